Background: an optimization exercise with open tools, aiming at small area, a short achievable clock period and few clock cycles per item. Do not read the settings as production practice. RTL that was checked went through simulation tests only; none was proved equivalent to the original. The runs stand in the order in which they began. Some may have run side by side, so a run need not build on the results above it, and the first need not be the original design. Not every run is shown, and edits may drop behaviour that the tests do not exercise. For runs 1, 3 to 5, 7, 8, 10 to 14, 16, 17, 20 to 23, 30 and 32, only the layout was checked, not whether the RTL still works. Power is estimated from default activity; no workload was simulated.

--- flow/config.mk ---
export PLATFORM = sky130hd
export DESIGN_NAME = tanh
export DESIGN_NICKNAME = tanh
export VERILOG_FILES = /design/flow/design.v
export SDC_FILE = /design/flow/constraint.sdc
export NUM_CORES = 4
export LEC_CHECK = 0
export CAP_MARGIN = 20
export CORE_MARGIN = 2
export CORE_UTILIZATION = 40
export SLEW_MARGIN = 20
--- flow/constraint.sdc ---
create_clock -name core_clock -period 8.0 [get_ports {clk}]
set_input_delay 1.6000 -clock core_clock [delete_from_list [all_inputs] [get_ports {clk}]]
set_output_delay 1.6000 -clock core_clock [all_outputs]
set_load 0.01 [all_outputs]
--- flow/design.v ---
module tanh (
    input  clk,          
    input  rst,          
    input  [13:0] i_x,   
    input  i_valid,      
    output o_ready,      
    output [13:0] o_fx,  
    output o_valid,      
    input  i_ready       
);
localparam signed [13:0] A0 = 14'b11101010101011;  
localparam signed [13:0] A1 = 14'b00001000100010;  
localparam signed [13:0] A2 = 14'b11111100100011;  
localparam signed [13:0] A3 = 14'b00000001011001;  
localparam signed [13:0] A4 = 14'b11111111011100;  
logic signed [13:0] x_1, x_2, x_3, x_4, x_5, x_6, x_7, x_8, x_9, x_10, 
                    x_11, x_12, x_13, x_14, x_15, x_16, x_17, x_18, x_19, x_20, x_21, x_22;                     
logic signed [13:0] x2_1, x2_2, x2_3, x2_4, x2_5, x2_6, x2_7, x2_8, 
                    x2_9, x2_10, x2_11, x2_12, x2_13, x2_14, x2_15, x2_16, x2_17, x2_18;                        
logic signed [13:0] res_1, res_2, res_3, res_4, res_5, res_6, res_7, res_8, res_9, res_10, res_11;                          
logic signed [13:0] r_o, r_x;                                                                    
logic r_valid1, r_valid2, r_valid3, r_valid4, r_valid5, r_valid6, r_valid7, r_valid8, r_valid9, r_valid10, r_valid11, 
      r_valid12, r_valid13, r_valid14, r_valid15, r_valid16, r_valid17, r_valid18, r_valid19, r_valid20, r_valid21, r_valid22;                              
logic r_o_valid, r_i_valid;                                                                      
logic signed [27:0] temp1, temp2, temp3, temp4, temp5, temp6, temp7, temp8, temp9, temp10, temp11;                                                                        
always_ff @(posedge clk) begin                                                                   
    if (rst) begin                                                                               
        x_1 <= 0; x_2 <= 0; x_3 <= 0; x_4 <= 0; x_5 <= 0;                                        
        x_6 <= 0; x_7 <= 0; x_8 <= 0; x_9 <= 0; x_10 <= 0; x_11 <= 0;                            
        x2_1 <= 0; x2_2 <= 0; x2_3 <= 0; x2_4 <= 0; x2_5 <= 0;                                   
        x2_6 <= 0; x2_7 <= 0; x2_8 <= 0; x2_9 <= 0;                                              
        res_1 <= 0; res_2 <= 0; res_3 <= 0; res_4 <= 0; res_5 <= 0;                              
        res_6 <= 0; res_7 <= 0; res_8 <= 0; res_9 <= 0; res_10 <= 0; res_11 <= 0;                
        r_valid1 <= 0; r_valid2 <= 0; r_valid3 <= 0; r_valid4 <= 0; r_valid5 <= 0;               
        r_valid6 <= 0; r_valid7 <= 0; r_valid8 <= 0; r_valid9 <= 0; r_valid10 <= 0; r_valid11 <= 0;
        r_valid12 <= 0; r_valid13 <= 0; r_valid14 <= 0; r_valid15 <= 0; r_valid16 <= 0;
        r_valid17 <= 0; r_valid18 <= 0; r_valid19 <= 0; r_valid20 <= 0; r_valid21 <= 0;
        r_valid22 <= 0; r_i_valid <= 0;
        r_o <= 0;                                                                                
        r_o_valid <= 0;                                                                          
    end else if (i_ready) begin                                                                  
        r_i_valid <= i_valid;
        r_x <= i_x;
        r_valid1 <= r_i_valid;
        x_1 <= r_x;
        temp1 <= r_x * r_x;
        r_valid2 <= r_valid1;
        x_2 <= x_1;
        x2_2 <= temp1[25:12];
        res_1 <= temp1[25:12];
        r_valid3 <= r_valid2;
        x_3 <= x_2;
        temp2 <= A4 * res_1;
        x2_3 <= x2_2;
        r_valid4 <= r_valid3;
        x_4 <= x_3;
        res_2 <= temp2[25:12];
        x2_4 <= x2_3;
        r_valid5 <= r_valid4;
        x_5 <= x_4;
        temp3 <= res_2 + A3;
        x2_5 <= x2_4;
        r_valid6 <= r_valid5;
        x_6 <= x_5;
        res_3 <= temp3;
        x2_6 <= x2_5;
        r_valid7 <= r_valid6;
        x_7 <= x_6;
        temp4 <= res_3 * x2_6;
        x2_7 <= x2_6;
        r_valid8 <= r_valid7;
        x_8 <= x_7;
        res_4 <= temp4[25:12];
        x2_8 <= x2_7;
        r_valid9 <= r_valid8;
        x_9 <= x_8;
        temp5 <= A2 + res_4;
        x2_9 <= x2_8;
        r_valid10 <= r_valid9;
        x_10 <= x_9;
        res_5 <= temp5;
        x2_10 <= x2_9;
        r_valid11 <= r_valid10;
        x_11 <= x_10;
        temp6 <= res_5 * x2_10;
        x2_11 <= x2_10;
        r_valid12 <= r_valid11;
        x_12 <= x_11;
        res_6 <= temp6[25:12];
        x2_12 <= x2_11;
        r_valid13 <= r_valid12;
        x_13 <= x_12;
        temp7 <= A1 + res_6;
        x2_13 <= x2_12;
        r_valid14 <= r_valid13;
        x_14 <= x_13;
        res_7 <= temp7;
        x2_14 <= x2_13;
        r_valid15 <= r_valid14;
        x_15 <= x_14;
        temp8 <= res_7 * x2_14;
        x2_15 <= x2_14;
        r_valid16 <= r_valid15;
        x_16 <= x_15;
        res_8 <= temp8[25:12];
        x2_16 <= x2_15;
        r_valid17 <= r_valid16;
        x_17 <= x_16;
        temp9 <= A0 + res_8;
        x2_17 <= x2_16;
        r_valid18 <= r_valid17;
        x_18 <= x_17;
        res_9 <= temp9;
        x2_18 <= x2_17;
        r_valid19 <= r_valid18;
        x_19 <= x_18;
        temp10 <= res_9 * x2_18;
        r_valid20 <= r_valid19;
        x_20 <= x_19;
        res_10 <= temp10[25:12];
        r_valid21 <= r_valid20;
        x_21 <= x_20;
        temp11 <= res_10 * x_20;
        r_valid22 <= r_valid21;
        x_22 <= x_21;
        res_11 <= temp11[25:12];
        r_o_valid <= r_valid22;
        r_o <= res_11 + x_22;                                                         
    end                                                                                          
end                                                                                              
assign o_ready = i_ready;
assign o_valid = r_o_valid;
assign o_fx = r_o;
endmodule
--- flow/run.sh ---
#!/bin/bash
# synth_recipe.tcl (not shown) runs the flow's synth.tcl, then flattens the netlist and writes it again
# the make line also repeats each setting of config.mk as NAME=value (left out here)
make -C /OpenROAD-flow-scripts/flow DESIGN_CONFIG=/design/flow/config.mk WORK_HOME=/design/flow/orfs CLKGATE_MAP_FILE= SYNTH_SCRIPT=/design/flow/synth_recipe.tcl finish
==> metrics.cfg, run 1 <==
[outcome]
outcome=complete, no violations

[route]
drc_errors=0
routed_wl_mm=142.5
via_per_inst=4.743
postRouteAntennaNets=0
dr.pass1.iters=6
vias=41550
wl_per_cell_um=16.26
first_iter_violations=1908

[floorplanning]
core_um2=174000
die-area_um2=178600
die_h_um=422.6
row_count=153
io_pins=34
die_x_um=422.6
initial_utilization=0.4028

[worst_setup_path]
crit_fanout=19
ff2ff_path_depth=22
r2r_end=temp1[24]$_DFFE_PP_
worstPathRequired_ns=8.47
crit_type=register to register
rrSetupSlack_ns=1.32
crit_path_start=r_x[4]$_DFFE_PP_
cp-end-kind=register
cp-start-kind=register
cp_slowest_cell=edfxtp_1
rr_startpoint=r_x[4]$_DFFE_PP_
crit_chain=nand2_1, fa_1, inv_1, fa_1, fa_1, inv_1, fa_1, inv_1, fa_1, inv_1, fa_1, inv_1, ha_1, a21o_1, a21o_1, a211oi_1, a21o_1, a21oi_1, o2111ai_1, nand3b_1, a21oi_1, xnor2_1
cp.arrival_ns=7.15
cp_common_cell=fa_1
slowest_delay_ns=0.83
worstSetupEndpoint=temp1[24]$_DFFE_PP_

[layout]
nets=7864
layoutNonFillerInstCount=8760
utilization=0.4367
areaGrowthSynthToFinish_pct=8.422
drive_gt1_frac=0.03326

[clock_tree]
cts.clk_slew.worst_paths_ns=0.07
hold_buffers=0
clock_sinks=874
cts_resized=0
htreeDepth=3
worst_skew_pair.late_latency_ns=0.73
cts.path.max_buffers=3
numCtsBuffers=93
cts-root-buf=clkbuf_16
cts_tree=done
post_cts_buffers=0

[synthesis]
ys_async_sr_fraction=0
syn_area_per_cell_um2=10.87
ys_ff_latch=874
synth-main-ff-cell=edfxtp_1
syn-num-nets=7959
yosysTopAreaCell=fa_1
synthTopCellsByArea=fa_1 (31%), edfxtp_1 (19%), dfxtp_1 (12%)
syn_area_um2=70090
synth_edf_count=439
syn-instance-count=6448
synth_top_area_share=0.3053
ys_seq_area_frac=0.3123
yosys_warnings=1
ys_types=69

[global_routing]
gr-usage-met3=0.02131
grt_util_met1=0.2115
grt_max_degree=228
top_usage_layer=met2
grt_pass1_vias=44880
antenna_found_initial=2
grt_remaining_overflow=0
grt_use_total=0.1654
grt_pass1_wl_mm=236.9
grt_use_met2=0.2902

[min_path]
hp-class=register to register

[timing]
finalHoldViolCount=0
rsz0062_at_grt=no
worst_pin_slew_ns=1.132
finalSetupViolations=0
skew_ns=0.03366
max_slew_margin=0.2451
fin_tns_setup_ns=0
min_period_over_period=0.8351
hold_ws_ns=0.4100
slew_violations=0
fmax_ghz=0.1497
fin_crit_ns=6.681

[placement]
hpwl_mm=107.5
io_buffers=33
dp_cells=8583
place_congestion=0.8472

[pwr]
power.density_nw_per_um2=321.1
p_leak_nw=35.59
ir_drop_v=0.0005901

[run]
maxCapViolations=0

==> power by group <==
group / internal, mW / switching [mW]
Sequential: 5.84 / 0.456
Clock: 2.69 / 1.91
Combinational: 6.11 / 7.41
==> worst max-delay path, delay by kind of cell, from the launching register on <==
family / cells / cell delay [ns]
fa+ha+maj: 7 / 3.35
compound gates: 7 / 1.58
flops: 1 / 0.83
simple gates: 2 / 0.34
buf+inv: 5 / 0.27
xor+xnor: 1 / 0.07
==> Yosys cell counts (all sizes together), types with 2 or more instances <==
library cell / number
o31a: 2
o21a: 25
or2: 5
nand2: 466
o21ai: 39
a211oi: 10
or3: 4
and2: 511
o211a: 2
xnor2: 152
nor2b: 64
nand4: 9
ha: 424
o211ai: 7
edfxtp: 439
a221oi: 3
a21oi: 64
nand2b: 33
a31oi: 6
nand3b: 4
a21boi: 7
xor2: 52
buf: 38
a31o: 5
nand3: 25
nor3: 31
nor4: 2
fa: 1069
dfxtp: 435
and3: 12
nor2: 537
a311oi: 2
a41o: 3
and2b: 3
o311ai: 3
a2111oi: 3
o21bai: 5
nor3b: 2
a211o: 4
clkbuf: 215
inv: 1254
o2111ai: 5
a21o: 25
mux2i: 433
==> cell families (layout without fill, tap and decap cells) <==
| logic type | count (synthesis) | count (layout) | share of synthesized area |
|---|---|---|---|
| AND/OR/NAND/NOR | 1712 | 1712 | 0.1164 |
| buffers and inverters | 1507 | 1493 | 0.08077 |
| adder cells (fa/ha/maj) | 1493 | 1493 | 0.3810 |
| flip-flops | 874 | 874 | 0.3123 |
| multiplexers | 434 | 434 | 0.06199 |
| AO/OA/AOI/OAI | 224 | 224 | 0.02205 |
| XOR/XNOR | 204 | 204 | 0.02549 |
| other | 0 | 1 | 0 |
==> per-layer routing <==
metal | vias to the layer above | wire (µm)
met5 | - | 0
met1 | 21110 | 61170
met2 | 617 | 72010
met4 | 0 | 4243
met3 | 206 | 5049
li1 | 19620 | -
==> through the flow <==
| stage | worst slack (ns) | instance area (µm²) | total power, mW |
|---|---|---|---|
| final | 1.319 | 76000 | 24.40 |
| after global routing | 0.8849 | 76000 | 27.07 |
| after CTS | 1.274 | 76000 | 24.87 |
| after detailed placement | 1.302 | 72700 | 20.13 |
| after global placement | 1.421 | 72700 | 19.73 |
| after floorplan | -0.8544 | 70140 | 17.01 |
==> worst min path at each step <==
stage | cells after the start | startpoint | slack (ns) | end
after floorplan | 0 | x2_11[0]$_DFFE_PP_ | 0.40 | x2_12[0]$_DFFE_PP_
after global placement | 0 | x_19[8]$_DFFE_PP_ | 0.40 | x_20[8]$_DFFE_PP_
after detailed placement | 0 | x2_13[12]$_DFFE_PP_ | 0.40 | x2_14[12]$_DFFE_PP_
after CTS | 0 | x2_11[10]$_DFFE_PP_ | 0.41 | x2_12[10]$_DFFE_PP_
after global routing | 0 | x2_11[10]$_DFFE_PP_ | 0.42 | x2_12[10]$_DFFE_PP_
final | 0 | x2_11[10]$_DFFE_PP_ | 0.41 | x2_12[10]$_DFFE_PP_
==> layout make-up <==
class	count	area, µm²
repair buffers	63	640.6
clock buffers	134	2715
flip-flops and latches	874	21890
inverters	1254	4707
clock inverters	42	583.1
multi-input cells	4067	42550
diodes	1	2.502
fillers	16340	98020
well taps	2325	2909
==> cells in the final DEF, fill, tap and decap left out, types with 11 or more instances in the layout <==
cell type and count:
inv_1 1253, fa_1 1069, nor2_1 536, and2_1 511, nand2_1 466, edfxtp_1 439, dfxtp_1 435, mux2i_1 433
ha_1 424, xnor2_1 152, clkbuf_16 96, nor2b_1 63, a21oi_1 58, xor2_1 52, o21ai_0 36, nand2b_1 33
nor3_1 31, clkdlybuf4s50_1 31, nand3_1 25, o21a_1 25, a21o_1 24, buf_4 24, clkbuf_1 21, clkbuf_8 17
clkinv_2 12, and3_1 11
--- run 2: outline of the changes from run 1 ---
flow/design.v: 134 -> 2492 lines; modules unchanged: 0
  tanh: edited, 134 -> 2492 lines, shown in part
==> module tanh, changes in run 2, first 33 of 2624 lines <==
@@ -1,134 +1,2492 @@
 module tanh (
-    input  clk,          
-    input  rst,          
-    input  [13:0] i_x,   
-    input  i_valid,      
-    output o_ready,      
-    output [13:0] o_fx,  
-    output o_valid,      
-    input  i_ready       
+    input  clk,
+    input  rst,
+    input  [13:0] i_x,
+    input  i_valid,
+    output o_ready,
+    output [13:0] o_fx,
+    output o_valid,
+    input  i_ready
 );
-localparam signed [13:0] A0 = 14'b11101010101011;  
-localparam signed [13:0] A1 = 14'b00001000100010;  
-localparam signed [13:0] A2 = 14'b11111100100011;  
-localparam signed [13:0] A3 = 14'b00000001011001;  
-localparam signed [13:0] A4 = 14'b11111111011100;  
-logic signed [13:0] x_1, x_2, x_3, x_4, x_5, x_6, x_7, x_8, x_9, x_10, 
-                    x_11, x_12, x_13, x_14, x_15, x_16, x_17, x_18, x_19, x_20, x_21, x_22;                     
-logic signed [13:0] x2_1, x2_2, x2_3, x2_4, x2_5, x2_6, x2_7, x2_8, 
-                    x2_9, x2_10, x2_11, x2_12, x2_13, x2_14, x2_15, x2_16, x2_17, x2_18;                        
-logic signed [13:0] res_1, res_2, res_3, res_4, res_5, res_6, res_7, res_8, res_9, res_10, res_11;                          
-logic signed [13:0] r_o, r_x;                                                                    
-logic r_valid1, r_valid2, r_valid3, r_valid4, r_valid5, r_valid6, r_valid7, r_valid8, r_valid9, r_valid10, r_valid11, 
-      r_valid12, r_valid13, r_valid14, r_valid15, r_valid16, r_valid17, r_valid18, r_valid19, r_valid20, r_valid21, r_valid22;                              
-logic r_o_valid, r_i_valid;                                                                      
==> metrics.cfg, run 2 <==
[clock_tree]
cts.path.max_buffers=3  ; unchanged
cts.clk_slew.worst_paths_ns=0.07  ; about the same
numCtsBuffers=28  ; was 93
hold_buffers=0  ; unchanged
clock_sinks=225  ; was 874
cts-root-buf=clkbuf_16  ; unchanged
post_cts_buffers=0  ; unchanged
htreeDepth=1  ; was 3
cts_tree=done  ; unchanged
worst_skew_pair.late_latency_ns=0.61  ; was 0.73 ns
cts_resized=0  ; unchanged

[layout]
areaGrowthSynthToFinish_pct=6.665  ; was 8.422%
nets=4060  ; was 7864
multiInputGateArea_um2=23670  ; was 42550 µm²
layout_common_cells=fa_1 (624), inv_1 (614), and2_1 (542)  ; was inv_1 (1253), fa_1 (1069), nor2_1 (536)
n_antenna_cell=0  ; was 1
fill_cells=7901  ; was 16340
regArea_um2=6666  ; was 21890 µm²
utilization=0.4309  ; was 0.4367
layout_commonest_cell=fa_1  ; was inv_1
drive_gt1_frac=0.02791  ; was 0.03326

[route]
dr.pass1.iters=5  ; was 6
first_iter_violations=930  ; was 1908
vias=21000  ; was 41550
postRouteAntennaNets=0  ; unchanged
routed_wl_mm=70.19  ; was 142.5 mm
wl_per_cell_um=16.48  ; was 16.26 µm
via_per_inst=4.930  ; was 4.743
drc_errors=0  ; unchanged

[timing]
worst_pin_slew_ns=0.9643  ; was 1.132 ns
finalHoldViolCount=0  ; unchanged
fin_crit_ns=7.407  ; was 6.681 ns
hold_ws_ns=0.3781  ; was 0.4100 ns
fmax_ghz=0.1350  ; was 0.1497 GHz
min_period_over_period=0.9258  ; was 0.8351
skew_ns=0.05842  ; was 0.03366 ns
layout_setup_ws_ns=0.5933  ; was 1.319 ns
fin_tns_setup_ns=0  ; unchanged
slew_violations=0  ; unchanged
max_slew_margin=0.3571  ; was 0.2451
finalSetupViolations=0  ; unchanged
rsz0062_at_grt=no  ; unchanged

[floorplanning]
die_x_um=291.7  ; was 422.6 µm
die_h_um=291.7  ; was 422.6 µm
initial_utilization=0.4040  ; was 0.4028
row_count=105  ; was 153
core_um2=81980  ; was 174000 µm²
io_pins=34  ; unchanged
die-area_um2=85110  ; was 178600 µm²

[synthesis]
synthSimpleGateAreaFrac=0.1692  ; was 0.1164
yosysTopAreaCell=fa_1  ; unchanged
syn_area_per_cell_um2=10.28  ; was 10.87 µm²
syn_area_um2=33120  ; was 70090 µm²
synth_common_cells=fa_1 (624), inv_1 (614), and2_1 (542)  ; was inv_1 (1253), fa_1 (1069), nor2_1 (536)
synth_top_area_share=0.3772  ; was 0.3053
syn-instance-count=3222  ; was 6448
synth.area.mux_share=0.007481  ; was 0.06199
ys_ff_latch=225  ; was 874
synth_compound_area_frac=0.04564  ; was 0.02204
synthTopCellsByArea=fa_1 (38%), edfxtp_1 (20%), and2_1 (10%)  ; was fa_1 (31%), edfxtp_1 (19%), dfxtp_1 (12%)
yosys.area_share.xor_xnor=0.02116  ; was 0.02549
synth_edf_count=216  ; was 439
yosys_warnings=1  ; unchanged
ys_async_sr_fraction=0  ; unchanged
yosysMostFrequentCell=fa_1  ; was inv_1
synth-main-ff-cell=edfxtp_1  ; unchanged
synth_top_family_by_area=adder cells  ; unchanged
ys_seq_area_frac=0.2013  ; was 0.3123
yosys.area_share.adder=0.4709  ; was 0.3810
ys_types=65  ; was 69
syn-num-nets=4112  ; was 7959

[global_routing]
grt_pass1_wl_mm=119.7  ; was 236.9 mm
grt_use_total=0.1735  ; was 0.1654
grt_pass1_vias=22940  ; was 44880
grt_remaining_overflow=0  ; unchanged
antenna_found_initial=0  ; was 2
grt_max_degree=77  ; was 228

[worst_setup_path]
cp-end-kind=register  ; unchanged
cp.arrival_ns=7.78  ; was 7.15 ns
crit_type=register to register  ; unchanged
worstPathRequired_ns=8.37  ; was 8.47 ns
crit_fanout=11  ; was 19
slowest_delay_ns=0.54  ; was 0.83 ns
cp_slowest_cell=fa_1  ; was edfxtp_1
cp-start-kind=register  ; unchanged

[placement]
place_congestion=0.8232  ; was 0.8472
dp_slack_ns=0.3489  ; was 1.302 ns
hpwl_mm=53.00  ; was 107.5 mm
io_buffers=33  ; unchanged

[min_path]
hp-class=register to register  ; unchanged

[outcome]
outcome=complete, no violations  ; unchanged

[run]
maxCapViolations=0  ; unchanged

## run 2: cell types whose count changed after synthesis, sizes merged, moves of 49 or more
cell and delta:
dfxtp -426, fa -445, edfxtp -223, ha -176
mux2i -424, inv -640, xnor2 -101, nand2 -161
clkbuf -95, nor2b -49, nor2 -449
## run 2: cell type report
type	instances	share of cell area
Tap cell	1070	0.03790
Multi-Input combinational cell	2255	0.6700
Clock inverter	17	0.005632
Clock buffer	32	0.02026
Timing Repair Buffer	46	0.01226
Inverter	614	0.06525
Sequential cell	225	0.1887
## run 2: final timing paths
check / startpoint / to / slack, ns / depth (start not counted)
worst max register to register: q1[2]$_DFFE_PP_ / r2[9]$_DFFE_PP_ / 0.59 / 30
worst min register to register: x3[6]$_DFFE_PP_ / x4[6]$_DFFE_PP_ / 0.38 / 0
worst max-delay path: q1[2]$_DFFE_PP_ / r2[9]$_DFFE_PP_ / 0.59 / 30
worst min-delay path: x3[6]$_DFFE_PP_ / x4[6]$_DFFE_PP_ / 0.38 / 0
## run 2: per-layer routing
layer	part of all wire	wire, µm	track usage
met2	0.49	34290	0.2979
met3	0.034	2400	0.01796
met4	0.016	1095	0.02879
met5	0	0	0
met1	0.46	32410	0.2415
## run 2: cells by family (layout without fill, tap and decap cells)
| logic type | after synthesis | count (layout) |
|---|---|---|
| AO/OA/AOI/OAI | 224 | 224 |
| flip-flops | 225 | 225 |
| AND/OR/NAND/NOR | 1056 | 1056 |
| XOR/XNOR | 80 | 80 |
| buffers and inverters | 742 | 709 |
| adder cells (fa/ha/maj) | 872 | 872 |
| multiplexers | 23 | 23 |
## run 2: critical path, delay by kind of cell (launching register included)
kind / cells / cell delay, ns
AO/OA/AOI/OAI: 11 / 2.13
XOR/XNOR: 2 / 0.49
flip-flops: 1 / 0.49
buffers and inverters: 5 / 0.59
adder cells (fa/ha/maj): 7 / 2.91
AND/OR/NAND/NOR: 5 / 0.56
## run 2: metrics by stage
step | cell area, µm² | instances
6_report | 35320 | 4259
3_3_place_gp | 34400 | 4210
3_5_place_dp | 34400 | 4210
2_1_floorplan | 33120 | 3222
5_1_grt | 35320 | 4259
4_1_cts | 35320 | 4259
Testbench counts for the RTL of run 2, summed over its fixed seeds: cycles 16,056, items 16,000.
Power of run 2 is not shown: default switching activity piles up to over one toggle a cycle in this logic, so the estimate is an artifact.
--- run 3: outline of the changes from run 2 ---
flow/design.v: 2492 -> 1614 lines; modules unchanged: 0
  tanh: edited, 2492 -> 1614 lines, not shown
--- a/flow/config.mk
+++ b/flow/config.mk
@@ -9,3 +9,4 @@
 export CORE_MARGIN = 2
 export CORE_UTILIZATION = 40
+export SETUP_SLACK_MARGIN = 3
 export SLEW_MARGIN = 20
==> metrics.cfg, run 3 <==
[synthesis]
synth_top_area_share=0.2227  ; was 0.3772
syn-instance-count=3169  ; was 3222
synthTopCellsByArea=edfxtp_1 (22%), fa_1 (20%), ha_1 (12%)  ; was fa_1 (38%), edfxtp_1 (20%), and2_1 (10%)
synth_common_cells=inv_1 (433), xnor2_1 (331), fa_1 (305)  ; was fa_1 (624), inv_1 (614), and2_1 (542)
ys_seq_area_frac=0.2305  ; was 0.2013
syn-num-nets=3790  ; was 4112
yosysTopAreaCell=edfxtp_1  ; was fa_1
synth-main-ff-cell=edfxtp_1  ; unchanged
syn_area_per_cell_um2=9.786  ; was 10.28 µm²
ys_ff_latch=242  ; was 225
ys_types=76  ; was 65
ys_async_sr_fraction=0  ; unchanged
yosys_warnings=1  ; unchanged
syn_area_um2=31010  ; was 33120 µm²
yosysMostFrequentCell=inv_1  ; was fa_1
synth_edf_count=230  ; was 216

[global_routing]
grt_remaining_overflow=0  ; unchanged
grt_pass1_wl_mm=122.0  ; was 119.7 mm
grt_use_total=0.1877  ; was 0.1735
antenna_found_initial=2  ; was 0
grt_max_degree=87  ; was 77
grt_pass1_vias=23100  ; was 22940

[floorplanning]
io_pins=34  ; unchanged
die-area_um2=79770  ; was 85110 µm²
row_count=102  ; was 105
initial_utilization=0.4023  ; was 0.4040
die_x_um=282.4  ; was 291.7 µm
core_um2=77080  ; was 81980 µm²
die_h_um=282.4  ; was 291.7 µm

[worst_setup_path]
rr_startpoint=q_s1[2]$_DFFE_PP_  ; was q1[2]$_DFFE_PP_
cp_common_cell=fa_1
critPathTopFamily=adder cells  ; unchanged
critPathBufInv=5  ; unchanged
cp_slowest_cell=fa_1  ; unchanged
cp-end-kind=register  ; unchanged
rrSetupSlack_ns=1.40  ; was 0.59 ns
slowest_delay_ns=0.53  ; was 0.54 ns
ff2ff_path_depth=28  ; was 30
crit_type=register to register  ; unchanged
r2r_end=r_s2[9]$_DFFE_PP_  ; was r2[9]$_DFFE_PP_
worstPathRequired_ns=8.30  ; was 8.37 ns
cp-start-kind=register  ; unchanged
crit_fanout=16  ; was 11
cp.arrival_ns=6.91  ; was 7.78 ns

[clock_tree]
htreeDepth=1  ; unchanged
hold_buffers=0  ; unchanged
worst_skew_pair.late_latency_ns=0.57  ; was 0.61 ns
clock_sinks=242  ; was 225
cts.clk_slew.worst_paths_ns=0.07  ; about the same
cts.path.max_buffers=3  ; unchanged
cts_tree=done  ; unchanged
numCtsBuffers=27  ; was 28
cts-root-buf=clkbuf_16  ; unchanged

[layout]
fill_cells=7098  ; was 7901
areaGrowthSynthToFinish_pct=21.09  ; was 6.665%
layoutNonFillerInstCount=4359  ; was 4259
layout_commonest_cell=inv_1  ; was fa_1
nets=3919  ; was 4060
drive_gt1_frac=0.2242  ; was 0.02791
stdcell_area_um2=37550  ; was 35320 µm²
layout_common_cells=inv_1 (397), xnor2_1 (302), fa_1 (295)  ; was fa_1 (624), inv_1 (614), and2_1 (542)
n_antenna_cell=0  ; unchanged

[outcome]
outcome=complete, no violations  ; unchanged

[placement]
place_congestion=0.8718  ; was 0.8232
placed_area_um2=32740  ; was 34400 µm²
io_buffers=33  ; unchanged
dp_cells=4066  ; was 4210
dp_slack_ns=0.5031  ; was 0.3489 ns
hpwl_mm=51.94  ; was 53.00 mm

[timing]
layout_setup_ws_ns=1.396  ; was 0.5933 ns
worst_pin_slew_ns=0.8358  ; was 0.9643 ns
skew_ns=0.02463  ; was 0.05842 ns
fin_tns_setup_ns=0  ; unchanged
min_period_over_period=0.8256  ; was 0.9258
finalHoldViolCount=0  ; unchanged
max_slew_margin=0.4421  ; was 0.3571
finalSetupViolations=0  ; unchanged
slew_violations=0  ; unchanged
fmax_ghz=0.1514  ; was 0.1350 GHz
fin_crit_ns=6.604  ; was 7.407 ns
rsz0062_at_grt=yes  ; was no

[route]
vias=23240  ; was 21000
drc_errors=0  ; unchanged
routed_wl_mm=75.01  ; was 70.19 mm
via_per_inst=5.331  ; was 4.930
dr.pass1.iters=5  ; unchanged
wl_per_cell_um=17.21  ; was 16.48 µm
first_iter_violations=1704  ; was 930
postRouteAntennaNets=0  ; unchanged

[run]
maxCapViolations=0  ; unchanged

[min_path]
min_from=x_s1[11]$_DFFE_PP_  ; was x3[6]$_DFFE_PP_
min_to=x_s2[11]$_DFFE_PP_  ; was x4[6]$_DFFE_PP_
hp-class=register to register  ; unchanged
min_path_cells=0  ; unchanged

## run 3: cell types whose count changed after synthesis, sizes merged, moves of 50 or more
cell | previous run | this run
o21ai | 40 | 126
fa | 624 | 305
nand2 | 305 | 162
inv | 614 | 448
clkbuf | 120 | 182
a22oi | 1 | 286
ha | 248 | 298
and2 | 542 | 59
xnor2 | 51 | 331
## run 3: area by class of cell
| type | instances | area, µm² | area share |
|---|---|---|---|
| clock buffer | 28 | 679.4 | 0.01809 |
| clock inverter | 22 | 266.5 | 0.007097 |
| inverter | 453 | 1803 | 0.04801 |
| multi-input combinational | 2273 | 23690 | 0.6309 |
| sequential | 242 | 7151 | 0.1904 |
| tap | 1040 | 1301 | 0.03465 |
| timing repair buffer | 301 | 2659 | 0.07080 |
## run 3: cell families (layout without fill, tap and decap cells)
logic type / count (synthesis) / in the layout / synth area share
muxes: 69 / 73 / 0.02409
xor gates and xnor gates: 403 / 403 / 0.1141
adders and majority gates: 605 / 605 / 0.3178
and+or+nand+nor: 465 / 468 / 0.07170
DFF: 242 / 242 / 0.2305
AOI/OAI and AO/OA: 724 / 724 / 0.1614
buffers and inverters: 661 / 804 / 0.08053
## run 3: through the flow
step / util / hold WS, ns
after detailed placement: 0.4248 / 0.4045
final: 0.4872 / 0.4171
after global routing: 0.4872 / 0.4261
after global placement: 0.4248 / 0.4000
after CTS: 0.4677 / 0.4156
after floorplan: - / 0.4003
## run 3: worst max path at each step
| stage | start | end | slack (ns) | depth (start not counted) |
|---|---|---|---|---|
| 2_1_floorplan | q_s1[1]$_DFFE_PP_ | r_s2[9]$_DFFE_PP_ | 1.54 | 29 |
| 3_3_place_gp | q_s1[9]$_DFFE_PP_ | r_s2[9]$_DFFE_PP_ | 0.53 | 24 |
| 3_5_place_dp | q_s1[9]$_DFFE_PP_ | r_s2[9]$_DFFE_PP_ | 0.50 | 24 |
| 4_1_cts | q_s1[3]$_DFFE_PP_ | r_s2[9]$_DFFE_PP_ | 1.35 | 30 |
| 5_1_grt | q_s1[2]$_DFFE_PP_ | r_s2[9]$_DFFE_PP_ | 1.16 | 27 |
| 6_report | q_s1[2]$_DFFE_PP_ | r_s2[9]$_DFFE_PP_ | 1.40 | 28 |
## run 3: per-layer routing
metal  track usage  wire (µm)  vias to the layer above
met5             0          0                        -
met4       0.04463       1542                        0
met3       0.01825       3315                       93
met2        0.3150      36520                      558
met1        0.2609      33630                    11520
li1              -          -                    11070
## run 3: repair_timing
action / CTS / global route
pin swaps: 123 / 141
setup buffers: 162 / 74
setup endpoints to repair: 81 / 76
gates resized for setup: 240 / 201
cloned: 4 / 3
Power of run 3 is left out for the same reason.
--- run 4: outline of the changes from run 3 ---
flow/design.v: 1614 -> 1859 lines; modules unchanged: 0
  tanh: edited, 1614 -> 1859 lines, shown in part
==> module tanh, changes in run 4, first 57 of 2857 lines <==
@@ -15,22 +15,39 @@
 logic        ov_r;
 logic [13:0] e0, e1;
-logic [13:0] x_s1;
 logic [13:0] q_s1;
+logic [13:0] x_s1;
+logic [7:0] r_s2;
+logic [6:0] qe_one_s2;
+logic [6:0] qe_two_s2;
+logic [6:0] qe_neg_s2;
 logic [13:0] x_s2;
-logic [13:0] q_s2;
-logic [9:0] r_s2;
+logic [9:0] r_s3;
+logic [6:0] qe_one_s3;
+logic [6:0] qe_two_s3;
+logic [6:0] qe_neg_s3;
 logic [13:0] x_s3;
-logic [13:0] q_s3;
-logic [10:0] r_s3;
+logic [10:0] r_s4;
+logic [6:0] qe_one_s4;
+logic [6:0] qe_two_s4;
+logic [6:0] qe_neg_s4;
 logic [13:0] x_s4;
-logic [13:0] q_s4;
-logic [12:0] r_s4;
+logic [12:0] r_s5;
+logic [6:0] qe_one_s5;
+logic [6:0] qe_two_s5;
+logic [6:0] qe_neg_s5;
+logic [13:0] r_s6;
+logic [6:0] xe_one_s5;
+logic [6:0] xe_one_s6;
+logic [6:0] xe_two_s5;
+logic [6:0] xe_two_s6;
+logic [6:0] xe_neg_s5;
+logic [6:0] xe_neg_s6;
 logic [13:0] x_s5;
-logic [13:0] r_s5;
-logic v0, v1, v2, v3, v4, v5;
+logic [13:0] x_s6;
+logic v0, v1, v2, v3, v4, v5, v6;
 wire acc     = i_valid & rdy_r;
 wire in_v    = skid_v | acc;
 wire deliver = ov_r & i_ready;
-wire arrive  = adv & v5;
+wire arrive  = adv & v6;
 wire [1:0] cnt_n = cnt + {1'b0, arrive} - {1'b0, deliver};
 wire m1_pp_1 = x0[0] & x0[1];
@@ -259,5 +276,4 @@
 wire [25:0] m1_rb = {m1_c_222, m1_c_220, m1_c_218, m1_c_216, m1_c_214, m1_c_212, m1_c_210, m1_c_208, m1_c_206, m1_c_204, m1_c_202, m1_c_200, m1_c_198, m1_c_196, m1_c_194, m1_c_192, m1_c_190, m1_c_188, m1_c_186, m1_c_184, m1_c_182, x0[2], 1'b0, x0[1], 1'b0, 1'b0};
 wire [25:0] m1_sum = m1_ra + m1_rb;
-wire [13:0] m1_out = m1_sum[25:12];
 wire m2a_pp_223 = ~(q_s1[0]);
 wire m2a_pp_224 = ~(q_s1[1]);
@@ -299,1264 +315,1476 @@
--- a/flow/config.mk
+++ b/flow/config.mk
@@ -9,4 +9,4 @@
 export CORE_MARGIN = 2
 export CORE_UTILIZATION = 40
-export SETUP_SLACK_MARGIN = 3
+export SETUP_SLACK_MARGIN = 4
 export SLEW_MARGIN = 20
==> metrics.cfg, run 4 <==
[route]
dr.pass1.iters=6  ; was 5
postRouteAntennaNets=0  ; unchanged
vias=25430  ; was 23240
via_per_inst=5.204  ; was 5.331
routed_wl_mm=83.42  ; was 75.01 mm
drc_errors=0  ; unchanged
first_iter_violations=1851  ; was 1704
wl_per_cell_um=17.07  ; was 17.21 µm

[placement]
io_buffers=33  ; unchanged
hpwl_mm=53.46  ; was 51.94 mm
place_congestion=0.8354  ; was 0.8718

[worst_setup_path]
crit_type=register to register  ; unchanged
cp-start-kind=register  ; unchanged
worstPathRequired_ns=8.33  ; was 8.30 ns
cp-end-kind=register  ; unchanged
crit_fanout=3  ; was 16
cp.arrival_ns=5.80  ; was 6.91 ns

[floorplanning]
die-area_um2=89660  ; was 79770 µm²
die_x_um=299.4  ; was 282.4 µm
core_um2=86620  ; was 77080 µm²
die_h_um=299.4  ; was 282.4 µm
initial_utilization=0.4031  ; was 0.4023
io_pins=34  ; unchanged
row_count=108  ; was 102

[clock_tree]
cts-root-buf=clkbuf_16  ; unchanged
cts.clk_slew.worst_paths_ns=0.06  ; was 0.07 ns
clock_sinks=333  ; was 242
cts_tree=done  ; unchanged
cts.path.max_buffers=3  ; unchanged
htreeDepth=2  ; was 1
hold_buffers=0  ; unchanged
numCtsBuffers=38  ; was 27
worst_skew_pair.late_latency_ns=0.59  ; was 0.57 ns

[global_routing]
grt_pass1_wl_mm=136.7  ; was 122.0 mm
grt_pass1_vias=26390  ; was 23100
grt_remaining_overflow=0  ; unchanged
antenna_found_initial=1  ; was 2
grt_use_total=0.1859  ; was 0.1877
grt_max_degree=88  ; was 87

[synthesis]
synth_common_cells=inv_1 (501), xnor2_1 (393), fa_1 (352)  ; was inv_1 (433), xnor2_1 (331), fa_1 (305)
ys_ff_latch=333  ; was 242
syn-num-nets=3989  ; was 3790
yosysTopAreaCell=edfxtp_1  ; unchanged
synth_top_area_share=0.2752  ; was 0.2227
ys_seq_area_frac=0.2827  ; was 0.2305
syn-instance-count=3323  ; was 3169
yosys_warnings=1  ; unchanged
syn_area_per_cell_um2=10.51  ; was 9.786 µm²
ys_types=70  ; was 76
yosysMostFrequentCell=inv_1  ; unchanged
ys_async_sr_fraction=0  ; unchanged
synth-main-ff-cell=edfxtp_1  ; unchanged
synthTopCellsByArea=edfxtp_1 (28%), fa_1 (20%), ha_1 (11%)  ; was edfxtp_1 (22%), fa_1 (20%), ha_1 (12%)
syn_area_um2=34910  ; was 31010 µm²
synth_edf_count=320  ; was 230

[timing]
worst_pin_slew_ns=1.032  ; was 0.8358 ns
fin_tns_setup_ns=0  ; unchanged
fmax_ghz=0.1829  ; was 0.1514 GHz
finalHoldViolCount=0  ; unchanged
finalSetupViolations=0  ; unchanged
skew_ns=0.03603  ; was 0.02463 ns
min_period_over_period=0.6833  ; was 0.8256
slew_violations=0  ; unchanged
max_slew_margin=0.3121  ; was 0.4421
rsz0062_at_grt=yes  ; unchanged
fin_crit_ns=5.466  ; was 6.604 ns

[layout]
n_antenna_cell=0  ; unchanged
drive_gt1_frac=0.2594  ; was 0.2242
areaGrowthSynthToFinish_pct=25.09  ; was 21.09%
fill_cells=7621  ; was 7098
layout_common_cells=inv_1 (484), buf_4 (404), xnor2_1 (358)  ; was inv_1 (397), xnor2_1 (302), fa_1 (295)
nets=4367  ; was 3919
layout_commonest_cell=inv_1  ; unchanged

[run]
maxCapViolations=0  ; unchanged

[min_path]
hp-class=register to register  ; unchanged

[outcome]
outcome=complete, no violations  ; unchanged

[run 4: metal layers]
layer / GRT usage / wire (µm)
met3: 0.02421 / 3788
met4: 0.04500 / 1837
met5: 0 / 0
met2: 0.3143 / 40760
met1: 0.2534 / 37030
[run 4: worst paths after layout]
path	startpoint	to	slack (ns)	cells past startpoint
hold reg to reg	x_s5[6]$_DFFE_PP_	x_s6[6]$_DFFE_PP_	0.41	0
hold / removal	x_s5[6]$_DFFE_PP_	x_s6[6]$_DFFE_PP_	0.41	0
setup reg to reg	qe_two_s4[6]$_DFFE_PP_	r_s5[12]$_DFFE_PP_	2.53	16
setup / recovery	qe_two_s4[6]$_DFFE_PP_	r_s5[12]$_DFFE_PP_	2.53	16
[run 4: worst max-delay path: stages (launching register included)]
cell      delay (ns)
edfxtp_1        0.48
buf_4           0.20
a22oi_1         0.29
mux2_2          0.41
fa_1            0.50
fa_1            0.44
fa_1            0.54
inv_1           0.06
fa_2            0.41
ha_4            0.25
a21o_1          0.20
a22o_1          0.25
or2_4           0.23
a221o_1         0.39
a211o_1         0.36
a21oi_2         0.16
xnor2_1         0.08
[run 4: timing repair]
action | CTS | global route
pin swaps | 170 | 144
gates resized for setup | 180 | 166
setup endpoints to repair | 89 | 89
setup buffers | 412 | 83
[run 4: per-stage QoR]
step	hold WS, ns	cells	utilization	setup slack, ns	area, µm²
finish	0.4150	4886	0.5042	2.534	43670
global route	0.4157	4886	0.5042	2.379	43670
CTS	0.4165	4803	0.4877	2.608	42240
detailed placement	0.4045	4321	0.4232	2.064	36660
global placement	0.4007	4321	0.4232	2.107	36660
floorplan	0.4003	3323	-	2.839	36240
[run 4: cell type report]
| class | count | area [µm²] | area share |
|---|---|---|---|
| clock buffer | 43 | 969.7 | 0.02220 |
| clock inverter | 27 | 312.8 | 0.007162 |
| inverter | 509 | 1914 | 0.04383 |
| multi-input combinational | 2285 | 24480 | 0.5606 |
| sequential | 333 | 9873 | 0.2261 |
| tap | 1155 | 1445 | 0.03309 |
| timing repair buffer | 534 | 4676 | 0.1071 |
[run 4: kinds of logic (layout without fill, tap and decap cells)]
kind of cell    count (synthesis)  after routing  share of synthesized area
simple gates                  416            416                    0.05512
fa+ha+maj                     648            648                     0.3079
buf+inv                       705           1113                    0.07601
mux                            70             70                    0.02208
flops                         333            333                     0.2827
xor+xnor                      503            503                     0.1264
compound gates                648            648                     0.1298
Power of run 4 is left out for the same reason.
==> run 5: too many edits to list; what changed since run 4 <==
flow/design.v: 1859 -> 1867 lines; modules unchanged: 0
  tanh: edited, 1859 -> 1859 lines, not shown
  tanh_fa: new, 4 lines
  tanh_ha: new, 4 lines
==> module tanh_fa as of run 5 <==
module tanh_fa (input a, input b, input c, output s, output co);
assign s  = a ^ b ^ c;
assign co = (a & b) | (a & c) | (b & c);
endmodule
==> module tanh_ha as of run 5 <==
module tanh_ha (input a, input b, output s, output co);
assign s  = a ^ b;
assign co = a & b;
endmodule
--- a/flow/config.mk
+++ b/flow/config.mk
@@ -11,2 +11,4 @@
 export SETUP_SLACK_MARGIN = 4
 export SLEW_MARGIN = 20
+export SYNTH_HIERARCHICAL = 1
+export SYNTH_MINIMUM_KEEP_SIZE = 0
==> metrics.cfg, run 5 <==
[synthesis]
synth_top_area_share=0.2752  ; about the same
syn_area_um2=34920  ; was 34910 µm²
synth_common_cells=xnor2_1 (456), fa_1 (441), a22oi_1 (354)  ; was inv_1 (501), xnor2_1 (393), fa_1 (352)
synth-main-ff-cell=edfxtp_1  ; unchanged
syn-instance-count=2990  ; was 3323
ys_ff_latch=333  ; unchanged
synth_edf_count=320  ; unchanged
syn-num-nets=3746  ; was 3989
ys_seq_area_frac=0.2826  ; was 0.2827
yosysMostFrequentCell=xnor2_1  ; was inv_1
syn_area_per_cell_um2=11.68  ; was 10.51 µm²
yosys_warnings=7  ; was 1
yosysTopAreaCell=edfxtp_1  ; unchanged
synthTopCellsByArea=edfxtp_1 (28%), fa_1 (25%), xnor2_1 (11%)  ; was edfxtp_1 (28%), fa_1 (20%), ha_1 (11%)
ys_types=69  ; was 70
ys_async_sr_fraction=0  ; unchanged

[timing]
finalSetupViolations=0  ; unchanged
finalHoldViolCount=0  ; unchanged
min_period_over_period=0.6633  ; was 0.6833
fin_tns_setup_ns=0  ; unchanged
fmax_ghz=0.1884  ; was 0.1829 GHz
rsz0062_at_grt=yes  ; unchanged
max_slew_margin=0.2576  ; was 0.3121
hold_ws_ns=0.4145  ; was 0.4150 ns
fin_crit_ns=5.306  ; was 5.466 ns
slew_violations=0  ; unchanged
worst_pin_slew_ns=1.111  ; was 1.032 ns
skew_ns=0.02316  ; was 0.03603 ns

[route]
first_iter_violations=1529  ; was 1851
postRouteAntennaNets=0  ; unchanged
dr.pass1.iters=5  ; was 6
routed_wl_mm=85.60  ; was 83.42 mm
wl_per_cell_um=18.72  ; was 17.07 µm
vias=24670  ; was 25430
drc_errors=0  ; unchanged
via_per_inst=5.396  ; was 5.204

[run]
maxCapViolations=0  ; unchanged

[floorplanning]
row_count=108  ; unchanged
initial_utilization=0.4032  ; was 0.4031
io_pins=34  ; unchanged
die_x_um=299.5  ; was 299.4 µm
core_um2=86620  ; unchanged
die_h_um=299.5  ; was 299.4 µm
die-area_um2=89690  ; was 89660 µm²

[layout]
layout_common_cells=xnor2_1 (417), buf_4 (415), fa_1 (399)  ; was inv_1 (484), buf_4 (404), xnor2_1 (358)
n_antenna_cell=0  ; unchanged
fill_cells=7370  ; was 7621
layout_commonest_cell=xnor2_1  ; was inv_1
multiInputGateArea_um2=25540  ; was 24480 µm²
drive_gt1_frac=0.2817  ; was 0.2594
regArea_um2=9873  ; unchanged
nets=4146  ; was 4367
areaGrowthSynthToFinish_pct=25.80  ; was 25.09%

[worst_setup_path]
cp-end-kind=register  ; unchanged
cp.arrival_ns=5.62  ; was 5.80 ns
cp-start-kind=register  ; unchanged
critPathBufInv=3  ; was 2
crit_chain=buf_6, buf_4, a22oi_2, xnor2_2, fa_2, fa_2, fa_2, fa_1, fa_2, ha_2, nand3_1, nand2_1, a41oi_4, buf_4, nand2b_4, a31oi_1, xnor2_1  ; was buf_4, a22oi_1, mux2_2, fa_1, fa_1, fa_1, inv_1, fa_2, ha_4, a21o_1, a22o_1, or2_4, a221o_1, a211o_1, a21oi_2, xnor2_1
critPathTopFamily=adder cells  ; unchanged
cp_common_cell=fa_2  ; was fa_1
cp_slowest_cell=fa_2  ; was fa_1
crit_fanout=5  ; was 3
crit_type=register to register  ; unchanged
worstPathRequired_ns=8.31  ; was 8.33 ns
slowest_delay_ns=0.59  ; was 0.54 ns

[placement]
hpwl_mm=57.26  ; was 53.46 mm
place_congestion=0.8604  ; was 0.8354
io_buffers=33  ; unchanged

[clock_tree]
cts-root-buf=clkbuf_16  ; unchanged
worst_skew_pair.late_latency_ns=0.58  ; was 0.59 ns
cts_tree=done  ; unchanged
htreeDepth=2  ; unchanged
cts.clk_slew.worst_paths_ns=0.06  ; about the same
numCtsBuffers=37  ; was 38
clock_sinks=333  ; unchanged
cts.path.max_buffers=3  ; unchanged

[global_routing]
grt_use_total=0.1918  ; was 0.1859
grt_max_degree=163  ; was 88
grt_remaining_overflow=0  ; unchanged
grt_pass1_vias=26610  ; was 26390
grt_pass1_wl_mm=140.1  ; was 136.7 mm
antenna_found_initial=1  ; unchanged

[min_path]
hp-class=register to register  ; unchanged

[outcome]
outcome=complete, no violations  ; unchanged

run 5: cell count changes in the layout (fill, tap and decap cells not counted), moves of 16 or more:
| cell | previous run | this run |
|---|---|---|
| mux2_2 | 46 | 30 |
| xnor2_1 | 358 | 417 |
| nor2_1 | 89 | 60 |
| inv_1 | 484 | 202 |
| fa_1 | 336 | 399 |
| fa_2 | 16 | 42 |
| a22o_1 | 38 | 1 |
| inv_2 | 22 | 1 |
| a22oi_1 | 238 | 283 |
| o21ai_0 | 58 | 29 |
| xor2_1 | 101 | 42 |
| nand2_1 | 142 | 102 |
run 5: layout make-up:
class / count / share of cell area
Clock inverter: 26 / 0.006009
Multi-Input combinational cell: 2245 / 0.5813
Sequential cell: 333 / 0.2247
Tap cell: 1155 / 0.03289
Clock buffer: 41 / 0.02142
Inverter: 210 / 0.01854
Timing Repair Buffer: 563 / 0.1151
run 5: worst reg2reg max path: cells and delay by family, from the launching register on:
| family | cells | cell delay, ns |
|---|---|---|
| buffers and inverters | 3 | 0.51 |
| AND/OR/NAND/NOR | 3 | 0.24 |
| XOR/XNOR | 2 | 0.21 |
| flip-flops | 1 | 0.50 |
| adder cells (fa/ha/maj) | 6 | 2.93 |
| AO/OA/AOI/OAI | 3 | 0.66 |
run 5: logic make-up after synthesis:
family / share of synthesized area
AOI/OAI and AO/OA: 0.1240
adders and majority gates: 0.3592
xor gates and xnor gates: 0.1259
buffers and inverters: 0.04432
and+or+nand+nor: 0.05116
muxes: 0.01279
DFF: 0.2826
run 5: modules after synthesis, one instance, submodules excluded:
module   cell area [µm²]  flip-flops and latches  cells inside  copies in the design
tanh               24980                     333          2460                     1
tanh_fa            20.02                       0             1                   441
tanh_ha            12.51                       0             1                    89
run 5: per-layer routing:
layer,global-route usage,vias up,wire length (µm)
met3,0.02493,165,4227
met4,0.05738,2,2251
li1,-,11240,-
met5,0,-,18
met1,0.2592,12580,36850
met2,0.3224,690,42250
run 5: repair_timing:
action / CTS / global route
setup endpoints to repair: 87 / 88
pin swaps: 205 / 144
gates resized for setup: 213 / 117
buffers inserted: 459 / 62
hold buffers: 0 / 0
run 5: through the flow:
step	instances	setup slack, ns	util	instance area [µm²]
floorplan	2990	2.927	-	36370
global placement	3985	2.124	0.4243	36750
detailed placement	3985	2.031	0.4243	36750
CTS	4511	2.720	0.4947	42850
global route	4573	2.481	0.5072	43930
finish	4573	2.694	0.5072	43930
run 5: worst paths after layout:
| path | end | cells after the start | startpoint | slack [ns] |
|---|---|---|---|---|
| min | xe_one_s6[4]$_DFFE_PP_ | 0 | xe_one_s5[4]$_DFFE_PP_ | 0.41 |
| min reg2reg | xe_one_s6[4]$_DFFE_PP_ | 0 | xe_one_s5[4]$_DFFE_PP_ | 0.41 |
| max reg2reg | r_s5[12]$_DFFE_PP_ | 17 | r_s4[7]$_DFFE_PP_ | 2.69 |
| max | r_s5[12]$_DFFE_PP_ | 17 | r_s4[7]$_DFFE_PP_ | 2.69 |
Power of run 5 is left out for the same reason.
==> run 6: too many edits to list; what changed since run 5 <==
flow/design.v: 1867 -> 1679 lines; modules unchanged: 0
  tanh: edited, 1859 -> 1679 lines, not shown
  removed: tanh_fa, tanh_ha
--- a/flow/config.mk
+++ b/flow/config.mk
@@ -9,6 +9,3 @@
 export CORE_MARGIN = 2
 export CORE_UTILIZATION = 40
-export SETUP_SLACK_MARGIN = 4
 export SLEW_MARGIN = 20
-export SYNTH_HIERARCHICAL = 1
-export SYNTH_MINIMUM_KEEP_SIZE = 0
==> metrics.cfg, run 6 <==
[outcome]
outcome=complete, no violations  ; unchanged

[layout]
areaGrowthSynthToFinish_pct=8.030  ; was 25.80%
drive_gt1_frac=0.05359  ; was 0.2817
layout_common_cells=edfxtp_1 (492), inv_1 (436), xnor2_1 (360)  ; was xnor2_1 (417), buf_4 (415), fa_1 (399)
n_antenna_cell=0  ; unchanged
nets=3891  ; was 4146
layout_commonest_cell=edfxtp_1  ; was xnor2_1

[timing]
skew_ns=0.02593  ; was 0.02316 ns
min_period_over_period=0.6526  ; was 0.6633
finalSetupViolations=0  ; unchanged
worst_pin_slew_ns=1.026  ; was 1.111 ns
rsz0062_at_grt=no  ; was yes
fmax_ghz=0.1916  ; was 0.1884 GHz
layout_setup_ws_ns=2.780  ; was 2.694 ns
fin_crit_ns=5.220  ; was 5.306 ns
slew_violations=0  ; unchanged
hold_ws_ns=0.4137  ; was 0.4145 ns
fin_tns_setup_ns=0  ; unchanged
finalHoldViolCount=0  ; unchanged
max_slew_margin=0.3162  ; was 0.2576

[clock_tree]
post_cts_buffers=0  ; was 459
cts_resized=0  ; was 213
hold_buffers=0  ; unchanged
cts.clk_slew.worst_paths_ns=0.06  ; about the same
numCtsBuffers=54  ; was 37
htreeDepth=2  ; unchanged
cts-root-buf=clkbuf_16  ; unchanged
cts.path.max_buffers=3  ; unchanged
clock_sinks=510  ; was 333
cts_tree=done  ; unchanged
worst_skew_pair.late_latency_ns=0.62  ; was 0.58 ns

[synthesis]
syn_area_per_cell_um2=11.58  ; was 11.68 µm²
ys_seq_area_frac=0.3895  ; was 0.2826
synth_edf_count=492  ; was 320
ys_ff_latch=510  ; was 333
synth_common_cells=edfxtp_1 (492), inv_1 (436), xnor2_1 (360)  ; was xnor2_1 (456), fa_1 (441), a22oi_1 (354)
yosysMostFrequentCell=edfxtp_1  ; was xnor2_1
synthTopCellsByArea=edfxtp_1 (38%), fa_1 (16%), ha_1 (9.7%)  ; was edfxtp_1 (28%), fa_1 (25%), xnor2_1 (11%)
ys_async_sr_fraction=0  ; unchanged
syn_area_um2=38860  ; was 34920 µm²
syn-instance-count=3357  ; was 2990
synth-main-ff-cell=edfxtp_1  ; unchanged
yosysTopAreaCell=edfxtp_1  ; unchanged
syn-num-nets=3990  ; was 3746
yosys_warnings=1  ; was 7
ys_types=66  ; was 69
synth_top_area_share=0.3802  ; was 0.2752

[route]
routed_wl_mm=74.93  ; was 85.60 mm
vias=23750  ; was 24670
first_iter_violations=1309  ; was 1529
dr.pass1.iters=6  ; was 5
drc_errors=0  ; unchanged
postRouteAntennaNets=0  ; unchanged
via_per_inst=5.186  ; was 5.396
wl_per_cell_um=16.36  ; was 18.72 µm

[placement]
dp_slack_ns=2.829  ; was 2.031 ns
io_buffers=33  ; unchanged
place_congestion=0.8410  ; was 0.8604
hpwl_mm=53.85  ; was 57.26 mm

[floorplanning]
initial_utilization=0.4030  ; was 0.4032
core_um2=96420  ; was 86620 µm²
row_count=114  ; was 108
io_pins=34  ; unchanged
die_x_um=315.7  ; was 299.5 µm
die_h_um=315.7  ; was 299.5 µm
die-area_um2=99660  ; was 89690 µm²

[worst_setup_path]
crit_type=register to register  ; unchanged
crit_fanout=15  ; was 5
cp-start-kind=register  ; unchanged
cp-end-kind=register  ; unchanged
cp.arrival_ns=5.57  ; was 5.62 ns
worstPathRequired_ns=8.35  ; was 8.31 ns

[global_routing]
grt_pass1_vias=24010  ; was 26610
antenna_found_initial=0  ; was 1
grt_pass1_wl_mm=126.1  ; was 140.1 mm
grt_max_degree=193  ; was 163
grt_remaining_overflow=0  ; unchanged
grt_use_total=0.1538  ; was 0.1918

[run]
maxCapViolations=0  ; unchanged

[min_path]
hp-class=register to register  ; unchanged

run 6: cell count changes after synthesis, moves of 49 or more:
cell / change
a22oi_1: -54
edfxtp_1: +172
fa_1: -127
inv_1: +226
nand2_1: +51
xnor2_1: -96
xor2_1: +49
run 6: worst paths after layout:
kind,from,endpoint,slack [ns],depth (start not counted)
worst max-delay path,r_s8[1]$_DFFE_PP_,hc_s9$_DFFE_PP_,2.78,14
worst min register to register,x_s9[2]$_DFFE_PP_,x_s10[2]$_DFFE_PP_,0.41,0
worst max register to register,r_s8[1]$_DFFE_PP_,hc_s9$_DFFE_PP_,2.78,14
worst min-delay path,x_s9[2]$_DFFE_PP_,x_s10[2]$_DFFE_PP_,0.41,0
run 6: kinds of logic (layout without fill, tap and decap cells):
kind of cell | count (synthesis) | count (layout) | synth area share
buffers and inverters | 653 | 599 | 0.06353
AOI/OAI and AO/OA | 627 | 627 | 0.1133
adders and majority gates | 615 | 615 | 0.2587
DFF | 510 | 510 | 0.3895
xor gates and xnor gates | 455 | 455 | 0.1026
and+or+nand+nor | 432 | 432 | 0.05406
muxes | 65 | 65 | 0.01838
run 6: through the flow:
step,std cells,util,instance area [µm²]
after global placement,4478,0.4163,40140
after CTS,4579,0.4354,41980
after global routing,4579,0.4354,41980
final,4579,0.4354,41980
after detailed placement,4478,0.4163,40140
after floorplan,3357,-,38860
run 6: layout make-up:
cell class              count  area [µm²]
multi-input cells        2194       21260
flip-flops and latches    510       15140
fillers                  9125       54440
inverters                 454        1704
repair buffers             44       437.9
clock buffers              64        1420
well taps                1276        1597
clock inverters            37       421.7
run 6: metal layers:
layer,wire [µm],vias up,track usage,part of all wire
met3,3120,90,0.01745,0.042
met1,35440,11810,0.2223,0.47
met4,1263,0,0.03544,0.017
met2,35120,473,0.2486,0.47
met5,0,-,0,0
li1,-,11380,-,-
run 6: worst max-delay path: stages, from the launching register on:
cell       delay [ns]
edfxtp_1         0.77
inv_1            0.41
ha_1             0.69
a22oi_1          0.18
xnor2_1          0.18
fa_1             0.50
inv_1            0.05
fa_1             0.49
fa_1             0.41
ha_1             0.33
nand2_1          0.08
nor2_1           0.04
a2111oi_0        0.41
a21oi_1          0.12
a211o_1          0.28
Testbench counts for the RTL of run 6, summed over its fixed seeds: cycles 16,104, items 16,000.
Power of run 6 is left out for the same reason.
==> inputs of run 7 (changes only) <==
==> flow/design.v: back to that of run 4 <==
==> metrics.cfg, run 7 <==
[worst_setup_path]
crit_chain=clkinv_1, xnor2_1, fa_1, inv_1, fa_1, inv_1, fa_1, inv_1, fa_1, ha_1, o21a_1, o21ai_0, o311a_4, o211ai_2, a221o_1, a21oi_2, xnor2_2, mux2_2  ; was inv_1, ha_1, a22oi_1, xnor2_1, fa_1, inv_1, fa_1, fa_1, ha_1, nand2_1, nor2_1, a2111oi_0, a21oi_1, a211o_1
rr_startpoint=xe_neg_s6[1]$_DFFE_PP_  ; was r_s8[1]$_DFFE_PP_
worstPathRequired_ns=8.31  ; was 8.35 ns
crit_fanout=13  ; was 15
r2r_end=e0[10]$_DFFE_PP_  ; was hc_s9$_DFFE_PP_
cp_common_cell=fa_1  ; unchanged
cp.arrival_ns=6.38  ; was 5.57 ns
worstSetupEndpoint=e0[10]$_DFFE_PP_  ; was hc_s9$_DFFE_PP_
critPathTopFamily=adder cells  ; unchanged
rrSetupSlack_ns=1.93  ; was 2.78 ns
critPathBufInv=4  ; was 2
cp_num_cells=18  ; was 14
cp-end-kind=register  ; unchanged
cp_slowest_cell=edfxtp_1  ; unchanged
crit_path_start=xe_neg_s6[1]$_DFFE_PP_  ; was r_s8[1]$_DFFE_PP_
slowest_delay_ns=0.81  ; was 0.77 ns
cp-start-kind=register  ; unchanged
crit_type=register to register  ; unchanged
ff2ff_path_depth=18  ; was 14

[synthesis]
ys_async_sr_fraction=0  ; unchanged
synth_edf_count=320  ; was 492
ys_types=70  ; was 66
yosysMostFrequentCell=inv_1  ; was edfxtp_1
syn-instance-count=3323  ; was 3357
yosysTopAreaCell=edfxtp_1  ; unchanged
syn_area_per_cell_um2=10.51  ; was 11.58 µm²
yosys_warnings=1  ; unchanged
syn-num-nets=3989  ; was 3990
synth_top_area_share=0.2752  ; was 0.3802
syn_area_um2=34910  ; was 38860 µm²
synth-main-ff-cell=edfxtp_1  ; unchanged
ys_ff_latch=333  ; was 510
synth_common_cells=inv_1 (501), xnor2_1 (393), fa_1 (352)  ; was edfxtp_1 (492), inv_1 (436), xnor2_1 (360)
synthTopCellsByArea=edfxtp_1 (28%), fa_1 (20%), ha_1 (11%)  ; was edfxtp_1 (38%), fa_1 (16%), ha_1 (9.7%)
ys_seq_area_frac=0.2827  ; was 0.3895

[layout]
nets=3879  ; was 3891
multiInputGateArea_um2=22400  ; was 21260 µm²
drive_gt1_frac=0.04903  ; was 0.05359
layout_common_cells=inv_1 (501), xnor2_1 (393), fa_1 (352)  ; was edfxtp_1 (492), inv_1 (436), xnor2_1 (360)
layout_commonest_cell=inv_1  ; was edfxtp_1
layoutNonFillerInstCount=4399  ; was 4579
areaGrowthSynthToFinish_pct=6.938  ; was 8.030%
utilization=0.4310  ; was 0.4354
fill_cells=8183  ; was 9125
regArea_um2=9873  ; was 15140 µm²

[global_routing]
grt_pass1_wl_mm=130.3  ; was 126.1 mm
grt_pass1_vias=23690  ; was 24010
grt_remaining_overflow=0  ; unchanged
grt_use_total=0.1801  ; was 0.1538
grt_max_degree=84  ; was 193
antenna_found_initial=2  ; was 0

[timing]
hold_ws_ns=0.4147  ; was 0.4137 ns
max_slew_margin=0.2823  ; was 0.3162
skew_ns=0.01910  ; was 0.02593 ns
fin_tns_setup_ns=0  ; unchanged
fmax_ghz=0.1647  ; was 0.1916 GHz
finalSetupViolations=0  ; unchanged
worst_pin_slew_ns=1.077  ; was 1.026 ns
finalHoldViolCount=0  ; unchanged
min_period_over_period=0.7591  ; was 0.6526
fin_crit_ns=6.073  ; was 5.220 ns
rsz0062_at_grt=no  ; unchanged
slew_violations=0  ; unchanged

[clock_tree]
cts.clk_slew.worst_paths_ns=0.06  ; about the same
cts_tree=done  ; unchanged
cts.path.max_buffers=3  ; unchanged
cts-root-buf=clkbuf_16  ; unchanged
htreeDepth=2  ; unchanged
post_cts_buffers=0  ; unchanged
cts_resized=0  ; unchanged
worst_skew_pair.late_latency_ns=0.57  ; was 0.62 ns
hold_buffers=0  ; unchanged
numCtsBuffers=40  ; was 54
clock_sinks=333  ; was 510

[min_path]
min_from=x_s3[12]$_DFFE_PP_  ; was x_s9[2]$_DFFE_PP_
hp-class=register to register  ; unchanged

[floorplanning]
row_count=108  ; was 114
die-area_um2=89660  ; was 99660 µm²
die_h_um=299.4  ; was 315.7 µm
die_x_um=299.4  ; was 315.7 µm
io_pins=34  ; unchanged
initial_utilization=0.4031  ; was 0.4030
core_um2=86620  ; was 96420 µm²

[route]
postRouteAntennaNets=0  ; unchanged
routed_wl_mm=79.42  ; was 74.93 mm
first_iter_violations=1548  ; was 1309
drc_errors=0  ; unchanged
vias=23170  ; was 23750
via_per_inst=5.266  ; was 5.186
wl_per_cell_um=18.05  ; was 16.36 µm
dr.pass1.iters=6  ; unchanged

[placement]
io_buffers=33  ; unchanged
place_congestion=0.8540  ; was 0.8410
hpwl_mm=59.11  ; was 53.85 mm
dp_cells=4326  ; was 4478

[outcome]
outcome=complete, no violations  ; unchanged

[run]
maxCapViolations=0  ; unchanged

run 7: changes by cell type after synthesis, sizes merged, moves of 13 or more:
cell and delta:
xnor2 +34, o31ai -25, fa +38, edfxtp -172, xor2 +14, nor3 -18, a21oi +13, nor2 +38
a22o +26, nand2b -18, inv +53, o21ai +16, a22oi +18
run 7: how the worst min path moves through the flow:
stage,slack [ns],cells after the start,to
floorplan,0.40,0,x_s2[0]$_DFFE_PP_
global placement,0.40,0,x_s3[8]$_DFFE_PP_
detailed placement,0.40,0,x_s2[12]$_DFFE_PP_
CTS,0.41,0,x_s4[12]$_DFFE_PP_
global route,0.42,0,x_s3[9]$_DFFE_PP_
finish,0.41,0,x_s4[12]$_DFFE_PP_
run 7: area by class of cell:
type / instances / share of cell area
Antenna cell: 1 / 0.00006702
Clock buffer: 46 / 0.02795
Clock inverter: 26 / 0.006702
Inverter: 509 / 0.05117
Multi-Input combinational cell: 2285 / 0.5999
Sequential cell: 333 / 0.2644
Tap cell: 1155 / 0.03871
Timing Repair Buffer: 44 / 0.01106
run 7: layer usage:
metal / up-vias / routed length [µm] / global-route usage
met5: - / 11 / 0
met4: 2 / 2097 / 0.05155
met3: 123 / 3545 / 0.02102
met2: 558 / 38390 / 0.3033
met1: 11510 / 35380 / 0.2448
li1: 10980 / - / -
run 7: cells by family (layout without fill, tap and decap cells):
kind of cell / count (synthesis) / count (layout) / share of synthesized area
and+or+nand+nor: 416 / 416 / 0.05512
adders and majority gates: 648 / 648 / 0.3079
muxes: 70 / 70 / 0.02208
AOI/OAI and AO/OA: 648 / 648 / 0.1298
buffers and inverters: 705 / 625 / 0.07601
xor gates and xnor gates: 503 / 503 / 0.1264
other: 0 / 1 / 0
DFF: 333 / 333 / 0.2827
run 7: stage by stage:
| stage | setup WS [ns] | cell area [µm²] |
|---|---|---|
| finish | 1.927 | 37340 |
| global route | 1.543 | 37330 |
| CTS | 1.899 | 37330 |
| detailed placement | 1.922 | 36040 |
| global placement | 1.970 | 36040 |
| floorplan | 2.126 | 34910 |
Power of run 7 is left out for the same reason.
## Run 8: large edit since run 7, in outline
flow/design.v: 1859 -> 1667 lines; modules unchanged: 0
  tanh: edited, 1859 -> 1667 lines, not shown
--- a/flow/config.mk
+++ b/flow/config.mk
@@ -9,3 +9,4 @@
 export CORE_MARGIN = 2
 export CORE_UTILIZATION = 40
+export SETUP_SLACK_MARGIN = 5
 export SLEW_MARGIN = 20
==> metrics.cfg, run 8 <==
[route]
routed_wl_mm=86.40  ; was 79.42 mm
first_iter_violations=1897  ; was 1548
via_per_inst=5.125  ; was 5.266
wl_per_cell_um=16.69  ; was 18.05 µm
vias=26530  ; was 23170
dr.pass1.iters=5  ; was 6
drc_errors=0  ; unchanged
postRouteAntennaNets=0  ; unchanged

[timing]
max_slew_margin=0.3605  ; was 0.2823
worst_pin_slew_ns=0.9593  ; was 1.077 ns
slew_violations=0  ; unchanged
min_period_over_period=0.4827  ; was 0.7591
rsz0062_at_grt=yes  ; was no
fin_tns_setup_ns=0  ; unchanged
finalSetupViolations=0  ; unchanged
skew_ns=0.03059  ; was 0.01910 ns
fmax_ghz=0.2590  ; was 0.1647 GHz
fin_crit_ns=3.861  ; was 6.073 ns
finalHoldViolCount=0  ; unchanged

[floorplanning]
io_pins=34  ; unchanged
initial_utilization=0.4048  ; was 0.4031
row_count=117  ; was 108
die_h_um=325.6  ; was 299.4 µm
die-area_um2=106000  ; was 89660 µm²
core_um2=102200  ; was 86620 µm²
die_x_um=325.6  ; was 299.4 µm

[synthesis]
ys_seq_area_frac=0.4194  ; was 0.2827
yosys_warnings=1  ; unchanged
ys_async_sr_fraction=0  ; unchanged
synth_top_area_share=0.4102  ; was 0.2752
synthTopCellsByArea=edfxtp_1 (41%), fa_1 (15%), ha_1 (9.2%)  ; was edfxtp_1 (28%), fa_1 (20%), ha_1 (11%)
ys_ff_latch=584  ; was 333
syn_area_per_cell_um2=12.02  ; was 10.51 µm²
syn_area_um2=41360  ; was 34910 µm²
syn-instance-count=3440  ; was 3323
yosysTopAreaCell=edfxtp_1  ; unchanged
synth_edf_count=565  ; was 320
synth_common_cells=edfxtp_1 (565), inv_1 (469), a22oi_1 (357)  ; was inv_1 (501), xnor2_1 (393), fa_1 (352)
syn-num-nets=4080  ; was 3989
synth-main-ff-cell=edfxtp_1  ; unchanged
ys_types=68  ; was 70
yosysMostFrequentCell=edfxtp_1  ; was inv_1

[worst_setup_path]
worstPathRequired_ns=8.40  ; was 8.31 ns
critPathBufInv=5  ; was 4
crit_chain=buf_4, buf_4, a22oi_1, xor2_1, fa_1, inv_1, fa_1, inv_1, fa_1, inv_1, ha_1, a21o_1, a21o_1, a21oi_2, nand2_1, a211oi_2, nor2_1  ; was clkinv_1, xnor2_1, fa_1, inv_1, fa_1, inv_1, fa_1, inv_1, fa_1, ha_1, o21a_1, o21ai_0, o311a_4, o211ai_2, a221o_1, a21oi_2, xnor2_2, mux2_2
critPathTopFamily=adder cells  ; unchanged
cp-start-kind=register  ; unchanged
cp.arrival_ns=4.26  ; was 6.38 ns
slowest_delay_ns=0.53  ; was 0.81 ns
cp-end-kind=register  ; unchanged
cp_slowest_cell=fa_1  ; was edfxtp_1
crit_type=register to register  ; unchanged
crit_fanout=3  ; was 13

[clock_tree]
htreeDepth=2  ; unchanged
cts_tree=done  ; unchanged
cts.clk_slew.worst_paths_ns=0.07  ; was 0.06 ns
worst_skew_pair.late_latency_ns=0.66  ; was 0.57 ns
clock_sinks=584  ; was 333
cts-root-buf=clkbuf_16  ; unchanged
cts.path.max_buffers=3  ; unchanged
numCtsBuffers=61  ; was 40

[global_routing]
grt_pass1_wl_mm=140.8  ; was 130.3 mm
grt_use_total=0.1605  ; was 0.1801
grt_remaining_overflow=0  ; unchanged
grt_max_degree=200  ; was 84
antenna_found_initial=0  ; was 2
grt_pass1_vias=26930  ; was 23690

[layout]
nets=4395  ; was 3879
layout_common_cells=edfxtp_1 (565), inv_1 (435), buf_4 (349)  ; was inv_1 (501), xnor2_1 (393), fa_1 (352)
layout_commonest_cell=edfxtp_1  ; was inv_1
fill_cells=9057  ; was 8183
areaGrowthSynthToFinish_pct=20.34  ; was 6.938%
drive_gt1_frac=0.2324  ; was 0.04903
n_antenna_cell=0  ; was 1

[min_path]
hp-class=register to register  ; unchanged

[placement]
place_congestion=0.8460  ; was 0.8540
hpwl_mm=54.61  ; was 59.11 mm
io_buffers=33  ; unchanged

[run]
maxCapViolations=0  ; unchanged

[outcome]
outcome=complete, no violations  ; unchanged

[run 8: cells by family (layout without fill, tap and decap cells)]
kind of cell,Yosys count,after routing,share of synthesized area
AOI/OAI and AO/OA,629,629,0.1093
xor gates and xnor gates,477,477,0.1010
adders and majority gates,622,622,0.2457
buffers and inverters,679,1047,0.06165
DFF,584,584,0.4194
muxes,65,65,0.01718
and+or+nand+nor,384,384,0.04580
[run 8: final cells by class]
cell class                      count  area, µm²  area share
Timing Repair Buffer              462       3933     0.07900
Inverter                          469       1760     0.03536
Tap cell                         1368       1712     0.03438
Multi-Input combinational cell   2177      22830      0.4587
Sequential cell                   584      17350      0.3485
Clock buffer                       70       1560     0.03134
Clock inverter                     46      633.1     0.01272
[run 8: metal layers]
| layer | GRT usage | share of wire | vias up |
|---|---|---|---|
| met1 | 0.2170 | 0.44 | 13290 |
| met3 | 0.01809 | 0.044 | 126 |
| met2 | 0.2743 | 0.50 | 605 |
| li1 | - | - | 12510 |
| met5 | 0 | 0 | - |
| met4 | 0.04228 | 0.020 | 0 |
[run 8: worst reg2reg max path, delay by kind of cell, from the launching register on]
kind | cells | cell delay [ns]
fa+ha+maj | 4 | 1.52
compound gates | 5 | 0.80
flops | 1 | 0.45
buf+inv | 5 | 0.44
xor+xnor | 1 | 0.23
simple gates | 2 | 0.15
[run 8: through the flow]
step	hold slack, ns	cells	area, µm²	worst slack, ns	util
after floorplan	0.4003	3440	42340	2.489	-
after global placement	0.4003	4644	43050	3.935	0.4213
after detailed placement	0.4045	4644	43050	3.903	0.4213
after CTS	0.4068	5080	48420	4.176	0.4738
after global routing	0.4131	5176	49780	3.963	0.4872
final	0.3892	5176	49780	4.139	0.4872
[run 8: what timing repair did]
item / in CTS / in global routing
pin swaps: 142 / 151
setup buffers: 320 / 96
endpoints found under the setup margin: 322 / 359
gates cloned: 0 / 0
gates resized for setup: 195 / 169
hold buffers: 0 / 0
[run 8: path summary, 6_finish.rpt]
check | startpoint | to | slack [ns] | depth (start not counted)
worst min register to register | q_s6[2]$_DFFE_PP_ | q_s7[2]$_DFFE_PP_ | 0.39 | 0
worst max-delay path | q_s9[7]$_DFFE_PP_ | m5_hc$_DFFE_PP_ | 4.14 | 17
worst min-delay path | q_s6[2]$_DFFE_PP_ | q_s7[2]$_DFFE_PP_ | 0.39 | 0
worst max register to register | q_s9[7]$_DFFE_PP_ | m5_hc$_DFFE_PP_ | 4.14 | 17
Power of run 8 is left out for the same reason.
==> inputs of run 9 (changes only) <==
==> flow/design.v: back to that of run 6 <==
==> metrics.cfg, run 9 <==
[synthesis]
synth-main-ff-cell=edfxtp_1  ; unchanged
ys_async_sr_fraction=0  ; unchanged
ys_ff_latch=510  ; was 584
synth_edf_count=492  ; was 565
synth.area.mux_share=0.01838  ; was 0.01718
synth_top_family_by_area=adder cells  ; unchanged
syn-num-nets=3990  ; was 4080
yosys.area_share.xor_xnor=0.1026  ; was 0.1010
synthSimpleGateAreaFrac=0.05406  ; was 0.04580
yosysTopAreaCell=edfxtp_1  ; unchanged
synthTopCellsByArea=edfxtp_1 (38%), fa_1 (16%), ha_1 (9.7%)  ; was edfxtp_1 (41%), fa_1 (15%), ha_1 (9.2%)
syn_area_um2=38860  ; was 41360 µm²
yosys.area_share.adder=0.2587  ; was 0.2457
syn_area_per_cell_um2=11.58  ; was 12.02 µm²
ys_types=66  ; was 68
ys_seq_area_frac=0.3895  ; was 0.4194
synth_top_area_share=0.3802  ; was 0.4102
yosys_warnings=1  ; unchanged
synth_common_cells=edfxtp_1 (492), inv_1 (436), xnor2_1 (360)  ; was edfxtp_1 (565), inv_1 (469), a22oi_1 (357)
syn-instance-count=3357  ; was 3440
yosysMostFrequentCell=edfxtp_1  ; unchanged
synth_compound_area_frac=0.1133  ; was 0.1093

[timing]
max_slew_margin=0.3489  ; was 0.3605
worst_pin_slew_ns=0.9767  ; was 0.9593 ns
skew_ns=0.03540  ; was 0.03059 ns
finalSetupViolations=0  ; unchanged
fin_tns_setup_ns=0  ; unchanged
finalHoldViolCount=0  ; unchanged
fmax_ghz=0.2298  ; was 0.2590 GHz
slew_violations=0  ; unchanged
rsz0062_at_grt=yes  ; unchanged
min_period_over_period=0.5440  ; was 0.4827
fin_crit_ns=4.352  ; was 3.861 ns

[route]
via_per_inst=5.198  ; was 5.125
first_iter_violations=1810  ; was 1897
postRouteAntennaNets=0  ; unchanged
vias=25030  ; was 26530
drc_errors=0  ; unchanged
dr.pass1.iters=5  ; unchanged
routed_wl_mm=83.43  ; was 86.40 mm
wl_per_cell_um=17.32  ; was 16.69 µm

[placement]
io_buffers=33  ; unchanged
hpwl_mm=55.29  ; was 54.61 mm
place_congestion=0.8550  ; was 0.8460
placed_area_um2=40730  ; was 43050 µm²

[worst_setup_path]
cp-end-kind=register  ; unchanged
cp.arrival_ns=4.74  ; was 4.26 ns
worstPathRequired_ns=8.39  ; was 8.40 ns
cp-start-kind=register  ; unchanged
crit_fanout=6  ; was 3
crit_path_start=x0[0]$_DFFE_PP_  ; was q_s9[7]$_DFFE_PP_
crit_type=register to register  ; unchanged
rr_startpoint=x0[0]$_DFFE_PP_  ; was q_s9[7]$_DFFE_PP_
ff2ff_path_depth=13  ; was 17

[global_routing]
antenna_found_initial=0  ; unchanged
grt_max_degree=205  ; was 200
grt_use_total=0.1669  ; was 0.1605
grt_pass1_wl_mm=135.1  ; was 140.8 mm
grt_remaining_overflow=0  ; unchanged
grt_pass1_vias=24980  ; was 26930

[clock_tree]
cts.path.max_buffers=3  ; unchanged
clock_sinks=510  ; was 584
worst_skew_pair.late_latency_ns=0.63  ; was 0.66 ns
cts-root-buf=clkbuf_16  ; unchanged
cts_tree=done  ; unchanged
htreeDepth=2  ; unchanged
numCtsBuffers=54  ; was 61
cts.clk_slew.worst_paths_ns=0.07  ; about the same

[layout]
multiInputGateArea_um2=23490  ; was 22830 µm²
areaGrowthSynthToFinish_pct=19.76  ; was 20.34%
nets=4127  ; was 4395
stdcell_area_um2=46540  ; was 49780 µm²
layout_common_cells=edfxtp_1 (492), inv_1 (385), xnor2_1 (319)  ; was edfxtp_1 (565), inv_1 (435), buf_4 (349)
fill_cells=8580  ; was 9057
regArea_um2=15140  ; was 17350 µm²
drive_gt1_frac=0.2325  ; was 0.2324
layout_commonest_cell=edfxtp_1  ; unchanged
n_antenna_cell=0  ; unchanged

[min_path]
hp-class=register to register  ; unchanged
min_from=x_s9[6]$_DFFE_PP_  ; was q_s6[2]$_DFFE_PP_
min_path_cells=0  ; unchanged

[floorplanning]
io_pins=34  ; unchanged
core_um2=96420  ; was 102200 µm²
initial_utilization=0.4030  ; was 0.4048
die_x_um=315.7  ; was 325.6 µm
die_h_um=315.7  ; was 325.6 µm
die-area_um2=99660  ; was 106000 µm²
row_count=114  ; was 117

[run]
maxCapViolations=0  ; unchanged

[outcome]
outcome=complete, no violations  ; unchanged

## run 9: cells by family (layout without fill, tap and decap cells)
kind of cell | count (synthesis) | in the layout
compound gates | 627 | 627
flops | 510 | 510
mux | 65 | 70
simple gates | 432 | 432
buf+inv | 653 | 831
fa+ha+maj | 615 | 615
xor+xnor | 455 | 455
## run 9: timing repair
action                     4_1_cts  5_1_grt
pin swaps                      195      183
gates resized for setup        333      172
buffers inserted               178       55
gates cloned                     4        1
setup endpoints to repair      239      345
hold buffers                     0        0
## run 9: per-layer routing
layer / share of wire / track usage
met1: 0.46 / 0.2426
met2: 0.47 / 0.2656
met3: 0.043 / 0.02171
met4: 0.022 / 0.03953
met5: 0 / 0
## run 9: cell type report
cell class,count,area share
multi-input combinational,2199,0.5047
clock buffer,62,0.03014
tap,1276,0.03430
clock inverter,40,0.01086
timing repair buffer,275,0.05514
sequential,510,0.3253
inverter,454,0.03957
## run 9: critical path, cell delays in order, from the launching register on
cell and delay, ns:
edfxtp_1 0.38, buf_6 0.15, and2_4 0.15, fa_1 0.54
fa_1 0.44, fa_1 0.50, inv_1 0.05, fa_1 0.48
ha_4 0.33, nand2_4 0.06, or4b_4 0.52, and3_4 0.22
o21a_1 0.18, xnor2_1 0.11
## run 9: final timing paths
check / endpoint / slack [ns]
max: q_s1[5]$_DFFE_PP_ / 3.65
min reg2reg: x_s10[6]$_DFFE_PP_ / 0.39
max reg2reg: q_s1[5]$_DFFE_PP_ / 3.65
min: x_s10[6]$_DFFE_PP_ / 0.39
## run 9: through the flow
stage,utilization,instances,hold WS (ns),setup WS [ns]
detailed placement,0.4224,4476,0.4045,3.255
CTS,0.4701,4760,0.3846,3.604
floorplan,-,3357,0.4003,2.894
global route,0.4827,4816,0.3949,3.521
global placement,0.4224,4476,0.4009,3.286
finish,0.4827,4816,0.3928,3.648
Testbench counts for the RTL of run 9, summed over its fixed seeds: cycles 16,104, items 16,000.
Power of run 9 is left out for the same reason.
--- run 10: outline of the changes from run 9 ---
flow/design.v: 1679 -> 1673 lines; modules unchanged: 0
  tanh: edited, 1679 -> 1673 lines, shown in part
==> module tanh, changes in run 10, first 84 of 2728 lines <==
@@ -15,52 +15,61 @@
 logic        ov_r;
 logic [13:0] e0, e1;
+logic [0:0] m1_hc;
+logic [17:0] m1_ha;
+logic [17:0] m1_hb;
 logic [13:0] x_s1;
-logic [13:0] q_s1;
-logic [13:0] x_s2;
 logic [13:0] q_s2;
-logic [7:0] r_s2;
-logic [13:0] x_s3;
+logic [13:0] x_s2;
+logic [4:0] d1_one;
+logic [4:0] d1_two;
+logic [4:0] d1_neg;
 logic [13:0] q_s3;
-logic [7:0] r_s3;
-logic [13:0] ha_s3;
-logic [13:0] hb_s3;
-logic [0:0] hc_s3;
+logic [13:0] x_s3;
+logic [0:0] m2_hc;
+logic [17:0] m2_ha;
+logic [17:0] m2_hb;
 logic [13:0] x_s4;
 logic [13:0] q_s4;
-logic [9:0] r_s4;
+logic [5:0] d2_one;
+logic [5:0] d2_two;
+logic [5:0] d2_neg;
 logic [13:0] x_s5;
 logic [13:0] q_s5;
-logic [9:0] r_s5;
-logic [13:0] ha_s5;
-logic [13:0] hb_s5;
-logic [0:0] hc_s5;
+logic [0:0] m3_hc;
+logic [17:0] m3_ha;
+logic [17:0] m3_hb;
 logic [13:0] x_s6;
 logic [13:0] q_s6;
-logic [10:0] r_s6;
+logic [5:0] d3_one;
+logic [5:0] d3_two;
+logic [5:0] d3_neg;
 logic [13:0] x_s7;
 logic [13:0] q_s7;
-logic [10:0] r_s7;
-logic [13:0] ha_s7;
-logic [13:0] hb_s7;
-logic [0:0] hc_s7;
+logic [0:0] m4_hc;
+logic [17:0] m4_ha;
+logic [17:0] m4_hb;
 logic [13:0] x_s8;
 logic [13:0] q_s8;
-logic [12:0] r_s8;
+logic [6:0] d4_one;
+logic [6:0] d4_two;
+logic [6:0] d4_neg;
 logic [13:0] x_s9;
-logic [12:0] r_s9;
-logic [13:0] ha_s9;
-logic [13:0] hb_s9;
-logic [0:0] hc_s9;
+logic [13:0] q_s9;
+logic [0:0] m5_hc;
+logic [17:0] m5_ha;
+logic [17:0] m5_hb;
 logic [13:0] x_s10;
-logic [13:0] r_s10;
-logic [13:0] r_s11;
-logic [13:0] ha_s11;
-logic [13:0] hb_s11;
-logic [0:0] hc_s11;
-logic v0, v1, v2, v3, v4, v5, v6, v7, v8, v9, v10, v11;
+logic [6:0] d5_one;
+logic [6:0] d5_two;
+logic [6:0] d5_neg;
+logic [13:0] x_s11;
+logic [0:0] m6_hc;
+logic [17:0] m6_ha;
+logic [17:0] m6_hb;
==> metrics.cfg, run 10 <==
[synthesis]
synth_compound_area_frac=0.1102  ; was 0.1133
syn_area_per_cell_um2=12.41  ; was 11.58 µm²
synth-main-ff-cell=edfxtp_1  ; unchanged
synthSimpleGateAreaFrac=0.03710  ; was 0.05406
yosys.area_share.xor_xnor=0.1001  ; was 0.1026
ys_seq_area_frac=0.4410  ; was 0.3895
synth_top_area_share=0.4321  ; was 0.3802
ys_ff_latch=632  ; was 510
syn-instance-count=3433  ; was 3357
synth.area.mux_share=0.01892  ; was 0.01838
syn-num-nets=4067  ; was 3990
yosys_warnings=1  ; unchanged
yosysTopAreaCell=edfxtp_1  ; unchanged
synth_top_family_by_area=adder cells  ; unchanged
synthTopCellsByArea=edfxtp_1 (43%), fa_1 (14%), ha_1 (9.1%)  ; was edfxtp_1 (38%), fa_1 (16%), ha_1 (9.7%)
yosys.area_share.adder=0.2347  ; was 0.2587
yosysMostFrequentCell=edfxtp_1  ; unchanged
synth_common_cells=edfxtp_1 (613), inv_1 (448), xnor2_1 (370)  ; was edfxtp_1 (492), inv_1 (436), xnor2_1 (360)
syn_area_um2=42600  ; was 38860 µm²
ys_async_sr_fraction=0  ; unchanged
ys_types=74  ; was 66
synth_edf_count=613  ; was 492

[route]
postRouteAntennaNets=0  ; unchanged
vias=27150  ; was 25030
drc_errors=0  ; unchanged
wl_per_cell_um=17.34  ; was 17.32 µm
routed_wl_mm=91.32  ; was 83.43 mm
first_iter_violations=1524  ; was 1810
via_per_inst=5.154  ; was 5.198
dr.pass1.iters=6  ; was 5

[placement]
io_buffers=33  ; unchanged
hpwl_mm=55.19  ; was 55.29 mm
placed_area_um2=44360  ; was 40730 µm²
place_congestion=0.8212  ; was 0.8550

[layout]
fill_cells=9135  ; was 8580
drive_gt1_frac=0.2695  ; was 0.2325
stdcell_area_um2=52470  ; was 46540 µm²
layout_common_cells=edfxtp_1 (613), inv_1 (395), buf_4 (361)  ; was edfxtp_1 (492), inv_1 (385), xnor2_1 (319)
areaGrowthSynthToFinish_pct=23.17  ; was 19.76%
nets=4458  ; was 4127
utilization=0.4977  ; was 0.4827
layout_commonest_cell=edfxtp_1  ; unchanged
n_antenna_cell=0  ; unchanged

[worst_setup_path]
critPathBufInv=2  ; unchanged
crit_fanout=3  ; was 6
cp.arrival_ns=3.68  ; was 4.74 ns
crit_type=register to register  ; unchanged
worstPathRequired_ns=8.38  ; was 8.39 ns
crit_chain=buf_6, a22oi_2, xor2_1, fa_1, inv_1, fa_1, fa_2, fa_2  ; was buf_6, and2_4, fa_1, fa_1, fa_1, inv_1, fa_1, ha_4, nand2_4, or4b_4, and3_4, o21a_1, xnor2_1
cp_slowest_cell=fa_2  ; was fa_1
critPathTopFamily=adder cells  ; unchanged
slowest_delay_ns=0.55  ; was 0.54 ns
cp-end-kind=register  ; unchanged
cp-start-kind=register  ; unchanged

[clock_tree]
cts.path.max_buffers=3  ; unchanged
cts_tree=done  ; unchanged
cts.clk_slew.worst_paths_ns=0.06  ; was 0.07 ns
htreeDepth=3  ; was 2
clock_sinks=632  ; was 510
numCtsBuffers=74  ; was 54
cts-root-buf=clkbuf_16  ; unchanged
worst_skew_pair.late_latency_ns=0.66  ; was 0.63 ns

[min_path]
hp-class=register to register  ; unchanged

[global_routing]
grt_pass1_vias=27610  ; was 24980
grt_remaining_overflow=0  ; unchanged
grt_max_degree=198  ; was 205
grt_pass1_wl_mm=146.7  ; was 135.1 mm
grt_use_total=0.1667  ; was 0.1669
antenna_found_initial=0  ; unchanged

[floorplanning]
die_x_um=330.3  ; was 315.7 µm
initial_utilization=0.4041  ; was 0.4030
die-area_um2=109100  ; was 99660 µm²
die_h_um=330.3  ; was 315.7 µm
core_um2=105400  ; was 96420 µm²
io_pins=34  ; unchanged
row_count=119  ; was 114

[timing]
worst_pin_slew_ns=1.033  ; was 0.9767 ns
fmax_ghz=0.3032  ; was 0.2298 GHz
finalSetupViolations=0  ; unchanged
finalHoldViolCount=0  ; unchanged
max_slew_margin=0.3113  ; was 0.3489
rsz0062_at_grt=yes  ; unchanged
hold_ws_ns=0.4053  ; was 0.3928 ns
min_period_over_period=0.4123  ; was 0.5440
fin_crit_ns=3.298  ; was 4.352 ns
slew_violations=0  ; unchanged
skew_ns=0.02352  ; was 0.03540 ns
fin_tns_setup_ns=0  ; unchanged

[outcome]
outcome=complete, no violations  ; unchanged

[run]
maxCapViolations=0  ; unchanged

[run 10: path summary, 6_finish.rpt]
check,startpoint,endpoint,slack [ns],depth (start not counted)
setup / recovery,d4_one[0]$_DFFE_PP_,m5_ha[5]$_DFFE_PP_,4.70,8
hold / removal,x_s4[3]$_DFFE_PP_,x_s5[3]$_DFFE_PP_,0.41,0
setup reg to reg,d4_one[0]$_DFFE_PP_,m5_ha[5]$_DFFE_PP_,4.70,8
hold reg to reg,x_s4[3]$_DFFE_PP_,x_s5[3]$_DFFE_PP_,0.41,0
[run 10: area by class of cell]
type	count	area, µm²	share of cell area
clock buffer	81	1878	0.03579
sequential	632	18790	0.3581
multi-input combinational	2144	23050	0.4392
inverter	457	1722	0.03281
timing repair buffer	515	4671	0.08902
tap	1391	1740	0.03317
clock inverter	48	620.6	0.01183
[run 10: cells by family after synthesis]
family	count (synthesis)
simple gates	316
xor+xnor	487
mux	72
flops	632
fa+ha+maj	616
buf+inv	657
compound gates	653
[run 10: what timing repair did]
item                       4_1_cts  5_1_grt
pin swaps                      205      178
resized for setup              255      179
hold buffers                     0        0
setup endpoints to repair      251      219
cloned                           2        0
buffers inserted               408       68
[run 10: layer usage]
metal	global-route usage	vias to the layer above	part of all wire
li1	-	12710	-
met1	0.2176	13600	0.43
met2	0.2817	638	0.50
met3	0.02587	204	0.043
met4	0.05941	0	0.033
met5	0	-	0
[run 10: through the flow]
stage                     instances  worst slack [ns]
final                          5268             4.702
after global routing           5268             4.619
after CTS                      5200             4.699
after detailed placement       4661             4.117
after global placement         4661             4.153
after floorplan                3433             1.986
Power of run 10 is left out for the same reason.
--- run 11: outline of the changes from run 10 ---
flow/design.v: 1673 -> 1429 lines; modules unchanged: 0
  tanh: edited, 1673 -> 1429 lines, shown in part
==> module tanh, changes in run 11, first 70 of 2491 lines <==
@@ -15,7 +15,8 @@
 logic        ov_r;
 logic [13:0] e0, e1;
-logic [0:0] m1_hc;
+logic [1:0] m1_hc;
 logic [17:0] m1_ha;
 logic [17:0] m1_hb;
+logic [17:0] m1_hd;
 logic [13:0] x_s1;
 logic [13:0] q_s2;
@@ -26,7 +27,8 @@
 logic [13:0] q_s3;
 logic [13:0] x_s3;
-logic [0:0] m2_hc;
+logic [1:0] m2_hc;
 logic [17:0] m2_ha;
 logic [17:0] m2_hb;
+logic [17:0] m2_hd;
 logic [13:0] x_s4;
 logic [13:0] q_s4;
@@ -36,7 +38,8 @@
 logic [13:0] x_s5;
 logic [13:0] q_s5;
-logic [0:0] m3_hc;
+logic [1:0] m3_hc;
 logic [17:0] m3_ha;
 logic [17:0] m3_hb;
+logic [17:0] m3_hd;
 logic [13:0] x_s6;
 logic [13:0] q_s6;
@@ -46,7 +49,8 @@
 logic [13:0] x_s7;
 logic [13:0] q_s7;
-logic [0:0] m4_hc;
+logic [1:0] m4_hc;
 logic [17:0] m4_ha;
 logic [17:0] m4_hb;
+logic [17:0] m4_hd;
 logic [13:0] x_s8;
 logic [13:0] q_s8;
@@ -56,7 +60,8 @@
 logic [13:0] x_s9;
 logic [13:0] q_s9;
-logic [0:0] m5_hc;
+logic [1:0] m5_hc;
 logic [17:0] m5_ha;
 logic [17:0] m5_hb;
+logic [17:0] m5_hd;
 logic [13:0] x_s10;
 logic [6:0] d5_one;
@@ -64,7 +69,8 @@
 logic [6:0] d5_neg;
 logic [13:0] x_s11;
-logic [0:0] m6_hc;
+logic [1:0] m6_hc;
 logic [17:0] m6_ha;
 logic [17:0] m6_hb;
+logic [17:0] m6_hd;
 logic v0, v1, v2, v3, v4, v5, v6, v7, v8, v9, v10, v11, v12;
 wire acc     = i_valid & rdy_r;
@@ -253,89 +259,48 @@
 wire m1_s_179 = m1_pp_81 ^ m1_pp_84 ^ m1_pp_86;
 wire m1_c_180 = (m1_pp_81 & m1_pp_84) | (m1_pp_81 & m1_pp_86) | (m1_pp_84 & m1_pp_86);
-wire m1_s_181 = m1_pp_3 ^ m1_pp_14;
-wire m1_c_182 = m1_pp_3 & m1_pp_14;
-wire m1_s_183 = m1_pp_4 ^ m1_pp_15;
-wire m1_c_184 = m1_pp_4 & m1_pp_15;
-wire m1_s_185 = m1_s_147 ^ m1_pp_26 ^ x0[3];
-wire m1_c_186 = (m1_s_147 & m1_pp_26) | (m1_s_147 & x0[3]) | (m1_pp_26 & x0[3]);
-wire m1_s_187 = m1_s_149 ^ m1_pp_27 ^ m1_c_148;
==> metrics.cfg, run 11 <==
[worst_setup_path]
crit_type=register to register  ; unchanged
cp_slowest_cell=fa_1  ; was fa_2
cp.arrival_ns=4.35  ; was 3.68 ns
critPathTopFamily=compound AO/OA/AOI/OAI gates  ; was adder cells
cp-end-kind=register  ; unchanged
slowest_delay_ns=0.55  ; about the same
cp-start-kind=register  ; unchanged
crit_chain=inv_2, fa_1, inv_2, fa_2, ha_4, and4b_1, o21a_1, o21a_1, o21a_4, o41ai_4, nor2b_2, o31a_1, ha_2, mux2i_2, o32a_1, o311ai_1  ; was buf_6, a22oi_2, xor2_1, fa_1, inv_1, fa_1, fa_2, fa_2
crit_fanout=2  ; was 3
critPathBufInv=2  ; unchanged
worstPathRequired_ns=8.39  ; was 8.38 ns

[synthesis]
syn_area_per_cell_um2=12.57  ; was 12.41 µm²
yosysMostFrequentCell=edfxtp_1  ; unchanged
syn-instance-count=3713  ; was 3433
synth-main-ff-cell=edfxtp_1  ; unchanged
ys_seq_area_frac=0.4592  ; was 0.4410
ys_ff_latch=720  ; was 632
synth_edf_count=701  ; was 613
ys_types=77  ; was 74
yosysTopAreaCell=edfxtp_1  ; unchanged
synth_common_cells=edfxtp_1 (701), inv_1 (539), ha_1 (368)  ; was edfxtp_1 (613), inv_1 (448), xnor2_1 (370)
synth_top_area_share=0.4511  ; was 0.4321
synthTopCellsByArea=edfxtp_1 (45%), fa_1 (13%), ha_1 (9.9%)  ; was edfxtp_1 (43%), fa_1 (14%), ha_1 (9.1%)
syn_area_um2=46670  ; was 42600 µm²
syn-num-nets=4412  ; was 4067
yosys_warnings=1  ; unchanged
ys_async_sr_fraction=0  ; unchanged

[timing]
finalSetupViolations=0  ; unchanged
slew_violations=0  ; unchanged
finalHoldViolCount=0  ; unchanged
fin_tns_setup_ns=0  ; unchanged
fin_crit_ns=3.955  ; was 3.298 ns
max_slew_margin=0.3467  ; was 0.3113
rsz0062_at_grt=yes  ; unchanged
min_period_over_period=0.4944  ; was 0.4123
skew_ns=0.04724  ; was 0.02352 ns
worst_pin_slew_ns=0.9800  ; was 1.033 ns
fmax_ghz=0.2528  ; was 0.3032 GHz

[clock_tree]
cts_tree=done  ; unchanged
cts.path.max_buffers=3  ; unchanged
clock_sinks=720  ; was 632
worst_skew_pair.late_latency_ns=0.66  ; about the same
htreeDepth=3  ; unchanged
cts.clk_slew.worst_paths_ns=0.06  ; about the same
numCtsBuffers=82  ; was 74
cts-root-buf=clkbuf_16  ; unchanged

[layout]
regArea_um2=21430  ; was 18790 µm²
layout_commonest_cell=edfxtp_1  ; unchanged
layout_common_cells=edfxtp_1 (701), inv_1 (507), a22oi_1 (326)  ; was edfxtp_1 (613), inv_1 (395), buf_4 (361)
areaGrowthSynthToFinish_pct=20.68  ; was 23.17%
n_antenna_cell=0  ; unchanged
stdcell_area_um2=56320  ; was 52470 µm²
multiInputGateArea_um2=24810  ; was 23050 µm²
fill_cells=10070  ; was 9135
nets=4667  ; was 4458
drive_gt1_frac=0.2176  ; was 0.2695

[placement]
placed_area_um2=48670  ; was 44360 µm²
io_buffers=33  ; unchanged
hpwl_mm=59.73  ; was 55.19 mm
place_congestion=0.7963  ; was 0.8212

[global_routing]
antenna_found_initial=0  ; unchanged
grt_max_degree=86  ; was 198
grt_pass1_wl_mm=153.9  ; was 146.7 mm
grt_pass1_vias=29080  ; was 27610
grt_remaining_overflow=0  ; unchanged
grt_use_total=0.1572  ; was 0.1667

[run]
maxCapViolations=0  ; unchanged

[route]
vias=28490  ; was 27150
via_per_inst=5.126  ; was 5.154
first_iter_violations=1763  ; was 1524
postRouteAntennaNets=0  ; unchanged
routed_wl_mm=94.99  ; was 91.32 mm
dr.pass1.iters=6  ; unchanged
drc_errors=0  ; unchanged
wl_per_cell_um=17.09  ; was 17.34 µm

[floorplanning]
die-area_um2=119400  ; was 109100 µm²
io_pins=34  ; unchanged
core_um2=115900  ; was 105400 µm²
die_x_um=345.6  ; was 330.3 µm
initial_utilization=0.4027  ; was 0.4041
die_h_um=345.6  ; was 330.3 µm
row_count=125  ; was 119

[min_path]
hp-class=register to register  ; unchanged

[outcome]
outcome=complete, no violations  ; unchanged

[run 11: worst paths after layout]
kind	startpoint	end	slack [ns]	cells past startpoint
max	m3_hc[1]$_DFFE_PP_	d3_two[4]$_DFFE_PP_	4.04	16
min	x_s6[5]$_DFFE_PP_	x_s7[5]$_DFFE_PP_	0.40	0
max reg2reg	m3_hc[1]$_DFFE_PP_	d3_two[4]$_DFFE_PP_	4.04	16
min reg2reg	x_s6[5]$_DFFE_PP_	x_s7[5]$_DFFE_PP_	0.40	0
[run 11: worst register-to-register path, delay by kind of cell (launching register included)]
family / cells / cell delay, ns
compound gates: 7 / 1.49
fa+ha+maj: 4 / 1.33
simple gates: 2 / 0.27
buf+inv: 2 / 0.08
mux: 1 / 0.18
flops: 1 / 0.33
[run 11: area by class of cell]
| type | count | area share |
|---|---|---|
| multi-input cells | 2246 | 0.4406 |
| flip-flops and latches | 720 | 0.3806 |
| repair buffers | 378 | 0.05888 |
| clock buffers | 90 | 0.03697 |
| inverters | 540 | 0.03599 |
| well taps | 1524 | 0.03386 |
| clock inverters | 60 | 0.01306 |
[run 11: logic make-up (layout without fill, tap and decap cells)]
group	after synthesis	after routing	share of synthesized area
adder cells (fa/ha/maj)	681	681	0.2329
buffers and inverters	747	1068	0.06011
AO/OA/AOI/OAI	645	645	0.1005
XOR/XNOR	486	486	0.09137
flip-flops	720	720	0.4592
multiplexers	66	66	0.01547
AND/OR/NAND/NOR	368	368	0.04035
[run 11: repair_timing]
action / CTS / global route
pin swaps: 138 / 186
gates cloned: 0 / 1
hold buffers: 0 / 0
endpoints found under the setup margin: 394 / 205
setup buffers: 216 / 103
endpoints found under the hold margin: 0 / 0
resized for setup: 272 / 236
[run 11: stage by stage]
step | hold WS, ns | std cells | utilization | setup slack (ns)
CTS | 0.4020 | 5454 | 0.4688 | 4.043
floorplan | 0.4003 | 3713 | - | 1.478
finish | 0.4025 | 5558 | 0.4859 | 4.045
global route | 0.4096 | 5558 | 0.4859 | 3.858
global placement | 0.4008 | 5088 | 0.4200 | 4.098
detailed placement | 0.4045 | 5088 | 0.4200 | 3.999
[run 11: layer usage]
metal / vias to the layer above / GRT usage / wire (µm)
li1: 13390 / - / -
met1: 14350 / 0.2135 / 42450
met2: 571 / 0.2584 / 45700
met3: 175 / 0.02711 / 4483
met4: 0 / 0.04538 / 2364
met5: - / 0 / 0
Power of run 11 is left out for the same reason.
==> inputs of run 12 (changes only) <==
==> flow/design.v: back to that of run 10 <==
--- a/flow/config.mk
+++ b/flow/config.mk
@@ -8,5 +8,5 @@
 export CAP_MARGIN = 20
 export CORE_MARGIN = 2
-export CORE_UTILIZATION = 40
+export CORE_UTILIZATION = 65
 export SETUP_SLACK_MARGIN = 5
 export SLEW_MARGIN = 20
==> metrics.cfg, run 12 <==
[synthesis]
synth_top_area_share=0.4321  ; was 0.4511
ys_async_sr_fraction=0  ; unchanged
yosys_warnings=1  ; unchanged
syn_area_um2=42600  ; was 46670 µm²
ys_types=74  ; was 77
syn-num-nets=4067  ; was 4412
ys_seq_area_frac=0.4410  ; was 0.4592
syn_area_per_cell_um2=12.41  ; was 12.57 µm²
syn-instance-count=3433  ; was 3713
yosysMostFrequentCell=edfxtp_1  ; unchanged
synth_edf_count=613  ; was 701
synth-main-ff-cell=edfxtp_1  ; unchanged
synth_common_cells=edfxtp_1 (613), inv_1 (448), xnor2_1 (370)  ; was edfxtp_1 (701), inv_1 (539), ha_1 (368)
ys_ff_latch=632  ; was 720
yosysTopAreaCell=edfxtp_1  ; unchanged
synthTopCellsByArea=edfxtp_1 (43%), fa_1 (14%), ha_1 (9.1%)  ; was edfxtp_1 (45%), fa_1 (13%), ha_1 (9.9%)

[floorplanning]
row_count=93  ; was 125
initial_utilization=0.6596  ; was 0.4027
die_x_um=260.0  ; was 345.6 µm
core_um2=64580  ; was 115900 µm²
io_pins=34  ; unchanged
die_h_um=260.0  ; was 345.6 µm
die-area_um2=67600  ; was 119400 µm²

[layout]
nets=4482  ; was 4667
layoutNonFillerInstCount=4756  ; was 5558
areaGrowthSynthToFinish_pct=21.79  ; was 20.68%
layout_commonest_cell=edfxtp_1  ; unchanged
layout_common_cells=edfxtp_1 (613), inv_1 (391), buf_4 (384)  ; was edfxtp_1 (701), inv_1 (507), a22oi_1 (326)
n_antenna_cell=0  ; unchanged
fill_cells=3589  ; was 10070
drive_gt1_frac=0.2792  ; was 0.2176

[route]
first_iter_violations=2161  ; was 1763
drc_errors=0  ; unchanged
postRouteAntennaNets=0  ; unchanged
via_per_inst=5.902  ; was 5.126
vias=28070  ; was 28490
wl_per_cell_um=20.01  ; was 17.09 µm
routed_wl_mm=95.18  ; was 94.99 mm
dr.pass1.iters=5  ; was 6

[worst_setup_path]
rr_startpoint=q_s7[12]$_DFFE_PP_  ; was m3_hc[1]$_DFFE_PP_
crit_fanout=4  ; was 2
ff2ff_path_depth=8  ; was 16
worstSetupEndpoint=m4_ha[4]$_DFFE_PP_  ; was d3_two[4]$_DFFE_PP_
r2r_end=m4_ha[4]$_DFFE_PP_  ; was d3_two[4]$_DFFE_PP_
cp-start-kind=register  ; unchanged
crit_path_start=q_s7[12]$_DFFE_PP_  ; was m3_hc[1]$_DFFE_PP_
rrSetupSlack_ns=4.65  ; was 4.04 ns
crit_type=register to register  ; unchanged
cp.arrival_ns=3.69  ; was 4.35 ns
worstPathRequired_ns=8.34  ; was 8.39 ns
cp-end-kind=register  ; unchanged

[clock_tree]
cts.path.max_buffers=3  ; unchanged
htreeDepth=3  ; unchanged
numCtsBuffers=70  ; was 82
worst_skew_pair.late_latency_ns=0.61  ; was 0.66 ns
cts_tree=done  ; unchanged
cts.clk_slew.worst_paths_ns=0.06  ; about the same
cts-root-buf=clkbuf_16  ; unchanged
clock_sinks=632  ; was 720

[global_routing]
grt_util_met1=0.3637  ; was 0.2135
grt_use_total=0.2756  ; was 0.1572
gr-usage-met3=0.04591  ; was 0.02711
grt_use_met2=0.4574  ; was 0.2584
grt_pass1_wl_mm=148.0  ; was 153.9 mm
antenna_found_initial=0  ; unchanged
top_usage_layer=met2  ; unchanged
grt_max_degree=204  ; was 86
grt_remaining_overflow=0  ; unchanged
grt_pass1_vias=29020  ; was 29080

[timing]
fin_tns_setup_ns=0  ; unchanged
max_slew_margin=0.2982  ; was 0.3467
fin_crit_ns=3.348  ; was 3.955 ns
layout_setup_ws_ns=4.652  ; was 4.045 ns
fmax_ghz=0.2987  ; was 0.2528 GHz
finalHoldViolCount=0  ; unchanged
min_period_over_period=0.4185  ; was 0.4944
slew_violations=0  ; unchanged
hold_ws_ns=0.4136  ; was 0.4025 ns
skew_ns=0.01470  ; was 0.04724 ns
worst_pin_slew_ns=1.053  ; was 0.9800 ns
rsz0062_at_grt=yes  ; unchanged
finalSetupViolations=0  ; unchanged

[placement]
dp_cells=4126  ; was 5088
hpwl_mm=55.46  ; was 59.73 mm
dp_slack_ns=4.119  ; was 3.999 ns
io_buffers=33  ; unchanged
place_congestion=0.8734  ; was 0.7963

[run]
maxCapViolations=0  ; unchanged

[outcome]
outcome=complete, no violations  ; unchanged

[min_path]
hp-class=register to register  ; unchanged

==> run 12: cell count changes after synthesis, moves of 11 or more <==
cell / previous run / this run
a21o_1: 32 / 44
nand2_1: 107 / 96
inv_1: 539 / 448
xor2_1: 165 / 117
ha_1: 368 / 311
o21a_1: 24 / 8
nor3_1: 28 / 12
edfxtp_1: 701 / 613
a21oi_1: 53 / 71
xnor2_1: 320 / 370
nor2_1: 67 / 54
==> run 12: how the worst min path moves through the flow <==
stage | cells after the start | slack (ns) | to | from
finish | 0 | 0.41 | x_s9[4]$_DFFE_PP_ | x_s8[4]$_DFFE_PP_
global route | 0 | 0.42 | q_s7[0]$_DFFE_PP_ | q_s6[0]$_DFFE_PP_
CTS | 0 | 0.41 | q_s7[0]$_DFFE_PP_ | q_s6[0]$_DFFE_PP_
detailed placement | 0 | 0.40 | q_s5[11]$_DFFE_PP_ | q_s4[11]$_DFFE_PP_
global placement | 0 | 0.40 | x_s10[5]$_DFFE_PP_ | x_s9[5]$_DFFE_PP_
floorplan | 0 | 0.40 | q_s5[0]$_DFFE_PP_ | q_s4[0]$_DFFE_PP_
==> run 12: critical path, cell delays in order (launching register included) <==
cell      delay, ns
edfxtp_1       0.53
buf_6          0.19
a22oi_2        0.17
xor2_1         0.21
fa_1           0.50
fa_2           0.56
fa_1           0.42
inv_2          0.07
fa_2           0.41
==> run 12: cells by family after synthesis <==
group / synth area share
adders and majority gates: 0.2347
AOI/OAI and AO/OA: 0.1102
and+or+nand+nor: 0.03710
xor gates and xnor gates: 0.1001
buffers and inverters: 0.05795
DFF: 0.4410
muxes: 0.01891
==> run 12: layout make-up <==
type	count	area, µm²	area share
clock buffers	79	1817	0.03502
flip-flops and latches	632	18790	0.3622
well taps	855	1070	0.02062
repair buffers	543	4868	0.09384
clock inverters	46	399.1	0.007693
multi-input cells	2144	23210	0.4474
inverters	457	1722	0.03318
==> run 12: what timing repair did <==
item / in CTS / in global routing
gates cloned: 0 / 2
endpoints found under the setup margin: 200 / 346
hold buffers: 0 / 0
gates resized for setup: 245 / 232
buffers inserted: 406 / 97
pin swaps: 194 / 179
==> run 12: metrics by stage <==
| stage | utilization | instance area, µm² |
|---|---|---|
| 2_1_floorplan | - | 43500 |
| 3_3_place_gp | 0.6767 | 43700 |
| 3_5_place_dp | 0.6767 | 43700 |
| 4_1_cts | 0.7745 | 50020 |
| 5_1_grt | 0.8034 | 51880 |
| 6_report | 0.8034 | 51880 |
==> run 12: metal layers <==
| layer | vias up | routed length [µm] |
|---|---|---|
| met5 | - | 0 |
| met1 | 14040 | 38610 |
| li1 | 12730 | - |
| met3 | 271 | 6055 |
| met4 | 0 | 3697 |
| met2 | 1026 | 46810 |
Power of run 12 is left out for the same reason.
==> inputs of run 13 (changes only) <==
--- a/flow/config.mk
+++ b/flow/config.mk
@@ -8,5 +8,5 @@
 export CAP_MARGIN = 20
 export CORE_MARGIN = 2
-export CORE_UTILIZATION = 65
-export SETUP_SLACK_MARGIN = 5
+export CORE_UTILIZATION = 40
+export SETUP_SLACK_MARGIN = 4.5
 export SLEW_MARGIN = 20
==> metrics.cfg, run 13 <==
[timing]
min_period_over_period=0.4307  ; was 0.4185
fmax_ghz=0.2902  ; was 0.2987 GHz
skew_ns=0.03015  ; was 0.01470 ns
fin_tns_setup_ns=0  ; unchanged
worst_pin_slew_ns=1.078  ; was 1.053 ns
finalSetupViolations=0  ; unchanged
rsz0062_at_grt=yes  ; unchanged
max_slew_margin=0.2791  ; was 0.2982
slew_violations=0  ; unchanged
finalHoldViolCount=0  ; unchanged
fin_crit_ns=3.446  ; was 3.348 ns

[worst_setup_path]
crit_chain=a22oi_1, xor2_1, fa_1, fa_1, fa_1, inv_1, fa_1  ; was buf_6, a22oi_2, xor2_1, fa_1, fa_2, fa_1, inv_2, fa_2
critPathTopFamily=adder cells  ; unchanged
cp_common_cell=fa_1
cp-start-kind=register  ; unchanged
cp-end-kind=register  ; unchanged
critPathBufInv=1  ; was 2
crit_type=register to register  ; unchanged
slowest_delay_ns=0.57  ; was 0.56 ns
cp_slowest_cell=edfxtp_1  ; was fa_2
crit_fanout=12  ; was 4
worstPathRequired_ns=8.35  ; was 8.34 ns
cp.arrival_ns=3.79  ; was 3.69 ns

[clock_tree]
clock_sinks=632  ; unchanged
htreeDepth=3  ; unchanged
worst_skew_pair.late_latency_ns=0.63  ; was 0.61 ns
numCtsBuffers=75  ; was 70
cts.clk_slew.worst_paths_ns=0.06  ; about the same
cts.path.max_buffers=3  ; unchanged
cts_tree=done  ; unchanged
cts-root-buf=clkbuf_16  ; unchanged

[global_routing]
grt_remaining_overflow=0  ; unchanged
grt_max_degree=147  ; was 204
grt_pass1_vias=25580  ; was 29020
antenna_found_initial=0  ; unchanged
grt_use_total=0.1467  ; was 0.2756
grt_pass1_wl_mm=131.3  ; was 148.0 mm

[floorplanning]
row_count=119  ; was 93
die_x_um=330.3  ; was 260.0 µm
io_pins=34  ; unchanged
die-area_um2=109100  ; was 67600 µm²
initial_utilization=0.4041  ; was 0.6596
core_um2=105400  ; was 64580 µm²
die_h_um=330.3  ; was 260.0 µm

[synthesis]
synthTopCellsByArea=edfxtp_1 (43%), fa_1 (14%), ha_1 (9.1%)  ; unchanged
synth_common_cells=edfxtp_1 (613), inv_1 (448), xnor2_1 (370)  ; unchanged
synth_edf_count=613  ; unchanged
ys_async_sr_fraction=0  ; unchanged
yosysTopAreaCell=edfxtp_1  ; unchanged
syn-num-nets=4067  ; unchanged
ys_ff_latch=632  ; unchanged
synth-main-ff-cell=edfxtp_1  ; unchanged
yosysMostFrequentCell=edfxtp_1  ; unchanged
ys_types=74  ; unchanged
synth_top_area_share=0.4321  ; unchanged
syn_area_per_cell_um2=12.41  ; unchanged
yosys_warnings=1  ; unchanged
syn_area_um2=42600  ; unchanged
syn-instance-count=3433  ; unchanged
ys_seq_area_frac=0.4410  ; unchanged

[layout]
layout_commonest_cell=edfxtp_1  ; unchanged
layout_common_cells=edfxtp_1 (613), inv_1 (447), xnor2_1 (368)  ; was edfxtp_1 (613), inv_1 (391), buf_4 (384)
nets=4209  ; was 4482
drive_gt1_frac=0.1263  ; was 0.2792
n_antenna_cell=0  ; unchanged
areaGrowthSynthToFinish_pct=14.01  ; was 21.79%
fill_cells=9577  ; was 3589

[route]
postRouteAntennaNets=0  ; unchanged
vias=25370  ; was 28070
via_per_inst=5.050  ; was 5.902
drc_errors=0  ; unchanged
routed_wl_mm=79.42  ; was 95.18 mm
dr.pass1.iters=6  ; was 5
first_iter_violations=1596  ; was 2161
wl_per_cell_um=15.81  ; was 20.01 µm

[placement]
io_buffers=33  ; unchanged
hpwl_mm=53.98  ; was 55.46 mm
place_congestion=0.8209  ; was 0.8734

[outcome]
outcome=complete, no violations  ; unchanged

[min_path]
hp-class=register to register  ; unchanged

[run]
maxCapViolations=0  ; unchanged

[run 13: cell type report]
| class | instances | area [µm²] | area share |
|---|---|---|---|
| multi-input cells | 2144 | 21570 | 0.4441 |
| flip-flops and latches | 632 | 18790 | 0.3869 |
| inverters | 457 | 1720 | 0.03542 |
| repair buffers | 265 | 2247 | 0.04627 |
| well taps | 1391 | 1740 | 0.03583 |
| clock buffers | 89 | 1972 | 0.04060 |
| clock inverters | 46 | 526.8 | 0.01085 |
[run 13: path summary, 6_finish.rpt]
check / start / endpoint / slack, ns / cells after the start
worst max register to register: q_s5[12]$_DFFE_PP_ / m3_ha[6]$_DFFE_PP_ / 4.55 / 7
worst max-delay path: q_s5[12]$_DFFE_PP_ / m3_ha[6]$_DFFE_PP_ / 4.55 / 7
worst min register to register: q_s6[4]$_DFFE_PP_ / q_s7[4]$_DFFE_PP_ / 0.41 / 0
worst min-delay path: q_s6[4]$_DFFE_PP_ / q_s7[4]$_DFFE_PP_ / 0.41 / 0
[run 13: repair_timing]
action / 4_1_cts / 5_1_grt
hold buffers: 0 / 0
endpoints found under the setup margin: 18 / 33
gates resized for setup: 2 / 20
pin swaps: 1 / 6
setup buffers: 45 / 180
[run 13: routing by layer]
metal	vias up	routed length [µm]	GRT usage
met5	-	0	0
met4	0	1749	0.04102
met3	109	3073	0.02270
met2	453	38250	0.2414
met1	12610	36350	0.2017
li1	12200	-	-
[run 13: through the flow]
stage | hold WS [ns] | util | area, µm² | setup slack (ns) | instances
floorplan | 0.4003 | - | 42740 | 1.986 | 3433
global placement | 0.4005 | 0.4186 | 44120 | 4.170 | 4664
global route | 0.4193 | 0.4607 | 48570 | 4.437 | 5024
finish | 0.4137 | 0.4607 | 48570 | 4.554 | 5024
CTS | 0.4078 | 0.4458 | 46990 | 4.356 | 4844
detailed placement | 0.4045 | 0.4186 | 44120 | 4.119 | 4664
[run 13: logic make-up (layout without fill, tap and decap cells)]
| kind of cell | count (synthesis) | count (layout) | synth area share |
|---|---|---|---|
| buffers and inverters | 657 | 857 | 0.05795 |
| adder cells (fa/ha/maj) | 616 | 616 | 0.2347 |
| XOR/XNOR | 487 | 487 | 0.1001 |
| multiplexers | 72 | 72 | 0.01891 |
| AND/OR/NAND/NOR | 316 | 316 | 0.03710 |
| AO/OA/AOI/OAI | 653 | 653 | 0.1102 |
| flip-flops | 632 | 632 | 0.4410 |
[run 13: worst reg2reg max path, cell delays in order, from the launching register on]
cell and delay (ns):
edfxtp_1 0.57, a22oi_1 0.32, xor2_1 0.24, fa_1 0.47, fa_1 0.53, fa_1 0.55
inv_1 0.06, fa_1 0.46
Power of run 13 is left out for the same reason.
==> inputs of run 14 (changes only) <==
--- a/flow/config.mk
+++ b/flow/config.mk
@@ -9,4 +9,4 @@
 export CORE_MARGIN = 2
 export CORE_UTILIZATION = 40
-export SETUP_SLACK_MARGIN = 4.5
+export SETUP_SLACK_MARGIN = 4.0
 export SLEW_MARGIN = 20
==> metrics.cfg, run 14 <==
[global_routing]
grt_remaining_overflow=0  ; unchanged
grt_max_degree=190  ; was 147
antenna_found_initial=0  ; unchanged
grt_use_total=0.1454  ; was 0.1467
grt_pass1_wl_mm=130.6  ; was 131.3 mm
grt_pass1_vias=25240  ; was 25580

[synthesis]
syn-num-nets=4067  ; unchanged
yosysMostFrequentCell=edfxtp_1  ; unchanged
syn_area_per_cell_um2=12.41  ; unchanged
synth_top_area_share=0.4321  ; unchanged
syn_area_um2=42600  ; unchanged
yosysTopAreaCell=edfxtp_1  ; unchanged
synth-main-ff-cell=edfxtp_1  ; unchanged
ys_async_sr_fraction=0  ; unchanged
synthTopCellsByArea=edfxtp_1 (43%), fa_1 (14%), ha_1 (9.1%)  ; unchanged
synth_common_cells=edfxtp_1 (613), inv_1 (448), xnor2_1 (370)  ; unchanged
ys_ff_latch=632  ; unchanged
ys_seq_area_frac=0.4410  ; unchanged
syn-instance-count=3433  ; unchanged
synth_edf_count=613  ; unchanged
yosys_warnings=1  ; unchanged
ys_types=74  ; unchanged

[worst_setup_path]
worstSetupEndpoint=d5_two[5]$_DFFE_PP_  ; was m3_ha[6]$_DFFE_PP_
worstPathRequired_ns=8.37  ; was 8.35 ns
crit_fanout=5  ; was 12
crit_path_start=m5_ha[2]$_DFFE_PP_  ; was q_s5[12]$_DFFE_PP_
rrSetupSlack_ns=4.33  ; was 4.55 ns
cp.arrival_ns=4.04  ; was 3.79 ns
cp-start-kind=register  ; unchanged
rr_startpoint=m5_ha[2]$_DFFE_PP_  ; was q_s5[12]$_DFFE_PP_
r2r_end=d5_two[5]$_DFFE_PP_  ; was m3_ha[6]$_DFFE_PP_
ff2ff_path_depth=12  ; was 7
cp-end-kind=register  ; unchanged
crit_type=register to register  ; unchanged

[layout]
layout_commonest_cell=edfxtp_1  ; unchanged
drive_gt1_frac=0.06028  ; was 0.1263
areaGrowthSynthToFinish_pct=9.067  ; was 14.01%
multiInputGateArea_um2=21470  ; was 21570 µm²
fill_cells=9668  ; was 9577
n_antenna_cell=0  ; unchanged
regArea_um2=18790  ; unchanged
utilization=0.4407  ; was 0.4607
layout_common_cells=edfxtp_1 (613), inv_1 (447), xnor2_1 (369)  ; was edfxtp_1 (613), inv_1 (447), xnor2_1 (368)
nets=3978  ; was 4209

[floorplanning]
initial_utilization=0.4041  ; unchanged
die-area_um2=109100  ; unchanged
core_um2=105400  ; unchanged
die_h_um=330.3  ; unchanged
die_x_um=330.3  ; unchanged
io_pins=34  ; unchanged
row_count=119  ; unchanged

[clock_tree]
cts_tree=done  ; unchanged
worst_skew_pair.late_latency_ns=0.63  ; about the same
cts.path.max_buffers=3  ; unchanged
htreeDepth=3  ; unchanged
numCtsBuffers=71  ; was 75
cts-root-buf=clkbuf_16  ; unchanged
cts.clk_slew.worst_paths_ns=0.06  ; about the same
clock_sinks=632  ; unchanged

[route]
vias=24450  ; was 25370
dr.pass1.iters=5  ; was 6
wl_met2_mm=36.20  ; was 38.25 mm
wl_met1_mm=35.96  ; was 36.35 mm
postRouteAntennaNets=0  ; unchanged
first_iter_violations=1436  ; was 1596
drc_errors=0  ; unchanged
wl_met3_mm=2.888  ; was 3.073 mm
dr.max_layer_used=met4  ; unchanged
wl_per_cell_um=16.00  ; was 15.81 µm
via_per_inst=5.103  ; was 5.050
routed_wl_mm=76.68  ; was 79.42 mm

[timing]
fin_crit_ns=3.666  ; was 3.446 ns
slew_violations=0  ; unchanged
finalSetupViolations=0  ; unchanged
fin_tns_setup_ns=0  ; unchanged
skew_ns=0.03115  ; was 0.03015 ns
rsz0062_at_grt=no  ; was yes
min_period_over_period=0.4582  ; was 0.4307
worst_pin_slew_ns=1.102  ; was 1.078 ns
fmax_ghz=0.2728  ; was 0.2902 GHz
max_slew_margin=0.2656  ; was 0.2791
finalHoldViolCount=0  ; unchanged

[outcome]
outcome=complete, no violations  ; unchanged

[run]
maxCapViolations=0  ; unchanged

[placement]
place_congestion=0.8353  ; was 0.8209
io_buffers=33  ; unchanged
hpwl_mm=53.44  ; was 53.98 mm

[min_path]
hp-class=register to register  ; unchanged

run 14: cell count changes in the layout (fill, tap and decap cells not counted), moves of 3 or more:
cell / delta
clkbuf_1: +3
clkinvlp_4: -5
o21ai_0: +3
clkbuf_16: -5
buf_4: -216
buf_12: -11
clkinv_1: +9
ha_1: +3
clkinv_2: -6
run 14: how the worst min path moves through the flow:
stage / start / to / slack, ns / cells after the start
after global routing: q_s6[6]$_DFFE_PP_ / q_s7[6]$_DFFE_PP_ / 0.40 / 0
final: q_s6[6]$_DFFE_PP_ / q_s7[6]$_DFFE_PP_ / 0.40 / 0
after detailed placement: q_s6[3]$_DFFE_PP_ / q_s7[3]$_DFFE_PP_ / 0.40 / 0
after floorplan: q_s4[0]$_DFFE_PP_ / q_s5[0]$_DFFE_PP_ / 0.40 / 0
after CTS: q_s6[6]$_DFFE_PP_ / q_s7[6]$_DFFE_PP_ / 0.40 / 0
after global placement: q_s8[8]$_DFFE_PP_ / q_s9[8]$_DFFE_PP_ / 0.40 / 0
run 14: cell families after synthesis:
logic type                 after synthesis  share of synthesized area
buffers and inverters                  657                    0.05795
and+or+nand+nor                        316                    0.03710
xor gates and xnor gates               487                     0.1001
adders and majority gates              616                     0.2347
muxes                                   72                    0.01891
AOI/OAI and AO/OA                      653                     0.1102
DFF                                    632                     0.4410
run 14: critical path: stages, from the launching register on:
cell and delay [ns]:
edfxtp_1 0.36, ha_1 0.31, a21oi_1 0.07, o22ai_1 0.29, a41oi_2 0.29, a211oi_1 0.50, nor2_1 0.10, xnor2_1 0.38
inv_1 0.09, ha_1 0.25, nor2b_1 0.14, mux4_2 0.45, nand4b_1 0.18
run 14: what timing repair did:
action / CTS / global route
hold buffers: 0 / 0
setup endpoints to repair: 0 / 1
gates resized for setup: 0 / 1
setup buffers: 0 / 2
run 14: metal layers:
metal	global-route usage	vias to the layer above
met4	0.04072	0
met5	0	-
li1	-	11730
met3	0.02258	109
met1	0.2019	12200
met2	0.2369	418
run 14: layout make-up:
type	count	share of cell area
Clock inverter	41	0.009668
Clock buffer	89	0.04058
Inverter	457	0.03692
Sequential cell	632	0.4045
Multi-Input combinational cell	2144	0.4622
Timing Repair Buffer	38	0.008725
Tap cell	1391	0.03746
run 14: stage by stage:
step                hold slack (ns)  cell area [µm²]  cells  setup slack [ns]
finish                       0.4009            46460   4792             4.334
global route                 0.4040            46460   4792             4.041
CTS                          0.3965            46440   4790             4.192
detailed placement           0.4045            44110   4660             4.120
global placement             0.4001            44110   4660             4.171
floorplan                    0.4003            42740   3433             1.986
Power of run 14 is left out for the same reason.
==> run 15: too many edits to list; what changed since run 14 <==
flow/design.v: 1673 -> 1653 lines; modules unchanged: 0
  tanh: edited, 1673 -> 1653 lines, not shown
--- a/flow/config.mk
+++ b/flow/config.mk
@@ -9,4 +9,4 @@
 export CORE_MARGIN = 2
 export CORE_UTILIZATION = 40
-export SETUP_SLACK_MARGIN = 4.0
+export SETUP_SLACK_MARGIN = 4.5
 export SLEW_MARGIN = 20
==> metrics.cfg, run 15 <==
[outcome]
outcome=complete, no violations  ; unchanged

[synthesis]
syn_area_um2=42310  ; was 42600 µm²
synth_top_area_share=0.4357  ; was 0.4321
yosysTopAreaCell=edfxtp_1  ; unchanged
synth_edf_count=614  ; was 613
syn_area_per_cell_um2=12.38  ; was 12.41 µm²
ys_seq_area_frac=0.4447  ; was 0.4410
yosys_warnings=1  ; unchanged
syn-instance-count=3418  ; was 3433
syn-num-nets=4041  ; was 4067
synth-main-ff-cell=edfxtp_1  ; unchanged
yosysMostFrequentCell=edfxtp_1  ; unchanged
synthTopCellsByArea=edfxtp_1 (44%), fa_1 (14%), ha_1 (9.2%)  ; was edfxtp_1 (43%), fa_1 (14%), ha_1 (9.1%)
ys_types=67  ; was 74
synth_common_cells=edfxtp_1 (614), inv_1 (432), a22oi_1 (368)  ; was edfxtp_1 (613), inv_1 (448), xnor2_1 (370)
ys_async_sr_fraction=0  ; unchanged
ys_ff_latch=633  ; was 632

[global_routing]
grt_max_degree=179  ; was 190
grt_pass1_wl_mm=133.5  ; was 130.6 mm
antenna_found_initial=0  ; unchanged
grt_use_total=0.1499  ; was 0.1454
grt_pass1_vias=25440  ; was 25240
grt_remaining_overflow=0  ; unchanged

[timing]
slew_violations=0  ; unchanged
skew_ns=0.03721  ; was 0.03115 ns
fin_tns_setup_ns=0  ; unchanged
max_slew_margin=0.3307  ; was 0.2656
min_period_over_period=0.4309  ; was 0.4582
fmax_ghz=0.2901  ; was 0.2728 GHz
worst_pin_slew_ns=1.004  ; was 1.102 ns
finalHoldViolCount=0  ; unchanged
finalSetupViolations=0  ; unchanged
fin_crit_ns=3.447  ; was 3.666 ns
rsz0062_at_grt=yes  ; was no

[floorplanning]
die-area_um2=108400  ; was 109100 µm²
io_pins=34  ; unchanged
die_h_um=329.2  ; was 330.3 µm
row_count=119  ; unchanged
core_um2=105100  ; was 105400 µm²
die_x_um=329.2  ; was 330.3 µm
initial_utilization=0.4025  ; was 0.4041

[route]
via_per_inst=5.060  ; was 5.103
postRouteAntennaNets=0  ; unchanged
vias=25080  ; was 24450
drc_errors=0  ; unchanged
dr.pass1.iters=6  ; was 5
wl_per_cell_um=16.19  ; was 16.00 µm
first_iter_violations=1867  ; was 1436
routed_wl_mm=80.22  ; was 76.68 mm

[placement]
io_buffers=33  ; unchanged
place_congestion=0.8157  ; was 0.8353
hpwl_mm=54.70  ; was 53.44 mm

[clock_tree]
cts-root-buf=clkbuf_16  ; unchanged
numCtsBuffers=74  ; was 71
cts.path.max_buffers=3  ; unchanged
cts_tree=done  ; unchanged
clock_sinks=633  ; was 632
cts.clk_slew.worst_paths_ns=0.06  ; about the same
htreeDepth=3  ; unchanged
worst_skew_pair.late_latency_ns=0.66  ; was 0.63 ns

[layout]
nets=4130  ; was 3978
layout_commonest_cell=edfxtp_1  ; unchanged
layout_common_cells=edfxtp_1 (614), inv_1 (431), a22oi_1 (365)  ; was edfxtp_1 (613), inv_1 (447), xnor2_1 (369)
n_antenna_cell=0  ; unchanged
areaGrowthSynthToFinish_pct=12.72  ; was 9.067%
drive_gt1_frac=0.1105  ; was 0.06028
utilization=0.4537  ; was 0.4407

[worst_setup_path]
crit_type=register to register  ; unchanged
worstPathRequired_ns=8.37  ; about the same
cp-start-kind=register  ; unchanged
ff2ff_path_depth=9  ; was 12
cp-end-kind=register  ; unchanged
crit_fanout=6  ; was 5
cp.arrival_ns=3.82  ; was 4.04 ns

[run]
maxCapViolations=0  ; unchanged

[min_path]
min_path_cells=0  ; unchanged
hp-class=register to register  ; unchanged

-- run 15: repair_timing --
action / in CTS / in global routing
hold buffers: 0 / 0
resized for setup: 0 / 9
hold endpoints to repair: 0 / 0
pin swaps: 0 / 1
endpoints found under the setup margin: 19 / 26
buffers inserted: 37 / 139
-- run 15: cell families (layout without fill, tap and decap cells) --
logic type	Yosys count	count (layout)	share of synthesized area
AOI/OAI and AO/OA	655	655	0.1094
buffers and inverters	643	790	0.05710
DFF	633	633	0.4447
adders and majority gates	605	605	0.2312
xor gates and xnor gates	495	495	0.1025
and+or+nand+nor	318	318	0.03714
muxes	69	69	0.01795
-- run 15: layout make-up --
cell class / count / area [µm²]
clock inverter: 47 / 540.5
multi-input combinational: 2142 / 21240
clock buffer: 87 / 1921
inverter: 439 / 1648
fill: 9649 / 57420
tap: 1391 / 1740
sequential: 633 / 18820
timing repair buffer: 217 / 1782
-- run 15: path summary, 6_finish.rpt --
| check | from | to | slack, ns |
|---|---|---|---|
| worst max-delay path | r5p[12]$_DFFE_PP_ | m6_ha[4]$_DFFE_PP_ | 4.55 |
| worst min-delay path | x_s6[0]$_DFFE_PP_ | x_s7[0]$_DFFE_PP_ | 0.39 |
| worst max register to register | r5p[12]$_DFFE_PP_ | m6_ha[4]$_DFFE_PP_ | 4.55 |
| worst min register to register | x_s6[0]$_DFFE_PP_ | x_s7[0]$_DFFE_PP_ | 0.39 |
-- run 15: metal layers --
metal	global-route usage	share of wire
met1	0.2021	0.46
met2	0.2516	0.49
met3	0.02252	0.036
met4	0.04170	0.021
met5	0	0
-- run 15: critical path, stage by stage (launching register included) --
cell and delay [ns]:
edfxtp_1 0.53, a22oi_1 0.25, xor2_1 0.13, fa_1 0.57
inv_1 0.06, fa_1 0.53, inv_1 0.06, fa_1 0.53
inv_1 0.05, fa_1 0.47
-- run 15: through the flow --
stage | hold WS (ns) | setup slack (ns) | std cells | cell area (µm²)
after global placement | 0.4006 | 4.200 | 4646 | 43830
after CTS | 0.3836 | 4.509 | 4817 | 46570
after floorplan | 0.4003 | 1.982 | 3418 | 42460
final | 0.3888 | 4.553 | 4956 | 47700
after detailed placement | 0.4045 | 4.137 | 4646 | 43830
after global routing | 0.3981 | 4.459 | 4956 | 47700
Testbench counts for the RTL of run 15, summed over its fixed seeds: cycles 16,112, items 16,000.
Power of run 15 is left out for the same reason.
==> inputs of run 16 (changes only) <==
--- a/flow/design.v
+++ b/flow/design.v
@@ -9,6 +9,5 @@
     input  i_ready
 );
-logic        rdy_r, skid_v, adv;
-logic [13:0] skid_x;
+logic        adv;
 logic [13:0] x0;
 logic [1:0]  cnt;
@@ -68,6 +67,4 @@
 logic [17:0] m6_hb;
 logic v0, v1, v2, v3, v4, v5, v6, v7, v8, v9, v10, v11, v12;
-wire acc     = i_valid & rdy_r;
-wire in_v    = skid_v | acc;
 wire deliver = ov_r & i_ready;
 wire arrive  = adv & v12;
@@ -1561,6 +1558,4 @@
 always_ff @(posedge clk) begin
     if (rst) begin
-        rdy_r  <= 1'b1;
-        skid_v <= 1'b0;
         adv    <= 1'b1;
         cnt    <= 2'd0;
@@ -1572,18 +1567,12 @@
         adv  <= cnt_n[1] == 1'b0;
         if (adv) begin
-            skid_v <= 1'b0;
-            rdy_r  <= 1'b1;
-            v0 <= in_v;
+            v0 <= i_valid;
             v1 <= v0; v2 <= v1; v3 <= v2; v4 <= v3; v5 <= v4; v6 <= v5; v7 <= v6; v8 <= v7; v9 <= v8; v10 <= v9; v11 <= v10; v12 <= v11;
-        end else begin
-            skid_v <= in_v;
-            rdy_r  <= ~in_v;
         end
     end
 end
 always_ff @(posedge clk) begin
-    if (!adv && !skid_v) skid_x <= i_x;
     if (adv) begin
-        x0 <= skid_v ? skid_x : i_x;
+        x0 <= i_x;
         m1_hc <= m1_lo[8:8];
         m1_ha <= m1_ra[25:8];
@@ -1648,5 +1637,5 @@
         e1 <= fres;
 end
-assign o_ready = rdy_r;
+assign o_ready = adv;
 assign o_valid = ov_r;
 assign o_fx    = e0;
==> metrics.cfg, run 16 <==
[clock_tree]
cts_tree=done  ; unchanged
clock_sinks=617  ; was 633
numCtsBuffers=71  ; was 74
cts-root-buf=clkbuf_16  ; unchanged
cts.clk_slew.worst_paths_ns=0.06  ; about the same
hold_buffers=0  ; unchanged
htreeDepth=3  ; unchanged
cts.path.max_buffers=3  ; unchanged
worst_skew_pair.late_latency_ns=0.64  ; was 0.66 ns

[placement]
io_buffers=33  ; unchanged
hpwl_mm=53.42  ; was 54.70 mm
dp_slack_ns=4.187  ; was 4.137 ns
place_congestion=0.8208  ; was 0.8157
dp_cells=4616  ; was 4646

[floorplanning]
die_x_um=327.2  ; was 329.2 µm
die-area_um2=107000  ; was 108400 µm²
die_h_um=327.2  ; was 329.2 µm
initial_utilization=0.4036  ; was 0.4025
core_um2=103500  ; was 105100 µm²
io_pins=34  ; unchanged
row_count=118  ; was 119

[synthesis]
yosys_warnings=1  ; unchanged
synth_edf_count=600  ; was 614
syn-num-nets=4023  ; was 4041
ys_ff_latch=617  ; was 633
syn_area_per_cell_um2=12.29  ; was 12.38 µm²
ys_async_sr_fraction=0  ; unchanged
ys_seq_area_frac=0.4395  ; was 0.4447
syn-instance-count=3400  ; was 3418
yosysMostFrequentCell=edfxtp_1  ; unchanged
synth-main-ff-cell=edfxtp_1  ; unchanged
yosysTopAreaCell=edfxtp_1  ; unchanged
synth_top_area_share=0.4313  ; was 0.4357
synthTopCellsByArea=edfxtp_1 (43%), fa_1 (14%), ha_1 (9.3%)  ; was edfxtp_1 (44%), fa_1 (14%), ha_1 (9.2%)
synth_common_cells=edfxtp_1 (600), inv_1 (444), a22oi_1 (368)  ; was edfxtp_1 (614), inv_1 (432), a22oi_1 (368)
syn_area_um2=41770  ; was 42310 µm²
ys_types=70  ; was 67

[worst_setup_path]
crit_path_start=dx_two[2]$_DFFE_PP_  ; was r5p[12]$_DFFE_PP_
crit_fanout=8  ; was 6
cp.arrival_ns=3.82  ; about the same
rr_startpoint=dx_two[2]$_DFFE_PP_  ; was r5p[12]$_DFFE_PP_
cp-start-kind=register  ; unchanged
crit_type=register to register  ; unchanged
worstPathRequired_ns=8.38  ; was 8.37 ns
cp-end-kind=register  ; unchanged

[timing]
rsz0062_at_grt=yes  ; unchanged
skew_ns=0.05482  ; was 0.03721 ns
layout_setup_ws_ns=4.561  ; was 4.553 ns
fin_crit_ns=3.439  ; was 3.447 ns
finalHoldViolCount=0  ; unchanged
worst_pin_slew_ns=1.022  ; was 1.004 ns
fmax_ghz=0.2908  ; was 0.2901 GHz
finalSetupViolations=0  ; unchanged
slew_violations=0  ; unchanged
fin_tns_setup_ns=0  ; unchanged
min_period_over_period=0.4299  ; was 0.4309
max_slew_margin=0.3185  ; was 0.3307
hold_ws_ns=0.4099  ; was 0.3888 ns

[layout]
nets=4135  ; was 4130
n_antenna_cell=0  ; unchanged
layout_common_cells=edfxtp_1 (600), inv_1 (442), a22oi_1 (363)  ; was edfxtp_1 (614), inv_1 (431), a22oi_1 (365)
layoutNonFillerInstCount=4945  ; was 4956
layout_commonest_cell=edfxtp_1  ; unchanged
fill_cells=9316  ; was 9649
areaGrowthSynthToFinish_pct=12.97  ; was 12.72%
drive_gt1_frac=0.1133  ; was 0.1105

[route]
wl_per_cell_um=16.09  ; was 16.19 µm
postRouteAntennaNets=0  ; unchanged
vias=25000  ; was 25080
drc_errors=0  ; unchanged
via_per_inst=5.056  ; was 5.060
dr.pass1.iters=8  ; was 6
routed_wl_mm=79.56  ; was 80.22 mm
first_iter_violations=1691  ; was 1867

[min_path]
hp-class=register to register  ; unchanged
min_from=q_s8[11]$_DFFE_PP_  ; was x_s6[0]$_DFFE_PP_

[global_routing]
antenna_found_initial=0  ; unchanged
grt_remaining_overflow=0  ; unchanged
grt_max_degree=179  ; unchanged
grt_use_total=0.1486  ; was 0.1499
grt_pass1_wl_mm=131.0  ; was 133.5 mm
grt_pass1_vias=25180  ; was 25440

[run]
maxCapViolations=0  ; unchanged

[outcome]
outcome=complete, no violations  ; unchanged

-- run 16: final timing paths --
kind / end / slack [ns] / cells past startpoint
max: m6_ha[8]$_DFFE_PP_ / 4.56 / 8
min: q_s9[11]$_DFFE_PP_ / 0.41 / 0
max reg2reg: m6_ha[8]$_DFFE_PP_ / 4.56 / 8
min reg2reg: q_s9[11]$_DFFE_PP_ / 0.41 / 0
-- run 16: cell families (layout without fill, tap and decap cells) --
group / Yosys count / count (layout) / share of synthesized area
buffers and inverters: 653 / 818 / 0.05889
flip-flops: 617 / 617 / 0.4395
AO/OA/AOI/OAI: 664 / 664 / 0.1122
AND/OR/NAND/NOR: 315 / 315 / 0.03774
multiplexers: 57 / 57 / 0.01492
XOR/XNOR: 489 / 489 / 0.1025
adder cells (fa/ha/maj): 605 / 605 / 0.2342
-- run 16: metrics by stage --
step           instance area, µm²    util
6_report                    47190  0.4560
5_1_grt                     47190  0.4560
4_1_cts                     45950  0.4440
3_5_place_dp                43230  0.4177
3_3_place_gp                43230  0.4177
2_1_floorplan               41890       -
-- run 16: routing by layer --
layer	share of wire	wire length, µm	vias up	GRT usage
li1	-	-	12000	-
met1	0.46	36500	12430	0.2024
met2	0.48	38330	472	0.2471
met3	0.039	3126	100	0.02271
met4	0.020	1594	0	0.04118
met5	0	0	-	0
-- run 16: area by class of cell --
class,instances,area [µm²],area share
Multi-Input combinational cell,2130,21100,0.4472
Sequential cell,617,18360,0.3891
Timing Repair Buffer,241,1976,0.04187
Clock buffer,81,1814,0.03845
Tap cell,1380,1727,0.03659
Inverter,451,1693,0.03587
Clock inverter,45,516.7,0.01095
-- run 16: what timing repair did --
| action | CTS | global route |
|---|---|---|
| gates cloned | 0 | 0 |
| resized for setup | 1 | 16 |
| buffers inserted | 52 | 151 |
| setup endpoints to repair | 17 | 109 |
| endpoints found under the hold margin | 0 | 0 |
| pin swaps | 0 | 10 |
-- run 16: worst max-delay path, cell delays in order, from the launching register on --
cell	delay (ns)
edfxtp_1	0.54
buf_4	0.21
a22oi_2	0.17
xor2_1	0.20
fa_1	0.48
fa_1	0.51
fa_1	0.55
inv_1	0.06
fa_1	0.47
Power of run 16 is left out for the same reason.
==> inputs of run 17 (changes only) <==
--- a/flow/config.mk
+++ b/flow/config.mk
@@ -9,4 +9,5 @@
 export CORE_MARGIN = 2
 export CORE_UTILIZATION = 40
-export SETUP_SLACK_MARGIN = 4.5
+export SETUP_SLACK_MARGIN = 5
 export SLEW_MARGIN = 20
+export TNS_END_PERCENT = 10
==> metrics.cfg, run 17 <==
[outcome]
outcome=complete, no violations  ; unchanged

[synthesis]
syn-num-nets=4023  ; unchanged
synth-main-ff-cell=edfxtp_1  ; unchanged
syn_area_um2=41770  ; unchanged
ys_seq_area_frac=0.4395  ; unchanged
ys_types=70  ; unchanged
syn-instance-count=3400  ; unchanged
synth_common_cells=edfxtp_1 (600), inv_1 (444), a22oi_1 (368)  ; unchanged
synth_edf_count=600  ; unchanged
syn_area_per_cell_um2=12.29  ; unchanged
yosysTopAreaCell=edfxtp_1  ; unchanged
synth_top_area_share=0.4313  ; unchanged
yosysMostFrequentCell=edfxtp_1  ; unchanged
ys_async_sr_fraction=0  ; unchanged
synthTopCellsByArea=edfxtp_1 (43%), fa_1 (14%), ha_1 (9.3%)  ; unchanged
ys_ff_latch=617  ; unchanged
yosys_warnings=1  ; unchanged

[layout]
layout_commonest_cell=edfxtp_1  ; unchanged
drive_gt1_frac=0.1761  ; was 0.1133
layout_common_cells=edfxtp_1 (600), inv_1 (425), xnor2_1 (346)  ; was edfxtp_1 (600), inv_1 (442), a22oi_1 (363)
n_antenna_cell=0  ; unchanged
areaGrowthSynthToFinish_pct=17.07  ; was 12.97%
nets=4276  ; was 4135

[route]
vias=25900  ; was 25000
dr.pass1.iters=5  ; was 8
postRouteAntennaNets=0  ; unchanged
wl_per_cell_um=16.40  ; was 16.09 µm
first_iter_violations=1834  ; was 1691
drc_errors=0  ; unchanged
routed_wl_mm=83.48  ; was 79.56 mm
via_per_inst=5.090  ; was 5.056

[worst_setup_path]
crit_type=register to register  ; unchanged
cp-end-kind=register  ; unchanged
cp.arrival_ns=3.71  ; was 3.82 ns
crit_path_start=r5p[12]$_DFFE_PP_  ; was dx_two[2]$_DFFE_PP_
rr_startpoint=r5p[12]$_DFFE_PP_  ; was dx_two[2]$_DFFE_PP_
cp-start-kind=register  ; unchanged
ff2ff_path_depth=10  ; was 8
r2r_end=m6_ha[5]$_DFFE_PP_  ; was m6_ha[8]$_DFFE_PP_
worstPathRequired_ns=8.39  ; was 8.38 ns
rrSetupSlack_ns=4.68  ; was 4.56 ns
crit_fanout=5  ; was 8
worstSetupEndpoint=m6_ha[5]$_DFFE_PP_  ; was m6_ha[8]$_DFFE_PP_

[timing]
finalHoldViolCount=0  ; unchanged
worst_pin_slew_ns=1.055  ; was 1.022 ns
finalSetupViolations=0  ; unchanged
fin_crit_ns=3.322  ; was 3.439 ns
fmax_ghz=0.3010  ; was 0.2908 GHz
min_period_over_period=0.4153  ; was 0.4299
rsz0062_at_grt=yes  ; unchanged
fin_tns_setup_ns=0  ; unchanged
max_slew_margin=0.2969  ; was 0.3185
slew_violations=0  ; unchanged
skew_ns=0.04163  ; was 0.05482 ns

[global_routing]
grt_pass1_vias=26460  ; was 25180
grt_remaining_overflow=0  ; unchanged
grt_use_total=0.1575  ; was 0.1486
grt_max_degree=158  ; was 179
antenna_found_initial=0  ; unchanged
grt_pass1_wl_mm=137.3  ; was 131.0 mm

[clock_tree]
cts_tree=done  ; unchanged
clock_sinks=617  ; unchanged
htreeDepth=3  ; unchanged
worst_skew_pair.late_latency_ns=0.63  ; was 0.64 ns
cts-root-buf=clkbuf_16  ; unchanged
cts.path.max_buffers=3  ; unchanged
cts.clk_slew.worst_paths_ns=0.06  ; about the same
numCtsBuffers=71  ; unchanged

[floorplanning]
io_pins=34  ; unchanged
initial_utilization=0.4036  ; unchanged
core_um2=103500  ; unchanged
die_x_um=327.2  ; unchanged
die_h_um=327.2  ; unchanged
row_count=118  ; unchanged
die-area_um2=107000  ; unchanged

[placement]
place_congestion=0.8178  ; was 0.8208
io_buffers=33  ; unchanged
hpwl_mm=53.24  ; was 53.42 mm

[min_path]
min_path_cells=0  ; unchanged
min_from=q_s8[3]$_DFFE_PP_  ; was q_s8[11]$_DFFE_PP_
hp-class=register to register  ; unchanged

[run]
maxCapViolations=0  ; unchanged

[run 17: cell count changes in the layout (fill, tap and decap cells not counted), moves of 16 or more]
| cell | change |
|---|---|
| buf_4 | +105 |
| a22oi_1 | -46 |
| a22oi_2 | +46 |
| buf_6 | +30 |
| inv_1 | -17 |
| inv_2 | +16 |
[run 17: timing repair]
item	4_1_cts	5_1_grt
pin swaps	83	72
hold buffers	0	0
setup buffers	275	65
endpoints found under the hold margin	0	0
resized for setup	82	98
setup endpoints to repair	244	278
[run 17: cells by family (layout without fill, tap and decap cells)]
family | count (synthesis) | in the layout | synth area share
multiplexers | 57 | 57 | 0.01492
buffers and inverters | 653 | 962 | 0.05889
AO/OA/AOI/OAI | 664 | 664 | 0.1122
flip-flops | 617 | 617 | 0.4395
AND/OR/NAND/NOR | 315 | 315 | 0.03774
adder cells (fa/ha/maj) | 605 | 605 | 0.2342
XOR/XNOR | 489 | 489 | 0.1025
[run 17: critical path: stages, from the launching register on]
cell and delay, ns:
edfxtp_1 0.50, buf_4 0.19, a22oi_2 0.18, xor2_1 0.12
fa_1 0.52, inv_2 0.05, fa_2 0.53, inv_2 0.04
fa_1 0.38, fa_1 0.54, inv_1 0.04
[run 17: final cells by class]
cell class / count / area, µm²
fill: 9082 / 54590
multi-input combinational: 2130 / 21630
sequential: 617 / 18360
timing repair buffer: 382 / 3231
clock buffer: 80 / 1832
tap: 1380 / 1727
inverter: 451 / 1698
clock inverter: 49 / 429.2
[run 17: worst min path at each step]
stage                          to
6_report        q_s9[3]$_DFFE_PP_
5_1_grt         q_s9[3]$_DFFE_PP_
2_1_floorplan   q_s5[0]$_DFFE_PP_
3_5_place_dp   q_s7[13]$_DFFE_PP_
4_1_cts         q_s9[3]$_DFFE_PP_
3_3_place_gp    q_s7[9]$_DFFE_PP_
[run 17: metal layers]
layer | GRT usage | vias up | share of wire
met5 | 0 | - | 0
met4 | 0.05684 | 0 | 0.029
li1 | - | 12290 | -
met2 | 0.2593 | 596 | 0.48
met1 | 0.2101 | 12880 | 0.45
met3 | 0.02604 | 145 | 0.046
[run 17: through the flow]
stage	area, µm²	setup WS [ns]	utilization	cells	hold slack (ns)
floorplan	41890	2.252	-	3400	0.4003
global placement	43250	4.245	0.4179	4620	0.4006
detailed placement	43250	4.199	0.4179	4620	0.4045
CTS	47920	4.730	0.4630	5024	0.4033
global route	48900	4.577	0.4725	5089	0.4150
finish	48900	4.678	0.4725	5089	0.3983
Power of run 17 is left out for the same reason.
==> run 18: too many edits to list; what changed since run 17 <==
flow/design.v: 1642 -> 1650 lines; modules unchanged: 0
  tanh: edited, 1642 -> 1642 lines, shown in part
  tanh_fa: new, 4 lines
  tanh_ha: new, 4 lines
==> module tanh as of run 18, first 70 of 1642 lines <==
module tanh (
    input  clk,
    input  rst,
    input  [13:0] i_x,
    input  i_valid,
    output o_ready,
    output [13:0] o_fx,
    output o_valid,
    input  i_ready
);
logic        adv;
logic [13:0] x0;
logic [1:0]  cnt;
logic        ov_r;
logic [13:0] e0, e1;
logic [0:0] m1_hc;
logic [17:0] m1_ha;
logic [17:0] m1_hb;
logic [13:0] x_s1;
logic [13:0] q_s2;
logic [13:0] x_s2;
logic [4:0] d1_one;
logic [3:0] d1_two;
logic [3:0] d1_neg;
logic [13:0] q_s3;
logic [13:0] x_s3;
logic [0:0] m2_hc;
logic [17:0] m2_ha;
logic [17:0] m2_hb;
logic [13:0] x_s4;
logic [13:0] q_s4;
logic [5:0] d2_one;
logic [4:0] d2_two;
logic [4:0] d2_neg;
logic [13:0] x_s5;
logic [13:0] q_s5;
logic [0:0] m3_hc;
logic [17:0] m3_ha;
logic [17:0] m3_hb;
logic [13:0] x_s6;
logic [13:0] q_s6;
logic [5:0] d3_one;
logic [5:0] d3_two;
logic [4:0] d3_neg;
logic [13:0] x_s7;
logic [13:0] q_s7;
logic [0:0] m4_hc;
logic [17:0] m4_ha;
logic [17:0] m4_hb;
logic [13:0] x_s8;
logic [13:0] q_s8;
logic [6:0] d4_one;
logic [6:0] d4_two;
logic [5:0] d4_neg;
logic [13:0] x_s9;
logic [13:0] q_s9;
logic [0:0] m5_hc;
logic [17:0] m5_ha;
logic [17:0] m5_hb;
logic [13:0] x_s10;
logic [14:0] r5p;
logic [6:0] dx_one;
logic [6:0] dx_two;
logic [6:0] dx_neg;
logic [0:0] m6_hc;
logic [17:0] m6_ha;
logic [17:0] m6_hb;
logic v0, v1, v2, v3, v4, v5, v6, v7, v8, v9, v10, v11, v12;
wire deliver = ov_r & i_ready;
wire arrive  = adv & v12;
==> module tanh_fa as of run 18 <==
module tanh_fa (input a, input b, input c, output s, output co);
assign s  = a ^ b ^ c;
assign co = (a & b) | (a & c) | (b & c);
endmodule
==> module tanh_ha as of run 18 <==
module tanh_ha (input a, input b, output s, output co);
assign s  = a ^ b;
assign co = a & b;
endmodule
--- a/flow/config.mk
+++ b/flow/config.mk
@@ -9,5 +9,6 @@
 export CORE_MARGIN = 2
 export CORE_UTILIZATION = 40
-export SETUP_SLACK_MARGIN = 5
+export SETUP_SLACK_MARGIN = 4.5
 export SLEW_MARGIN = 20
-export TNS_END_PERCENT = 10
+export SYNTH_HIERARCHICAL = 1
+export SYNTH_MINIMUM_KEEP_SIZE = 0
==> metrics.cfg, run 18 <==
[outcome]
outcome=complete, no violations  ; unchanged

[synthesis]
synth-main-ff-cell=edfxtp_1  ; unchanged
synthSimpleGateAreaFrac=0.03854  ; was 0.03774
synth_edf_count=600  ; unchanged
syn-instance-count=3084  ; was 3400
synthTopCellsByArea=edfxtp_1 (44%), fa_1 (15%), ha_1 (9.4%)  ; was edfxtp_1 (43%), fa_1 (14%), ha_1 (9.3%)
yosys_warnings=7  ; was 1
yosysTopAreaCell=edfxtp_1  ; unchanged
syn_area_per_cell_um2=13.18  ; was 12.29 µm²
syn_area_um2=40640  ; was 41770 µm²
ys_ff_latch=617  ; unchanged
yosysMostFrequentCell=edfxtp_1  ; unchanged
synth_common_cells=edfxtp_1 (600), xnor2_1 (415), a22oi_1 (367)  ; was edfxtp_1 (600), inv_1 (444), a22oi_1 (368)
synth_top_family_by_area=adder cells  ; unchanged
synth.area.mux_share=0.01318  ; was 0.01492
synth_top_area_share=0.4433  ; was 0.4313
yosys.area_share.xor_xnor=0.1042  ; was 0.1025
synth_compound_area_frac=0.1106  ; was 0.1122
ys_types=64  ; was 70
ys_async_sr_fraction=0  ; unchanged
ys_seq_area_frac=0.4517  ; was 0.4395
syn-num-nets=3717  ; was 4023
yosys.area_share.adder=0.2466  ; was 0.2342

[route]
postRouteAntennaNets=0  ; unchanged
wl_per_cell_um=17.03  ; was 16.40 µm
routed_wl_mm=77.30  ; was 83.48 mm
dr.pass1.iters=5  ; unchanged
first_iter_violations=1482  ; was 1834
via_per_inst=5.179  ; was 5.090
vias=23500  ; was 25900
drc_errors=0  ; unchanged

[placement]
hpwl_mm=53.01  ; was 53.24 mm
place_congestion=0.7905  ; was 0.8178
io_buffers=33  ; unchanged
dp_cells=4282  ; was 4620

[clock_tree]
cts.path.max_buffers=3  ; unchanged
hold_buffers=0  ; unchanged
cts.clk_slew.worst_paths_ns=0.06  ; about the same
cts-root-buf=clkbuf_16  ; unchanged
numCtsBuffers=68  ; was 71
cts_tree=done  ; unchanged
htreeDepth=3  ; unchanged
clock_sinks=617  ; unchanged
worst_skew_pair.late_latency_ns=0.62  ; was 0.63 ns

[timing]
max_slew_margin=0.3189  ; was 0.2969
finalHoldViolCount=0  ; unchanged
worst_pin_slew_ns=1.022  ; was 1.055 ns
skew_ns=0.02015  ; was 0.04163 ns
finalSetupViolations=0  ; unchanged
rsz0062_at_grt=yes  ; unchanged
min_period_over_period=0.4263  ; was 0.4153
fin_crit_ns=3.410  ; was 3.322 ns
fin_tns_setup_ns=0  ; unchanged
fmax_ghz=0.2932  ; was 0.3010 GHz
slew_violations=0  ; unchanged

[global_routing]
grt_use_total=0.1506  ; was 0.1575
grt_pass1_vias=23930  ; was 26460
grt_pass1_wl_mm=127.2  ; was 137.3 mm
grt_remaining_overflow=0  ; unchanged
antenna_found_initial=0  ; unchanged
grt_max_degree=192  ; was 158

[layout]
layoutNonFillerInstCount=4538  ; was 5089
layout_common_cells=edfxtp_1 (600), xnor2_1 (414), a22oi_1 (367)  ; was edfxtp_1 (600), inv_1 (425), xnor2_1 (346)
drive_gt1_frac=0.1019  ; was 0.1761
layout_commonest_cell=edfxtp_1  ; unchanged
nets=3763  ; was 4276
utilization=0.4524  ; was 0.4725
areaGrowthSynthToFinish_pct=11.79  ; was 17.07%
n_antenna_cell=0  ; unchanged

[worst_setup_path]
crit_fanout=13  ; was 5
cp-start-kind=register  ; unchanged
cp.arrival_ns=3.76  ; was 3.71 ns
worstPathRequired_ns=8.35  ; was 8.39 ns
cp-end-kind=register  ; unchanged
rrSetupSlack_ns=4.59  ; was 4.68 ns
crit_type=register to register  ; unchanged

[run]
maxCapViolations=0  ; unchanged

[min_path]
hp-class=register to register  ; unchanged

[floorplanning]
die-area_um2=104200  ; was 107000 µm²
initial_utilization=0.4047  ; was 0.4036
io_pins=34  ; unchanged
die_h_um=322.8  ; was 327.2 µm
core_um2=100400  ; was 103500 µm²
die_x_um=322.8  ; was 327.2 µm
row_count=116  ; was 118

==> run 18: cell types whose count changed in the layout (fill, tap and decap cells not counted), sizes merged, moves of 7 or more <==
| cell | before | now |
|---|---|---|
| and2 | 82 | 94 |
| xnor2 | 353 | 417 |
| nor2 | 68 | 53 |
| xor2 | 136 | 65 |
| inv | 451 | 182 |
| o21ai | 82 | 69 |
| nand3 | 14 | 6 |
| fa | 295 | 310 |
| buf | 350 | 147 |
| clkinvlp | 9 | 2 |
| nor3 | 5 | 12 |
| a21o | 51 | 40 |
| nand2 | 94 | 82 |
==> run 18: worst max-delay path, stage by stage (launching register included) <==
cell      delay, ns
edfxtp_1       0.75
a22oi_1        0.17
xnor2_1        0.24
fa_1           0.48
fa_1           0.52
fa_1           0.52
fa_1           0.48
==> run 18: worst paths after layout <==
path / startpoint / to / cells after the start
worst max-delay path: q_s7[9]$_DFFE_PP_ / m4_ha[5]$_DFFE_PP_ / 6
worst min-delay path: x_s1[1]$_DFFE_PP_ / x_s2[1]$_DFFE_PP_ / 0
worst min register to register: x_s1[1]$_DFFE_PP_ / x_s2[1]$_DFFE_PP_ / 0
worst max register to register: q_s7[9]$_DFFE_PP_ / m4_ha[5]$_DFFE_PP_ / 6
==> run 18: final cells by class <==
type / instances / area [µm²]
clock buffers: 78 / 1759
clock inverters: 43 / 356.6
fillers: 9111 / 55000
inverters: 177 / 664.4
multi-input cells: 2086 / 21000
flip-flops and latches: 617 / 18360
well taps: 1357 / 1698
repair buffers: 180 / 1600
==> run 18: metrics by stage <==
stage / cell area [µm²] / hold slack, ns / setup slack [ns]
2_1_floorplan: 40780 / 0.4003 / 2.246
3_5_place_dp: 42130 / 0.4045 / 4.157
5_1_grt: 45430 / 0.4173 / 4.451
6_report: 45430 / 0.4128 / 4.590
4_1_cts: 44360 / 0.4129 / 4.389
3_3_place_gp: 42130 / 0.4005 / 4.209
==> run 18: repair_timing <==
action                                  CTS  global route
pin swaps                                 0             4
gates cloned                              0             0
setup buffers                            14           121
endpoints found under the setup margin   86           111
resized for setup                         5             5
==> run 18: per-layer routing <==
| layer | vias to the layer above | wire (µm) | track usage |
|---|---|---|---|
| met5 | - | 0 | 0 |
| met4 | 0 | 1685 | 0.04052 |
| met3 | 107 | 2800 | 0.02241 |
| met2 | 454 | 37660 | 0.2536 |
| met1 | 11800 | 35150 | 0.2030 |
| li1 | 11140 | - | - |
==> run 18: Yosys stat by module (local to each module, per instance) <==
| module | cells inside | area [µm²] | times used | flops+latches |
|---|---|---|---|---|
| tanh | 2690 | 33390 | 1 | 617 |
| tanh_fa | 1 | 20.02 | 310 | 0 |
| tanh_ha | 1 | 12.51 | 84 | 0 |
==> run 18: cell families (layout without fill, tap and decap cells) <==
kind of cell               count (synthesis)  count (layout)
AOI/OAI and AO/OA                        635             635
xor gates and xnor gates                 482             482
adders and majority gates                615             615
buffers and inverters                    381             478
DFF                                      617             617
muxes                                     49              49
and+or+nand+nor                          305             305
Testbench counts for the RTL of run 18, summed over its fixed seeds: cycles 16,112, items 16,000.
Power of run 18 is left out for the same reason.
==> inputs of run 19 (changes only) <==
--- a/flow/config.mk
+++ b/flow/config.mk
@@ -9,5 +9,5 @@
 export CORE_MARGIN = 2
 export CORE_UTILIZATION = 40
-export SETUP_SLACK_MARGIN = 4.5
+export SETUP_SLACK_MARGIN = 5
 export SLEW_MARGIN = 20
 export SYNTH_HIERARCHICAL = 1
==> metrics.cfg, run 19 <==
[synthesis]
synthTopCellsByArea=edfxtp_1 (44%), fa_1 (15%), ha_1 (9.4%)  ; unchanged
ys_types=64  ; unchanged
synth-main-ff-cell=edfxtp_1  ; unchanged
syn-instance-count=3084  ; unchanged
syn_area_per_cell_um2=13.18  ; unchanged
synth_top_area_share=0.4433  ; unchanged
syn_area_um2=40640  ; unchanged
ys_async_sr_fraction=0  ; unchanged
yosysTopAreaCell=edfxtp_1  ; unchanged
yosys_warnings=7  ; unchanged
ys_ff_latch=617  ; unchanged
syn-num-nets=3717  ; unchanged
ys_seq_area_frac=0.4517  ; unchanged
yosysMostFrequentCell=edfxtp_1  ; unchanged
synth_common_cells=edfxtp_1 (600), xnor2_1 (415), a22oi_1 (367)  ; unchanged
synth_edf_count=600  ; unchanged

[clock_tree]
cts.path.max_buffers=3  ; unchanged
worst_skew_pair.late_latency_ns=0.62  ; about the same
hold_buffers=0  ; unchanged
htreeDepth=3  ; unchanged
cts_tree=done  ; unchanged
cts-root-buf=clkbuf_16  ; unchanged
cts.clk_slew.worst_paths_ns=0.06  ; about the same
clock_sinks=617  ; unchanged
numCtsBuffers=68  ; unchanged

[timing]
hold_ws_ns=0.4144  ; was 0.4128 ns
min_period_over_period=0.4046  ; was 0.4263
fmax_ghz=0.3089  ; was 0.2932 GHz
max_slew_margin=0.3467  ; was 0.3189
finalHoldViolCount=0  ; unchanged
fin_crit_ns=3.237  ; was 3.410 ns
skew_ns=0.02374  ; was 0.02015 ns
rsz0062_at_grt=yes  ; unchanged
slew_violations=0  ; unchanged
finalSetupViolations=0  ; unchanged
fin_tns_setup_ns=0  ; unchanged
worst_pin_slew_ns=0.9800  ; was 1.022 ns

[worst_setup_path]
cp-end-kind=register  ; unchanged
crit_fanout=5  ; was 13
crit_type=register to register  ; unchanged
cp.arrival_ns=3.60  ; was 3.76 ns
cp-start-kind=register  ; unchanged
worstPathRequired_ns=8.36  ; was 8.35 ns

[route]
vias=24950  ; was 23500
first_iter_violations=1555  ; was 1482
via_per_inst=5.193  ; was 5.179
wl_per_cell_um=17.91  ; was 17.03 µm
drc_errors=0  ; unchanged
dr.pass1.iters=5  ; unchanged
routed_wl_mm=86.06  ; was 77.30 mm
postRouteAntennaNets=0  ; unchanged

[layout]
drive_gt1_frac=0.2404  ; was 0.1019
areaGrowthSynthToFinish_pct=21.41  ; was 11.79%
layout_commonest_cell=edfxtp_1  ; unchanged
stdcell_area_um2=49340  ; was 45430 µm²
nets=4035  ; was 3763
n_antenna_cell=0  ; unchanged
layout_common_cells=edfxtp_1 (600), xnor2_1 (380), buf_4 (327)  ; was edfxtp_1 (600), xnor2_1 (414), a22oi_1 (367)
layoutNonFillerInstCount=4805  ; was 4538

[floorplanning]
die_h_um=322.8  ; unchanged
die-area_um2=104200  ; unchanged
die_x_um=322.8  ; unchanged
row_count=116  ; unchanged
io_pins=34  ; unchanged
core_um2=100400  ; unchanged
initial_utilization=0.4047  ; unchanged

[global_routing]
grt_pass1_vias=25480  ; was 23930
grt_max_degree=161  ; was 192
grt_pass1_wl_mm=138.2  ; was 127.2 mm
antenna_found_initial=1  ; was 0
grt_remaining_overflow=0  ; unchanged
grt_use_total=0.1667  ; was 0.1506

[placement]
place_congestion=0.7914  ; was 0.7905
placed_area_um2=42430  ; was 42130 µm²
io_buffers=33  ; unchanged
hpwl_mm=55.25  ; was 53.01 mm
dp_cells=4285  ; was 4282

[run]
maxCapViolations=0  ; unchanged

[min_path]
hp-class=register to register  ; unchanged

[outcome]
outcome=complete, no violations  ; unchanged

[run 19: kinds of logic (layout without fill, tap and decap cells)]
logic type / count (synthesis) / after routing / synth area share
compound gates: 635 / 635 / 0.1106
xor+xnor: 482 / 482 / 0.1042
fa+ha+maj: 615 / 615 / 0.2466
buf+inv: 381 / 745 / 0.03522
flops: 617 / 617 / 0.4517
mux: 49 / 49 / 0.01318
simple gates: 305 / 305 / 0.03854
[run 19: worst paths after layout]
path                                      endpoint  slack, ns  depth (start not counted)          startpoint
worst max register to register  m5_ha[4]$_DFFE_PP_       4.76                          7  q_s9[12]$_DFFE_PP_
worst min register to register   q_s5[3]$_DFFE_PP_       0.41                          0   q_s4[3]$_DFFE_PP_
worst max-delay path            m5_ha[4]$_DFFE_PP_       4.76                          7  q_s9[12]$_DFFE_PP_
worst min-delay path             q_s5[3]$_DFFE_PP_       0.41                          0   q_s4[3]$_DFFE_PP_
[run 19: Yosys stat by module (local to each module, per instance)]
module   flip-flops and latches  times used  cells inside
tanh                        617           1          2690
tanh_ha                       0          84             1
tanh_fa                       0         310             1
[run 19: stage by stage]
step	setup WS (ns)	utilization
floorplan	2.246	-
global placement	4.270	0.4225
detailed placement	4.243	0.4225
CTS	4.780	0.4791
global route	4.671	0.4913
finish	4.763	0.4913
[run 19: area by class of cell]
cell class | count | area (µm²)
Inverter | 177 | 664.4
Timing Repair Buffer | 452 | 4203
Sequential cell | 617 | 18360
Tap cell | 1357 | 1698
Multi-Input combinational cell | 2086 | 22190
Clock buffer | 77 | 1767
Clock inverter | 39 | 462.9
Fill cell | 8735 | 51090
[run 19: layer usage]
| metal | share of wire | GRT usage | vias up |
|---|---|---|---|
| met5 | 0 | 0 | - |
| li1 | - | - | 11690 |
| met3 | 0.037 | 0.02154 | 167 |
| met2 | 0.50 | 0.2859 | 534 |
| met1 | 0.44 | 0.2178 | 12560 |
| met4 | 0.030 | 0.05643 | 0 |
[run 19: critical path: stages (launching register included)]
cell	delay [ns]
edfxtp_1	0.54
buf_4	0.21
a22oi_2	0.17
xnor2_2	0.10
fa_1	0.54
fa_2	0.46
fa_1	0.54
fa_2	0.43
[run 19: timing repair]
| action | CTS | global route |
|---|---|---|
| gates cloned | 3 | 0 |
| endpoints found under the setup margin | 138 | 284 |
| resized for setup | 130 | 155 |
| buffers inserted | 344 | 57 |
| pin swaps | 116 | 168 |
Power of run 19 is left out for the same reason.
==> inputs of run 20 (changes only) <==
--- a/flow/design.v
+++ b/flow/design.v
@@ -15,6 +15,6 @@
 logic [13:0] e0, e1;
 logic [0:0] m1_hc;
-logic [17:0] m1_ha;
-logic [17:0] m1_hb;
+logic [13:0] m1_ha;
+logic [13:0] m1_hb;
 logic [13:0] x_s1;
 logic [13:0] q_s2;
@@ -26,6 +26,6 @@
 logic [13:0] x_s3;
 logic [0:0] m2_hc;
-logic [17:0] m2_ha;
-logic [17:0] m2_hb;
+logic [13:0] m2_ha;
+logic [13:0] m2_hb;
 logic [13:0] x_s4;
 logic [13:0] q_s4;
@@ -36,6 +36,6 @@
 logic [13:0] q_s5;
 logic [0:0] m3_hc;
-logic [17:0] m3_ha;
-logic [17:0] m3_hb;
+logic [13:0] m3_ha;
+logic [13:0] m3_hb;
 logic [13:0] x_s6;
 logic [13:0] q_s6;
@@ -46,6 +46,6 @@
 logic [13:0] q_s7;
 logic [0:0] m4_hc;
-logic [17:0] m4_ha;
-logic [17:0] m4_hb;
+logic [13:0] m4_ha;
+logic [13:0] m4_hb;
 logic [13:0] x_s8;
 logic [13:0] q_s8;
@@ -56,6 +56,6 @@
 logic [13:0] q_s9;
 logic [0:0] m5_hc;
-logic [17:0] m5_ha;
-logic [17:0] m5_hb;
+logic [13:0] m5_ha;
+logic [13:0] m5_hb;
 logic [13:0] x_s10;
 logic [14:0] r5p;
@@ -64,6 +64,6 @@
 logic [6:0] dx_neg;
 logic [0:0] m6_hc;
-logic [17:0] m6_ha;
-logic [17:0] m6_hb;
+logic [13:0] m6_ha;
+logic [13:0] m6_hb;
 logic v0, v1, v2, v3, v4, v5, v6, v7, v8, v9, v10, v11, v12;
 wire deliver = ov_r & i_ready;
@@ -294,7 +294,7 @@
 wire [25:0] m1_ra = {m1_pp_90, m1_s_157, m1_s_156, m1_s_155, m1_s_154, m1_s_153, m1_s_152, m1_s_151, m1_s_150, m1_s_149, m1_s_148, m1_s_147, m1_s_146, m1_s_145, m1_s_144, m1_s_143, m1_s_142, m1_s_141, m1_s_140, m1_s_139, m1_s_138, m1_s_137, m1_pp_2, m1_pp_1, 1'b0, x0[0]};
 wire [25:0] m1_rb = {m1_c_157, m1_c_156, m1_c_155, m1_c_154, m1_c_153, m1_c_152, m1_c_151, m1_c_150, m1_c_149, m1_c_148, m1_c_147, m1_c_146, m1_c_145, m1_c_144, m1_c_143, m1_c_142, m1_c_141, m1_c_140, m1_c_139, m1_c_138, m1_c_137, x0[2], 1'b0, x0[1], 1'b0, 1'b0};
-wire [8:0] m1_lo = m1_ra[7:0] + m1_rb[7:0];
-wire [17:0] m1_full = m1_ha + m1_hb + {17'd0, m1_hc};
-wire [13:0] m1_sum = m1_full[17:4];
+wire [12:0] m1_lo = m1_ra[11:0] + m1_rb[11:0];
+wire [13:0] m1_full = m1_ha + m1_hb + {13'd0, m1_hc};
+wire [13:0] m1_sum = m1_full[13:0];
 wire m2a_pp_158 = ~(q_s2[0]);
 wire m2a_pp_159 = ~(q_s2[1]);
@@ -519,7 +519,7 @@
 wire [25:0] m2_ra = {1'b1, 1'b1, 1'b1, m2_c_316, m2_s_315, m2_s_313, m2_s_311, m2_s_309, m2_s_308, m2_s_307, m2_s_306, m2_s_305, m2_s_304, m2_s_303, m2_s_302, m2_s_301, m2_s_300, m2_s_299, m2_s_298, m2_s_297, m2_s_296, m2_s_295, m2_s_294, m2_s_293, m2_pp_185, m2_pp_184};
 wire [25:0] m2_rb = {1'b0, 1'b0, 1'b0, 1'b0, m2_c_314, m2_c_312, m2_c_310, m2_c_308, m2_c_307, m2_c_306, m2_c_305, m2_c_304, m2_c_303, m2_c_302, m2_c_301, m2_c_300, m2_c_299, m2_c_298, m2_c_297, m2_c_296, m2_c_295, m2_c_294, m2_c_293, d1_neg[1], 1'b0, d1_neg[0]};
-wire [8:0] m2_lo = m2_ra[7:0] + m2_rb[7:0];
-wire [17:0] m2_full = m2_ha + m2_hb + {17'd0, m2_hc};
-wire [13:0] m2_sum = m2_full[17:4];
+wire [12:0] m2_lo = m2_ra[11:0] + m2_rb[11:0];
+wire [13:0] m2_full = m2_ha + m2_hb + {13'd0, m2_hc};
+wire [13:0] m2_sum = m2_full[13:0];
 wire [9:0] m2_r = m2_sum[9:0];
 wire [5:0] d2_one_w = {~m2_r[9], (m2_r[8] ^ m2_r[7]), (m2_r[6] ^ m2_r[5]), (m2_r[4] ^ m2_r[3]), (m2_r[2] ^ m2_r[1]), m2_r[0]};
@@ -751,7 +751,7 @@
 wire [25:0] m3_ra = {1'b1, 1'b1, m3_pp_405, m3_s_478, m3_s_477, m3_s_476, m3_s_475, m3_s_474, m3_s_473, m3_s_472, m3_s_471, m3_s_470, m3_s_469, m3_s_468, m3_s_467, m3_s_466, m3_s_465, m3_s_464, m3_s_463, m3_s_462, m3_s_461, m3_s_460, m3_s_459, m3_s_458, m3_pp_318, m3_pp_317};
 wire [25:0] m3_rb = {1'b0, 1'b0, m3_c_479, m3_c_477, m3_c_476, m3_c_475, m3_c_474, m3_c_473, m3_c_472, m3_c_471, m3_c_470, m3_c_469, m3_c_468, m3_c_467, m3_c_466, m3_c_465, m3_c_464, m3_c_463, m3_c_462, m3_c_461, m3_c_460, m3_c_459, m3_c_458, d2_neg[1], 1'b0, d2_neg[0]};
-wire [8:0] m3_lo = m3_ra[7:0] + m3_rb[7:0];
-wire [17:0] m3_full = m3_ha + m3_hb + {17'd0, m3_hc};
-wire [13:0] m3_sum = m3_full[17:4];
+wire [12:0] m3_lo = m3_ra[11:0] + m3_rb[11:0];
+wire [13:0] m3_full = m3_ha + m3_hb + {13'd0, m3_hc};
+wire [13:0] m3_sum = m3_full[13:0];
 wire [10:0] m3_r = m3_sum[10:0];
 wire [5:0] d3_one_w = {(m3_r[10] ^ m3_r[9]), (m3_r[8] ^ m3_r[7]), (m3_r[6] ^ m3_r[5]), (m3_r[4] ^ m3_r[3]), (m3_r[2] ^ m3_r[1]), m3_r[0]};
@@ -976,7 +976,7 @@
 wire [25:0] m4_ra = {1'b1, m4_pp_569, m4_pp_568, m4_s_638, m4_s_637, m4_s_635, m4_s_634, m4_s_633, m4_s_632, m4_s_631, m4_s_630, m4_s_629, m4_s_628, m4_s_627, m4_s_626, m4_s_625, m4_s_624, m4_s_623, m4_s_622, m4_s_621, m4_s_620, m4_s_619, m4_s_618, m4_s_617, m4_pp_481, m4_pp_480};
 wire [25:0] m4_rb = {1'b0, 1'b0, m4_c_639, m4_c_637, m4_c_636, m4_c_634, m4_c_633, m4_c_632, m4_c_631, m4_c_630, m4_c_629, m4_c_628, m4_c_627, m4_c_626, m4_c_625, m4_c_624, m4_c_623, m4_c_622, m4_c_621, m4_c_620, m4_c_619, m4_c_618, m4_c_617, d3_neg[1], 1'b0, d3_neg[0]};
-wire [8:0] m4_lo = m4_ra[7:0] + m4_rb[7:0];
-wire [17:0] m4_full = m4_ha + m4_hb + {17'd0, m4_hc};
-wire [13:0] m4_sum = m4_full[17:4];
+wire [12:0] m4_lo = m4_ra[11:0] + m4_rb[11:0];
+wire [13:0] m4_full = m4_ha + m4_hb + {13'd0, m4_hc};
+wire [13:0] m4_sum = m4_full[13:0];
 wire [12:0] m4_r = m4_sum[12:0];
 wire [6:0] d4_one_w = {(m4_r[12] ^ m4_r[11]), (m4_r[10] ^ m4_r[9]), (m4_r[8] ^ m4_r[7]), (m4_r[6] ^ m4_r[5]), (m4_r[4] ^ m4_r[3]), (m4_r[2] ^ m4_r[1]), m4_r[0]};
@@ -1255,7 +1255,7 @@
 wire [25:0] m5_ra = {m5_s_833, m5_s_832, m5_s_830, m5_s_829, m5_s_828, m5_s_827, m5_s_826, m5_s_825, m5_s_824, m5_s_823, m5_s_822, m5_s_821, m5_s_820, m5_s_819, m5_s_818, m5_s_817, m5_s_816, m5_s_815, m5_s_814, m5_s_813, m5_s_812, m5_s_811, m5_s_810, m5_s_809, m5_pp_641, m5_pp_640};
 wire [25:0] m5_rb = {m5_c_832, m5_c_831, m5_c_829, m5_c_828, m5_c_827, m5_c_826, m5_c_825, m5_c_824, m5_c_823, m5_c_822, m5_c_821, m5_c_820, m5_c_819, m5_c_818, m5_c_817, m5_c_816, m5_c_815, m5_c_814, m5_c_813, m5_c_812, m5_c_811, m5_c_810, m5_c_809, d4_neg[1], 1'b0, d4_neg[0]};
-wire [8:0] m5_lo = m5_ra[7:0] + m5_rb[7:0];
-wire [17:0] m5_full = m5_ha + m5_hb + {17'd0, m5_hc};
-wire [13:0] m5_sum = m5_full[17:4];
+wire [12:0] m5_lo = m5_ra[11:0] + m5_rb[11:0];
+wire [13:0] m5_full = m5_ha + m5_hb + {13'd0, m5_hc};
+wire [13:0] m5_sum = m5_full[13:0];
 wire [13:0] m5_r = m5_sum[13:0];
 wire [14:0] r5p_w = {m5_r[13], m5_r} + 15'd4096;
@@ -1552,7 +1552,7 @@
 wire [25:0] m6_ra = {m6_s_1037, m6_s_1035, m6_s_1034, m6_s_1033, m6_s_1032, m6_s_1031, m6_s_1030, m6_s_1029, m6_s_1028, m6_s_1027, m6_s_1026, m6_s_1025, m6_s_1024, m6_s_1023, m6_s_1022, m6_s_1021, m6_s_1020, m6_s_1019, m6_s_1018, m6_s_1017, m6_s_1016, m6_s_1015, m6_s_1014, m6_s_1013, m6_pp_835, m6_pp_834};
 wire [25:0] m6_rb = {m6_c_1036, m6_c_1034, m6_c_1033, m6_c_1032, m6_c_1031, m6_c_1030, m6_c_1029, m6_c_1028, m6_c_1027, m6_c_1026, m6_c_1025, m6_c_1024, m6_c_1023, m6_c_1022, m6_c_1021, m6_c_1020, m6_c_1019, m6_c_1018, m6_c_1017, m6_c_1016, m6_c_1015, m6_c_1014, m6_c_1013, dx_neg[1], 1'b0, dx_neg[0]};
-wire [8:0] m6_lo = m6_ra[7:0] + m6_rb[7:0];
-wire [17:0] m6_full = m6_ha + m6_hb + {17'd0, m6_hc};
-wire [13:0] m6_sum = m6_full[17:4];
+wire [12:0] m6_lo = m6_ra[11:0] + m6_rb[11:0];
+wire [13:0] m6_full = m6_ha + m6_hb + {13'd0, m6_hc};
+wire [13:0] m6_sum = m6_full[13:0];
 wire [13:0] fres = m6_sum;
 always_ff @(posedge clk) begin
@@ -1575,7 +1575,7 @@
     if (adv) begin
         x0 <= i_x;
-        m1_hc <= m1_lo[8:8];
-        m1_ha <= m1_ra[25:8];
-        m1_hb <= m1_rb[25:8];
+        m1_hc <= m1_lo[12:12];
+        m1_ha <= m1_ra[25:12];
+        m1_hb <= m1_rb[25:12];
         x_s1 <= x0;
         q_s2 <= m1_sum;
@@ -1586,7 +1586,7 @@
         q_s3 <= q_s2;
         x_s3 <= x_s2;
-        m2_hc <= m2_lo[8:8];
-        m2_ha <= m2_ra[25:8];
-        m2_hb <= m2_rb[25:8];
+        m2_hc <= m2_lo[12:12];
+        m2_ha <= m2_ra[25:12];
+        m2_hb <= m2_rb[25:12];
         x_s4 <= x_s3;
         q_s4 <= q_s3;
@@ -1596,7 +1596,7 @@
         x_s5 <= x_s4;
         q_s5 <= q_s4;
-        m3_hc <= m3_lo[8:8];
-        m3_ha <= m3_ra[25:8];
-        m3_hb <= m3_rb[25:8];
+        m3_hc <= m3_lo[12:12];
+        m3_ha <= m3_ra[25:12];
+        m3_hb <= m3_rb[25:12];
         x_s6 <= x_s5;
         q_s6 <= q_s5;
@@ -1606,7 +1606,7 @@
         x_s7 <= x_s6;
         q_s7 <= q_s6;
-        m4_hc <= m4_lo[8:8];
-        m4_ha <= m4_ra[25:8];
-        m4_hb <= m4_rb[25:8];
+        m4_hc <= m4_lo[12:12];
+        m4_ha <= m4_ra[25:12];
+        m4_hb <= m4_rb[25:12];
         x_s8 <= x_s7;
         q_s8 <= q_s7;
@@ -1616,7 +1616,7 @@
         x_s9 <= x_s8;
         q_s9 <= q_s8;
-        m5_hc <= m5_lo[8:8];
-        m5_ha <= m5_ra[25:8];
-        m5_hb <= m5_rb[25:8];
+        m5_hc <= m5_lo[12:12];
+        m5_ha <= m5_ra[25:12];
+        m5_hb <= m5_rb[25:12];
         x_s10 <= x_s9;
         r5p <= r5p_w;
@@ -1624,7 +1624,7 @@
         dx_two <= dx_two_w;
         dx_neg <= dx_neg_w;
-        m6_hc <= m6_lo[8:8];
-        m6_ha <= m6_ra[25:8];
-        m6_hb <= m6_rb[25:8];
+        m6_hc <= m6_lo[12:12];
+        m6_ha <= m6_ra[25:12];
+        m6_hb <= m6_rb[25:12];
     end
 end
--- a/flow/config.mk
+++ b/flow/config.mk
@@ -9,5 +9,5 @@
 export CORE_MARGIN = 2
 export CORE_UTILIZATION = 40
-export SETUP_SLACK_MARGIN = 5
+export SETUP_SLACK_MARGIN = 4.5
 export SLEW_MARGIN = 20
 export SYNTH_HIERARCHICAL = 1
==> metrics.cfg, run 20 <==
[outcome]
outcome=complete, no violations  ; unchanged

[layout]
regArea_um2=16920  ; was 18360 µm²
n_antenna_cell=0  ; unchanged
multiInputGateArea_um2=21610  ; was 22190 µm²
drive_gt1_frac=0.1753  ; was 0.2404
layout_commonest_cell=edfxtp_1  ; unchanged
largest-register=r5p
areaGrowthSynthToFinish_pct=17.24  ; was 21.41%
largest_reg_flops=15
nets=3953  ; was 4035
fill_cells=8749  ; was 8735
utilization=0.4715  ; was 0.4913
layout_common_cells=edfxtp_1 (552), xnor2_1 (398), fa_1 (315)  ; was edfxtp_1 (600), xnor2_1 (380), buf_4 (327)

[global_routing]
grt_use_total=0.1610  ; was 0.1667
grt_max_degree=177  ; was 161
grt_pass1_vias=25250  ; was 25480
grt_pass1_wl_mm=133.7  ; was 138.2 mm
grt_remaining_overflow=0  ; unchanged
antenna_found_initial=0  ; was 1

[synthesis]
ys_seq_area_frac=0.4287  ; was 0.4517
syn-num-nets=3724  ; was 3717
syn_area_per_cell_um2=12.79  ; was 13.18 µm²
synth_common_cells=edfxtp_1 (552), xnor2_1 (419), a22oi_1 (367)  ; was edfxtp_1 (600), xnor2_1 (415), a22oi_1 (367)
synth_top_area_share=0.4200  ; was 0.4433
ys_async_sr_fraction=0  ; unchanged
syn_area_um2=39460  ; was 40640 µm²
synth_edf_count=552  ; was 600
ys_types=69  ; was 64
yosys_warnings=7  ; unchanged
yosysMostFrequentCell=edfxtp_1  ; unchanged
ys_ff_latch=569  ; was 617
syn-instance-count=3085  ; was 3084
synthTopCellsByArea=edfxtp_1 (42%), fa_1 (16%), ha_1 (9.5%)  ; was edfxtp_1 (44%), fa_1 (15%), ha_1 (9.4%)
yosysTopAreaCell=edfxtp_1  ; unchanged
synth-main-ff-cell=edfxtp_1  ; unchanged

[timing]
fin_crit_ns=3.668  ; was 3.237 ns
worst_pin_slew_ns=0.9886  ; was 0.9800 ns
slew_violations=0  ; unchanged
finalHoldViolCount=0  ; unchanged
fmax_ghz=0.2726  ; was 0.3089 GHz
finalSetupViolations=0  ; unchanged
rsz0062_at_grt=yes  ; unchanged
fin_tns_setup_ns=0  ; unchanged
min_period_over_period=0.4585  ; was 0.4046
skew_ns=0.02645  ; was 0.02374 ns
max_slew_margin=0.3397  ; was 0.3467

[worst_setup_path]
crit_fanout=6  ; was 5
worstSetupEndpoint=m6_hc$_DFFE_PP_  ; was m5_ha[4]$_DFFE_PP_
critPathTopFamily=adder cells  ; unchanged
rr_startpoint=dx_one[0]$_DFFE_PP_  ; was q_s9[12]$_DFFE_PP_
cp_slowest_cell=fa_1  ; was edfxtp_1
ff2ff_path_depth=11  ; was 7
crit_path_start=dx_one[0]$_DFFE_PP_  ; was q_s9[12]$_DFFE_PP_
critPathBufInv=1  ; unchanged
cp.arrival_ns=4.06  ; was 3.60 ns
r2r_end=m6_hc$_DFFE_PP_  ; was m5_ha[4]$_DFFE_PP_
cp_num_cells=11  ; was 7
crit_chain=buf_4, a22oi_2, xnor2_1, ha_1, fa_1, fa_1, fa_1, ha_1, nand4_1, nor3_1, or3_1  ; was buf_4, a22oi_2, xnor2_2, fa_1, fa_2, fa_1, fa_2
cp_common_cell=fa_1
slowest_delay_ns=0.52  ; was 0.54 ns
cp-end-kind=register  ; unchanged
rrSetupSlack_ns=4.33  ; was 4.76 ns
worstPathRequired_ns=8.40  ; was 8.36 ns
cp-start-kind=register  ; unchanged
crit_type=register to register  ; unchanged

[clock_tree]
cts_tree=done  ; unchanged
worst_skew_pair.late_latency_ns=0.66  ; was 0.62 ns
numCtsBuffers=61  ; was 68
cts.clk_slew.worst_paths_ns=0.06  ; about the same
clock_sinks=569  ; was 617
cts-root-buf=clkbuf_16  ; unchanged
htreeDepth=2  ; was 3
cts.path.max_buffers=3  ; unchanged

[route]
postRouteAntennaNets=0  ; unchanged
vias=24140  ; was 24950
via_per_inst=5.189  ; was 5.193
routed_wl_mm=80.62  ; was 86.06 mm
drc_errors=0  ; unchanged
dr.pass1.iters=6  ; was 5
first_iter_violations=1447  ; was 1555
wl_per_cell_um=17.33  ; was 17.91 µm

[placement]
place_congestion=0.8219  ; was 0.7914
hpwl_mm=52.24  ; was 55.25 mm
io_buffers=33  ; unchanged

[run]
maxCapViolations=0  ; unchanged

[floorplanning]
die_h_um=318.1  ; was 322.8 µm
die-area_um2=101200  ; was 104200 µm²
row_count=115  ; was 116
initial_utilization=0.4021  ; was 0.4047
die_x_um=318.1  ; was 322.8 µm
core_um2=98130  ; was 100400 µm²
io_pins=34  ; unchanged

[min_path]
hp-class=register to register  ; unchanged

[run 20: cell types whose count changed after synthesis, sizes merged, moves of 13 or more]
cell | before | now
edfxtp | 600 | 552
inv | 177 | 216
a21oi | 73 | 55
xor2 | 65 | 50
o21ai | 69 | 82
nor2b | 10 | 27
[run 20: logic make-up (layout without fill, tap and decap cells)]
logic type / count (synthesis) / in the layout / share of synthesized area
adder cells (fa/ha/maj): 621 / 621 / 0.2581
AO/OA/AOI/OAI: 619 / 619 / 0.1121
flip-flops: 569 / 569 / 0.4287
XOR/XNOR: 470 / 470 / 0.1045
buffers and inverters: 422 / 702 / 0.04014
AND/OR/NAND/NOR: 341 / 341 / 0.04455
multiplexers: 43 / 43 / 0.01192
[run 20: per-stage QoR]
stage / std cells / hold WS (ns) / setup slack, ns / cell area [µm²]
global route: 4652 / 0.4204 / 4.176 / 46270
floorplan: 3085 / 0.4003 / 2.623 / 40270
finish: 4652 / 0.4128 / 4.332 / 46270
global placement: 4210 / 0.4005 / 4.081 / 41000
CTS: 4620 / 0.4169 / 4.358 / 45650
detailed placement: 4210 / 0.4045 / 4.076 / 41000
[run 20: worst min-delay path by stage]
| stage | start | to | slack (ns) | cells after the start |
|---|---|---|---|---|
| 2_1_floorplan | q_s4[0]$_DFFE_PP_ | q_s5[0]$_DFFE_PP_ | 0.40 | 0 |
| 3_3_place_gp | x_s5[10]$_DFFE_PP_ | x_s6[10]$_DFFE_PP_ | 0.40 | 0 |
| 3_5_place_dp | q_s6[9]$_DFFE_PP_ | q_s7[9]$_DFFE_PP_ | 0.40 | 0 |
| 4_1_cts | x_s1[6]$_DFFE_PP_ | x_s2[6]$_DFFE_PP_ | 0.42 | 0 |
| 5_1_grt | x_s3[7]$_DFFE_PP_ | x_s4[7]$_DFFE_PP_ | 0.42 | 0 |
| 6_report | x_s4[5]$_DFFE_PP_ | x_s5[5]$_DFFE_PP_ | 0.41 | 0 |
[run 20: routing by layer]
metal / vias to the layer above / track usage / wire length [µm]
met5: - / 0 / 0
met4: 0 / 0.04518 / 1840
met3: 134 / 0.02283 / 3774
met2: 550 / 0.2730 / 39070
met1: 12020 / 0.2160 / 35940
li1: 11440 / - / -
[run 20: cell type report]
cell class / instances / area share
sequential: 569 / 0.3657
timing repair buffer: 372 / 0.06985
multi-input combinational: 2094 / 0.4671
tap: 1287 / 0.03480
inverter: 216 / 0.01752
clock buffer: 68 / 0.03356
clock inverter: 46 / 0.01144
[run 20: modules after synthesis, one instance, submodules excluded]
module,cells inside,copies in the design,flip-flops and latches,cell area (µm²)
tanh_fa,1,310,0,20.02
tanh,2691,1,569,32210
tanh_ha,1,84,0,12.51
[run 20: what timing repair did]
item | 4_1_cts | 5_1_grt
setup buffers | 296 | 32
hold buffers | 0 | 0
endpoints found under the hold margin | 0 | 0
endpoints found under the setup margin | 19 | 34
resized for setup | 19 | 70
pin swaps | 39 | 93
Power of run 20 is left out for the same reason.
==> inputs of run 21 (changes only) <==
--- a/flow/design.v
+++ b/flow/design.v
@@ -15,6 +15,6 @@
 logic [13:0] e0, e1;
 logic [0:0] m1_hc;
-logic [13:0] m1_ha;
-logic [13:0] m1_hb;
+logic [15:0] m1_ha;
+logic [15:0] m1_hb;
 logic [13:0] x_s1;
 logic [13:0] q_s2;
@@ -26,6 +26,6 @@
 logic [13:0] x_s3;
 logic [0:0] m2_hc;
-logic [13:0] m2_ha;
-logic [13:0] m2_hb;
+logic [15:0] m2_ha;
+logic [15:0] m2_hb;
 logic [13:0] x_s4;
 logic [13:0] q_s4;
@@ -36,6 +36,6 @@
 logic [13:0] q_s5;
 logic [0:0] m3_hc;
-logic [13:0] m3_ha;
-logic [13:0] m3_hb;
+logic [15:0] m3_ha;
+logic [15:0] m3_hb;
 logic [13:0] x_s6;
 logic [13:0] q_s6;
@@ -46,6 +46,6 @@
 logic [13:0] q_s7;
 logic [0:0] m4_hc;
-logic [13:0] m4_ha;
-logic [13:0] m4_hb;
+logic [15:0] m4_ha;
+logic [15:0] m4_hb;
 logic [13:0] x_s8;
 logic [13:0] q_s8;
@@ -56,6 +56,6 @@
 logic [13:0] q_s9;
 logic [0:0] m5_hc;
-logic [13:0] m5_ha;
-logic [13:0] m5_hb;
+logic [15:0] m5_ha;
+logic [15:0] m5_hb;
 logic [13:0] x_s10;
 logic [14:0] r5p;
@@ -64,6 +64,6 @@
 logic [6:0] dx_neg;
 logic [0:0] m6_hc;
-logic [13:0] m6_ha;
-logic [13:0] m6_hb;
+logic [15:0] m6_ha;
+logic [15:0] m6_hb;
 logic v0, v1, v2, v3, v4, v5, v6, v7, v8, v9, v10, v11, v12;
 wire deliver = ov_r & i_ready;
@@ -294,7 +294,7 @@
 wire [25:0] m1_ra = {m1_pp_90, m1_s_157, m1_s_156, m1_s_155, m1_s_154, m1_s_153, m1_s_152, m1_s_151, m1_s_150, m1_s_149, m1_s_148, m1_s_147, m1_s_146, m1_s_145, m1_s_144, m1_s_143, m1_s_142, m1_s_141, m1_s_140, m1_s_139, m1_s_138, m1_s_137, m1_pp_2, m1_pp_1, 1'b0, x0[0]};
 wire [25:0] m1_rb = {m1_c_157, m1_c_156, m1_c_155, m1_c_154, m1_c_153, m1_c_152, m1_c_151, m1_c_150, m1_c_149, m1_c_148, m1_c_147, m1_c_146, m1_c_145, m1_c_144, m1_c_143, m1_c_142, m1_c_141, m1_c_140, m1_c_139, m1_c_138, m1_c_137, x0[2], 1'b0, x0[1], 1'b0, 1'b0};
-wire [12:0] m1_lo = m1_ra[11:0] + m1_rb[11:0];
-wire [13:0] m1_full = m1_ha + m1_hb + {13'd0, m1_hc};
-wire [13:0] m1_sum = m1_full[13:0];
+wire [10:0] m1_lo = m1_ra[9:0] + m1_rb[9:0];
+wire [15:0] m1_full = m1_ha + m1_hb + {15'd0, m1_hc};
+wire [13:0] m1_sum = m1_full[15:2];
 wire m2a_pp_158 = ~(q_s2[0]);
 wire m2a_pp_159 = ~(q_s2[1]);
@@ -519,7 +519,7 @@
 wire [25:0] m2_ra = {1'b1, 1'b1, 1'b1, m2_c_316, m2_s_315, m2_s_313, m2_s_311, m2_s_309, m2_s_308, m2_s_307, m2_s_306, m2_s_305, m2_s_304, m2_s_303, m2_s_302, m2_s_301, m2_s_300, m2_s_299, m2_s_298, m2_s_297, m2_s_296, m2_s_295, m2_s_294, m2_s_293, m2_pp_185, m2_pp_184};
 wire [25:0] m2_rb = {1'b0, 1'b0, 1'b0, 1'b0, m2_c_314, m2_c_312, m2_c_310, m2_c_308, m2_c_307, m2_c_306, m2_c_305, m2_c_304, m2_c_303, m2_c_302, m2_c_301, m2_c_300, m2_c_299, m2_c_298, m2_c_297, m2_c_296, m2_c_295, m2_c_294, m2_c_293, d1_neg[1], 1'b0, d1_neg[0]};
-wire [12:0] m2_lo = m2_ra[11:0] + m2_rb[11:0];
-wire [13:0] m2_full = m2_ha + m2_hb + {13'd0, m2_hc};
-wire [13:0] m2_sum = m2_full[13:0];
+wire [10:0] m2_lo = m2_ra[9:0] + m2_rb[9:0];
+wire [15:0] m2_full = m2_ha + m2_hb + {15'd0, m2_hc};
+wire [13:0] m2_sum = m2_full[15:2];
 wire [9:0] m2_r = m2_sum[9:0];
 wire [5:0] d2_one_w = {~m2_r[9], (m2_r[8] ^ m2_r[7]), (m2_r[6] ^ m2_r[5]), (m2_r[4] ^ m2_r[3]), (m2_r[2] ^ m2_r[1]), m2_r[0]};
@@ -751,7 +751,7 @@
 wire [25:0] m3_ra = {1'b1, 1'b1, m3_pp_405, m3_s_478, m3_s_477, m3_s_476, m3_s_475, m3_s_474, m3_s_473, m3_s_472, m3_s_471, m3_s_470, m3_s_469, m3_s_468, m3_s_467, m3_s_466, m3_s_465, m3_s_464, m3_s_463, m3_s_462, m3_s_461, m3_s_460, m3_s_459, m3_s_458, m3_pp_318, m3_pp_317};
 wire [25:0] m3_rb = {1'b0, 1'b0, m3_c_479, m3_c_477, m3_c_476, m3_c_475, m3_c_474, m3_c_473, m3_c_472, m3_c_471, m3_c_470, m3_c_469, m3_c_468, m3_c_467, m3_c_466, m3_c_465, m3_c_464, m3_c_463, m3_c_462, m3_c_461, m3_c_460, m3_c_459, m3_c_458, d2_neg[1], 1'b0, d2_neg[0]};
-wire [12:0] m3_lo = m3_ra[11:0] + m3_rb[11:0];
-wire [13:0] m3_full = m3_ha + m3_hb + {13'd0, m3_hc};
-wire [13:0] m3_sum = m3_full[13:0];
+wire [10:0] m3_lo = m3_ra[9:0] + m3_rb[9:0];
+wire [15:0] m3_full = m3_ha + m3_hb + {15'd0, m3_hc};
+wire [13:0] m3_sum = m3_full[15:2];
 wire [10:0] m3_r = m3_sum[10:0];
 wire [5:0] d3_one_w = {(m3_r[10] ^ m3_r[9]), (m3_r[8] ^ m3_r[7]), (m3_r[6] ^ m3_r[5]), (m3_r[4] ^ m3_r[3]), (m3_r[2] ^ m3_r[1]), m3_r[0]};
@@ -976,7 +976,7 @@
 wire [25:0] m4_ra = {1'b1, m4_pp_569, m4_pp_568, m4_s_638, m4_s_637, m4_s_635, m4_s_634, m4_s_633, m4_s_632, m4_s_631, m4_s_630, m4_s_629, m4_s_628, m4_s_627, m4_s_626, m4_s_625, m4_s_624, m4_s_623, m4_s_622, m4_s_621, m4_s_620, m4_s_619, m4_s_618, m4_s_617, m4_pp_481, m4_pp_480};
 wire [25:0] m4_rb = {1'b0, 1'b0, m4_c_639, m4_c_637, m4_c_636, m4_c_634, m4_c_633, m4_c_632, m4_c_631, m4_c_630, m4_c_629, m4_c_628, m4_c_627, m4_c_626, m4_c_625, m4_c_624, m4_c_623, m4_c_622, m4_c_621, m4_c_620, m4_c_619, m4_c_618, m4_c_617, d3_neg[1], 1'b0, d3_neg[0]};
-wire [12:0] m4_lo = m4_ra[11:0] + m4_rb[11:0];
-wire [13:0] m4_full = m4_ha + m4_hb + {13'd0, m4_hc};
-wire [13:0] m4_sum = m4_full[13:0];
+wire [10:0] m4_lo = m4_ra[9:0] + m4_rb[9:0];
+wire [15:0] m4_full = m4_ha + m4_hb + {15'd0, m4_hc};
+wire [13:0] m4_sum = m4_full[15:2];
 wire [12:0] m4_r = m4_sum[12:0];
 wire [6:0] d4_one_w = {(m4_r[12] ^ m4_r[11]), (m4_r[10] ^ m4_r[9]), (m4_r[8] ^ m4_r[7]), (m4_r[6] ^ m4_r[5]), (m4_r[4] ^ m4_r[3]), (m4_r[2] ^ m4_r[1]), m4_r[0]};
@@ -1255,7 +1255,7 @@
 wire [25:0] m5_ra = {m5_s_833, m5_s_832, m5_s_830, m5_s_829, m5_s_828, m5_s_827, m5_s_826, m5_s_825, m5_s_824, m5_s_823, m5_s_822, m5_s_821, m5_s_820, m5_s_819, m5_s_818, m5_s_817, m5_s_816, m5_s_815, m5_s_814, m5_s_813, m5_s_812, m5_s_811, m5_s_810, m5_s_809, m5_pp_641, m5_pp_640};
 wire [25:0] m5_rb = {m5_c_832, m5_c_831, m5_c_829, m5_c_828, m5_c_827, m5_c_826, m5_c_825, m5_c_824, m5_c_823, m5_c_822, m5_c_821, m5_c_820, m5_c_819, m5_c_818, m5_c_817, m5_c_816, m5_c_815, m5_c_814, m5_c_813, m5_c_812, m5_c_811, m5_c_810, m5_c_809, d4_neg[1], 1'b0, d4_neg[0]};
-wire [12:0] m5_lo = m5_ra[11:0] + m5_rb[11:0];
-wire [13:0] m5_full = m5_ha + m5_hb + {13'd0, m5_hc};
-wire [13:0] m5_sum = m5_full[13:0];
+wire [10:0] m5_lo = m5_ra[9:0] + m5_rb[9:0];
+wire [15:0] m5_full = m5_ha + m5_hb + {15'd0, m5_hc};
+wire [13:0] m5_sum = m5_full[15:2];
 wire [13:0] m5_r = m5_sum[13:0];
 wire [14:0] r5p_w = {m5_r[13], m5_r} + 15'd4096;
@@ -1552,7 +1552,7 @@
 wire [25:0] m6_ra = {m6_s_1037, m6_s_1035, m6_s_1034, m6_s_1033, m6_s_1032, m6_s_1031, m6_s_1030, m6_s_1029, m6_s_1028, m6_s_1027, m6_s_1026, m6_s_1025, m6_s_1024, m6_s_1023, m6_s_1022, m6_s_1021, m6_s_1020, m6_s_1019, m6_s_1018, m6_s_1017, m6_s_1016, m6_s_1015, m6_s_1014, m6_s_1013, m6_pp_835, m6_pp_834};
 wire [25:0] m6_rb = {m6_c_1036, m6_c_1034, m6_c_1033, m6_c_1032, m6_c_1031, m6_c_1030, m6_c_1029, m6_c_1028, m6_c_1027, m6_c_1026, m6_c_1025, m6_c_1024, m6_c_1023, m6_c_1022, m6_c_1021, m6_c_1020, m6_c_1019, m6_c_1018, m6_c_1017, m6_c_1016, m6_c_1015, m6_c_1014, m6_c_1013, dx_neg[1], 1'b0, dx_neg[0]};
-wire [12:0] m6_lo = m6_ra[11:0] + m6_rb[11:0];
-wire [13:0] m6_full = m6_ha + m6_hb + {13'd0, m6_hc};
-wire [13:0] m6_sum = m6_full[13:0];
+wire [10:0] m6_lo = m6_ra[9:0] + m6_rb[9:0];
+wire [15:0] m6_full = m6_ha + m6_hb + {15'd0, m6_hc};
+wire [13:0] m6_sum = m6_full[15:2];
 wire [13:0] fres = m6_sum;
 always_ff @(posedge clk) begin
@@ -1575,7 +1575,7 @@
     if (adv) begin
         x0 <= i_x;
-        m1_hc <= m1_lo[12:12];
-        m1_ha <= m1_ra[25:12];
-        m1_hb <= m1_rb[25:12];
+        m1_hc <= m1_lo[10:10];
+        m1_ha <= m1_ra[25:10];
+        m1_hb <= m1_rb[25:10];
         x_s1 <= x0;
         q_s2 <= m1_sum;
@@ -1586,7 +1586,7 @@
         q_s3 <= q_s2;
         x_s3 <= x_s2;
-        m2_hc <= m2_lo[12:12];
-        m2_ha <= m2_ra[25:12];
-        m2_hb <= m2_rb[25:12];
+        m2_hc <= m2_lo[10:10];
+        m2_ha <= m2_ra[25:10];
+        m2_hb <= m2_rb[25:10];
         x_s4 <= x_s3;
         q_s4 <= q_s3;
@@ -1596,7 +1596,7 @@
         x_s5 <= x_s4;
         q_s5 <= q_s4;
-        m3_hc <= m3_lo[12:12];
-        m3_ha <= m3_ra[25:12];
-        m3_hb <= m3_rb[25:12];
+        m3_hc <= m3_lo[10:10];
+        m3_ha <= m3_ra[25:10];
+        m3_hb <= m3_rb[25:10];
         x_s6 <= x_s5;
         q_s6 <= q_s5;
@@ -1606,7 +1606,7 @@
         x_s7 <= x_s6;
         q_s7 <= q_s6;
-        m4_hc <= m4_lo[12:12];
-        m4_ha <= m4_ra[25:12];
-        m4_hb <= m4_rb[25:12];
+        m4_hc <= m4_lo[10:10];
+        m4_ha <= m4_ra[25:10];
+        m4_hb <= m4_rb[25:10];
         x_s8 <= x_s7;
         q_s8 <= q_s7;
@@ -1616,7 +1616,7 @@
         x_s9 <= x_s8;
         q_s9 <= q_s8;
-        m5_hc <= m5_lo[12:12];
-        m5_ha <= m5_ra[25:12];
-        m5_hb <= m5_rb[25:12];
+        m5_hc <= m5_lo[10:10];
+        m5_ha <= m5_ra[25:10];
+        m5_hb <= m5_rb[25:10];
         x_s10 <= x_s9;
         r5p <= r5p_w;
@@ -1624,7 +1624,7 @@
         dx_two <= dx_two_w;
         dx_neg <= dx_neg_w;
-        m6_hc <= m6_lo[12:12];
-        m6_ha <= m6_ra[25:12];
-        m6_hb <= m6_rb[25:12];
+        m6_hc <= m6_lo[10:10];
+        m6_ha <= m6_ra[25:10];
+        m6_hb <= m6_rb[25:10];
     end
 end
==> metrics.cfg, run 21 <==
[route]
routed_wl_mm=77.00  ; was 80.62 mm
first_iter_violations=1417  ; was 1447
dr.pass1.iters=5  ; was 6
wl_per_cell_um=16.76  ; was 17.33 µm
via_per_inst=5.193  ; was 5.189
postRouteAntennaNets=0  ; unchanged
drc_errors=0  ; unchanged
vias=23850  ; was 24140

[timing]
fin_crit_ns=3.387  ; was 3.668 ns
fin_tns_setup_ns=0  ; unchanged
fmax_ghz=0.2953  ; was 0.2726 GHz
rsz0062_at_grt=yes  ; unchanged
finalSetupViolations=0  ; unchanged
min_period_over_period=0.4234  ; was 0.4585
slew_violations=0  ; unchanged
max_slew_margin=0.3099  ; was 0.3397
finalHoldViolCount=0  ; unchanged
worst_pin_slew_ns=1.035  ; was 0.9886 ns
skew_ns=0.03137  ; was 0.02645 ns

[synthesis]
syn-instance-count=3072  ; was 3085
ys_types=61  ; was 69
syn_area_per_cell_um2=12.97  ; was 12.79 µm²
syn_area_um2=39840  ; was 39460 µm²
synth_edf_count=576  ; was 552
yosys_warnings=7  ; unchanged
synth_top_area_share=0.4341  ; was 0.4200
synthTopCellsByArea=edfxtp_1 (43%), fa_1 (16%), ha_1 (9.6%)  ; was edfxtp_1 (42%), fa_1 (16%), ha_1 (9.5%)
synth_common_cells=edfxtp_1 (576), xnor2_1 (427), a22oi_1 (367)  ; was edfxtp_1 (552), xnor2_1 (419), a22oi_1 (367)
ys_ff_latch=593  ; was 569
yosysMostFrequentCell=edfxtp_1  ; unchanged
yosysTopAreaCell=edfxtp_1  ; unchanged
ys_seq_area_frac=0.4427  ; was 0.4287
ys_async_sr_fraction=0  ; unchanged
syn-num-nets=3705  ; was 3724
synth-main-ff-cell=edfxtp_1  ; unchanged

[clock_tree]
hold_buffers=0  ; unchanged
cts_tree=done  ; unchanged
worst_skew_pair.late_latency_ns=0.63  ; was 0.66 ns
cts-root-buf=clkbuf_16  ; unchanged
clock_sinks=593  ; was 569
cts.path.max_buffers=3  ; unchanged
cts.clk_slew.worst_paths_ns=0.06  ; about the same
htreeDepth=3  ; was 2
numCtsBuffers=69  ; was 61

[placement]
place_congestion=0.8031  ; was 0.8219
hpwl_mm=50.96  ; was 52.24 mm
dp_cells=4202  ; was 4210
io_buffers=33  ; unchanged

[layout]
layout_commonest_cell=edfxtp_1  ; unchanged
nets=3887  ; was 3953
fill_cells=8719  ; was 8749
n_antenna_cell=0  ; unchanged
drive_gt1_frac=0.1313  ; was 0.1753
layout_common_cells=edfxtp_1 (576), xnor2_1 (426), a22oi_1 (367)  ; was edfxtp_1 (552), xnor2_1 (398), fa_1 (315)
regArea_um2=17640  ; was 16920 µm²
multiInputGateArea_um2=20870  ; was 21610 µm²
layoutNonFillerInstCount=4593  ; was 4652
areaGrowthSynthToFinish_pct=15.58  ; was 17.24%

[worst_setup_path]
rrSetupSlack_ns=4.61  ; was 4.33 ns
crit_chain=inv_1, ha_1, ha_1, a21o_1, a211o_1, o21ai_4, o21ai_2, nor2_2, xnor2_1, ha_2, or4b_2, mux2i_1, a211o_1  ; was buf_4, a22oi_2, xnor2_1, ha_1, fa_1, fa_1, fa_1, ha_1, nand4_1, nor3_1, or3_1
worstSetupEndpoint=d1_two[2]$_DFFE_PP_  ; was m6_hc$_DFFE_PP_
cp-end-kind=register  ; unchanged
critPathTopFamily=compound AO/OA/AOI/OAI gates  ; was adder cells
critPathBufInv=1  ; unchanged
ff2ff_path_depth=13  ; was 11
worstPathRequired_ns=8.50  ; was 8.40 ns
cp.arrival_ns=3.89  ; was 4.06 ns
cp-start-kind=register  ; unchanged
rr_startpoint=q_s2[8]$_DFFE_PP_  ; was dx_one[0]$_DFFE_PP_
crit_type=register to register  ; unchanged
crit_path_start=q_s2[8]$_DFFE_PP_  ; was dx_one[0]$_DFFE_PP_
slowest_delay_ns=0.59  ; was 0.52 ns
cp_num_cells=13  ; was 11
r2r_end=d1_two[2]$_DFFE_PP_  ; was m6_hc$_DFFE_PP_
cp_slowest_cell=or4b_2  ; was fa_1
crit_fanout=4  ; was 6

[floorplanning]
io_pins=34  ; unchanged
die_h_um=319.6  ; was 318.1 µm
row_count=115  ; unchanged
die-area_um2=102100  ; was 101200 µm²
initial_utilization=0.4042  ; was 0.4021
core_um2=98560  ; was 98130 µm²
die_x_um=319.6  ; was 318.1 µm

[min_path]
hp-class=register to register  ; unchanged
min_from=q_s4[7]$_DFFE_PP_  ; was x_s4[5]$_DFFE_PP_

[outcome]
outcome=complete, no violations  ; unchanged

[global_routing]
antenna_found_initial=0  ; unchanged
grt_pass1_wl_mm=125.6  ; was 133.7 mm
grt_remaining_overflow=0  ; unchanged
grt_max_degree=171  ; was 177
grt_use_total=0.1497  ; was 0.1610
grt_pass1_vias=23820  ; was 25250

[run]
maxCapViolations=0  ; unchanged

==> run 21: cells by family (layout without fill, tap and decap cells) <==
family / Yosys count / count (layout) / synth area share
AOI/OAI and AO/OA: 607 / 607 / 0.1081
xor gates and xnor gates: 488 / 488 / 0.1073
adders and majority gates: 615 / 615 / 0.2516
buffers and inverters: 381 / 615 / 0.03590
DFF: 593 / 593 / 0.4427
muxes: 44 / 44 / 0.01184
and+or+nand+nor: 344 / 344 / 0.04265
==> run 21: layer usage <==
layer / GRT usage / share of wire / vias to the layer above
li1: - / - / 11320
met1: 0.1987 / 0.44 / 11960
met2: 0.2525 / 0.49 / 468
met3: 0.02381 / 0.046 / 104
met4: 0.04507 / 0.021 / 0
met5: 0 / 0 / -
==> run 21: stage by stage <==
stage	utilization	instance area (µm²)	setup WS [ns]	hold WS, ns
after global routing	0.4672	46050	4.434	0.4193
after detailed placement	0.4183	41230	4.327	0.4045
final	0.4672	46050	4.613	0.4133
after CTS	0.4443	43790	4.501	0.4129
after floorplan	-	39930	2.415	0.4003
after global placement	0.4183	41230	4.357	0.4001
==> run 21: layout make-up <==
| class | count | share of cell area |
|---|---|---|
| sequential | 593 | 0.3831 |
| clock buffer | 81 | 0.03894 |
| inverter | 173 | 0.01410 |
| tap | 1287 | 0.03497 |
| timing repair buffer | 319 | 0.06548 |
| multi-input combinational | 2098 | 0.4532 |
| clock inverter | 42 | 0.01024 |
==> run 21: how the worst min path moves through the flow <==
stage	endpoint	slack (ns)	depth (start not counted)
4_1_cts	x_s3[12]$_DFFE_PP_	0.41	0
5_1_grt	x_s4[9]$_DFFE_PP_	0.42	0
6_report	q_s5[7]$_DFFE_PP_	0.41	0
3_3_place_gp	x_s2[7]$_DFFE_PP_	0.40	0
2_1_floorplan	q_s5[0]$_DFFE_PP_	0.40	0
3_5_place_dp	q_s5[9]$_DFFE_PP_	0.40	0
==> run 21: timing repair <==
action	CTS	global route
resized for setup	2	7
cloned	0	0
pin swaps	1	1
setup buffers	27	241
setup endpoints to repair	15	37
==> run 21: modules after synthesis (local to each module, per instance) <==
| module | area (µm²) | cells inside | times used | flops+latches |
|---|---|---|---|---|
| tanh | 32580 | 2678 | 1 | 593 |
| tanh_fa | 20.02 | 1 | 310 | 0 |
| tanh_ha | 12.51 | 1 | 84 | 0 |
Power of run 21 is left out for the same reason.
--- run 22: outline of the changes from run 21 ---
flow/design.v: 1650 -> 1541 lines; modules unchanged: 2
  tanh: edited, 1642 -> 1533 lines, shown in part
==> module tanh, changes in run 22, first 62 of 1781 lines <==
@@ -15,6 +15,6 @@
 logic [13:0] e0, e1;
 logic [0:0] m1_hc;
-logic [15:0] m1_ha;
-logic [15:0] m1_hb;
+logic [17:0] m1_ha;
+logic [17:0] m1_hb;
 logic [13:0] x_s1;
 logic [13:0] q_s2;
@@ -26,6 +26,6 @@
 logic [13:0] x_s3;
 logic [0:0] m2_hc;
-logic [15:0] m2_ha;
-logic [15:0] m2_hb;
+logic [17:0] m2_ha;
+logic [17:0] m2_hb;
 logic [13:0] x_s4;
 logic [13:0] q_s4;
@@ -36,6 +36,6 @@
 logic [13:0] q_s5;
 logic [0:0] m3_hc;
-logic [15:0] m3_ha;
-logic [15:0] m3_hb;
+logic [17:0] m3_ha;
+logic [17:0] m3_hb;
 logic [13:0] x_s6;
 logic [13:0] q_s6;
@@ -46,6 +46,6 @@
 logic [13:0] q_s7;
 logic [0:0] m4_hc;
-logic [15:0] m4_ha;
-logic [15:0] m4_hb;
+logic [17:0] m4_ha;
+logic [17:0] m4_hb;
 logic [13:0] x_s8;
 logic [13:0] q_s8;
@@ -55,7 +55,8 @@
 logic [13:0] x_s9;
 logic [13:0] q_s9;
-logic [0:0] m5_hc;
-logic [15:0] m5_ha;
-logic [15:0] m5_hb;
+logic [1:0] m5_hc;
+logic [17:0] m5_ha;
+logic [17:0] m5_hb;
+logic [17:0] m5_hd;
 logic [13:0] x_s10;
 logic [14:0] r5p;
@@ -63,7 +64,8 @@
 logic [6:0] dx_two;
 logic [6:0] dx_neg;
-logic [0:0] m6_hc;
-logic [15:0] m6_ha;
-logic [15:0] m6_hb;
+logic [1:0] m6_hc;
+logic [17:0] m6_ha;
+logic [17:0] m6_hb;
+logic [17:0] m6_hd;
 logic v0, v1, v2, v3, v4, v5, v6, v7, v8, v9, v10, v11, v12;
 wire deliver = ov_r & i_ready;
@@ -294,7 +296,7 @@
 wire [25:0] m1_ra = {m1_pp_90, m1_s_157, m1_s_156, m1_s_155, m1_s_154, m1_s_153, m1_s_152, m1_s_151, m1_s_150, m1_s_149, m1_s_148, m1_s_147, m1_s_146, m1_s_145, m1_s_144, m1_s_143, m1_s_142, m1_s_141, m1_s_140, m1_s_139, m1_s_138, m1_s_137, m1_pp_2, m1_pp_1, 1'b0, x0[0]};
--- a/flow/config.mk
+++ b/flow/config.mk
@@ -9,5 +9,5 @@
 export CORE_MARGIN = 2
 export CORE_UTILIZATION = 40
-export SETUP_SLACK_MARGIN = 4.5
+export SETUP_SLACK_MARGIN = 5
 export SLEW_MARGIN = 20
 export SYNTH_HIERARCHICAL = 1
==> metrics.cfg, run 22 <==
[outcome]
outcome=complete, no violations  ; unchanged

[synthesis]
ys_ff_latch=651  ; was 593
synth_compound_area_frac=0.1051  ; was 0.1081
synth.area.mux_share=0.01398  ; was 0.01184
synthTopCellsByArea=edfxtp_1 (45%), fa_1 (15%), ha_1 (10%)  ; was edfxtp_1 (43%), fa_1 (16%), ha_1 (9.6%)
synth_top_family_by_area=adder cells  ; unchanged
yosys.area_share.adder=0.2462  ; was 0.2516
synth-main-ff-cell=edfxtp_1  ; unchanged
syn-instance-count=3269  ; was 3072
ys_seq_area_frac=0.4548  ; was 0.4427
synthSimpleGateAreaFrac=0.03694  ; was 0.04265
syn-num-nets=3940  ; was 3705
synth_common_cells=edfxtp_1 (634), xnor2_1 (424), a22oi_1 (364)  ; was edfxtp_1 (576), xnor2_1 (427), a22oi_1 (367)
synth_edf_count=634  ; was 576
yosys.area_share.xor_xnor=0.09929  ; was 0.1073
yosys_warnings=7  ; unchanged
yosysMostFrequentCell=edfxtp_1  ; unchanged
ys_async_sr_fraction=0  ; unchanged
syn_area_um2=42610  ; was 39840 µm²
synth_top_area_share=0.4468  ; was 0.4341
yosysTopAreaCell=edfxtp_1  ; unchanged
syn_area_per_cell_um2=13.03  ; was 12.97 µm²
ys_types=63  ; was 61

[route]
dr.pass1.iters=16  ; was 5
via_per_inst=5.191  ; was 5.193
drc_errors=0  ; unchanged
first_iter_violations=1732  ; was 1417
vias=25970  ; was 23850
postRouteAntennaNets=0  ; unchanged
routed_wl_mm=88.34  ; was 77.00 mm
wl_per_cell_um=17.66  ; was 16.76 µm

[clock_tree]
clock_sinks=651  ; was 593
cts.path.max_buffers=3  ; unchanged
cts_tree=done  ; unchanged
hold_buffers=0  ; unchanged
numCtsBuffers=76  ; was 69
cts.clk_slew.worst_paths_ns=0.06  ; about the same
worst_skew_pair.late_latency_ns=0.66  ; was 0.63 ns
htreeDepth=3  ; unchanged
cts-root-buf=clkbuf_16  ; unchanged

[floorplanning]
initial_utilization=0.4042  ; about the same
core_um2=105400  ; was 98560 µm²
die_x_um=330.4  ; was 319.6 µm
die-area_um2=109100  ; was 102100 µm²
die_h_um=330.4  ; was 319.6 µm
io_pins=34  ; unchanged
row_count=119  ; was 115

[worst_setup_path]
cp.arrival_ns=3.93  ; was 3.89 ns
worstPathRequired_ns=8.40  ; was 8.50 ns
cp-start-kind=register  ; unchanged
r2r_end=e0[12]$_DFFE_PP_  ; was d1_two[2]$_DFFE_PP_
crit_path_start=m6_hc[1]$_DFFE_PP_  ; was q_s2[8]$_DFFE_PP_
rrSetupSlack_ns=4.48  ; was 4.61 ns
ff2ff_path_depth=12  ; was 13
cp-end-kind=register  ; unchanged
rr_startpoint=m6_hc[1]$_DFFE_PP_  ; was q_s2[8]$_DFFE_PP_
crit_type=register to register  ; unchanged
worstSetupEndpoint=e0[12]$_DFFE_PP_  ; was d1_two[2]$_DFFE_PP_
crit_fanout=3  ; was 4

[timing]
fmax_ghz=0.2837  ; was 0.2953 GHz
slew_violations=0  ; unchanged
fin_tns_setup_ns=0  ; unchanged
rsz0062_at_grt=yes  ; unchanged
finalHoldViolCount=0  ; unchanged
min_period_over_period=0.4406  ; was 0.4234
worst_pin_slew_ns=1.128  ; was 1.035 ns
max_slew_margin=0.2478  ; was 0.3099
fin_crit_ns=3.524  ; was 3.387 ns
skew_ns=0.05389  ; was 0.03137 ns
finalSetupViolations=0  ; unchanged

[global_routing]
grt_use_met2=0.2740  ; was 0.2525
grt_remaining_overflow=0  ; unchanged
grt_util_met1=0.2166  ; was 0.1987
gr-usage-met3=0.02126  ; was 0.02381
grt_pass1_wl_mm=141.7  ; was 125.6 mm
grt_max_degree=205  ; was 171
antenna_found_initial=1  ; was 0
grt_pass1_vias=26380  ; was 23820
grt_use_total=0.1617  ; was 0.1497
top_usage_layer=met2  ; unchanged

[layout]
drive_gt1_frac=0.2068  ; was 0.1313
layout_common_cells=edfxtp_1 (634), xnor2_1 (416), a22oi_1 (330)  ; was edfxtp_1 (576), xnor2_1 (426), a22oi_1 (367)
layout_commonest_cell=edfxtp_1  ; unchanged
layoutNonFillerInstCount=5003  ; was 4593
n_antenna_cell=0  ; unchanged
areaGrowthSynthToFinish_pct=20.48  ; was 15.58%
nets=4219  ; was 3887

[min_path]
hp-class=register to register  ; unchanged

[placement]
hpwl_mm=54.72  ; was 50.96 mm
place_congestion=0.7930  ; was 0.8031
dp_cells=4502  ; was 4202
io_buffers=33  ; unchanged

[run]
maxCapViolations=0  ; unchanged

-- run 22: area by class of cell --
cell class / instances / area [µm²]
Fill cell: 9126 / 54090
Multi-Input combinational cell: 2123 / 22760
Tap cell: 1391 / 1740
Clock buffer: 88 / 1978
Clock inverter: 54 / 723.2
Timing Repair Buffer: 404 / 3650
Inverter: 292 / 1099
Sequential cell: 651 / 19380
-- run 22: what timing repair did --
item / CTS / global route
gates resized for setup: 124 / 150
pin swaps: 49 / 159
setup buffers: 210 / 149
endpoints found under the setup margin: 194 / 178
-- run 22: cell families (layout without fill, tap and decap cells) --
logic type / Yosys count / in the layout
AOI/OAI and AO/OA: 623 / 623
DFF: 651 / 651
muxes: 54 / 54
buffers and inverters: 495 / 838
adders and majority gates: 653 / 653
and+or+nand+nor: 310 / 310
xor gates and xnor gates: 483 / 483
-- run 22: worst max-delay path, cell delays in order, from the launching register on --
cell	delay [ns]
edfxtp_1	0.35
inv_2	0.04
fa_1	0.55
inv_2	0.04
fa_2	0.35
ha_4	0.26
nand4b_1	0.21
a221oi_4	0.37
a311oi_2	0.20
o31ai_2	0.34
a21oi_1	0.13
xnor2_1	0.16
mux2_4	0.26
-- run 22: how the worst min path moves through the flow --
stage / startpoint / to / slack, ns / cells past startpoint
floorplan: q_s4[0]$_DFFE_PP_ / q_s5[0]$_DFFE_PP_ / 0.40 / 0
finish: x_s3[8]$_DFFE_PP_ / x_s4[8]$_DFFE_PP_ / 0.41 / 0
detailed placement: q_s8[10]$_DFFE_PP_ / q_s9[10]$_DFFE_PP_ / 0.40 / 0
global route: x_s8[3]$_DFFE_PP_ / x_s9[3]$_DFFE_PP_ / 0.41 / 0
global placement: x_s7[6]$_DFFE_PP_ / x_s8[6]$_DFFE_PP_ / 0.40 / 0
CTS: x_s3[8]$_DFFE_PP_ / x_s4[8]$_DFFE_PP_ / 0.41 / 0
-- run 22: through the flow --
stage / cell area (µm²) / setup slack (ns) / util / hold WS (ns)
after floorplan: 42950 / 2.019 / - / 0.4003
after global placement: 44210 / 4.281 / 0.4194 / 0.4009
after detailed placement: 44210 / 4.220 / 0.4194 / 0.4045
after CTS: 49180 / 4.480 / 0.4665 / 0.4106
after global routing: 51330 / 4.363 / 0.4869 / 0.4116
final: 51330 / 4.476 / 0.4869 / 0.4114
-- run 22: per-layer routing --
metal / wire length (µm) / vias to the layer above
li1: - / 12170
met1: 39070 / 13110
met2: 43800 / 563
met3: 3571 / 128
met4: 1906 / 0
met5: 0 / -
-- run 22: per-module statistics from Yosys, one instance, submodules excluded --
module | cell area, µm² | flip-flops and latches | cells inside | copies in the design
tanh_fa | 20.02 | 0 | 1 | 269
tanh | 36170 | 651 | 2916 | 1
tanh_ha | 12.51 | 0 | 1 | 84
Power of run 22 is left out for the same reason.
==> inputs of run 23 (changes only) <==
--- a/flow/config.mk
+++ b/flow/config.mk
@@ -9,5 +9,5 @@
 export CORE_MARGIN = 2
 export CORE_UTILIZATION = 40
-export SETUP_SLACK_MARGIN = 5
+export SETUP_SLACK_MARGIN = 4.5
 export SLEW_MARGIN = 20
 export SYNTH_HIERARCHICAL = 1
==> metrics.cfg, run 23 <==
[outcome]
outcome=complete, no violations  ; unchanged

[clock_tree]
cts_tree=done  ; unchanged
clock_sinks=651  ; unchanged
worst_skew_pair.late_latency_ns=0.64  ; was 0.66 ns
cts.clk_slew.worst_paths_ns=0.07  ; was 0.06 ns
cts.path.max_buffers=3  ; unchanged
numCtsBuffers=74  ; was 76
htreeDepth=3  ; unchanged
cts-root-buf=clkbuf_16  ; unchanged

[floorplanning]
initial_utilization=0.4042  ; unchanged
core_um2=105400  ; unchanged
die_x_um=330.4  ; unchanged
die_h_um=330.4  ; unchanged
die-area_um2=109100  ; unchanged
row_count=119  ; unchanged
io_pins=34  ; unchanged

[timing]
slew_violations=0  ; unchanged
rsz0062_at_grt=yes  ; unchanged
fmax_ghz=0.2862  ; was 0.2837 GHz
skew_ns=0.03045  ; was 0.05389 ns
fin_crit_ns=3.494  ; was 3.524 ns
layout_setup_ws_ns=4.506  ; was 4.476 ns
max_slew_margin=0.3250  ; was 0.2478
min_period_over_period=0.4368  ; was 0.4406
fin_tns_setup_ns=0  ; unchanged
finalHoldViolCount=0  ; unchanged
worst_pin_slew_ns=1.012  ; was 1.128 ns
finalSetupViolations=0  ; unchanged

[route]
drc_errors=0  ; unchanged
vias=24500  ; was 25970
routed_wl_mm=81.35  ; was 88.34 mm
wl_per_cell_um=17.29  ; was 17.66 µm
via_per_inst=5.206  ; was 5.191
dr.pass1.iters=16  ; unchanged
postRouteAntennaNets=0  ; unchanged
first_iter_violations=1736  ; was 1732

[layout]
layout_common_cells=edfxtp_1 (634), xnor2_1 (423), a22oi_1 (361)  ; was edfxtp_1 (634), xnor2_1 (416), a22oi_1 (330)
nets=3928  ; was 4219
layout_commonest_cell=edfxtp_1  ; unchanged
regArea_um2=19380  ; unchanged
multiInputGateArea_um2=21640  ; was 22760 µm²
drive_gt1_frac=0.08600  ; was 0.2068
utilization=0.4490  ; was 0.4869
areaGrowthSynthToFinish_pct=11.09  ; was 20.48%
fill_cells=9560  ; was 9126
n_antenna_cell=0  ; unchanged

[synthesis]
yosys_warnings=7  ; unchanged
syn-instance-count=3269  ; unchanged
ys_seq_area_frac=0.4548  ; unchanged
ys_async_sr_fraction=0  ; unchanged
syn_area_per_cell_um2=13.03  ; unchanged
ys_ff_latch=651  ; unchanged
yosysTopAreaCell=edfxtp_1  ; unchanged
ys_types=63  ; unchanged
synth_edf_count=634  ; unchanged
synthTopCellsByArea=edfxtp_1 (45%), fa_1 (15%), ha_1 (10%)  ; unchanged
synth_common_cells=edfxtp_1 (634), xnor2_1 (424), a22oi_1 (364)  ; unchanged
syn_area_um2=42610  ; unchanged
synth-main-ff-cell=edfxtp_1  ; unchanged
synth_top_area_share=0.4468  ; unchanged
syn-num-nets=3940  ; unchanged
yosysMostFrequentCell=edfxtp_1  ; unchanged

[global_routing]
grt_pass1_vias=25360  ; was 26380
grt_pass1_wl_mm=135.1  ; was 141.7 mm
grt_remaining_overflow=0  ; unchanged
grt_use_total=0.1525  ; was 0.1617
grt_max_degree=184  ; was 205
antenna_found_initial=0  ; was 1

[worst_setup_path]
crit_fanout=3  ; unchanged
ff2ff_path_depth=12  ; unchanged
cp-start-kind=register  ; unchanged
cp-end-kind=register  ; unchanged
cp.arrival_ns=3.86  ; was 3.93 ns
worstPathRequired_ns=8.37  ; was 8.40 ns
crit_type=register to register  ; unchanged

[min_path]
hp-class=register to register  ; unchanged
min_path_cells=0  ; unchanged

[placement]
hpwl_mm=55.04  ; was 54.72 mm
dp_slack_ns=3.931  ; was 4.220 ns
place_congestion=0.7956  ; was 0.7930
io_buffers=33  ; unchanged

[run]
maxCapViolations=0  ; unchanged

-- run 23: cell counts after synthesis --
No cell type changed its count.
-- run 23: final cells by class --
type,count,area share
Multi-Input combinational cell,2123,0.4572
Sequential cell,651,0.4095
Clock buffer,87,0.04036
Tap cell,1391,0.03677
Inverter,292,0.02316
Timing Repair Buffer,115,0.02220
Clock inverter,46,0.01081
-- run 23: path summary, 6_finish.rpt --
kind / from / end / slack, ns
worst max register to register: m6_hb[1]$_DFFE_PP_ / e0[13]$_DFFE_PP_ / 4.51
worst min register to register: x_s9[11]$_DFFE_PP_ / x_s10[11]$_DFFE_PP_ / 0.41
worst min-delay path: x_s9[11]$_DFFE_PP_ / x_s10[11]$_DFFE_PP_ / 0.41
worst max-delay path: m6_hb[1]$_DFFE_PP_ / e0[13]$_DFFE_PP_ / 4.51
-- run 23: routing by layer --
layer | track usage | routed length (µm) | vias to the layer above
li1 | - | - | 11570
met1 | 0.2026 | 36540 | 12350
met2 | 0.2616 | 40280 | 461
met3 | 0.02072 | 3028 | 112
met4 | 0.04220 | 1497 | 0
met5 | 0 | 0 | -
-- run 23: per-stage QoR --
step	std cells	hold WS (ns)	instance area, µm²
final	4705	0.4054	47330
after global routing	4705	0.4146	47330
after floorplan	3269	0.4003	42690
after detailed placement	4506	0.4045	44120
after CTS	4684	0.4079	47000
after global placement	4506	0.4000	44120
-- run 23: repair_timing --
item,4_1_cts,5_1_grt
pin swaps,14,11
buffers inserted,45,20
resized for setup,17,31
hold buffers,0,0
endpoints found under the setup margin,99,101
cloned,0,0
-- run 23: modules after synthesis (local to each module, per instance) --
module	copies in the design	cell area [µm²]
tanh	1	36170
tanh_fa	269	20.02
tanh_ha	84	12.51
-- run 23: kinds of logic after synthesis --
family | synth area share
AOI/OAI and AO/OA | 0.1051
and+or+nand+nor | 0.03694
muxes | 0.01398
DFF | 0.4548
adders and majority gates | 0.2462
buffers and inverters | 0.04361
xor gates and xnor gates | 0.09929
-- run 23: worst max-delay path, cell delays in order, from the launching register on --
cell	delay, ns
edfxtp_1	0.33
inv_2	0.04
fa_1	0.53
inv_1	0.05
fa_2	0.36
ha_4	0.27
nand4b_1	0.17
a221oi_4	0.37
a311oi_2	0.19
o31ai_2	0.37
a31oi_1	0.15
xnor2_1	0.15
mux2_2	0.26
Power of run 23 is left out for the same reason.
==> inputs of run 24 (changes only) <==
==> flow/design.v: back to that of run 18 <==
--- a/flow/config.mk
+++ b/flow/config.mk
@@ -9,4 +9,5 @@
 export CORE_MARGIN = 2
 export CORE_UTILIZATION = 40
+export PLACE_DENSITY = 0.75
 export SETUP_SLACK_MARGIN = 4.5
 export SLEW_MARGIN = 20
==> metrics.cfg, run 24 <==
[outcome]
outcome=complete, no violations  ; unchanged

[route]
vias=24150  ; was 24500
routed_wl_mm=78.06  ; was 81.35 mm
first_iter_violations=1942  ; was 1736
dr.pass1.iters=6  ; was 16
postRouteAntennaNets=0  ; unchanged
via_per_inst=5.269  ; was 5.206
wl_per_cell_um=17.03  ; was 17.29 µm
drc_errors=0  ; unchanged

[worst_setup_path]
crit_fanout=13  ; was 3
worstPathRequired_ns=8.37  ; about the same
cp-start-kind=register  ; unchanged
cp_common_cell=fa_1
crit_type=register to register  ; unchanged
r2r_end=m4_ha[5]$_DFFE_PP_  ; was e0[13]$_DFFE_PP_
crit_chain=a22oi_1, xnor2_1, fa_1, fa_1, fa_1, fa_1  ; was inv_2, fa_1, inv_1, fa_2, ha_4, nand4b_1, a221oi_4, a311oi_2, o31ai_2, a31oi_1, xnor2_1, mux2_2
slowest_delay_ns=0.67  ; was 0.53 ns
ff2ff_path_depth=6  ; was 12
cp.arrival_ns=3.84  ; was 3.86 ns
rr_startpoint=q_s7[11]$_DFFE_PP_  ; was m6_hb[1]$_DFFE_PP_
rrSetupSlack_ns=4.53  ; was 4.51 ns
cp-end-kind=register  ; unchanged
cp_slowest_cell=edfxtp_1  ; was fa_1

[timing]
worst_pin_slew_ns=1.034  ; was 1.012 ns
rsz0062_at_grt=no  ; was yes
skew_ns=0.02142  ; was 0.03045 ns
layout_setup_ws_ns=4.534  ; was 4.506 ns
finalSetupViolations=0  ; unchanged
min_period_over_period=0.4333  ; was 0.4368
fin_crit_ns=3.466  ; was 3.494 ns
fin_tns_setup_ns=0  ; unchanged
finalHoldViolCount=0  ; unchanged
max_slew_margin=0.3106  ; was 0.3250
slew_violations=0  ; unchanged
fmax_ghz=0.2885  ; was 0.2862 GHz

[layout]
layout_common_cells=edfxtp_1 (600), xnor2_1 (414), a22oi_1 (367)  ; was edfxtp_1 (634), xnor2_1 (423), a22oi_1 (361)
areaGrowthSynthToFinish_pct=12.79  ; was 11.09%
fill_cells=8695  ; was 9560
nets=3813  ; was 3928
drive_gt1_frac=0.1153  ; was 0.08600
utilization=0.4564  ; was 0.4490
multiInputGateArea_um2=20980  ; was 21640 µm²
layout_commonest_cell=edfxtp_1  ; unchanged
regArea_um2=18360  ; was 19380 µm²
n_antenna_cell=0  ; unchanged

[synthesis]
yosysMostFrequentCell=edfxtp_1  ; unchanged
synth_edf_count=600  ; was 634
syn_area_per_cell_um2=13.18  ; was 13.03 µm²
synth_compound_area_frac=0.1106  ; was 0.1051
synth_common_cells=edfxtp_1 (600), xnor2_1 (415), a22oi_1 (367)  ; was edfxtp_1 (634), xnor2_1 (424), a22oi_1 (364)
synth_top_area_share=0.4433  ; was 0.4468
synth-main-ff-cell=edfxtp_1  ; unchanged
ys_seq_area_frac=0.4517  ; was 0.4548
yosys_warnings=7  ; unchanged
ys_async_sr_fraction=0  ; unchanged
synthTopCellsByArea=edfxtp_1 (44%), fa_1 (15%), ha_1 (9.4%)  ; was edfxtp_1 (45%), fa_1 (15%), ha_1 (10%)
synth_top_family_by_area=adder cells  ; unchanged
ys_types=64  ; was 63
yosysTopAreaCell=edfxtp_1  ; unchanged
yosys.area_share.xor_xnor=0.1042  ; was 0.09929
synth.area.mux_share=0.01318  ; was 0.01398
syn_area_um2=40640  ; was 42610 µm²
syn-instance-count=3084  ; was 3269
ys_ff_latch=617  ; was 651
yosys.area_share.adder=0.2466  ; was 0.2462
syn-num-nets=3717  ; was 3940
synthSimpleGateAreaFrac=0.03854  ; was 0.03694

[clock_tree]
hold_buffers=0  ; unchanged
worst_skew_pair.late_latency_ns=0.65  ; was 0.64 ns
clock_sinks=617  ; was 651
cts_tree=done  ; unchanged
cts-root-buf=clkbuf_16  ; unchanged
htreeDepth=2  ; was 3
numCtsBuffers=59  ; was 74
cts.path.max_buffers=3  ; unchanged
cts.clk_slew.worst_paths_ns=0.06  ; was 0.07 ns

[floorplanning]
die_x_um=322.8  ; was 330.4 µm
initial_utilization=0.4047  ; was 0.4042
die_h_um=322.8  ; was 330.4 µm
die-area_um2=104200  ; was 109100 µm²
io_pins=34  ; unchanged
row_count=116  ; was 119
core_um2=100400  ; was 105400 µm²

[global_routing]
grt_pass1_wl_mm=126.6  ; was 135.1 mm
antenna_found_initial=0  ; unchanged
grt_use_total=0.1490  ; was 0.1525
grt_remaining_overflow=0  ; unchanged
grt_max_degree=183  ; was 184
grt_pass1_vias=24570  ; was 25360

[run]
maxCapViolations=0  ; unchanged

[placement]
io_buffers=33  ; unchanged
place_congestion=0.8307  ; was 0.7956
hpwl_mm=52.65  ; was 55.04 mm
dp_slack_ns=4.156  ; was 3.931 ns

[min_path]
min_to=q_s7[11]$_DFFE_PP_  ; was x_s10[11]$_DFFE_PP_
min_from=q_s6[11]$_DFFE_PP_  ; was x_s9[11]$_DFFE_PP_
min_path_cells=0  ; unchanged
hp-class=register to register  ; unchanged

## run 24: changes by cell type after synthesis, moves of 8 or more
cell      change
a21oi_1      +14
ha_1         -39
edfxtp_1     -34
xnor2_1       -9
nor3_1        -8
inv_1       -116
nor2_1       -11
## run 24: worst max-delay path, delay by kind of cell (launching register included)
kind                       cells  cell delay, ns
DFF                            1            0.67
adders and majority gates      4            2.02
AOI/OAI and AO/OA              1            0.21
xor gates and xnor gates       1            0.29
## run 24: Yosys stat by module (local to each module, per instance)
module | copies in the design | flip-flops and latches | cells
tanh_ha | 84 | 0 | 1
tanh_fa | 310 | 0 | 1
tanh | 1 | 617 | 2690
## run 24: worst max path at each step
stage                        from                 end  slack (ns)  cells after the start
4_1_cts         r5p[10]$_DFFE_PP_  m6_ha[8]$_DFFE_PP_        4.51                      6
5_1_grt        q_s7[11]$_DFFE_PP_  m4_ha[5]$_DFFE_PP_        4.41                      6
6_report       q_s7[11]$_DFFE_PP_  m4_ha[5]$_DFFE_PP_        4.53                      6
3_3_place_gp              i_ready    e0[10]$_DFFE_PP_        4.22                      4
3_5_place_dp              i_ready    e0[12]$_DFFE_PP_        4.16                      4
2_1_floorplan      adv$_SDFF_PP1_     ov_r$_SDFF_PP0_        2.25                     10
## run 24: metal layers
layer | share of wire | track usage | vias to the layer above
met5 | 0 | 0 | -
met4 | 0.030 | 0.05478 | 0
met3 | 0.049 | 0.01965 | 161
met2 | 0.52 | 0.2676 | 699
met1 | 0.40 | 0.1822 | 12060
li1 | - | - | 11230
## run 24: logic make-up (layout without fill, tap and decap cells)
logic type,Yosys count,count (layout)
flip-flops,617,617
AND/OR/NAND/NOR,305,305
adder cells (fa/ha/maj),615,615
multiplexers,49,49
AO/OA/AOI/OAI,635,635
buffers and inverters,381,524
XOR/XNOR,482,482
## run 24: repair_timing
action,CTS,global route
gates cloned,0,0
setup buffers,21,178
hold endpoints to repair,0,0
setup endpoints to repair,10,33
pin swaps,0,3
resized for setup,0,2
## run 24: layout make-up
cell class	count	share of cell area
timing repair buffer	239	0.04610
clock inverter	44	0.01168
sequential	617	0.4005
multi-input combinational	2086	0.4575
inverter	177	0.01449
clock buffer	64	0.03262
tap	1357	0.03704
## run 24: metrics by stage
stage          area [µm²]  hold WS (ns)  instances
2_1_floorplan       40780        0.4003       3084
3_3_place_gp        42100        0.4007       4277
3_5_place_dp        42100        0.4045       4277
4_1_cts             44340        0.4027       4406
5_1_grt             45840        0.4186       4584
6_report            45840        0.4031       4584
Testbench counts for the RTL of run 24, summed over its fixed seeds: cycles 16,112, items 16,000.
Power of run 24 is left out for the same reason.
==> inputs of run 25 (changes only) <==
--- a/flow/config.mk
+++ b/flow/config.mk
@@ -8,7 +8,6 @@
 export CAP_MARGIN = 20
 export CORE_MARGIN = 2
-export CORE_UTILIZATION = 40
-export PLACE_DENSITY = 0.75
-export SETUP_SLACK_MARGIN = 4.5
+export CORE_UTILIZATION = 55
+export SETUP_SLACK_MARGIN = 4.6
 export SLEW_MARGIN = 20
 export SYNTH_HIERARCHICAL = 1
==> metrics.cfg, run 25 <==
[synthesis]
synthTopCellsByArea=edfxtp_1 (44%), fa_1 (15%), ha_1 (9.4%)  ; unchanged
syn_area_um2=40640  ; unchanged
ys_types=64  ; unchanged
ys_seq_area_frac=0.4517  ; unchanged
synth-main-ff-cell=edfxtp_1  ; unchanged
yosysTopAreaCell=edfxtp_1  ; unchanged
yosysMostFrequentCell=edfxtp_1  ; unchanged
synth_top_area_share=0.4433  ; unchanged
synth_common_cells=edfxtp_1 (600), xnor2_1 (415), a22oi_1 (367)  ; unchanged
syn_area_per_cell_um2=13.18  ; unchanged
yosys_warnings=7  ; unchanged
synth_edf_count=600  ; unchanged
ys_async_sr_fraction=0  ; unchanged
syn-instance-count=3084  ; unchanged
ys_ff_latch=617  ; unchanged
syn-num-nets=3717  ; unchanged

[layout]
n_antenna_cell=0  ; unchanged
layout_common_cells=edfxtp_1 (600), xnor2_1 (414), a22oi_1 (364)  ; was edfxtp_1 (600), xnor2_1 (414), a22oi_1 (367)
nets=3898  ; was 3813
fill_cells=5605  ; was 8695
drive_gt1_frac=0.1387  ; was 0.1153
layout_commonest_cell=edfxtp_1  ; unchanged
areaGrowthSynthToFinish_pct=13.86  ; was 12.79%
stdcell_area_um2=46280  ; was 45840 µm²
utilization=0.6332  ; was 0.4564

[global_routing]
antenna_found_initial=1  ; was 0
grt_use_total=0.2317  ; was 0.1490
grt_pass1_wl_mm=137.4  ; was 126.6 mm
grt_remaining_overflow=0  ; unchanged
grt_max_degree=79  ; was 183
grt_pass1_vias=25250  ; was 24570

[clock_tree]
numCtsBuffers=69  ; was 59
hold_buffers=0  ; unchanged
clock_sinks=617  ; unchanged
cts-root-buf=clkbuf_16  ; unchanged
cts.path.max_buffers=3  ; unchanged
htreeDepth=3  ; was 2
worst_skew_pair.late_latency_ns=0.60  ; was 0.65 ns
cts.clk_slew.worst_paths_ns=0.06  ; about the same
cts_tree=done  ; unchanged

[placement]
io_buffers=33  ; unchanged
place_congestion=0.8491  ; was 0.8307
hpwl_mm=58.66  ; was 52.65 mm
placed_area_um2=41590  ; was 42100 µm²

[route]
drc_errors=0  ; unchanged
wl_per_cell_um=20.30  ; was 17.03 µm
first_iter_violations=1688  ; was 1942
dr.pass1.iters=16  ; was 6
vias=24580  ; was 24150
via_per_inst=5.749  ; was 5.269
routed_wl_mm=86.81  ; was 78.06 mm
postRouteAntennaNets=0  ; unchanged

[outcome]
outcome=complete, no violations  ; unchanged

[timing]
fin_tns_setup_ns=0  ; unchanged
max_slew_margin=0.3195  ; was 0.3106
slew_violations=0  ; unchanged
worst_pin_slew_ns=1.021  ; was 1.034 ns
finalSetupViolations=0  ; unchanged
min_period_over_period=0.4153  ; was 0.4333
finalHoldViolCount=0  ; unchanged
fmax_ghz=0.3010  ; was 0.2885 GHz
fin_crit_ns=3.322  ; was 3.466 ns
rsz0062_at_grt=yes  ; was no
skew_ns=0.01263  ; was 0.02142 ns

[worst_setup_path]
cp.arrival_ns=3.66  ; was 3.84 ns
cp-start-kind=register  ; unchanged
worstPathRequired_ns=8.34  ; was 8.37 ns
rr_startpoint=q_s2[4]$_DFFE_PP_  ; was q_s7[11]$_DFFE_PP_
crit_type=register to register  ; unchanged
crit_fanout=6  ; was 13
cp-end-kind=register  ; unchanged
cp_common_cell=ha_1  ; was fa_1
crit_chain=inv_2, ha_1, ha_1, or4b_4, a21oi_2, o2111ai_1, a21boi_2, buf_4, a31oi_2, xnor2_2, buf_4, ha_1, mux2_2  ; was a22oi_1, xnor2_1, fa_1, fa_1, fa_1, fa_1
cp_slowest_cell=or4b_4  ; was edfxtp_1
crit_path_start=q_s2[4]$_DFFE_PP_  ; was q_s7[11]$_DFFE_PP_
slowest_delay_ns=0.47  ; was 0.67 ns

[min_path]
min_from=x_s8[13]$_DFFE_PP_  ; was q_s6[11]$_DFFE_PP_
hp-class=register to register  ; unchanged

[floorplanning]
die-area_um2=76080  ; was 104200 µm²
io_pins=34  ; unchanged
row_count=99  ; was 116
initial_utilization=0.5561  ; was 0.4047
core_um2=73080  ; was 100400 µm²
die_h_um=275.8  ; was 322.8 µm
die_x_um=275.8  ; was 322.8 µm

[run]
maxCapViolations=0  ; unchanged

==> run 25: cell count changes in the layout (fill, tap and decap cells not counted), moves of 4 or more <==
cell	previous run	this run
clkbuf_2	0	5
buf_4	187	249
clkbuf_1	5	11
clkinv_2	11	7
clkbuf_16	59	74
buf_12	17	22
==> run 25: critical path, delay by kind of cell, from the launching register on <==
kind            cells  cell delay [ns]
compound gates      4             0.61
buf+inv             3             0.39
simple gates        1             0.47
fa+ha+maj           3             0.72
flops               1             0.42
xor+xnor            1             0.19
mux                 1             0.27
==> run 25: logic make-up after synthesis <==
family | share of synthesized area
multiplexers | 0.01318
XOR/XNOR | 0.1042
AO/OA/AOI/OAI | 0.1106
flip-flops | 0.4517
AND/OR/NAND/NOR | 0.03854
adder cells (fa/ha/maj) | 0.2466
buffers and inverters | 0.03522
==> run 25: worst paths after layout <==
check | depth (start not counted) | endpoint | slack [ns]
setup / recovery | 13 | d1_two[3]$_DFFE_PP_ | 4.68
hold / removal | 0 | x_s9[13]$_DFFE_PP_ | 0.41
setup reg to reg | 13 | d1_two[3]$_DFFE_PP_ | 4.68
hold reg to reg | 0 | x_s9[13]$_DFFE_PP_ | 0.41
==> run 25: through the flow <==
step | setup slack, ns | instances | hold WS (ns)
finish | 4.678 | 4276 | 0.4126
global route | 4.547 | 4276 | 0.4165
detailed placement | 4.089 | 3881 | 0.4045
CTS | 4.600 | 4122 | 0.4135
floorplan | 2.246 | 3084 | 0.4003
global placement | 4.172 | 3881 | 0.4004
==> run 25: what timing repair did <==
item | in CTS | in global routing
setup endpoints to repair | 171 | 41
resized for setup | 5 | 6
buffers inserted | 118 | 154
pin swaps | 4 | 7
==> run 25: routing by layer <==
layer	global-route usage	vias up	share of wire
met3	0.03375	140	0.045
met4	0.07654	0	0.029
met2	0.4095	571	0.52
met1	0.2931	12460	0.41
li1	-	11420	-
met5	0	-	0
==> run 25: area by class of cell <==
class / count / area (µm²) / share of cell area
Clock inverter: 36 / 397.9 / 0.008598
Clock buffer: 87 / 1921 / 0.04150
Inverter: 177 / 664.4 / 0.01436
Sequential cell: 617 / 18360 / 0.3968
Multi-Input combinational cell: 2086 / 21010 / 0.4539
Timing Repair Buffer: 314 / 2725 / 0.05889
Tap cell: 959 / 1200 / 0.02593
==> run 25: modules after synthesis, one instance, submodules excluded <==
module	cells inside	flip-flops and latches	area, µm²
tanh	2690	617	33390
tanh_fa	1	0	20.02
tanh_ha	1	0	12.51
Power of run 25 is left out for the same reason.
==> inputs of run 26 (changes only) <==
--- a/flow/config.mk
+++ b/flow/config.mk
@@ -8,5 +8,6 @@
 export CAP_MARGIN = 20
 export CORE_MARGIN = 2
-export CORE_UTILIZATION = 55
+export CORE_UTILIZATION = 40
+export CTS_BUF_LIST = sky130_fd_sc_hd__clkbuf_8 sky130_fd_sc_hd__clkbuf_4
 export SETUP_SLACK_MARGIN = 4.6
 export SLEW_MARGIN = 20
==> metrics.cfg, run 26 <==
[worst_setup_path]
critPathTopFamily=adder cells  ; unchanged
cp-end-kind=register  ; unchanged
critPathBufInv=0  ; was 3
ff2ff_path_depth=6  ; was 13
crit_chain=a22oi_1, xnor2_1, fa_1, fa_1, fa_1, fa_1  ; was inv_2, ha_1, ha_1, or4b_4, a21oi_2, o2111ai_1, a21boi_2, buf_4, a31oi_2, xnor2_2, buf_4, ha_1, mux2_2
slowest_delay_ns=0.72  ; was 0.47 ns
cp-start-kind=register  ; unchanged
cp_slowest_cell=edfxtp_1  ; was or4b_4
r2r_end=m5_ha[6]$_DFFE_PP_  ; was d1_two[3]$_DFFE_PP_
cp.arrival_ns=3.84  ; was 3.66 ns
crit_type=register to register  ; unchanged
rr_startpoint=q_s9[4]$_DFFE_PP_  ; was q_s2[4]$_DFFE_PP_
worstPathRequired_ns=8.45  ; was 8.34 ns
crit_fanout=14  ; was 6
rrSetupSlack_ns=4.61  ; was 4.68 ns
cp_common_cell=fa_1  ; was ha_1

[timing]
slew_violations=0  ; unchanged
finalSetupViolations=0  ; unchanged
worst_pin_slew_ns=1.011  ; was 1.021 ns
fin_tns_setup_ns=0  ; unchanged
fin_crit_ns=3.389  ; was 3.322 ns
skew_ns=0.03638  ; was 0.01263 ns
fmax_ghz=0.2951  ; was 0.3010 GHz
finalHoldViolCount=0  ; unchanged
max_slew_margin=0.3239  ; was 0.3195
min_period_over_period=0.4236  ; was 0.4153
rsz0062_at_grt=yes  ; unchanged

[global_routing]
grt_pass1_vias=24030  ; was 25250
grt_use_total=0.1545  ; was 0.2317
grt_max_degree=138  ; was 79
grt_pass1_wl_mm=129.6  ; was 137.4 mm
grt_remaining_overflow=0  ; unchanged
antenna_found_initial=2  ; was 1

[synthesis]
ys_types=64  ; unchanged
synth_top_family_by_area=adder cells  ; unchanged
synth_compound_area_frac=0.1106  ; unchanged
yosys_warnings=7  ; unchanged
synth_top_area_share=0.4433  ; unchanged
synthTopCellsByArea=edfxtp_1 (44%), fa_1 (15%), ha_1 (9.4%)  ; unchanged
yosysTopAreaCell=edfxtp_1  ; unchanged
synth.area.mux_share=0.01318  ; unchanged
syn_area_per_cell_um2=13.18  ; unchanged
synthSimpleGateAreaFrac=0.03854  ; unchanged
yosys.area_share.adder=0.2466  ; unchanged
syn-num-nets=3717  ; unchanged
synth-main-ff-cell=edfxtp_1  ; unchanged
synth_edf_count=600  ; unchanged
syn-instance-count=3084  ; unchanged
ys_async_sr_fraction=0  ; unchanged
ys_seq_area_frac=0.4517  ; unchanged
yosys.area_share.xor_xnor=0.1042  ; unchanged
ys_ff_latch=617  ; unchanged
yosysMostFrequentCell=edfxtp_1  ; unchanged
syn_area_um2=40640  ; unchanged
synth_common_cells=edfxtp_1 (600), xnor2_1 (415), a22oi_1 (367)  ; unchanged

[layout]
drive_gt1_frac=0.1435  ; was 0.1387
fill_cells=9124  ; was 5605
layout_common_cells=edfxtp_1 (600), xnor2_1 (414), a22oi_1 (367)  ; was edfxtp_1 (600), xnor2_1 (414), a22oi_1 (364)
areaGrowthSynthToFinish_pct=13.50  ; was 13.86%
layoutNonFillerInstCount=4691  ; was 4276
nets=3877  ; was 3898
layout_commonest_cell=edfxtp_1  ; unchanged

[clock_tree]
cts.clk_slew.worst_paths_ns=0.06  ; about the same
numCtsBuffers=103  ; was 69
htreeDepth=3  ; unchanged
clock_sinks=617  ; unchanged
cts-root-buf=clkbuf_8  ; was clkbuf_16
worst_skew_pair.late_latency_ns=0.71  ; was 0.60 ns
hold_buffers=0  ; unchanged
cts_tree=done  ; unchanged
cts.path.max_buffers=3  ; unchanged

[route]
drc_errors=0  ; unchanged
via_per_inst=5.091  ; was 5.749
routed_wl_mm=79.52  ; was 86.81 mm
first_iter_violations=1397  ; was 1688
wl_per_cell_um=16.95  ; was 20.30 µm
dr.pass1.iters=5  ; was 16
postRouteAntennaNets=0  ; unchanged
vias=23880  ; was 24580

[floorplanning]
io_pins=34  ; unchanged
die_h_um=322.8  ; was 275.8 µm
die-area_um2=104200  ; was 76080 µm²
die_x_um=322.8  ; was 275.8 µm
core_um2=100400  ; was 73080 µm²
row_count=116  ; was 99
initial_utilization=0.4047  ; was 0.5561

[min_path]
min_to=x_s10[2]$_DFFE_PP_  ; was x_s9[13]$_DFFE_PP_
hp-class=register to register  ; unchanged
min_from=x_s9[2]$_DFFE_PP_  ; was x_s8[13]$_DFFE_PP_
min_path_cells=0  ; unchanged

[placement]
place_congestion=0.8046  ; was 0.8491
dp_cells=4283  ; was 3881
hpwl_mm=54.58  ; was 58.66 mm
io_buffers=33  ; unchanged

[outcome]
outcome=complete, no violations  ; unchanged

[run]
maxCapViolations=0  ; unchanged

[run 26: cells by family (layout without fill, tap and decap cells)]
logic type,after synthesis,count (layout)
AO/OA/AOI/OAI,635,635
flip-flops,617,617
adder cells (fa/ha/maj),615,615
XOR/XNOR,482,482
buffers and inverters,381,629
AND/OR/NAND/NOR,305,305
multiplexers,49,49
other,0,2
[run 26: final cells by class]
cell class	instances	area (µm²)	area share
inverter	177	664.4	0.01440
antenna	2	5.005	0.0001085
multi-input combinational	2086	21040	0.4560
tap	1357	1698	0.03681
sequential	617	18360	0.3980
clock inverter	51	437.9	0.009493
timing repair buffer	259	2205	0.04779
clock buffer	142	1723	0.03735
[run 26: what timing repair did]
item / CTS / global route
endpoints found under the setup margin: 27 / 120
pin swaps: 2 / 4
setup buffers: 59 / 154
gates resized for setup: 3 / 14
[run 26: per-layer routing]
metal,vias to the layer above,global-route usage,wire (µm)
met1,11900,0.2024,35370
met2,437,0.2624,38910
met3,147,0.02229,2816
li1,11400,-,-
met4,2,0.05240,2412
met5,-,0,13
[run 26: modules after synthesis, one instance, submodules excluded]
| module | flops+latches | copies in the design | area, µm² | cells |
|---|---|---|---|---|
| tanh_fa | 0 | 310 | 20.02 | 1 |
| tanh_ha | 0 | 84 | 12.51 | 1 |
| tanh | 617 | 1 | 33390 | 2690 |
[run 26: worst reg2reg max path, stage by stage (launching register included)]
cell,delay [ns]
edfxtp_1,0.72
a22oi_1,0.20
xnor2_1,0.25
fa_1,0.47
fa_1,0.50
fa_1,0.52
fa_1,0.49
[run 26: stage by stage]
step                      setup slack, ns  utilization  hold slack (ns)  cell area, µm²
final                               4.611       0.4593           0.3967           46130
after global routing                4.533       0.4593           0.4017           46130
after CTS                           4.600       0.4460           0.4046           44790
after detailed placement            4.185       0.4195           0.4045           42140
after global placement              4.240       0.4195           0.4000           42140
after floorplan                     2.246            -           0.4003           40780
[run 26: worst max path at each step]
| stage | startpoint | endpoint | cells past startpoint |
|---|---|---|---|
| floorplan | adv$_SDFF_PP1_ | ov_r$_SDFF_PP0_ | 10 |
| global placement | i_ready | e0[11]$_DFFE_PP_ | 4 |
| detailed placement | i_ready | e0[12]$_DFFE_PP_ | 4 |
| CTS | d2_one[0]$_DFFE_PP_ | m3_ha[6]$_DFFE_PP_ | 6 |
| global route | dx_two[5]$_DFFE_PP_ | m6_ha[7]$_DFFE_PP_ | 6 |
| finish | q_s9[4]$_DFFE_PP_ | m5_ha[6]$_DFFE_PP_ | 6 |
Power of run 26 is left out for the same reason.
==> inputs of run 27 (changes only) <==
--- a/flow/config.mk
+++ b/flow/config.mk
@@ -9,6 +9,5 @@
 export CORE_MARGIN = 2
 export CORE_UTILIZATION = 40
-export CTS_BUF_LIST = sky130_fd_sc_hd__clkbuf_8 sky130_fd_sc_hd__clkbuf_4
-export SETUP_SLACK_MARGIN = 4.6
+export SETUP_SLACK_MARGIN = 4.7
 export SLEW_MARGIN = 20
 export SYNTH_HIERARCHICAL = 1
==> metrics.cfg, run 27 <==
[route]
postRouteAntennaNets=0  ; unchanged
wl_per_cell_um=17.93  ; was 16.95 µm
routed_wl_mm=84.26  ; was 79.52 mm
dr.pass1.iters=5  ; unchanged
vias=24330  ; was 23880
via_per_inst=5.178  ; was 5.091
first_iter_violations=1455  ; was 1397
drc_errors=0  ; unchanged

[timing]
max_slew_margin=0.3018  ; was 0.3239
rsz0062_at_grt=yes  ; unchanged
finalSetupViolations=0  ; unchanged
slew_violations=0  ; unchanged
worst_pin_slew_ns=1.040  ; was 1.011 ns
skew_ns=0.03142  ; was 0.03638 ns
finalHoldViolCount=0  ; unchanged
fin_tns_setup_ns=0  ; unchanged
fin_crit_ns=3.284  ; was 3.389 ns
min_period_over_period=0.4105  ; was 0.4236
fmax_ghz=0.3045  ; was 0.2951 GHz

[global_routing]
grt_use_met2=0.2760  ; was 0.2624
gr-usage-met3=0.02719  ; was 0.02229
grt_pass1_vias=24970  ; was 24030
grt_util_met1=0.2168  ; was 0.2024
grt_remaining_overflow=0  ; unchanged
top_usage_layer=met2  ; unchanged
grt_max_degree=84  ; was 138
grt_pass1_wl_mm=135.7  ; was 129.6 mm
antenna_found_initial=1  ; was 2
grt_use_total=0.1640  ; was 0.1545

[layout]
nets=3918  ; was 3877
layout_commonest_cell=edfxtp_1  ; unchanged
regArea_um2=18360  ; unchanged
areaGrowthSynthToFinish_pct=15.65  ; was 13.50%
layout_common_cells=edfxtp_1 (600), xnor2_1 (412), a22oi_1 (350)  ; was edfxtp_1 (600), xnor2_1 (414), a22oi_1 (367)
drive_gt1_frac=0.1512  ; was 0.1435
fill_cells=9098  ; was 9124
multiInputGateArea_um2=21190  ; was 21040 µm²

[synthesis]
ys_types=64  ; unchanged
yosysMostFrequentCell=edfxtp_1  ; unchanged
syn_area_per_cell_um2=13.18  ; unchanged
synth_top_area_share=0.4433  ; unchanged
yosysTopAreaCell=edfxtp_1  ; unchanged
yosys_warnings=7  ; unchanged
syn-instance-count=3084  ; unchanged
synth-main-ff-cell=edfxtp_1  ; unchanged
ys_async_sr_fraction=0  ; unchanged
syn_area_um2=40640  ; unchanged
synth_common_cells=edfxtp_1 (600), xnor2_1 (415), a22oi_1 (367)  ; unchanged
ys_seq_area_frac=0.4517  ; unchanged
syn-num-nets=3717  ; unchanged
ys_ff_latch=617  ; unchanged
synth_edf_count=600  ; unchanged
synthTopCellsByArea=edfxtp_1 (44%), fa_1 (15%), ha_1 (9.4%)  ; unchanged

[clock_tree]
numCtsBuffers=72  ; was 103
htreeDepth=3  ; unchanged
hold_buffers=0  ; unchanged
cts.path.max_buffers=3  ; unchanged
cts-root-buf=clkbuf_16  ; was clkbuf_8
worst_skew_pair.late_latency_ns=0.62  ; was 0.71 ns
cts_tree=done  ; unchanged
cts.clk_slew.worst_paths_ns=0.06  ; about the same
clock_sinks=617  ; unchanged

[worst_setup_path]
cp.arrival_ns=3.64  ; was 3.84 ns
crit_fanout=7  ; was 14
worstPathRequired_ns=8.36  ; was 8.45 ns
cp-end-kind=register  ; unchanged
crit_type=register to register  ; unchanged
cp_common_cell=fa_1  ; unchanged
crit_chain=buf_12, a22oi_2, xnor2_2, fa_1, fa_1, fa_1, fa_2  ; was a22oi_1, xnor2_1, fa_1, fa_1, fa_1, fa_1
cp_slowest_cell=fa_1  ; was edfxtp_1
critPathBufInv=1  ; was 0
slowest_delay_ns=0.62  ; was 0.72 ns
cp-start-kind=register  ; unchanged
critPathTopFamily=adder cells  ; unchanged

[placement]
io_buffers=33  ; unchanged
place_congestion=0.7904  ; was 0.8046
hpwl_mm=55.59  ; was 54.58 mm

[floorplanning]
core_um2=100400  ; unchanged
die_h_um=322.8  ; unchanged
initial_utilization=0.4047  ; unchanged
row_count=116  ; unchanged
io_pins=34  ; unchanged
die-area_um2=104200  ; unchanged
die_x_um=322.8  ; unchanged

[outcome]
outcome=complete, no violations  ; unchanged

[min_path]
hp-class=register to register  ; unchanged

[run]
maxCapViolations=0  ; unchanged

==> run 27: layout make-up <==
type                            instances  share of cell area
Antenna cell                            2           0.0001065
Clock buffer                           90             0.04113
Clock inverter                         39            0.008732
Inverter                              177             0.01414
Multi-Input combinational cell       2086              0.4507
Sequential cell                       617              0.3907
Tap cell                             1357             0.03612
Timing Repair Buffer                  331             0.05838
==> run 27: repair_timing <==
action                     4_1_cts  5_1_grt
setup endpoints to repair      207      157
gates cloned                     0        0
buffers inserted               192       92
pin swaps                        5       46
resized for setup                6       45
==> run 27: stage by stage <==
| stage | utilization | instance area, µm² | instances | setup slack, ns | hold WS, ns |
|---|---|---|---|---|---|
| after detailed placement | 0.4195 | 42130 | 4284 | 3.939 | 0.4045 |
| after global placement | 0.4195 | 42130 | 4284 | 3.994 | 0.4011 |
| after CTS | 0.4589 | 46090 | 4605 | 4.702 | 0.4116 |
| after global routing | 0.4679 | 47000 | 4697 | 4.631 | 0.4192 |
| final | 0.4680 | 47000 | 4699 | 4.716 | 0.4111 |
| after floorplan | - | 40800 | 3084 | 2.246 | 0.4003 |
==> run 27: cell families after synthesis <==
kind of cell | synth area share
adders and majority gates | 0.2466
buffers and inverters | 0.03522
muxes | 0.01318
AOI/OAI and AO/OA | 0.1106
and+or+nand+nor | 0.03854
DFF | 0.4517
xor gates and xnor gates | 0.1042
==> run 27: path summary, 6_finish.rpt <==
path,slack [ns],end,depth (start not counted),from
min,0.41,x_s10[6]$_DFFE_PP_,0,x_s9[6]$_DFFE_PP_
max,4.72,m6_ha[7]$_DFFE_PP_,7,r5p[10]$_DFFE_PP_
max reg2reg,4.72,m6_ha[7]$_DFFE_PP_,7,r5p[10]$_DFFE_PP_
min reg2reg,0.41,x_s10[6]$_DFFE_PP_,0,x_s9[6]$_DFFE_PP_
==> run 27: per-layer routing <==
| metal | wire length, µm | up-vias |
|---|---|---|
| met3 | 3405 | 137 |
| met5 | 0 | - |
| li1 | - | 11470 |
| met1 | 37010 | 12230 |
| met2 | 41640 | 487 |
| met4 | 2202 | 0 |
==> run 27: modules after synthesis, one instance, submodules excluded <==
module | area, µm² | cells inside
tanh_ha | 12.51 | 1
tanh_fa | 20.02 | 1
tanh | 33390 | 2690
Power of run 27 is left out for the same reason.
--- run 28: outline of the changes from run 27 ---
flow/design.v: 1650 -> 1640 lines; modules unchanged: 2
  tanh: edited, 1642 -> 1632 lines, not shown
==> metrics.cfg, run 28 <==
[synthesis]
ys_async_sr_fraction=0  ; unchanged
synth_common_cells=edfxtp_1 (600), xnor2_1 (408), a22oi_1 (365)  ; was edfxtp_1 (600), xnor2_1 (415), a22oi_1 (367)
ys_types=76  ; was 64
syn-num-nets=3636  ; was 3717
yosysMostFrequentCell=edfxtp_1  ; unchanged
ys_ff_latch=617  ; unchanged
synth_top_area_share=0.4455  ; was 0.4433
yosys_warnings=7  ; unchanged
syn_area_per_cell_um2=13.43  ; was 13.18 µm²
yosysTopAreaCell=edfxtp_1  ; unchanged
syn-instance-count=3012  ; was 3084
synth-main-ff-cell=edfxtp_1  ; unchanged
syn_area_um2=40450  ; was 40640 µm²
synth_edf_count=600  ; unchanged
ys_seq_area_frac=0.4539  ; was 0.4517
synthTopCellsByArea=edfxtp_1 (45%), fa_1 (16%), ha_1 (8.9%)  ; was edfxtp_1 (44%), fa_1 (15%), ha_1 (9.4%)

[timing]
finalSetupViolations=0  ; unchanged
slew_violations=0  ; unchanged
fin_tns_setup_ns=0  ; unchanged
worst_pin_slew_ns=1.131  ; was 1.040 ns
finalHoldViolCount=0  ; unchanged
layout_setup_ws_ns=4.803  ; was 4.716 ns
fin_crit_ns=3.197  ; was 3.284 ns
fmax_ghz=0.3128  ; was 0.3045 GHz
min_period_over_period=0.3996  ; was 0.4105
max_slew_margin=0.2458  ; was 0.3018
rsz0062_at_grt=yes  ; unchanged
skew_ns=0.02396  ; was 0.03142 ns

[global_routing]
grt_pass1_wl_mm=130.8  ; was 135.7 mm
grt_pass1_vias=24590  ; was 24970
grt_remaining_overflow=0  ; unchanged
grt_max_degree=190  ; was 84
antenna_found_initial=0  ; was 1
grt_use_total=0.1565  ; was 0.1640

[floorplanning]
initial_utilization=0.4039  ; was 0.4047
die_h_um=322.0  ; was 322.8 µm
die_x_um=322.0  ; was 322.8 µm
row_count=116  ; unchanged
core_um2=100100  ; was 100400 µm²
io_pins=34  ; unchanged
die-area_um2=103700  ; was 104200 µm²

[clock_tree]
htreeDepth=3  ; unchanged
cts_tree=done  ; unchanged
numCtsBuffers=68  ; was 72
cts-root-buf=clkbuf_16  ; unchanged
clock_sinks=617  ; unchanged
worst_skew_pair.late_latency_ns=0.62  ; about the same
hold_buffers=0  ; unchanged
cts.path.max_buffers=3  ; unchanged
cts.clk_slew.worst_paths_ns=0.06  ; about the same

[worst_setup_path]
crit_fanout=13  ; was 7
cp-start-kind=register  ; unchanged
r2r_end=m1_ha[9]$_DFFE_PP_  ; was m6_ha[7]$_DFFE_PP_
worstPathRequired_ns=8.36  ; about the same
cp-end-kind=register  ; unchanged
crit_type=register to register  ; unchanged
cp.arrival_ns=3.56  ; was 3.64 ns
ff2ff_path_depth=5  ; was 7
rrSetupSlack_ns=4.80  ; was 4.72 ns
rr_startpoint=x0[13]$_DFFE_PP_  ; was r5p[10]$_DFFE_PP_

[layout]
layout_common_cells=edfxtp_1 (600), xnor2_1 (407), a22oi_1 (365)  ; was edfxtp_1 (600), xnor2_1 (412), a22oi_1 (350)
areaGrowthSynthToFinish_pct=11.51  ; was 15.65%
layout_commonest_cell=edfxtp_1  ; unchanged
nets=3657  ; was 3918
n_antenna_cell=0  ; was 2
drive_gt1_frac=0.09689  ; was 0.1512

[placement]
dp_slack_ns=4.235  ; was 3.939 ns
place_congestion=0.8274  ; was 0.7904
hpwl_mm=56.92  ; was 55.59 mm
io_buffers=33  ; unchanged

[min_path]
min_from=x_s3[2]$_DFFE_PP_  ; was x_s9[6]$_DFFE_PP_
hp-class=register to register  ; unchanged
min_to=x_s4[2]$_DFFE_PP_  ; was x_s10[6]$_DFFE_PP_
min_path_cells=0  ; unchanged

[route]
postRouteAntennaNets=0  ; unchanged
first_iter_violations=1471  ; was 1455
via_per_inst=5.369  ; was 5.178
drc_errors=0  ; unchanged
dr.pass1.iters=5  ; unchanged
vias=23540  ; was 24330
routed_wl_mm=80.42  ; was 84.26 mm
wl_per_cell_um=18.34  ; was 17.93 µm

[outcome]
outcome=complete, no violations  ; unchanged

[run]
maxCapViolations=0  ; unchanged

[run 28: cell types whose count changed after synthesis, sizes merged, moves of 5 or more]
cell | previous run | this run
nand2 | 82 | 76
fa | 310 | 319
xor2 | 65 | 75
inv | 177 | 132
a211oi | 12 | 7
xnor2 | 417 | 408
buf | 25 | 19
ha | 305 | 287
a21oi | 73 | 62
clkbuf | 179 | 187
[run 28: critical path: stages (launching register included)]
cell	delay, ns
edfxtp_1	0.89
nand2_1	0.18
fa_1	0.49
fa_1	0.46
fa_1	0.51
fa_1	0.40
[run 28: modules after synthesis (local to each module, per instance)]
module   flip-flops and latches  cell area, µm²  cells
tanh_fa                       0           20.02      1
tanh_ha                       0           12.51      1
tanh                        617           33130   2619
[run 28: stage by stage]
step             util  hold WS, ns  area (µm²)  instances
2_1_floorplan       -       0.4003       40580       3012
3_3_place_gp   0.4176       0.4005       41820       4143
3_5_place_dp   0.4176       0.4045       41820       4143
4_1_cts        0.4402       0.4101       44090       4276
5_1_grt        0.4504       0.4170       45100       4384
6_report       0.4504       0.4099       45100       4384
[run 28: area by class of cell]
class                   instances  area [µm²]
flip-flops and latches        617       18360
clock buffers                  79        1807
repair buffers                157        1506
clock inverters                44       344.1
well taps                    1298        1624
multi-input cells            2057       20960
inverters                     132       495.5
fillers                      8840       55050
[run 28: how the worst max path moves through the flow]
| stage | end | slack, ns | start |
|---|---|---|---|
| CTS | d2_two[4]$_DFFE_PP_ | 4.70 | m2_ha[1]$_DFFE_PP_ |
| finish | m1_ha[9]$_DFFE_PP_ | 4.80 | x0[13]$_DFFE_PP_ |
| global route | d2_two[4]$_DFFE_PP_ | 4.65 | m2_ha[0]$_DFFE_PP_ |
| detailed placement | e0[10]$_DFFE_PP_ | 4.23 | i_ready |
| floorplan | ov_r$_SDFF_PP0_ | 2.25 | adv$_SDFF_PP1_ |
| global placement | e0[10]$_DFFE_PP_ | 4.29 | i_ready |
[run 28: logic make-up after synthesis]
group / Yosys count / synth area share
compound gates: 637 / 0.1140
xor+xnor: 483 / 0.1046
fa+ha+maj: 606 / 0.2467
buf+inv: 338 / 0.03140
flops: 617 / 0.4539
mux: 52 / 0.01423
simple gates: 279 / 0.03517
[run 28: repair_timing]
item / 4_1_cts / 5_1_grt
endpoints found under the setup margin: 7 / 18
endpoints found under the hold margin: 0 / 0
gates resized for setup: 6 / 6
buffers inserted: 10 / 108
pin swaps: 1 / 3
[run 28: per-layer routing]
metal | up-vias | global-route usage | wire (µm)
li1 | 10930 | - | -
met1 | 11990 | 0.1943 | 34050
met2 | 481 | 0.2764 | 41090
met3 | 132 | 0.02282 | 2653
met4 | 0 | 0.05649 | 2620
met5 | - | 0 | 0
Testbench counts for the RTL of run 28, summed over its fixed seeds: cycles 16,112, items 16,000.
Power of run 28 is left out for the same reason.
==> inputs of run 29 (changes only) <==
--- a/flow/config.mk
+++ b/flow/config.mk
@@ -9,5 +9,5 @@
 export CORE_MARGIN = 2
 export CORE_UTILIZATION = 40
-export SETUP_SLACK_MARGIN = 4.7
+export SETUP_SLACK_MARGIN = 5
 export SLEW_MARGIN = 20
 export SYNTH_HIERARCHICAL = 1
==> metrics.cfg, run 29 <==
[layout]
nets=3929  ; was 3657
utilization=0.4818  ; was 0.4504
areaGrowthSynthToFinish_pct=19.31  ; was 11.51%
layout_commonest_cell=edfxtp_1  ; unchanged
layout_common_cells=edfxtp_1 (600), xnor2_1 (393), buf_4 (337)  ; was edfxtp_1 (600), xnor2_1 (407), a22oi_1 (365)
drive_gt1_frac=0.2099  ; was 0.09689

[worst_setup_path]
rrSetupSlack_ns=4.89  ; was 4.80 ns
worstPathRequired_ns=8.35  ; was 8.36 ns
crit_type=register to register  ; unchanged
cp_common_cell=fa_2  ; was fa_1
critPathBufInv=1  ; was 0
ff2ff_path_depth=7  ; was 5
rr_startpoint=r5p[12]$_DFFE_PP_  ; was x0[13]$_DFFE_PP_
crit_chain=buf_4, a22oi_2, xnor2_2, fa_2, fa_2, fa_2, fa_2  ; was nand2_1, fa_1, fa_1, fa_1, fa_1
cp.arrival_ns=3.46  ; was 3.56 ns
r2r_end=m6_ha[6]$_DFFE_PP_  ; was m1_ha[9]$_DFFE_PP_
critPathTopFamily=adder cells  ; unchanged
crit_fanout=6  ; was 13
cp_slowest_cell=fa_2  ; was edfxtp_1
cp-start-kind=register  ; unchanged
cp-end-kind=register  ; unchanged
slowest_delay_ns=0.54  ; was 0.89 ns

[clock_tree]
numCtsBuffers=68  ; unchanged
cts.path.max_buffers=3  ; unchanged
cts.clk_slew.worst_paths_ns=0.06  ; about the same
hold_buffers=0  ; unchanged
clock_sinks=617  ; unchanged
htreeDepth=3  ; unchanged
cts_tree=done  ; unchanged
worst_skew_pair.late_latency_ns=0.62  ; about the same
cts-root-buf=clkbuf_16  ; unchanged

[floorplanning]
row_count=116  ; unchanged
die_x_um=322.0  ; unchanged
die_h_um=322.0  ; unchanged
die-area_um2=103700  ; unchanged
initial_utilization=0.4039  ; unchanged
core_um2=100100  ; unchanged
io_pins=34  ; unchanged

[synthesis]
synth_edf_count=600  ; unchanged
synth.area.mux_share=0.01423  ; unchanged
yosysTopAreaCell=edfxtp_1  ; unchanged
ys_types=76  ; unchanged
synth-main-ff-cell=edfxtp_1  ; unchanged
synthTopCellsByArea=edfxtp_1 (45%), fa_1 (16%), ha_1 (8.9%)  ; unchanged
syn-num-nets=3636  ; unchanged
yosys.area_share.xor_xnor=0.1046  ; unchanged
syn_area_um2=40450  ; unchanged
ys_async_sr_fraction=0  ; unchanged
synth_top_area_share=0.4455  ; unchanged
ys_ff_latch=617  ; unchanged
syn-instance-count=3012  ; unchanged
yosysMostFrequentCell=edfxtp_1  ; unchanged
yosys.area_share.adder=0.2467  ; unchanged
synth_common_cells=edfxtp_1 (600), xnor2_1 (408), a22oi_1 (365)  ; unchanged
synth_compound_area_frac=0.1140  ; unchanged
syn_area_per_cell_um2=13.43  ; unchanged
yosys_warnings=7  ; unchanged
synthSimpleGateAreaFrac=0.03517  ; unchanged
ys_seq_area_frac=0.4539  ; unchanged
synth_top_family_by_area=adder cells  ; unchanged

[timing]
fin_tns_setup_ns=0  ; unchanged
skew_ns=0.02347  ; was 0.02396 ns
fmax_ghz=0.3218  ; was 0.3128 GHz
worst_pin_slew_ns=1.039  ; was 1.131 ns
max_slew_margin=0.3010  ; was 0.2458
layout_setup_ws_ns=4.892  ; was 4.803 ns
fin_crit_ns=3.108  ; was 3.197 ns
min_period_over_period=0.3884  ; was 0.3996
finalHoldViolCount=0  ; unchanged
finalSetupViolations=0  ; unchanged
hold_ws_ns=0.4068  ; was 0.4099 ns
rsz0062_at_grt=yes  ; unchanged
slew_violations=0  ; unchanged

[route]
postRouteAntennaNets=0  ; unchanged
dr.pass1.iters=6  ; was 5
wl_per_cell_um=18.89  ; was 18.34 µm
first_iter_violations=1611  ; was 1471
via_per_inst=5.351  ; was 5.369
drc_errors=0  ; unchanged
vias=24900  ; was 23540
routed_wl_mm=87.90  ; was 80.42 mm

[global_routing]
antenna_found_initial=0  ; unchanged
grt_pass1_vias=26060  ; was 24590
grt_remaining_overflow=0  ; unchanged
grt_use_total=0.1684  ; was 0.1565
grt_pass1_wl_mm=140.1  ; was 130.8 mm
grt_max_degree=155  ; was 190

[outcome]
outcome=complete, no violations  ; unchanged

[min_path]
min_to=x_s8[12]$_DFFE_PP_  ; was x_s4[2]$_DFFE_PP_
min_path_cells=0  ; unchanged
hp-class=register to register  ; unchanged
min_from=x_s7[12]$_DFFE_PP_  ; was x_s3[2]$_DFFE_PP_

[placement]
dp_slack_ns=4.199  ; was 4.235 ns
io_buffers=33  ; unchanged
hpwl_mm=57.70  ; was 56.92 mm
place_congestion=0.8470  ; was 0.8274

[run]
maxCapViolations=0  ; unchanged

run 29: cell counts after synthesis:
Identical to the previous run, type by type.
run 29: metrics by stage:
step | instances | area (µm²)
2_1_floorplan | 3012 | 40620
3_3_place_gp | 4144 | 41820
3_5_place_dp | 4144 | 41820
4_1_cts | 4492 | 46210
5_1_grt | 4652 | 48250
6_report | 4653 | 48250
run 29: timing repair:
item                       4_1_cts  5_1_grt
cloned                           0        1
setup endpoints to repair       94      152
buffers inserted               229      159
pin swaps                       25       69
resized for setup               57      148
run 29: final cells by class:
type                            instances  area, µm²
Antenna cell                            1      2.502
Clock buffer                           80       1789
Timing Repair Buffer                  429       3830
Sequential cell                       617      18360
Tap cell                             1298       1624
Fill cell                            8645      51890
Clock inverter                         39      489.2
Multi-Input combinational cell       2057      21660
Inverter                              132      495.5
run 29: logic make-up (layout without fill, tap and decap cells):
logic type	count (synthesis)	in the layout
AOI/OAI and AO/OA	637	637
DFF	617	617
adders and majority gates	606	606
xor gates and xnor gates	483	483
buffers and inverters	338	680
and+or+nand+nor	279	279
muxes	52	52
other	0	1
run 29: routing by layer:
metal,vias up,GRT usage,share of wire
li1,11470,-,-
met1,12630,0.2045,0.40
met2,633,0.2979,0.51
met3,171,0.02176,0.040
met4,0,0.07612,0.042
met5,-,0,0
run 29: how the worst max path moves through the flow:
stage	start	to	slack (ns)	depth (start not counted)
floorplan	adv$_SDFF_PP1_	ov_r$_SDFF_PP0_	2.25	10
global placement	i_ready	e0[10]$_DFFE_PP_	4.28	4
detailed placement	i_ready	e0[12]$_DFFE_PP_	4.20	4
CTS	adv$_SDFF_PP1_	o_ready	4.85	1
global route	m2_hc$_DFFE_PP_	d2_two[4]$_DFFE_PP_	4.68	14
finish	r5p[12]$_DFFE_PP_	m6_ha[6]$_DFFE_PP_	4.89	7
run 29: Yosys stat by module, one instance, submodules excluded:
module | times used | flops+latches
tanh_fa | 319 | 0
tanh_ha | 74 | 0
tanh | 1 | 617
run 29: worst register-to-register path: cells and delay by family, from the launching register on:
kind | cells | cell delay, ns
adders and majority gates | 4 | 1.79
DFF | 1 | 0.52
buffers and inverters | 1 | 0.20
AOI/OAI and AO/OA | 1 | 0.17
xor gates and xnor gates | 1 | 0.16
Power of run 29 is left out for the same reason.
==> inputs of run 30 (changes only) <==
--- a/flow/design.v
+++ b/flow/design.v
@@ -161,23 +161,23 @@
 wire m1_pp_90 = ~(x0[11] & x0[13]);
 wire m1_s_91, m1_c_91;
-tanh_ha m1_ha_91 (.a(m1_pp_11), .b(m1_pp_22), .s(m1_s_91), .co(m1_c_91));
+tanh_ha m1_ha_91 (.a(x0[6]), .b(m1_pp_11), .s(m1_s_91), .co(m1_c_91));
 wire m1_s_92, m1_c_92;
 tanh_ha m1_ha_92 (.a(m1_pp_12), .b(m1_pp_23), .s(m1_s_92), .co(m1_c_92));
-wire m1_s_93 = ~(m1_pp_13 ^ m1_pp_24);
-wire m1_c_94 = m1_pp_13 | m1_pp_24;
+wire m1_s_93 = ~(x0[7] ^ m1_pp_13);
+wire m1_c_94 = x0[7] | m1_pp_13;
 wire m1_s_95, m1_c_95;
-tanh_fa m1_fa_95 (.a(m1_pp_34), .b(m1_pp_43), .c(m1_pp_51), .s(m1_s_95), .co(m1_c_95));
+tanh_fa m1_fa_95 (.a(m1_pp_24), .b(m1_pp_34), .c(m1_pp_43), .s(m1_s_95), .co(m1_c_95));
 wire m1_s_96, m1_c_96;
 tanh_fa m1_fa_96 (.a(m1_pp_25), .b(m1_pp_35), .c(m1_pp_44), .s(m1_s_96), .co(m1_c_96));
 wire m1_s_97, m1_c_97;
-tanh_fa m1_fa_97 (.a(m1_pp_36), .b(m1_pp_45), .c(m1_pp_53), .s(m1_s_97), .co(m1_c_97));
+tanh_fa m1_fa_97 (.a(x0[8]), .b(m1_pp_36), .c(m1_pp_45), .s(m1_s_97), .co(m1_c_97));
 wire m1_s_98, m1_c_98;
-tanh_ha m1_ha_98 (.a(m1_pp_7), .b(m1_pp_18), .s(m1_s_98), .co(m1_c_98));
+tanh_ha m1_ha_98 (.a(x0[4]), .b(m1_pp_7), .s(m1_s_98), .co(m1_c_98));
 wire m1_s_99, m1_c_99;
 tanh_ha m1_ha_99 (.a(m1_pp_8), .b(m1_pp_19), .s(m1_s_99), .co(m1_c_99));
 wire m1_s_100, m1_c_100;
-tanh_fa m1_fa_100 (.a(m1_pp_9), .b(m1_pp_20), .c(m1_pp_30), .s(m1_s_100), .co(m1_c_100));
+tanh_fa m1_fa_100 (.a(x0[5]), .b(m1_pp_9), .c(m1_pp_20), .s(m1_s_100), .co(m1_c_100));
 wire m1_s_101, m1_c_101;
-tanh_ha m1_ha_101 (.a(m1_pp_39), .b(m1_pp_47), .s(m1_s_101), .co(m1_c_101));
+tanh_ha m1_ha_101 (.a(m1_pp_30), .b(m1_pp_39), .s(m1_s_101), .co(m1_c_101));
 wire m1_s_102, m1_c_102;
 tanh_fa m1_fa_102 (.a(m1_pp_10), .b(m1_pp_21), .c(m1_pp_31), .s(m1_s_102), .co(m1_c_102));
@@ -185,7 +185,7 @@
 tanh_ha m1_ha_103 (.a(m1_pp_40), .b(m1_pp_48), .s(m1_s_103), .co(m1_c_103));
 wire m1_s_104, m1_c_104;
-tanh_fa m1_fa_104 (.a(m1_pp_32), .b(m1_pp_41), .c(m1_pp_49), .s(m1_s_104), .co(m1_c_104));
+tanh_fa m1_fa_104 (.a(m1_pp_22), .b(m1_pp_32), .c(m1_pp_41), .s(m1_s_104), .co(m1_c_104));
 wire m1_s_105, m1_c_105;
-tanh_fa m1_fa_105 (.a(m1_pp_56), .b(x0[6]), .c(m1_s_91), .s(m1_s_105), .co(m1_c_105));
+tanh_fa m1_fa_105 (.a(m1_pp_49), .b(m1_pp_56), .c(m1_s_91), .s(m1_s_105), .co(m1_c_105));
 wire m1_s_106, m1_c_106;
 tanh_fa m1_fa_106 (.a(m1_pp_33), .b(m1_pp_42), .c(m1_pp_50), .s(m1_s_106), .co(m1_c_106));
@@ -193,5 +193,5 @@
 tanh_fa m1_fa_107 (.a(m1_pp_57), .b(m1_c_91), .c(m1_s_92), .s(m1_s_107), .co(m1_c_107));
 wire m1_s_108, m1_c_108;
-tanh_fa m1_fa_108 (.a(m1_pp_58), .b(m1_pp_64), .c(x0[7]), .s(m1_s_108), .co(m1_c_108));
+tanh_fa m1_fa_108 (.a(m1_pp_51), .b(m1_pp_58), .c(m1_pp_64), .s(m1_s_108), .co(m1_c_108));
 wire m1_s_109, m1_c_109;
 tanh_fa m1_fa_109 (.a(m1_c_92), .b(m1_s_93), .c(m1_s_95), .s(m1_s_109), .co(m1_c_109));
@@ -201,7 +201,7 @@
 tanh_fa m1_fa_111 (.a(m1_c_94), .b(m1_c_95), .c(m1_s_96), .s(m1_s_111), .co(m1_c_111));
 wire m1_s_112, m1_c_112;
-tanh_fa m1_fa_112 (.a(m1_pp_60), .b(m1_pp_66), .c(m1_pp_71), .s(m1_s_112), .co(m1_c_112));
+tanh_fa m1_fa_112 (.a(m1_pp_53), .b(m1_pp_60), .c(m1_pp_66), .s(m1_s_112), .co(m1_c_112));
 wire m1_s_113, m1_c_113;
-tanh_fa m1_fa_113 (.a(x0[8]), .b(m1_c_96), .c(m1_s_97), .s(m1_s_113), .co(m1_c_113));
+tanh_fa m1_fa_113 (.a(m1_pp_71), .b(m1_c_96), .c(m1_s_97), .s(m1_s_113), .co(m1_c_113));
 wire m1_s_114, m1_c_114;
 tanh_fa m1_fa_114 (.a(m1_pp_46), .b(m1_pp_54), .c(m1_pp_61), .s(m1_s_114), .co(m1_c_114));
@@ -209,21 +209,21 @@
 tanh_fa m1_fa_115 (.a(m1_pp_67), .b(m1_pp_72), .c(m1_c_97), .s(m1_s_115), .co(m1_c_115));
 wire m1_s_116, m1_c_116;
-tanh_fa m1_fa_116 (.a(m1_pp_55), .b(m1_pp_62), .c(m1_pp_68), .s(m1_s_116), .co(m1_c_116));
+tanh_fa m1_fa_116 (.a(x0[9]), .b(m1_pp_55), .c(m1_pp_62), .s(m1_s_116), .co(m1_c_116));
 wire m1_s_117, m1_c_117;
-tanh_fa m1_fa_117 (.a(m1_pp_73), .b(m1_pp_77), .c(x0[9]), .s(m1_s_117), .co(m1_c_117));
+tanh_fa m1_fa_117 (.a(m1_pp_68), .b(m1_pp_73), .c(m1_pp_77), .s(m1_s_117), .co(m1_c_117));
 wire m1_s_118, m1_c_118;
 tanh_fa m1_fa_118 (.a(m1_pp_63), .b(m1_pp_69), .c(m1_pp_74), .s(m1_s_118), .co(m1_c_118));
 wire m1_s_119, m1_c_119;
-tanh_fa m1_fa_119 (.a(m1_pp_70), .b(m1_pp_75), .c(m1_pp_79), .s(m1_s_119), .co(m1_c_119));
+tanh_fa m1_fa_119 (.a(x0[10]), .b(m1_pp_70), .c(m1_pp_75), .s(m1_s_119), .co(m1_c_119));
 wire m1_s_120, m1_c_120;
-tanh_ha m1_ha_120 (.a(m1_pp_5), .b(m1_pp_16), .s(m1_s_120), .co(m1_c_120));
+tanh_ha m1_ha_120 (.a(x0[3]), .b(m1_pp_5), .s(m1_s_120), .co(m1_c_120));
 wire m1_s_121, m1_c_121;
 tanh_ha m1_ha_121 (.a(m1_pp_6), .b(m1_pp_17), .s(m1_s_121), .co(m1_c_121));
 wire m1_s_122, m1_c_122;
-tanh_fa m1_fa_122 (.a(m1_pp_28), .b(m1_pp_37), .c(x0[4]), .s(m1_s_122), .co(m1_c_122));
+tanh_fa m1_fa_122 (.a(m1_pp_18), .b(m1_pp_28), .c(m1_pp_37), .s(m1_s_122), .co(m1_c_122));
 wire m1_s_123, m1_c_123;
 tanh_fa m1_fa_123 (.a(m1_pp_29), .b(m1_pp_38), .c(m1_c_98), .s(m1_s_123), .co(m1_c_123));
 wire m1_s_124, m1_c_124;
-tanh_fa m1_fa_124 (.a(x0[5]), .b(m1_c_99), .c(m1_s_101), .s(m1_s_124), .co(m1_c_124));
+tanh_fa m1_fa_124 (.a(m1_pp_47), .b(m1_c_99), .c(m1_s_101), .s(m1_s_124), .co(m1_c_124));
 wire m1_s_125, m1_c_125;
 tanh_fa m1_fa_125 (.a(m1_c_101), .b(m1_s_103), .c(m1_c_100), .s(m1_s_125), .co(m1_c_125));
@@ -245,15 +245,15 @@
 tanh_fa m1_fa_133 (.a(m1_pp_78), .b(m1_c_116), .c(m1_c_117), .s(m1_s_133), .co(m1_c_133));
 wire m1_s_134, m1_c_134;
-tanh_fa m1_fa_134 (.a(m1_pp_82), .b(x0[10]), .c(m1_c_118), .s(m1_s_134), .co(m1_c_134));
+tanh_fa m1_fa_134 (.a(m1_pp_79), .b(m1_pp_82), .c(m1_c_118), .s(m1_s_134), .co(m1_c_134));
 wire m1_s_135, m1_c_135;
 tanh_fa m1_fa_135 (.a(m1_pp_76), .b(m1_pp_80), .c(m1_pp_83), .s(m1_s_135), .co(m1_c_135));
 wire m1_s_136, m1_c_136;
-tanh_fa m1_fa_136 (.a(m1_pp_81), .b(m1_pp_84), .c(m1_pp_86), .s(m1_s_136), .co(m1_c_136));
+tanh_fa m1_fa_136 (.a(x0[11]), .b(m1_pp_81), .c(m1_pp_84), .s(m1_s_136), .co(m1_c_136));
 wire m1_s_137, m1_c_137;
-tanh_ha m1_ha_137 (.a(m1_pp_3), .b(m1_pp_14), .s(m1_s_137), .co(m1_c_137));
+tanh_ha m1_ha_137 (.a(x0[2]), .b(m1_pp_3), .s(m1_s_137), .co(m1_c_137));
 wire m1_s_138, m1_c_138;
 tanh_ha m1_ha_138 (.a(m1_pp_4), .b(m1_pp_15), .s(m1_s_138), .co(m1_c_138));
 wire m1_s_139, m1_c_139;
-tanh_fa m1_fa_139 (.a(m1_pp_26), .b(x0[3]), .c(m1_s_120), .s(m1_s_139), .co(m1_c_139));
+tanh_fa m1_fa_139 (.a(m1_pp_16), .b(m1_pp_26), .c(m1_s_120), .s(m1_s_139), .co(m1_c_139));
 wire m1_s_140, m1_c_140;
 tanh_fa m1_fa_140 (.a(m1_pp_27), .b(m1_c_120), .c(m1_s_121), .s(m1_s_140), .co(m1_c_140));
@@ -287,11 +287,11 @@
 tanh_fa m1_fa_154 (.a(m1_c_119), .b(m1_s_135), .c(m1_c_134), .s(m1_s_154), .co(m1_c_154));
 wire m1_s_155, m1_c_155;
-tanh_fa m1_fa_155 (.a(x0[11]), .b(m1_c_135), .c(m1_s_136), .s(m1_s_155), .co(m1_c_155));
+tanh_fa m1_fa_155 (.a(m1_pp_86), .b(m1_c_135), .c(m1_s_136), .s(m1_s_155), .co(m1_c_155));
 wire m1_s_156, m1_c_156;
 tanh_fa m1_fa_156 (.a(m1_pp_85), .b(m1_pp_87), .c(m1_c_136), .s(m1_s_156), .co(m1_c_156));
 wire m1_s_157, m1_c_157;
-tanh_fa m1_fa_157 (.a(m1_pp_88), .b(m1_pp_89), .c(x0[12]), .s(m1_s_157), .co(m1_c_157));
-wire [25:0] m1_ra = {m1_pp_90, m1_s_157, m1_s_156, m1_s_155, m1_s_154, m1_s_153, m1_s_152, m1_s_151, m1_s_150, m1_s_149, m1_s_148, m1_s_147, m1_s_146, m1_s_145, m1_s_144, m1_s_143, m1_s_142, m1_s_141, m1_s_140, m1_s_139, m1_s_138, m1_s_137, m1_pp_2, m1_pp_1, 1'b0, x0[0]};
-wire [25:0] m1_rb = {m1_c_157, m1_c_156, m1_c_155, m1_c_154, m1_c_153, m1_c_152, m1_c_151, m1_c_150, m1_c_149, m1_c_148, m1_c_147, m1_c_146, m1_c_145, m1_c_144, m1_c_143, m1_c_142, m1_c_141, m1_c_140, m1_c_139, m1_c_138, m1_c_137, x0[2], 1'b0, x0[1], 1'b0, 1'b0};
+tanh_fa m1_fa_157 (.a(x0[12]), .b(m1_pp_88), .c(m1_pp_89), .s(m1_s_157), .co(m1_c_157));
+wire [25:0] m1_ra = {m1_pp_90, m1_s_157, m1_s_156, m1_s_155, m1_s_154, m1_s_153, m1_s_152, m1_s_151, m1_s_150, m1_s_149, m1_s_148, m1_s_147, m1_s_146, m1_s_145, m1_s_144, m1_s_143, m1_s_142, m1_s_141, m1_s_140, m1_s_139, m1_s_138, m1_s_137, m1_pp_2, x0[1], 1'b0, x0[0]};
+wire [25:0] m1_rb = {m1_c_157, m1_c_156, m1_c_155, m1_c_154, m1_c_153, m1_c_152, m1_c_151, m1_c_150, m1_c_149, m1_c_148, m1_c_147, m1_c_146, m1_c_145, m1_c_144, m1_c_143, m1_c_142, m1_c_141, m1_c_140, m1_c_139, m1_c_138, m1_c_137, m1_pp_14, 1'b0, m1_pp_1, 1'b0, 1'b0};
 wire [8:0] m1_lo = m1_ra[7:0] + m1_rb[7:0];
 wire [17:0] m1_full = m1_ha + m1_hb + {17'd0, m1_hc};
@@ -330,5 +330,5 @@
 tanh_ha m2a_ha_181 (.a(m2a_pp_167), .b(m2a_pp_170), .s(m2a_s_181), .co(m2a_c_181));
 wire m2a_s_182, m2a_c_182;
-tanh_ha m2a_ha_182 (.a(m2a_pp_168), .b(q_s2[13]), .s(m2a_s_182), .co(m2a_c_182));
+tanh_ha m2a_ha_182 (.a(q_s2[13]), .b(m2a_pp_168), .s(m2a_s_182), .co(m2a_c_182));
 wire m2a_s_183 = ~m2a_pp_169;
 wire [25:0] m2a_ra = {1'b0, 1'b0, 1'b0, 1'b0, 1'b0, 1'b0, 1'b0, q_s2[13], m2a_pp_170, m2a_s_183, m2a_s_182, m2a_s_181, m2a_s_180, m2a_s_178, m2a_s_177, m2a_s_176, m2a_s_175, m2a_s_174, m2a_s_173, m2a_s_172, m2a_s_171, m2a_pp_160, m2a_pp_159, 1'b1, 1'b0, 1'b0};
@@ -414,5 +414,5 @@
 wire m2_pp_257 = ~((d1_one[4] & q_s3[13]));
 wire m2_s_258, m2_c_258;
-tanh_ha m2_ha_258 (.a(m2_pp_190), .b(m2_pp_203), .s(m2_s_258), .co(m2_c_258));
+tanh_ha m2_ha_258 (.a(d1_neg[3]), .b(m2_pp_190), .s(m2_s_258), .co(m2_c_258));
 wire m2_s_259, m2_c_259;
 tanh_ha m2_ha_259 (.a(m2_pp_191), .b(m2_pp_204), .s(m2_s_259), .co(m2_c_259));
@@ -444,9 +444,9 @@
 tanh_fa m2_fa_276 (.a(m2_pp_213), .b(m2_pp_226), .c(m2_pp_239), .s(m2_s_276), .co(m2_c_276));
 wire m2_s_277, m2_c_277;
-tanh_ha m2_ha_277 (.a(m2_pp_188), .b(m2_pp_201), .s(m2_s_277), .co(m2_c_277));
+tanh_ha m2_ha_277 (.a(d1_neg[2]), .b(m2_pp_188), .s(m2_s_277), .co(m2_c_277));
 wire m2_s_278, m2_c_278;
 tanh_ha m2_ha_278 (.a(m2_pp_189), .b(m2_pp_202), .s(m2_s_278), .co(m2_c_278));
 wire m2_s_279, m2_c_279;
-tanh_fa m2_fa_279 (.a(m2_pp_216), .b(m2_pp_229), .c(d1_neg[3]), .s(m2_s_279), .co(m2_c_279));
+tanh_fa m2_fa_279 (.a(m2_pp_203), .b(m2_pp_216), .c(m2_pp_229), .s(m2_s_279), .co(m2_c_279));
 wire m2_s_280, m2_c_280;
 tanh_fa m2_fa_280 (.a(m2_pp_217), .b(m2_pp_230), .c(m2_c_258), .s(m2_s_280), .co(m2_c_280));
@@ -476,9 +476,9 @@
 wire m2_s_294 = ~m2_pp_243;
 wire m2_s_295, m2_c_295;
-tanh_ha m2_ha_295 (.a(m2_pp_186), .b(m2_pp_199), .s(m2_s_295), .co(m2_c_295));
+tanh_ha m2_ha_295 (.a(d1_neg[1]), .b(m2_pp_186), .s(m2_s_295), .co(m2_c_295));
 wire m2_s_296, m2_c_296;
 tanh_ha m2_ha_296 (.a(m2_pp_187), .b(m2_pp_200), .s(m2_s_296), .co(m2_c_296));
 wire m2_s_297, m2_c_297;
-tanh_fa m2_fa_297 (.a(m2_pp_214), .b(d1_neg[2]), .c(m2_s_277), .s(m2_s_297), .co(m2_c_297));
+tanh_fa m2_fa_297 (.a(m2_pp_201), .b(m2_pp_214), .c(m2_s_277), .s(m2_s_297), .co(m2_c_297));
 wire m2_s_298, m2_c_298;
 tanh_fa m2_fa_298 (.a(m2_pp_215), .b(m2_c_277), .c(m2_s_278), .s(m2_s_298), .co(m2_c_298));
@@ -515,6 +515,6 @@
 wire m2_s_314 = ~(m2_pp_257 ^ m2_pp_243);
 wire m2_c_315 = m2_pp_257 | m2_pp_243;
-wire [25:0] m2_ra = {1'b1, 1'b1, 1'b1, m2_c_315, m2_s_314, m2_s_313, m2_s_312, m2_s_311, m2_s_310, m2_s_309, m2_s_308, m2_s_307, m2_s_306, m2_s_305, m2_s_304, m2_s_303, m2_s_302, m2_s_301, m2_s_300, m2_s_299, m2_s_298, m2_s_297, m2_s_296, m2_s_295, m2_pp_185, m2_pp_184};
-wire [25:0] m2_rb = {1'b0, 1'b0, 1'b0, 1'b0, m2_c_313, m2_c_312, m2_c_311, m2_c_310, m2_c_309, m2_c_308, m2_c_307, m2_c_306, m2_c_305, m2_c_304, m2_c_303, m2_c_302, m2_c_301, m2_c_300, m2_c_299, m2_c_298, m2_c_297, m2_c_296, m2_c_295, d1_neg[1], 1'b0, d1_neg[0]};
+wire [25:0] m2_ra = {1'b1, 1'b1, 1'b1, m2_c_315, m2_s_314, m2_s_313, m2_s_312, m2_s_311, m2_s_310, m2_s_309, m2_s_308, m2_s_307, m2_s_306, m2_s_305, m2_s_304, m2_s_303, m2_s_302, m2_s_301, m2_s_300, m2_s_299, m2_s_298, m2_s_297, m2_s_296, m2_s_295, m2_pp_185, d1_neg[0]};
+wire [25:0] m2_rb = {1'b0, 1'b0, 1'b0, 1'b0, m2_c_313, m2_c_312, m2_c_311, m2_c_310, m2_c_309, m2_c_308, m2_c_307, m2_c_306, m2_c_305, m2_c_304, m2_c_303, m2_c_302, m2_c_301, m2_c_300, m2_c_299, m2_c_298, m2_c_297, m2_c_296, m2_c_295, m2_pp_199, 1'b0, m2_pp_184};
 wire [8:0] m2_lo = m2_ra[7:0] + m2_rb[7:0];
 wire [17:0] m2_full = m2_ha + m2_hb + {17'd0, m2_hc};
@@ -624,11 +624,11 @@
 wire m3_s_412 = ~m3_pp_344;
 wire m3_s_413, m3_c_413;
-tanh_ha m3_ha_413 (.a(m3_pp_322), .b(m3_pp_335), .s(m3_s_413), .co(m3_c_413));
+tanh_ha m3_ha_413 (.a(d2_neg[3]), .b(m3_pp_322), .s(m3_s_413), .co(m3_c_413));
 wire m3_s_414, m3_c_414;
 tanh_ha m3_ha_414 (.a(m3_pp_323), .b(m3_pp_336), .s(m3_s_414), .co(m3_c_414));
 wire m3_s_415, m3_c_415;
-tanh_fa m3_fa_415 (.a(m3_pp_324), .b(m3_pp_337), .c(m3_pp_350), .s(m3_s_415), .co(m3_c_415));
+tanh_fa m3_fa_415 (.a(d2_neg[4]), .b(m3_pp_324), .c(m3_pp_337), .s(m3_s_415), .co(m3_c_415));
 wire m3_s_416, m3_c_416;
-tanh_ha m3_ha_416 (.a(m3_pp_363), .b(m3_pp_376), .s(m3_s_416), .co(m3_c_416));
+tanh_ha m3_ha_416 (.a(m3_pp_350), .b(m3_pp_363), .s(m3_s_416), .co(m3_c_416));
 wire m3_s_417, m3_c_417;
 tanh_fa m3_fa_417 (.a(m3_pp_325), .b(m3_pp_338), .c(m3_pp_351), .s(m3_s_417), .co(m3_c_417));
@@ -669,13 +669,13 @@
 wire m3_s_436 = ~m3_pp_374;
 wire m3_s_437, m3_c_437;
-tanh_ha m3_ha_437 (.a(m3_pp_320), .b(m3_pp_333), .s(m3_s_437), .co(m3_c_437));
+tanh_ha m3_ha_437 (.a(d2_neg[2]), .b(m3_pp_320), .s(m3_s_437), .co(m3_c_437));
 wire m3_s_438, m3_c_438;
 tanh_ha m3_ha_438 (.a(m3_pp_321), .b(m3_pp_334), .s(m3_s_438), .co(m3_c_438));
 wire m3_s_439, m3_c_439;
-tanh_fa m3_fa_439 (.a(m3_pp_348), .b(m3_pp_361), .c(d2_neg[3]), .s(m3_s_439), .co(m3_c_439));
+tanh_fa m3_fa_439 (.a(m3_pp_335), .b(m3_pp_348), .c(m3_pp_361), .s(m3_s_439), .co(m3_c_439));
 wire m3_s_440, m3_c_440;
 tanh_fa m3_fa_440 (.a(m3_pp_349), .b(m3_pp_362), .c(m3_c_413), .s(m3_s_440), .co(m3_c_440));
 wire m3_s_441, m3_c_441;
-tanh_fa m3_fa_441 (.a(d2_neg[4]), .b(m3_c_414), .c(m3_s_416), .s(m3_s_441), .co(m3_c_441));
+tanh_fa m3_fa_441 (.a(m3_pp_376), .b(m3_c_414), .c(m3_s_416), .s(m3_s_441), .co(m3_c_441));
 wire m3_s_442, m3_c_442;
 tanh_fa m3_fa_442 (.a(m3_c_416), .b(m3_s_418), .c(m3_c_415), .s(m3_s_442), .co(m3_c_442));
@@ -703,9 +703,9 @@
 tanh_fa m3_fa_453 (.a(m3_pp_375), .b(m3_pp_388), .c(m3_pp_401), .s(m3_s_453), .co(m3_c_453));
 wire m3_s_454, m3_c_454;
-tanh_ha m3_ha_454 (.a(m3_pp_318), .b(m3_pp_331), .s(m3_s_454), .co(m3_c_454));
+tanh_ha m3_ha_454 (.a(d2_neg[1]), .b(m3_pp_318), .s(m3_s_454), .co(m3_c_454));
 wire m3_s_455, m3_c_455;
 tanh_ha m3_ha_455 (.a(m3_pp_319), .b(m3_pp_332), .s(m3_s_455), .co(m3_c_455));
 wire m3_s_456, m3_c_456;
-tanh_fa m3_fa_456 (.a(m3_pp_346), .b(d2_neg[2]), .c(m3_s_437), .s(m3_s_456), .co(m3_c_456));
+tanh_fa m3_fa_456 (.a(m3_pp_333), .b(m3_pp_346), .c(m3_s_437), .s(m3_s_456), .co(m3_c_456));
 wire m3_s_457, m3_c_457;
 tanh_fa m3_fa_457 (.a(m3_pp_347), .b(m3_c_437), .c(m3_s_438), .s(m3_s_457), .co(m3_c_457));
@@ -744,6 +744,6 @@
 wire m3_s_474 = ~(m3_pp_390 ^ m3_pp_403);
 wire m3_c_475 = m3_pp_390 | m3_pp_403;
-wire [25:0] m3_ra = {1'b1, 1'b1, m3_pp_404, m3_s_474, m3_s_473, m3_s_472, m3_s_471, m3_s_470, m3_s_469, m3_s_468, m3_s_467, m3_s_466, m3_s_465, m3_s_464, m3_s_463, m3_s_462, m3_s_461, m3_s_460, m3_s_459, m3_s_458, m3_s_457, m3_s_456, m3_s_455, m3_s_454, m3_pp_317, m3_pp_316};
-wire [25:0] m3_rb = {1'b0, 1'b0, m3_c_475, m3_c_473, m3_c_472, m3_c_471, m3_c_470, m3_c_469, m3_c_468, m3_c_467, m3_c_466, m3_c_465, m3_c_464, m3_c_463, m3_c_462, m3_c_461, m3_c_460, m3_c_459, m3_c_458, m3_c_457, m3_c_456, m3_c_455, m3_c_454, d2_neg[1], 1'b0, d2_neg[0]};
+wire [25:0] m3_ra = {1'b1, 1'b1, m3_pp_404, m3_s_474, m3_s_473, m3_s_472, m3_s_471, m3_s_470, m3_s_469, m3_s_468, m3_s_467, m3_s_466, m3_s_465, m3_s_464, m3_s_463, m3_s_462, m3_s_461, m3_s_460, m3_s_459, m3_s_458, m3_s_457, m3_s_456, m3_s_455, m3_s_454, m3_pp_317, d2_neg[0]};
+wire [25:0] m3_rb = {1'b0, 1'b0, m3_c_475, m3_c_473, m3_c_472, m3_c_471, m3_c_470, m3_c_469, m3_c_468, m3_c_467, m3_c_466, m3_c_465, m3_c_464, m3_c_463, m3_c_462, m3_c_461, m3_c_460, m3_c_459, m3_c_458, m3_c_457, m3_c_456, m3_c_455, m3_c_454, m3_pp_331, 1'b0, m3_pp_316};
 wire [8:0] m3_lo = m3_ra[7:0] + m3_rb[7:0];
 wire [17:0] m3_full = m3_ha + m3_hb + {17'd0, m3_hc};
@@ -849,11 +849,11 @@
 wire m4_c_570 = m4_pp_490 | m4_pp_503;
 wire m4_s_571, m4_c_571;
-tanh_ha m4_ha_571 (.a(m4_pp_482), .b(m4_pp_495), .s(m4_s_571), .co(m4_c_571));
+tanh_ha m4_ha_571 (.a(d3_neg[3]), .b(m4_pp_482), .s(m4_s_571), .co(m4_c_571));
 wire m4_s_572, m4_c_572;
 tanh_ha m4_ha_572 (.a(m4_pp_483), .b(m4_pp_496), .s(m4_s_572), .co(m4_c_572));
 wire m4_s_573, m4_c_573;
-tanh_fa m4_fa_573 (.a(m4_pp_484), .b(m4_pp_497), .c(m4_pp_510), .s(m4_s_573), .co(m4_c_573));
+tanh_fa m4_fa_573 (.a(d3_neg[4]), .b(m4_pp_484), .c(m4_pp_497), .s(m4_s_573), .co(m4_c_573));
 wire m4_s_574, m4_c_574;
-tanh_ha m4_ha_574 (.a(m4_pp_523), .b(m4_pp_536), .s(m4_s_574), .co(m4_c_574));
+tanh_ha m4_ha_574 (.a(m4_pp_510), .b(m4_pp_523), .s(m4_s_574), .co(m4_c_574));
 wire m4_s_575, m4_c_575;
 tanh_fa m4_fa_575 (.a(m4_pp_485), .b(m4_pp_498), .c(m4_pp_511), .s(m4_s_575), .co(m4_c_575));
@@ -893,13 +893,13 @@
 wire m4_c_594 = m4_pp_520 | m4_pp_533;
 wire m4_s_595, m4_c_595;
-tanh_ha m4_ha_595 (.a(m4_pp_480), .b(m4_pp_493), .s(m4_s_595), .co(m4_c_595));
+tanh_ha m4_ha_595 (.a(d3_neg[2]), .b(m4_pp_480), .s(m4_s_595), .co(m4_c_595));
 wire m4_s_596, m4_c_596;
 tanh_ha m4_ha_596 (.a(m4_pp_481), .b(m4_pp_494), .s(m4_s_596), .co(m4_c_596));
 wire m4_s_597, m4_c_597;
-tanh_fa m4_fa_597 (.a(m4_pp_508), .b(m4_pp_521), .c(d3_neg[3]), .s(m4_s_597), .co(m4_c_597));
+tanh_fa m4_fa_597 (.a(m4_pp_495), .b(m4_pp_508), .c(m4_pp_521), .s(m4_s_597), .co(m4_c_597));
 wire m4_s_598, m4_c_598;
 tanh_fa m4_fa_598 (.a(m4_pp_509), .b(m4_pp_522), .c(m4_c_571), .s(m4_s_598), .co(m4_c_598));
 wire m4_s_599, m4_c_599;
-tanh_fa m4_fa_599 (.a(d3_neg[4]), .b(m4_c_572), .c(m4_s_574), .s(m4_s_599), .co(m4_c_599));
+tanh_fa m4_fa_599 (.a(m4_pp_536), .b(m4_c_572), .c(m4_s_574), .s(m4_s_599), .co(m4_c_599));
 wire m4_s_600, m4_c_600;
 tanh_fa m4_fa_600 (.a(m4_c_574), .b(m4_s_576), .c(m4_c_573), .s(m4_s_600), .co(m4_c_600));
@@ -927,9 +927,9 @@
 wire m4_c_612 = m4_pp_535 | m4_pp_548;
 wire m4_s_613, m4_c_613;
-tanh_ha m4_ha_613 (.a(m4_pp_478), .b(m4_pp_491), .s(m4_s_613), .co(m4_c_613));
+tanh_ha m4_ha_613 (.a(d3_neg[1]), .b(m4_pp_478), .s(m4_s_613), .co(m4_c_613));
 wire m4_s_614, m4_c_614;
 tanh_ha m4_ha_614 (.a(m4_pp_479), .b(m4_pp_492), .s(m4_s_614), .co(m4_c_614));
 wire m4_s_615, m4_c_615;
-tanh_fa m4_fa_615 (.a(m4_pp_506), .b(d3_neg[2]), .c(m4_s_595), .s(m4_s_615), .co(m4_c_615));
+tanh_fa m4_fa_615 (.a(m4_pp_493), .b(m4_pp_506), .c(m4_s_595), .s(m4_s_615), .co(m4_c_615));
 wire m4_s_616, m4_c_616;
 tanh_fa m4_fa_616 (.a(m4_pp_507), .b(m4_c_595), .c(m4_s_596), .s(m4_s_616), .co(m4_c_616));
@@ -968,6 +968,6 @@
 wire m4_s_633 = ~(m4_pp_550 ^ m4_pp_563);
 wire m4_c_634 = m4_pp_550 | m4_pp_563;
-wire [25:0] m4_ra = {1'b1, m4_pp_565, m4_pp_564, m4_s_633, m4_s_632, m4_s_631, m4_s_630, m4_s_629, m4_s_628, m4_s_627, m4_s_626, m4_s_625, m4_s_624, m4_s_623, m4_s_622, m4_s_621, m4_s_620, m4_s_619, m4_s_618, m4_s_617, m4_s_616, m4_s_615, m4_s_614, m4_s_613, m4_pp_477, m4_pp_476};
-wire [25:0] m4_rb = {1'b0, 1'b0, m4_c_634, m4_c_632, m4_c_631, m4_c_630, m4_c_629, m4_c_628, m4_c_627, m4_c_626, m4_c_625, m4_c_624, m4_c_623, m4_c_622, m4_c_621, m4_c_620, m4_c_619, m4_c_618, m4_c_617, m4_c_616, m4_c_615, m4_c_614, m4_c_613, d3_neg[1], 1'b0, d3_neg[0]};
+wire [25:0] m4_ra = {1'b1, m4_pp_565, m4_pp_564, m4_s_633, m4_s_632, m4_s_631, m4_s_630, m4_s_629, m4_s_628, m4_s_627, m4_s_626, m4_s_625, m4_s_624, m4_s_623, m4_s_622, m4_s_621, m4_s_620, m4_s_619, m4_s_618, m4_s_617, m4_s_616, m4_s_615, m4_s_614, m4_s_613, m4_pp_477, d3_neg[0]};
+wire [25:0] m4_rb = {1'b0, 1'b0, m4_c_634, m4_c_632, m4_c_631, m4_c_630, m4_c_629, m4_c_628, m4_c_627, m4_c_626, m4_c_625, m4_c_624, m4_c_623, m4_c_622, m4_c_621, m4_c_620, m4_c_619, m4_c_618, m4_c_617, m4_c_616, m4_c_615, m4_c_614, m4_c_613, m4_pp_491, 1'b0, m4_pp_476};
 wire [8:0] m4_lo = m4_ra[7:0] + m4_rb[7:0];
 wire [17:0] m4_full = m4_ha + m4_hb + {17'd0, m4_hc};
@@ -1082,5 +1082,5 @@
 wire m5_pp_738 = ~((d4_one[6] & q_s9[13]) | (d4_two[6] & q_s9[12]));
 wire m5_s_739, m5_c_739;
-tanh_ha m5_ha_739 (.a(m5_pp_645), .b(m5_pp_658), .s(m5_s_739), .co(m5_c_739));
+tanh_ha m5_ha_739 (.a(d4_neg[5]), .b(m5_pp_645), .s(m5_s_739), .co(m5_c_739));
 wire m5_s_740, m5_c_740;
 tanh_ha m5_ha_740 (.a(m5_pp_646), .b(m5_pp_659), .s(m5_s_740), .co(m5_c_740));
@@ -1105,11 +1105,11 @@
 wire m5_s_753 = ~m5_pp_678;
 wire m5_s_754, m5_c_754;
-tanh_ha m5_ha_754 (.a(m5_pp_641), .b(m5_pp_654), .s(m5_s_754), .co(m5_c_754));
+tanh_ha m5_ha_754 (.a(d4_neg[3]), .b(m5_pp_641), .s(m5_s_754), .co(m5_c_754));
 wire m5_s_755, m5_c_755;
 tanh_ha m5_ha_755 (.a(m5_pp_642), .b(m5_pp_655), .s(m5_s_755), .co(m5_c_755));
 wire m5_s_756, m5_c_756;
-tanh_fa m5_fa_756 (.a(m5_pp_643), .b(m5_pp_656), .c(m5_pp_669), .s(m5_s_756), .co(m5_c_756));
+tanh_fa m5_fa_756 (.a(d4_neg[4]), .b(m5_pp_643), .c(m5_pp_656), .s(m5_s_756), .co(m5_c_756));
 wire m5_s_757, m5_c_757;
-tanh_ha m5_ha_757 (.a(m5_pp_682), .b(m5_pp_695), .s(m5_s_757), .co(m5_c_757));
+tanh_ha m5_ha_757 (.a(m5_pp_669), .b(m5_pp_682), .s(m5_s_757), .co(m5_c_757));
 wire m5_s_758, m5_c_758;
 tanh_fa m5_fa_758 (.a(m5_pp_644), .b(m5_pp_657), .c(m5_pp_670), .s(m5_s_758), .co(m5_c_758));
@@ -1117,7 +1117,7 @@
 tanh_ha m5_ha_759 (.a(m5_pp_683), .b(m5_pp_696), .s(m5_s_759), .co(m5_c_759));
 wire m5_s_760, m5_c_760;
-tanh_fa m5_fa_760 (.a(m5_pp_671), .b(m5_pp_684), .c(m5_pp_697), .s(m5_s_760), .co(m5_c_760));
+tanh_fa m5_fa_760 (.a(m5_pp_658), .b(m5_pp_671), .c(m5_pp_684), .s(m5_s_760), .co(m5_c_760));
 wire m5_s_761, m5_c_761;
-tanh_fa m5_fa_761 (.a(m5_pp_710), .b(d4_neg[5]), .c(m5_s_739), .s(m5_s_761), .co(m5_c_761));
+tanh_fa m5_fa_761 (.a(m5_pp_697), .b(m5_pp_710), .c(m5_s_739), .s(m5_s_761), .co(m5_c_761));
 wire m5_s_762, m5_c_762;
 tanh_fa m5_fa_762 (.a(m5_pp_672), .b(m5_pp_685), .c(m5_pp_698), .s(m5_s_762), .co(m5_c_762));
@@ -1160,13 +1160,13 @@
 wire m5_s_782 = ~m5_pp_708;
 wire m5_s_783, m5_c_783;
-tanh_ha m5_ha_783 (.a(m5_pp_639), .b(m5_pp_652), .s(m5_s_783), .co(m5_c_783));
+tanh_ha m5_ha_783 (.a(d4_neg[2]), .b(m5_pp_639), .s(m5_s_783), .co(m5_c_783));
 wire m5_s_784, m5_c_784;
 tanh_ha m5_ha_784 (.a(m5_pp_640), .b(m5_pp_653), .s(m5_s_784), .co(m5_c_784));
 wire m5_s_785, m5_c_785;
-tanh_fa m5_fa_785 (.a(m5_pp_667), .b(m5_pp_680), .c(d4_neg[3]), .s(m5_s_785), .co(m5_c_785));
+tanh_fa m5_fa_785 (.a(m5_pp_654), .b(m5_pp_667), .c(m5_pp_680), .s(m5_s_785), .co(m5_c_785));
 wire m5_s_786, m5_c_786;
 tanh_fa m5_fa_786 (.a(m5_pp_668), .b(m5_pp_681), .c(m5_c_754), .s(m5_s_786), .co(m5_c_786));
 wire m5_s_787, m5_c_787;
-tanh_fa m5_fa_787 (.a(d4_neg[4]), .b(m5_c_755), .c(m5_s_757), .s(m5_s_787), .co(m5_c_787));
+tanh_fa m5_fa_787 (.a(m5_pp_695), .b(m5_c_755), .c(m5_s_757), .s(m5_s_787), .co(m5_c_787));
 wire m5_s_788, m5_c_788;
 tanh_fa m5_fa_788 (.a(m5_c_757), .b(m5_s_759), .c(m5_c_756), .s(m5_s_788), .co(m5_c_788));
@@ -1199,9 +1199,9 @@
 wire m5_s_802 = ~m5_pp_723;
 wire m5_s_803, m5_c_803;
-tanh_ha m5_ha_803 (.a(m5_pp_637), .b(m5_pp_650), .s(m5_s_803), .co(m5_c_803));
+tanh_ha m5_ha_803 (.a(d4_neg[1]), .b(m5_pp_637), .s(m5_s_803), .co(m5_c_803));
 wire m5_s_804, m5_c_804;
 tanh_ha m5_ha_804 (.a(m5_pp_638), .b(m5_pp_651), .s(m5_s_804), .co(m5_c_804));
 wire m5_s_805, m5_c_805;
-tanh_fa m5_fa_805 (.a(m5_pp_665), .b(d4_neg[2]), .c(m5_s_783), .s(m5_s_805), .co(m5_c_805));
+tanh_fa m5_fa_805 (.a(m5_pp_652), .b(m5_pp_665), .c(m5_s_783), .s(m5_s_805), .co(m5_c_805));
 wire m5_s_806, m5_c_806;
 tanh_fa m5_fa_806 (.a(m5_pp_666), .b(m5_c_783), .c(m5_s_784), .s(m5_s_806), .co(m5_c_806));
@@ -1245,6 +1245,6 @@
 tanh_fa m5_fa_825 (.a(m5_pp_724), .b(m5_pp_737), .c(m5_pp_723), .s(m5_s_825), .co(m5_c_825));
 wire m5_s_826 = ~m5_pp_738;
-wire [25:0] m5_ra = {m5_s_826, m5_s_825, m5_s_824, m5_s_823, m5_s_822, m5_s_821, m5_s_820, m5_s_819, m5_s_818, m5_s_817, m5_s_816, m5_s_815, m5_s_814, m5_s_813, m5_s_812, m5_s_811, m5_s_810, m5_s_809, m5_s_808, m5_s_807, m5_s_806, m5_s_805, m5_s_804, m5_s_803, m5_pp_636, m5_pp_635};
-wire [25:0] m5_rb = {m5_c_825, m5_c_824, m5_c_823, m5_c_822, m5_c_821, m5_c_820, m5_c_819, m5_c_818, m5_c_817, m5_c_816, m5_c_815, m5_c_814, m5_c_813, m5_c_812, m5_c_811, m5_c_810, m5_c_809, m5_c_808, m5_c_807, m5_c_806, m5_c_805, m5_c_804, m5_c_803, d4_neg[1], 1'b0, d4_neg[0]};
+wire [25:0] m5_ra = {m5_s_826, m5_s_825, m5_s_824, m5_s_823, m5_s_822, m5_s_821, m5_s_820, m5_s_819, m5_s_818, m5_s_817, m5_s_816, m5_s_815, m5_s_814, m5_s_813, m5_s_812, m5_s_811, m5_s_810, m5_s_809, m5_s_808, m5_s_807, m5_s_806, m5_s_805, m5_s_804, m5_s_803, m5_pp_636, d4_neg[0]};
+wire [25:0] m5_rb = {m5_c_825, m5_c_824, m5_c_823, m5_c_822, m5_c_821, m5_c_820, m5_c_819, m5_c_818, m5_c_817, m5_c_816, m5_c_815, m5_c_814, m5_c_813, m5_c_812, m5_c_811, m5_c_810, m5_c_809, m5_c_808, m5_c_807, m5_c_806, m5_c_805, m5_c_804, m5_c_803, m5_pp_650, 1'b0, m5_pp_635};
 wire [8:0] m5_lo = m5_ra[7:0] + m5_rb[7:0];
 wire [17:0] m5_full = m5_ha + m5_hb + {17'd0, m5_hc};
@@ -1366,11 +1366,11 @@
 wire m6_pp_936 = (((dx_one[6] & r5p[13]) | (dx_two[6] & r5p[12])) ^ dx_neg[6]);
 wire m6_s_937, m6_c_937;
-tanh_ha m6_ha_937 (.a(m6_pp_837), .b(m6_pp_851), .s(m6_s_937), .co(m6_c_937));
+tanh_ha m6_ha_937 (.a(dx_neg[5]), .b(m6_pp_837), .s(m6_s_937), .co(m6_c_937));
 wire m6_s_938, m6_c_938;
 tanh_ha m6_ha_938 (.a(m6_pp_838), .b(m6_pp_852), .s(m6_s_938), .co(m6_c_938));
 wire m6_s_939, m6_c_939;
-tanh_fa m6_fa_939 (.a(m6_pp_839), .b(m6_pp_853), .c(m6_pp_867), .s(m6_s_939), .co(m6_c_939));
+tanh_fa m6_fa_939 (.a(dx_neg[6]), .b(m6_pp_839), .c(m6_pp_853), .s(m6_s_939), .co(m6_c_939));
 wire m6_s_940, m6_c_940;
-tanh_ha m6_ha_940 (.a(m6_pp_881), .b(m6_pp_895), .s(m6_s_940), .co(m6_c_940));
+tanh_ha m6_ha_940 (.a(m6_pp_867), .b(m6_pp_881), .s(m6_s_940), .co(m6_c_940));
 wire m6_s_941, m6_c_941;
 tanh_fa m6_fa_941 (.a(m6_pp_840), .b(m6_pp_854), .c(m6_pp_868), .s(m6_s_941), .co(m6_c_941));
@@ -1393,11 +1393,11 @@
 wire m6_s_952 = ~m6_pp_873;
 wire m6_s_953, m6_c_953;
-tanh_ha m6_ha_953 (.a(m6_pp_833), .b(m6_pp_847), .s(m6_s_953), .co(m6_c_953));
+tanh_ha m6_ha_953 (.a(dx_neg[3]), .b(m6_pp_833), .s(m6_s_953), .co(m6_c_953));
 wire m6_s_954, m6_c_954;
 tanh_ha m6_ha_954 (.a(m6_pp_834), .b(m6_pp_848), .s(m6_s_954), .co(m6_c_954));
 wire m6_s_955, m6_c_955;
-tanh_fa m6_fa_955 (.a(m6_pp_835), .b(m6_pp_849), .c(m6_pp_863), .s(m6_s_955), .co(m6_c_955));
+tanh_fa m6_fa_955 (.a(dx_neg[4]), .b(m6_pp_835), .c(m6_pp_849), .s(m6_s_955), .co(m6_c_955));
 wire m6_s_956, m6_c_956;
-tanh_ha m6_ha_956 (.a(m6_pp_877), .b(m6_pp_891), .s(m6_s_956), .co(m6_c_956));
+tanh_ha m6_ha_956 (.a(m6_pp_863), .b(m6_pp_877), .s(m6_s_956), .co(m6_c_956));
 wire m6_s_957, m6_c_957;
 tanh_fa m6_fa_957 (.a(m6_pp_836), .b(m6_pp_850), .c(m6_pp_864), .s(m6_s_957), .co(m6_c_957));
@@ -1405,7 +1405,7 @@
 tanh_ha m6_ha_958 (.a(m6_pp_878), .b(m6_pp_892), .s(m6_s_958), .co(m6_c_958));
 wire m6_s_959, m6_c_959;
-tanh_fa m6_fa_959 (.a(m6_pp_865), .b(m6_pp_879), .c(m6_pp_893), .s(m6_s_959), .co(m6_c_959));
+tanh_fa m6_fa_959 (.a(m6_pp_851), .b(m6_pp_865), .c(m6_pp_879), .s(m6_s_959), .co(m6_c_959));
 wire m6_s_960, m6_c_960;
-tanh_fa m6_fa_960 (.a(m6_pp_907), .b(dx_neg[5]), .c(m6_s_937), .s(m6_s_960), .co(m6_c_960));
+tanh_fa m6_fa_960 (.a(m6_pp_893), .b(m6_pp_907), .c(m6_s_937), .s(m6_s_960), .co(m6_c_960));
 wire m6_s_961, m6_c_961;
 tanh_fa m6_fa_961 (.a(m6_pp_866), .b(m6_pp_880), .c(m6_pp_894), .s(m6_s_961), .co(m6_c_961));
@@ -1413,5 +1413,5 @@
 tanh_fa m6_fa_962 (.a(m6_pp_908), .b(m6_c_937), .c(m6_s_938), .s(m6_s_962), .co(m6_c_962));
 wire m6_s_963, m6_c_963;
-tanh_fa m6_fa_963 (.a(m6_pp_909), .b(m6_pp_923), .c(dx_neg[6]), .s(m6_s_963), .co(m6_c_963));
+tanh_fa m6_fa_963 (.a(m6_pp_895), .b(m6_pp_909), .c(m6_pp_923), .s(m6_s_963), .co(m6_c_963));
 wire m6_s_964, m6_c_964;
 tanh_fa m6_fa_964 (.a(m6_c_938), .b(m6_s_940), .c(m6_s_939), .s(m6_s_964), .co(m6_c_964));
@@ -1452,13 +1452,13 @@
 wire m6_s_983 = ~m6_pp_905;
 wire m6_s_984, m6_c_984;
-tanh_ha m6_ha_984 (.a(m6_pp_831), .b(m6_pp_845), .s(m6_s_984), .co(m6_c_984));
+tanh_ha m6_ha_984 (.a(dx_neg[2]), .b(m6_pp_831), .s(m6_s_984), .co(m6_c_984));
 wire m6_s_985, m6_c_985;
 tanh_ha m6_ha_985 (.a(m6_pp_832), .b(m6_pp_846), .s(m6_s_985), .co(m6_c_985));
 wire m6_s_986, m6_c_986;
-tanh_fa m6_fa_986 (.a(m6_pp_861), .b(m6_pp_875), .c(dx_neg[3]), .s(m6_s_986), .co(m6_c_986));
+tanh_fa m6_fa_986 (.a(m6_pp_847), .b(m6_pp_861), .c(m6_pp_875), .s(m6_s_986), .co(m6_c_986));
 wire m6_s_987, m6_c_987;
 tanh_fa m6_fa_987 (.a(m6_pp_862), .b(m6_pp_876), .c(m6_c_953), .s(m6_s_987), .co(m6_c_987));
 wire m6_s_988, m6_c_988;
-tanh_fa m6_fa_988 (.a(dx_neg[4]), .b(m6_c_954), .c(m6_s_956), .s(m6_s_988), .co(m6_c_988));
+tanh_fa m6_fa_988 (.a(m6_pp_891), .b(m6_c_954), .c(m6_s_956), .s(m6_s_988), .co(m6_c_988));
 wire m6_s_989, m6_c_989;
 tanh_fa m6_fa_989 (.a(m6_c_956), .b(m6_s_958), .c(m6_c_955), .s(m6_s_989), .co(m6_c_989));
@@ -1493,9 +1493,9 @@
 wire m6_s_1004 = ~m6_pp_921;
 wire m6_s_1005, m6_c_1005;
-tanh_ha m6_ha_1005 (.a(m6_pp_829), .b(m6_pp_843), .s(m6_s_1005), .co(m6_c_1005));
+tanh_ha m6_ha_1005 (.a(dx_neg[1]), .b(m6_pp_829), .s(m6_s_1005), .co(m6_c_1005));
 wire m6_s_1006, m6_c_1006;
 tanh_ha m6_ha_1006 (.a(m6_pp_830), .b(m6_pp_844), .s(m6_s_1006), .co(m6_c_1006));
 wire m6_s_1007, m6_c_1007;
-tanh_fa m6_fa_1007 (.a(m6_pp_859), .b(dx_neg[2]), .c(m6_s_984), .s(m6_s_1007), .co(m6_c_1007));
+tanh_fa m6_fa_1007 (.a(m6_pp_845), .b(m6_pp_859), .c(m6_s_984), .s(m6_s_1007), .co(m6_c_1007));
 wire m6_s_1008, m6_c_1008;
 tanh_fa m6_fa_1008 (.a(m6_pp_860), .b(m6_c_984), .c(m6_s_985), .s(m6_s_1008), .co(m6_c_1008));
@@ -1540,6 +1540,6 @@
 wire m6_s_1028, m6_c_1028;
 tanh_fa m6_fa_1028 (.a(m6_pp_922), .b(m6_pp_936), .c(m6_pp_921), .s(m6_s_1028), .co(m6_c_1028));
-wire [25:0] m6_ra = {m6_s_1028, m6_s_1027, m6_s_1026, m6_s_1025, m6_s_1024, m6_s_1023, m6_s_1022, m6_s_1021, m6_s_1020, m6_s_1019, m6_s_1018, m6_s_1017, m6_s_1016, m6_s_1015, m6_s_1014, m6_s_1013, m6_s_1012, m6_s_1011, m6_s_1010, m6_s_1009, m6_s_1008, m6_s_1007, m6_s_1006, m6_s_1005, m6_pp_828, m6_pp_827};
-wire [25:0] m6_rb = {m6_c_1027, m6_c_1026, m6_c_1025, m6_c_1024, m6_c_1023, m6_c_1022, m6_c_1021, m6_c_1020, m6_c_1019, m6_c_1018, m6_c_1017, m6_c_1016, m6_c_1015, m6_c_1014, m6_c_1013, m6_c_1012, m6_c_1011, m6_c_1010, m6_c_1009, m6_c_1008, m6_c_1007, m6_c_1006, m6_c_1005, dx_neg[1], 1'b0, dx_neg[0]};
+wire [25:0] m6_ra = {m6_s_1028, m6_s_1027, m6_s_1026, m6_s_1025, m6_s_1024, m6_s_1023, m6_s_1022, m6_s_1021, m6_s_1020, m6_s_1019, m6_s_1018, m6_s_1017, m6_s_1016, m6_s_1015, m6_s_1014, m6_s_1013, m6_s_1012, m6_s_1011, m6_s_1010, m6_s_1009, m6_s_1008, m6_s_1007, m6_s_1006, m6_s_1005, m6_pp_828, dx_neg[0]};
+wire [25:0] m6_rb = {m6_c_1027, m6_c_1026, m6_c_1025, m6_c_1024, m6_c_1023, m6_c_1022, m6_c_1021, m6_c_1020, m6_c_1019, m6_c_1018, m6_c_1017, m6_c_1016, m6_c_1015, m6_c_1014, m6_c_1013, m6_c_1012, m6_c_1011, m6_c_1010, m6_c_1009, m6_c_1008, m6_c_1007, m6_c_1006, m6_c_1005, m6_pp_843, 1'b0, m6_pp_827};
 wire [8:0] m6_lo = m6_ra[7:0] + m6_rb[7:0];
 wire [17:0] m6_full = m6_ha + m6_hb + {17'd0, m6_hc};
--- a/flow/config.mk
+++ b/flow/config.mk
@@ -9,5 +9,5 @@
 export CORE_MARGIN = 2
 export CORE_UTILIZATION = 40
-export SETUP_SLACK_MARGIN = 5
+export SETUP_SLACK_MARGIN = 4.7
 export SLEW_MARGIN = 20
 export SYNTH_HIERARCHICAL = 1
==> metrics.cfg, run 30 <==
[outcome]
outcome=complete, no violations  ; unchanged

[worst_setup_path]
cp.arrival_ns=3.60  ; was 3.46 ns
ff2ff_path_depth=6  ; was 7
worstPathRequired_ns=8.36  ; was 8.35 ns
crit_chain=a22oi_1, xnor2_1, fa_1, fa_1, fa_1, fa_1  ; was buf_4, a22oi_2, xnor2_2, fa_2, fa_2, fa_2, fa_2
crit_fanout=16  ; was 6
cp-end-kind=register  ; unchanged
critPathTopFamily=adder cells  ; unchanged
cp-start-kind=register  ; unchanged
slowest_delay_ns=0.72  ; was 0.54 ns
critPathBufInv=0  ; was 1
r2r_end=m6_ha[8]$_DFFE_PP_  ; was m6_ha[6]$_DFFE_PP_
crit_type=register to register  ; unchanged
cp_common_cell=fa_1  ; was fa_2
cp_slowest_cell=edfxtp_1  ; was fa_2
rrSetupSlack_ns=4.76  ; was 4.89 ns
rr_startpoint=dx_one[4]$_DFFE_PP_  ; was r5p[12]$_DFFE_PP_

[placement]
place_congestion=0.8036  ; was 0.8470
hpwl_mm=52.33  ; was 57.70 mm
io_buffers=33  ; unchanged
dp_slack_ns=4.138  ; was 4.199 ns

[route]
wl_per_cell_um=17.32  ; was 18.89 µm
drc_errors=0  ; unchanged
vias=23260  ; was 24900
routed_wl_mm=77.54  ; was 87.90 mm
dr.pass1.iters=7  ; was 6
first_iter_violations=1437  ; was 1611
via_per_inst=5.196  ; was 5.351
postRouteAntennaNets=0  ; unchanged

[clock_tree]
numCtsBuffers=71  ; was 68
cts.clk_slew.worst_paths_ns=0.06  ; about the same
worst_skew_pair.late_latency_ns=0.64  ; was 0.62 ns
clock_sinks=617  ; unchanged
htreeDepth=3  ; unchanged
cts.path.max_buffers=3  ; unchanged
cts_tree=done  ; unchanged
cts-root-buf=clkbuf_16  ; unchanged

[run]
maxCapViolations=0  ; unchanged

[layout]
nets=3687  ; was 3929
areaGrowthSynthToFinish_pct=12.37  ; was 19.31%
fill_cells=8937  ; was 8645
drive_gt1_frac=0.09108  ; was 0.2099
utilization=0.4541  ; was 0.4818
layout_commonest_cell=edfxtp_1  ; unchanged
layout_common_cells=edfxtp_1 (600), xnor2_1 (415), a22oi_1 (365)  ; was edfxtp_1 (600), xnor2_1 (393), buf_4 (337)

[timing]
fmax_ghz=0.3086  ; was 0.3218 GHz
skew_ns=0.03633  ; was 0.02347 ns
fin_tns_setup_ns=0  ; unchanged
slew_violations=0  ; unchanged
rsz0062_at_grt=no  ; was yes
worst_pin_slew_ns=1.090  ; was 1.039 ns
finalSetupViolations=0  ; unchanged
max_slew_margin=0.2736  ; was 0.3010
layout_setup_ws_ns=4.760  ; was 4.892 ns
fin_crit_ns=3.240  ; was 3.108 ns
min_period_over_period=0.4051  ; was 0.3884
finalHoldViolCount=0  ; unchanged

[global_routing]
grt_remaining_overflow=0  ; unchanged
grt_max_degree=193  ; was 155
grt_pass1_wl_mm=128.6  ; was 140.1 mm
antenna_found_initial=0  ; unchanged
grt_use_total=0.1524  ; was 0.1684
grt_pass1_vias=23940  ; was 26060

[min_path]
hp-class=register to register  ; unchanged
min_from=q_s6[11]$_DFFE_PP_  ; was x_s7[12]$_DFFE_PP_
min_to=q_s7[11]$_DFFE_PP_  ; was x_s8[12]$_DFFE_PP_
min_path_cells=0  ; unchanged

[synthesis]
ys_seq_area_frac=0.4530  ; was 0.4539
ys_async_sr_fraction=0  ; unchanged
synth_common_cells=edfxtp_1 (600), xnor2_1 (417), a22oi_1 (365)  ; was edfxtp_1 (600), xnor2_1 (408), a22oi_1 (365)
ys_types=72  ; was 76
synth-main-ff-cell=edfxtp_1  ; unchanged
synthTopCellsByArea=edfxtp_1 (44%), fa_1 (16%), xnor2_1 (9.0%)  ; was edfxtp_1 (45%), fa_1 (16%), ha_1 (8.9%)
synth_top_area_share=0.4446  ; was 0.4455
syn_area_um2=40530  ; was 40450 µm²
yosysMostFrequentCell=edfxtp_1  ; unchanged
ys_ff_latch=617  ; unchanged
syn-instance-count=3045  ; was 3012
synth_edf_count=600  ; unchanged
yosysTopAreaCell=edfxtp_1  ; unchanged
syn-num-nets=3669  ; was 3636
yosys_warnings=7  ; unchanged
syn_area_per_cell_um2=13.31  ; was 13.43 µm²

[floorplanning]
core_um2=100300  ; was 100100 µm²
row_count=116  ; unchanged
die-area_um2=103900  ; was 103700 µm²
io_pins=34  ; unchanged
die_h_um=322.3  ; was 322.0 µm
initial_utilization=0.4041  ; was 0.4039
die_x_um=322.3  ; was 322.0 µm

-- run 30: changes by cell type after synthesis, sizes merged, moves of 5 or more --
cell,before,now
nor3,11,16
inv,132,138
a31oi,6,12
nor2b,7,14
nand3,10,19
o31ai,5,0
xor2,75,67
xnor2,408,419
nand2,76,86
-- run 30: area by class of cell --
class	instances	area (µm²)	share of cell area
antenna	1	2.502	0.00005495
clock buffer	83	1822	0.04000
clock inverter	45	634.4	0.01393
inverter	138	518.0	0.01137
multi-input combinational	2082	21050	0.4622
sequential	617	18360	0.4032
tap	1357	1698	0.03728
timing repair buffer	153	1458	0.03201
-- run 30: cells by family (layout without fill, tap and decap cells) --
kind of cell,count (synthesis),count (layout),synth area share
XOR/XNOR,486,486,0.1054
multiplexers,49,49,0.01324
AND/OR/NAND/NOR,316,316,0.03958
flip-flops,617,617,0.4530
other,0,1,0
buffers and inverters,346,419,0.03214
AO/OA/AOI/OAI,625,625,0.1105
adder cells (fa/ha/maj),606,606,0.2462
-- run 30: worst max path at each step --
stage	depth (start not counted)	startpoint	to
floorplan	10	adv$_SDFF_PP1_	ov_r$_SDFF_PP0_
global placement	3	adv$_SDFF_PP1_	m4_ha[14]$_DFFE_PP_
detailed placement	3	adv$_SDFF_PP1_	m4_hb[14]$_DFFE_PP_
CTS	5	d4_neg[3]$_DFFE_PP_	m5_ha[7]$_DFFE_PP_
global route	6	dx_one[4]$_DFFE_PP_	m6_ha[8]$_DFFE_PP_
finish	6	dx_one[4]$_DFFE_PP_	m6_ha[8]$_DFFE_PP_
-- run 30: metrics by stage --
stage / hold WS, ns / instance area [µm²] / instances
5_1_grt: 0.4174 / 45540 / 4475
3_5_place_dp: 0.4045 / 41980 / 4237
3_3_place_gp: 0.4008 / 41980 / 4237
6_report: 0.4061 / 45540 / 4476
2_1_floorplan: 0.4003 / 40660 / 3045
4_1_cts: 0.4086 / 44740 / 4396
-- run 30: Yosys stat by module (local to each module, per instance) --
module	cell area, µm²	cells inside
tanh	33220	2652
tanh_fa	20.02	1
tanh_ha	12.51	1
-- run 30: worst register-to-register path: stages, from the launching register on --
cell and delay (ns):
edfxtp_1 0.72, a22oi_1 0.19, xnor2_1 0.25, fa_1 0.47, fa_1 0.42, fa_1 0.51
fa_1 0.41
-- run 30: per-layer routing --
layer / global-route usage / vias to the layer above / part of all wire
met5: 0 / - / 0
met4: 0.04683 / 0 / 0.024
met3: 0.02267 / 119 / 0.038
met2: 0.2540 / 445 / 0.49
met1: 0.2055 / 11700 / 0.45
li1: - / 11000 / -
-- run 30: timing repair --
item	4_1_cts	5_1_grt
pin swaps	1	6
hold buffers	0	0
setup endpoints to repair	242	170
resized for setup	4	9
setup buffers	31	79
Power of run 30 is left out for the same reason.
==> inputs of run 31 (changes only) <==
==> flow/design.v: back to that of run 28 <==
--- a/flow/config.mk
+++ b/flow/config.mk
@@ -9,5 +9,5 @@
 export CORE_MARGIN = 2
 export CORE_UTILIZATION = 40
-export SETUP_SLACK_MARGIN = 4.7
+export SETUP_SLACK_MARGIN = 4.5
 export SLEW_MARGIN = 20
 export SYNTH_HIERARCHICAL = 1
==> metrics.cfg, run 31 <==
[outcome]
outcome=complete, no violations  ; unchanged

[timing]
skew_ns=0.02601  ; was 0.03633 ns
fin_tns_setup_ns=0  ; unchanged
finalHoldViolCount=0  ; unchanged
min_period_over_period=0.4168  ; was 0.4051
max_slew_margin=0.2239  ; was 0.2736
slew_violations=0  ; unchanged
hold_ws_ns=0.4121  ; was 0.4061 ns
fin_crit_ns=3.335  ; was 3.240 ns
fmax_ghz=0.2999  ; was 0.3086 GHz
finalSetupViolations=0  ; unchanged
worst_pin_slew_ns=1.154  ; was 1.090 ns
rsz0062_at_grt=no  ; unchanged

[floorplanning]
die_h_um=322.0  ; was 322.3 µm
core_um2=100100  ; was 100300 µm²
initial_utilization=0.4039  ; was 0.4041
die-area_um2=103700  ; was 103900 µm²
row_count=116  ; unchanged
die_x_um=322.0  ; was 322.3 µm
io_pins=34  ; unchanged

[route]
postRouteAntennaNets=0  ; unchanged
via_per_inst=5.430  ; was 5.196
wl_per_cell_um=19.30  ; was 17.32 µm
routed_wl_mm=82.48  ; was 77.54 mm
vias=23210  ; was 23260
first_iter_violations=1766  ; was 1437
drc_errors=0  ; unchanged
dr.pass1.iters=5  ; was 7

[clock_tree]
cts_tree=done  ; unchanged
clock_sinks=617  ; unchanged
htreeDepth=3  ; unchanged
numCtsBuffers=68  ; was 71
cts.clk_slew.worst_paths_ns=0.07  ; was 0.06 ns
cts.path.max_buffers=3  ; unchanged
worst_skew_pair.late_latency_ns=0.62  ; was 0.64 ns
cts-root-buf=clkbuf_16  ; unchanged
hold_buffers=0  ; unchanged

[placement]
hpwl_mm=58.28  ; was 52.33 mm
io_buffers=33  ; unchanged
place_congestion=0.8607  ; was 0.8036

[synthesis]
ys_ff_latch=617  ; unchanged
syn_area_um2=40450  ; was 40530 µm²
syn-instance-count=3012  ; was 3045
syn_area_per_cell_um2=13.43  ; was 13.31 µm²
yosysMostFrequentCell=edfxtp_1  ; unchanged
yosysTopAreaCell=edfxtp_1  ; unchanged
ys_types=76  ; was 72
synth-main-ff-cell=edfxtp_1  ; unchanged
synthTopCellsByArea=edfxtp_1 (45%), fa_1 (16%), ha_1 (8.9%)  ; was edfxtp_1 (44%), fa_1 (16%), xnor2_1 (9.0%)
ys_seq_area_frac=0.4539  ; was 0.4530
synth_common_cells=edfxtp_1 (600), xnor2_1 (408), a22oi_1 (365)  ; was edfxtp_1 (600), xnor2_1 (417), a22oi_1 (365)
syn-num-nets=3636  ; was 3669
synth_top_area_share=0.4455  ; was 0.4446
ys_async_sr_fraction=0  ; unchanged
yosys_warnings=7  ; unchanged
synth_edf_count=600  ; unchanged

[global_routing]
grt_remaining_overflow=0  ; unchanged
top_usage_layer=met2  ; unchanged
grt_use_met2=0.2822  ; was 0.2540
grt_max_degree=174  ; was 193
grt_pass1_wl_mm=134.4  ; was 128.6 mm
antenna_found_initial=1  ; was 0
grt_pass1_vias=24670  ; was 23940
gr-usage-met3=0.02414  ; was 0.02267
grt_use_total=0.1625  ; was 0.1524
grt_util_met1=0.2065  ; was 0.2055

[worst_setup_path]
worstPathRequired_ns=8.35  ; was 8.36 ns
cp-start-kind=register  ; unchanged
ff2ff_path_depth=5  ; was 6
rrSetupSlack_ns=4.67  ; was 4.76 ns
cp-end-kind=register  ; unchanged
r2r_end=m5_ha[7]$_DFFE_PP_  ; was m6_ha[8]$_DFFE_PP_
crit_path_start=d4_neg[2]$_DFFE_PP_  ; was dx_one[4]$_DFFE_PP_
worstSetupEndpoint=m5_ha[7]$_DFFE_PP_  ; was m6_ha[8]$_DFFE_PP_
cp.arrival_ns=3.69  ; was 3.60 ns
cp_common_cell=fa_1  ; unchanged
crit_chain=xnor2_1, fa_1, fa_1, fa_1, fa_1  ; was a22oi_1, xnor2_1, fa_1, fa_1, fa_1, fa_1
slowest_delay_ns=0.96  ; was 0.72 ns
crit_type=register to register  ; unchanged
cp_slowest_cell=edfxtp_1  ; unchanged
crit_fanout=16  ; unchanged
rr_startpoint=d4_neg[2]$_DFFE_PP_  ; was dx_one[4]$_DFFE_PP_

[run]
maxCapViolations=0  ; unchanged

[layout]
layout_commonest_cell=edfxtp_1  ; unchanged
layout_common_cells=edfxtp_1 (600), xnor2_1 (407), a22oi_1 (365)  ; was edfxtp_1 (600), xnor2_1 (415), a22oi_1 (365)
fill_cells=8919  ; was 8937
drive_gt1_frac=0.06552  ; was 0.09108
nets=3547  ; was 3687
areaGrowthSynthToFinish_pct=9.587  ; was 12.37%
n_antenna_cell=0  ; was 1

[min_path]
hp-class=register to register  ; unchanged

[run 31: what timing repair did]
item / 4_1_cts / 5_1_grt
pin swaps: 0 / 3
setup buffers: 0 / 6
endpoints found under the setup margin: 174 / 121
gates resized for setup: 5 / 3
[run 31: Yosys stat by module (local to each module, per instance)]
module | flip-flops and latches | cells inside
tanh_fa | 0 | 1
tanh_ha | 0 | 1
tanh | 617 | 2619
[run 31: per-layer routing]
metal / part of all wire / vias to the layer above
met3: 0.042 / 132
met4: 0.032 / 0
met1: 0.42 / 11830
li1: - / 10690
met5: 0 / -
met2: 0.50 / 556
[run 31: worst max-delay path, delay by kind of cell (launching register included)]
kind / cells / cell delay, ns
flops: 1 / 0.96
fa+ha+maj: 4 / 1.88
xor+xnor: 1 / 0.22
[run 31: logic make-up (layout without fill, tap and decap cells)]
kind of cell / count (synthesis) / count (layout) / synth area share
DFF: 617 / 617 / 0.4539
xor gates and xnor gates: 483 / 483 / 0.1046
muxes: 52 / 52 / 0.01423
buffers and inverters: 338 / 302 / 0.03140
AOI/OAI and AO/OA: 637 / 637 / 0.1140
and+or+nand+nor: 279 / 279 / 0.03517
adders and majority gates: 606 / 606 / 0.2467
[run 31: how the worst min path moves through the flow]
stage / cells after the start / from / endpoint / slack [ns]
finish: 0 / x_s4[2]$_DFFE_PP_ / x_s5[2]$_DFFE_PP_ / 0.41
global route: 0 / x_s3[13]$_DFFE_PP_ / x_s4[13]$_DFFE_PP_ / 0.42
CTS: 0 / q_s8[12]$_DFFE_PP_ / q_s9[12]$_DFFE_PP_ / 0.41
detailed placement: 0 / q_s4[11]$_DFFE_PP_ / q_s5[11]$_DFFE_PP_ / 0.40
global placement: 0 / x_s7[8]$_DFFE_PP_ / x_s8[8]$_DFFE_PP_ / 0.40
floorplan: 0 / q_s4[0]$_DFFE_PP_ / q_s5[0]$_DFFE_PP_ / 0.40
[run 31: through the flow]
step / utilization / worst slack, ns / area [µm²] / instances
after floorplan: - / 2.246 / 40570 / 3012
after global placement: 0.4175 / 4.278 / 41810 / 4144
after detailed placement: 0.4175 / 4.193 / 41810 / 4144
after CTS: 0.4418 / 4.450 / 44240 / 4267
after global routing: 0.4426 / 4.500 / 44320 / 4274
final: 0.4426 / 4.665 / 44320 / 4274
[run 31: area by class of cell]
| cell class | instances | area, µm² | share of cell area |
|---|---|---|---|
| clock buffers | 77 | 1767 | 0.03986 |
| clock inverters | 46 | 655.6 | 0.01479 |
| multi-input cells | 2057 | 20940 | 0.4723 |
| inverters | 132 | 495.5 | 0.01118 |
| flip-flops and latches | 617 | 18360 | 0.4143 |
| repair buffers | 47 | 484.2 | 0.01092 |
| well taps | 1298 | 1624 | 0.03664 |
Testbench counts for the RTL of run 31, summed over its fixed seeds: cycles 16,112, items 16,000.
Power of run 31 is left out for the same reason.
==> inputs of run 32 (changes only) <==
--- a/flow/design.v
+++ b/flow/design.v
@@ -26,6 +26,6 @@
 logic [13:0] x_s3;
 logic [0:0] m2_hc;
-logic [17:0] m2_ha;
-logic [17:0] m2_hb;
+logic [15:0] m2_ha;
+logic [15:0] m2_hb;
 logic [13:0] x_s4;
 logic [13:0] q_s4;
@@ -517,7 +517,7 @@
 wire [25:0] m2_ra = {1'b1, 1'b1, 1'b1, m2_c_315, m2_s_314, m2_s_313, m2_s_312, m2_s_311, m2_s_310, m2_s_309, m2_s_308, m2_s_307, m2_s_306, m2_s_305, m2_s_304, m2_s_303, m2_s_302, m2_s_301, m2_s_300, m2_s_299, m2_s_298, m2_s_297, m2_s_296, m2_s_295, m2_pp_185, m2_pp_184};
 wire [25:0] m2_rb = {1'b0, 1'b0, 1'b0, 1'b0, m2_c_313, m2_c_312, m2_c_311, m2_c_310, m2_c_309, m2_c_308, m2_c_307, m2_c_306, m2_c_305, m2_c_304, m2_c_303, m2_c_302, m2_c_301, m2_c_300, m2_c_299, m2_c_298, m2_c_297, m2_c_296, m2_c_295, d1_neg[1], 1'b0, d1_neg[0]};
-wire [8:0] m2_lo = m2_ra[7:0] + m2_rb[7:0];
-wire [17:0] m2_full = m2_ha + m2_hb + {17'd0, m2_hc};
-wire [13:0] m2_sum = m2_full[17:4];
+wire [10:0] m2_lo = m2_ra[9:0] + m2_rb[9:0];
+wire [15:0] m2_full = m2_ha + m2_hb + {15'd0, m2_hc};
+wire [13:0] m2_sum = m2_full[15:2];
 wire [9:0] m2_r = m2_sum[9:0];
 wire [5:0] d2_one_w = {~m2_r[9], (m2_r[8] ^ m2_r[7]), (m2_r[6] ^ m2_r[5]), (m2_r[4] ^ m2_r[3]), (m2_r[2] ^ m2_r[1]), m2_r[0]};
@@ -1576,7 +1576,7 @@
         q_s3 <= q_s2;
         x_s3 <= x_s2;
-        m2_hc <= m2_lo[8:8];
-        m2_ha <= m2_ra[25:8];
-        m2_hb <= m2_rb[25:8];
+        m2_hc <= m2_lo[10:10];
+        m2_ha <= m2_ra[25:10];
+        m2_hb <= m2_rb[25:10];
         x_s4 <= x_s3;
         q_s4 <= q_s3;
--- a/flow/config.mk
+++ b/flow/config.mk
@@ -9,5 +9,5 @@
 export CORE_MARGIN = 2
 export CORE_UTILIZATION = 40
-export SETUP_SLACK_MARGIN = 4.5
+export SETUP_SLACK_MARGIN = 4.7
 export SLEW_MARGIN = 20
 export SYNTH_HIERARCHICAL = 1
==> metrics.cfg, run 32 <==
[outcome]
outcome=complete, no violations  ; unchanged

[synthesis]
synth-main-ff-cell=edfxtp_1  ; unchanged
syn-instance-count=3042  ; was 3012
yosysMostFrequentCell=edfxtp_1  ; unchanged
syn_area_per_cell_um2=13.31  ; was 13.43 µm²
synth_common_cells=edfxtp_1 (596), xnor2_1 (407), a22oi_1 (365)  ; was edfxtp_1 (600), xnor2_1 (408), a22oi_1 (365)
ys_types=71  ; was 76
synth_edf_count=596  ; was 600
ys_async_sr_fraction=0  ; unchanged
ys_ff_latch=613  ; was 617
ys_seq_area_frac=0.4503  ; was 0.4539
syn-num-nets=3666  ; was 3636
syn_area_um2=40500  ; was 40450 µm²
synthTopCellsByArea=edfxtp_1 (44%), fa_1 (16%), ha_1 (8.9%)  ; was edfxtp_1 (45%), fa_1 (16%), ha_1 (8.9%)
synth_top_area_share=0.4419  ; was 0.4455
yosys_warnings=7  ; unchanged
yosysTopAreaCell=edfxtp_1  ; unchanged

[placement]
placed_area_um2=41940  ; was 41810 µm²
dp_slack_ns=4.012  ; was 4.193 ns
hpwl_mm=52.39  ; was 58.28 mm
place_congestion=0.7848  ; was 0.8607
io_buffers=33  ; unchanged

[layout]
layout_common_cells=edfxtp_1 (596), xnor2_1 (406), a22oi_1 (365)  ; was edfxtp_1 (600), xnor2_1 (407), a22oi_1 (365)
multiInputGateArea_um2=21160  ; was 20940 µm²
regArea_um2=18240  ; was 18360 µm²
n_antenna_cell=0  ; unchanged
nets=3685  ; was 3547
fill_cells=9065  ; was 8919
areaGrowthSynthToFinish_pct=11.66  ; was 9.587%
layout_commonest_cell=edfxtp_1  ; unchanged
drive_gt1_frac=0.09692  ; was 0.06552
stdcell_area_um2=45220  ; was 44320 µm²

[clock_tree]
worst_skew_pair.late_latency_ns=0.62  ; about the same
cts.clk_slew.worst_paths_ns=0.07  ; about the same
clock_sinks=613  ; was 617
cts-root-buf=clkbuf_16  ; unchanged
numCtsBuffers=71  ; was 68
cts_tree=done  ; unchanged
cts.path.max_buffers=3  ; unchanged
htreeDepth=3  ; unchanged

[timing]
finalSetupViolations=0  ; unchanged
fmax_ghz=0.3151  ; was 0.2999 GHz
fin_crit_ns=3.174  ; was 3.335 ns
max_slew_margin=0.3282  ; was 0.2239
worst_pin_slew_ns=1.008  ; was 1.154 ns
rsz0062_at_grt=yes  ; was no
min_period_over_period=0.3967  ; was 0.4168
slew_violations=0  ; unchanged
layout_setup_ws_ns=4.826  ; was 4.665 ns
finalHoldViolCount=0  ; unchanged
skew_ns=0.04532  ; was 0.02601 ns
fin_tns_setup_ns=0  ; unchanged

[floorplanning]
row_count=116  ; unchanged
io_pins=34  ; unchanged
die_h_um=322.2  ; was 322.0 µm
die-area_um2=103800  ; was 103700 µm²
initial_utilization=0.4038  ; was 0.4039
die_x_um=322.2  ; was 322.0 µm
core_um2=100300  ; was 100100 µm²

[global_routing]
grt_use_total=0.1514  ; was 0.1625
grt_pass1_wl_mm=128.0  ; was 134.4 mm
grt_remaining_overflow=0  ; unchanged
grt_pass1_vias=24220  ; was 24670
grt_max_degree=90  ; was 174
antenna_found_initial=0  ; was 1

[min_path]
hp-class=register to register  ; unchanged

[worst_setup_path]
crit_chain=a22oi_1, xnor2_1, fa_1, fa_1, fa_1, fa_1  ; was xnor2_1, fa_1, fa_1, fa_1, fa_1
cp_common_cell=fa_1  ; unchanged
crit_type=register to register  ; unchanged
cp-start-kind=register  ; unchanged
slowest_delay_ns=0.74  ; was 0.96 ns
cp.arrival_ns=3.53  ; was 3.69 ns
worstPathRequired_ns=8.36  ; was 8.35 ns
rrSetupSlack_ns=4.83  ; was 4.67 ns
cp_slowest_cell=edfxtp_1  ; unchanged
cp-end-kind=register  ; unchanged
crit_fanout=14  ; was 16

[route]
via_per_inst=5.243  ; was 5.430
drc_errors=0  ; unchanged
postRouteAntennaNets=0  ; unchanged
vias=23450  ; was 23210
wl_per_cell_um=17.30  ; was 19.30 µm
first_iter_violations=1528  ; was 1766
routed_wl_mm=77.38  ; was 82.48 mm
dr.pass1.iters=6  ; was 5

[run]
maxCapViolations=0  ; unchanged

-- run 32: path summary, 6_finish.rpt --
check,end,cells after the start,startpoint
worst max-delay path,m5_ha[9]$_DFFE_PP_,6,d4_two[2]$_DFFE_PP_
worst max register to register,m5_ha[9]$_DFFE_PP_,6,d4_two[2]$_DFFE_PP_
worst min register to register,x_s10[13]$_DFFE_PP_,0,x_s9[13]$_DFFE_PP_
worst min-delay path,x_s10[13]$_DFFE_PP_,0,x_s9[13]$_DFFE_PP_
-- run 32: kinds of logic (layout without fill, tap and decap cells) --
family | Yosys count | after routing | synth area share
XOR/XNOR | 484 | 484 | 0.1047
flip-flops | 613 | 613 | 0.4503
buffers and inverters | 329 | 403 | 0.03052
AND/OR/NAND/NOR | 318 | 318 | 0.04140
adder cells (fa/ha/maj) | 606 | 606 | 0.2463
AO/OA/AOI/OAI | 643 | 643 | 0.1136
multiplexers | 49 | 49 | 0.01313
-- run 32: metrics by stage --
step | util | hold slack (ns) | instances
after floorplan | - | 0.4003 | 3042
after global placement | 0.4182 | 0.4003 | 4236
after detailed placement | 0.4182 | 0.4045 | 4236
after CTS | 0.4422 | 0.4121 | 4379
after global routing | 0.4509 | 0.4121 | 4473
final | 0.4509 | 0.4050 | 4473
-- run 32: repair_timing --
item	in CTS	in global routing
pin swaps	1	3
endpoints found under the setup margin	90	104
endpoints found under the hold margin	0	0
hold buffers	0	0
gates resized for setup	6	8
buffers inserted	15	94
-- run 32: metal layers --
metal | part of all wire | track usage | vias to the layer above
met2 | 0.48 | 0.2545 | 471
met5 | 0 | 0 | -
met1 | 0.46 | 0.2046 | 11860
met4 | 0.019 | 0.04008 | 0
li1 | - | - | 11020
met3 | 0.041 | 0.02348 | 104
-- run 32: worst max-delay path, delay by kind of cell (launching register included) --
kind / cells / cell delay, ns
fa+ha+maj: 4 / 1.81
compound gates: 1 / 0.21
flops: 1 / 0.74
xor+xnor: 1 / 0.18
-- run 32: layout make-up --
class                      count  area share
timing repair buffer         155     0.03215
clock inverter                46    0.008466
sequential                   613      0.4034
clock buffer                  82     0.04064
inverter                     120    0.009960
tap                         1357     0.03754
multi-input combinational   2100      0.4679
-- run 32: Yosys stat by module (local to each module, per instance) --
module   cells  flip-flops and latches  area (µm²)  copies in the design
tanh_ha      1                       0       12.51                    74
tanh      2649                     613       33190                     1
tanh_fa      1                       0       20.02                   319
Power of run 32 is left out for the same reason.
==> inputs of run 33 (changes only) <==
--- a/flow/design.v
+++ b/flow/design.v
@@ -26,6 +26,6 @@
 logic [13:0] x_s3;
 logic [0:0] m2_hc;
-logic [15:0] m2_ha;
-logic [15:0] m2_hb;
+logic [17:0] m2_ha;
+logic [17:0] m2_hb;
 logic [13:0] x_s4;
 logic [13:0] q_s4;
@@ -517,7 +517,7 @@
 wire [25:0] m2_ra = {1'b1, 1'b1, 1'b1, m2_c_315, m2_s_314, m2_s_313, m2_s_312, m2_s_311, m2_s_310, m2_s_309, m2_s_308, m2_s_307, m2_s_306, m2_s_305, m2_s_304, m2_s_303, m2_s_302, m2_s_301, m2_s_300, m2_s_299, m2_s_298, m2_s_297, m2_s_296, m2_s_295, m2_pp_185, m2_pp_184};
 wire [25:0] m2_rb = {1'b0, 1'b0, 1'b0, 1'b0, m2_c_313, m2_c_312, m2_c_311, m2_c_310, m2_c_309, m2_c_308, m2_c_307, m2_c_306, m2_c_305, m2_c_304, m2_c_303, m2_c_302, m2_c_301, m2_c_300, m2_c_299, m2_c_298, m2_c_297, m2_c_296, m2_c_295, d1_neg[1], 1'b0, d1_neg[0]};
-wire [10:0] m2_lo = m2_ra[9:0] + m2_rb[9:0];
-wire [15:0] m2_full = m2_ha + m2_hb + {15'd0, m2_hc};
-wire [13:0] m2_sum = m2_full[15:2];
+wire [8:0] m2_lo = m2_ra[7:0] + m2_rb[7:0];
+wire [17:0] m2_full = m2_ha + m2_hb + {17'd0, m2_hc};
+wire [13:0] m2_sum = m2_full[17:4];
 wire [9:0] m2_r = m2_sum[9:0];
 wire [5:0] d2_one_w = {~m2_r[9], (m2_r[8] ^ m2_r[7]), (m2_r[6] ^ m2_r[5]), (m2_r[4] ^ m2_r[3]), (m2_r[2] ^ m2_r[1]), m2_r[0]};
@@ -1576,7 +1576,7 @@
         q_s3 <= q_s2;
         x_s3 <= x_s2;
-        m2_hc <= m2_lo[10:10];
-        m2_ha <= m2_ra[25:10];
-        m2_hb <= m2_rb[25:10];
+        m2_hc <= m2_lo[8:8];
+        m2_ha <= m2_ra[25:8];
+        m2_hb <= m2_rb[25:8];
         x_s4 <= x_s3;
         q_s4 <= q_s3;
--- a/flow/config.mk
+++ b/flow/config.mk
@@ -9,5 +9,5 @@
 export CORE_MARGIN = 2
 export CORE_UTILIZATION = 40
-export SETUP_SLACK_MARGIN = 4.7
+export SETUP_SLACK_MARGIN = 4.85
 export SLEW_MARGIN = 20
 export SYNTH_HIERARCHICAL = 1
==> metrics.cfg, run 33 <==
[synthesis]
syn_area_per_cell_um2=13.43  ; was 13.31 µm²
syn-num-nets=3636  ; was 3666
synth_top_family_by_area=adder cells  ; unchanged
yosysMostFrequentCell=edfxtp_1  ; unchanged
synth.area.mux_share=0.01423  ; was 0.01313
yosys.area_share.adder=0.2467  ; was 0.2463
synth_edf_count=600  ; was 596
synthSimpleGateAreaFrac=0.03517  ; was 0.04140
synth_common_cells=edfxtp_1 (600), xnor2_1 (408), a22oi_1 (365)  ; was edfxtp_1 (596), xnor2_1 (407), a22oi_1 (365)
ys_ff_latch=617  ; was 613
ys_async_sr_fraction=0  ; unchanged
synth_top_area_share=0.4455  ; was 0.4419
ys_seq_area_frac=0.4539  ; was 0.4503
yosysTopAreaCell=edfxtp_1  ; unchanged
ys_types=76  ; was 71
syn_area_um2=40450  ; was 40500 µm²
yosys.area_share.xor_xnor=0.1046  ; was 0.1047
synth_compound_area_frac=0.1140  ; was 0.1136
yosys_warnings=7  ; unchanged
synth-main-ff-cell=edfxtp_1  ; unchanged
synthTopCellsByArea=edfxtp_1 (45%), fa_1 (16%), ha_1 (8.9%)  ; was edfxtp_1 (44%), fa_1 (16%), ha_1 (8.9%)
syn-instance-count=3012  ; was 3042

[worst_setup_path]
crit_fanout=4  ; was 14
slowest_delay_ns=0.49  ; was 0.74 ns
cp_slowest_cell=a2111oi_4  ; was edfxtp_1
cp-end-kind=register  ; unchanged
worstPathRequired_ns=8.36  ; about the same
cp.arrival_ns=3.48  ; was 3.53 ns
crit_chain=ha_1, a21o_1, a21o_1, a2111oi_4, o32a_1, o21ai_2, or2_4, xor2_1, ha_1, mux2_2  ; was a22oi_1, xnor2_1, fa_1, fa_1, fa_1, fa_1
cp-start-kind=register  ; unchanged
rrSetupSlack_ns=4.88  ; was 4.83 ns
crit_type=register to register  ; unchanged

[clock_tree]
clock_sinks=617  ; was 613
cts.path.max_buffers=3  ; unchanged
cts.clk_slew.worst_paths_ns=0.06  ; was 0.07 ns
worst_skew_pair.late_latency_ns=0.63  ; was 0.62 ns
htreeDepth=3  ; unchanged
cts-root-buf=clkbuf_16  ; unchanged
numCtsBuffers=68  ; was 71
cts_tree=done  ; unchanged

[route]
vias=24240  ; was 23450
via_per_inst=5.389  ; was 5.243
dr.pass1.iters=7  ; was 6
drc_errors=0  ; unchanged
first_iter_violations=1531  ; was 1528
routed_wl_mm=84.64  ; was 77.38 mm
wl_per_cell_um=18.81  ; was 17.30 µm
postRouteAntennaNets=0  ; unchanged

[global_routing]
grt_max_degree=138  ; was 90
grt_use_total=0.1641  ; was 0.1514
grt_pass1_wl_mm=136.3  ; was 128.0 mm
antenna_found_initial=0  ; unchanged
grt_pass1_vias=25740  ; was 24220
grt_remaining_overflow=0  ; unchanged

[placement]
io_buffers=33  ; unchanged
hpwl_mm=57.98  ; was 52.39 mm
place_congestion=0.8706  ; was 0.7848

[timing]
rsz0062_at_grt=yes  ; unchanged
finalHoldViolCount=0  ; unchanged
fmax_ghz=0.3201  ; was 0.3151 GHz
skew_ns=0.02482  ; was 0.04532 ns
worst_pin_slew_ns=1.149  ; was 1.008 ns
hold_ws_ns=0.4019  ; was 0.4050 ns
max_slew_margin=0.2274  ; was 0.3282
finalSetupViolations=0  ; unchanged
fin_tns_setup_ns=0  ; unchanged
slew_violations=0  ; unchanged
min_period_over_period=0.3905  ; was 0.3967
fin_crit_ns=3.124  ; was 3.174 ns

[floorplanning]
io_pins=34  ; unchanged
die_h_um=322.0  ; was 322.2 µm
initial_utilization=0.4039  ; was 0.4038
die_x_um=322.0  ; was 322.2 µm
core_um2=100100  ; was 100300 µm²
row_count=116  ; unchanged
die-area_um2=103700  ; was 103800 µm²

[run]
maxCapViolations=0  ; unchanged

[outcome]
outcome=complete, no violations  ; unchanged

[layout]
regArea_um2=18360  ; was 18240 µm²
multiInputGateArea_um2=21190  ; was 21160 µm²
areaGrowthSynthToFinish_pct=14.25  ; was 11.66%
n_antenna_cell=0  ; unchanged
nets=3773  ; was 3685
utilization=0.4614  ; was 0.4509
fill_cells=8776  ; was 9065
drive_gt1_frac=0.1406  ; was 0.09692
layout_common_cells=edfxtp_1 (600), xnor2_1 (407), a22oi_1 (363)  ; was edfxtp_1 (596), xnor2_1 (406), a22oi_1 (365)
layout_commonest_cell=edfxtp_1  ; unchanged

[min_path]
hp-class=register to register  ; unchanged

[run 33: cell types whose count changed in the layout (fill, tap and decap cells not counted), sizes merged, moves of 8 or more]
cell           previous run  this run
inv                     125       140
dlygate4sd2               0         8
clkdlybuf4s50            32        22
o21ai                    83        65
clkinv                   35        26
buf                     122       239
[run 33: cells by family after synthesis]
| group | after synthesis |
|---|---|
| buffers and inverters | 338 |
| flip-flops | 617 |
| multiplexers | 52 |
| AO/OA/AOI/OAI | 637 |
| AND/OR/NAND/NOR | 279 |
| adder cells (fa/ha/maj) | 606 |
| XOR/XNOR | 483 |
[run 33: worst paths after layout]
| path | startpoint | cells past startpoint | endpoint |
|---|---|---|---|
| setup / recovery | m4_hb[0]$_DFFE_PP_ | 10 | d4_two[4]$_DFFE_PP_ |
| hold / removal | x_s9[13]$_DFFE_PP_ | 0 | x_s10[13]$_DFFE_PP_ |
| setup reg to reg | m4_hb[0]$_DFFE_PP_ | 10 | d4_two[4]$_DFFE_PP_ |
| hold reg to reg | x_s9[13]$_DFFE_PP_ | 0 | x_s10[13]$_DFFE_PP_ |
[run 33: area by class of cell]
| cell class | instances | area share |
|---|---|---|
| multi-input combinational | 2057 | 0.4585 |
| sequential | 617 | 0.3974 |
| timing repair buffer | 273 | 0.05047 |
| clock buffer | 78 | 0.03764 |
| tap | 1298 | 0.03515 |
| inverter | 132 | 0.01072 |
| clock inverter | 44 | 0.01013 |
[run 33: stage by stage]
step                worst slack, ns  cells  instance area (µm²)
finish                        4.876   4499                46210
global route                  4.748   4499                46210
CTS                           4.818   4382                44980
detailed placement            4.203   4147                41830
global placement              4.263   4147                41830
floorplan                     2.246   3012                40580
[run 33: worst max-delay path: cells and delay by family, from the launching register on]
kind / cells / cell delay [ns]
AO/OA/AOI/OAI: 5 / 1.39
XOR/XNOR: 1 / 0.14
adder cells (fa/ha/maj): 2 / 0.47
flip-flops: 1 / 0.37
multiplexers: 1 / 0.25
AND/OR/NAND/NOR: 1 / 0.24
[run 33: routing by layer]
layer	GRT usage	vias up	routed length, µm
li1	-	11140	-
met1	0.2000	12370	34940
met2	0.2917	580	43740
met3	0.02245	155	3160
met4	0.06687	0	2800
met5	0	-	0
[run 33: modules after synthesis, one instance, submodules excluded]
module	cells inside	flip-flops and latches	copies in the design	cell area, µm²
tanh	2619	617	1	33130
tanh_fa	1	0	319	20.02
tanh_ha	1	0	74	12.51
[run 33: timing repair]
action / 4_1_cts / 5_1_grt
resized for setup: 26 / 45
setup endpoints to repair: 39 / 62
pin swaps: 15 / 24
buffers inserted: 113 / 117
hold buffers: 0 / 0
Testbench counts for the RTL of run 33, summed over its fixed seeds: cycles 16,112, items 16,000.
Power of run 33 is left out for the same reason.
==> inputs of run 34 (changes only) <==
--- a/flow/config.mk
+++ b/flow/config.mk
@@ -9,5 +9,6 @@
 export CORE_MARGIN = 2
 export CORE_UTILIZATION = 40
-export SETUP_SLACK_MARGIN = 4.85
+export GPL_ROUTABILITY_DRIVEN = 0
+export SETUP_SLACK_MARGIN = 4.7
 export SLEW_MARGIN = 20
 export SYNTH_HIERARCHICAL = 1
==> metrics.cfg, run 34 <==
[layout]
layout_commonest_cell=edfxtp_1  ; unchanged
fill_cells=8921  ; was 8776
nets=3681  ; was 3773
layoutNonFillerInstCount=4406  ; was 4499
layout_common_cells=edfxtp_1 (600), xnor2_1 (407), a22oi_1 (365)  ; was edfxtp_1 (600), xnor2_1 (407), a22oi_1 (363)
stdcell_area_um2=45350  ; was 46210 µm²
n_antenna_cell=0  ; unchanged
drive_gt1_frac=0.1049  ; was 0.1406
areaGrowthSynthToFinish_pct=12.14  ; was 14.25%

[synthesis]
yosysMostFrequentCell=edfxtp_1  ; unchanged
ys_seq_area_frac=0.4539  ; unchanged
ys_ff_latch=617  ; unchanged
synth-main-ff-cell=edfxtp_1  ; unchanged
syn_area_um2=40450  ; unchanged
synth_edf_count=600  ; unchanged
synthTopCellsByArea=edfxtp_1 (45%), fa_1 (16%), ha_1 (8.9%)  ; unchanged
syn-num-nets=3636  ; unchanged
yosysTopAreaCell=edfxtp_1  ; unchanged
synth_top_area_share=0.4455  ; unchanged
syn_area_per_cell_um2=13.43  ; unchanged
ys_async_sr_fraction=0  ; unchanged
yosys_warnings=7  ; unchanged
ys_types=76  ; unchanged
synth_common_cells=edfxtp_1 (600), xnor2_1 (408), a22oi_1 (365)  ; unchanged
syn-instance-count=3012  ; unchanged

[timing]
rsz0062_at_grt=yes  ; unchanged
worst_pin_slew_ns=1.075  ; was 1.149 ns
slew_violations=0  ; unchanged
fmax_ghz=0.3072  ; was 0.3201 GHz
finalHoldViolCount=0  ; unchanged
skew_ns=0.02341  ; was 0.02482 ns
min_period_over_period=0.4070  ; was 0.3905
finalSetupViolations=0  ; unchanged
max_slew_margin=0.2833  ; was 0.2274
fin_crit_ns=3.256  ; was 3.124 ns
fin_tns_setup_ns=0  ; unchanged

[outcome]
outcome=complete, no violations  ; unchanged

[global_routing]
grt_util_met1=0.1964  ; was 0.2000
top_usage_layer=met2  ; unchanged
grt_use_total=0.1599  ; was 0.1641
grt_pass1_wl_mm=133.7  ; was 136.3 mm
grt_use_met2=0.2827  ; was 0.2917
gr-usage-met3=0.02553  ; was 0.02245
grt_pass1_vias=24970  ; was 25740
antenna_found_initial=0  ; unchanged
grt_max_degree=184  ; was 138
grt_remaining_overflow=0  ; unchanged

[clock_tree]
numCtsBuffers=69  ; was 68
cts_tree=done  ; unchanged
hold_buffers=0  ; unchanged
cts.path.max_buffers=3  ; unchanged
cts-root-buf=clkbuf_16  ; unchanged
worst_skew_pair.late_latency_ns=0.63  ; about the same
clock_sinks=617  ; unchanged
cts.clk_slew.worst_paths_ns=0.06  ; about the same
htreeDepth=3  ; unchanged

[placement]
io_buffers=33  ; unchanged
placed_area_um2=41820  ; was 41830 µm²
hpwl_mm=57.71  ; was 57.98 mm
dp_cells=4145  ; was 4147

[route]
drc_errors=0  ; unchanged
via_per_inst=5.404  ; was 5.389
routed_wl_mm=82.66  ; was 84.64 mm
postRouteAntennaNets=0  ; unchanged
vias=23810  ; was 24240
dr.pass1.iters=5  ; was 7
first_iter_violations=1640  ; was 1531
wl_per_cell_um=18.76  ; was 18.81 µm

[floorplanning]
initial_utilization=0.4039  ; unchanged
die_x_um=322.0  ; unchanged
die-area_um2=103700  ; unchanged
io_pins=34  ; unchanged
row_count=116  ; unchanged
core_um2=100100  ; unchanged
die_h_um=322.0  ; unchanged

[worst_setup_path]
worstPathRequired_ns=8.37  ; was 8.36 ns
rrSetupSlack_ns=4.74  ; was 4.88 ns
cp.arrival_ns=3.62  ; was 3.48 ns
cp-end-kind=register  ; unchanged
cp-start-kind=register  ; unchanged
crit_fanout=4  ; unchanged
crit_type=register to register  ; unchanged

[min_path]
hp-class=register to register  ; unchanged

[run]
maxCapViolations=0  ; unchanged

run 34: cell count changes in the layout (fill, tap and decap cells not counted), sizes merged, moves of 3 or more:
| cell | delta |
|---|---|
| buf | -92 |
| clkbuf | +7 |
| clkdlybuf4s50 | +10 |
| clkinv | -3 |
| dlygate4sd2 | -8 |
| inv | -3 |
run 34: worst paths after layout:
check / startpoint / endpoint / cells past startpoint
max reg2reg: m2_hc$_DFFE_PP_ / d2_two[4]$_DFFE_PP_ / 14
max: m2_hc$_DFFE_PP_ / d2_two[4]$_DFFE_PP_ / 14
min reg2reg: q_s8[9]$_DFFE_PP_ / q_s9[9]$_DFFE_PP_ / 0
min: q_s8[9]$_DFFE_PP_ / q_s9[9]$_DFFE_PP_ / 0
run 34: Yosys stat by module, one instance, submodules excluded:
| module | flip-flops and latches | cells | times used | area (µm²) |
|---|---|---|---|---|
| tanh | 617 | 2619 | 1 | 33130 |
| tanh_fa | 0 | 1 | 319 | 20.02 |
| tanh_ha | 0 | 1 | 74 | 12.51 |
run 34: metal layers:
metal | share of wire | vias up
met5 | 0 | -
met4 | 0.032 | 0
met3 | 0.037 | 159
met2 | 0.52 | 515
met1 | 0.42 | 12170
li1 | - | 10970
run 34: metrics by stage:
stage | worst slack [ns] | utilization | hold slack, ns
finish | 4.744 | 0.4529 | 0.4059
global route | 4.561 | 0.4529 | 0.4219
CTS | 4.705 | 0.4422 | 0.4038
detailed placement | 4.215 | 0.4176 | 0.4045
global placement | 4.249 | 0.4176 | 0.4003
floorplan | 2.246 | - | 0.4003
run 34: layout make-up:
class	instances	area, µm²	area share
Clock buffer	86	1812	0.03995
Clock inverter	36	375.4	0.008276
Sequential cell	617	18360	0.4049
Inverter	132	495.5	0.01092
Tap cell	1298	1624	0.03581
Multi-Input combinational cell	2057	21030	0.4637
Timing Repair Buffer	180	1655	0.03650
run 34: logic make-up (layout without fill, tap and decap cells):
kind of cell,Yosys count,in the layout,share of synthesized area
xor gates and xnor gates,483,483,0.1046
DFF,617,617,0.4539
AOI/OAI and AO/OA,637,637,0.1140
muxes,52,52,0.01423
buffers and inverters,338,434,0.03140
and+or+nand+nor,279,279,0.03517
adders and majority gates,606,606,0.2467
run 34: critical path, stage by stage, from the launching register on:
cell and delay (ns):
edfxtp_1 0.37, ha_1 0.34, a211oi_4 0.30, o21ai_2 0.11
a311oi_2 0.39, buf_4 0.17, o21ba_2 0.17, a21oi_2 0.10
xor2_1 0.25, inv_1 0.11, ha_4 0.19, nand2_1 0.06
a21oi_1 0.09, a311oi_2 0.25, nand2_1 0.09
run 34: what timing repair did:
item | CTS | global route
setup endpoints to repair | 83 | 56
pin swaps | 3 | 16
buffers inserted | 25 | 114
resized for setup | 8 | 17
Power of run 34 is left out for the same reason.
==> inputs of run 35 (changes only) <==
--- a/flow/config.mk
+++ b/flow/config.mk
@@ -7,7 +7,8 @@
 export LEC_CHECK = 0
 export CAP_MARGIN = 20
+export CELL_PAD_IN_SITES_DETAIL_PLACEMENT = 0
+export CELL_PAD_IN_SITES_GLOBAL_PLACEMENT = 0
 export CORE_MARGIN = 2
 export CORE_UTILIZATION = 40
-export GPL_ROUTABILITY_DRIVEN = 0
 export SETUP_SLACK_MARGIN = 4.7
 export SLEW_MARGIN = 20
==> metrics.cfg, run 35 <==
[synthesis]
syn_area_um2=40450  ; unchanged
ys_seq_area_frac=0.4539  ; unchanged
synth_edf_count=600  ; unchanged
synth_common_cells=edfxtp_1 (600), xnor2_1 (408), a22oi_1 (365)  ; unchanged
synth_top_family_by_area=adder cells  ; unchanged
yosysTopAreaCell=edfxtp_1  ; unchanged
synth_compound_area_frac=0.1140  ; unchanged
yosys.area_share.xor_xnor=0.1046  ; unchanged
syn-num-nets=3636  ; unchanged
syn_area_per_cell_um2=13.43  ; unchanged
synth-main-ff-cell=edfxtp_1  ; unchanged
yosysMostFrequentCell=edfxtp_1  ; unchanged
synth_top_area_share=0.4455  ; unchanged
syn-instance-count=3012  ; unchanged
synthSimpleGateAreaFrac=0.03517  ; unchanged
ys_types=76  ; unchanged
yosys.area_share.adder=0.2467  ; unchanged
synthTopCellsByArea=edfxtp_1 (45%), fa_1 (16%), ha_1 (8.9%)  ; unchanged
ys_ff_latch=617  ; unchanged
ys_async_sr_fraction=0  ; unchanged
synth.area.mux_share=0.01423  ; unchanged
yosys_warnings=7  ; unchanged

[timing]
rsz0062_at_grt=yes  ; unchanged
fin_tns_setup_ns=0  ; unchanged
worst_pin_slew_ns=1.131  ; was 1.075 ns
fmax_ghz=0.3128  ; was 0.3072 GHz
finalSetupViolations=0  ; unchanged
max_slew_margin=0.2458  ; was 0.2833
finalHoldViolCount=0  ; unchanged
slew_violations=0  ; unchanged
min_period_over_period=0.3996  ; was 0.4070
fin_crit_ns=3.197  ; was 3.256 ns
skew_ns=0.02396  ; was 0.02341 ns

[floorplanning]
io_pins=34  ; unchanged
die-area_um2=103700  ; unchanged
initial_utilization=0.4039  ; unchanged
row_count=116  ; unchanged
die_h_um=322.0  ; unchanged
core_um2=100100  ; unchanged
die_x_um=322.0  ; unchanged

[route]
first_iter_violations=1471  ; was 1640
vias=23540  ; was 23810
via_per_inst=5.369  ; was 5.404
dr.pass1.iters=5  ; unchanged
postRouteAntennaNets=0  ; unchanged
routed_wl_mm=80.42  ; was 82.66 mm
drc_errors=0  ; unchanged
wl_per_cell_um=18.34  ; was 18.76 µm

[clock_tree]
cts-root-buf=clkbuf_16  ; unchanged
cts_tree=done  ; unchanged
hold_buffers=0  ; unchanged
htreeDepth=3  ; unchanged
cts.path.max_buffers=3  ; unchanged
cts.clk_slew.worst_paths_ns=0.06  ; about the same
numCtsBuffers=68  ; was 69
clock_sinks=617  ; unchanged
worst_skew_pair.late_latency_ns=0.62  ; was 0.63 ns

[worst_setup_path]
crit_type=register to register  ; unchanged
cp_slowest_cell=edfxtp_1  ; was a311oi_2
cp_common_cell=fa_1
crit_chain=nand2_1, fa_1, fa_1, fa_1, fa_1  ; was ha_1, a211oi_4, o21ai_2, a311oi_2, buf_4, o21ba_2, a21oi_2, xor2_1, inv_1, ha_4, nand2_1, a21oi_1, a311oi_2, nand2_1
cp-end-kind=register  ; unchanged
slowest_delay_ns=0.89  ; was 0.39 ns
critPathTopFamily=adder cells  ; was compound AO/OA/AOI/OAI gates
cp-start-kind=register  ; unchanged
cp.arrival_ns=3.56  ; was 3.62 ns
worstPathRequired_ns=8.36  ; was 8.37 ns
critPathBufInv=0  ; was 2
crit_fanout=13  ; was 4

[layout]
stdcell_area_um2=45100  ; was 45350 µm²
drive_gt1_frac=0.09689  ; was 0.1049
layout_common_cells=edfxtp_1 (600), xnor2_1 (407), a22oi_1 (365)  ; unchanged
areaGrowthSynthToFinish_pct=11.51  ; was 12.14%
nets=3657  ; was 3681
n_antenna_cell=0  ; unchanged
layout_commonest_cell=edfxtp_1  ; unchanged

[global_routing]
grt_use_total=0.1565  ; was 0.1599
grt_remaining_overflow=0  ; unchanged
grt_pass1_vias=24590  ; was 24970
grt_pass1_wl_mm=130.8  ; was 133.7 mm
grt_max_degree=190  ; was 184
antenna_found_initial=0  ; unchanged

[run]
maxCapViolations=0  ; unchanged

[min_path]
hp-class=register to register  ; unchanged

[placement]
hpwl_mm=56.92  ; was 57.71 mm
placed_area_um2=41820  ; about the same
place_congestion=0.8274
io_buffers=33  ; unchanged

[outcome]
outcome=complete, no violations  ; unchanged

-- run 35: layout make-up --
cell class,instances,area (µm²)
flip-flops and latches,617,18360
inverters,132,495.5
clock buffers,79,1807
clock inverters,44,344.1
repair buffers,157,1506
fillers,8840,55050
well taps,1298,1624
multi-input cells,2057,20960
-- run 35: path summary, 6_finish.rpt --
kind | from | end | slack, ns | cells after the start
max | x0[13]$_DFFE_PP_ | m1_ha[9]$_DFFE_PP_ | 4.80 | 5
min | x_s3[2]$_DFFE_PP_ | x_s4[2]$_DFFE_PP_ | 0.41 | 0
max reg2reg | x0[13]$_DFFE_PP_ | m1_ha[9]$_DFFE_PP_ | 4.80 | 5
min reg2reg | x_s3[2]$_DFFE_PP_ | x_s4[2]$_DFFE_PP_ | 0.41 | 0
-- run 35: metal layers --
metal / vias up / global-route usage / part of all wire
met5: - / 0 / 0
met3: 132 / 0.02282 / 0.033
met4: 0 / 0.05649 / 0.033
met2: 481 / 0.2764 / 0.51
li1: 10930 / - / -
met1: 11990 / 0.1943 / 0.42
-- run 35: per-module statistics from Yosys, one instance, submodules excluded --
module   area, µm²  cells inside  times used  flops+latches
tanh         33130          2619           1            617
tanh_fa      20.02             1         319              0
tanh_ha      12.51             1          74              0
-- run 35: cell families (layout without fill, tap and decap cells) --
logic type	count (synthesis)	count (layout)
xor gates and xnor gates	483	483
and+or+nand+nor	279	279
DFF	617	617
muxes	52	52
buffers and inverters	338	412
AOI/OAI and AO/OA	637	637
adders and majority gates	606	606
-- run 35: worst register-to-register path, cell delays in order, from the launching register on --
cell and delay, ns:
edfxtp_1 0.89, nand2_1 0.20, fa_1 0.49, fa_1 0.46
fa_1 0.51, fa_1 0.40
-- run 35: what timing repair did --
item,4_1_cts,5_1_grt
gates resized for setup,6,6
buffers inserted,10,108
endpoints found under the setup margin,7,18
pin swaps,1,3
-- run 35: stage by stage --
stage	hold slack (ns)	utilization	worst slack (ns)	cells
CTS	0.4101	0.4402	4.700	4276
global route	0.4170	0.4504	4.647	4384
global placement	0.4005	0.4176	4.285	4143
detailed placement	0.4045	0.4176	4.235	4143
floorplan	0.4003	-	2.246	3012
finish	0.4099	0.4504	4.803	4384
Power of run 35 is left out for the same reason.
--- run 36: outline of the changes from run 35 ---
flow/design.v: 1640 -> 1632 lines; modules unchanged: 0
  tanh: edited, 1632 -> 1632 lines, not shown
  removed: tanh_fa, tanh_ha
==> flow/config.mk (replaced) <==
export PLATFORM = sky130hd
export DESIGN_NAME = tanh
export DESIGN_NICKNAME = tanh
export VERILOG_FILES = /design/flow/design.v
export SDC_FILE = /design/flow/constraint.sdc
export NUM_CORES = 4
export LEC_CHECK = 0
export CAP_MARGIN = 20
export CORE_MARGIN = 2
export CORE_UTILIZATION = 40
export SETUP_SLACK_MARGIN = 4.7
export SLEW_MARGIN = 20
==> metrics.cfg, run 36 <==
[route]
first_iter_violations=1680  ; was 1471
vias=25170  ; was 23540
dr.max_layer_used=met4  ; unchanged
dr.pass1.iters=5  ; unchanged
wl_met3_mm=3.120  ; was 2.653 mm
routed_wl_mm=81.42  ; was 80.42 mm
wl_met1_mm=37.62  ; was 34.05 mm
via_per_inst=5.102  ; was 5.369
wl_met2_mm=38.79  ; was 41.09 mm
drc_errors=0  ; unchanged
wl_per_cell_um=16.50  ; was 18.34 µm
postRouteAntennaNets=0  ; unchanged

[timing]
skew_ns=0.04298  ; was 0.02396 ns
fin_tns_setup_ns=0  ; unchanged
rsz0062_at_grt=yes  ; unchanged
finalHoldViolCount=0  ; unchanged
fmax_ghz=0.3081  ; was 0.3128 GHz
worst_pin_slew_ns=1.063  ; was 1.131 ns
max_slew_margin=0.2914  ; was 0.2458
finalSetupViolations=0  ; unchanged
slew_violations=0  ; unchanged
fin_crit_ns=3.246  ; was 3.197 ns
min_period_over_period=0.4057  ; was 0.3996

[synthesis]
ys_async_sr_fraction=0  ; unchanged
synth_compound_area_frac=0.1133  ; was 0.1140
yosysMostFrequentCell=edfxtp_1  ; unchanged
yosysTopAreaCell=edfxtp_1  ; unchanged
synthSimpleGateAreaFrac=0.03842  ; was 0.03517
ys_seq_area_frac=0.4393  ; was 0.4539
yosys.area_share.xor_xnor=0.1061  ; was 0.1046
synthTopCellsByArea=edfxtp_1 (43%), fa_1 (14%), ha_1 (8.7%)  ; was edfxtp_1 (45%), fa_1 (16%), ha_1 (8.9%)
synth-main-ff-cell=edfxtp_1  ; unchanged
synth_top_family_by_area=adder cells  ; unchanged
synth.area.mux_share=0.01746  ; was 0.01423
yosys.area_share.adder=0.2299  ; was 0.2467
syn_area_um2=41790  ; was 40450 µm²
yosys_warnings=1  ; was 7
synth_common_cells=edfxtp_1 (600), inv_1 (406), a22oi_1 (363)  ; was edfxtp_1 (600), xnor2_1 (408), a22oi_1 (365)
synth_top_area_share=0.4312  ; was 0.4455
ys_ff_latch=617  ; unchanged
syn-num-nets=3975  ; was 3636
synth_edf_count=600  ; unchanged
syn-instance-count=3368  ; was 3012
syn_area_per_cell_um2=12.41  ; was 13.43 µm²
ys_types=81  ; was 76

[clock_tree]
htreeDepth=3  ; unchanged
cts_tree=done  ; unchanged
cts.clk_slew.worst_paths_ns=0.07  ; was 0.06 ns
clock_sinks=617  ; unchanged
cts-root-buf=clkbuf_16  ; unchanged
worst_skew_pair.late_latency_ns=0.63  ; was 0.62 ns
cts.path.max_buffers=3  ; unchanged
numCtsBuffers=73  ; was 68

[layout]
drive_gt1_frac=0.1213  ; was 0.09689
layout_common_cells=edfxtp_1 (600), inv_1 (406), a22oi_1 (358)  ; was edfxtp_1 (600), xnor2_1 (407), a22oi_1 (365)
nets=4108  ; was 3657
areaGrowthSynthToFinish_pct=13.80  ; was 11.51%
layout_commonest_cell=edfxtp_1  ; unchanged
n_antenna_cell=0  ; unchanged

[global_routing]
grt_use_total=0.1530  ; was 0.1565
grt_max_degree=201  ; was 190
grt_remaining_overflow=0  ; unchanged
grt_pass1_wl_mm=134.3  ; was 130.8 mm
grt_pass1_vias=25670  ; was 24590
antenna_found_initial=0  ; unchanged

[placement]
place_congestion=0.8203  ; was 0.8274
io_buffers=33  ; unchanged
hpwl_mm=53.87  ; was 56.92 mm

[run]
maxCapViolations=0  ; unchanged

[floorplanning]
die-area_um2=107100  ; was 103700 µm²
initial_utilization=0.4038  ; was 0.4039
die_x_um=327.2  ; was 322.0 µm
die_h_um=327.2  ; was 322.0 µm
io_pins=34  ; unchanged
core_um2=103500  ; was 100100 µm²
row_count=118  ; was 116

[worst_setup_path]
cp_slowest_cell=edfxtp_1  ; unchanged
worstPathRequired_ns=8.37  ; was 8.36 ns
crit_fanout=6  ; was 13
cp.arrival_ns=3.62  ; was 3.56 ns
cp-end-kind=register  ; unchanged
cp-start-kind=register  ; unchanged
slowest_delay_ns=0.54  ; was 0.89 ns
cp_common_cell=fa_1  ; unchanged
crit_type=register to register  ; unchanged
crit_chain=a22oi_1, xnor2_1, fa_1, inv_1, fa_1, fa_1, inv_1, fa_1  ; was nand2_1, fa_1, fa_1, fa_1, fa_1

[outcome]
outcome=complete, no violations  ; unchanged

[min_path]
hp-class=register to register  ; unchanged

[run 36: per-stage QoR]
stage	cell area, µm²	instances	hold slack [ns]	worst slack, ns	utilization
final	47560	4934	0.3977	4.754	0.4595
after detailed placement	43190	4581	0.4045	4.149	0.4173
after global placement	43190	4581	0.4002	4.161	0.4173
after global routing	47560	4934	0.4153	4.619	0.4595
after floorplan	41860	3368	0.4003	2.019	-
after CTS	46230	4783	0.3933	4.703	0.4467
[run 36: what timing repair did]
action                     CTS  global route
pin swaps                    1             7
setup endpoints to repair  176           190
gates resized for setup      9            19
setup buffers               74           151
hold buffers                 0             0
cloned                       0             0
[run 36: final timing paths]
kind | start | endpoint | slack [ns] | cells after the start
min | q_s4[10]$_DFFE_PP_ | q_s5[10]$_DFFE_PP_ | 0.40 | 0
min reg2reg | q_s4[10]$_DFFE_PP_ | q_s5[10]$_DFFE_PP_ | 0.40 | 0
max | q_s9[9]$_DFFE_PP_ | m5_ha[7]$_DFFE_PP_ | 4.75 | 8
max reg2reg | q_s9[9]$_DFFE_PP_ | m5_ha[7]$_DFFE_PP_ | 4.75 | 8
[run 36: worst max-delay path, delay by kind of cell, from the launching register on]
kind,cells,cell delay (ns)
flip-flops,1,0.54
buffers and inverters,2,0.10
XOR/XNOR,1,0.11
AO/OA/AOI/OAI,1,0.28
adder cells (fa/ha/maj),4,1.94
[run 36: layout make-up]
type | instances | area, µm²
fill | 9285 | 55940
multi-input combinational | 2133 | 21280
clock inverter | 40 | 519.2
sequential | 617 | 18360
timing repair buffer | 266 | 2238
inverter | 410 | 1539
clock buffer | 88 | 1896
tap | 1380 | 1727
[run 36: logic make-up (layout without fill, tap and decap cells)]
family,after synthesis,in the layout
AOI/OAI and AO/OA,658,658
buffers and inverters,618,804
DFF,617,617
adders and majority gates,589,589
xor gates and xnor gates,502,502
and+or+nand+nor,317,317
muxes,67,67
[run 36: per-layer routing]
| layer | GRT usage | up-vias |
|---|---|---|
| met3 | 0.02180 | 124 |
| li1 | - | 11970 |
| met4 | 0.04667 | 0 |
| met1 | 0.2097 | 12600 |
| met2 | 0.2520 | 482 |
| met5 | 0 | - |
Testbench counts for the RTL of run 36, summed over its fixed seeds: cycles 16,112, items 16,000.
Power of run 36 is left out for the same reason.
==> inputs of run 37 (changes only) <==
==> flow/design.v: back to that of run 28 <==
--- a/flow/config.mk
+++ b/flow/config.mk
@@ -9,4 +9,8 @@
 export CORE_MARGIN = 2
 export CORE_UTILIZATION = 40
+export CTS_CLUSTER_DIAMETER = 150
+export CTS_CLUSTER_SIZE = 30
 export SETUP_SLACK_MARGIN = 4.7
 export SLEW_MARGIN = 20
+export SYNTH_HIERARCHICAL = 1
+export SYNTH_MINIMUM_KEEP_SIZE = 0
==> metrics.cfg, run 37 <==
[synthesis]
yosys_warnings=7  ; was 1
synth_top_area_share=0.4455  ; was 0.4312
syn-instance-count=3012  ; was 3368
ys_seq_area_frac=0.4539  ; was 0.4393
yosysMostFrequentCell=edfxtp_1  ; unchanged
syn_area_per_cell_um2=13.43  ; was 12.41 µm²
ys_async_sr_fraction=0  ; unchanged
ys_types=76  ; was 81
yosysTopAreaCell=edfxtp_1  ; unchanged
ys_ff_latch=617  ; unchanged
synth_common_cells=edfxtp_1 (600), xnor2_1 (408), a22oi_1 (365)  ; was edfxtp_1 (600), inv_1 (406), a22oi_1 (363)
syn-num-nets=3636  ; was 3975
synthTopCellsByArea=edfxtp_1 (45%), fa_1 (16%), ha_1 (8.9%)  ; was edfxtp_1 (43%), fa_1 (14%), ha_1 (8.7%)
synth_edf_count=600  ; unchanged
syn_area_um2=40450  ; was 41790 µm²
synth-main-ff-cell=edfxtp_1  ; unchanged

[route]
vias=23190  ; was 25170
wl_per_cell_um=18.48  ; was 16.50 µm
dr.pass1.iters=6  ; was 5
postRouteAntennaNets=0  ; unchanged
routed_wl_mm=79.27  ; was 81.42 mm
first_iter_violations=1384  ; was 1680
drc_errors=0  ; unchanged
via_per_inst=5.405  ; was 5.102

[clock_tree]
cts-root-buf=clkbuf_16  ; unchanged
worst_skew_pair.late_latency_ns=0.62  ; was 0.63 ns
clock_sinks=617  ; unchanged
hold_buffers=0  ; unchanged
cts_tree=done  ; unchanged
cts.clk_slew.worst_paths_ns=0.12  ; was 0.07 ns
cts.path.max_buffers=3  ; unchanged
numCtsBuffers=24  ; was 73
htreeDepth=1  ; was 3

[global_routing]
grt_remaining_overflow=0  ; unchanged
grt_pass1_vias=24170  ; was 25670
grt_use_total=0.1526  ; was 0.1530
antenna_found_initial=1  ; was 0
grt_pass1_wl_mm=129.1  ; was 134.3 mm
grt_max_degree=190  ; was 201

[layout]
nets=3608  ; was 4108
fill_cells=8975  ; was 9285
layout_commonest_cell=edfxtp_1  ; unchanged
utilization=0.4349  ; was 0.4595
layout_common_cells=edfxtp_1 (600), xnor2_1 (407), a22oi_1 (365)  ; was edfxtp_1 (600), inv_1 (406), a22oi_1 (358)
drive_gt1_frac=0.07487  ; was 0.1213
areaGrowthSynthToFinish_pct=7.681  ; was 13.80%
n_antenna_cell=0  ; unchanged

[floorplanning]
core_um2=100100  ; was 103500 µm²
die_h_um=322.0  ; was 327.2 µm
row_count=116  ; was 118
die_x_um=322.0  ; was 327.2 µm
die-area_um2=103700  ; was 107100 µm²
initial_utilization=0.4039  ; was 0.4038
io_pins=34  ; unchanged

[worst_setup_path]
critPathTopFamily=adder cells  ; unchanged
cp-start-kind=register  ; unchanged
crit_chain=a22oi_1, xnor2_1, fa_1, fa_1, fa_1, fa_1  ; was a22oi_1, xnor2_1, fa_1, inv_1, fa_1, fa_1, inv_1, fa_1
critPathBufInv=0  ; was 2
cp_num_cells=6  ; was 8
cp_common_cell=fa_1  ; unchanged
crit_type=register to register  ; unchanged
crit_path_start=q_s9[6]$_DFFE_PP_  ; was q_s9[9]$_DFFE_PP_
crit_fanout=14  ; was 6
cp_slowest_cell=edfxtp_1  ; unchanged
slowest_delay_ns=0.75  ; was 0.54 ns
worstPathRequired_ns=8.36  ; was 8.37 ns
rr_startpoint=q_s9[6]$_DFFE_PP_  ; was q_s9[9]$_DFFE_PP_
cp.arrival_ns=3.61  ; was 3.62 ns
cp-end-kind=register  ; unchanged
ff2ff_path_depth=6  ; was 8

[timing]
slew_violations=0  ; unchanged
fmax_ghz=0.3080  ; was 0.3081 GHz
finalHoldViolCount=0  ; unchanged
finalSetupViolations=0  ; unchanged
skew_ns=0.02553  ; was 0.04298 ns
fin_tns_setup_ns=0  ; unchanged
worst_pin_slew_ns=1.109  ; was 1.063 ns
fin_crit_ns=3.247  ; was 3.246 ns
rsz0062_at_grt=yes  ; unchanged
max_slew_margin=0.2605  ; was 0.2914
min_period_over_period=0.4059  ; was 0.4057

[placement]
place_congestion=0.8274  ; was 0.8203
io_buffers=33  ; unchanged
hpwl_mm=56.92  ; was 53.87 mm

[outcome]
outcome=complete, no violations  ; unchanged

[min_path]
min_path_cells=0  ; unchanged
hp-class=register to register  ; unchanged
min_from=x_s9[8]$_DFFE_PP_  ; was q_s4[10]$_DFFE_PP_

[run]
maxCapViolations=0  ; unchanged

run 37: cell types whose count changed after synthesis, moves of 5 or more:
cell	delta
inv_1	-274
nor2b_1	-12
a21oi_1	-8
o21ai_1	-11
nand2_1	-26
and2_1	+15
xnor2_1	+117
o21a_1	-9
mux2_1	-10
nand2b_1	-5
fa_1	+21
xor2_1	-132
mux2i_1	-6
run 37: per-module statistics from Yosys (local to each module, per instance):
module	cell area (µm²)	cells	times used
tanh_fa	20.02	1	319
tanh	33130	2619	1
tanh_ha	12.51	1	74
run 37: final cells by class:
class	instances	area, µm²	share of cell area
Multi-Input combinational cell	2057	20970	0.4814
Timing Repair Buffer	152	1445	0.03318
Clock buffer	31	626.9	0.01439
Clock inverter	3	32.53	0.0007470
Inverter	132	495.5	0.01138
Sequential cell	617	18360	0.4216
Tap cell	1298	1624	0.03729
run 37: worst register-to-register path, delay by kind of cell, from the launching register on:
family	cells	cell delay (ns)
AO/OA/AOI/OAI	1	0.16
XOR/XNOR	1	0.28
adder cells (fa/ha/maj)	4	1.82
flip-flops	1	0.75
run 37: layer usage:
layer / vias up / GRT usage / share of wire
met5: - / 0 / 0
met4: 0 / 0.03998 / 0.022
met3: 88 / 0.01327 / 0.030
met2: 439 / 0.2778 / 0.52
met1: 11890 / 0.1943 / 0.43
li1: 10770 / - / -
run 37: path summary, 6_finish.rpt:
kind / end / slack, ns
setup / recovery: m5_ha[7]$_DFFE_PP_ / 4.75
hold / removal: x_s10[8]$_DFFE_PP_ / 0.42
setup reg to reg: m5_ha[7]$_DFFE_PP_ / 4.75
hold reg to reg: x_s10[8]$_DFFE_PP_ / 0.42
run 37: repair_timing:
item | 4_1_cts | 5_1_grt
gates resized for setup | 4 | 8
buffers inserted | 16 | 97
pin swaps | 2 | 5
endpoints found under the setup margin | 7 | 21
run 37: per-stage QoR:
| stage | hold WS, ns | instance area (µm²) | setup WS (ns) | instances |
|---|---|---|---|---|
| final | 0.4202 | 43550 | 4.753 | 4290 |
| after global routing | 0.4261 | 43550 | 4.649 | 4290 |
| after CTS | 0.4175 | 42620 | 4.679 | 4193 |
| after detailed placement | 0.4045 | 41820 | 4.235 | 4143 |
| after global placement | 0.4005 | 41820 | 4.285 | 4143 |
| after floorplan | 0.4003 | 40580 | 2.246 | 3012 |
run 37: cells by family after synthesis:
| group | count (synthesis) | synth area share |
|---|---|---|
| AOI/OAI and AO/OA | 637 | 0.1140 |
| buffers and inverters | 338 | 0.03140 |
| muxes | 52 | 0.01423 |
| adders and majority gates | 606 | 0.2467 |
| xor gates and xnor gates | 483 | 0.1046 |
| and+or+nand+nor | 279 | 0.03517 |
| DFF | 617 | 0.4539 |
Testbench counts for the RTL of run 37, summed over its fixed seeds: cycles 16,112, items 16,000.
Power of run 37 is left out for the same reason.
==> inputs of run 38 (changes only) <==
--- a/flow/config.mk
+++ b/flow/config.mk
@@ -9,6 +9,6 @@
 export CORE_MARGIN = 2
 export CORE_UTILIZATION = 40
-export CTS_CLUSTER_DIAMETER = 150
-export CTS_CLUSTER_SIZE = 30
+export CTS_CLUSTER_DIAMETER = 100
+export CTS_CLUSTER_SIZE = 26
 export SETUP_SLACK_MARGIN = 4.7
 export SLEW_MARGIN = 20
==> metrics.cfg, run 38 <==
[global_routing]
grt_pass1_vias=24200  ; was 24170
top_usage_layer=met2  ; unchanged
grt_use_total=0.1531  ; was 0.1526
gr-usage-met3=0.01377  ; was 0.01327
grt_pass1_wl_mm=129.3  ; was 129.1 mm
grt_use_met2=0.2777  ; was 0.2778
antenna_found_initial=0  ; was 1
grt_max_degree=190  ; unchanged
grt_remaining_overflow=0  ; unchanged
grt_util_met1=0.1952  ; was 0.1943

[synthesis]
ys_async_sr_fraction=0  ; unchanged
syn-num-nets=3636  ; unchanged
synth-main-ff-cell=edfxtp_1  ; unchanged
ys_types=76  ; unchanged
syn_area_per_cell_um2=13.43  ; unchanged
synthTopCellsByArea=edfxtp_1 (45%), fa_1 (16%), ha_1 (8.9%)  ; unchanged
yosysMostFrequentCell=edfxtp_1  ; unchanged
syn_area_um2=40450  ; unchanged
ys_seq_area_frac=0.4539  ; unchanged
synth_top_area_share=0.4455  ; unchanged
syn-instance-count=3012  ; unchanged
yosysTopAreaCell=edfxtp_1  ; unchanged
yosys_warnings=7  ; unchanged
synth_edf_count=600  ; unchanged
ys_ff_latch=617  ; unchanged
synth_common_cells=edfxtp_1 (600), xnor2_1 (408), a22oi_1 (365)  ; unchanged

[timing]
rsz0062_at_grt=yes  ; unchanged
fmax_ghz=0.3126  ; was 0.3080 GHz
skew_ns=0.02762  ; was 0.02553 ns
min_period_over_period=0.3998  ; was 0.4059
slew_violations=0  ; unchanged
worst_pin_slew_ns=1.098  ; was 1.109 ns
max_slew_margin=0.2680  ; was 0.2605
finalHoldViolCount=0  ; unchanged
finalSetupViolations=0  ; unchanged
fin_tns_setup_ns=0  ; unchanged
fin_crit_ns=3.199  ; was 3.247 ns

[layout]
nets=3632  ; was 3608
n_antenna_cell=0  ; unchanged
areaGrowthSynthToFinish_pct=8.545  ; was 7.681%
drive_gt1_frac=0.08306  ; was 0.07487
layout_common_cells=edfxtp_1 (600), xnor2_1 (407), a22oi_1 (365)  ; unchanged
fill_cells=8938  ; was 8975
layout_commonest_cell=edfxtp_1  ; unchanged

[route]
postRouteAntennaNets=0  ; unchanged
via_per_inst=5.380  ; was 5.405
wl_per_cell_um=18.41  ; was 18.48 µm
first_iter_violations=1425  ; was 1384
vias=23240  ; was 23190
drc_errors=0  ; unchanged
routed_wl_mm=79.51  ; was 79.27 mm
dr.pass1.iters=5  ; was 6

[run]
maxCapViolations=0  ; unchanged

[worst_setup_path]
crit_fanout=3  ; was 14
slowest_delay_ns=0.41  ; was 0.75 ns
crit_type=register to register  ; unchanged
critPathTopFamily=compound AO/OA/AOI/OAI gates  ; was adder cells
cp_common_cell=ha_1  ; was fa_1
crit_chain=inv_1, ha_1, ha_1, a21o_1, a221oi_2, a21oi_1, o21ai_0, a21boi_0, xor2_1, buf_4, ha_1, mux2_2  ; was a22oi_1, xnor2_1, fa_1, fa_1, fa_1, fa_1
cp-start-kind=register  ; unchanged
cp.arrival_ns=3.59  ; was 3.61 ns
cp-end-kind=register  ; unchanged
critPathBufInv=2  ; was 0
cp_slowest_cell=edfxtp_1  ; unchanged
worstPathRequired_ns=8.39  ; was 8.36 ns

[placement]
place_congestion=0.8274  ; unchanged
hpwl_mm=56.92  ; unchanged
io_buffers=33  ; unchanged

[clock_tree]
hold_buffers=0  ; unchanged
cts.clk_slew.worst_paths_ns=0.10  ; was 0.12 ns
cts.path.max_buffers=3  ; unchanged
htreeDepth=1  ; unchanged
worst_skew_pair.late_latency_ns=0.63  ; was 0.62 ns
numCtsBuffers=29  ; was 24
cts-root-buf=clkbuf_16  ; unchanged
clock_sinks=617  ; unchanged
cts_tree=done  ; unchanged

[outcome]
outcome=complete, no violations  ; unchanged

[floorplanning]
core_um2=100100  ; unchanged
io_pins=34  ; unchanged
die_h_um=322.0  ; unchanged
row_count=116  ; unchanged
initial_utilization=0.4039  ; unchanged
die_x_um=322.0  ; unchanged
die-area_um2=103700  ; unchanged

[min_path]
hp-class=register to register  ; unchanged

-- run 38: Yosys stat by module, one instance, submodules excluded --
| module | flip-flops and latches | cells |
|---|---|---|
| tanh_fa | 0 | 1 |
| tanh | 617 | 2619 |
| tanh_ha | 0 | 1 |
-- run 38: cell type report --
cell class                      instances  area (µm²)  share of cell area
Sequential cell                       617       18360              0.4182
Clock buffer                           39       763.2             0.01739
Tap cell                             1298        1624             0.03699
Inverter                              132       495.5             0.01129
Timing Repair Buffer                  171        1613             0.03674
Clock inverter                          6       73.82            0.001682
Multi-Input combinational cell       2057       20970              0.4777
-- run 38: worst paths after layout --
check | from | end | slack [ns] | cells after the start
max reg2reg | q_s2[4]$_DFFE_PP_ | d1_two[3]$_DFFE_PP_ | 4.80 | 12
max | q_s2[4]$_DFFE_PP_ | d1_two[3]$_DFFE_PP_ | 4.80 | 12
min reg2reg | x_s1[2]$_DFFE_PP_ | x_s2[2]$_DFFE_PP_ | 0.42 | 0
min | x_s1[2]$_DFFE_PP_ | x_s2[2]$_DFFE_PP_ | 0.42 | 0
-- run 38: per-stage QoR --
stage | cells | setup WS [ns] | instance area, µm² | hold slack, ns | utilization
6_report | 4320 | 4.802 | 43900 | 0.4217 | 0.4384
5_1_grt | 4320 | 4.620 | 43900 | 0.4301 | 0.4384
4_1_cts | 4202 | 4.665 | 42790 | 0.4214 | 0.4272
3_5_place_dp | 4143 | 4.235 | 41820 | 0.4045 | 0.4176
3_3_place_gp | 4143 | 4.285 | 41820 | 0.4005 | 0.4176
2_1_floorplan | 3012 | 2.246 | 40580 | 0.4003 | -
-- run 38: what timing repair did --
| item | in CTS | in global routing |
|---|---|---|
| endpoints found under the hold margin | 0 | 0 |
| gates resized for setup | 4 | 9 |
| pin swaps | 0 | 10 |
| buffers inserted | 14 | 118 |
| endpoints found under the setup margin | 6 | 26 |
-- run 38: layer usage --
layer	part of all wire	vias to the layer above
met5	0	-
met4	0.025	0
met3	0.028	89
met2	0.52	439
met1	0.43	11880
li1	-	10830
-- run 38: logic make-up (layout without fill, tap and decap cells) --
family / count (synthesis) / count (layout) / share of synthesized area
xor+xnor: 483 / 483 / 0.1046
fa+ha+maj: 606 / 606 / 0.2467
flops: 617 / 617 / 0.4539
simple gates: 279 / 279 / 0.03517
compound gates: 637 / 637 / 0.1140
mux: 52 / 52 / 0.01423
buf+inv: 338 / 348 / 0.03140
-- run 38: worst register-to-register path, cell delays in order (launching register included) --
cell and delay [ns]:
edfxtp_1 0.41, inv_1 0.12, ha_1 0.24, ha_1 0.31
a21o_1 0.18, a221oi_2 0.34, a21oi_1 0.15, o21ai_0 0.26
a21boi_0 0.15, xor2_1 0.20, buf_4 0.16, ha_1 0.19
mux2_2 0.27
Power of run 38 is left out for the same reason.
==> inputs of run 39 (changes only) <==
--- a/flow/config.mk
+++ b/flow/config.mk
@@ -9,6 +9,6 @@
 export CORE_MARGIN = 2
 export CORE_UTILIZATION = 40
-export CTS_CLUSTER_DIAMETER = 100
-export CTS_CLUSTER_SIZE = 26
+export CTS_CLUSTER_DIAMETER = 120
+export CTS_CLUSTER_SIZE = 22
 export SETUP_SLACK_MARGIN = 4.7
 export SLEW_MARGIN = 20
==> metrics.cfg, run 39 <==
[clock_tree]
cts_tree=done  ; unchanged
numCtsBuffers=34  ; was 29
worst_skew_pair.late_latency_ns=0.59  ; was 0.63 ns
cts.clk_slew.worst_paths_ns=0.10  ; about the same
cts-root-buf=clkbuf_16  ; unchanged
cts.path.max_buffers=3  ; unchanged
clock_sinks=617  ; unchanged
hold_buffers=0  ; unchanged
htreeDepth=2  ; was 1

[synthesis]
ys_async_sr_fraction=0  ; unchanged
synth-main-ff-cell=edfxtp_1  ; unchanged
synthTopCellsByArea=edfxtp_1 (45%), fa_1 (16%), ha_1 (8.9%)  ; unchanged
syn_area_per_cell_um2=13.43  ; unchanged
ys_types=76  ; unchanged
yosysTopAreaCell=edfxtp_1  ; unchanged
yosys_warnings=7  ; unchanged
ys_ff_latch=617  ; unchanged
ys_seq_area_frac=0.4539  ; unchanged
syn_area_um2=40450  ; unchanged
syn-num-nets=3636  ; unchanged
synth_common_cells=edfxtp_1 (600), xnor2_1 (408), a22oi_1 (365)  ; unchanged
synth_edf_count=600  ; unchanged
yosysMostFrequentCell=edfxtp_1  ; unchanged
syn-instance-count=3012  ; unchanged
synth_top_area_share=0.4455  ; unchanged

[placement]
hpwl_mm=56.92  ; unchanged
io_buffers=33  ; unchanged
place_congestion=0.8274  ; unchanged

[timing]
fin_crit_ns=3.175  ; was 3.199 ns
fin_tns_setup_ns=0  ; unchanged
worst_pin_slew_ns=1.126  ; was 1.098 ns
finalSetupViolations=0  ; unchanged
rsz0062_at_grt=yes  ; unchanged
max_slew_margin=0.2496  ; was 0.2680
finalHoldViolCount=0  ; unchanged
min_period_over_period=0.3968  ; was 0.3998
slew_violations=0  ; unchanged
fmax_ghz=0.3150  ; was 0.3126 GHz
skew_ns=0.02711  ; was 0.02762 ns

[worst_setup_path]
ff2ff_path_depth=13  ; was 12
rrSetupSlack_ns=4.83  ; was 4.80 ns
crit_fanout=4  ; was 3
critPathTopFamily=compound AO/OA/AOI/OAI gates  ; unchanged
cp-start-kind=register  ; unchanged
cp_num_cells=13  ; was 12
cp.arrival_ns=3.51  ; was 3.59 ns
r2r_end=d2_two[4]$_DFFE_PP_  ; was d1_two[3]$_DFFE_PP_
slowest_delay_ns=0.38  ; was 0.41 ns
critPathBufInv=1  ; was 2
cp-end-kind=register  ; unchanged
rr_startpoint=m2_hc$_DFFE_PP_  ; was q_s2[4]$_DFFE_PP_
worstPathRequired_ns=8.34  ; was 8.39 ns
worstSetupEndpoint=d2_two[4]$_DFFE_PP_  ; was d1_two[3]$_DFFE_PP_
crit_type=register to register  ; unchanged
cp_slowest_cell=edfxtp_1  ; unchanged
crit_chain=ha_1, a211oi_2, o21ai_1, a311oi_2, o21bai_1, o31ai_2, xor2_1, inv_1, ha_1, nand2_1, a21oi_1, a311oi_1, nand2_1  ; was inv_1, ha_1, ha_1, a21o_1, a221oi_2, a21oi_1, o21ai_0, a21boi_0, xor2_1, buf_4, ha_1, mux2_2
crit_path_start=m2_hc$_DFFE_PP_  ; was q_s2[4]$_DFFE_PP_

[layout]
nets=3619  ; was 3632
n_antenna_cell=0  ; unchanged
fill_cells=8955  ; was 8938
regArea_um2=18360  ; unchanged
layout_commonest_cell=edfxtp_1  ; unchanged
multiInputGateArea_um2=20970  ; about the same
layout_common_cells=edfxtp_1 (600), xnor2_1 (407), a22oi_1 (365)  ; unchanged
drive_gt1_frac=0.07828  ; was 0.08306
areaGrowthSynthToFinish_pct=8.393  ; was 8.545%

[floorplanning]
io_pins=34  ; unchanged
die_x_um=322.0  ; unchanged
initial_utilization=0.4039  ; unchanged
row_count=116  ; unchanged
die-area_um2=103700  ; unchanged
core_um2=100100  ; unchanged
die_h_um=322.0  ; unchanged

[global_routing]
antenna_found_initial=0  ; unchanged
grt_remaining_overflow=0  ; unchanged
top_usage_layer=met2  ; unchanged
gr-usage-met3=0.01792  ; was 0.01377
grt_pass1_wl_mm=129.9  ; was 129.3 mm
grt_use_met2=0.2791  ; was 0.2777
grt_pass1_vias=24320  ; was 24200
grt_max_degree=190  ; unchanged
grt_util_met1=0.1951  ; was 0.1952
grt_use_total=0.1549  ; was 0.1531

[route]
first_iter_violations=1402  ; was 1425
routed_wl_mm=79.80  ; was 79.51 mm
dr.pass1.iters=5  ; unchanged
postRouteAntennaNets=0  ; unchanged
vias=23170  ; was 23240
drc_errors=0  ; unchanged
via_per_inst=5.389  ; was 5.380
wl_per_cell_um=18.56  ; was 18.41 µm

[run]
maxCapViolations=0  ; unchanged

[outcome]
outcome=complete, no violations  ; unchanged

[min_path]
hp-class=register to register  ; unchanged

-- run 39: cell counts after synthesis --
Identical to the previous run, type by type.
-- run 39: logic make-up (layout without fill, tap and decap cells) --
family / Yosys count / after routing / synth area share
AO/OA/AOI/OAI: 637 / 637 / 0.1140
XOR/XNOR: 483 / 483 / 0.1046
adder cells (fa/ha/maj): 606 / 606 / 0.2467
buffers and inverters: 338 / 328 / 0.03140
flip-flops: 617 / 617 / 0.4539
multiplexers: 52 / 52 / 0.01423
AND/OR/NAND/NOR: 279 / 279 / 0.03517
-- run 39: per-layer routing --
layer | share of wire | up-vias | wire length [µm]
li1 | - | 10790 | -
met1 | 0.42 | 11860 | 33810
met2 | 0.52 | 429 | 41640
met3 | 0.033 | 89 | 2649
met4 | 0.021 | 0 | 1693
met5 | 0 | - | 0
-- run 39: area by class of cell --
class                      count  share of cell area
clock inverter                 2           0.0006564
sequential                   617              0.4188
clock buffer                  41             0.02049
inverter                     132             0.01130
tap                         1298             0.03705
timing repair buffer         153             0.03342
multi-input combinational   2057              0.4783
-- run 39: per-module statistics from Yosys (local to each module, per instance) --
| module | cell area [µm²] | times used | cells |
|---|---|---|---|
| tanh | 33130 | 1 | 2619 |
| tanh_fa | 20.02 | 319 | 1 |
| tanh_ha | 12.51 | 74 | 1 |
-- run 39: worst min path at each step --
stage,start,to,slack (ns),depth (start not counted)
6_report,x_s3[2]$_DFFE_PP_,x_s4[2]$_DFFE_PP_,0.41,0
5_1_grt,q_s6[1]$_DFFE_PP_,q_s7[1]$_DFFE_PP_,0.42,0
4_1_cts,x_s3[2]$_DFFE_PP_,x_s4[2]$_DFFE_PP_,0.41,0
3_5_place_dp,q_s8[10]$_DFFE_PP_,q_s9[10]$_DFFE_PP_,0.40,0
3_3_place_gp,x_s8[8]$_DFFE_PP_,x_s9[8]$_DFFE_PP_,0.40,0
2_1_floorplan,q_s4[0]$_DFFE_PP_,q_s5[0]$_DFFE_PP_,0.40,0
-- run 39: metrics by stage --
step | area [µm²] | util | setup slack (ns) | cells | hold WS (ns)
after CTS | 42900 | 0.4284 | 4.723 | 4202 | 0.4133
after floorplan | 40580 | - | 2.246 | 3012 | 0.4003
after detailed placement | 41820 | 0.4176 | 4.235 | 4143 | 0.4045
after global routing | 43840 | 0.4378 | 4.651 | 4300 | 0.4207
after global placement | 41820 | 0.4176 | 4.285 | 4143 | 0.4005
final | 43840 | 0.4378 | 4.825 | 4300 | 0.4076
-- run 39: what timing repair did --
| action | in CTS | in global routing |
|---|---|---|
| pin swaps | 2 | 5 |
| hold endpoints to repair | 0 | 0 |
| setup endpoints to repair | 8 | 23 |
| setup buffers | 16 | 98 |
| resized for setup | 5 | 7 |
Power of run 39 is left out for the same reason.
==> inputs of run 40 (changes only) <==
--- a/flow/config.mk
+++ b/flow/config.mk
@@ -15,2 +15,3 @@
 export SYNTH_HIERARCHICAL = 1
 export SYNTH_MINIMUM_KEEP_SIZE = 0
+export TNS_END_PERCENT = 20
==> metrics.cfg, run 40 <==
[route]
postRouteAntennaNets=0  ; unchanged
wl_per_cell_um=19.30  ; was 18.56 µm
vias=23220  ; was 23170
first_iter_violations=1753  ; was 1402
via_per_inst=5.445  ; was 5.389
routed_wl_mm=82.29  ; was 79.80 mm
drc_errors=0  ; unchanged
dr.pass1.iters=6  ; was 5

[placement]
io_buffers=33  ; unchanged
placed_area_um2=41810  ; was 41820 µm²
hpwl_mm=58.28  ; was 56.92 mm
place_congestion=0.8607  ; was 0.8274

[timing]
finalHoldViolCount=0  ; unchanged
rsz0062_at_grt=yes  ; unchanged
skew_ns=0.03328  ; was 0.02711 ns
slew_violations=0  ; unchanged
max_slew_margin=0.2469  ; was 0.2496
hold_ws_ns=0.4042  ; was 0.4076 ns
min_period_over_period=0.4162  ; was 0.3968
finalSetupViolations=0  ; unchanged
fmax_ghz=0.3003  ; was 0.3150 GHz
fin_tns_setup_ns=0  ; unchanged
fin_crit_ns=3.330  ; was 3.175 ns
worst_pin_slew_ns=1.120  ; was 1.126 ns

[synthesis]
ys_seq_area_frac=0.4539  ; unchanged
ys_types=76  ; unchanged
yosysTopAreaCell=edfxtp_1  ; unchanged
synth_edf_count=600  ; unchanged
synth_top_area_share=0.4455  ; unchanged
synth_common_cells=edfxtp_1 (600), xnor2_1 (408), a22oi_1 (365)  ; unchanged
ys_async_sr_fraction=0  ; unchanged
syn_area_um2=40450  ; unchanged
synth-main-ff-cell=edfxtp_1  ; unchanged
yosysMostFrequentCell=edfxtp_1  ; unchanged
syn-num-nets=3636  ; unchanged
syn_area_per_cell_um2=13.43  ; unchanged
syn-instance-count=3012  ; unchanged
synthTopCellsByArea=edfxtp_1 (45%), fa_1 (16%), ha_1 (8.9%)  ; unchanged
yosys_warnings=7  ; unchanged
ys_ff_latch=617  ; unchanged

[worst_setup_path]
cp_common_cell=fa_1
cp.arrival_ns=3.65  ; was 3.51 ns
crit_chain=xnor2_1, fa_1, fa_1, fa_1, fa_1  ; was ha_1, a211oi_2, o21ai_1, a311oi_2, o21bai_1, o31ai_2, xor2_1, inv_1, ha_1, nand2_1, a21oi_1, a311oi_1, nand2_1
cp-end-kind=register  ; unchanged
ff2ff_path_depth=5  ; was 13
crit_fanout=16  ; was 4
critPathTopFamily=adder cells  ; was compound AO/OA/AOI/OAI gates
critPathBufInv=0  ; was 1
cp_slowest_cell=edfxtp_1  ; unchanged
rrSetupSlack_ns=4.67  ; was 4.83 ns
crit_type=register to register  ; unchanged
crit_path_start=d4_neg[2]$_DFFE_PP_  ; was m2_hc$_DFFE_PP_
cp_num_cells=5  ; was 13
cp-start-kind=register  ; unchanged
worstPathRequired_ns=8.32  ; was 8.34 ns
rr_startpoint=d4_neg[2]$_DFFE_PP_  ; was m2_hc$_DFFE_PP_
r2r_end=m5_ha[7]$_DFFE_PP_  ; was d2_two[4]$_DFFE_PP_
slowest_delay_ns=0.99  ; was 0.38 ns
worstSetupEndpoint=m5_ha[7]$_DFFE_PP_  ; was d2_two[4]$_DFFE_PP_

[layout]
layout_common_cells=edfxtp_1 (600), xnor2_1 (407), a22oi_1 (365)  ; unchanged
n_antenna_cell=0  ; unchanged
areaGrowthSynthToFinish_pct=7.449  ; was 8.393%
stdcell_area_um2=43460  ; was 43840 µm²
layout_commonest_cell=edfxtp_1  ; unchanged
nets=3581  ; was 3619
drive_gt1_frac=0.06507  ; was 0.07828
fill_cells=8995  ; was 8955

[global_routing]
grt_pass1_vias=24350  ; was 24320
antenna_found_initial=1  ; was 0
grt_use_total=0.1602  ; was 0.1549
grt_pass1_wl_mm=133.0  ; was 129.9 mm
grt_max_degree=174  ; was 190
grt_remaining_overflow=0  ; unchanged

[clock_tree]
cts_tree=done  ; unchanged
worst_skew_pair.late_latency_ns=0.60  ; was 0.59 ns
cts.clk_slew.worst_paths_ns=0.09  ; was 0.10 ns
numCtsBuffers=34  ; unchanged
cts.path.max_buffers=3  ; unchanged
htreeDepth=2  ; unchanged
clock_sinks=617  ; unchanged
cts-root-buf=clkbuf_16  ; unchanged
hold_buffers=0  ; unchanged

[floorplanning]
initial_utilization=0.4039  ; unchanged
core_um2=100100  ; unchanged
die-area_um2=103700  ; unchanged
row_count=116  ; unchanged
io_pins=34  ; unchanged
die_x_um=322.0  ; unchanged
die_h_um=322.0  ; unchanged

[run]
maxCapViolations=0  ; unchanged

[outcome]
outcome=complete, no violations  ; unchanged

[min_path]
hp-class=register to register  ; unchanged

## run 40: cell counts after synthesis
Identical to the previous run, type by type.
## run 40: per-module statistics from Yosys, one instance, submodules excluded
module,flip-flops and latches,times used,cells
tanh_fa,0,319,1
tanh_ha,0,74,1
tanh,617,1,2619
## run 40: how the worst min path moves through the flow
stage | startpoint | endpoint | slack [ns] | depth (start not counted)
final | x_s8[12]$_DFFE_PP_ | x_s9[12]$_DFFE_PP_ | 0.40 | 0
after global routing | x_s5[11]$_DFFE_PP_ | x_s6[11]$_DFFE_PP_ | 0.41 | 0
after CTS | x_s8[12]$_DFFE_PP_ | x_s9[12]$_DFFE_PP_ | 0.40 | 0
after detailed placement | q_s4[11]$_DFFE_PP_ | q_s5[11]$_DFFE_PP_ | 0.40 | 0
after global placement | x_s7[8]$_DFFE_PP_ | x_s8[8]$_DFFE_PP_ | 0.40 | 0
after floorplan | q_s4[0]$_DFFE_PP_ | q_s5[0]$_DFFE_PP_ | 0.40 | 0
## run 40: what timing repair did
item                                    4_1_cts  5_1_grt
endpoints found under the setup margin      184      204
setup buffers                                 0       74
resized for setup                             6        3
pin swaps                                     0        3
## run 40: logic make-up (layout without fill, tap and decap cells)
group / Yosys count / in the layout / synth area share
muxes: 52 / 52 / 0.01423
DFF: 617 / 617 / 0.4539
and+or+nand+nor: 279 / 279 / 0.03517
adders and majority gates: 606 / 606 / 0.2467
AOI/OAI and AO/OA: 637 / 637 / 0.1140
xor gates and xnor gates: 483 / 483 / 0.1046
buffers and inverters: 338 / 292 / 0.03140
## run 40: metrics by stage
step	util	cells	worst slack (ns)
final	0.4339	4264	4.670
after detailed placement	0.4175	4144	4.193
after floorplan	-	3012	2.246
after global placement	0.4175	4144	4.278
after global routing	0.4339	4264	4.516
after CTS	0.4270	4189	4.595
## run 40: metal layers
metal / vias up / GRT usage / routed length, µm
li1: 10700 / - / -
met1: 11880 / 0.2053 / 34910
met2: 532 / 0.2812 / 41690
met3: 97 / 0.01918 / 3333
met4: 0 / 0.05275 / 2359
met5: - / 0 / 0
## run 40: layout make-up
type | instances | area, µm² | share of cell area
clock buffers | 41 | 898.4 | 0.02067
well taps | 1298 | 1624 | 0.03737
flip-flops and latches | 617 | 18360 | 0.4225
multi-input cells | 2057 | 20940 | 0.4817
clock inverters | 4 | 36.28 | 0.0008349
repair buffers | 115 | 1107 | 0.02548
inverters | 132 | 495.5 | 0.01140
Power of run 40 is left out for the same reason.
==> inputs of run 41 (changes only) <==
==> flow/design.v: back to that of run 36 <==
--- a/flow/config.mk
+++ b/flow/config.mk
@@ -13,5 +13,2 @@
 export SETUP_SLACK_MARGIN = 4.7
 export SLEW_MARGIN = 20
-export SYNTH_HIERARCHICAL = 1
-export SYNTH_MINIMUM_KEEP_SIZE = 0
-export TNS_END_PERCENT = 20
==> metrics.cfg, run 41 <==
[placement]
io_buffers=33  ; unchanged
place_congestion=0.8203  ; was 0.8607
placed_area_um2=43190  ; was 41810 µm²
hpwl_mm=53.87  ; was 58.28 mm

[clock_tree]
numCtsBuffers=35  ; was 34
clock_sinks=617  ; unchanged
cts.clk_slew.worst_paths_ns=0.09  ; about the same
worst_skew_pair.late_latency_ns=0.60  ; about the same
cts.path.max_buffers=3  ; unchanged
cts_tree=done  ; unchanged
cts-root-buf=clkbuf_16  ; unchanged
htreeDepth=2  ; unchanged

[worst_setup_path]
r2r_end=m5_ha[7]$_DFFE_PP_  ; unchanged
crit_path_start=q_s9[9]$_DFFE_PP_  ; was d4_neg[2]$_DFFE_PP_
cp.arrival_ns=3.57  ; was 3.65 ns
crit_type=register to register  ; unchanged
cp-end-kind=register  ; unchanged
worstSetupEndpoint=m5_ha[7]$_DFFE_PP_  ; unchanged
rrSetupSlack_ns=4.78  ; was 4.67 ns
ff2ff_path_depth=8  ; was 5
cp-start-kind=register  ; unchanged
crit_fanout=6  ; was 16
rr_startpoint=q_s9[9]$_DFFE_PP_  ; was d4_neg[2]$_DFFE_PP_
worstPathRequired_ns=8.34  ; was 8.32 ns

[synthesis]
ys_async_sr_fraction=0  ; unchanged
ys_seq_area_frac=0.4393  ; was 0.4539
synth_edf_count=600  ; unchanged
synth-main-ff-cell=edfxtp_1  ; unchanged
ys_types=81  ; was 76
yosysMostFrequentCell=edfxtp_1  ; unchanged
yosys_warnings=1  ; was 7
syn_area_um2=41790  ; was 40450 µm²
syn_area_per_cell_um2=12.41  ; was 13.43 µm²
synth_common_cells=edfxtp_1 (600), inv_1 (406), a22oi_1 (363)  ; was edfxtp_1 (600), xnor2_1 (408), a22oi_1 (365)
syn-num-nets=3975  ; was 3636
synthTopCellsByArea=edfxtp_1 (43%), fa_1 (14%), ha_1 (8.7%)  ; was edfxtp_1 (45%), fa_1 (16%), ha_1 (8.9%)
synth_top_area_share=0.4312  ; was 0.4455
syn-instance-count=3368  ; was 3012
ys_ff_latch=617  ; unchanged
yosysTopAreaCell=edfxtp_1  ; unchanged

[global_routing]
grt_remaining_overflow=0  ; unchanged
antenna_found_initial=0  ; was 1
grt_use_total=0.1498  ; was 0.1602
top_usage_layer=met2  ; unchanged
grt_max_degree=201  ; was 174
grt_pass1_wl_mm=132.4  ; was 133.0 mm
grt_util_met1=0.2078  ; was 0.2053
grt_use_met2=0.2523  ; was 0.2812
grt_pass1_vias=25180  ; was 24350
gr-usage-met3=0.01580  ; was 0.01918

[timing]
hold_ws_ns=0.4142  ; was 0.4042 ns
worst_pin_slew_ns=1.067  ; was 1.120 ns
finalHoldViolCount=0  ; unchanged
slew_violations=0  ; unchanged
fin_tns_setup_ns=0  ; unchanged
max_slew_margin=0.2884  ; was 0.2469
fin_crit_ns=3.223  ; was 3.330 ns
finalSetupViolations=0  ; unchanged
skew_ns=0.02914  ; was 0.03328 ns
min_period_over_period=0.4028  ; was 0.4162
fmax_ghz=0.3103  ; was 0.3003 GHz
rsz0062_at_grt=yes  ; unchanged

[layout]
stdcell_area_um2=46190  ; was 43460 µm²
areaGrowthSynthToFinish_pct=10.54  ; was 7.449%
multiInputGateArea_um2=21280  ; was 20940 µm²
utilization=0.4463  ; was 0.4339
layout_common_cells=edfxtp_1 (600), inv_1 (406), a22oi_1 (358)  ; was edfxtp_1 (600), xnor2_1 (407), a22oi_1 (365)
nets=4067  ; was 3581
drive_gt1_frac=0.1043  ; was 0.06507
layout_commonest_cell=edfxtp_1  ; unchanged
regArea_um2=18360  ; unchanged
fill_cells=9405  ; was 8995
n_antenna_cell=0  ; unchanged

[floorplanning]
die_x_um=327.2  ; was 322.0 µm
core_um2=103500  ; was 100100 µm²
die_h_um=327.2  ; was 322.0 µm
row_count=118  ; was 116
die-area_um2=107100  ; was 103700 µm²
initial_utilization=0.4038  ; was 0.4039
io_pins=34  ; unchanged

[route]
vias=24800  ; was 23220
via_per_inst=5.112  ; was 5.445
wl_per_cell_um=16.60  ; was 19.30 µm
dr.pass1.iters=7  ; was 6
first_iter_violations=1677  ; was 1753
drc_errors=0  ; unchanged
postRouteAntennaNets=0  ; unchanged
routed_wl_mm=80.51  ; was 82.29 mm

[min_path]
hp-class=register to register  ; unchanged

[outcome]
outcome=complete, no violations  ; unchanged

[run]
maxCapViolations=0  ; unchanged

[run 41: changes by cell type after synthesis, moves of 5 or more]
cell	previous run	this run
xnor2_1	408	291
xor2_1	75	207
nand2_1	76	102
inv_1	132	406
fa_1	319	298
a21oi_1	60	68
and2_1	92	77
mux2_1	0	10
nand2b_1	11	16
o21a_1	11	20
o21ai_1	1	12
nor2b_1	7	19
mux2i_1	17	23
[run 41: final cells by class]
cell class	count	share of cell area
multi-input cells	2133	0.4607
flip-flops and latches	617	0.3975
repair buffers	263	0.04851
well taps	1380	0.03738
inverters	410	0.03332
clock buffers	39	0.01929
clock inverters	9	0.003332
[run 41: cells by family (layout without fill, tap and decap cells)]
kind of cell    count (synthesis)  count (layout)  share of synthesized area
simple gates                  317             317                    0.03842
xor+xnor                      502             502                     0.1061
buf+inv                       618             721                    0.05554
flops                         617             617                     0.4393
mux                            67              67                    0.01746
fa+ha+maj                     589             589                     0.2299
compound gates                658             658                     0.1133
[run 41: worst min-delay path by stage]
stage | from | cells past startpoint | to | slack, ns
floorplan | q_s4[0]$_DFFE_PP_ | 0 | q_s5[0]$_DFFE_PP_ | 0.40
global placement | x_s6[8]$_DFFE_PP_ | 0 | x_s7[8]$_DFFE_PP_ | 0.40
detailed placement | q_s6[11]$_DFFE_PP_ | 0 | q_s7[11]$_DFFE_PP_ | 0.40
CTS | x_s6[12]$_DFFE_PP_ | 0 | x_s7[12]$_DFFE_PP_ | 0.41
global route | x_s6[12]$_DFFE_PP_ | 0 | x_s7[12]$_DFFE_PP_ | 0.42
finish | x_s6[12]$_DFFE_PP_ | 0 | x_s7[12]$_DFFE_PP_ | 0.41
[run 41: critical path: stages, from the launching register on]
cell      delay [ns]
edfxtp_1        0.55
a22oi_1         0.28
xnor2_1         0.11
fa_1            0.48
inv_1           0.05
fa_1            0.46
fa_1            0.54
inv_1           0.05
fa_1            0.46
[run 41: timing repair]
| action | CTS | global route |
|---|---|---|
| buffers inserted | 70 | 152 |
| endpoints found under the setup margin | 175 | 191 |
| hold buffers | 0 | 0 |
| pin swaps | 1 | 8 |
| resized for setup | 10 | 20 |
[run 41: per-layer routing]
layer / up-vias / wire (µm)
li1: 11850 / -
met1: 12380 / 37310
met2: 463 / 38820
met3: 104 / 2815
met4: 0 / 1566
met5: - / 0
[run 41: through the flow]
step | worst slack [ns] | std cells
after global placement | 4.161 | 4581
after global routing | 4.653 | 4851
after floorplan | 2.019 | 3368
after CTS | 4.504 | 4699
final | 4.777 | 4851
after detailed placement | 4.149 | 4581
Testbench counts for the RTL of run 41, summed over its fixed seeds: cycles 16,112, items 16,000.
Power of run 41 is left out for the same reason.
==> inputs of run 42 (changes only) <==
==> flow/design.v: back to that of run 28 <==
--- a/flow/config.mk
+++ b/flow/config.mk
@@ -11,4 +11,6 @@
 export CTS_CLUSTER_DIAMETER = 120
 export CTS_CLUSTER_SIZE = 22
-export SETUP_SLACK_MARGIN = 4.7
+export SETUP_SLACK_MARGIN = 4.8
 export SLEW_MARGIN = 20
+export SYNTH_HIERARCHICAL = 1
+export SYNTH_MINIMUM_KEEP_SIZE = 0
==> metrics.cfg, run 42 <==
[layout]
n_antenna_cell=0  ; unchanged
areaGrowthSynthToFinish_pct=10.37  ; was 10.54%
fill_cells=8896  ; was 9405
layout_common_cells=edfxtp_1 (600), xnor2_1 (406), a22oi_1 (365)  ; was edfxtp_1 (600), inv_1 (406), a22oi_1 (358)
layout_commonest_cell=edfxtp_1  ; unchanged
drive_gt1_frac=0.1074  ; was 0.1043
nets=3697  ; was 4067
multiInputGateArea_um2=21090  ; was 21280 µm²
regArea_um2=18360  ; unchanged

[timing]
slew_violations=0  ; unchanged
finalHoldViolCount=0  ; unchanged
skew_ns=0.02286  ; was 0.02914 ns
worst_pin_slew_ns=1.140  ; was 1.067 ns
rsz0062_at_grt=yes  ; unchanged
fmax_ghz=0.3171  ; was 0.3103 GHz
fin_crit_ns=3.154  ; was 3.223 ns
fin_tns_setup_ns=0  ; unchanged
max_slew_margin=0.2332  ; was 0.2884
min_period_over_period=0.3942  ; was 0.4028
finalSetupViolations=0  ; unchanged

[worst_setup_path]
cp_common_cell=nand2_1  ; was fa_1
worstPathRequired_ns=8.33  ; was 8.34 ns
cp.arrival_ns=3.48  ; was 3.57 ns
slowest_delay_ns=0.38  ; was 0.55 ns
cp_slowest_cell=edfxtp_1  ; unchanged
crit_chain=ha_1, a211oi_2, o21ai_2, a311oi_2, o21bai_1, o31ai_2, xor2_1, buf_4, inv_1, ha_2, nand2_1, a21oi_1, a311oi_1, nand2_1  ; was a22oi_1, xnor2_1, fa_1, inv_1, fa_1, fa_1, inv_1, fa_1
cp-start-kind=register  ; unchanged
crit_type=register to register  ; unchanged
crit_fanout=4  ; was 6
cp-end-kind=register  ; unchanged

[synthesis]
ys_types=76  ; was 81
synth_top_area_share=0.4455  ; was 0.4312
ys_seq_area_frac=0.4539  ; was 0.4393
ys_ff_latch=617  ; unchanged
yosysMostFrequentCell=edfxtp_1  ; unchanged
yosysTopAreaCell=edfxtp_1  ; unchanged
ys_async_sr_fraction=0  ; unchanged
synth-main-ff-cell=edfxtp_1  ; unchanged
syn-num-nets=3636  ; was 3975
syn-instance-count=3012  ; was 3368
syn_area_per_cell_um2=13.43  ; was 12.41 µm²
yosys_warnings=7  ; was 1
synthTopCellsByArea=edfxtp_1 (45%), fa_1 (16%), ha_1 (8.9%)  ; was edfxtp_1 (43%), fa_1 (14%), ha_1 (8.7%)
synth_common_cells=edfxtp_1 (600), xnor2_1 (408), a22oi_1 (365)  ; was edfxtp_1 (600), inv_1 (406), a22oi_1 (363)
syn_area_um2=40450  ; was 41790 µm²
synth_edf_count=600  ; unchanged

[route]
postRouteAntennaNets=0  ; unchanged
via_per_inst=5.429  ; was 5.112
wl_per_cell_um=18.82  ; was 16.60 µm
first_iter_violations=1541  ; was 1677
routed_wl_mm=82.45  ; was 80.51 mm
drc_errors=0  ; unchanged
dr.pass1.iters=5  ; was 7
vias=23780  ; was 24800

[global_routing]
grt_use_total=0.1594  ; was 0.1498
grt_remaining_overflow=0  ; unchanged
grt_pass1_wl_mm=133.5  ; was 132.4 mm
antenna_found_initial=0  ; unchanged
grt_max_degree=138  ; was 201
grt_pass1_vias=25110  ; was 25180

[clock_tree]
htreeDepth=2  ; unchanged
worst_skew_pair.late_latency_ns=0.59  ; was 0.60 ns
hold_buffers=0  ; unchanged
cts-root-buf=clkbuf_16  ; unchanged
cts_tree=done  ; unchanged
numCtsBuffers=34  ; was 35
cts.path.max_buffers=3  ; unchanged
clock_sinks=617  ; unchanged
cts.clk_slew.worst_paths_ns=0.09  ; about the same

[run]
maxCapViolations=0  ; unchanged

[floorplanning]
initial_utilization=0.4039  ; was 0.4038
core_um2=100100  ; was 103500 µm²
die_x_um=322.0  ; was 327.2 µm
row_count=116  ; was 118
die_h_um=322.0  ; was 327.2 µm
die-area_um2=103700  ; was 107100 µm²
io_pins=34  ; unchanged

[placement]
io_buffers=33  ; unchanged
place_congestion=0.8706  ; was 0.8203
hpwl_mm=57.98  ; was 53.87 mm

[min_path]
hp-class=register to register  ; unchanged

[outcome]
outcome=complete, no violations  ; unchanged

run 42: cell types whose count changed in the layout (fill, tap and decap cells not counted), sizes merged, moves of 12 or more:
cell / before / now
inv: 414 / 133
nor2b: 19 / 7
xor2: 207 / 75
xnor2: 294 / 408
and2: 77 / 92
nand2: 102 / 76
buf: 230 / 198
fa: 298 / 319
run 42: cell type report:
| cell class | instances | share of cell area |
|---|---|---|
| Clock buffer | 43 | 0.02125 |
| Sequential cell | 617 | 0.4113 |
| Multi-Input combinational cell | 2057 | 0.4724 |
| Timing Repair Buffer | 231 | 0.04698 |
| Clock inverter | 2 | 0.0005606 |
| Inverter | 132 | 0.01110 |
| Tap cell | 1298 | 0.03638 |
run 42: path summary, 6_finish.rpt:
| kind | end | start | slack (ns) | cells past startpoint |
|---|---|---|---|---|
| max | d2_two[4]$_DFFE_PP_ | m2_ha[0]$_DFFE_PP_ | 4.85 | 14 |
| min reg2reg | x_s8[11]$_DFFE_PP_ | x_s7[11]$_DFFE_PP_ | 0.41 | 0 |
| max reg2reg | d2_two[4]$_DFFE_PP_ | m2_ha[0]$_DFFE_PP_ | 4.85 | 14 |
| min | x_s8[11]$_DFFE_PP_ | x_s7[11]$_DFFE_PP_ | 0.41 | 0 |
run 42: cells by family after synthesis:
group / Yosys count / share of synthesized area
adder cells (fa/ha/maj): 606 / 0.2467
multiplexers: 52 / 0.01423
flip-flops: 617 / 0.4539
XOR/XNOR: 483 / 0.1046
AND/OR/NAND/NOR: 279 / 0.03517
buffers and inverters: 338 / 0.03140
AO/OA/AOI/OAI: 637 / 0.1140
run 42: per-stage QoR:
| step | utilization | hold slack, ns | instance area [µm²] | cells | setup slack, ns |
|---|---|---|---|---|---|
| floorplan | - | 0.4003 | 40580 | 3012 | 2.246 |
| finish | 0.4458 | 0.4102 | 44640 | 4380 | 4.846 |
| detailed placement | 0.4177 | 0.4045 | 41830 | 4147 | 4.203 |
| CTS | 0.4332 | 0.4132 | 43380 | 4251 | 4.803 |
| global placement | 0.4177 | 0.4006 | 41830 | 4147 | 4.263 |
| global route | 0.4458 | 0.4168 | 44640 | 4380 | 4.657 |
run 42: per-module statistics from Yosys, one instance, submodules excluded:
module | cells | copies in the design | flip-flops and latches
tanh_fa | 1 | 319 | 0
tanh_ha | 1 | 74 | 0
tanh | 2619 | 1 | 617
run 42: critical path: cells and delay by family, from the launching register on:
family,cells,cell delay [ns]
simple gates,2,0.17
fa+ha+maj,2,0.52
compound gates,7,1.42
flops,1,0.38
buf+inv,2,0.22
xor+xnor,1,0.20
run 42: timing repair:
action,CTS,global route
setup endpoints to repair,29,53
resized for setup,13,23
pin swaps,10,17
setup buffers,59,129
run 42: routing by layer:
layer  up-vias  share of wire  track usage
met5         -              0            0
met4         0          0.030      0.05898
met3       127          0.035      0.01830
met2       544           0.52       0.2851
met1     12170           0.42       0.1977
li1      10940              -            -
Testbench counts for the RTL of run 42, summed over its fixed seeds: cycles 16,112, items 16,000.
Power of run 42 is left out for the same reason.
==> inputs of run 43 (changes only) <==
--- a/flow/config.mk
+++ b/flow/config.mk
@@ -9,7 +9,7 @@
 export CORE_MARGIN = 2
 export CORE_UTILIZATION = 40
-export CTS_CLUSTER_DIAMETER = 120
-export CTS_CLUSTER_SIZE = 22
-export SETUP_SLACK_MARGIN = 4.8
+export CTS_CLUSTER_DIAMETER = 110
+export CTS_CLUSTER_SIZE = 18
+export SETUP_SLACK_MARGIN = 4.7
 export SLEW_MARGIN = 20
 export SYNTH_HIERARCHICAL = 1
==> metrics.cfg, run 43 <==
[synthesis]
ys_async_sr_fraction=0  ; unchanged
synth_common_cells=edfxtp_1 (600), xnor2_1 (408), a22oi_1 (365)  ; unchanged
syn-instance-count=3012  ; unchanged
synth_edf_count=600  ; unchanged
synthTopCellsByArea=edfxtp_1 (45%), fa_1 (16%), ha_1 (8.9%)  ; unchanged
yosysTopAreaCell=edfxtp_1  ; unchanged
synth_top_area_share=0.4455  ; unchanged
syn-num-nets=3636  ; unchanged
synth-main-ff-cell=edfxtp_1  ; unchanged
ys_ff_latch=617  ; unchanged
ys_types=76  ; unchanged
ys_seq_area_frac=0.4539  ; unchanged
syn_area_per_cell_um2=13.43  ; unchanged
yosysMostFrequentCell=edfxtp_1  ; unchanged
syn_area_um2=40450  ; unchanged
yosys_warnings=7  ; unchanged

[floorplanning]
die-area_um2=103700  ; unchanged
initial_utilization=0.4039  ; unchanged
die_x_um=322.0  ; unchanged
core_um2=100100  ; unchanged
die_h_um=322.0  ; unchanged
row_count=116  ; unchanged
io_pins=34  ; unchanged

[placement]
place_congestion=0.8274  ; was 0.8706
hpwl_mm=56.92  ; was 57.98 mm
io_buffers=33  ; unchanged

[layout]
areaGrowthSynthToFinish_pct=8.705  ; was 10.37%
drive_gt1_frac=0.08043  ; was 0.1074
layout_common_cells=edfxtp_1 (600), xnor2_1 (407), a22oi_1 (365)  ; was edfxtp_1 (600), xnor2_1 (406), a22oi_1 (365)
utilization=0.4390  ; was 0.4458
nets=3623  ; was 3697
n_antenna_cell=0  ; unchanged
layout_commonest_cell=edfxtp_1  ; unchanged

[worst_setup_path]
slowest_delay_ns=0.88  ; was 0.38 ns
crit_fanout=13  ; was 4
cp_slowest_cell=edfxtp_1  ; unchanged
crit_type=register to register  ; unchanged
crit_chain=nand2_1, fa_1, fa_1, fa_1, fa_1  ; was ha_1, a211oi_2, o21ai_2, a311oi_2, o21bai_1, o31ai_2, xor2_1, buf_4, inv_1, ha_2, nand2_1, a21oi_1, a311oi_1, nand2_1
cp_common_cell=fa_1  ; was nand2_1
worstPathRequired_ns=8.34  ; was 8.33 ns
cp-start-kind=register  ; unchanged
cp-end-kind=register  ; unchanged
cp.arrival_ns=3.54  ; was 3.48 ns

[timing]
finalHoldViolCount=0  ; unchanged
slew_violations=0  ; unchanged
fin_tns_setup_ns=0  ; unchanged
worst_pin_slew_ns=1.112  ; was 1.140 ns
rsz0062_at_grt=yes  ; unchanged
fin_crit_ns=3.194  ; was 3.154 ns
finalSetupViolations=0  ; unchanged
max_slew_margin=0.2586  ; was 0.2332
min_period_over_period=0.3992  ; was 0.3942
fmax_ghz=0.3131  ; was 0.3171 GHz
skew_ns=0.01761  ; was 0.02286 ns

[global_routing]
grt_pass1_vias=24400  ; was 25110
grt_use_total=0.1549  ; was 0.1594
grt_max_degree=190  ; was 138
antenna_found_initial=0  ; unchanged
gr-usage-met3=0.01698  ; was 0.01830
top_usage_layer=met2  ; unchanged
grt_remaining_overflow=0  ; unchanged
grt_pass1_wl_mm=129.9  ; was 133.5 mm
grt_util_met1=0.1946  ; was 0.1977
grt_use_met2=0.2785  ; was 0.2851

[clock_tree]
cts_tree=done  ; unchanged
worst_skew_pair.late_latency_ns=0.60  ; was 0.59 ns
cts.clk_slew.worst_paths_ns=0.08  ; was 0.09 ns
numCtsBuffers=40  ; was 34
clock_sinks=617  ; unchanged
htreeDepth=2  ; unchanged
cts.path.max_buffers=3  ; unchanged
cts-root-buf=clkbuf_16  ; unchanged
hold_buffers=0  ; unchanged

[min_path]
hp-class=register to register  ; unchanged

[route]
dr.pass1.iters=6  ; was 5
routed_wl_mm=79.61  ; was 82.45 mm
first_iter_violations=1423  ; was 1541
wl_per_cell_um=18.48  ; was 18.82 µm
drc_errors=0  ; unchanged
vias=23230  ; was 23780
via_per_inst=5.394  ; was 5.429
postRouteAntennaNets=0  ; unchanged

[outcome]
outcome=complete, no violations  ; unchanged

[run]
maxCapViolations=0  ; unchanged

## run 43: cell counts after synthesis
No cell type changed its count.
## run 43: worst paths after layout
| path | end | slack [ns] | start | cells after the start |
|---|---|---|---|---|
| min reg2reg | x_s10[9]$_DFFE_PP_ | 0.41 | x_s9[9]$_DFFE_PP_ | 0 |
| max reg2reg | m1_ha[9]$_DFFE_PP_ | 4.81 | x0[13]$_DFFE_PP_ | 5 |
| min | x_s10[9]$_DFFE_PP_ | 0.41 | x_s9[9]$_DFFE_PP_ | 0 |
| max | m1_ha[9]$_DFFE_PP_ | 4.81 | x0[13]$_DFFE_PP_ | 5 |
## run 43: kinds of logic after synthesis
kind of cell,Yosys count,synth area share
buffers and inverters,338,0.03140
AO/OA/AOI/OAI,637,0.1140
flip-flops,617,0.4539
adder cells (fa/ha/maj),606,0.2467
XOR/XNOR,483,0.1046
AND/OR/NAND/NOR,279,0.03517
multiplexers,52,0.01423
## run 43: metrics by stage
stage	hold WS, ns	worst slack (ns)	area [µm²]	cells
after floorplan	0.4003	2.246	40580	3012
after global placement	0.4005	4.285	41820	4143
after detailed placement	0.4045	4.235	41820	4143
after CTS	0.4178	4.718	43080	4210
after global routing	0.4195	4.625	43970	4307
final	0.4117	4.806	43970	4307
## run 43: cell type report
type / instances / area (µm²)
Fill cell: 8917 / 56180
Timing Repair Buffer: 151 / 1400
Tap cell: 1298 / 1624
Sequential cell: 617 / 18360
Inverter: 132 / 495.5
Multi-Input combinational cell: 2057 / 20970
Clock inverter: 3 / 31.28
Clock buffer: 49 / 1087
## run 43: modules after synthesis, one instance, submodules excluded
module	cells inside	copies in the design
tanh_ha	1	74
tanh	2619	1
tanh_fa	1	319
## run 43: what timing repair did
item                                   CTS  global route
setup endpoints to repair                7            19
buffers inserted                        15            97
pin swaps                                1             4
endpoints found under the hold margin    0             0
gates resized for setup                  5             7
## run 43: worst max-delay path, delay by kind of cell, from the launching register on
family	cells	cell delay (ns)
adders and majority gates	4	1.86
DFF	1	0.88
and+or+nand+nor	1	0.18
## run 43: layer usage
| layer | vias up | share of wire | routed length [µm] |
|---|---|---|---|
| li1 | 10800 | - | - |
| met1 | 11840 | 0.42 | 33610 |
| met2 | 478 | 0.52 | 41110 |
| met3 | 114 | 0.035 | 2791 |
| met4 | 0 | 0.026 | 2096 |
| met5 | - | 0 | 0 |
Power of run 43 is left out for the same reason.

==> port drivers added, routing unchanged <==
How much do the figures lean on ideal ports? The routed layouts below were timed once more, with nothing changed but the port constraints.
Step 1 assumes that a clkbuf_16 drives the clock port and a buf_2 every other input.
Step 2 moves the port delays by t, midway between the first and last clock arrival at a register: inputs arrive t later, outputs are due t later. That takes back most of the time a late clock gives input paths.
Slacks: ideal ports / drivers / drivers and shift; pairs: ideal ports / drivers.
run | t (ns) | setup WS [ns] | latest minus earliest clock arrival (ns) | slew at the worst register clock pin (ns)
run 1 | 0.799 | 1.319 / 1.319 / 1.319 | 0.040 / 0.040 | 0.07 / 0.07
run 2 | 0.641 | 0.593 / 0.593 / 0.593 | 0.059 / 0.059 | 0.07 / 0.07
run 3 | 0.619 | 1.396 / 1.396 / 1.396 | 0.030 / 0.029 | 0.08 / 0.08
run 4 | 0.629 | 2.534 / 2.534 / 2.534 | 0.039 / 0.039 | 0.07 / 0.07
run 5 | 0.627 | 2.694 / 2.694 / 2.694 | 0.025 / 0.025 | 0.07 / 0.07
run 6 | 0.661 | 2.780 / 2.780 / 2.780 | 0.031 / 0.031 | 0.06 / 0.06
run 7 | 0.611 | 1.927 / 1.927 / 1.927 | 0.024 / 0.024 | 0.06 / 0.06
run 8 | 0.709 | 4.139 / 4.139 / 4.139 | 0.034 / 0.034 | 0.07 / 0.07
run 9 | 0.672 | 3.648 / 3.648 / 3.648 | 0.038 / 0.038 | 0.07 / 0.07
run 10 | 0.709 | 4.702 / 4.702 / 4.555 | 0.034 / 0.034 | 0.07 / 0.07
run 11 | 0.712 | 4.045 / 4.045 / 4.045 | 0.048 / 0.047 | 0.06 / 0.06
run 12 | 0.664 | 4.652 / 4.652 / 4.556 | 0.021 / 0.020 | 0.06 / 0.06
run 13 | 0.676 | 4.554 / 4.554 / 4.141 | 0.038 / 0.038 | 0.07 / 0.07
run 14 | 0.679 | 4.334 / 4.334 / 4.144 | 0.031 / 0.031 | 0.06 / 0.06
run 15 | 0.712 | 4.553 / 4.553 / 4.422 | 0.041 / 0.041 | 0.07 / 0.07
run 16 | 0.685 | 4.561 / 4.561 / 4.212 | 0.066 / 0.067 | 0.07 / 0.07
run 17 | 0.689 | 4.678 / 4.678 / 4.233 | 0.063 / 0.063 | 0.06 / 0.06
run 18 | 0.684 | 4.590 / 4.590 / 4.208 | 0.021 / 0.020 | 0.06 / 0.06
run 19 | 0.674 | 4.763 / 4.763 / 4.546 | 0.024 / 0.024 | 0.06 / 0.06
run 20 | 0.716 | 4.332 / 4.332 / 4.291 | 0.037 / 0.037 | 0.07 / 0.07
run 21 | 0.674 | 4.613 / 4.613 / 4.345 | 0.032 / 0.032 | 0.07 / 0.07
run 22 | 0.696 | 4.476 / 4.476 / 4.476 | 0.054 / 0.054 | 0.07 / 0.07
run 23 | 0.688 | 4.506 / 4.506 / 4.384 | 0.032 / 0.032 | 0.07 / 0.07
run 24 | 0.702 | 4.534 / 4.534 / 4.230 | 0.023 / 0.023 | 0.07 / 0.07
run 25 | 0.657 | 4.678 / 4.667 / 4.193 | 0.015 / 0.015 | 0.06 / 0.06
run 26 | 0.767 | 4.611 / 4.611 / 4.201 | 0.037 / 0.036 | 0.07 / 0.07
run 27 | 0.670 | 4.716 / 4.716 / 4.238 | 0.033 / 0.032 | 0.06 / 0.06
run 28 | 0.671 | 4.803 / 4.782 / 4.262 | 0.026 / 0.026 | 0.06 / 0.06
run 29 | 0.681 | 4.892 / 4.892 / 4.467 | 0.026 / 0.026 | 0.07 / 0.07
run 30 | 0.684 | 4.760 / 4.760 / 4.238 | 0.037 / 0.037 | 0.07 / 0.07
run 31 | 0.673 | 4.665 / 4.604 / 4.223 | 0.030 / 0.030 | 0.07 / 0.07
run 32 | 0.669 | 4.826 / 4.789 / 4.264 | 0.057 / 0.058 | 0.07 / 0.07
run 33 | 0.680 | 4.876 / 4.853 / 4.507 | 0.029 / 0.029 | 0.06 / 0.06
run 34 | 0.684 | 4.744 / 4.744 / 4.230 | 0.026 / 0.027 | 0.06 / 0.06
run 35 | 0.671 | 4.803 / 4.782 / 4.262 | 0.026 / 0.026 | 0.06 / 0.06
run 36 | 0.680 | 4.754 / 4.754 / 4.482 | 0.044 / 0.044 | 0.07 / 0.07
run 37 | 0.667 | 4.753 / 4.753 / 4.257 | 0.034 / 0.035 | 0.12 / 0.12
run 38 | 0.683 | 4.802 / 4.761 / 4.259 | 0.032 / 0.032 | 0.11 / 0.11
run 39 | 0.647 | 4.825 / 4.811 / 4.251 | 0.029 / 0.029 | 0.10 / 0.10
run 40 | 0.643 | 4.670 / 4.636 / 4.222 | 0.038 / 0.039 | 0.10 / 0.10
run 41 | 0.653 | 4.777 / 4.777 / 4.483 | 0.036 / 0.036 | 0.09 / 0.09
run 42 | 0.639 | 4.846 / 4.802 / 4.512 | 0.027 / 0.027 | 0.09 / 0.09
run 43 | 0.655 | 4.806 / 4.802 / 4.250 | 0.018 / 0.019 | 0.08 / 0.08
After both steps every run listed still meets setup and hold. The setup slack of run 39, which loses most, moves by -0.014 ns with the drivers and by -0.574 ns with both steps.
